Context: an optimization exercise on an open-source flow, tuned for small area and a short achievable clock period. The choices shown serve that exercise and are no tape-out recipe.
RTL that was checked went through simulation tests only; none was proved equivalent to the original.
The runs stand in the order in which they began. Some may have run side by side, so a run need not build on the results above it, and the first need not be the original design.
The series may have gaps, and a smaller design here may also do less where the tests do not look.
For runs 2 to 4, 12, 16, 18 and 30, only the layout was checked, not whether the RTL still works.
The flow treats the clock pin as an ideal source, which a real chip does not have.
Power and IR drop assume default switching activity.

===== flow/run.sh =====
#!/bin/bash
# synth_recipe.tcl (not shown) runs the flow's synth.tcl, then flattens the netlist and writes it again
# the make line also repeats each setting of config.mk as NAME=value (left out here)
make -C /OpenROAD-flow-scripts/flow DESIGN_CONFIG=/design/flow/config.mk WORK_HOME=/design/flow/orfs CLKGATE_MAP_FILE= SYNTH_SCRIPT=/design/flow/synth_recipe.tcl finish

===== flow/constraint.sdc =====
create_clock -name core_clock -period 6.0 [get_ports {clk}]
set_input_delay 1.2000 -clock core_clock [delete_from_list [all_inputs] [get_ports {clk}]]
set_output_delay 1.2000 -clock core_clock [all_outputs]
set_load 0.01 [all_outputs]

===== flow/config.mk =====
export PLATFORM = sky130hd
export DESIGN_NAME = alu_top
export DESIGN_NICKNAME = alu_top
export VERILOG_FILES = /design/flow/design.v
export SDC_FILE = /design/flow/constraint.sdc
export NUM_CORES = 4
export LEC_CHECK = 0
export CAP_MARGIN = 20
export CORE_MARGIN = 2
export CORE_UTILIZATION = 40
export SLEW_MARGIN = 20

===== flow/design.v =====
`timescale 1ns / 1ps
module alu_top(
    input             clk,
    input      [31:0] a,
    input      [31:0] b,
    input      [3:0]  aluc,
    output reg [31:0] r,
    output reg        zero,
    output reg        carry,
    output reg        negative,
    output reg        overflow
    );
    reg  [31:0] a_q;
    reg  [31:0] b_q;
    reg  [3:0]  aluc_q;
    wire [31:0] r_w;
    wire        zero_w;
    wire        carry_w;
    wire        negative_w;
    wire        overflow_w;
    alu u_alu(
        .a(a_q), .b(b_q), .aluc(aluc_q),
        .r(r_w), .zero(zero_w), .carry(carry_w),
        .negative(negative_w), .overflow(overflow_w)
    );
    always @(posedge clk) begin
        a_q      <= a;
        b_q      <= b;
        aluc_q   <= aluc;
        r        <= r_w;
        zero     <= zero_w;
        carry    <= carry_w;
        negative <= negative_w;
        overflow <= overflow_w;
    end
endmodule

`timescale 1ns / 1ps
module alu(
    input [31:0] a,		
    input  [31:0] b,
    input [3:0] aluc,		     
    output reg [31:0] r,		 
    output reg zero,			 
    output reg carry,			 
    output reg negative,		 
    output reg overflow		     
    );
    reg mid;
    always @(*)
    begin
    overflow=0;             
    carry=0;
    zero=0;                 
    negative=0;             
    case (aluc)
    4'b0000: {carry,r}=$unsigned(a)+$unsigned(b);         
    4'b0010:                                                 
    begin
    r=$signed(a)+$signed(b);                               
    overflow=a[31]&b[31]^a[30]&b[30];                      
    negative=r[31];
    end    
    4'b0001:{carry,r}=$unsigned(a)-$unsigned(b);      
    4'b0011:                                                  
    begin
    r=$signed(a)-$signed(b);
   overflow=((a[31]==0&&b[31]==1&&r[31]==1)|| (a[31]==1&&b[31]==0&&r[31]==0))?1:0;
    negative=r[31];
    end
    4'b0100:r=a&b;        	 
    4'b0101:r=a|b;        	 
    4'b0110:r=a^b;            
    4'b0111:r=~(a|b);         
    4'b1001:r={b[15:0],16'b0};
    4'b1000:r={b[15:0],16'b0};
    4'b1011:
    begin
    r=( $signed(a)<$signed(b) )? 1:0;             
zero=(a-b==0)?1:0;
    negative=r;
    end
    4'b1010:
    begin
    r=(a<b)? 1:0;         
zero=(a-b==0)?1:0;	
    carry=r[0];
    end
   4'b1100:
        begin
        r=$signed(b)>>>a;                   
        carry=(a<32)? b[a[4:0]] : 1'b0;    
        end
        4'b1110:
        begin
        r=b<<a;              
        if(a>0)              
        carry=(a<=32)? b[6'd32-a[5:0]] : 1'b0;    
        end
        4'b1111:
        begin
        r=b<<a;              
        if(a>0)              
        carry=(a<=32)? b[6'd32-a[5:0]] : 1'b0;    
        end
        4'b1101:
        begin
        r=b>>a;        
        carry=(a<32)? b[a[4:0]] : 1'b0;    
        end
    endcase
    if(aluc!=4'b1011&&aluc!=4'b1010)
    zero=(r==0)?1:0;             
    if(aluc!=4'b1011&&aluc!=4'b0010&&aluc!=4'b0011)
    negative=r[31];
    end
endmodule

==> run summary, run 1 <==
The flow ran to the end and the layout has no timing, DRC or antenna violations. The number of fill cells in the layout came out at 3603. The yosys synthesis warning count is 2. The combinational fraction of design power is 48.9%. The count of unresolved DRC violations after routing came out at 0. Internal power comes to 1630 uW.

After clock tree synthesis, the flow added hold-fix buffers numbering 0. The average cell area after synthesis is 7.83 sq um. From bottom edge to top edge, the die measures 194 microns.

The number of antenna violations at the first check in global routing is 3. The initial core utilization came out at 40.7%. In this run the remaining antenna-violating nets after routing total 0. The worst vdd rail ir drop is 0.143 mV. The area growth from synthesis to layout is 13.0%.

Dividing the final minimum period by the clock period gives 90.6%. By startpoint and endpoint, the worst setup path is classified as flip-flop to flip-flop. The max-slew violation count came out at 0. After synthesis the netlist holds a flip-flop and latch count of 104. The max-slew headroom at the worst pin came out at 28.3%.

The share of total power dissipated in the clock network is 22.1%. The highest attainable clock frequency came out at 184 MHz. The signal arrival time at the worst endpoint came out at 5.78 ns. The dominant cell type by area after synthesis is sky130_fd_sc_hd__dfxtp_1. The post-route clock skew came out at 0.0145 ns. The count of unique library cells instantiated by Yosys is 92. The share of layout cells above drive strength 1 is 12.9%.

The wire length per cell is 33.7 microns. The share of total power dissipated in sequential elements is 29.0%. The number of enable flip-flop cells after synthesis is 0. The number of max-cap violations is 0. For this run, the leading register cell type out of synthesis is sky130_fd_sc_hd__dfxtp_1. The min-delay analysis places its worst path in the category flip-flop to flip-flop. The share of Yosys cell area claimed by the top area cell type is 14.3%. The category of the worst setup path launch point is a flip-flop. The number of H-tree levels is 3.

The number of cells on the worst reg-to-reg path is 14. The number of global-route vias before repair came to 15600. The length of the first detailed-routing pass in iterations came out at 6. The async set-or-reset flop fraction in the synthesized netlist came out at 0%. The proportion of synthesized chip area in sequential cells is 14.3%. The DRC marker count from the first detailed-route iteration is 2613.

The number of gates resized after CTS is 0. Summed over all nets, the switching power comes to 1270 uW. The clock insertion delay at the later pin of the skew report came out at 0.40 ns. The time the final worst path needs with I/O delays and setup came out at 5.44 ns.

The cell count after synthesis is 1854. The number of ports placed on the die boundary is 105. The total number of clock tree sinks is 104. The post-synthesis instance area came out at 0.0145 sq mm.

The core region is 0.0357 sq mm. The fraction of power spent switching nets came out at 43.9%. The die extent in x came out at 194 microns. In this run the clock root is driven by a sky130_fd_sc_hd__clkbuf_16. Global routing used 41.1% of the available tracks across all layers.

The count of endpoints failing setup in the final report is 0. Summed over all cells, the static leakage comes to 0.00634 uW. The hold violation total from the final report is 0. STA classifies the critical path endpoint as a flip-flop. The final net count came out at 2059.

The clock passes through at most 2 buffers. For this design the ratio of total power to cell area is 177 mW/mm^2. The first global-routing pass estimated 113 mm of wire.

The number of cells on the worst hold path is 3. Setup repair after global routing left no endpoint under its margin. Routability-driven placement finished with a final weighted congestion of 1.12.

The largest net degree at the start of global routing came out at 80. In the post-synthesis netlist, the biggest area contributors are sky130_fd_sc_hd__dfxtp_1 14%, sky130_fd_sc_hd__mux4_2 11%, sky130_fd_sc_hd__ha_1 8.4%. The remaining global-route overflow is 0.

Using the TritonRoute via totals, the vias-per-cell ratio works out to 7.04. The number of nets handed over by synthesis was 2023. The number of placement rows came out at 69. The count of buffers added by post-CTS timing repair for setup is 0. The number of non-filler instances in the completed layout is 2357.

The total number of vias came out at 16600. The slew at the pin closest to its max-slew limit came out at 1.07 ns. The quantity of I/O buffers inserted on ports is 104. The CTS tree is yes.

The maximum fanout count along the critical path is 19. Clock-pin slew was measured on the worst setup and hold paths at 0.08 ns. The setup total negative slack is 0 ns. The floorplan step defined a die boundary enclosing 0.0378 sq mm. STA puts the critical path data required time at 6.34 ns. Counting the buffers created by CTS gives 9.

After legalization and detailed placement, the total HPWL measured 61.3 mm. The wire length after detailed routing is 79.3 mm. The placed instance count is 2340.
## placed cells by master (no fill, tap or decap), drive strengths merged, types with 13 or more instances in the layout
cell type and count:
nor2 161, a21oi 130, nand2 129, inv 108, clkdlybuf4s50 104, dfxtp 104
ha 98, o21ai 93, buf 87, mux2i 77, xnor2 75, mux4 70
nor3 62, nand3 47, o211ai 33, a22oi 31, a211oi 28, o22ai 27
mux2 25, nor4 25, a221oi 22, a31oi 22, nand2b 21, o31ai 18
nor2b 15, a21o 14, nand4 13, or3 13, and3 13
## metrics by stage
stage / hold slack (ns) / total power, uW / util, % / setup slack (ns) / cell area [sq um]
floorplan: 0.722 / 1660 / - / 1.21 / 14500
global placement: 0.908 / 2210 / 45.1 / 0.803 / 16100
detailed placement: 0.909 / 2210 / 45.1 / 0.781 / 16100
CTS: 0.925 / 2860 / 46.0 / 0.759 / 16400
global route: 0.970 / 2990 / 46.0 / 0.286 / 16400
finish: 0.926 / 2900 / 46.0 / 0.564 / 16400
## kinds of logic after synthesis
group                    synth area share [%]
AO/OA/AOI/OAI                            26.7
XOR/XNOR                                 5.25
adder cells (fa/ha/maj)                  8.73
buffers and inverters                    7.96
flip-flops                               14.3
multiplexers                             18.1
AND/OR/NAND/NOR                          18.9
## state kept, by name, summed over array words and instances, names as in the netlist
name      count
aluc_q        4
r            32
carry         1
zero          1
overflow      1
negative      1
b_q          32
a_q          32
## path summary, 6_finish.rpt
check	slack, ns	endpoint	from
max	0.56	zero$_DFF_P_	a_q[4]$_DFF_P_
min	0.93	overflow$_DFF_P_	a_q[31]$_DFF_P_
max reg2reg	0.56	zero$_DFF_P_	a_q[4]$_DFF_P_
min reg2reg	0.93	overflow$_DFF_P_	a_q[31]$_DFF_P_
## power groups by stage
stage	logic (uW)	clock network, uW	registers [uW]
after detailed placement	1360	0	853
after global placement	1360	0	854
after global routing	1470	675	845
after CTS	1370	656	838
after floorplan	848	0	815
final	1420	639	842
## per-layer routing
layer	share of wire [%]	vias to the layer above	wire length (microns)	global-route usage, %
met3	12	307	9210	10.2
met5	0.016	-	13	0
met1	39	7922	30800	53.4
met2	42	1341	33200	60.5
met4	7.8	2	6160	26.6
li1	-	7025	-	-
## layout make-up
class / count / area [sq um] / area share [%]
timing repair buffer: 191 / 1730 / 10.6
clock buffer: 9 / 225 / 1.37
multi-input combinational: 1475 / 11300 / 68.8
tap: 461 / 577 / 3.52
sequential: 104 / 2100 / 12.8
inverter: 109 / 409 / 2.50
antenna: 1 / 2.50 / 0.0153
clock inverter: 7 / 77.6 / 0.473
## synthesized netlist by cell type (all sizes together), types with 10 or more instances
cell,n
nor2,161
a21oi,130
nand2,129
inv,105
dfxtp,104
ha,98
clkbuf,93
o21ai,93
mux2i,77
xnor2,75
buf,73
mux4,70
nor3,62
nand3,47
o211ai,33
a22oi,31
a211oi,28
o22ai,27
mux2,25
nor4,25
a221oi,22
a31oi,22
nand2b,21
o31ai,18
nor2b,15
a21o,14
and3,13
nand4,13
or3,13
o221ai,12
xor2,12
a311oi,11
and2,11
or2,11
or4,10
## critical path, cell delays in order, from the launching register on
cell	delay (ns)
sky130_fd_sc_hd__dfxtp_1	0.78
sky130_fd_sc_hd__clkinv_1	0.43
sky130_fd_sc_hd__ha_1	0.51
sky130_fd_sc_hd__a21oi_1	0.21
sky130_fd_sc_hd__o211ai_1	0.22
sky130_fd_sc_hd__a21boi_0	0.38
sky130_fd_sc_hd__mux2_2	0.38
sky130_fd_sc_hd__a211oi_1	0.36
sky130_fd_sc_hd__o211ai_1	0.18
sky130_fd_sc_hd__nor4_1	0.49
sky130_fd_sc_hd__o21ai_0	0.29
sky130_fd_sc_hd__nor4_2	0.38
sky130_fd_sc_hd__nand4b_1	0.21
sky130_fd_sc_hd__or4_1	0.50
sky130_fd_sc_hd__nand2_1	0.07
==> run 2: changes to the inputs <==
==> flow/design.v (replaced) <==
`timescale 1ns / 1ps
module alu_top(
    input             clk,
    input      [31:0] a,
    input      [31:0] b,
    input      [3:0]  aluc,
    output reg [31:0] r,
    output reg        zero,
    output reg        carry,
    output reg        negative,
    output reg        overflow
    );
    reg  [31:0] a_q;
    reg  [31:0] b_q;
    reg  [3:0]  aluc_q;
    wire [31:0] r_w;
    wire        zero_w;
    wire        carry_w;
    wire        negative_w;
    wire        overflow_w;
    alu u_alu(
        .a(a_q), .b(b_q), .aluc(aluc_q),
        .r(r_w), .zero(zero_w), .carry(carry_w),
        .negative(negative_w), .overflow(overflow_w)
    );
    always @(posedge clk) begin
        a_q      <= a;
        b_q      <= b;
        aluc_q   <= aluc;
        r        <= r_w;
        zero     <= zero_w;
        carry    <= carry_w;
        negative <= negative_w;
        overflow <= overflow_w;
    end
endmodule

`timescale 1ns / 1ps
module alu(
    input  [31:0] a,
    input  [31:0] b,
    input  [3:0]  aluc,
    output [31:0] r,
    output        zero,
    output        carry,
    output        negative,
    output        overflow
    );
    wire op_arith = (aluc[3:2] == 2'b00);             
    wire op_logic = (aluc[3:2] == 2'b01);             
    wire op_lui   = (aluc[3:1] == 3'b100);            
    wire op_slt   = (aluc[3:1] == 3'b101);            
    wire op_shift = (aluc[3:2] == 2'b11);             
    wire op_left  = (aluc[3:1] == 3'b111);            
    wire op_sra   = (aluc == 4'b1100);
    wire        inv = aluc[0] | aluc[3];
    wire [31:0] bx  = b ^ {32{inv}};
    wire [32:0] s   = {1'b0, a} + {1'b0, bx} + {32'b0, inv};
    wire [31:0] sum = s[31:0];
    wire        cout = s[32];
    wire [31:0] p  = a ^ bx;
    wire [31:0] kz = {p[31:1] ~^ (a[30:0] | bx[30:0]), p[0] ~^ inv};
    wire sum_zero  = &kz;
    wire eq   = ~|(a ^ b);
    wire lt_u = ~cout;
    wire lt_s = (a[31] ^ b[31]) ? a[31] : sum[31];
    wire lt   = aluc[0] ? lt_s : lt_u;
    reg [31:0] lg;
    always @(*) begin
        case (aluc[1:0])
            2'b00: lg = a & b;
            2'b01: lg = a | b;
            2'b10: lg = a ^ b;
            default: lg = ~(a | b);
        endcase
    end
    wire [31:0] brev;
    genvar i;
    generate for (i = 0; i < 32; i = i + 1) begin : g_rev
        assign brev[i] = b[31 - i];
    end endgenerate
    wire        fill = op_sra & b[31];
    wire [32:0] x    = {op_left ? brev : b, 1'b0};
    wire [32:0] y    = $signed({fill, x}) >>> a[4:0];
    wire [31:0] yr   = y[32:1];
    wire [31:0] yl;
    generate for (i = 0; i < 32; i = i + 1) begin : g_rrev
        assign yl[i] = yr[31 - i];
    end endgenerate
    wire big   = |a[31:5];
    wire a_is32 = (a == 32'd32);
    wire [31:0] sh = big ? (op_left ? 32'b0 : {32{fill}}) : (op_left ? yl : yr);
    wire sh_carry = op_left ? (big ? (a_is32 & b[0]) : y[0]) : (~big & y[1]);
    wire [31:0] other = ({32{op_logic}} & lg)
                      | ({32{op_lui}}   & {b[15:0], 16'b0})
                      | ({32{op_shift}} & sh);
    assign r = op_arith ? sum : (other | {31'b0, op_slt & lt});
    assign zero = op_arith ? sum_zero : op_slt ? eq : ~|other;
    assign negative = r[31] | (aluc == 4'b1011 & lt_s);
    assign carry = (aluc == 4'b0000 & cout)
                 | (aluc == 4'b0001 & ~cout)
                 | (aluc == 4'b1010 & lt_u)
                 | (op_shift & sh_carry);
    assign overflow = (aluc == 4'b0010 & ((a[31] & b[31]) ^ (a[30] & b[30])))
                    | (aluc == 4'b0011 & (a[31] ^ b[31]) & (sum[31] ^ a[31]));
endmodule
==> run summary, run 2 <==
The critical path capture point type was a flip-flop (unchanged). The startpoint of the lowest-slack hold path was a_q[31]$_DFF_P_ (unchanged). The count of buffers added by post-CTS timing repair for setup came out at 0 (unchanged). The total internal power is 1510 uW (was 1630 uW). The post-route antenna net violation count is 0 (unchanged).

The placed instance count is 1718 (was 2340). The cell depth of the worst flop-to-flop path is 16 (was 14). The switching power came out at 1090 uW (was 1270 uW). The initial core utilization was 40.8% (was 40.7%).

The TritonCTS buffer count is 9 (unchanged). The length of the first detailed-routing pass in iterations is 7 (was 6). Result of the run: complete, no violations (unchanged). The cts-stage hold buffer count came out at 0 (unchanged).

The count of unresolved DRC violations after routing is 0 (unchanged). The area growth from synthesis to layout is 13.7% (was 13.0%). The number of enable flip-flop cells after synthesis came to 0 (unchanged). The number of nets produced by synthesis is 1546 (was 2023). Top cells by count, synth: 125 x sky130_fd_sc_hd__ha_1, 111 x sky130_fd_sc_hd__nand2_1, 104 x sky130_fd_sc_hd__dfxtp_1 (was 157 x sky130_fd_sc_hd__nor2_1, 128 x sky130_fd_sc_hd__a21oi_1, 128 x sky130_fd_sc_hd__nand2_1). The async set-or-reset flop fraction in the synthesized netlist is 0% (unchanged). The end point of the most critical hold path was overflow$_DFF_P_ (unchanged). The share of Yosys cell area claimed by the top area cell type came out at 18.9% (was 14.3%).

The max-slew headroom at the worst pin is 34.0% (was 28.3%). The final net count is 1583 (was 2059). The share of the clock period used by the worst path after layout is 79.8% (was 90.6%). The total number of clock tree sinks came to 104 (unchanged). The signal arrival time at the worst endpoint came out at 5.09 ns (was 5.78 ns). The clock insertion delay at the later pin of the skew report came out at 0.38 ns (was 0.40 ns). The average cell area after synthesis came to 8.17 sq um (was 7.83 sq um). The area of the die is 0.0289 sq mm (was 0.0378 sq mm). The prevailing post-synth register cell is sky130_fd_sc_hd__dfxtp_1 (unchanged). The wire length per cell came out at 26.3 microns (was 33.7 microns).

The power density of the placed cells came out at 207 mW/mm^2 (was 177 mW/mm^2). The final HPWL from detailed placement came out at 35.2 mm (was 61.3 mm). The highest attainable clock frequency came to 209 MHz (was 184 MHz).

The DRC marker count from the first detailed-route iteration came out at 1499 (was 2613). The hold violation total from the final report came out at 0 (unchanged). The leading cell type in the layout, fill and taps excluded is sky130_fd_sc_hd__ha_1 (was sky130_fd_sc_hd__nor2_1). The wire length after detailed routing was 45.5 mm (was 79.3 mm). The max-slew violation count is 0 (unchanged).

The weighted congestion at the end of routability-driven global placement is 1.03 (was 1.12). The reported leakage power is 0.00547 uW (was 0.00634 uW). Top post-synthesis cells by area: sky130_fd_sc_hd__dfxtp_1 19%, sky130_fd_sc_hd__ha_1 14%, sky130_fd_sc_hd__mux2i_1 8.5% (was sky130_fd_sc_hd__dfxtp_1 14%, sky130_fd_sc_hd__mux4_2 11%, sky130_fd_sc_hd__ha_1 8.4%). The sequential group share of total power is 32.4% (was 29.0%). The most repeated cell in the gate-level netlist after synthesis is sky130_fd_sc_hd__ha_1 (was sky130_fd_sc_hd__nor2_1). The share of layout cells above drive strength 1 came out at 6.96% (was 12.9%).

The register bit total from synthesis is 104 (unchanged). The number of H-tree levels is 3 (unchanged). The fraction of power spent switching nets is 42.0% (was 43.9%). The clock root buffer is sky130_fd_sc_hd__clkbuf_16 (unchanged).

The worst reg-to-reg setup slack is 1.21 ns (was 0.56 ns). The worst vdd rail ir drop is 0.131 mV (was 0.143 mV). The number of cells on the worst hold path came out at 4 (was 3). The die extent in x came to 170 microns (was 194 microns). The number of placement rows is 60 (was 69). Commonest non-fill, non-tap cells in the layout: 125 x sky130_fd_sc_hd__ha_1, 111 x sky130_fd_sc_hd__nand2_1, 104 x sky130_fd_sc_hd__clkdlybuf4s50_1 (was 157 x sky130_fd_sc_hd__nor2_1, 128 x sky130_fd_sc_hd__nand2_1, 128 x sky130_fd_sc_hd__a21oi_1). The setup total negative slack was 0 ns (unchanged). The class of the tightest hold or removal check is flip-flop to flip-flop (unchanged).

The area of the core came out at 0.0270 sq mm (was 0.0357 sq mm). The slew at the pin closest to its max-slew limit was 0.988 ns (was 1.07 ns). The CTS tree was yes (unchanged). The die outline height is 170 microns (was 194 microns). The buffer levels on the longest clock path came out at 2 (unchanged).

The class of the most critical setup path is flip-flop to flip-flop (unchanged). Top flop regs: a_q (32), b_q (32), r (32) (unchanged). The total number of vias is 10900 (was 16600). The number of ports placed on the die boundary came out at 105 (unchanged).

The number of gates resized after CTS came out at 0 (unchanged). The first-pass GRT wire length is 66.3 mm (was 113 mm). The reg-to-reg critical path endpoint is r[0]$_DFF_P_ (was zero$_DFF_P_). The number of vias per cell is 6.30 (was 7.04). The time the final worst path needs with I/O delays and setup is 4.79 ns (was 5.44 ns).

The number of non-filler instances in the completed layout came to 1734 (was 2357). The post-route clock skew is 0.0203 ns (was 0.0145 ns). The aggregate global-route resource usage came out at 31.1% (was 41.1%). The post-synthesis instance area is 0.0110 sq mm (was 0.0145 sq mm).

The source of the worst register-to-register timing path is aluc_q[3]$_DFF_P_ (was a_q[4]$_DFF_P_). The dominant cell type by area after synthesis was sky130_fd_sc_hd__dfxtp_1 (unchanged). The quantity of I/O buffers inserted on ports came out at 104 (unchanged).

The number of max-cap violations was 0 (unchanged). The maximum fanout count along the critical path came out at 18 (was 19). The count of endpoints failing setup in the final report was 0 (unchanged). The remaining global-route overflow is 0 (unchanged). The category of the worst setup path launch point was a flip-flop (unchanged). The number of antenna violations at the first check in global routing is 0 (was 3).

The combinational fraction of design power came out at 43.1% (was 48.9%). The number of global-route vias before repair is 9898 (was 15600). The yosys synthesis warning count is 2 (unchanged). RSZ-0062 raised after global routing: no (unchanged).

The clock share of power is 24.5% (was 22.1%). The required arrival time at the worst endpoint came out at 6.31 ns (was 6.34 ns). The cell count after synthesis came to 1351 (was 1854).

The count of unique library cells instantiated by Yosys is 78 (was 92). The clock-pin slew on the worst setup and hold paths came out at 0.09 ns (was 0.08 ns). The proportion of synthesized chip area in sequential cells is 18.9% (was 14.3%). The largest net degree at the start of global routing came out at 74 (was 80).

The final antenna diode count came to 0 (was 1).
[run 2: worst max path at each step]
stage / slack (ns) / endpoint / cells after the start / start
3_5_place_dp: 1.33 / r[0]$_DFF_P_ / 16 / aluc_q[3]$_DFF_P_
6_report: 1.21 / r[0]$_DFF_P_ / 16 / aluc_q[3]$_DFF_P_
2_1_floorplan: 1.48 / r[0]$_DFF_P_ / 20 / aluc_q[0]$_DFF_P_
3_3_place_gp: 1.48 / r[0]$_DFF_P_ / 16 / aluc_q[3]$_DFF_P_
4_1_cts: 1.32 / r[0]$_DFF_P_ / 16 / aluc_q[3]$_DFF_P_
5_1_grt: 0.78 / r[0]$_DFF_P_ / 16 / aluc_q[3]$_DFF_P_
[run 2: final cells by class]
| class | count | area [sq um] |
|---|---|---|
| clock inverters | 7 | 70.1 |
| multi-input cells | 1050 | 8170 |
| fillers | 2734 | 14500 |
| repair buffers | 124 | 1190 |
| inverters | 99 | 372 |
| well taps | 341 | 427 |
| flip-flops and latches | 104 | 2090 |
| clock buffers | 9 | 225 |
[run 2: routing by layer]
layer | part of all wire [%] | global-route usage [%] | vias up
li1 | - | - | 4923
met1 | 43 | 45.1 | 5245
met2 | 43 | 46.1 | 687
met3 | 11 | 6.12 | 76
met4 | 3.0 | 10.0 | 0
met5 | 0 | 0 | -
[run 2: power by group through the flow]
| stage | clock (uW) | sequential, uW | combinational [uW] |
|---|---|---|---|
| finish | 636 | 841 | 1120 |
| global route | 668 | 846 | 1180 |
| CTS | 640 | 839 | 1080 |
| detailed placement | 0 | 855 | 1080 |
| global placement | 0 | 854 | 1080 |
| floorplan | 0 | 822 | 681 |
[run 2: metrics by stage]
stage	total power (uW)	setup slack [ns]	hold WS, ns	utilization, %	area [sq um]
detailed placement	1930	1.33	0.857	45.3	12300
global placement	1930	1.48	0.860	45.3	12300
CTS	2560	1.32	0.885	46.4	12500
floorplan	1500	1.48	0.627	-	11000
global route	2700	0.780	0.967	46.4	12500
finish	2600	1.21	0.888	46.4	12500
[run 2: kinds of logic (layout without fill, tap and decap cells)]
group / count (synthesis) / count (layout) / synth area share (%)
buffers and inverters: 197 / 239 / 7.22
xor gates and xnor gates: 125 / 125 / 9.92
and+or+nand+nor: 323 / 323 / 13.9
muxes: 135 / 135 / 15.6
DFF: 104 / 104 / 18.9
adders and majority gates: 126 / 126 / 14.3
AOI/OAI and AO/OA: 341 / 341 / 20.2
[run 2: worst max-delay path, cell delays in order, from the launching register on]
cell and delay (ns):
sky130_fd_sc_hd__dfxtp_1 0.50, sky130_fd_sc_hd__nor2_4 0.54, sky130_fd_sc_hd__buf_4 0.43, sky130_fd_sc_hd__xnor2_1 0.20
sky130_fd_sc_hd__inv_1 0.07, sky130_fd_sc_hd__ha_1 0.41, sky130_fd_sc_hd__nand4_1 0.11, sky130_fd_sc_hd__nor4b_1 0.30
sky130_fd_sc_hd__o32a_1 0.26, sky130_fd_sc_hd__a31o_2 0.23, sky130_fd_sc_hd__a21oi_1 0.12, sky130_fd_sc_hd__o31ai_1 0.52
sky130_fd_sc_hd__a31oi_1 0.19, sky130_fd_sc_hd__xnor2_1 0.31, sky130_fd_sc_hd__mux2_1 0.19, sky130_fd_sc_hd__nand3_1 0.10
sky130_fd_sc_hd__a31oi_1 0.21
==> run 3: changes to the inputs <==
--- a/flow/config.mk
+++ b/flow/config.mk
@@ -8,4 +8,5 @@
 export CAP_MARGIN = 20
 export CORE_MARGIN = 2
 export CORE_UTILIZATION = 40
+export SETUP_SLACK_MARGIN = 3.5
 export SLEW_MARGIN = 20
==> run summary, run 3 <==
The number of max-cap violations is 0 (unchanged). The number of non-filler instances in the completed layout is 1838 (was 1734). The area of the core is 0.0270 sq mm (unchanged).

The final HPWL from detailed placement came out at 37.1 mm (was 35.2 mm). The initial core utilization came out at 40.8% (unchanged). The worst hold slack across all endpoints came out at 0.849 ns (was 0.888 ns). The most repeated cell in the gate-level netlist after synthesis was sky130_fd_sc_hd__ha_1 (unchanged). The leading cell type in the layout, fill and taps excluded is sky130_fd_sc_hd__nand2_1 (was sky130_fd_sc_hd__ha_1). The total internal power is 1750 uW (was 1510 uW). The max-slew headroom at the worst pin came to 31.7% (was 34.0%).

The setup total negative slack is 0 ns (unchanged). The time the final worst path needs with I/O delays and setup came out at 3.50 ns (was 4.79 ns). Result of the run: complete, no violations (unchanged). The number of ports placed on the die boundary is 105 (unchanged). The async set-or-reset flop fraction in the synthesized netlist is 0% (unchanged). The worst vdd rail ir drop came out at 0.116 mV (was 0.131 mV). The TritonCTS buffer count came out at 9 (unchanged). The weighted congestion at the end of routability-driven global placement came out at 0.993 (was 1.03).

The average cell area after synthesis came out at 8.17 sq um (unchanged). The fraction of the mapped netlist area in adder cells is 14.3% (unchanged). The synthesized-area fraction occupied by ao, oa, aoi and oai cells is 20.2% (unchanged). The number of enable flip-flop cells after synthesis came out at 0 (unchanged). The fraction of power spent switching nets is 41.7% (was 42.0%). The slew at the pin closest to its max-slew limit came to 1.02 ns (was 0.988 ns). The maximum fanout count along the critical path is 8 (was 18). The number of global-route vias before repair came out at 11100 (was 9898). The number of placement rows is 60 (unchanged). Top post-synthesis cells by area: sky130_fd_sc_hd__dfxtp_1 19%, sky130_fd_sc_hd__ha_1 14%, sky130_fd_sc_hd__mux2i_1 8.5% (unchanged).

The highest-utilization routing layer at the global route stage is met2 (unchanged). The combinational fraction of design power is 50.7% (was 43.1%). The xor-xnor portion of the synthesized cell area is 9.92% (unchanged). The max-slew violation count came out at 0 (unchanged). The cell with the biggest individual delay on the critical path is sky130_fd_sc_hd__dfxtp_1 (was sky130_fd_sc_hd__nor2_4). The DRC marker count from the first detailed-route iteration came out at 1442 (was 1499). The share of the clock period used by the worst path after layout was 58.4% (was 79.8%). The quantity of I/O buffers inserted on ports came out at 104 (unchanged). Top flop regs: a_q (32), b_q (32), r (32) (unchanged). The fraction of the mapped netlist area in simple logic gates came out at 13.9% (unchanged). The main combinational cell family by area after synthesis was compound AO/OA/AOI/OAI gates (unchanged). The final net count is 1686 (was 1583). The hold violation total from the final report was 0 (unchanged). The cell count after synthesis came out at 1351 (unchanged). The clock insertion delay at the later pin of the skew report came out at 0.38 ns (about the same). The total number of vias came to 11800 (was 10900). The largest net degree at the start of global routing is 63 (was 74).

The class of the most critical setup path was flip-flop to flip-flop (unchanged). The number of H-tree levels came to 3 (unchanged). The share of Yosys cell area claimed by the top area cell type is 18.9% (unchanged).

The global routing usage on met2 came to 51.4% (was 46.1%). The clock share of power came out at 21.3% (was 24.5%). The count of unique library cells instantiated by Yosys is 78 (unchanged). The CTS tree is yes (unchanged). The first-pass GRT wire length came to 72.7 mm (was 66.3 mm). The remaining global-route overflow was 0 (unchanged). The count of unresolved DRC violations after routing came out at 0 (unchanged).

The yosys synthesis warning count came out at 2 (unchanged). The number of nets produced by synthesis is 1546 (unchanged). The number of cells on the worst hold path was 2 (was 4).

The highest attainable clock frequency came out at 286 MHz (was 209 MHz). The total number of clock tree sinks is 104 (unchanged). The length of the first detailed-routing pass in iterations is 5 (was 7). The clock root buffer is sky130_fd_sc_hd__clkbuf_16 (unchanged). The register bit total from synthesis was 104 (unchanged).

The die extent in x came out at 170 microns (unchanged). The proportion of synthesized chip area in sequential cells is 18.9% (unchanged). The post-synthesis mux area share came to 15.6% (unchanged). The met1 track utilization from global routing is 47.0% (was 45.1%). The clock-pin slew on the worst setup and hold paths came out at 0.08 ns (was 0.09 ns). The biggest cell delay along the critical path came to 0.83 ns (was 0.54 ns). The signal arrival time at the worst endpoint is 3.74 ns (was 5.09 ns). Chain of cells forming the critical path: xnor2_2 > inv_1 > ha_1 > nand4_1 > o221ai_2 > a221oi_2 > nand2_1 > a21oi_4 > buf_4 > buf_6 > buf_6 > buf_6 > nor2_4 > a31oi_4 > xor2_2 > o21ai_1 (was nor2_4 > buf_4 > xnor2_1 > inv_1 > ha_1 > nand4_1 > nor4b_1 > o32a_1 > a31o_2 > a21oi_1 > o31ai_1 > a31oi_1 > xnor2_1 > mux2_1 > nand3_1 > a31oi_1). The die outline height is 170 microns (unchanged). Commonest non-fill, non-tap cells in the layout: 107 x sky130_fd_sc_hd__nand2_1, 105 x sky130_fd_sc_hd__ha_1, 104 x sky130_fd_sc_hd__clkdlybuf4s50_1 (was 125 x sky130_fd_sc_hd__ha_1, 111 x sky130_fd_sc_hd__nand2_1, 104 x sky130_fd_sc_hd__clkdlybuf4s50_1). The met3 global-route usage came to 7.05% (was 6.12%). The post-route clock skew came out at 0.0188 ns (was 0.0203 ns). The count of endpoints failing setup in the final report is 0 (unchanged).

The share of layout cells above drive strength 1 was 25.3% (was 6.96%). Top cells by count, synth: 125 x sky130_fd_sc_hd__ha_1, 111 x sky130_fd_sc_hd__nand2_1, 104 x sky130_fd_sc_hd__dfxtp_1 (unchanged). The class of the tightest hold or removal check is flip-flop to flip-flop (unchanged). The power density of the placed cells is 200 mW/mm^2 (was 207 mW/mm^2).

The number of antenna violations at the first check in global routing was 1 (was 0). The buffer levels on the longest clock path is 2 (unchanged). The required arrival time at the worst endpoint is 6.23 ns (was 6.31 ns). The area of the die came out at 0.0289 sq mm (unchanged).

The post-route core utilization was 55.5% (was 46.4%). The total power came to 3000 uW (was 2600 uW). The critical path capture point type is a flip-flop (unchanged). RSZ-0062 raised after global routing: yes (was no). The placed instance count was 1723 (was 1718). The post-route antenna net violation count came to 0 (unchanged). The cell depth of the worst flop-to-flop path is 16 (unchanged). The wire length after detailed routing is 51.1 mm (was 45.5 mm). The wire length per cell is 27.8 microns (was 26.3 microns). The category of the worst setup path launch point is a flip-flop (unchanged). The aggregate global-route resource usage came out at 34.4% (was 31.1%). The prevailing post-synth register cell is sky130_fd_sc_hd__dfxtp_1 (unchanged). The sequential group share of total power is 28.0% (was 32.4%).

The switching power is 1250 uW (was 1090 uW). The area growth from synthesis to layout came out at 35.8% (was 13.7%). The number of vias per cell was 6.44 (was 6.30).

The post-synthesis instance area came out at 0.0110 sq mm (unchanged). The dominant cell type by area after synthesis was sky130_fd_sc_hd__dfxtp_1 (unchanged). The cts-stage hold buffer count is 0 (unchanged).

The cell type with the highest occurrence count on the critical path is sky130_fd_sc_hd__buf_6. The reported leakage power came out at 0.00642 uW (was 0.00547 uW).
-- run 3: changes by cell type in the layout (fill, tap and decap cells not counted), sizes merged --
cell | previous run | this run
diode | 0 | 1
buf | 20 | 116
clkinv | 3 | 2
bufbuf | 0 | 6
inv | 103 | 102
and3 | 5 | 6
clkinvlp | 0 | 1
clkbuf | 9 | 10
-- run 3: worst max-delay path: cells and delay by family, from the launching register on --
family / cells / cell delay, ns
compound gates: 5 / 0.96
xor+xnor: 2 / 0.38
fa+ha+maj: 1 / 0.35
buf+inv: 5 / 0.49
flops: 1 / 0.83
simple gates: 3 / 0.35
-- run 3: layout make-up --
| type | count | area, sq um |
|---|---|---|
| Fill cell | 2423 | 12000 |
| Multi-Input combinational cell | 1051 | 9430 |
| Inverter | 99 | 380 |
| Timing Repair Buffer | 226 | 2320 |
| Antenna cell | 1 | 2.50 |
| Clock inverter | 6 | 70.1 |
| Clock buffer | 10 | 239 |
| Tap cell | 341 | 427 |
| Sequential cell | 104 | 2120 |
-- run 3: timing repair --
action,in CTS,in global routing
gates resized for setup,185,125
endpoints found under the setup margin,36,36
cloned,7,0
pin swaps,54,53
buffers inserted,64,27
-- run 3: stage by stage --
stage	setup WS (ns)	cell area, sq um
6_report	2.50	15000
5_1_grt	2.39	15000
4_1_cts	2.61	14200
3_5_place_dp	1.75	12300
3_3_place_gp	1.62	12300
2_1_floorplan	2.19	11200
-- run 3: routing by layer --
| layer | vias to the layer above | share of wire (%) |
|---|---|---|
| met2 | 856 | 42 |
| met5 | - | 0 |
| met3 | 188 | 12 |
| met4 | 0 | 6.1 |
| met1 | 5657 | 40 |
| li1 | 5143 | - |
-- run 3: worst paths after layout --
check | slack [ns] | end | startpoint
worst min register to register | 0.85 | r[22]$_DFF_P_ | b_q[6]$_DFF_P_
worst min-delay path | 0.85 | r[22]$_DFF_P_ | b_q[6]$_DFF_P_
worst max-delay path | 2.50 | r[25]$_DFF_P_ | b_q[15]$_DFF_P_
worst max register to register | 2.50 | r[25]$_DFF_P_ | b_q[15]$_DFF_P_
-- run 3: power groups by stage --
stage | Clock (uW) | Sequential, uW | Combinational (uW)
floorplan | 0 | 822 | 699
global route | 669 | 840 | 1590
finish | 640 | 839 | 1520
global placement | 0 | 853 | 1100
CTS | 642 | 832 | 1310
detailed placement | 0 | 854 | 1100
-- run 3: logic make-up after synthesis --
| kind of cell | after synthesis |
|---|---|
| AO/OA/AOI/OAI | 341 |
| XOR/XNOR | 125 |
| adder cells (fa/ha/maj) | 126 |
| buffers and inverters | 197 |
| flip-flops | 104 |
| multiplexers | 135 |
| AND/OR/NAND/NOR | 323 |
==> run 4: changes to the inputs <==
--- a/flow/design.v
+++ b/flow/design.v
@@ -55,10 +55,18 @@
     wire op_sra   = (aluc == 4'b1100);
     wire        inv = aluc[0] | aluc[3];
     wire [31:0] bx  = b ^ {32{inv}};
-    wire [32:0] s   = {1'b0, a} + {1'b0, bx} + {32'b0, inv};
-    wire [31:0] sum = s[31:0];
-    wire        cout = s[32];
-    wire [31:0] p  = a ^ bx;
+    wire [31:0] p   = a ^ bx;
+    wire [31:0] g   = a & bx;
+    wire [31:0] g0 = {g[31:1], g[0] | (p[0] & inv)};
+    wire [31:0] g1, p1, g2, p2, g3, p3, g4, p4, g5, p5;
+    sk_level #(0) u_l0 (.gi(g0), .pi(p),  .go(g1), .po(p1));
+    sk_level #(1) u_l1 (.gi(g1), .pi(p1), .go(g2), .po(p2));
+    sk_level #(2) u_l2 (.gi(g2), .pi(p2), .go(g3), .po(p3));
+    sk_level #(3) u_l3 (.gi(g3), .pi(p3), .go(g4), .po(p4));
+    sk_level #(4) u_l4 (.gi(g4), .pi(p4), .go(g5), .po(p5));
+    wire [31:0] c    = {g5[30:0], inv};         
+    wire [31:0] sum  = p ^ c;
+    wire        cout = g5[31];
     wire [31:0] kz = {p[31:1] ~^ (a[30:0] | bx[30:0]), p[0] ~^ inv};
     wire sum_zero  = &kz;
     wire eq   = ~|(a ^ b);
@@ -104,3 +112,21 @@
     assign overflow = (aluc == 4'b0010 & ((a[31] & b[31]) ^ (a[30] & b[30])))
                     | (aluc == 4'b0011 & (a[31] ^ b[31]) & (sum[31] ^ a[31]));
 endmodule
+module sk_level #(parameter L = 0) (
+    input  [31:0] gi,
+    input  [31:0] pi,
+    output [31:0] go,
+    output [31:0] po
+    );
+    genvar k;
+    generate for (k = 0; k < 32; k = k + 1) begin : g_bit
+        if (k & (1 << L)) begin : g_op
+            localparam integer J = ((k >> L) << L) - 1;
+            assign go[k] = gi[k] | (pi[k] & gi[J]);
+            assign po[k] = pi[k] & pi[J];
+        end else begin : g_pass
+            assign go[k] = gi[k];
+            assign po[k] = pi[k];
+        end
+    end endgenerate
+endmodule
--- a/flow/config.mk
+++ b/flow/config.mk
@@ -5,8 +5,8 @@
 export SDC_FILE = /design/flow/constraint.sdc
 export NUM_CORES = 4
 export LEC_CHECK = 0
+export ABC_AREA = 1
 export CAP_MARGIN = 20
 export CORE_MARGIN = 2
-export CORE_UTILIZATION = 40
-export SETUP_SLACK_MARGIN = 3.5
+export CORE_UTILIZATION = 60
 export SLEW_MARGIN = 20
==> run summary, run 4 <==
The final HPWL from detailed placement came out at 29.5 mm (was 37.1 mm). The remaining global-route overflow is 0 (unchanged). The share of Yosys cell area claimed by the top area cell type came out at 20.5% (was 18.9%). The number of enable flip-flop cells after synthesis came out at 0 (unchanged). The final setup slack of the worst path is 1.48 ns (was 2.50 ns). The post-route antenna net violation count is 0 (unchanged). The class of the tightest hold or removal check is flip-flop to flip-flop (unchanged). The required arrival time at the worst endpoint is 6.21 ns (was 6.23 ns). The number of placement rows came out at 47 (was 60). The highest attainable clock frequency is 221 MHz (was 286 MHz). The length of the first detailed-routing pass in iterations is 10 (was 5).

The quantity of I/O buffers inserted on ports came out at 104 (unchanged). Top cells by count, synth: 342 x sky130_fd_sc_hd__nand3_1, 338 x sky130_fd_sc_hd__nand2_1, 147 x sky130_fd_sc_hd__inv_1 (was 125 x sky130_fd_sc_hd__ha_1, 111 x sky130_fd_sc_hd__nand2_1, 104 x sky130_fd_sc_hd__dfxtp_1). The total number of vias is 11500 (was 11800). The maximum fanout count along the critical path came out at 21 (was 8). The area of the die came out at 0.0180 sq mm (was 0.0289 sq mm). RSZ-0062 raised after global routing: no (was yes). The first-pass GRT wire length came out at 58.8 mm (was 72.7 mm). The proportion of synthesized chip area in sequential cells is 20.5% (was 18.9%).

The setup total negative slack came out at 0 ns (unchanged). The most repeated cell in the gate-level netlist after synthesis was sky130_fd_sc_hd__nand3_1 (was sky130_fd_sc_hd__ha_1). The hold violation total from the final report came out at 0 (unchanged). The async set-or-reset flop fraction in the synthesized netlist came out at 0% (unchanged). The final antenna diode count came to 0 (was 1).

The clock root buffer is sky130_fd_sc_hd__clkbuf_16 (unchanged). The number of max-cap violations came out at 0 (unchanged). The yosys synthesis warning count is 2 (unchanged). The CTS tree is yes (unchanged). The number of antenna violations at the first check in global routing came out at 1 (unchanged). The clock insertion delay at the later pin of the skew report is 0.37 ns (was 0.38 ns). The max-slew headroom at the worst pin is 20.5% (was 31.7%). The wire length per cell was 21.2 microns (was 27.8 microns). The count of endpoints failing setup in the final report came out at 0 (unchanged). Top post-synthesis cells by area: sky130_fd_sc_hd__dfxtp_1 20%, sky130_fd_sc_hd__nand3_1 17%, sky130_fd_sc_hd__ha_1 15% (was sky130_fd_sc_hd__dfxtp_1 19%, sky130_fd_sc_hd__ha_1 14%, sky130_fd_sc_hd__mux2i_1 8.5%). The slew at the pin closest to its max-slew limit came out at 1.19 ns (was 1.02 ns).

The critical path capture point type is a flip-flop (unchanged). The number of gates resized after CTS is 0 (was 185). The leading cell type in the layout, fill and taps excluded is sky130_fd_sc_hd__nand3_1 (was sky130_fd_sc_hd__nand2_1). The largest net degree at the start of global routing is 74 (was 63). The clock-pin slew on the worst setup and hold paths is 0.08 ns (about the same).

The wire length after detailed routing is 38.4 mm (was 51.1 mm). The placed instance count is 1789 (was 1723). The count of unresolved DRC violations after routing is 0 (unchanged). The die outline height was 134 microns (was 170 microns). The cell count after synthesis is 1531 (was 1351). The final net count is 1779 (was 1686). The time the final worst path needs with I/O delays and setup came to 4.52 ns (was 3.50 ns).

Commonest non-fill, non-tap cells in the layout: 342 x sky130_fd_sc_hd__nand3_1, 338 x sky130_fd_sc_hd__nand2_1, 146 x sky130_fd_sc_hd__inv_1 (was 107 x sky130_fd_sc_hd__nand2_1, 105 x sky130_fd_sc_hd__ha_1, 104 x sky130_fd_sc_hd__clkdlybuf4s50_1). The TritonCTS buffer count came to 9 (unchanged). The DRC marker count from the first detailed-route iteration is 1835 (was 1442). Result of the run: complete, no violations (unchanged). The class of the most critical setup path is flip-flop to flip-flop (unchanged). The count of buffers added by post-CTS timing repair for setup came out at 0 (was 64). The category of the worst setup path launch point is a flip-flop (unchanged). The average cell area after synthesis came out at 6.65 sq um (was 8.17 sq um).

The initial core utilization came to 61.4% (was 40.8%). The number of vias per cell came out at 6.34 (was 6.44). The buffer levels on the longest clock path came out at 2 (unchanged). The share of layout cells above drive strength 1 came out at 3.40% (was 25.3%). Top flop regs: a_q (32), b_q (32), r (32) (unchanged). The placement-stage worst setup slack came out at 1.68 ns (was 1.75 ns).

The post-route clock skew is 0.00838 ns (was 0.0188 ns). The max-slew violation count is 0 (unchanged). The reported leakage power came out at 0.00565 uW (was 0.00642 uW). The count of unique library cells instantiated by Yosys came out at 47 (was 78). The number of global-route vias before repair is 10400 (was 11100). The register bit total from synthesis came out at 104 (unchanged). The power density of the placed cells was 202 mW/mm^2 (was 200 mW/mm^2). The cts-stage hold buffer count is 0 (unchanged).

The number of ports placed on the die boundary came to 105 (unchanged). The worst vdd rail ir drop came out at 0.186 mV (was 0.116 mV). The number of H-tree levels was 3 (unchanged).

The die extent in x was 134 microns (was 170 microns). The number of nets produced by synthesis was 1729 (was 1546). The dominant cell type by area after synthesis is sky130_fd_sc_hd__dfxtp_1 (unchanged). The area of the core is 0.0166 sq mm (was 0.0270 sq mm). The area growth from synthesis to layout is 13.3% (was 35.8%). The weighted congestion at the end of routability-driven global placement is 1.13 (was 0.993).

The signal arrival time at the worst endpoint is 4.73 ns (was 3.74 ns). The post-synthesis instance area is 0.0102 sq mm (was 0.0110 sq mm). The aggregate global-route resource usage came out at 42.3% (was 34.4%). The prevailing post-synth register cell is sky130_fd_sc_hd__dfxtp_1 (unchanged). The share of the clock period used by the worst path after layout came out at 75.4% (was 58.4%). The total number of clock tree sinks came to 104 (unchanged). The number of non-filler instances in the completed layout is 1806 (was 1838).
[run 4: cell count changes in the layout (fill, tap and decap cells not counted), moves of 19 or more]
cell,delta
sky130_fd_sc_hd__xor2_1,+38
sky130_fd_sc_hd__mux2i_1,-91
sky130_fd_sc_hd__ha_1,+19
sky130_fd_sc_hd__buf_4,-69
sky130_fd_sc_hd__mux4_2,-28
sky130_fd_sc_hd__nand2_1,+231
sky130_fd_sc_hd__xnor2_1,-51
sky130_fd_sc_hd__inv_1,+55
sky130_fd_sc_hd__dfxtp_1,+20
sky130_fd_sc_hd__buf_6,-22
sky130_fd_sc_hd__o21ai_0,-30
sky130_fd_sc_hd__nand3_1,+321
[run 4: where the power goes]
part	total [uW]	internal (uW)	leakage, uW	switching [uW]
logic	930	361	0.00464	569
registers	809	749	0.000874	59.8
clock network	588	299	0.000141	289
total	2330	1410	0.00565	918
[run 4: kinds of logic (layout without fill, tap and decap cells)]
group | after synthesis | count (layout) | synth area share, %
AO/OA/AOI/OAI | 162 | 162 | 10.3
XOR/XNOR | 82 | 82 | 7.06
buffers and inverters | 234 | 289 | 9.49
adder cells (fa/ha/maj) | 129 | 129 | 16.2
AND/OR/NAND/NOR | 820 | 820 | 36.4
flip-flops | 104 | 104 | 20.5
[run 4: routing by layer]
layer / global-route usage [%] / routed length, microns / up-vias
met1: 54.1 / 14400 / 5129
li1: - / - / 5267
met3: 11.7 / 5220 / 191
met2: 64.0 / 15900 / 866
met5: 0 / 35 / -
met4: 23.9 / 2780 / 4
[run 4: cell type report]
type                       instances  area (sq um)
sequential                       104          2080
multi-input combinational       1193          7140
timing repair buffer             120          1170
clock inverter                     6          50.0
inverter                         153           574
clock buffer                      10           239
fill                            1461          5050
tap                              220           275
[run 4: worst paths after layout]
check	startpoint	to	slack (ns)	depth (start not counted)
max reg2reg	aluc_q[3]$_DFF_P_	r[0]$_DFF_P_	1.48	20
min	a_q[31]$_DFF_P_	overflow$_DFF_P_	0.66	3
min reg2reg	a_q[31]$_DFF_P_	overflow$_DFF_P_	0.66	3
max	aluc_q[3]$_DFF_P_	r[0]$_DFF_P_	1.48	20
[run 4: critical path, stage by stage, from the launching register on]
cell and delay (ns):
sky130_fd_sc_hd__dfxtp_1 0.82, sky130_fd_sc_hd__nor2_4 0.21, sky130_fd_sc_hd__nand2_1 0.13, sky130_fd_sc_hd__o21ai_0 0.13, sky130_fd_sc_hd__fa_1 0.44, sky130_fd_sc_hd__inv_1 0.11, sky130_fd_sc_hd__nand3_1 0.09, sky130_fd_sc_hd__nand2_1 0.11
sky130_fd_sc_hd__nand3_1 0.08, sky130_fd_sc_hd__nand2_1 0.12, sky130_fd_sc_hd__nand2_1 0.10, sky130_fd_sc_hd__a31oi_1 0.28, sky130_fd_sc_hd__a21oi_1 0.24, sky130_fd_sc_hd__o21ai_4 0.36, sky130_fd_sc_hd__nand3_1 0.17, sky130_fd_sc_hd__nand2_1 0.11
sky130_fd_sc_hd__nand2_1 0.08, sky130_fd_sc_hd__nand2_1 0.13, sky130_fd_sc_hd__o21ai_0 0.12, sky130_fd_sc_hd__o21ai_0 0.32, sky130_fd_sc_hd__nand3_1 0.20
[run 4: through the flow]
step / cell area (sq um) / hold WS [ns] / util (%) / power [uW]
6_report: 11500 / 0.662 / 69.5 / 2330
2_1_floorplan: 10200 / 0.545 / - / 1400
3_3_place_gp: 11200 / 0.625 / 67.7 / 1700
4_1_cts: 11500 / 0.644 / 69.4 / 2300
5_1_grt: 11500 / 0.698 / 69.5 / 2440
3_5_place_dp: 11200 / 0.630 / 67.7 / 1710
==> run 5: changes to the inputs <==
--- a/flow/design.v
+++ b/flow/design.v
@@ -50,10 +50,10 @@
     wire op_logic = (aluc[3:2] == 2'b01);             
     wire op_lui   = (aluc[3:1] == 3'b100);            
     wire op_slt   = (aluc[3:1] == 3'b101);            
-    wire op_shift = (aluc[3:2] == 2'b11);             
     wire op_left  = (aluc[3:1] == 3'b111);            
+    wire op_right = (aluc[3:1] == 3'b110);            
     wire op_sra   = (aluc == 4'b1100);
-    wire        inv = aluc[0] | aluc[3];
+    wire        inv = ~aluc[2] & (aluc[0] | aluc[3]);
     wire [31:0] bx  = b ^ {32{inv}};
     wire [31:0] p   = a ^ bx;
     wire [31:0] g   = a & bx;
@@ -67,48 +67,42 @@
     wire [31:0] c    = {g5[30:0], inv};         
     wire [31:0] sum  = p ^ c;
     wire        cout = g5[31];
-    wire [31:0] kz = {p[31:1] ~^ (a[30:0] | bx[30:0]), p[0] ~^ inv};
+    wire [31:0] kz = {p[31:1] ~^ (g[30:0] | p[30:0]), p[0] ~^ inv};
     wire sum_zero  = &kz;
-    wire eq   = ~|(a ^ b);
     wire lt_u = ~cout;
     wire lt_s = (a[31] ^ b[31]) ? a[31] : sum[31];
     wire lt   = aluc[0] ? lt_s : lt_u;
-    reg [31:0] lg;
-    always @(*) begin
-        case (aluc[1:0])
-            2'b00: lg = a & b;
-            2'b01: lg = a | b;
-            2'b10: lg = a ^ b;
-            default: lg = ~(a | b);
-        endcase
-    end
+    wire t_and = op_logic & ~aluc[1];                 
+    wire t_xor = op_logic & (aluc[1] ^ aluc[0]);      
+    wire t_nor = op_logic & aluc[1] & aluc[0];        
+    wire [31:0] lg = ({32{t_and}} & g) | ({32{t_xor}} & p) | ({32{t_nor}} & ~(g | p));
     wire [31:0] brev;
     genvar i;
     generate for (i = 0; i < 32; i = i + 1) begin : g_rev
         assign brev[i] = b[31 - i];
     end endgenerate
+    wire        big  = |a[31:5];
     wire        fill = op_sra & b[31];
-    wire [32:0] x    = {op_left ? brev : b, 1'b0};
-    wire [32:0] y    = $signed({fill, x}) >>> a[4:0];
+    wire [31:0] xs   = big ? {32{fill}} : (op_left ? brev : b);
+    wire [32:0] y    = $signed({fill, xs, 1'b0}) >>> a[4:0];
     wire [31:0] yr   = y[32:1];
     wire [31:0] yl;
     generate for (i = 0; i < 32; i = i + 1) begin : g_rrev
         assign yl[i] = yr[31 - i];
     end endgenerate
-    wire big   = |a[31:5];
-    wire a_is32 = (a == 32'd32);
-    wire [31:0] sh = big ? (op_left ? 32'b0 : {32{fill}}) : (op_left ? yl : yr);
+    wire a_is32   = ~|a[31:6] & a[5] & ~|a[4:0];
     wire sh_carry = op_left ? (big ? (a_is32 & b[0]) : y[0]) : (~big & y[1]);
-    wire [31:0] other = ({32{op_logic}} & lg)
+    wire [31:0] other = lg
                       | ({32{op_lui}}   & {b[15:0], 16'b0})
-                      | ({32{op_shift}} & sh);
+                      | ({32{op_right}} & yr)
+                      | ({32{op_left}}  & yl);
     assign r = op_arith ? sum : (other | {31'b0, op_slt & lt});
-    assign zero = op_arith ? sum_zero : op_slt ? eq : ~|other;
+    assign zero = (op_arith | op_slt) ? sum_zero : ~|other;
     assign negative = r[31] | (aluc == 4'b1011 & lt_s);
     assign carry = (aluc == 4'b0000 & cout)
                  | (aluc == 4'b0001 & ~cout)
                  | (aluc == 4'b1010 & lt_u)
-                 | (op_shift & sh_carry);
+                 | ((op_left | op_right) & sh_carry);
     assign overflow = (aluc == 4'b0010 & ((a[31] & b[31]) ^ (a[30] & b[30])))
                     | (aluc == 4'b0011 & (a[31] ^ b[31]) & (sum[31] ^ a[31]));
 endmodule
@@ -120,7 +114,7 @@
     );
     genvar k;
     generate for (k = 0; k < 32; k = k + 1) begin : g_bit
-        if (k & (1 << L)) begin : g_op
+        if ((k >> L) % 2 == 1) begin : g_op
             localparam integer J = ((k >> L) << L) - 1;
             assign go[k] = gi[k] | (pi[k] & gi[J]);
             assign po[k] = pi[k] & pi[J];
==> flow/flow/run.sh (new file) <==
#!/bin/bash
# Layout flow: the standard synthesis, then the combinational logic is
# mapped again onto the standard cells with a delay-oriented ABC script (the
# registers, their names and cell types are kept as the standard synthesis
# made them), then the standard layout from floorplan to finish with
# buf_1 port buffers.
# Each tool's output goes to a log file of its own in this folder.
set -euo pipefail
here=$(pwd)
res=$here/orfs/results/${FLOW_PLATFORM}/alu_top/base
lib=$FLOW_HOME/platforms/${FLOW_PLATFORM}/lib/sky130_fd_sc_hd__tt_025C_1v80.lib
yosys_bin=$FLOW_HOME/../tools/install/yosys/bin/yosys
[[ -x $yosys_bin ]] || yosys_bin=yosys

# 1. standard synthesis
bash standard.sh synth > "$here/flow_synth.log" 2>&1

# 2. map the combinational logic again
cp "$res/1_2_yosys.v" "$here/standard_synth.v"
dont_use=""
for c in $(sed -n '/^export DONT_USE_CELLS/,/^#/p' "$FLOW_HOME/platforms/${FLOW_PLATFORM}/config.mk" | grep -o 'sky130_fd_sc_hd__[A-Za-z0-9_]*'); do
  dont_use="$dont_use -dont_use $c"
done
cat > "$here/remap.ys" <<EOS
read_liberty -ignore_miss_func $lib
read_verilog $here/standard_synth.v
hierarchy -top $FLOW_TOP
setattr -mod -set keep_hierarchy 1 sky130_fd_sc_hd__dfxtp_1
flatten
opt_clean -purge
abc -script $here/flow/remap.abc -liberty $lib $dont_use
opt_clean -purge
hilomap -singleton -hicell sky130_fd_sc_hd__conb_1 HI -locell sky130_fd_sc_hd__conb_1 LO
splitnets
opt_clean -purge
select $FLOW_TOP
tee -o $here/remap_stat.txt stat -liberty $lib
write_verilog -noattr -nohex -nodec -selected $here/remap.v
EOS
"$yosys_bin" -s "$here/remap.ys" > "$here/remap.log" 2>&1
cp "$here/remap.v" "$res/1_2_yosys.v"
rm -f "$res/1_synth.odb" "$res/1_synth.sdc"

# 3. standard layout on the new netlist
bash standard.sh "BUFFER_PORTS_ARGS=-buffer_cell sky130_fd_sc_hd__buf_1" finish > "$here/flow_finish.log" 2>&1
==> flow/flow/remap.abc (new file) <==
strash
 dch -f
 map
 topo
 stime -c
 buffer -c
 upsize -c
 dnsize -c
 dnsize -c
==> flow/standard.sh (new file) <==
#!/bin/bash
# synth_recipe.tcl (not shown) runs the flow's synth.tcl, then flattens the netlist and writes it again
# the make line also repeats each setting of config.mk as NAME=value (left out here)
make -C /OpenROAD-flow-scripts/flow DESIGN_CONFIG=/design/flow/config.mk WORK_HOME=/design/flow/orfs CLKGATE_MAP_FILE= SYNTH_SCRIPT=/design/flow/synth_recipe.tcl "${@:-finish}"
--- a/flow/config.mk
+++ b/flow/config.mk
@@ -5,8 +5,7 @@
 export SDC_FILE = /design/flow/constraint.sdc
 export NUM_CORES = 4
 export LEC_CHECK = 0
-export ABC_AREA = 1
 export CAP_MARGIN = 20
 export CORE_MARGIN = 2
-export CORE_UTILIZATION = 60
+export CORE_UTILIZATION = 45
 export SLEW_MARGIN = 20
removed: flow/run.sh
==> run summary, run 5 <==
The startpoint of the lowest-slack hold path was a_q[30]$_DFF_P_ (was a_q[31]$_DFF_P_). The cell area after layout is 0.0107 sq mm (was 0.0115 sq mm). The register cell area after layout came out at 0.00208 sq mm (unchanged). The number of non-filler instances in the completed layout came out at 1911 (was 1806).

The placement-stage worst setup slack came out at 1.56 ns (was 1.68 ns). The buffer levels on the longest clock path was 2 (unchanged). The remaining global-route overflow is 0 (unchanged). The area growth from synthesis to layout is 9.82% (was 13.3%). The share of layout cells above drive strength 1 was 7.42% (was 3.40%). The buffers plus inverters on the worst setup path is 2 (was 1). The CTS tree is yes (unchanged). The worst vdd rail ir drop came to 0.169 mV (was 0.186 mV).

The weighted congestion at the end of routability-driven global placement is 1.14 (was 1.13). The average cell area after synthesis came out at 6.35 sq um (was 6.65 sq um). The number of cells on the worst hold path came out at 4 (was 3). The placed instance count is 1890 (was 1789).

The wire length per cell is 27.6 microns (was 21.2 microns). The number of global-route vias before repair is 11200 (was 10400). The largest net degree at the start of global routing came to 52 (was 74). The yosys synthesis warning count was 1 (was 2). The clock-pin slew on the worst setup and hold paths was 0.10 ns (was 0.08 ns).

The slew at the pin closest to its max-slew limit came out at 1.06 ns (was 1.19 ns). The length of the first detailed-routing pass in iterations came out at 9 (was 10). The post-synthesis instance area came out at 0.00976 sq mm (was 0.0102 sq mm). The post-route core utilization is 50.7% (was 69.5%). The switching power was 1030 uW (was 918 uW). The area of the core is 0.0212 sq mm (was 0.0166 sq mm).

The total number of clock tree sinks is 104 (unchanged). The total area of multi-input combinational cells came out at 0.00690 sq mm (was 0.00714 sq mm). The cell with the biggest individual delay on the critical path is sky130_fd_sc_hd__a2111oi_1 (was sky130_fd_sc_hd__dfxtp_1). The number of ports placed on the die boundary was 105 (unchanged). The area of the die is 0.0229 sq mm (was 0.0180 sq mm). The cell type with the highest occurrence count on the critical path is sky130_fd_sc_hd__o21ai_0 (was sky130_fd_sc_hd__nand2_1).

The power density of the placed cells came to 215 mW/mm^2 (was 202 mW/mm^2). The final setup slack of the worst path came to 1.29 ns (was 1.48 ns). The count of buffers added by post-CTS timing repair for setup is 0 (unchanged).

The final HPWL from detailed placement was 41.6 mm (was 29.5 mm). The biggest cell delay along the critical path is 0.90 ns (was 0.82 ns). The die extent in x came out at 151 microns (was 134 microns). The leading cell type in the layout, fill and taps excluded is sky130_fd_sc_hd__nand2_1 (was sky130_fd_sc_hd__nand3_1). The class of the tightest hold or removal check is flip-flop to flip-flop (unchanged). The number of max-cap violations came out at 0 (unchanged). The count of endpoints failing setup in the final report came to 0 (unchanged). The cell family with the largest share of critical-path delay is compound AO/OA/AOI/OAI gates (was simple AND/OR/NAND/NOR gates). The total cell area at the placement stage came out at 0.0104 sq mm (was 0.0112 sq mm). Commonest non-fill, non-tap cells in the layout: 389 x sky130_fd_sc_hd__nand2_1, 153 x sky130_fd_sc_hd__nand3_1, 115 x sky130_fd_sc_hd__inv_1 (was 342 x sky130_fd_sc_hd__nand3_1, 338 x sky130_fd_sc_hd__nand2_1, 146 x sky130_fd_sc_hd__inv_1).

The TritonCTS buffer count came out at 9 (unchanged). The first-pass GRT wire length came out at 75.3 mm (was 58.8 mm). The maximum fanout count along the critical path is 33 (was 21). Top flop regs: a_q (32), b_q (32), r (32) (unchanged). The number of vias per cell came to 6.86 (was 6.34). The sequential group share of total power came to 34.5% (was 34.8%). The class of the most critical setup path is flip-flop to flip-flop (unchanged). The combinational fraction of design power came out at 37.3% (was 40.0%). The aggregate global-route resource usage is 45.9% (was 42.3%). The reported leakage power is 0.00460 uW (was 0.00565 uW).

The total internal power was 1280 uW (was 1410 uW). RSZ-0062 raised after global routing: no (unchanged). The cell depth of the worst flop-to-flop path is 11 (was 20). The max-slew violation count came to 0 (unchanged). Chain of cells forming the critical path: inv_1 > nor2_4 > buf_4 > o21ai_0 > a2111oi_1 > o221ai_1 > nand4_1 > nor2_1 > a21oi_1 > a21boi_0 > o21ai_0 (was nor2_4 > nand2_1 > o21ai_0 > fa_1 > inv_1 > nand3_1 > nand2_1 > nand3_1 > nand2_1 > nand2_1 > a31oi_1 > a21oi_1 > o21ai_4 > nand3_1 > nand2_1 > nand2_1 > nand2_1 > o21ai_0 > o21ai_0 > nand3_1). The fraction of power spent switching nets came out at 44.6% (was 39.4%). The source of the worst register-to-register timing path is aluc_q[1]$_DFF_P_ (was aluc_q[3]$_DFF_P_). The highest attainable clock frequency is 212 MHz (was 221 MHz). The number of placement rows came out at 53 (was 47). The required arrival time at the worst endpoint is 6.25 ns (was 6.21 ns). The category of the worst setup path launch point is a flip-flop (unchanged).

The number of nets produced by synthesis came out at 1605 (was 1729). The clock root buffer was sky130_fd_sc_hd__clkbuf_16 (unchanged). The final net count is 1695 (was 1779). The count of unresolved DRC violations after routing is 0 (unchanged). The DRC marker count from the first detailed-route iteration is 2579 (was 1835).

The number of fill cells in the layout is 2238 (was 1461). The number of gates on the worst path with buffers counted came out at 11 (was 20). The clock insertion delay at the later pin of the skew report came to 0.39 ns (was 0.37 ns). The quantity of I/O buffers inserted on ports is 104 (unchanged). The total number of vias came out at 13100 (was 11500). The signal arrival time at the worst endpoint came out at 4.96 ns (was 4.73 ns).

The wire length after detailed routing is 52.7 mm (was 38.4 mm). The number of gates resized after CTS came out at 0 (unchanged). The critical path capture point type is a flip-flop (unchanged). The post-route clock skew is 0.0196 ns (was 0.00838 ns).

The first element of the critical path is aluc_q[1]$_DFF_P_ (was aluc_q[3]$_DFF_P_). The die outline height is 151 microns (was 134 microns). The hold violation total from the final report came to 0 (unchanged). The number of antenna violations at the first check in global routing came out at 3 (was 1).

The initial core utilization came to 46.1% (was 61.4%). The time the final worst path needs with I/O delays and setup is 4.71 ns (was 4.52 ns). The post-route antenna net violation count was 0 (unchanged). The max-slew headroom at the worst pin came out at 29.1% (was 20.5%). The number of H-tree levels came out at 3 (unchanged). The clock share of power came out at 28.2% (was 25.3%). The share of the clock period used by the worst path after layout is 78.5% (was 75.4%).

The cell count after synthesis came out at 1536 (was 1531). The cts-stage hold buffer count was 0 (unchanged). The setup total negative slack came out at 0 ns (unchanged). Result of the run: complete, no violations (unchanged).
run 5: worst paths after layout:
path | to | slack, ns
hold reg to reg | overflow$_DFF_P_ | 0.69
setup / recovery | r[26]$_DFF_P_ | 1.29
setup reg to reg | r[26]$_DFF_P_ | 1.29
hold / removal | overflow$_DFF_P_ | 0.69
run 5: per-stage QoR:
step,hold WS [ns],power (uW)
final,0.690,2310
after global routing,0.730,2380
after global placement,0.636,1620
after CTS,0.668,2250
after detailed placement,0.653,1610
after floorplan,0.562,1310
run 5: worst register-to-register path, cell delays in order, from the launching register on:
cell,delay (ns)
sky130_fd_sc_hd__dfxtp_1,0.62
sky130_fd_sc_hd__inv_1,0.17
sky130_fd_sc_hd__nor2_4,0.66
sky130_fd_sc_hd__buf_4,0.42
sky130_fd_sc_hd__o21ai_0,0.27
sky130_fd_sc_hd__a2111oi_1,0.90
sky130_fd_sc_hd__o221ai_1,0.31
sky130_fd_sc_hd__nand4_1,0.38
sky130_fd_sc_hd__nor2_1,0.08
sky130_fd_sc_hd__a21oi_1,0.26
sky130_fd_sc_hd__a21boi_0,0.17
sky130_fd_sc_hd__o21ai_0,0.35
run 5: cell type report:
cell class / instances / area share [%]
antenna: 5 / 0.117
clock buffer: 9 / 2.10
clock inverter: 7 / 0.806
inverter: 128 / 4.48
multi-input combinational: 1253 / 64.4
sequential: 104 / 19.4
tap: 275 / 3.21
timing repair buffer: 130 / 5.46
run 5: metal layers:
metal  vias to the layer above  part of all wire [%]  routed length (microns)  track usage (%)
li1                       5732                     -                        -                -
met1                      5929                    38                    20000             60.9
met2                      1238                    39                    20700             63.7
met3                       210                    17                     8890             19.1
met4                         2                   5.9                     3100             21.6
met5                         -                  0.12                       64             2.27
run 5: power by group through the flow:
stage | logic (uW) | registers [uW] | clock network (uW)
floorplan | 483 | 825 | 0
global placement | 808 | 808 | 0
detailed placement | 799 | 811 | 0
CTS | 802 | 795 | 653
global route | 900 | 801 | 679
finish | 859 | 797 | 650
==> run 6: changes to the inputs <==
==> flow/run.sh (new file) <==
#!/bin/bash
# synth_recipe.tcl (not shown) runs the flow's synth.tcl, then flattens the netlist and writes it again
# the make line also repeats each setting of config.mk as NAME=value (left out here)
make -C /OpenROAD-flow-scripts/flow DESIGN_CONFIG=/design/flow/config.mk WORK_HOME=/design/flow/orfs CLKGATE_MAP_FILE= SYNTH_SCRIPT=/design/flow/synth_recipe.tcl finish
--- a/flow/config.mk
+++ b/flow/config.mk
@@ -5,6 +5,7 @@
 export SDC_FILE = /design/flow/constraint.sdc
 export NUM_CORES = 4
 export LEC_CHECK = 0
+export ABC_AREA = 1
 export CAP_MARGIN = 20
 export CORE_MARGIN = 2
 export CORE_UTILIZATION = 45
removed: flow/flow/run.sh
removed: flow/flow/remap.abc
removed: flow/standard.sh
==> run summary, run 6 <==
The most common cell in the synthesized netlist is sky130_fd_sc_hd__nand3_1. The total number of vias is 9772 (was 13100). The maximum fanout count along the critical path came to 12 (was 33). The share of layout cells above drive strength 1 came to 4.53% (was 7.42%). The number of vias per cell came out at 5.67 (was 6.86). The first element of the critical path is aluc_q[3]$_DFF_P_ (was aluc_q[1]$_DFF_P_). The number of ports placed on the die boundary is 105 (unchanged).

After synthesis the netlist holds a flip-flop and latch count of 104. The count of unique library cells instantiated by Yosys is 47. The proportion of synthesized chip area in sequential cells is 23.2%. The initial core utilization is 45.9% (was 46.1%). The aggregate global-route resource usage is 33.4% (was 45.9%). Commonest non-fill, non-tap cells in the layout: 308 x sky130_fd_sc_hd__nand3_1, 296 x sky130_fd_sc_hd__nand2_1, 142 x sky130_fd_sc_hd__inv_1 (was 389 x sky130_fd_sc_hd__nand2_1, 153 x sky130_fd_sc_hd__nand3_1, 115 x sky130_fd_sc_hd__inv_1).

After synthesis, the most frequently instantiated cells are 308 x sky130_fd_sc_hd__nand3_1, 296 x sky130_fd_sc_hd__nand2_1, 142 x sky130_fd_sc_hd__inv_1. The cell area after layout is 0.0104 sq mm (was 0.0107 sq mm). The clock-pin slew on the worst setup and hold paths is 0.08 ns (was 0.10 ns). The total power came to 2310 uW (about the same).

The max-slew headroom at the worst pin came out at 29.2% (was 29.1%). The worst reg-to-reg setup slack came to 1.79 ns (was 1.29 ns). The die extent in x came to 145 microns (was 151 microns).

The combinational fraction of design power is 37.8% (was 37.3%). The clock share of power came out at 27.2% (was 28.2%). The required arrival time at the worst endpoint was 6.25 ns (about the same). The wire length per cell came out at 20.5 microns (was 27.6 microns). The largest net degree at the start of global routing is 64 (was 52). The post-route clock skew is 0.0163 ns (was 0.0196 ns).

The share of the clock period used by the worst path after layout came out at 70.2% (was 78.5%). The cell count after synthesis is 1395 (was 1536). Top flop regs: a_q (32), b_q (32), r (32) (unchanged).

Among all flip-flop cells after synthesis, the most frequent one is sky130_fd_sc_hd__dfxtp_1. The average cell area after synthesis is 6.43 sq um (was 6.35 sq um). The die outline height is 145 microns (was 151 microns). The source of the worst register-to-register timing path is aluc_q[3]$_DFF_P_ (was aluc_q[1]$_DFF_P_). The slew at the pin closest to its max-slew limit came to 1.06 ns (about the same). In the post-synthesis netlist, the biggest area contributors are sky130_fd_sc_hd__dfxtp_1 23%, sky130_fd_sc_hd__nand3_1 17%, sky130_fd_sc_hd__nand2_1 12%. The post-route antenna net violation count came out at 0 (unchanged). The class of the most critical setup path is flip-flop to flip-flop (unchanged). The reported leakage power is 0.00504 uW (was 0.00460 uW). The sequential group share of total power is 35.0% (was 34.5%). The share of Yosys cell area claimed by the top area cell type came out at 23.2%. The CTS tree is yes (unchanged).

The total number of clock tree sinks came out at 104 (unchanged). The number of gates resized after CTS is 0 (unchanged). RSZ-0062 raised after global routing: no (unchanged). The remaining global-route overflow is 0 (unchanged). The area of the die came out at 0.0211 sq mm (was 0.0229 sq mm). The count of endpoints failing setup in the final report is 0 (unchanged). The synthesized design spends more area on one cell type than any other, namely sky130_fd_sc_hd__dfxtp_1. The number of max-cap violations is 0 (unchanged).

The weighted congestion at the end of routability-driven global placement is 1.04 (was 1.14). The fraction of power spent switching nets is 39.0% (was 44.6%). The total cell area at the placement stage came out at 0.0101 sq mm (was 0.0104 sq mm). The class of the tightest hold or removal check is flip-flop to flip-flop (unchanged). The yosys synthesis warning count came out at 1 (unchanged). The time the final worst path needs with I/O delays and setup came out at 4.21 ns (was 4.71 ns). The final antenna diode count is 0 (was 5).

The first-pass GRT wire length came out at 53.7 mm (was 75.3 mm). The total internal power is 1410 uW (was 1280 uW). The leading cell type in the layout, fill and taps excluded is sky130_fd_sc_hd__nand3_1 (was sky130_fd_sc_hd__nand2_1). The number of antenna violations at the first check in global routing came to 0 (was 3). The number of global-route vias before repair is 8979 (was 11200). The switching power came out at 900 uW (was 1030 uW).

The TritonCTS buffer count is 9 (unchanged). The wire length after detailed routing is 35.3 mm (was 52.7 mm). The post-synthesis instance area is 0.00897 sq mm (was 0.00976 sq mm). The cts-stage hold buffer count came out at 0 (unchanged). The clock root buffer is sky130_fd_sc_hd__clkbuf_16 (unchanged).

Counting flops with an async set or reset pin after synthesis yields a share of 0%. The DRC marker count from the first detailed-route iteration is 1502 (was 2579). The setup total negative slack is 0 ns (unchanged). The area of the core is 0.0195 sq mm (was 0.0212 sq mm).

The buffer levels on the longest clock path came out at 2 (unchanged). The worst vdd rail ir drop came out at 0.143 mV (was 0.169 mV). The category of the worst setup path launch point was a flip-flop (unchanged).

The max-slew violation count came out at 0 (unchanged). The number of H-tree levels is 3 (unchanged). The hold violation total from the final report is 0 (unchanged). The area growth from synthesis to layout is 16.4% (was 9.82%). The final net count came out at 1595 (was 1695).

The final HPWL from detailed placement came out at 28.2 mm (was 41.6 mm). The length of the first detailed-routing pass in iterations came out at 6 (was 9). The highest attainable clock frequency was 237 MHz (was 212 MHz).

The startpoint of the lowest-slack hold path is a_q[31]$_DFF_P_ (was a_q[30]$_DFF_P_). Result of the run: complete, no violations (unchanged). The count of unresolved DRC violations after routing is 0 (unchanged). The critical path capture point type is a flip-flop (unchanged).

The signal arrival time at the worst endpoint came out at 4.46 ns (was 4.96 ns). The power density of the placed cells was 221 mW/mm^2 (was 215 mW/mm^2). The count of buffers added by post-CTS timing repair for setup is 0 (unchanged).

Yosys mapped a number of flops with a built-in enable equal to 0. The clock insertion delay at the later pin of the skew report was 0.38 ns (was 0.39 ns). The number of nets produced by synthesis came out at 1538 (was 1605). The quantity of I/O buffers inserted on ports is 104 (unchanged). The number of placement rows came out at 51 (was 53).
==> run 6: power groups by stage <==
stage,registers (uW),clock network (uW),logic [uW]
floorplan,822,0,524
global placement,824,0,853
detailed placement,823,0,852
CTS,807,644,857
global route,815,662,958
finish,808,628,872
==> run 6: area by class of cell <==
class	count	area (sq um)
clock buffers	9	225
clock inverters	7	85.1
fillers	2075	9080
inverters	161	604
multi-input cells	1057	5960
flip-flops and latches	104	2080
well taps	265	332
repair buffers	119	1150
==> run 6: logic make-up (layout without fill, tap and decap cells) <==
family                   after synthesis  in the layout  synth area share (%)
adder cells (fa/ha/maj)               74             74                  10.7
AND/OR/NAND/NOR                      744            744                  36.8
AO/OA/AOI/OAI                        160            160                  11.0
buffers and inverters                234            296                  10.6
XOR/XNOR                              79             79                  7.71
flip-flops                           104            104                  23.2
==> run 6: critical path, cell delays in order, from the launching register on <==
cell,delay (ns)
sky130_fd_sc_hd__dfxtp_1,0.42
sky130_fd_sc_hd__o21ai_4,0.43
sky130_fd_sc_hd__buf_4,0.32
sky130_fd_sc_hd__xor2_1,0.30
sky130_fd_sc_hd__inv_1,0.08
sky130_fd_sc_hd__ha_1,0.33
sky130_fd_sc_hd__a21oi_1,0.08
sky130_fd_sc_hd__o21ai_0,0.24
sky130_fd_sc_hd__nand2_1,0.08
sky130_fd_sc_hd__nand2_1,0.08
sky130_fd_sc_hd__nand2_1,0.09
sky130_fd_sc_hd__a31oi_1,0.23
sky130_fd_sc_hd__nand2_1,0.08
sky130_fd_sc_hd__nand2_1,0.11
sky130_fd_sc_hd__nand2_1,0.06
sky130_fd_sc_hd__nand2_1,0.17
sky130_fd_sc_hd__nand2_1,0.08
sky130_fd_sc_hd__nand2_1,0.25
sky130_fd_sc_hd__a21oi_1,0.13
sky130_fd_sc_hd__nor2_1,0.15
sky130_fd_sc_hd__inv_1,0.07
sky130_fd_sc_hd__nand3_1,0.08
sky130_fd_sc_hd__nand3_1,0.07
sky130_fd_sc_hd__nand2_1,0.09
sky130_fd_sc_hd__nand3_1,0.06
==> run 6: path summary, 6_finish.rpt <==
check,to,cells past startpoint
setup reg to reg,r[0]$_DFF_P_,24
hold reg to reg,overflow$_DFF_P_,3
setup / recovery,r[0]$_DFF_P_,24
hold / removal,overflow$_DFF_P_,3
==> run 6: metrics by stage <==
stage,hold WS [ns],cells,setup WS [ns],util [%]
2_1_floorplan,0.524,1395,2.42,-
5_1_grt,0.662,1722,1.45,53.5
6_report,0.611,1722,1.79,53.5
3_5_place_dp,0.599,1706,1.62,51.9
3_3_place_gp,0.611,1706,1.75,51.9
4_1_cts,0.612,1722,1.58,53.5
==> run 6: per-layer routing <==
| layer | wire, microns | track usage (%) |
|---|---|---|
| met3 | 3750 | 7.96 |
| met1 | 15200 | 46.6 |
| met4 | 1600 | 14.3 |
| met5 | 0 | 0 |
| met2 | 14700 | 49.0 |
==> run 7: changes to the inputs <==
==> flow/flow/run.sh (new file) <==
#!/bin/bash
# Layout flow: the standard synthesis, then the combinational logic is
# mapped again onto the standard cells with a delay-oriented ABC script (the
# registers, their names and cell types are kept as the standard synthesis
# made them), then the standard layout from floorplan to finish with
# buf_1 port buffers.
# Each tool's output goes to a log file of its own in this folder.
set -euo pipefail
here=$(pwd)
res=$here/orfs/results/${FLOW_PLATFORM}/alu_top/base
lib=$FLOW_HOME/platforms/${FLOW_PLATFORM}/lib/sky130_fd_sc_hd__tt_025C_1v80.lib
yosys_bin=$FLOW_HOME/../tools/install/yosys/bin/yosys
[[ -x $yosys_bin ]] || yosys_bin=yosys

# 1. standard synthesis
bash standard.sh synth > "$here/flow_synth.log" 2>&1

# 2. map the combinational logic again
cp "$res/1_2_yosys.v" "$here/standard_synth.v"
dont_use=""
for c in $(sed -n '/^export DONT_USE_CELLS/,/^#/p' "$FLOW_HOME/platforms/${FLOW_PLATFORM}/config.mk" | grep -o 'sky130_fd_sc_hd__[A-Za-z0-9_]*'); do
  dont_use="$dont_use -dont_use $c"
done
cat > "$here/remap.ys" <<EOS
read_liberty -ignore_miss_func $lib
read_verilog $here/standard_synth.v
hierarchy -top $FLOW_TOP
setattr -mod -set keep_hierarchy 1 sky130_fd_sc_hd__dfxtp_1
flatten
opt_clean -purge
abc -script $here/flow/remap.abc -liberty $lib $dont_use
opt_clean -purge
hilomap -singleton -hicell sky130_fd_sc_hd__conb_1 HI -locell sky130_fd_sc_hd__conb_1 LO
splitnets
opt_clean -purge
select $FLOW_TOP
tee -o $here/remap_stat.txt stat -liberty $lib
write_verilog -noattr -nohex -nodec -selected $here/remap.v
EOS
"$yosys_bin" -s "$here/remap.ys" > "$here/remap.log" 2>&1
cp "$here/remap.v" "$res/1_2_yosys.v"
rm -f "$res/1_synth.odb" "$res/1_synth.sdc"

# 3. standard layout on the new netlist
bash standard.sh "BUFFER_PORTS_ARGS=-buffer_cell sky130_fd_sc_hd__buf_1" finish > "$here/flow_finish.log" 2>&1
==> flow/flow/remap.abc (new file) <==
strash
 dch -f
 map
 topo
 stime -c
 buffer -c
 upsize -c
 dnsize -c
==> flow/standard.sh (new file) <==
#!/bin/bash
# synth_recipe.tcl (not shown) runs the flow's synth.tcl, then flattens the netlist and writes it again
# the make line also repeats each setting of config.mk as NAME=value (left out here)
make -C /OpenROAD-flow-scripts/flow DESIGN_CONFIG=/design/flow/config.mk WORK_HOME=/design/flow/orfs CLKGATE_MAP_FILE= SYNTH_SCRIPT=/design/flow/synth_recipe.tcl "${@:-finish}"
--- a/flow/config.mk
+++ b/flow/config.mk
@@ -8,5 +8,5 @@
 export ABC_AREA = 1
 export CAP_MARGIN = 20
 export CORE_MARGIN = 2
-export CORE_UTILIZATION = 45
+export CORE_UTILIZATION = 40
 export SLEW_MARGIN = 20
removed: flow/run.sh
==> run summary, run 7 <==
The clock root buffer is sky130_fd_sc_hd__clkbuf_16 (unchanged). The number of global-route vias before repair is 9484 (was 8979). The reported leakage power is 0.00415 uW (was 0.00504 uW). The category of the worst setup path launch point is a flip-flop (unchanged). The share of layout cells above drive strength 1 came out at 6.84% (was 4.53%). The number of max-cap violations came to 0 (unchanged). The highest attainable clock frequency was 233 MHz (was 237 MHz). The remaining global-route overflow is 0 (unchanged).

The count of unresolved DRC violations after routing came out at 0 (unchanged). The worst hold slack across all endpoints came out at 0.554 ns (was 0.611 ns). The combinational fraction of design power is 34.8% (was 37.8%). The number of antenna violations at the first check in global routing came out at 0 (unchanged).

The total number of clock tree sinks is 104 (unchanged). The total number of vias came out at 10700 (was 9772). The power density of the placed cells came out at 233 mW/mm^2 (was 221 mW/mm^2). The slew at the pin closest to its max-slew limit was 0.980 ns (was 1.06 ns). The critical path capture point type is a flip-flop (unchanged). The area of the die came out at 0.0227 sq mm (was 0.0211 sq mm).

The DRC marker count from the first detailed-route iteration came to 1446 (was 1502). The clock share of power came out at 29.5% (was 27.2%). The post-route core utilization came out at 45.3% (was 53.5%). The buffers plus inverters on the worst setup path came out at 1 (was 3). The signal arrival time at the worst endpoint is 4.53 ns (was 4.46 ns). The leading cell type in the layout, fill and taps excluded is sky130_fd_sc_hd__nand2_1 (was sky130_fd_sc_hd__nand3_1). The cell family with the largest share of critical-path delay is compound AO/OA/AOI/OAI gates (was simple AND/OR/NAND/NOR gates). The sequential group share of total power is 35.7% (was 35.0%). The area growth from synthesis to layout is 11.0% (was 16.4%). The time the final worst path needs with I/O delays and setup is 4.29 ns (was 4.21 ns).

Result of the run: complete, no violations (unchanged). The number of vias per cell came to 6.16 (was 5.67). The post-synthesis instance area is 0.00861 sq mm (was 0.00897 sq mm). The area of the core is 0.0211 sq mm (was 0.0195 sq mm). The yosys synthesis warning count is 1 (unchanged). The cts-stage hold buffer count came out at 0 (unchanged). The CTS tree is yes (unchanged). The die extent in x came out at 151 microns (was 145 microns).

The final setup slack of the worst path was 1.71 ns (was 1.79 ns). The final net count is 1526 (was 1595). The clock insertion delay at the later pin of the skew report came to 0.38 ns (about the same).

The source of the worst register-to-register timing path is a_q[7]$_DFF_P_ (was aluc_q[3]$_DFF_P_). The wire length after detailed routing came to 43.0 mm (was 35.3 mm). The number of nets produced by synthesis is 1444 (was 1538). The placement-stage worst setup slack came out at 1.64 ns (was 1.62 ns). The die outline height came out at 151 microns (was 145 microns). The clock-pin slew on the worst setup and hold paths came out at 0.09 ns (was 0.08 ns). The post-route antenna net violation count is 0 (unchanged). The first-pass GRT wire length is 62.4 mm (was 53.7 mm).

The number of H-tree levels is 3 (unchanged). Top flop regs: a_q (32), b_q (32), r (32) (unchanged). The required arrival time at the worst endpoint came out at 6.24 ns (was 6.25 ns). The average cell area after synthesis is 6.26 sq um (was 6.43 sq um). The share of the clock period used by the worst path after layout came out at 71.5% (was 70.2%). The TritonCTS buffer count is 9 (unchanged). The initial core utilization came to 40.8% (was 45.9%). The total internal power is 1280 uW (was 1410 uW). The post-route clock skew was 0.0241 ns (was 0.0163 ns). The quantity of I/O buffers inserted on ports was 104 (unchanged).

The first element of the critical path is a_q[7]$_DFF_P_ (was aluc_q[3]$_DFF_P_). The setup total negative slack came out at 0 ns (unchanged). The final antenna diode count came out at 0 (unchanged).

RSZ-0062 raised after global routing: no (unchanged). Chain of cells forming the critical path: nor4_1 > nand3b_1 > o21ai_4 > buf_4 > nand3_1 > nand3_1 > o211ai_1 > nand4_1 > a32oi_1 > o221ai_1 > nor3_1 > nand4_1 > o22ai_1 (was o21ai_4 > buf_4 > xor2_1 > inv_1 > ha_1 > a21oi_1 > o21ai_0 > nand2_1 > nand2_1 > nand2_1 > a31oi_1 > nand2_1 > nand2_1 > nand2_1 > nand2_1 > nand2_1 > nand2_1 > a21oi_1 > nor2_1 > inv_1 > nand3_1 > nand3_1 > nand2_1 > nand3_1). The number of gates resized after CTS came out at 0 (unchanged). The maximum fanout count along the critical path came to 45 (was 12).

The buffer levels on the longest clock path came out at 2 (unchanged). The class of the most critical setup path is flip-flop to flip-flop (unchanged). The number of ports placed on the die boundary is 105 (unchanged).

The count of endpoints failing setup in the final report was 0 (unchanged). The max-slew headroom at the worst pin is 34.4% (was 29.2%). The fraction of power spent switching nets is 42.5% (was 39.0%). The hold violation total from the final report is 0 (unchanged).

The worst vdd rail ir drop came to 0.127 mV (was 0.143 mV). The final HPWL from detailed placement is 34.9 mm (was 28.2 mm). The number of placement rows is 53 (was 51).

The startpoint of the lowest-slack hold path is b_q[30]$_DFF_P_ (was a_q[31]$_DFF_P_). The weighted congestion at the end of routability-driven global placement is 1.04 (about the same). The max-slew violation count is 0 (unchanged).

The total power was 2220 uW (was 2310 uW). The wire length per cell is 24.8 microns (was 20.5 microns). The switching power is 945 uW (was 900 uW).

The largest net degree at the start of global routing is 68 (was 64). The class of the tightest hold or removal check was flip-flop to flip-flop (unchanged). The count of buffers added by post-CTS timing repair for setup is 0 (unchanged). The aggregate global-route resource usage is 38.2% (was 33.4%).

Commonest non-fill, non-tap cells in the layout: 290 x sky130_fd_sc_hd__nand2_1, 223 x sky130_fd_sc_hd__nand3_1, 135 x sky130_fd_sc_hd__inv_1 (was 308 x sky130_fd_sc_hd__nand3_1, 296 x sky130_fd_sc_hd__nand2_1, 142 x sky130_fd_sc_hd__inv_1). The length of the first detailed-routing pass in iterations came out at 6 (unchanged). The cell count after synthesis was 1375 (was 1395). The biggest cell delay along the critical path is 0.86 ns (was 0.43 ns).

The number of fill cells in the layout came out at 2320 (was 2075). The cell with the biggest individual delay on the critical path was sky130_fd_sc_hd__o21ai_4 (unchanged).
[run 7: worst reg2reg max path, stage by stage (launching register included)]
cell and delay, ns:
sky130_fd_sc_hd__dfxtp_1 0.35, sky130_fd_sc_hd__nor4_1 0.55, sky130_fd_sc_hd__nand3b_1 0.34, sky130_fd_sc_hd__o21ai_4 0.87, sky130_fd_sc_hd__buf_4 0.36, sky130_fd_sc_hd__nand3_1 0.12
sky130_fd_sc_hd__nand3_1 0.15, sky130_fd_sc_hd__o211ai_1 0.15, sky130_fd_sc_hd__nand4_1 0.20, sky130_fd_sc_hd__a32oi_1 0.10, sky130_fd_sc_hd__o221ai_1 0.65, sky130_fd_sc_hd__nor3_1 0.12
sky130_fd_sc_hd__nand4_1 0.13, sky130_fd_sc_hd__o22ai_1 0.07
[run 7: cell type report]
| class | count | area, sq um | area share, % |
|---|---|---|---|
| clock buffers | 9 | 225 | 2.36 |
| clock inverters | 7 | 96.3 | 1.01 |
| inverters | 148 | 556 | 5.81 |
| multi-input cells | 1069 | 5710 | 59.7 |
| flip-flops and latches | 104 | 2080 | 21.8 |
| well taps | 275 | 344 | 3.60 |
| repair buffers | 125 | 548 | 5.73 |
[run 7: metal layers]
layer	routed length [microns]	share of wire (%)	vias to the layer above	track usage [%]
met5	0	0	-	0
met4	2240	5.2	0	17.1
met3	5020	12	99	9.03
met2	17900	42	719	55.9
met1	17900	41	4885	53.1
li1	-	-	4993	-
[run 7: per-stage QoR]
stage	instances	area, sq um
final	1737	9560
after floorplan	1375	8610
after CTS	1737	9550
after global routing	1737	9560
after global placement	1721	9230
after detailed placement	1721	9230
[run 7: power by group through the flow]
stage,sequential (uW),combinational [uW],clock [uW]
final,794,772,656
after global placement,809,753,0
after global routing,802,827,691
after CTS,793,746,666
after detailed placement,809,743,0
after floorplan,825,453,0
[run 7: path summary, 6_finish.rpt]
| kind | to | slack [ns] | cells past startpoint |
|---|---|---|---|
| worst max register to register | zero$_DFF_P_ | 1.71 | 13 |
| worst min-delay path | overflow$_DFF_P_ | 0.55 | 2 |
| worst min register to register | overflow$_DFF_P_ | 0.55 | 2 |
| worst max-delay path | zero$_DFF_P_ | 1.71 | 13 |
==> run 8: changes to the inputs <==
--- a/flow/config.mk
+++ b/flow/config.mk
@@ -9,4 +9,5 @@
 export CAP_MARGIN = 20
 export CORE_MARGIN = 2
 export CORE_UTILIZATION = 40
+export GPL_TIMING_DRIVEN = 0
 export SLEW_MARGIN = 20
==> run summary, run 8 <==
Result of the run: complete, no violations (unchanged). The number of max-cap violations came out at 0 (unchanged). The number of ports placed on the die boundary came out at 105 (unchanged).

The class of the most critical setup path is flip-flop to flip-flop (unchanged). The biggest cell delay along the critical path is 0.87 ns (was 0.86 ns). The yosys synthesis warning count is 1 (unchanged).

The DRC marker count from the first detailed-route iteration came to 1377 (was 1446). The critical path capture point type is a flip-flop (unchanged). The number of antenna violations at the first check in global routing is 1 (was 0).

The clock-pin slew on the worst setup and hold paths is 0.08 ns (was 0.09 ns). The cts-stage hold buffer count was 0 (unchanged). The cell with the biggest individual delay on the critical path is sky130_fd_sc_hd__nor4_2 (was sky130_fd_sc_hd__o21ai_4). The remaining global-route overflow came out at 0 (unchanged). The total number of clock tree sinks came out at 104 (unchanged). The number of vias per cell came out at 6.17 (was 6.16). The wire length after detailed routing came to 44.1 mm (was 43.0 mm). The count of unresolved DRC violations after routing came out at 0 (unchanged).

The average cell area after synthesis was 6.26 sq um (unchanged). The reported leakage power came out at 0.00420 uW (was 0.00415 uW). The largest net degree at the start of global routing came out at 40 (was 68). The initial core utilization is 40.8% (unchanged). The final net count came out at 1559 (was 1526).

The category of the worst setup path launch point was a flip-flop (unchanged). The number of gates resized after CTS came out at 0 (unchanged). The number of H-tree levels came out at 3 (unchanged). The class of the tightest hold or removal check is flip-flop to flip-flop (unchanged).

The post-route antenna net violation count is 0 (unchanged). The power density of the placed cells came to 228 mW/mm^2 (was 233 mW/mm^2). Top flop regs: a_q (32), b_q (32), r (32) (unchanged). The clock root buffer is sky130_fd_sc_hd__clkbuf_16 (unchanged). The wire length per cell came out at 24.9 microns (was 24.8 microns).

The number of global-route vias before repair is 9803 (was 9484). The length of the first detailed-routing pass in iterations came out at 6 (unchanged). The quantity of I/O buffers inserted on ports came out at 104 (unchanged). The share of layout cells above drive strength 1 came out at 6.76% (was 6.84%).

The signal arrival time at the worst endpoint came to 4.83 ns (was 4.53 ns). The buffer levels on the longest clock path is 2 (unchanged). The share of the clock period used by the worst path after layout is 76.4% (was 71.5%). The first-pass GRT wire length was 63.5 mm (was 62.4 mm). The cell count after synthesis came to 1375 (unchanged). The worst vdd rail ir drop came out at 0.136 mV (was 0.127 mV). The post-route clock skew came out at 0.00934 ns (was 0.0241 ns). The total number of vias is 10900 (was 10700).

The time the final worst path needs with I/O delays and setup came out at 4.59 ns (was 4.29 ns). The required arrival time at the worst endpoint was 6.24 ns (about the same). The number of non-filler instances in the completed layout was 1771 (was 1737). The maximum fanout count along the critical path came out at 11 (was 45).

The count of buffers added by post-CTS timing repair for setup was 0 (unchanged). RSZ-0062 raised after global routing: no (unchanged). The weighted congestion at the end of routability-driven global placement came out at 1.05 (was 1.04). Chain of cells forming the critical path: nand2_1 > nor4_2 > inv_1 > o21ai_2 > buf_2 > nand3_1 > nand3_1 > nand2_1 > o211ai_1 > a32oi_1 > o221ai_1 > nor3_1 > nand4_1 > o22ai_1 (was nor4_1 > nand3b_1 > o21ai_4 > buf_4 > nand3_1 > nand3_1 > o211ai_1 > nand4_1 > a32oi_1 > o221ai_1 > nor3_1 > nand4_1 > o22ai_1).

The die outline height came to 151 microns (unchanged). The post-synthesis instance area came to 0.00861 sq mm (unchanged). The highest attainable clock frequency is 218 MHz (was 233 MHz). The area of the core is 0.0211 sq mm (unchanged). The number of placement rows is 53 (unchanged). The die extent in x was 151 microns (unchanged). The CTS tree is yes (unchanged).

The setup total negative slack came out at 0 ns (unchanged). The final HPWL from detailed placement is 36.1 mm (was 34.9 mm). The area growth from synthesis to layout came out at 12.1% (was 11.0%). The placed instance count came out at 1754 (was 1721). The slew at the pin closest to its max-slew limit came out at 1.04 ns (was 0.980 ns). The max-slew violation count came out at 0 (unchanged).

The hold violation total from the final report came to 0 (unchanged). The aggregate global-route resource usage is 38.8% (was 38.2%). The number of nets produced by synthesis is 1444 (unchanged).

The leading cell type in the layout, fill and taps excluded is sky130_fd_sc_hd__nand2_1 (unchanged). Commonest non-fill, non-tap cells in the layout: 290 x sky130_fd_sc_hd__nand2_1, 224 x sky130_fd_sc_hd__nand3_1, 135 x sky130_fd_sc_hd__inv_1 (was 290 x sky130_fd_sc_hd__nand2_1, 223 x sky130_fd_sc_hd__nand3_1, 135 x sky130_fd_sc_hd__inv_1). The area of the die is 0.0227 sq mm (unchanged). The max-slew headroom at the worst pin came to 30.2% (was 34.4%).

The count of endpoints failing setup in the final report came to 0 (unchanged). The clock insertion delay at the later pin of the skew report is 0.37 ns (was 0.38 ns). The TritonCTS buffer count is 9 (unchanged). The number of fill cells in the layout came out at 2353 (was 2320).
run 8: layer usage:
metal,global-route usage (%),vias up,wire length [microns]
li1,-,5053,-
met1,52.8,5004,18400
met2,57.6,741,18200
met3,10.5,130,5210
met4,16.8,0,2270
met5,0,-,0
run 8: layout make-up:
cell class,instances,area [sq um],share of cell area [%]
multi-input combinational,1069,5690,58.9
sequential,104,2080,21.6
inverter,148,556,5.75
timing repair buffer,104,390,4.04
tap,275,344,3.56
buffer,54,287,2.97
clock buffer,10,229,2.37
clock inverter,6,76.3,0.791
antenna,1,2.50,0.0259
run 8: final timing paths:
check	from	endpoint	slack, ns	depth (start not counted)
setup / recovery	aluc_q[3]$_DFF_P_	zero$_DFF_P_	1.41	14
setup reg to reg	aluc_q[3]$_DFF_P_	zero$_DFF_P_	1.41	14
hold / removal	b_q[30]$_DFF_P_	overflow$_DFF_P_	0.58	2
hold reg to reg	b_q[30]$_DFF_P_	overflow$_DFF_P_	0.58	2
run 8: worst max-delay path, delay by kind of cell (launching register included):
family / cells / cell delay, ns
buf+inv: 2 / 0.64
compound gates: 5 / 1.49
flops: 1 / 0.60
simple gates: 7 / 1.73
run 8: per-stage QoR:
stage	hold WS (ns)	utilization [%]	total power, uW	area, sq um	setup slack, ns
after global placement	0.553	44.3	1560	9340	1.62
after CTS	0.585	45.8	2180	9650	1.74
after detailed placement	0.567	44.3	1560	9350	1.74
after global routing	0.610	45.8	2290	9650	1.29
final	0.583	45.8	2210	9650	1.41
after floorplan	0.521	-	1280	8610	3.18
run 8: power by group:
group          total [uW]  internal, uW  switching [uW]
Sequential            806           754            52.4
Clock                 625           331             294
Combinational         774           220             554
==> run 9: changes to the inputs <==
--- a/flow/config.mk
+++ b/flow/config.mk
@@ -9,5 +9,5 @@
 export CAP_MARGIN = 20
 export CORE_MARGIN = 2
 export CORE_UTILIZATION = 40
-export GPL_TIMING_DRIVEN = 0
+export SETUP_SLACK_MARGIN = 3.2
 export SLEW_MARGIN = 20
==> run summary, run 9 <==
The share of layout cells above drive strength 1 came to 23.5% (was 6.76%). The setup total negative slack came to 0 ns (unchanged). The share of the clock period used by the worst path after layout was 55.2% (was 76.4%). The number of antenna violations at the first check in global routing came to 0 (was 1). The total internal power is 1410 uW (was 1300 uW). The final setup slack of the worst path is 2.69 ns (was 1.41 ns). The weighted congestion at the end of routability-driven global placement came out at 1.07 (was 1.05).

The class of the most critical setup path was flip-flop to flip-flop (unchanged). The required arrival time at the worst endpoint is 6.29 ns (was 6.24 ns). The die extent in x came out at 151 microns (unchanged). The final HPWL from detailed placement came out at 35.0 mm (was 36.1 mm).

The clock insertion delay at the later pin of the skew report was 0.37 ns (about the same). The number of cells on the worst hold path is 2 (unchanged). Chain of cells forming the critical path: nor4_4 > nand2_1 > nor2_4 > buf_12 > nand4_1 > nand3_2 > nand2_2 > o211ai_1 > nand4_1 > a32oi_2 > o221ai_4 > nor3_2 > nand4_1 > o22ai_1 (was nand2_1 > nor4_2 > inv_1 > o21ai_2 > buf_2 > nand3_1 > nand3_1 > nand2_1 > o211ai_1 > a32oi_1 > o221ai_1 > nor3_1 > nand4_1 > o22ai_1). The number of gates on the worst path with buffers counted came out at 14 (unchanged). The post-synthesis instance area is 0.00861 sq mm (unchanged). The length of the first detailed-routing pass in iterations came out at 7 (was 6). The quantity of I/O buffers inserted on ports is 104 (unchanged). The fraction of power spent switching nets was 42.2% (was 40.8%). The cell count after synthesis came out at 1375 (unchanged).

The post-route antenna net violation count came to 0 (unchanged). The number of non-filler instances in the completed layout was 1798 (was 1771). The slew at the pin closest to its max-slew limit was 0.835 ns (was 1.04 ns). The number of max-cap violations came out at 0 (unchanged). The clock share of power is 27.4% (was 28.3%).

The reported leakage power was 0.00479 uW (was 0.00420 uW). The sequential group share of total power came out at 33.0% (was 36.5%). The total power came to 2430 uW (was 2210 uW). The signal arrival time at the worst endpoint came out at 3.61 ns (was 4.83 ns). The combinational fraction of design power came out at 39.6% (was 35.1%). The number of nets produced by synthesis is 1444 (unchanged).

The switching power came out at 1030 uW (was 901 uW). The initial core utilization came out at 40.8% (unchanged). The count of endpoints failing setup in the final report is 0 (unchanged). The number of placement rows came out at 53 (unchanged). The hold violation total from the final report came out at 0 (unchanged).

The total number of clock tree sinks is 104 (unchanged). The area growth from synthesis to layout came out at 32.5% (was 12.1%). The cell area after layout was 0.0114 sq mm (was 0.00965 sq mm). The cell that appears most often on the critical path is sky130_fd_sc_hd__nand4_1. The max-slew violation count came out at 0 (unchanged). The clock root buffer is sky130_fd_sc_hd__clkbuf_16 (unchanged). The final antenna diode count is 0 (was 1). The highest attainable clock frequency is 302 MHz (was 218 MHz). The biggest cell delay along the critical path is 0.41 ns (was 0.87 ns).

The placement-stage worst setup slack is 1.88 ns (was 1.74 ns). The max-slew headroom at the worst pin is 43.7% (was 30.2%). The class of the tightest hold or removal check is flip-flop to flip-flop (unchanged). The die outline height came out at 151 microns (unchanged). The reg-to-reg critical path endpoint is zero$_DFF_P_ (unchanged). The time the final worst path needs with I/O delays and setup came out at 3.31 ns (was 4.59 ns). The wire length after detailed routing came to 46.5 mm (was 44.1 mm).

The cell with the biggest individual delay on the critical path is sky130_fd_sc_hd__nor4_4 (was sky130_fd_sc_hd__nor4_2). The leading cell type in the layout, fill and taps excluded was sky130_fd_sc_hd__nand2_1 (unchanged). RSZ-0062 raised after global routing: yes (was no). Top flop regs: a_q (32), b_q (32), r (32) (unchanged). The clock-pin slew on the worst setup and hold paths came out at 0.08 ns (about the same). The buffer levels on the longest clock path came out at 2 (unchanged). The first element of the critical path is a_q[7]$_DFF_P_ (was aluc_q[3]$_DFF_P_).

The count of unresolved DRC violations after routing is 0 (unchanged). The category of the worst setup path launch point is a flip-flop (unchanged). The largest net degree at the start of global routing is 40 (unchanged). The area of the die is 0.0227 sq mm (unchanged). The area of the core came to 0.0211 sq mm (unchanged). The total cell area at the placement stage is 0.00920 sq mm (was 0.00935 sq mm).

The cell depth of the worst flop-to-flop path came to 14 (unchanged). Commonest non-fill, non-tap cells in the layout: 260 x sky130_fd_sc_hd__nand2_1, 172 x sky130_fd_sc_hd__nand3_1, 128 x sky130_fd_sc_hd__inv_1 (was 290 x sky130_fd_sc_hd__nand2_1, 224 x sky130_fd_sc_hd__nand3_1, 135 x sky130_fd_sc_hd__inv_1). The first-pass GRT wire length came out at 65.8 mm (was 63.5 mm). The TritonCTS buffer count is 9 (unchanged). The final net count is 1587 (was 1559). The yosys synthesis warning count is 1 (unchanged).

The worst vdd rail ir drop is 0.147 mV (was 0.136 mV). The cell family with the largest share of critical-path delay is simple AND/OR/NAND/NOR gates (unchanged). The destination of the critical timing path is zero$_DFF_P_ (unchanged). The number of vias per cell came to 6.38 (was 6.17). The cts-stage hold buffer count came out at 0 (unchanged). The buffers plus inverters on the worst setup path came out at 1 (was 2).

The maximum fanout count along the critical path is 16 (was 11). The average cell area after synthesis came to 6.26 sq um (unchanged). The power density of the placed cells came out at 213 mW/mm^2 (was 228 mW/mm^2).

The critical path capture point type is a flip-flop (unchanged). The total number of vias is 11500 (was 10900). The number of global-route vias before repair is 10200 (was 9803). The number of H-tree levels is 3 (unchanged).

Result of the run: complete, no violations (unchanged). The placed instance count came out at 1717 (was 1754). The aggregate global-route resource usage came out at 40.0% (was 38.8%). The remaining global-route overflow came to 0 (unchanged). The source of the worst register-to-register timing path was a_q[7]$_DFF_P_ (was aluc_q[3]$_DFF_P_). The DRC marker count from the first detailed-route iteration is 1558 (was 1377). The worst reg-to-reg setup slack is 2.69 ns (was 1.41 ns). The wire length per cell is 25.9 microns (was 24.9 microns). The number of ports placed on the die boundary is 105 (unchanged). The post-route clock skew was 0.0166 ns (was 0.00934 ns). The CTS tree is yes (unchanged).
[run 9: cell types whose count changed in the layout (fill, tap and decap cells not counted), moves of 17 or more]
cell / before / now
sky130_fd_sc_hd__buf_4: 4 / 56
sky130_fd_sc_hd__nand3_1: 224 / 172
sky130_fd_sc_hd__nand3_2: 6 / 54
sky130_fd_sc_hd__clkbuf_1: 30 / 0
sky130_fd_sc_hd__nand2_1: 290 / 260
sky130_fd_sc_hd__a21oi_1: 72 / 49
sky130_fd_sc_hd__a21oi_2: 2 / 23
sky130_fd_sc_hd__nand2_2: 6 / 27
sky130_fd_sc_hd__nor2_1: 104 / 84
sky130_fd_sc_hd__o21ai_0: 77 / 60
[run 9: worst register-to-register path, stage by stage, from the launching register on]
cell	delay [ns]
sky130_fd_sc_hd__dfxtp_2	0.37
sky130_fd_sc_hd__nor4_4	0.41
sky130_fd_sc_hd__nand2_1	0.16
sky130_fd_sc_hd__nor2_4	0.18
sky130_fd_sc_hd__buf_12	0.17
sky130_fd_sc_hd__nand4_1	0.22
sky130_fd_sc_hd__nand3_2	0.15
sky130_fd_sc_hd__nand2_2	0.08
sky130_fd_sc_hd__o211ai_1	0.29
sky130_fd_sc_hd__nand4_1	0.24
sky130_fd_sc_hd__a32oi_2	0.30
sky130_fd_sc_hd__o221ai_4	0.20
sky130_fd_sc_hd__nor3_2	0.22
sky130_fd_sc_hd__nand4_1	0.12
sky130_fd_sc_hd__o22ai_1	0.13
[run 9: worst min-delay path by stage]
| stage | startpoint | to | slack (ns) |
|---|---|---|---|
| after floorplan | b_q[30]$_DFF_P_ | overflow$_DFF_P_ | 0.52 |
| after global placement | b_q[30]$_DFF_P_ | overflow$_DFF_P_ | 0.56 |
| after detailed placement | b_q[30]$_DFF_P_ | overflow$_DFF_P_ | 0.55 |
| after CTS | b_q[30]$_DFF_P_ | overflow$_DFF_P_ | 0.57 |
| after global routing | b_q[30]$_DFF_P_ | overflow$_DFF_P_ | 0.59 |
| final | b_q[30]$_DFF_P_ | overflow$_DFF_P_ | 0.58 |
[run 9: what timing repair did]
item	CTS	global route
cloned	7	4
setup buffers	40	14
endpoints found under the setup margin	36	36
pin swaps	57	37
resized for setup	195	109
[run 9: layout make-up]
| type | instances | area (sq um) |
|---|---|---|
| multi-input cells | 1070 | 6780 |
| inverters | 148 | 572 |
| flip-flops and latches | 104 | 2110 |
| clock buffers | 9 | 225 |
| repair buffers | 184 | 1260 |
| well taps | 275 | 344 |
| clock inverters | 7 | 100 |
| fillers | 2109 | 9680 |
| repair inverters | 1 | 5.00 |
[run 9: power groups by stage]
| stage | logic [uW] | clock network (uW) | registers, uW |
|---|---|---|---|
| floorplan | 453 | 0 | 825 |
| CTS | 874 | 667 | 801 |
| global placement | 758 | 0 | 813 |
| finish | 964 | 666 | 803 |
| detailed placement | 744 | 0 | 813 |
| global route | 1010 | 695 | 808 |
[run 9: per-layer routing]
| layer | vias up | GRT usage (%) | part of all wire [%] |
|---|---|---|---|
| li1 | 5130 | - | - |
| met1 | 5298 | 54.2 | 39 |
| met2 | 886 | 58.8 | 42 |
| met3 | 161 | 9.55 | 13 |
| met4 | 0 | 20.4 | 6.3 |
| met5 | - | 0 | 0 |
[run 9: metrics by stage]
stage / utilization (%) / hold slack [ns]
after floorplan: - / 0.521
after global routing: 54.1 / 0.586
after CTS: 51.0 / 0.568
after global placement: 43.6 / 0.560
final: 54.1 / 0.585
after detailed placement: 43.6 / 0.548
==> run 10: changes to the inputs <==
--- a/flow/config.mk
+++ b/flow/config.mk
@@ -9,5 +9,5 @@
 export CAP_MARGIN = 20
 export CORE_MARGIN = 2
 export CORE_UTILIZATION = 40
-export SETUP_SLACK_MARGIN = 3.2
+export SETUP_SLACK_MARGIN = 2.5
 export SLEW_MARGIN = 20
==> run summary, run 10 <==
Result of the run: complete, no violations (unchanged). The die extent in x is 151 microns (unchanged). The maximum fanout count along the critical path came out at 31 (was 16). The post-route clock skew came out at 0.0285 ns (was 0.0166 ns). The number of antenna violations at the first check in global routing is 0 (unchanged). The number of H-tree levels came out at 3 (unchanged). The setup total negative slack is 0 ns (unchanged). The number of cells on the worst hold path is 2 (unchanged). The class of the tightest hold or removal check is flip-flop to flip-flop (unchanged). The area of the core came out at 0.0211 sq mm (unchanged).

The number of ports placed on the die boundary came out at 105 (unchanged). The weighted congestion at the end of routability-driven global placement came out at 1.04 (was 1.07). The hold violation total from the final report came to 0 (unchanged). The highest attainable clock frequency came out at 289 MHz (was 302 MHz). The signal arrival time at the worst endpoint is 3.75 ns (was 3.61 ns). The worst hold slack across all endpoints was 0.550 ns (was 0.585 ns). The cell type with the highest occurrence count on the critical path is sky130_fd_sc_hd__nand3_1 (was sky130_fd_sc_hd__nand4_1). The reported leakage power is 0.00425 uW (was 0.00479 uW). The placed instance count is 1721 (was 1717). The category of the worst setup path launch point is a flip-flop (unchanged). The highest-utilization routing layer at the global route stage is met2 (unchanged). The length of the first detailed-routing pass in iterations is 6 (was 7). The total number of clock tree sinks is 104 (unchanged). The share of layout cells above drive strength 1 is 9.48% (was 23.5%).

The wire length after detailed routing is 43.9 mm (was 46.5 mm). The first-pass GRT wire length came out at 63.5 mm (was 65.8 mm). The max-slew violation count is 0 (unchanged). The die outline height is 151 microns (unchanged).

The buffer levels on the longest clock path came out at 2 (unchanged). The worst vdd rail ir drop was 0.129 mV (was 0.147 mV). Commonest non-fill, non-tap cells in the layout: 289 x sky130_fd_sc_hd__nand2_1, 222 x sky130_fd_sc_hd__nand3_1, 134 x sky130_fd_sc_hd__inv_1 (was 260 x sky130_fd_sc_hd__nand2_1, 172 x sky130_fd_sc_hd__nand3_1, 128 x sky130_fd_sc_hd__inv_1). The cell count after synthesis came out at 1375 (unchanged). The CTS tree is yes (unchanged). The buffers plus inverters on the worst setup path came out at 1 (unchanged). The share of the clock period used by the worst path after layout is 57.7% (was 55.2%). The initial core utilization is 40.8% (unchanged).

The met3 global-route usage came to 9.58% (was 9.55%). The power density of the placed cells is 227 mW/mm^2 (was 213 mW/mm^2). The final antenna diode count is 0 (unchanged). The area of the die came to 0.0227 sq mm (unchanged).

The slew at the pin closest to its max-slew limit came out at 0.902 ns (was 0.835 ns). The count of endpoints failing setup in the final report is 0 (unchanged). The aggregate global-route resource usage was 38.8% (was 40.0%). The total number of vias came out at 11000 (was 11500). The final HPWL from detailed placement came to 34.9 mm (was 35.0 mm). RSZ-0062 raised after global routing: yes (unchanged).

The leading cell type in the layout, fill and taps excluded is sky130_fd_sc_hd__nand2_1 (unchanged). The required arrival time at the worst endpoint is 6.29 ns (about the same). The biggest cell delay along the critical path is 0.39 ns (was 0.41 ns). The final net count came out at 1541 (was 1587). The remaining global-route overflow came out at 0 (unchanged). The area growth from synthesis to layout was 15.1% (was 32.5%). The count of unresolved DRC violations after routing is 0 (unchanged).

The number of fill cells in the layout came out at 2285 (was 2109). The largest net degree at the start of global routing is 40 (unchanged). The number of non-filler instances in the completed layout is 1752 (was 1798).

The quantity of I/O buffers inserted on ports is 104 (unchanged). The global routing usage on met2 is 56.1% (was 58.8%). The class of the most critical setup path is flip-flop to flip-flop (unchanged). The critical path capture point type is a flip-flop (unchanged).

The TritonCTS buffer count is 9 (unchanged). The number of global-route vias before repair is 9688 (was 10200). The clock root buffer was sky130_fd_sc_hd__clkbuf_16 (unchanged). The cell with the biggest individual delay on the critical path is sky130_fd_sc_hd__nor4_4 (unchanged). The DRC marker count from the first detailed-route iteration came out at 1590 (was 1558).

The number of placement rows is 53 (unchanged). The post-route core utilization came out at 47.0% (was 54.1%). The yosys synthesis warning count is 1 (unchanged). The time the final worst path needs with I/O delays and setup was 3.46 ns (was 3.31 ns). The clock-pin slew on the worst setup and hold paths was 0.09 ns (was 0.08 ns). The number of vias per cell was 6.27 (was 6.38). The number of gates on the worst path with buffers counted was 15 (was 14). The wire length per cell is 25.1 microns (was 25.9 microns).

The met1 track utilization from global routing came out at 53.4% (was 54.2%). Top flop regs: a_q (32), b_q (32), r (32) (unchanged). The max-slew headroom at the worst pin came out at 39.6% (was 43.7%).

The post-route antenna net violation count came out at 0 (unchanged). The average cell area after synthesis came out at 6.26 sq um (unchanged). The number of max-cap violations came out at 0 (unchanged). Chain of cells forming the critical path: nor4_4 > nand2_1 > nor2_2 > buf_8 > nand4_1 > nand3_1 > nand3_1 > nand3_1 > o21ai_0 > o21a_1 > nand3_1 > o2111ai_2 > nor3b_2 > nand4_1 > o22ai_1 (was nor4_4 > nand2_1 > nor2_4 > buf_12 > nand4_1 > nand3_2 > nand2_2 > o211ai_1 > nand4_1 > a32oi_2 > o221ai_4 > nor3_2 > nand4_1 > o22ai_1). The cell family with the largest share of critical-path delay is simple AND/OR/NAND/NOR gates (unchanged). The number of nets produced by synthesis came out at 1444 (unchanged).

The clock insertion delay at the later pin of the skew report was 0.39 ns (was 0.37 ns). The post-synthesis instance area is 0.00861 sq mm (unchanged). The cell depth of the worst flop-to-flop path came out at 15 (was 14).
run 10: routing by layer:
layer	up-vias	wire, microns
met4	0	2670
met3	124	5200
li1	5040	-
met2	796	18200
met5	-	0
met1	5018	17900
run 10: cell type report:
class / count / area, sq um / share of cell area (%)
Clock buffer: 9 / 225 / 2.27
Clock inverter: 7 / 96.3 / 0.972
Inverter: 148 / 564 / 5.69
Multi-Input combinational cell: 1073 / 5920 / 59.7
Sequential cell: 104 / 2090 / 21.1
Tap cell: 275 / 344 / 3.47
Timing Repair Buffer: 136 / 677 / 6.83
run 10: per-stage QoR:
| stage | power (uW) | setup WS, ns | cell area (sq um) |
|---|---|---|---|
| after global routing | 2350 | 2.45 | 9910 |
| after CTS | 2210 | 2.51 | 9700 |
| after floorplan | 1280 | 3.18 | 8610 |
| after detailed placement | 1550 | 1.64 | 9230 |
| final | 2250 | 2.54 | 9910 |
| after global placement | 1560 | 1.67 | 9230 |
run 10: power by group:
group / leakage, uW / switching [uW] / internal [uW]
clock: 0.000156 / 353 / 307
sequential: 0.000876 / 44.9 / 754
combinational: 0.00322 / 565 / 228
total: 0.00425 / 963 / 1290
run 10: timing repair:
| action | CTS | global route |
|---|---|---|
| setup endpoints to repair | 36 | 23 |
| hold endpoints to repair | 0 | 0 |
| pin swaps | 6 | 6 |
| hold buffers | 0 | 0 |
| setup buffers | 6 | 5 |
| cloned | 4 | 0 |
| gates resized for setup | 13 | 38 |
run 10: final timing paths:
path	from	end	slack (ns)
worst max register to register	a_q[7]$_DFF_P_	zero$_DFF_P_	2.54
worst min register to register	b_q[30]$_DFF_P_	overflow$_DFF_P_	0.55
worst min-delay path	b_q[30]$_DFF_P_	overflow$_DFF_P_	0.55
worst max-delay path	a_q[7]$_DFF_P_	zero$_DFF_P_	2.54
run 10: worst register-to-register path, cell delays in order, from the launching register on:
cell and delay, ns:
sky130_fd_sc_hd__dfxtp_1 0.37, sky130_fd_sc_hd__nor4_4 0.39, sky130_fd_sc_hd__nand2_1 0.11, sky130_fd_sc_hd__nor2_2 0.14
sky130_fd_sc_hd__buf_8 0.23, sky130_fd_sc_hd__nand4_1 0.33, sky130_fd_sc_hd__nand3_1 0.22, sky130_fd_sc_hd__nand3_1 0.11
sky130_fd_sc_hd__nand3_1 0.10, sky130_fd_sc_hd__o21ai_0 0.12, sky130_fd_sc_hd__o21a_1 0.24, sky130_fd_sc_hd__nand3_1 0.16
sky130_fd_sc_hd__o2111ai_2 0.23, sky130_fd_sc_hd__nor3b_2 0.37, sky130_fd_sc_hd__nand4_1 0.14, sky130_fd_sc_hd__o22ai_1 0.13
==> run 11: changes to the inputs <==
==> flow/flow/remap.abc (replaced) <==
strash
 dch -f
 amap
 topo
 stime -c
 buffer -c
 upsize -c
 dnsize -c
==> run summary, run 11 <==
The number of max-cap violations is 0 (unchanged). The placed instance count is 1345 (was 1721). The total number of vias is 9244 (was 11000).

The buffer levels on the longest clock path is 2 (unchanged). The cell with the biggest individual delay on the critical path is sky130_fd_sc_hd__a2111o_1 (was sky130_fd_sc_hd__nor4_4). The number of nets produced by synthesis was 1112 (was 1444). The number of non-filler instances in the completed layout is 1451 (was 1752). The first element of the critical path is aluc_q[0]$_DFF_P_ (was a_q[7]$_DFF_P_). The share of layout cells above drive strength 1 came out at 23.3% (was 9.48%). The critical path capture point type is a flip-flop (unchanged).

The final net count came out at 1286 (was 1541). The yosys synthesis warning count is 1 (unchanged). The final setup slack of the worst path is 1.54 ns (was 2.54 ns).

The cell depth of the worst flop-to-flop path came to 28 (was 15). The share of the clock period used by the worst path after layout is 74.3% (was 57.7%). The final antenna diode count came out at 0 (unchanged). The aggregate global-route resource usage was 34.0% (was 38.8%). The number of ports placed on the die boundary is 105 (unchanged). The post-route clock skew is 0.0115 ns (was 0.0285 ns). The die outline height is 138 microns (was 151 microns). The max-slew headroom at the worst pin came out at 26.1% (was 39.6%). The final HPWL from detailed placement is 24.6 mm (was 34.9 mm). The buffers plus inverters on the worst setup path came out at 7 (was 1).

The length of the first detailed-routing pass in iterations is 6 (unchanged). The weighted congestion at the end of routability-driven global placement came out at 1.06 (was 1.04). The max-slew violation count came out at 0 (unchanged).

The average cell area after synthesis came to 6.90 sq um (was 6.26 sq um). The source of the worst register-to-register timing path was aluc_q[0]$_DFF_P_ (was a_q[7]$_DFF_P_). The cell count after synthesis came out at 1043 (was 1375). Commonest non-fill, non-tap cells in the layout: 161 x sky130_fd_sc_hd__nor2_1, 122 x sky130_fd_sc_hd__o22ai_1, 105 x sky130_fd_sc_hd__buf_1 (was 289 x sky130_fd_sc_hd__nand2_1, 222 x sky130_fd_sc_hd__nand3_1, 134 x sky130_fd_sc_hd__inv_1). The area of the die is 0.0191 sq mm (was 0.0227 sq mm). The clock insertion delay at the later pin of the skew report came out at 0.37 ns (was 0.39 ns). The quantity of I/O buffers inserted on ports came out at 104 (unchanged). The wire length after detailed routing is 33.9 mm (was 43.9 mm). Result of the run: complete, no violations (unchanged).

The remaining global-route overflow came out at 0 (unchanged). The required arrival time at the worst endpoint was 6.24 ns (was 6.29 ns). The count of unresolved DRC violations after routing was 0 (unchanged). The class of the most critical setup path was flip-flop to flip-flop (unchanged).

The total power is 2270 uW (was 2250 uW). The number of vias per cell came out at 6.37 (was 6.27). The post-synthesis instance area came out at 0.00720 sq mm (was 0.00861 sq mm). The DRC marker count from the first detailed-route iteration is 1615 (was 1590). The power density of the placed cells is 238 mW/mm^2 (was 227 mW/mm^2). The initial core utilization is 40.5% (was 40.8%). The number of fill cells in the layout came out at 1788 (was 2285). The largest net degree at the start of global routing is 38 (was 40). The biggest cell delay along the critical path is 0.37 ns (was 0.39 ns). The hold violation total from the final report is 0 (unchanged). The TritonCTS buffer count is 9 (unchanged). The number of global-route vias before repair was 8273 (was 9688). The leading cell type in the layout, fill and taps excluded was sky130_fd_sc_hd__nor2_1 (was sky130_fd_sc_hd__nand2_1). The count of endpoints failing setup in the final report was 0 (unchanged). The number of antenna violations at the first check in global routing came out at 1 (was 0).

The slew at the pin closest to its max-slew limit came to 1.10 ns (was 0.902 ns). The highest attainable clock frequency came to 224 MHz (was 289 MHz). Top flop regs: a_q (32), b_q (32), r (32) (unchanged). RSZ-0062 raised after global routing: yes (unchanged).

The cell type with the highest occurrence count on the critical path is sky130_fd_sc_hd__inv_2 (was sky130_fd_sc_hd__nand3_1). The number of H-tree levels is 3 (unchanged). The signal arrival time at the worst endpoint is 4.70 ns (was 3.75 ns).

The worst vdd rail ir drop came out at 0.145 mV (was 0.129 mV). The maximum fanout count along the critical path is 6 (was 31). The total number of clock tree sinks is 104 (unchanged).

The startpoint of the lowest-slack hold path is a_q[31]$_DFF_P_ (was b_q[30]$_DFF_P_). The cell family with the largest share of critical-path delay is compound AO/OA/AOI/OAI gates (was simple AND/OR/NAND/NOR gates). The area of the core came out at 0.0178 sq mm (was 0.0211 sq mm). The time the final worst path needs with I/O delays and setup is 4.46 ns (was 3.46 ns). The placement-stage worst setup slack is 1.12 ns (was 1.64 ns). The setup total negative slack was 0 ns (unchanged). The number of gates on the worst path with buffers counted is 28 (was 15). The post-route antenna net violation count was 0 (unchanged). The first-pass GRT wire length came to 49.9 mm (was 63.5 mm). The area growth from synthesis to layout came out at 32.7% (was 15.1%). The die extent in x is 138 microns (was 151 microns).

The class of the tightest hold or removal check is flip-flop to flip-flop (unchanged). The category of the worst setup path launch point is a flip-flop (unchanged). The number of placement rows is 49 (was 53).

The reported leakage power was 0.00387 uW (was 0.00425 uW). The CTS tree was yes (unchanged). The clock root buffer was sky130_fd_sc_hd__clkbuf_16 (unchanged). The clock-pin slew on the worst setup and hold paths is 0.08 ns (was 0.09 ns).

The number of cells on the worst hold path is 2 (unchanged). The wire length per cell came out at 23.4 microns (was 25.1 microns).
## run 11: power by group
group          leakage (uW)  internal, uW  switching, uW  total, uW
sequential         0.000877           751           53.0        804
clock              0.000150           300            307        607
combinational       0.00285           336            527        863
total               0.00387          1390            888       2270
## run 11: final timing paths
path,endpoint,slack [ns]
hold reg to reg,overflow$_DFF_P_,0.70
setup reg to reg,r[0]$_DFF_P_,1.54
hold / removal,overflow$_DFF_P_,0.70
setup / recovery,r[0]$_DFF_P_,1.54
## run 11: layout make-up
type / count / area [sq um] / share of cell area (%)
Tap cell: 229 / 287 / 3.00
Clock buffer: 9 / 225 / 2.36
Multi-Input combinational cell: 773 / 5090 / 53.3
Sequential cell: 104 / 2110 / 22.1
Timing Repair inverter: 5 / 31.3 / 0.328
Timing Repair Buffer: 204 / 1230 / 12.9
Clock inverter: 7 / 81.3 / 0.852
Inverter: 120 / 494 / 5.17
## run 11: repair_timing
action / 4_1_cts / 5_1_grt
buffers inserted: 67 / 17
endpoints found under the setup margin: 36 / 36
gates cloned: 6 / 0
pin swaps: 35 / 9
hold buffers: 0 / 0
gates resized for setup: 105 / 73
## run 11: layer usage
metal	vias to the layer above	GRT usage (%)	wire length (microns)
met5	-	0	0
met4	0	13.5	1560
met3	109	7.48	3960
met2	729	50.7	14300
met1	4147	47.8	14100
li1	4259	-	-
## run 11: worst min-delay path: stages, from the launching register on
cell and delay (ns):
sky130_fd_sc_hd__dfxtp_2 0.38, sky130_fd_sc_hd__o22ai_4 0.18, sky130_fd_sc_hd__o41ai_2 0.09
## run 11: per-stage QoR
stage               utilization (%)  instance area (sq um)  hold WS, ns
CTS                            51.2                   9100        0.680
detailed placement             44.2                   7860        0.652
global placement               44.2                   7850        0.665
global route                   53.7                   9550        0.715
floorplan                         -                   7240        0.560
finish                         53.7                   9550        0.702
==> run 12: changes to the inputs <==
--- a/flow/design.v
+++ b/flow/design.v
@@ -55,8 +55,9 @@
     wire op_sra   = (aluc == 4'b1100);
     wire        inv = ~aluc[2] & (aluc[0] | aluc[3]);
     wire [31:0] bx  = b ^ {32{inv}};
-    wire [31:0] p   = a ^ bx;
-    wire [31:0] g   = a & bx;
+    wire [31:0] xab = a ^ b;
+    wire [31:0] p   = xab ^ {32{inv}};
+    wire [31:0] g   = inv ? (a & ~b) : (a & b);
     wire [31:0] g0 = {g[31:1], g[0] | (p[0] & inv)};
     wire [31:0] g1, p1, g2, p2, g3, p3, g4, p4, g5, p5;
     sk_level #(0) u_l0 (.gi(g0), .pi(p),  .go(g1), .po(p1));
@@ -83,7 +84,7 @@
     end endgenerate
     wire        big  = |a[31:5];
     wire        fill = op_sra & b[31];
-    wire [31:0] xs   = big ? {32{fill}} : (op_left ? brev : b);
+    wire [31:0] xs   = op_left ? brev : b;
     wire [32:0] y    = $signed({fill, xs, 1'b0}) >>> a[4:0];
     wire [31:0] yr   = y[32:1];
     wire [31:0] yl;
@@ -92,10 +93,14 @@
     end endgenerate
     wire a_is32   = ~|a[31:6] & a[5] & ~|a[4:0];
     wire sh_carry = op_left ? (big ? (a_is32 & b[0]) : y[0]) : (~big & y[1]);
+    wire en_right = op_right & ~big;
+    wire en_left  = op_left & ~big;
+    wire fill_big = fill & big;
     wire [31:0] other = lg
                       | ({32{op_lui}}   & {b[15:0], 16'b0})
-                      | ({32{op_right}} & yr)
-                      | ({32{op_left}}  & yl);
+                      | ({32{en_right}} & yr)
+                      | ({32{en_left}}  & yl)
+                      | {32{fill_big}};
     assign r = op_arith ? sum : (other | {31'b0, op_slt & lt});
     assign zero = (op_arith | op_slt) ? sum_zero : ~|other;
     assign negative = r[31] | (aluc == 4'b1011 & lt_s);
==> flow/flow/remap.abc (replaced) <==
strash
 dch -f
 map
 topo
 stime -c
 buffer -c
 upsize -c
 dnsize -c
==> run summary, run 12 <==
Result of the run: complete, no violations (unchanged). The number of H-tree levels is 3 (unchanged). The class of the most critical setup path is flip-flop to flip-flop (unchanged). The post-synthesis instance area came to 0.00941 sq mm (was 0.00720 sq mm).

The final antenna diode count is 0 (unchanged). The cts-stage hold buffer count was 0 (unchanged). The cell family with the largest share of critical-path delay was simple AND/OR/NAND/NOR gates (was compound AO/OA/AOI/OAI gates). The clock insertion delay at the later pin of the skew report was 0.37 ns (about the same). The final net count is 1647 (was 1286). The hold violation total from the final report is 0 (unchanged).

The area of the core is 0.0233 sq mm (was 0.0178 sq mm). The highest attainable clock frequency came out at 275 MHz (was 224 MHz). The DRC marker count from the first detailed-route iteration came out at 2131 (was 1615). The largest net degree at the start of global routing is 48 (was 38). The count of endpoints failing setup in the final report came out at 0 (unchanged).

The max-slew violation count came out at 0 (unchanged). The worst hold slack across all endpoints came out at 0.701 ns (was 0.702 ns). Top flop regs: a_q (32), b_q (32), r (32) (unchanged). The first-pass GRT wire length was 74.3 mm (was 49.9 mm). The total number of vias came out at 12500 (was 9244).

The yosys synthesis warning count came out at 1 (unchanged). The cell with the biggest individual delay on the critical path is sky130_fd_sc_hd__nand4_1 (was sky130_fd_sc_hd__a2111o_1). The weighted congestion at the end of routability-driven global placement came out at 1.09 (was 1.06). The area growth from synthesis to layout is 12.5% (was 32.7%). The buffers plus inverters on the worst setup path is 1 (was 7). The share of layout cells above drive strength 1 is 5.94% (was 23.3%).

The number of nets produced by synthesis came out at 1556 (was 1112). The aggregate global-route resource usage came out at 41.8% (was 34.0%). The TritonCTS buffer count came out at 9 (unchanged). The number of placement rows is 56 (was 49).

The required arrival time at the worst endpoint came out at 6.29 ns (was 6.24 ns). The signal arrival time at the worst endpoint is 3.92 ns (was 4.70 ns). The max-slew headroom at the worst pin is 41.3% (was 26.1%). The length of the first detailed-routing pass in iterations came out at 7 (was 6). The die outline height came out at 157 microns (was 138 microns). The number of ports placed on the die boundary came to 105 (unchanged). The critical path capture point type is a flip-flop (unchanged). The wire length per cell is 27.4 microns (was 23.4 microns). The leading cell type in the layout, fill and taps excluded is sky130_fd_sc_hd__nand2_1 (was sky130_fd_sc_hd__nor2_1). The reported leakage power came out at 0.00461 uW (was 0.00387 uW). The initial core utilization came out at 40.4% (was 40.5%). The time the final worst path needs with I/O delays and setup came out at 3.63 ns (was 4.46 ns).

Traced cell by cell, the critical path runs through nor2_1 > nand4_1 > o21ai_4 > buf_12 > nor3b_1 > nand4_1 > nor4_2 > nand4_1 > o22ai_1. The cell count after synthesis is 1487 (was 1043). The buffer levels on the longest clock path is 2 (unchanged). The setup total negative slack came out at 0 ns (unchanged). The die extent in x came out at 157 microns (was 138 microns). The total number of clock tree sinks came out at 104 (unchanged). The quantity of I/O buffers inserted on ports came out at 104 (unchanged). The share of the clock period used by the worst path after layout came out at 60.5% (was 74.3%).

The number of antenna violations at the first check in global routing is 0 (was 1). The clock-pin slew on the worst setup and hold paths is 0.08 ns (about the same). The count of unresolved DRC violations after routing came out at 0 (unchanged). The area of the die was 0.0248 sq mm (was 0.0191 sq mm). The category of the worst setup path launch point is a flip-flop (unchanged). The class of the tightest hold or removal check is flip-flop to flip-flop (unchanged).

The slew at the pin closest to its max-slew limit was 0.871 ns (was 1.10 ns). The final HPWL from detailed placement came out at 41.9 mm (was 24.6 mm). Commonest non-fill, non-tap cells in the layout: 343 x sky130_fd_sc_hd__nand2_1, 271 x sky130_fd_sc_hd__nand3_1, 126 x sky130_fd_sc_hd__inv_1 (was 161 x sky130_fd_sc_hd__nor2_1, 122 x sky130_fd_sc_hd__o22ai_1, 105 x sky130_fd_sc_hd__buf_1).

The power density of the placed cells came out at 221 mW/mm^2 (was 238 mW/mm^2). The maximum fanout count along the critical path is 17 (was 6). The post-route clock skew came out at 0.0117 ns (was 0.0115 ns). The worst vdd rail ir drop is 0.164 mV (was 0.145 mV). RSZ-0062 raised after global routing: yes (unchanged). The wire length after detailed routing came out at 52.1 mm (was 33.9 mm). The remaining global-route overflow came to 0 (unchanged).

The CTS tree was yes (unchanged). The average cell area after synthesis came out at 6.33 sq um (was 6.90 sq um). The biggest cell delay along the critical path came out at 0.65 ns (was 0.37 ns).

The cell type with the highest occurrence count on the critical path is sky130_fd_sc_hd__nand4_1 (was sky130_fd_sc_hd__inv_2). The post-route antenna net violation count came out at 0 (unchanged). The clock root buffer is sky130_fd_sc_hd__clkbuf_16 (unchanged). The number of max-cap violations is 0 (unchanged). The number of global-route vias before repair came out at 10900 (was 8273).

The number of vias per cell came out at 6.58 (was 6.37).
[run 12: layout make-up]
class	count	area (sq um)
clock buffers	9	225
flip-flops and latches	104	2080
multi-input cells	1193	6590
fillers	2619	12700
inverters	133	513
clock inverters	7	70.1
repair buffers	137	697
well taps	319	399
[run 12: tightest hold or removal path, stage by stage (launching register included)]
cell and delay (ns):
sky130_fd_sc_hd__dfxtp_1 0.37, sky130_fd_sc_hd__nand3_1 0.12, sky130_fd_sc_hd__nand3_1 0.07, sky130_fd_sc_hd__o21ai_0 0.10
[run 12: final timing paths]
check | slack [ns] | depth (start not counted) | endpoint | start
min | 0.70 | 3 | overflow$_DFF_P_ | a_q[31]$_DFF_P_
max reg2reg | 2.37 | 9 | zero$_DFF_P_ | a_q[31]$_DFF_P_
max | 2.37 | 9 | zero$_DFF_P_ | a_q[31]$_DFF_P_
min reg2reg | 0.70 | 3 | overflow$_DFF_P_ | a_q[31]$_DFF_P_
[run 12: timing repair]
item	in CTS	in global routing
endpoints found under the setup margin	26	21
pin swaps	3	3
gates resized for setup	8	12
gates cloned	1	0
buffers inserted	2	3
[run 12: per-stage QoR]
step                total power, uW  cell area, sq um  cells  worst slack [ns]  utilization [%]
detailed placement             1670             10100   1880              2.03             43.6
global placement               1680             10100   1880              1.94             43.6
finish                         2340             10600   1902              2.37             45.5
CTS                            2290             10500   1899              2.51             45.1
global route                   2430             10600   1902              2.43             45.5
floorplan                      1350              9410   1487              3.04                -
[run 12: power breakdown]
part           switching (uW)  internal, uW  total, uW
Combinational             657           261        918
Sequential               58.8           748        807
Clock                     317           296        613
Total                    1030          1310       2340
[run 12: metal layers]
layer  global-route usage (%)  up-vias  wire, microns
met4                     22.3        0           3560
li1                         -     5606              -
met5                        0        -              0
met2                     58.6     1046          20500
met1                     58.3     5691          21100
met3                     10.2      173           6880
==> run 13: changes to the inputs <==
--- a/flow/design.v
+++ b/flow/design.v
@@ -55,9 +55,8 @@
     wire op_sra   = (aluc == 4'b1100);
     wire        inv = ~aluc[2] & (aluc[0] | aluc[3]);
     wire [31:0] bx  = b ^ {32{inv}};
-    wire [31:0] xab = a ^ b;
-    wire [31:0] p   = xab ^ {32{inv}};
-    wire [31:0] g   = inv ? (a & ~b) : (a & b);
+    wire [31:0] p   = a ^ bx;
+    wire [31:0] g   = a & bx;
     wire [31:0] g0 = {g[31:1], g[0] | (p[0] & inv)};
     wire [31:0] g1, p1, g2, p2, g3, p3, g4, p4, g5, p5;
     sk_level #(0) u_l0 (.gi(g0), .pi(p),  .go(g1), .po(p1));
@@ -84,7 +83,7 @@
     end endgenerate
     wire        big  = |a[31:5];
     wire        fill = op_sra & b[31];
-    wire [31:0] xs   = op_left ? brev : b;
+    wire [31:0] xs   = big ? {32{fill}} : (op_left ? brev : b);
     wire [32:0] y    = $signed({fill, xs, 1'b0}) >>> a[4:0];
     wire [31:0] yr   = y[32:1];
     wire [31:0] yl;
@@ -93,14 +92,10 @@
     end endgenerate
     wire a_is32   = ~|a[31:6] & a[5] & ~|a[4:0];
     wire sh_carry = op_left ? (big ? (a_is32 & b[0]) : y[0]) : (~big & y[1]);
-    wire en_right = op_right & ~big;
-    wire en_left  = op_left & ~big;
-    wire fill_big = fill & big;
     wire [31:0] other = lg
                       | ({32{op_lui}}   & {b[15:0], 16'b0})
-                      | ({32{en_right}} & yr)
-                      | ({32{en_left}}  & yl)
-                      | {32{fill_big}};
+                      | ({32{op_right}} & yr)
+                      | ({32{op_left}}  & yl);
     assign r = op_arith ? sum : (other | {31'b0, op_slt & lt});
     assign zero = (op_arith | op_slt) ? sum_zero : ~|other;
     assign negative = r[31] | (aluc == 4'b1011 & lt_s);
==> flow/flow/remap.abc (replaced) <==
strash
 dch -f
 map -D 2500
 topo
 stime -c
 buffer -c
 upsize -c
 dnsize -c
==> run summary, run 13 <==
Result of the run: complete, no violations (unchanged). The share of the clock period used by the worst path after layout came out at 61.7% (was 60.5%). The reported leakage power came out at 0.00426 uW (was 0.00461 uW). The total number of clock tree sinks came to 104 (unchanged).

The highest attainable clock frequency came out at 270 MHz (was 275 MHz). The clock root buffer is sky130_fd_sc_hd__clkbuf_16 (unchanged). The biggest cell delay along the critical path is 0.37 ns (was 0.65 ns). The top layer reached by signal wires was met4 (unchanged). The number of H-tree levels is 3 (unchanged). The routed metal-1 wire length came out at 15.0 mm (was 21.1 mm).

The quantity of I/O buffers inserted on ports came to 104 (unchanged). Top flop regs: a_q (32), b_q (32), r (32) (unchanged). The time the final worst path needs with I/O delays and setup is 3.70 ns (was 3.63 ns).

The die extent in x is 145 microns (was 157 microns). The required arrival time at the worst endpoint is 6.29 ns (about the same). The worst vdd rail ir drop came to 0.148 mV (was 0.164 mV). Chain of cells forming the critical path: nor4_2 > nand2_1 > nor3_4 > nand3_4 > buf_12 > inv_12 > a21oi_1 > o21ai_1 > nand2_1 > o21ai_1 > o21ai_1 > nor2_1 > a31oi_2 > o21ai_2 > a21oi_2 > a21oi_2 > o21ai_2 > nor4_4 > nand4_1 > o22ai_1 (was nor2_1 > nand4_1 > o21ai_4 > buf_12 > nor3b_1 > nand4_1 > nor4_2 > nand4_1 > o22ai_1).

The worst hold slack across all endpoints came out at 0.559 ns (was 0.701 ns). The cell count after synthesis came out at 1243 (was 1487). The post-route antenna net violation count is 0 (unchanged). The post-route clock skew was 0.0107 ns (was 0.0117 ns). The cell type with the highest occurrence count on the critical path is sky130_fd_sc_hd__o21ai_1 (was sky130_fd_sc_hd__nand4_1).

The final HPWL from detailed placement came out at 27.1 mm (was 41.9 mm). The first-pass GRT wire length came out at 52.7 mm (was 74.3 mm). The buffer levels on the longest clock path is 2 (unchanged). The area of the core is 0.0195 sq mm (was 0.0233 sq mm). The remaining global-route overflow was 0 (unchanged).

The post-route core utilization came out at 50.3% (was 45.5%). The cell area after layout came to 0.00982 sq mm (was 0.0106 sq mm). The power density of the placed cells was 231 mW/mm^2 (was 221 mW/mm^2). The DRC marker count from the first detailed-route iteration came out at 1833 (was 2131). The number of placement rows is 51 (was 56). The number of fill cells in the layout came to 2091 (was 2619). The clock-pin slew on the worst setup and hold paths came out at 0.07 ns (was 0.08 ns). The signal arrival time at the worst endpoint came out at 3.99 ns (was 3.92 ns). The final net count is 1451 (was 1647).

The hold violation total from the final report came out at 0 (unchanged). The placed instance count is 1587 (was 1880). The post-synthesis instance area was 0.00797 sq mm (was 0.00941 sq mm). The class of the tightest hold or removal check is flip-flop to flip-flop (unchanged).

The number of ports placed on the die boundary is 105 (unchanged). The cell with the biggest individual delay on the critical path is sky130_fd_sc_hd__nor4_4 (was sky130_fd_sc_hd__nand4_1). The cell depth of the worst flop-to-flop path came out at 20 (was 9). The total number of vias is 9814 (was 12500). The worst reg-to-reg setup slack was 2.30 ns (was 2.37 ns). The average cell area after synthesis came out at 6.41 sq um (was 6.33 sq um).

The number of antenna violations at the first check in global routing came out at 1 (was 0). The weighted congestion at the end of routability-driven global placement is 1.05 (was 1.09). The slew at the pin closest to its max-slew limit is 0.788 ns (was 0.871 ns). The maximum fanout count along the critical path was 7 (was 17). The TritonCTS buffer count is 9 (unchanged).

The clock insertion delay at the later pin of the skew report came out at 0.37 ns (about the same). The CTS tree is yes (unchanged). The max-slew violation count came out at 0 (unchanged). The aggregate global-route resource usage is 32.8% (was 41.8%).

The count of unresolved DRC violations after routing came out at 0 (unchanged). The class of the most critical setup path is flip-flop to flip-flop (unchanged). The setup total negative slack came out at 0 ns (unchanged). The final antenna diode count is 0 (unchanged). The number of vias per cell came out at 5.94 (was 6.58). The number of max-cap violations is 0 (unchanged). The critical path capture point type is a flip-flop (unchanged). The startpoint of the lowest-slack hold path is b_q[30]$_DFF_P_ (was a_q[31]$_DFF_P_). RSZ-0062 raised after global routing: yes (unchanged). The largest net degree at the start of global routing is 66 (was 48). The number of nets produced by synthesis came out at 1312 (was 1556).

The area growth from synthesis to layout came out at 23.3% (was 12.5%). The end point of the most critical hold path is overflow$_DFF_P_ (unchanged). The category of the worst setup path launch point is a flip-flop (unchanged). Commonest non-fill, non-tap cells in the layout: 259 x sky130_fd_sc_hd__nand2_1, 165 x sky130_fd_sc_hd__nor2_1, 132 x sky130_fd_sc_hd__inv_1 (was 343 x sky130_fd_sc_hd__nand2_1, 271 x sky130_fd_sc_hd__nand3_1, 126 x sky130_fd_sc_hd__inv_1). The number of non-filler instances in the completed layout came out at 1651 (was 1902). The length of the first detailed-routing pass in iterations is 7 (unchanged). The number of cells on the worst hold path was 2 (was 3). The share of layout cells above drive strength 1 came out at 16.0% (was 5.94%).

The source of the worst register-to-register timing path is a_q[27]$_DFF_P_ (was a_q[31]$_DFF_P_). The wire length per cell came out at 21.9 microns (was 27.4 microns). The reg-to-reg critical path endpoint is zero$_DFF_P_ (unchanged). The wire length on met3 is 4.50 mm (was 6.88 mm). The leading cell type in the layout, fill and taps excluded is sky130_fd_sc_hd__nand2_1 (unchanged). The die outline height is 145 microns (was 157 microns).

The number of global-route vias before repair is 8624 (was 10900). The max-slew headroom at the worst pin is 47.2% (was 41.3%). The area of the die is 0.0211 sq mm (was 0.0248 sq mm).

The yosys synthesis warning count is 1 (unchanged). The count of endpoints failing setup in the final report was 0 (unchanged). The initial core utilization is 40.8% (was 40.4%). The sum of met2 wire segment lengths after detailed routing is 14.6 mm (was 20.5 mm). The wire length after detailed routing is 36.2 mm (was 52.1 mm). The total cell area at the placement stage is 0.00858 sq mm (was 0.0101 sq mm).
[run 13: timing repair]
item / CTS / global route
endpoints found under the setup margin: 36 / 25
pin swaps: 15 / 19
gates resized for setup: 57 / 80
gates cloned: 5 / 2
buffers inserted: 17 / 25
hold buffers: 0 / 0
endpoints found under the hold margin: 0 / 0
[run 13: worst max-delay path by stage]
stage                                  from       endpoint  slack, ns  depth (start not counted)
after floorplan              a_q[0]$_DFF_P_  carry$_DFF_P_       2.80                         21
after global placement       a_q[1]$_DFF_P_  carry$_DFF_P_       1.43                         21
after detailed placement    a_q[30]$_DFF_P_   zero$_DFF_P_       1.44                         20
after CTS                 aluc_q[0]$_DFF_P_  carry$_DFF_P_       2.35                         25
after global routing        a_q[25]$_DFF_P_   zero$_DFF_P_       2.19                         19
final                       a_q[27]$_DFF_P_   zero$_DFF_P_       2.30                         20
[run 13: routing by layer]
metal / global-route usage [%] / vias up
met5: 0 / -
met4: 18.4 / 0
met3: 6.57 / 123
met2: 45.6 / 730
met1: 46.9 / 4446
li1: - / 4515
[run 13: worst max-delay path, delay by kind of cell (launching register included)]
kind | cells | cell delay (ns)
AOI/OAI and AO/OA | 10 | 1.46
buffers and inverters | 2 | 0.27
DFF | 1 | 0.33
and+or+nand+nor | 8 | 1.54
[run 13: layout make-up]
type / count / area, sq um / area share (%)
Clock buffer: 10 / 229 / 2.33
Clock inverter: 5 / 81.3 / 0.828
Inverter: 146 / 587 / 5.98
Multi-Input combinational cell: 954 / 5570 / 56.8
Sequential cell: 104 / 2100 / 21.4
Tap cell: 265 / 332 / 3.38
Timing Repair Buffer: 161 / 867 / 8.83
Timing Repair inverter: 6 / 48.8 / 0.497
[run 13: per-stage QoR]
stage | power [uW] | setup slack [ns]
final | 2270 | 2.30
after global routing | 2360 | 2.19
after CTS | 2180 | 2.35
after detailed placement | 1500 | 1.44
after global placement | 1510 | 1.43
after floorplan | 1260 | 2.80
[run 13: power by group]
| part | switching, uW | internal (uW) |
|---|---|---|
| clock | 290 | 365 |
| combinational | 555 | 265 |
| sequential | 38.2 | 755 |
==> run 14: changes to the inputs <==
==> flow/flow/remap.abc (replaced) <==
strash
 dch -f
 map
 topo
 stime -c
 buffer -c
 upsize -c
 dnsize -c
--- a/flow/config.mk
+++ b/flow/config.mk
@@ -9,5 +9,5 @@
 export CAP_MARGIN = 20
 export CORE_MARGIN = 2
 export CORE_UTILIZATION = 40
-export SETUP_SLACK_MARGIN = 2.5
+export SETUP_SLACK_MARGIN = 2.8
 export SLEW_MARGIN = 20
==> run summary, run 14 <==
Result of the run: complete, no violations (unchanged). The startpoint of the lowest-slack hold path is b_q[30]$_DFF_P_ (unchanged). The reg-to-reg critical path endpoint is zero$_DFF_P_ (unchanged). Commonest non-fill, non-tap cells in the layout: 272 x sky130_fd_sc_hd__nand2_1, 204 x sky130_fd_sc_hd__nand3_1, 133 x sky130_fd_sc_hd__inv_1 (was 259 x sky130_fd_sc_hd__nand2_1, 165 x sky130_fd_sc_hd__nor2_1, 132 x sky130_fd_sc_hd__inv_1). The worst hold slack across all endpoints came out at 0.549 ns (was 0.559 ns). The routed metal-1 wire length came out at 18.2 mm (was 15.0 mm). The category of the worst setup path launch point is a flip-flop (unchanged). The final net count is 1577 (was 1451). The number of H-tree levels came out at 3 (unchanged). The time the final worst path needs with I/O delays and setup is 3.34 ns (was 3.70 ns). The total number of vias was 11300 (was 9814). The total power came to 2340 uW (was 2270 uW). The setup total negative slack came out at 0 ns (unchanged). The clock root buffer is sky130_fd_sc_hd__clkbuf_16 (unchanged). The reported leakage power came out at 0.00456 uW (was 0.00426 uW). The power density of the placed cells is 218 mW/mm^2 (was 231 mW/mm^2).

The number of max-cap violations came to 0 (unchanged). The DRC marker count from the first detailed-route iteration is 1503 (was 1833). The highest attainable clock frequency is 299 MHz (was 270 MHz).

The end point of the most critical hold path was overflow$_DFF_P_ (unchanged). The share of the clock period used by the worst path after layout came to 55.7% (was 61.7%). The CTS tree was yes (unchanged). The total number of clock tree sinks came out at 104 (unchanged).

The clock-pin slew on the worst setup and hold paths was 0.09 ns (was 0.07 ns). The area of the die is 0.0227 sq mm (was 0.0211 sq mm). The source of the worst register-to-register timing path is a_q[11]$_DFF_P_ (was a_q[27]$_DFF_P_). The critical path capture point type is a flip-flop (unchanged). The share of layout cells above drive strength 1 came out at 16.0% (about the same).

The TritonCTS buffer count is 9 (unchanged). The buffer levels on the longest clock path came out at 2 (unchanged). The class of the tightest hold or removal check is flip-flop to flip-flop (unchanged). The clock insertion delay at the later pin of the skew report was 0.39 ns (was 0.37 ns). The wire length on met3 is 5.41 mm (was 4.50 mm). The final antenna diode count is 0 (unchanged). The worst vdd rail ir drop is 0.132 mV (was 0.148 mV). The wire length per cell came to 25.2 microns (was 21.9 microns). The max-slew headroom at the worst pin came out at 33.1% (was 47.2%). The average cell area after synthesis is 6.26 sq um (was 6.41 sq um). Top flop regs: a_q (32), b_q (32), r (32) (unchanged).

The class of the most critical setup path is flip-flop to flip-flop (unchanged). The number of ports placed on the die boundary is 105 (unchanged). The first-pass GRT wire length is 63.9 mm (was 52.7 mm). The maximum fanout count along the critical path was 16 (was 7).

The count of endpoints failing setup in the final report is 0 (unchanged). The top layer reached by signal wires is met4 (unchanged). The number of vias per cell is 6.34 (was 5.94). The number of antenna violations at the first check in global routing is 0 (was 1). The remaining global-route overflow is 0 (unchanged). The hold violation total from the final report is 0 (unchanged).

The aggregate global-route resource usage came out at 39.0% (was 32.8%). The area of the core is 0.0211 sq mm (was 0.0195 sq mm). The leading cell type in the layout, fill and taps excluded is sky130_fd_sc_hd__nand2_1 (unchanged). The initial core utilization was 40.8% (about the same). The post-route clock skew came out at 0.0292 ns (was 0.0107 ns). The cell count after synthesis came out at 1375 (was 1243). The post-synthesis instance area came out at 0.00861 sq mm (was 0.00797 sq mm).

The required arrival time at the worst endpoint came out at 6.29 ns (about the same). RSZ-0062 raised after global routing: yes (unchanged). The count of unresolved DRC violations after routing is 0 (unchanged). The length of the first detailed-routing pass in iterations came out at 8 (was 7). The quantity of I/O buffers inserted on ports came out at 104 (unchanged). The die outline height came out at 151 microns (was 145 microns). The area growth from synthesis to layout is 24.8% (was 23.3%). The max-slew violation count is 0 (unchanged). The number of nets produced by synthesis is 1444 (was 1312).

The number of cells on the worst hold path is 2 (unchanged). The slew at the pin closest to its max-slew limit came out at 0.999 ns (was 0.788 ns). The sum of met2 wire segment lengths after detailed routing came out at 18.5 mm (was 14.6 mm). The yosys synthesis warning count came out at 1 (unchanged). The number of placement rows is 53 (was 51). The final HPWL from detailed placement came out at 34.9 mm (was 27.1 mm).

The cell depth of the worst flop-to-flop path is 14 (was 20). The post-route antenna net violation count was 0 (unchanged). The wire length after detailed routing is 45.1 mm (was 36.2 mm). The number of global-route vias before repair is 9774 (was 8624). The die extent in x came to 151 microns (was 145 microns). The weighted congestion at the end of routability-driven global placement was 1.04 (was 1.05). The signal arrival time at the worst endpoint came out at 3.64 ns (was 3.99 ns). The largest net degree at the start of global routing came out at 40 (was 66). The worst reg-to-reg setup slack came to 2.66 ns (was 2.30 ns).
==> run 14: worst max path at each step <==
| stage | from | endpoint | slack [ns] | depth (start not counted) |
|---|---|---|---|---|
| CTS | a_q[7]$_DFF_P_ | zero$_DFF_P_ | 2.72 | 15 |
| detailed placement | aluc_q[3]$_DFF_P_ | zero$_DFF_P_ | 1.64 | 13 |
| global placement | aluc_q[3]$_DFF_P_ | zero$_DFF_P_ | 1.67 | 13 |
| global route | a_q[26]$_DFF_P_ | zero$_DFF_P_ | 2.59 | 15 |
| floorplan | a_q[0]$_DFF_P_ | negative$_DFF_P_ | 3.18 | 15 |
| finish | a_q[11]$_DFF_P_ | zero$_DFF_P_ | 2.66 | 14 |
==> run 14: timing repair <==
item,4_1_cts,5_1_grt
setup endpoints to repair,36,26
gates cloned,4,4
hold buffers,0,0
buffers inserted,13,30
pin swaps,11,41
gates resized for setup,46,109
==> run 14: where the power goes <==
part	internal (uW)	switching [uW]	total, uW
clock	307	358	665
combinational	273	600	873
sequential	754	45.1	799
==> run 14: through the flow <==
| stage | cell area [sq um] | instances | utilization, % | worst slack, ns |
|---|---|---|---|---|
| finish | 10700 | 1788 | 50.9 | 2.66 |
| global route | 10700 | 1788 | 50.9 | 2.59 |
| CTS | 9920 | 1754 | 47.0 | 2.72 |
| detailed placement | 9230 | 1721 | 43.8 | 1.64 |
| global placement | 9230 | 1721 | 43.8 | 1.67 |
| floorplan | 8610 | 1375 | - | 3.18 |
==> run 14: layout make-up <==
class                   count  area [sq um]
fillers                  2223         10300
multi-input cells        1074          6300
flip-flops and latches    104          2100
repair buffers            171          1100
inverters                 148           571
well taps                 275           344
clock buffers               9           225
clock inverters             7          96.3
==> run 14: worst max-delay path, stage by stage (launching register included) <==
cell and delay, ns:
sky130_fd_sc_hd__dfxtp_2 0.36, sky130_fd_sc_hd__nor4_4 0.36, sky130_fd_sc_hd__nand2_1 0.15, sky130_fd_sc_hd__nor2_4 0.23, sky130_fd_sc_hd__buf_12 0.18, sky130_fd_sc_hd__nand4_1 0.25
sky130_fd_sc_hd__nand3_1 0.22, sky130_fd_sc_hd__nand3_1 0.10, sky130_fd_sc_hd__o211ai_1 0.16, sky130_fd_sc_hd__nand4_1 0.24, sky130_fd_sc_hd__a32oi_2 0.30, sky130_fd_sc_hd__o221ai_4 0.23
sky130_fd_sc_hd__nor3_1 0.23, sky130_fd_sc_hd__nand4_1 0.11, sky130_fd_sc_hd__o22ai_1 0.13
==> run 14: routing by layer <==
| metal | track usage (%) | vias up |
|---|---|---|
| met5 | 0 | - |
| met2 | 56.1 | 815 |
| met4 | 20.3 | 0 |
| met3 | 10.0 | 158 |
| met1 | 53.4 | 5247 |
| li1 | - | 5116 |
==> run 15: changes to the inputs <==
==> flow/flow/remap.abc (replaced) <==
strash
 dch -f
 map
 strash
 dch -f
 map
 topo
 stime -c
 buffer -c
 upsize -c
 dnsize -c
--- a/flow/config.mk
+++ b/flow/config.mk
@@ -9,5 +9,5 @@
 export CAP_MARGIN = 20
 export CORE_MARGIN = 2
 export CORE_UTILIZATION = 40
-export SETUP_SLACK_MARGIN = 2.8
+export SETUP_SLACK_MARGIN = 2.5
 export SLEW_MARGIN = 20
==> run summary, run 15 <==
Result of the run: complete, no violations (unchanged). The die outline height was 149 microns (was 151 microns). The TritonCTS buffer count came out at 9 (unchanged). The max-slew headroom at the worst pin is 42.4% (was 33.1%).

The post-route antenna net violation count is 0 (unchanged). The share of the clock period used by the worst path after layout was 56.8% (was 55.7%). The category of the worst setup path launch point was a flip-flop (unchanged). The highest attainable clock frequency is 293 MHz (was 299 MHz).

Commonest non-fill, non-tap cells in the layout: 255 x sky130_fd_sc_hd__nand2_1, 239 x sky130_fd_sc_hd__nand3_1, 126 x sky130_fd_sc_hd__inv_1 (was 272 x sky130_fd_sc_hd__nand2_1, 204 x sky130_fd_sc_hd__nand3_1, 133 x sky130_fd_sc_hd__inv_1). The required arrival time at the worst endpoint came out at 6.23 ns (was 6.29 ns). The final HPWL from detailed placement came out at 33.1 mm (was 34.9 mm).

The number of fill cells in the layout came out at 2222 (was 2223). The weighted congestion at the end of routability-driven global placement came out at 1.05 (was 1.04). The buffers plus inverters on the worst setup path came to 0 (was 1). The number of max-cap violations was 0 (unchanged). The area growth from synthesis to layout was 18.3% (was 24.8%). The cts-stage hold buffer count was 0 (unchanged). The cell area after layout is 0.00999 sq mm (was 0.0107 sq mm). The die extent in x is 149 microns (was 151 microns). The slew at the pin closest to its max-slew limit is 0.864 ns (was 0.999 ns). The cell count after synthesis came to 1342 (was 1375). The number of placement rows is 53 (unchanged). The total number of vias is 10900 (was 11300).

The initial core utilization came out at 40.4% (was 40.8%). The count of endpoints failing setup in the final report was 0 (unchanged). The cell with the biggest individual delay on the critical path is sky130_fd_sc_hd__xor2_1 (was sky130_fd_sc_hd__dfxtp_2). The number of H-tree levels is 3 (unchanged). The biggest cell delay along the critical path came out at 0.49 ns (was 0.36 ns).

The largest net degree at the start of global routing came out at 62 (was 40). The number of nets produced by synthesis is 1411 (was 1444). The number of vias per cell is 6.29 (was 6.34). The buffer levels on the longest clock path is 2 (unchanged). The signal arrival time at the worst endpoint is 3.64 ns (about the same).

The reported leakage power came out at 0.00417 uW (was 0.00456 uW). The max-slew violation count came out at 0 (unchanged). The length of the first detailed-routing pass in iterations came out at 6 (was 8). The final net count was 1517 (was 1577). The class of the tightest hold or removal check is flip-flop to flip-flop (unchanged). The remaining global-route overflow came out at 0 (unchanged). The area of the core was 0.0209 sq mm (was 0.0211 sq mm). The clock insertion delay at the later pin of the skew report is 0.38 ns (was 0.39 ns). The wire length per cell is 24.6 microns (was 25.2 microns). The clock-pin slew on the worst setup and hold paths was 0.10 ns (was 0.09 ns). The share of layout cells above drive strength 1 came out at 11.5% (was 16.0%). The cell type with the highest occurrence count on the critical path is sky130_fd_sc_hd__a21oi_1 (was sky130_fd_sc_hd__nand4_1). The maximum fanout count along the critical path came out at 8 (was 16). The average cell area after synthesis is 6.29 sq um (was 6.26 sq um).

The setup total negative slack is 0 ns (unchanged). The worst vdd rail ir drop is 0.136 mV (was 0.132 mV). RSZ-0062 raised after global routing: yes (unchanged).

The clock root buffer is sky130_fd_sc_hd__clkbuf_16 (unchanged). The hold violation total from the final report came out at 0 (unchanged). The total number of clock tree sinks came out at 104 (unchanged). The yosys synthesis warning count came out at 1 (unchanged). The number of ports placed on the die boundary was 105 (unchanged). The final antenna diode count came out at 0 (unchanged). The area of the die is 0.0223 sq mm (was 0.0227 sq mm). The number of antenna violations at the first check in global routing came to 0 (unchanged).

The first-pass GRT wire length is 61.6 mm (was 63.9 mm). The number of global-route vias before repair came out at 9661 (was 9774). The time the final worst path needs with I/O delays and setup came out at 3.41 ns (was 3.34 ns). Chain of cells forming the critical path: o21bai_4 > xor2_1 > nor2_1 > nor2_2 > nand4_1 > a21oi_1 > o21bai_1 > a21boi_1 > o21ai_0 > nand2_1 > a21oi_1 > o21ai_2 > nand3_1 (was nor4_4 > nand2_1 > nor2_4 > buf_12 > nand4_1 > nand3_1 > nand3_1 > o211ai_1 > nand4_1 > a32oi_2 > o221ai_4 > nor3_1 > nand4_1 > o22ai_1).

The leading cell type in the layout, fill and taps excluded is sky130_fd_sc_hd__nand2_1 (unchanged). The post-synthesis instance area is 0.00844 sq mm (was 0.00861 sq mm). The DRC marker count from the first detailed-route iteration is 1702 (was 1503). The critical path capture point type is a flip-flop (unchanged). The cell family with the largest share of critical-path delay is compound AO/OA/AOI/OAI gates (was simple AND/OR/NAND/NOR gates). The class of the most critical setup path was flip-flop to flip-flop (unchanged).

The aggregate global-route resource usage was 37.8% (was 39.0%). The CTS tree is yes (unchanged). The wire length after detailed routing came out at 42.5 mm (was 45.1 mm). The total cell area at the placement stage is 0.00907 sq mm (was 0.00923 sq mm). Top flop regs: a_q (32), b_q (32), r (32) (unchanged). The quantity of I/O buffers inserted on ports came out at 104 (unchanged). The post-route clock skew came out at 0.0240 ns (was 0.0292 ns).

The power density of the placed cells came out at 227 mW/mm^2 (was 218 mW/mm^2). The count of unresolved DRC violations after routing is 0 (unchanged).
run 15: cell count changes in the layout (fill, tap and decap cells not counted), moves of 7 or more:
cell	change
sky130_fd_sc_hd__nand3_1	+35
sky130_fd_sc_hd__o21ai_1	-8
sky130_fd_sc_hd__nand4_1	-26
sky130_fd_sc_hd__o22ai_1	+11
sky130_fd_sc_hd__buf_4	-20
sky130_fd_sc_hd__nand2_1	-17
sky130_fd_sc_hd__nor2_1	-7
sky130_fd_sc_hd__nand3_2	-8
sky130_fd_sc_hd__nand2_2	-15
sky130_fd_sc_hd__inv_1	-7
run 15: cell type report:
cell class              count  area (sq um)  area share, %
well taps                 275           344           3.44
inverters                 141           551           5.51
clock inverters             7           103           1.03
repair inverters            1          5.00         0.0501
flip-flops and latches    104          2090           20.9
repair buffers            140           764           7.65
multi-input cells        1051          5900           59.1
clock buffers               9           225           2.25
run 15: path summary, 6_finish.rpt:
kind | cells after the start | start | slack (ns) | end
max reg2reg | 13 | aluc_q[2]$_DFF_P_ | 2.59 | r[23]$_DFF_P_
max | 13 | aluc_q[2]$_DFF_P_ | 2.59 | r[23]$_DFF_P_
min | 3 | aluc_q[2]$_DFF_P_ | 0.67 | carry$_DFF_P_
min reg2reg | 3 | aluc_q[2]$_DFF_P_ | 0.67 | carry$_DFF_P_
run 15: power breakdown:
group	total (uW)	internal, uW	leakage (uW)	switching (uW)
clock network	668	310	0.000160	358
logic	801	239	0.00314	562
registers	802	754	0.000876	47.4
run 15: stage by stage:
stage	hold slack, ns	util [%]	worst slack, ns	total power (uW)	cells
after floorplan	0.597	-	3.09	1270	1342
after global placement	0.687	43.4	1.62	1540	1689
after global routing	0.729	47.8	2.47	2360	1728
final	0.670	47.8	2.59	2270	1728
after CTS	0.670	46.2	2.50	2210	1719
after detailed placement	0.680	43.4	1.66	1540	1689
run 15: worst register-to-register path, cell delays in order (launching register included):
cell	delay [ns]
sky130_fd_sc_hd__dfxtp_2	0.42
sky130_fd_sc_hd__o21bai_4	0.18
sky130_fd_sc_hd__xor2_1	0.49
sky130_fd_sc_hd__nor2_1	0.24
sky130_fd_sc_hd__nor2_2	0.40
sky130_fd_sc_hd__nand4_1	0.27
sky130_fd_sc_hd__a21oi_1	0.19
sky130_fd_sc_hd__o21bai_1	0.16
sky130_fd_sc_hd__a21boi_1	0.32
sky130_fd_sc_hd__o21ai_0	0.12
sky130_fd_sc_hd__nand2_1	0.11
sky130_fd_sc_hd__a21oi_1	0.09
sky130_fd_sc_hd__o21ai_2	0.15
sky130_fd_sc_hd__nand3_1	0.12
run 15: metal layers:
layer	up-vias	GRT usage (%)	wire (microns)
met1	5014	51.9	17500
met4	2	22.3	2830
met2	757	53.7	17200
met3	125	8.41	4820
li1	4968	-	-
met5	-	0	81
run 15: timing repair:
action	in CTS	in global routing
resized for setup	25	57
setup buffers	9	9
setup endpoints to repair	32	21
gates cloned	5	0
pin swaps	5	5
==> run 16: changes to the inputs <==
--- a/flow/design.v
+++ b/flow/design.v
@@ -83,7 +83,7 @@
     end endgenerate
     wire        big  = |a[31:5];
     wire        fill = op_sra & b[31];
-    wire [31:0] xs   = big ? {32{fill}} : (op_left ? brev : b);
+    wire [31:0] xs   = op_left ? brev : b;
     wire [32:0] y    = $signed({fill, xs, 1'b0}) >>> a[4:0];
     wire [31:0] yr   = y[32:1];
     wire [31:0] yl;
@@ -96,8 +96,10 @@
                       | ({32{op_lui}}   & {b[15:0], 16'b0})
                       | ({32{op_right}} & yr)
                       | ({32{op_left}}  & yl);
-    assign r = op_arith ? sum : (other | {31'b0, op_slt & lt});
-    assign zero = (op_arith | op_slt) ? sum_zero : ~|other;
+    wire kill = big & (op_left | op_right);
+    wire [31:0] other_k = (other & {32{~kill}}) | {32{kill & fill}};
+    assign r = op_arith ? sum : (other_k | {31'b0, op_slt & lt});
+    assign zero = (op_arith | op_slt) ? sum_zero : kill ? ~fill : ~|other;
     assign negative = r[31] | (aluc == 4'b1011 & lt_s);
     assign carry = (aluc == 4'b0000 & cout)
                  | (aluc == 4'b0001 & ~cout)
==> flow/flow/remap.abc (replaced) <==
strash
 dch -f
 map
 topo
 stime -c
 buffer -c
 upsize -c
 dnsize -c
==> run summary, run 16 <==
The number of fill cells in the layout is 2323 (was 2222). The final setup slack of the worst path is 2.55 ns (was 2.59 ns). The remaining global-route overflow came out at 0 (unchanged). The cell depth of the worst flop-to-flop path is 10 (was 13).

The area of the die is 0.0233 sq mm (was 0.0223 sq mm). The quantity of I/O buffers inserted on ports is 104 (unchanged). The total number of vias came out at 11500 (was 10900).

The cell type with the highest occurrence count on the critical path is sky130_fd_sc_hd__nor2_1 (was sky130_fd_sc_hd__a21oi_1). The critical path capture point type was a flip-flop (unchanged). The clock root buffer is sky130_fd_sc_hd__clkbuf_16 (unchanged).

The number of global-route vias before repair is 10500 (was 9661). The category of the worst setup path launch point was a flip-flop (unchanged). The die extent in x is 153 microns (was 149 microns). The share of the clock period used by the worst path after layout came out at 57.5% (was 56.8%). The clock-pin slew on the worst setup and hold paths is 0.09 ns (was 0.10 ns). The destination of the critical timing path is r[0]$_DFF_P_ (was r[23]$_DFF_P_).

The post-synthesis instance area came out at 0.00882 sq mm (was 0.00844 sq mm). The hold violation total from the final report came to 0 (unchanged). The worst reg-to-reg setup slack came out at 2.55 ns (was 2.59 ns). The max-slew headroom at the worst pin came out at 48.7% (was 42.4%).

The reported leakage power is 0.00421 uW (was 0.00417 uW). The number of antenna violations at the first check in global routing came to 2 (was 0). The signal arrival time at the worst endpoint is 3.75 ns (was 3.64 ns). The DRC marker count from the first detailed-route iteration came out at 1868 (was 1702).

The count of unresolved DRC violations after routing came out at 0 (unchanged). The post-route antenna net violation count came to 0 (unchanged). The total power came out at 2330 uW (was 2270 uW).

The first-pass GRT wire length came to 65.8 mm (was 61.6 mm). The clock insertion delay at the later pin of the skew report is 0.38 ns (about the same). The cell area after layout was 0.00993 sq mm (was 0.00999 sq mm). The maximum fanout count along the critical path is 27 (was 8). The biggest cell delay along the critical path is 0.59 ns (was 0.49 ns). The first element of the critical path is a_q[8]$_DFF_P_ (was aluc_q[2]$_DFF_P_). The highest attainable clock frequency is 290 MHz (was 293 MHz). The wire length after detailed routing came out at 43.9 mm (was 42.5 mm). The cell with the biggest individual delay on the critical path is sky130_fd_sc_hd__nor4_1 (was sky130_fd_sc_hd__xor2_1). The post-route clock skew is 0.0212 ns (was 0.0240 ns). The total cell area at the placement stage came out at 0.00944 sq mm (was 0.00907 sq mm). Result of the run: complete, no violations (unchanged). The placement-stage worst setup slack is 1.85 ns (was 1.66 ns).

The share of layout cells above drive strength 1 is 7.22% (was 11.5%). The average cell area after synthesis was 6.29 sq um (about the same). The aggregate global-route resource usage came out at 37.1% (was 37.8%). The number of nets produced by synthesis is 1472 (was 1411). The reg-to-reg critical path endpoint is r[0]$_DFF_P_ (was r[23]$_DFF_P_).

The area of the core came out at 0.0218 sq mm (was 0.0209 sq mm). Commonest non-fill, non-tap cells in the layout: 299 x sky130_fd_sc_hd__nand2_1, 238 x sky130_fd_sc_hd__nand3_1, 104 x sky130_fd_sc_hd__inv_1, 104 x sky130_fd_sc_hd__buf_1, 100 x sky130_fd_sc_hd__dfxtp_1 (was 255 x sky130_fd_sc_hd__nand2_1, 239 x sky130_fd_sc_hd__nand3_1, 126 x sky130_fd_sc_hd__inv_1). The wire length per cell is 24.7 microns (was 24.6 microns). The length of the first detailed-routing pass in iterations came out at 8 (was 6).

The power density of the placed cells is 235 mW/mm^2 (was 227 mW/mm^2). The weighted congestion at the end of routability-driven global placement is 1.12 (was 1.05). The final antenna diode count is 0 (unchanged).

The class of the most critical setup path is flip-flop to flip-flop (unchanged). Top flop regs: a_q (32), b_q (32), r (32) (unchanged). The worst vdd rail ir drop is 0.159 mV (was 0.136 mV). The largest net degree at the start of global routing came out at 54 (was 62).

The time the final worst path needs with I/O delays and setup came out at 3.45 ns (was 3.41 ns). The die outline height came out at 153 microns (was 149 microns). The source of the worst register-to-register timing path is a_q[8]$_DFF_P_ (was aluc_q[2]$_DFF_P_). The area growth from synthesis to layout was 12.5% (was 18.3%).

The count of endpoints failing setup in the final report came out at 0 (unchanged). The slew at the pin closest to its max-slew limit is 0.769 ns (was 0.864 ns). The number of placement rows came out at 54 (was 53). The initial core utilization came out at 40.6% (was 40.4%). The TritonCTS buffer count is 9 (unchanged). The class of the tightest hold or removal check is flip-flop to flip-flop (unchanged). The number of max-cap violations came out at 0 (unchanged). The leading cell type in the layout, fill and taps excluded was sky130_fd_sc_hd__nand2_1 (unchanged). The yosys synthesis warning count is 1 (unchanged). The total number of clock tree sinks came out at 104 (unchanged). The final net count came out at 1559 (was 1517).

The number of ports placed on the die boundary came out at 105 (unchanged). RSZ-0062 raised after global routing: yes (unchanged). The number of H-tree levels came to 3 (unchanged). The CTS tree is yes (unchanged). The cts-stage hold buffer count is 0 (unchanged). The final HPWL from detailed placement came to 34.0 mm (was 33.1 mm). Chain of cells forming the critical path: nor4_1 > nand4_1 > or2_2 > nor2_1 > nor2_1 > clkinvlp_4 > a21oi_1 > o21ai_0 > a41oi_1 > o21ai_1 (was o21bai_4 > xor2_1 > nor2_1 > nor2_2 > nand4_1 > a21oi_1 > o21bai_1 > a21boi_1 > o21ai_0 > nand2_1 > a21oi_1 > o21ai_2 > nand3_1). The cell count after synthesis came to 1403 (was 1342). The required arrival time at the worst endpoint came to 6.30 ns (was 6.23 ns). The post-route core utilization is 45.6% (was 47.8%). The number of vias per cell came to 6.49 (was 6.29). The buffer levels on the longest clock path came out at 2 (unchanged). The setup total negative slack came out at 0 ns (unchanged). The max-slew violation count is 0 (unchanged).
==> run 16: cell count changes in the layout (fill, tap and decap cells not counted), moves of 8 or more <==
cell                       before  now
sky130_fd_sc_hd__nand3_2       13    4
sky130_fd_sc_hd__o21ai_0       73   93
sky130_fd_sc_hd__inv_1        126  104
sky130_fd_sc_hd__nor2_1        88   66
sky130_fd_sc_hd__buf_4         28   14
sky130_fd_sc_hd__o211ai_1      37   78
sky130_fd_sc_hd__o221ai_1      11   19
sky130_fd_sc_hd__o22ai_1       36   16
sky130_fd_sc_hd__nand2_1      255  299
sky130_fd_sc_hd__nand4_1       34   52
sky130_fd_sc_hd__a21oi_1       68   94
==> run 16: routing by layer <==
layer | vias up | GRT usage (%) | wire length (microns)
li1 | 5231 | - | -
met1 | 5280 | 49.7 | 17500
met2 | 842 | 54.3 | 17900
met3 | 167 | 10.8 | 5860
met4 | 2 | 18.7 | 2690
met5 | - | 0 | 12
==> run 16: critical path: cells and delay by family, from the launching register on <==
family                 cells  cell delay [ns]
AOI/OAI and AO/OA          4             0.58
buffers and inverters      1             0.43
DFF                        1             0.36
and+or+nand+nor            5             2.00
==> run 16: repair_timing <==
action / 4_1_cts / 5_1_grt
pin swaps: 1 / 2
setup endpoints to repair: 36 / 33
buffers inserted: 3 / 2
cloned: 2 / 1
resized for setup: 9 / 23
==> run 16: area by class of cell <==
| type | count | area [sq um] | area share (%) |
|---|---|---|---|
| Clock buffer | 9 | 225 | 2.27 |
| Clock inverter | 7 | 88.8 | 0.895 |
| Inverter | 114 | 440 | 4.44 |
| Timing Repair inverter | 1 | 5.00 | 0.0504 |
| Multi-Input combinational cell | 1135 | 6140 | 61.9 |
| Sequential cell | 104 | 2090 | 21.1 |
| Tap cell | 280 | 350 | 3.53 |
| Timing Repair Buffer | 125 | 583 | 5.87 |
==> run 16: worst min path at each step <==
stage | start | cells after the start | slack [ns] | endpoint
final | b_q[30]$_DFF_P_ | 3 | 0.62 | overflow$_DFF_P_
after global routing | b_q[30]$_DFF_P_ | 3 | 0.66 | overflow$_DFF_P_
after CTS | b_q[30]$_DFF_P_ | 3 | 0.62 | overflow$_DFF_P_
after detailed placement | b_q[30]$_DFF_P_ | 3 | 0.59 | overflow$_DFF_P_
after global placement | b_q[30]$_DFF_P_ | 3 | 0.60 | overflow$_DFF_P_
after floorplan | b_q[30]$_DFF_P_ | 3 | 0.52 | overflow$_DFF_P_
==> run 16: power breakdown <==
group | switching (uW) | internal, uW
logic | 622 | 260
clock network | 330 | 304
registers | 60.6 | 754
==> run 16: stage by stage <==
stage          cells  hold WS, ns
2_1_floorplan   1403        0.518
6_report        1775        0.623
3_5_place_dp    1751        0.589
4_1_cts         1772        0.617
5_1_grt         1775        0.662
3_3_place_gp    1751        0.601
==> run 17: changes to the inputs <==
--- a/flow/design.v
+++ b/flow/design.v
@@ -83,7 +83,7 @@
     end endgenerate
     wire        big  = |a[31:5];
     wire        fill = op_sra & b[31];
-    wire [31:0] xs   = op_left ? brev : b;
+    wire [31:0] xs   = big ? {32{fill}} : (op_left ? brev : b);
     wire [32:0] y    = $signed({fill, xs, 1'b0}) >>> a[4:0];
     wire [31:0] yr   = y[32:1];
     wire [31:0] yl;
@@ -96,10 +96,8 @@
                       | ({32{op_lui}}   & {b[15:0], 16'b0})
                       | ({32{op_right}} & yr)
                       | ({32{op_left}}  & yl);
-    wire kill = big & (op_left | op_right);
-    wire [31:0] other_k = (other & {32{~kill}}) | {32{kill & fill}};
-    assign r = op_arith ? sum : (other_k | {31'b0, op_slt & lt});
-    assign zero = (op_arith | op_slt) ? sum_zero : kill ? ~fill : ~|other;
+    assign r = op_arith ? sum : (other | {31'b0, op_slt & lt});
+    assign zero = (op_arith | op_slt) ? sum_zero : ~|other;
     assign negative = r[31] | (aluc == 4'b1011 & lt_s);
     assign carry = (aluc == 4'b0000 & cout)
                  | (aluc == 4'b0001 & ~cout)
--- a/flow/config.mk
+++ b/flow/config.mk
@@ -8,6 +8,6 @@
 export ABC_AREA = 1
 export CAP_MARGIN = 20
 export CORE_MARGIN = 2
-export CORE_UTILIZATION = 40
+export CORE_UTILIZATION = 55
 export SETUP_SLACK_MARGIN = 2.5
 export SLEW_MARGIN = 20
==> run summary, run 17 <==
The number of nets produced by synthesis came to 1444 (was 1472). The count of endpoints failing setup in the final report came out at 0 (unchanged). The largest net degree at the start of global routing came out at 40 (was 54). The signal arrival time at the worst endpoint came out at 3.80 ns (was 3.75 ns). The worst vdd rail ir drop came out at 0.200 mV (was 0.159 mV). The wire length per cell is 24.7 microns (about the same). The clock root buffer was sky130_fd_sc_hd__clkbuf_16 (unchanged). The slew at the pin closest to its max-slew limit is 0.910 ns (was 0.769 ns). The final HPWL from detailed placement is 32.0 mm (was 34.0 mm). The DRC marker count from the first detailed-route iteration came out at 2414 (was 1868).

The number of fill cells in the layout is 1420 (was 2323). The clock share of power is 28.5% (was 27.2%). The die outline height came out at 129 microns (was 153 microns). The hold violation total from the final report came to 0 (unchanged). The share of layout cells above drive strength 1 came to 10.1% (was 7.22%). The total number of vias came to 11600 (was 11500).

The number of cells on the worst hold path is 2 (was 3). The clock-pin slew on the worst setup and hold paths is 0.09 ns (about the same). The final antenna diode count came out at 0 (unchanged). The area growth from synthesis to layout is 14.1% (was 12.5%). The cts-stage hold buffer count is 0 (unchanged).

The category of the worst setup path launch point is a flip-flop (unchanged). The average cell area after synthesis is 6.26 sq um (was 6.29 sq um). The total area of multi-input combinational cells came out at 0.00590 sq mm (was 0.00614 sq mm). The source of the worst register-to-register timing path is a_q[25]$_DFF_P_ (was a_q[8]$_DFF_P_). The yosys synthesis warning count is 1 (unchanged). The register cell area after layout came out at 0.00209 sq mm (about the same). The number of placement rows came out at 45 (was 54). The number of global-route vias before repair came to 10300 (was 10500). The final net count came to 1544 (was 1559).

The number of ports placed on the die boundary is 105 (unchanged). The power density of the placed cells came to 230 mW/mm^2 (was 235 mW/mm^2). The length of the first detailed-routing pass in iterations came out at 11 (was 8). RSZ-0062 raised after global routing: yes (unchanged). The post-route clock skew came out at 0.0149 ns (was 0.0212 ns). The number of antenna violations at the first check in global routing is 0 (was 2). The critical path capture point type is a flip-flop (unchanged).

The setup total negative slack is 0 ns (unchanged). The quantity of I/O buffers inserted on ports came out at 104 (unchanged). The count of unresolved DRC violations after routing came out at 0 (unchanged). The die extent in x came to 129 microns (was 153 microns). The area of the die was 0.0167 sq mm (was 0.0233 sq mm). The remaining global-route overflow came out at 0 (unchanged). The leading cell type in the layout, fill and taps excluded is sky130_fd_sc_hd__nand2_1 (unchanged). The total power came out at 2260 uW (was 2330 uW). The aggregate global-route resource usage was 49.9% (was 37.1%). The total number of clock tree sinks came out at 104 (unchanged). The post-route antenna net violation count came out at 0 (unchanged). The cell count after synthesis was 1375 (was 1403). The highest attainable clock frequency came out at 282 MHz (was 290 MHz). The class of the most critical setup path is flip-flop to flip-flop (unchanged). The switching power came to 964 uW (was 1010 uW).

The reported leakage power is 0.00425 uW (was 0.00421 uW). The post-synthesis instance area was 0.00861 sq mm (was 0.00882 sq mm). Top flop regs: a_q (32), b_q (32), r (32) (unchanged). The area of the core was 0.0153 sq mm (was 0.0218 sq mm). The first-pass GRT wire length came out at 61.6 mm (was 65.8 mm). Result of the run: complete, no violations (unchanged).

The combinational fraction of design power came to 36.0% (was 37.9%). The number of H-tree levels came to 3 (unchanged). The required arrival time at the worst endpoint came to 6.25 ns (was 6.30 ns).

The cell depth of the worst flop-to-flop path is 17 (was 10). The wire length after detailed routing came out at 41.8 mm (was 43.9 mm). The worst reg-to-reg setup slack is 2.45 ns (was 2.55 ns). The max-slew violation count came out at 0 (unchanged). The CTS tree is yes (unchanged). The fraction of power spent switching nets came out at 42.8% (was 43.4%). The max-slew headroom at the worst pin is 39.1% (was 48.7%). The class of the tightest hold or removal check is flip-flop to flip-flop (unchanged). The weighted congestion at the end of routability-driven global placement is 1.16 (was 1.12). The share of the clock period used by the worst path after layout is 59.2% (was 57.5%).

The buffer levels on the longest clock path came out at 2 (unchanged). The clock insertion delay at the later pin of the skew report came out at 0.38 ns (about the same). The reg-to-reg critical path endpoint is zero$_DFF_P_ (was r[0]$_DFF_P_). The number of vias per cell came out at 6.85 (was 6.49).

The total internal power came out at 1290 uW (was 1320 uW). The initial core utilization came out at 56.4% (was 40.6%). The end point of the most critical hold path is overflow$_DFF_P_ (unchanged). The maximum fanout count along the critical path was 36 (was 27). Commonest non-fill, non-tap cells in the layout: 286 x sky130_fd_sc_hd__nand2_1, 223 x sky130_fd_sc_hd__nand3_1, 133 x sky130_fd_sc_hd__inv_1 (was 299 x sky130_fd_sc_hd__nand2_1, 238 x sky130_fd_sc_hd__nand3_1, 104 x sky130_fd_sc_hd__inv_1, 104 x sky130_fd_sc_hd__buf_1, 100 x sky130_fd_sc_hd__dfxtp_1). The number of max-cap violations came out at 0 (unchanged).

The startpoint of the lowest-slack hold path was b_q[30]$_DFF_P_ (unchanged). The sequential group share of total power was 35.4% (was 34.9%). The time the final worst path needs with I/O delays and setup came out at 3.55 ns (was 3.45 ns). The TritonCTS buffer count came out at 9 (unchanged).
[run 17: cell count changes in the layout (fill, tap and decap cells not counted), sizes merged, moves of 17 or more]
cell	previous run	this run
o211ai	78	31
nor2	83	120
inv	113	143
a21oi	98	76
nand2	313	296
[run 17: worst max-delay path, stage by stage, from the launching register on]
cell and delay, ns:
sky130_fd_sc_hd__dfxtp_1 0.38, sky130_fd_sc_hd__nor2_1 0.16, sky130_fd_sc_hd__nand4_1 0.30, sky130_fd_sc_hd__nand3b_1 0.26, sky130_fd_sc_hd__buf_4 0.18, sky130_fd_sc_hd__o21ai_4 0.23, sky130_fd_sc_hd__buf_6 0.28, sky130_fd_sc_hd__nand3_1 0.15
sky130_fd_sc_hd__nand3_1 0.24, sky130_fd_sc_hd__nand3_1 0.13, sky130_fd_sc_hd__nand3_1 0.09, sky130_fd_sc_hd__nand3_1 0.08, sky130_fd_sc_hd__a31oi_1 0.31, sky130_fd_sc_hd__nand2_1 0.09, sky130_fd_sc_hd__o211ai_1 0.24, sky130_fd_sc_hd__nor3b_2 0.13
sky130_fd_sc_hd__nand4_1 0.11, sky130_fd_sc_hd__o22ai_1 0.07
[run 17: power by group through the flow]
stage / Combinational (uW) / Clock, uW / Sequential [uW]
finish: 813 / 644 / 799
global route: 855 / 661 / 804
CTS: 740 / 642 / 796
detailed placement: 730 / 0 / 810
global placement: 731 / 0 / 808
floorplan: 453 / 0 / 825
[run 17: cell type report]
type                            count  area share [%]
Multi-Input combinational cell   1072            60.0
Sequential cell                   104            21.3
Timing Repair Buffer              139            6.93
Inverter                          148            5.77
Tap cell                          211            2.69
Clock buffer                        9            2.29
Clock inverter                      7           0.955
Timing Repair inverter              1          0.0509
[run 17: timing repair]
item / in CTS / in global routing
cloned: 4 / 0
setup endpoints to repair: 36 / 27
gates resized for setup: 22 / 30
setup buffers: 7 / 10
pin swaps: 5 / 7
[run 17: layer usage]
| layer | part of all wire [%] | track usage, % |
|---|---|---|
| met5 | 0 | 0 |
| met4 | 9.2 | 31.8 |
| met3 | 16 | 19.3 |
| met2 | 39 | 71.2 |
| met1 | 36 | 62.9 |
[run 17: worst max path at each step]
stage                            from          endpoint  slack (ns)  depth (start not counted)
finish                a_q[25]$_DFF_P_      zero$_DFF_P_        2.45                         17
global route          a_q[11]$_DFF_P_      zero$_DFF_P_        2.41                         15
CTS                 aluc_q[3]$_DFF_P_     r[29]$_DFF_P_        2.51                         17
detailed placement  aluc_q[3]$_DFF_P_  negative$_DFF_P_        1.60                         11
global placement    aluc_q[3]$_DFF_P_  negative$_DFF_P_        1.58                         11
floorplan              a_q[0]$_DFF_P_  negative$_DFF_P_        3.18                         15
[run 17: stage by stage]
| step | cell area [sq um] | util (%) | setup WS, ns | hold WS, ns | cells |
|---|---|---|---|---|---|
| after global placement | 9130 | 59.8 | 1.58 | 0.604 | 1654 |
| after global routing | 9830 | 64.4 | 2.41 | 0.635 | 1691 |
| after floorplan | 8610 | - | 3.18 | 0.521 | 1375 |
| after detailed placement | 9130 | 59.8 | 1.60 | 0.629 | 1654 |
| after CTS | 9610 | 63.0 | 2.51 | 0.639 | 1681 |
| final | 9830 | 64.4 | 2.45 | 0.641 | 1691 |
==> run 18: changes to the inputs <==
--- a/flow/design.v
+++ b/flow/design.v
@@ -83,7 +83,7 @@
     end endgenerate
     wire        big  = |a[31:5];
     wire        fill = op_sra & b[31];
-    wire [31:0] xs   = big ? {32{fill}} : (op_left ? brev : b);
+    wire [31:0] xs   = op_left ? brev : b;
     wire [32:0] y    = $signed({fill, xs, 1'b0}) >>> a[4:0];
     wire [31:0] yr   = y[32:1];
     wire [31:0] yl;
@@ -96,8 +96,10 @@
                       | ({32{op_lui}}   & {b[15:0], 16'b0})
                       | ({32{op_right}} & yr)
                       | ({32{op_left}}  & yl);
-    assign r = op_arith ? sum : (other | {31'b0, op_slt & lt});
-    assign zero = (op_arith | op_slt) ? sum_zero : ~|other;
+    wire kill = big & (op_left | op_right);
+    wire [31:0] other_k = (other & {32{~kill}}) | {32{kill & fill}};
+    assign r = op_arith ? sum : (other_k | {31'b0, op_slt & lt});
+    assign zero = (op_arith | op_slt) ? sum_zero : kill ? ~fill : ~|other;
     assign negative = r[31] | (aluc == 4'b1011 & lt_s);
     assign carry = (aluc == 4'b0000 & cout)
                  | (aluc == 4'b0001 & ~cout)
--- a/flow/config.mk
+++ b/flow/config.mk
@@ -8,6 +8,6 @@
 export ABC_AREA = 1
 export CAP_MARGIN = 20
 export CORE_MARGIN = 2
-export CORE_UTILIZATION = 55
-export SETUP_SLACK_MARGIN = 2.5
+export CORE_UTILIZATION = 40
+export SETUP_SLACK_MARGIN = 3.0
 export SLEW_MARGIN = 20
==> run summary, run 18 <==
The setup total negative slack came out at 0 ns (unchanged). The average cell area after synthesis came out at 6.29 sq um (was 6.26 sq um). The aggregate global-route resource usage came out at 38.9% (was 49.9%). The post-route antenna net violation count is 0 (unchanged). The class of the tightest hold or removal check is flip-flop to flip-flop (unchanged). The max-slew violation count came to 0 (unchanged). The highest attainable clock frequency is 332 MHz (was 282 MHz).

The signal arrival time at the worst endpoint is 3.32 ns (was 3.80 ns). The number of H-tree levels is 3 (unchanged). The area of the die is 0.0233 sq mm (was 0.0167 sq mm). The total number of vias is 11900 (was 11600). The cell count after synthesis was 1403 (was 1375). The CTS tree is yes (unchanged). The cell with the biggest individual delay on the critical path is sky130_fd_sc_hd__dfxtp_4 (was sky130_fd_sc_hd__dfxtp_1). The worst vdd rail ir drop came out at 0.149 mV (was 0.200 mV). The number of nets produced by synthesis came out at 1472 (was 1444).

The cts-stage hold buffer count was 0 (unchanged). The number of non-filler instances in the completed layout came to 1843 (was 1691). The buffer levels on the longest clock path was 2 (unchanged). The class of the most critical setup path was flip-flop to flip-flop (unchanged).

The number of max-cap violations is 0 (unchanged). The quantity of I/O buffers inserted on ports came to 104 (unchanged). The time the final worst path needs with I/O delays and setup came out at 3.01 ns (was 3.55 ns).

The die extent in x is 153 microns (was 129 microns). The total number of clock tree sinks came out at 104 (unchanged). The wire length per cell came out at 25.7 microns (was 24.7 microns).

The area growth from synthesis to layout is 28.2% (was 14.1%). The post-route clock skew came out at 0.0296 ns (was 0.0149 ns). The sequential group share of total power was 32.5% (was 35.4%). The initial core utilization is 40.6% (was 56.4%). The buffers plus inverters on the worst setup path was 4 (was 2). The area of the core came out at 0.0218 sq mm (was 0.0153 sq mm). The clock insertion delay at the later pin of the skew report was 0.40 ns (was 0.38 ns). The final HPWL from detailed placement was 35.7 mm (was 32.0 mm). The yosys synthesis warning count is 1 (unchanged). The reported leakage power came out at 0.00473 uW (was 0.00425 uW). The leading cell type in the layout, fill and taps excluded is sky130_fd_sc_hd__nand2_1 (unchanged). The number of antenna violations at the first check in global routing is 0 (unchanged). Chain of cells forming the critical path: clkinvlp_4 > nor2_1 > nor2_1 > nand2_1 > buf_8 > clkinvlp_4 > buf_4 > nand3_1 > o211ai_1 > a41oi_2 > nand4_1 > nor2_2 > nand4_1 > o22ai_2 > o2bb2ai_1 (was nor2_1 > nand4_1 > nand3b_1 > buf_4 > o21ai_4 > buf_6 > nand3_1 > nand3_1 > nand3_1 > nand3_1 > nand3_1 > a31oi_1 > nand2_1 > o211ai_1 > nor3b_2 > nand4_1 > o22ai_1). The placed instance count came out at 1757 (was 1654).

The category of the worst setup path launch point was a flip-flop (unchanged). The slew at the pin closest to its max-slew limit was 0.813 ns (was 0.910 ns). The first-pass GRT wire length came out at 68.3 mm (was 61.6 mm). The count of endpoints failing setup in the final report came to 0 (unchanged). The length of the first detailed-routing pass in iterations came out at 7 (was 11). The power density of the placed cells came to 222 mW/mm^2 (was 230 mW/mm^2). The wire length after detailed routing is 47.3 mm (was 41.8 mm).

The TritonCTS buffer count came out at 9 (unchanged). The register cell area after layout is 0.00210 sq mm (was 0.00209 sq mm). The post-synthesis instance area is 0.00882 sq mm (was 0.00861 sq mm).

The number of vias per cell came out at 6.44 (was 6.85). The max-slew headroom at the worst pin came to 45.6% (was 39.1%). The clock root buffer is sky130_fd_sc_hd__clkbuf_16 (unchanged). The cell family with the largest share of critical-path delay was compound AO/OA/AOI/OAI gates (was simple AND/OR/NAND/NOR gates).

The number of global-route vias before repair was 10500 (was 10300). The largest net degree at the start of global routing came out at 53 (was 40). The combinational fraction of design power came out at 41.0% (was 36.0%). The required arrival time at the worst endpoint is 6.31 ns (was 6.25 ns). The share of the clock period used by the worst path after layout is 50.2% (was 59.2%). The clock share of power came out at 26.5% (was 28.5%).

The share of layout cells above drive strength 1 is 17.6% (was 10.1%). The total internal power is 1400 uW (was 1290 uW). The number of fill cells in the layout was 2242 (was 1420). The critical path capture point type was a flip-flop (unchanged). The hold violation total from the final report came out at 0 (unchanged). The final net count came out at 1626 (was 1544). The total area of multi-input combinational cells was 0.00683 sq mm (was 0.00590 sq mm). The switching power is 1110 uW (was 964 uW). The fraction of power spent switching nets came out at 44.3% (was 42.8%). The biggest cell delay along the critical path is 0.46 ns (was 0.38 ns). The DRC marker count from the first detailed-route iteration was 1792 (was 2414). Top flop regs: a_q (32), b_q (32), r (32) (unchanged).

The clock-pin slew on the worst setup and hold paths came out at 0.09 ns (about the same). The post-route core utilization came out at 52.0% (was 64.4%). Commonest non-fill, non-tap cells in the layout: 287 x sky130_fd_sc_hd__nand2_1, 214 x sky130_fd_sc_hd__nand3_1, 104 x sky130_fd_sc_hd__buf_1 (was 286 x sky130_fd_sc_hd__nand2_1, 223 x sky130_fd_sc_hd__nand3_1, 133 x sky130_fd_sc_hd__inv_1). The weighted congestion at the end of routability-driven global placement came out at 1.04 (was 1.16). The count of unresolved DRC violations after routing came out at 0 (unchanged). The number of ports placed on the die boundary is 105 (unchanged). RSZ-0062 raised after global routing: yes (unchanged). The number of placement rows is 54 (was 45).

The maximum fanout count along the critical path is 20 (was 36). Result of the run: complete, no violations (unchanged). The remaining global-route overflow came out at 0 (unchanged). The die outline height is 153 microns (was 129 microns).
==> run 18: metrics by stage <==
stage | setup slack, ns | hold WS (ns) | cell area [sq um] | total power, uW
floorplan | 3.17 | 0.518 | 8830 | 1360
global placement | 1.91 | 0.579 | 9490 | 1670
detailed placement | 1.77 | 0.579 | 9490 | 1670
CTS | 2.99 | 0.615 | 10400 | 2370
global route | 2.95 | 0.680 | 11300 | 2610
finish | 2.99 | 0.641 | 11300 | 2510
==> run 18: cell type report <==
type	count	share of cell area (%)
multi-input combinational	1138	60.3
timing repair buffer	189	11.0
clock buffer	9	1.99
antenna	1	0.0221
inverter	114	4.08
sequential	104	18.6
clock inverter	7	0.874
tap	280	3.10
timing repair inverter	1	0.0442
==> run 18: what timing repair did <==
item                                    in CTS  in global routing
endpoints found under the hold margin        0                  0
gates cloned                                 5                  4
gates resized for setup                     91                137
buffers inserted                            26                 34
pin swaps                                   11                 41
endpoints found under the setup margin      36                 26
==> run 18: worst reg2reg max path: stages, from the launching register on <==
cell and delay (ns):
sky130_fd_sc_hd__dfxtp_4 0.46, sky130_fd_sc_hd__clkinvlp_4 0.18, sky130_fd_sc_hd__nor2_1 0.17, sky130_fd_sc_hd__nor2_1 0.06, sky130_fd_sc_hd__nand2_1 0.10, sky130_fd_sc_hd__buf_8 0.21
sky130_fd_sc_hd__clkinvlp_4 0.24, sky130_fd_sc_hd__buf_4 0.19, sky130_fd_sc_hd__nand3_1 0.07, sky130_fd_sc_hd__o211ai_1 0.26, sky130_fd_sc_hd__a41oi_2 0.32, sky130_fd_sc_hd__nand4_1 0.16
sky130_fd_sc_hd__nor2_2 0.12, sky130_fd_sc_hd__nand4_1 0.11, sky130_fd_sc_hd__o22ai_2 0.14, sky130_fd_sc_hd__o2bb2ai_1 0.14
==> run 18: power by group through the flow <==
stage | sequential (uW) | combinational, uW | clock, uW
after floorplan | 835 | 527 | 0
after global placement | 827 | 847 | 0
after detailed placement | 826 | 840 | 0
after CTS | 810 | 895 | 665
after global routing | 818 | 1090 | 693
final | 815 | 1030 | 665
==> run 18: final timing paths <==
kind	slack (ns)	cells after the start	endpoint	from
worst max-delay path	2.99	15	zero$_DFF_P_	aluc_q[1]$_DFF_P_
worst min-delay path	0.64	3	overflow$_DFF_P_	b_q[30]$_DFF_P_
worst max register to register	2.99	15	zero$_DFF_P_	aluc_q[1]$_DFF_P_
worst min register to register	0.64	3	overflow$_DFF_P_	b_q[30]$_DFF_P_
==> run 18: per-layer routing <==
metal	vias to the layer above	track usage [%]	part of all wire [%]
met5	-	0	0
met4	0	18.4	6.3
met3	186	9.22	12
met2	839	57.1	41
met1	5477	53.9	41
li1	5374	-	-
==> run 19: changes to the inputs <==
--- a/flow/design.v
+++ b/flow/design.v
@@ -83,7 +83,7 @@
     end endgenerate
     wire        big  = |a[31:5];
     wire        fill = op_sra & b[31];
-    wire [31:0] xs   = op_left ? brev : b;
+    wire [31:0] xs   = big ? {32{fill}} : (op_left ? brev : b);
     wire [32:0] y    = $signed({fill, xs, 1'b0}) >>> a[4:0];
     wire [31:0] yr   = y[32:1];
     wire [31:0] yl;
@@ -96,10 +96,8 @@
                       | ({32{op_lui}}   & {b[15:0], 16'b0})
                       | ({32{op_right}} & yr)
                       | ({32{op_left}}  & yl);
-    wire kill = big & (op_left | op_right);
-    wire [31:0] other_k = (other & {32{~kill}}) | {32{kill & fill}};
-    assign r = op_arith ? sum : (other_k | {31'b0, op_slt & lt});
-    assign zero = (op_arith | op_slt) ? sum_zero : kill ? ~fill : ~|other;
+    assign r = op_arith ? sum : (other | {31'b0, op_slt & lt});
+    assign zero = (op_arith | op_slt) ? sum_zero : ~|other;
     assign negative = r[31] | (aluc == 4'b1011 & lt_s);
     assign carry = (aluc == 4'b0000 & cout)
                  | (aluc == 4'b0001 & ~cout)
==> flow/flow/remap.abc (replaced) <==
strash
 dch -f
 map
 strash
 dch -f
 map
 topo
 stime -c
 buffer -c
 upsize -c
 dnsize -c
--- a/flow/config.mk
+++ b/flow/config.mk
@@ -9,5 +9,5 @@
 export CAP_MARGIN = 20
 export CORE_MARGIN = 2
 export CORE_UTILIZATION = 40
-export SETUP_SLACK_MARGIN = 3.0
+export SETUP_SLACK_MARGIN = 2.65
 export SLEW_MARGIN = 20
==> run summary, run 19 <==
The placement-stage worst setup slack came out at 1.66 ns (was 1.77 ns). The category of the worst setup path launch point is a flip-flop (unchanged). The TritonCTS buffer count came out at 9 (unchanged). Result of the run: complete, no violations (unchanged).

The yosys synthesis warning count is 1 (unchanged). The share of the clock period used by the worst path after layout is 55.1% (was 50.2%). The number of nets produced by synthesis is 1411 (was 1472). Top flop regs: a_q (32), b_q (32), r (32) (unchanged). The quantity of I/O buffers inserted on ports came out at 104 (unchanged). The required arrival time at the worst endpoint came to 6.31 ns (about the same).

The largest net degree at the start of global routing is 62 (was 53). The number of ports placed on the die boundary is 105 (unchanged). The post-route antenna net violation count came out at 0 (unchanged).

Commonest non-fill, non-tap cells in the layout: 248 x sky130_fd_sc_hd__nand2_1, 232 x sky130_fd_sc_hd__nand3_1, 125 x sky130_fd_sc_hd__inv_1 (was 287 x sky130_fd_sc_hd__nand2_1, 214 x sky130_fd_sc_hd__nand3_1, 104 x sky130_fd_sc_hd__buf_1). The final setup slack of the worst path is 2.69 ns (was 2.99 ns). The hold violation total from the final report came out at 0 (unchanged). The worst hold slack across all endpoints is 0.673 ns (was 0.641 ns). RSZ-0062 raised after global routing: no (was yes). The share of layout cells above drive strength 1 came out at 14.1% (was 17.6%). The leading cell type in the layout, fill and taps excluded is sky130_fd_sc_hd__nand2_1 (unchanged). The max-slew headroom at the worst pin is 35.9% (was 45.6%). The number of fill cells in the layout came out at 2199 (was 2242). The CTS tree is yes (unchanged). The reported leakage power is 0.00428 uW (was 0.00473 uW). The highest attainable clock frequency was 303 MHz (was 332 MHz). The number of max-cap violations is 0 (unchanged). The count of unresolved DRC violations after routing is 0 (unchanged). The clock root buffer is sky130_fd_sc_hd__clkbuf_16 (unchanged). The first-pass GRT wire length is 61.7 mm (was 68.3 mm). The length of the first detailed-routing pass in iterations came out at 6 (was 7). The final antenna diode count is 0 (was 1).

The DRC marker count from the first detailed-route iteration came to 1838 (was 1792). The worst vdd rail ir drop came to 0.136 mV (was 0.149 mV). The max-slew violation count is 0 (unchanged). The critical path capture point type is a flip-flop (unchanged). The aggregate global-route resource usage came out at 37.8% (was 38.9%).

The post-route core utilization came out at 49.4% (was 52.0%). The die extent in x is 149 microns (was 153 microns). The post-synthesis instance area came to 0.00844 sq mm (was 0.00882 sq mm).

The final net count came out at 1531 (was 1626). The register cell area after layout came to 0.00209 sq mm (was 0.00210 sq mm). The number of H-tree levels is 3 (unchanged). The slew at the pin closest to its max-slew limit is 0.961 ns (was 0.813 ns). The signal arrival time at the worst endpoint is 3.61 ns (was 3.32 ns). The total number of vias was 11000 (was 11900). The setup total negative slack is 0 ns (unchanged). The area of the core was 0.0209 sq mm (was 0.0218 sq mm). The area of the die is 0.0223 sq mm (was 0.0233 sq mm).

The cell count after synthesis came out at 1342 (was 1403). The total number of clock tree sinks came out at 104 (unchanged). The power density of the placed cells is 223 mW/mm^2 (was 222 mW/mm^2). The average cell area after synthesis came out at 6.29 sq um (about the same). The class of the most critical setup path is flip-flop to flip-flop (unchanged). The remaining global-route overflow came out at 0 (unchanged). The area growth from synthesis to layout is 22.1% (was 28.2%). The number of placement rows is 53 (was 54).

The count of endpoints failing setup in the final report came to 0 (unchanged). The wire length per cell came to 24.8 microns (was 25.7 microns). The class of the tightest hold or removal check was flip-flop to flip-flop (unchanged). The time the final worst path needs with I/O delays and setup came out at 3.31 ns (was 3.01 ns). The post-route clock skew came out at 0.0243 ns (was 0.0296 ns). The clock insertion delay at the later pin of the skew report was 0.38 ns (was 0.40 ns). The die outline height is 149 microns (was 153 microns).

The final HPWL from detailed placement was 33.1 mm (was 35.7 mm). The buffer levels on the longest clock path is 2 (unchanged). The number of antenna violations at the first check in global routing is 0 (unchanged). The wire length after detailed routing is 43.1 mm (was 47.3 mm). The total area of multi-input combinational cells is 0.00611 sq mm (was 0.00683 sq mm). The weighted congestion at the end of routability-driven global placement is 1.05 (was 1.04). The clock-pin slew on the worst setup and hold paths came to 0.10 ns (was 0.09 ns).

The initial core utilization is 40.4% (was 40.6%). The number of vias per cell was 6.34 (was 6.44). The number of global-route vias before repair is 9704 (was 10500).

The maximum fanout count along the critical path came out at 18 (was 20).
==> run 19: path summary, 6_finish.rpt <==
path | startpoint | end | slack [ns] | depth (start not counted)
hold reg to reg | aluc_q[2]$_DFF_P_ | carry$_DFF_P_ | 0.67 | 3
setup / recovery | aluc_q[3]$_DFF_P_ | zero$_DFF_P_ | 2.69 | 11
setup reg to reg | aluc_q[3]$_DFF_P_ | zero$_DFF_P_ | 2.69 | 11
hold / removal | aluc_q[2]$_DFF_P_ | carry$_DFF_P_ | 0.67 | 3
==> run 19: timing repair <==
action,in CTS,in global routing
cloned,5,2
hold buffers,0,0
pin swaps,5,15
buffers inserted,11,19
resized for setup,45,86
endpoints found under the setup margin,36,23
==> run 19: area by class of cell <==
| class | instances | area share, % |
|---|---|---|
| Timing Repair Buffer | 152 | 8.45 |
| Timing Repair inverter | 2 | 0.0971 |
| Clock inverter | 7 | 0.995 |
| Tap cell | 275 | 3.34 |
| Multi-Input combinational cell | 1052 | 59.3 |
| Sequential cell | 104 | 20.3 |
| Clock buffer | 9 | 2.18 |
| Inverter | 141 | 5.34 |
==> run 19: metrics by stage <==
stage,power (uW),cell area (sq um),instances
final,2300,10300,1742
after CTS,2220,9760,1721
after detailed placement,1540,9070,1689
after global placement,1540,9070,1689
after global routing,2390,10300,1742
after floorplan,1270,8440,1342
==> run 19: layer usage <==
| metal | track usage (%) | up-vias | part of all wire, % |
|---|---|---|---|
| met1 | 51.6 | 5105 | 41 |
| met3 | 8.62 | 159 | 11 |
| li1 | - | 4991 | - |
| met2 | 54.0 | 786 | 40 |
| met5 | 3.64 | - | 0.24 |
| met4 | 22.0 | 2 | 7.4 |
==> run 19: critical path: stages (launching register included) <==
cell and delay [ns]:
sky130_fd_sc_hd__dfxtp_4 0.41, sky130_fd_sc_hd__o21bai_4 0.20, sky130_fd_sc_hd__bufbuf_16 0.37, sky130_fd_sc_hd__xor2_2 0.29, sky130_fd_sc_hd__nand2_1 0.18, sky130_fd_sc_hd__inv_1 0.12, sky130_fd_sc_hd__nor2_2 0.08, sky130_fd_sc_hd__a221oi_1 0.81
sky130_fd_sc_hd__nand3_2 0.29, sky130_fd_sc_hd__nor3_1 0.24, sky130_fd_sc_hd__nand4_1 0.11, sky130_fd_sc_hd__o22ai_1 0.12
==> run 19: power by group <==
| group | internal (uW) | leakage (uW) | switching [uW] |
|---|---|---|---|
| Sequential | 754 | 0.000876 | 50.2 |
| Combinational | 253 | 0.00324 | 577 |
| Clock | 310 | 0.000160 | 357 |
| Total | 1320 | 0.00428 | 984 |
==> run 20: changes to the inputs <==
--- a/flow/config.mk
+++ b/flow/config.mk
@@ -9,5 +9,5 @@
 export CAP_MARGIN = 20
 export CORE_MARGIN = 2
 export CORE_UTILIZATION = 40
-export SETUP_SLACK_MARGIN = 2.65
+export SETUP_SLACK_MARGIN = 2.3
 export SLEW_MARGIN = 20
==> run summary, run 20 <==
Result of the run: complete, no violations (unchanged). The buffer levels on the longest clock path came out at 2 (unchanged). The aggregate global-route resource usage was 37.4% (was 37.8%). The wire length after detailed routing came out at 42.3 mm (was 43.1 mm).

The remaining global-route overflow is 0 (unchanged). The CTS tree was yes (unchanged). The worst vdd rail ir drop is 0.136 mV (about the same). The number of fill cells in the layout was 2241 (was 2199). The max-slew headroom at the worst pin came out at 46.5% (was 35.9%).

The power density of the placed cells is 230 mW/mm^2 (was 223 mW/mm^2). The total number of clock tree sinks is 104 (unchanged). The final setup slack of the worst path is 2.41 ns (was 2.69 ns). The largest net degree at the start of global routing came out at 62 (unchanged). The biggest cell delay along the critical path came out at 0.49 ns (was 0.81 ns). The total number of vias is 10700 (was 11000). The number of placement rows is 53 (unchanged).

The weighted congestion at the end of routability-driven global placement was 1.05 (unchanged). The number of vias per cell came out at 6.23 (was 6.34). The share of layout cells above drive strength 1 came out at 9.68% (was 14.1%). The cell family with the largest share of critical-path delay was compound AO/OA/AOI/OAI gates (unchanged). The post-route clock skew is 0.0252 ns (was 0.0243 ns). The maximum fanout count along the critical path came out at 18 (unchanged).

The number of max-cap violations is 0 (unchanged). The placement-stage worst setup slack came out at 1.66 ns (unchanged). The post-synthesis instance area came out at 0.00844 sq mm (unchanged). The time the final worst path needs with I/O delays and setup is 3.59 ns (was 3.31 ns). The clock insertion delay at the later pin of the skew report is 0.39 ns (was 0.38 ns).

The number of antenna violations at the first check in global routing came to 0 (unchanged). The total cell area at the placement stage is 0.00907 sq mm (unchanged). The class of the most critical setup path is flip-flop to flip-flop (unchanged).

The die extent in x is 149 microns (unchanged). The final net count is 1511 (was 1531). The length of the first detailed-routing pass in iterations came out at 6 (unchanged). The category of the worst setup path launch point is a flip-flop (unchanged). The average cell area after synthesis was 6.29 sq um (unchanged). The area of the die is 0.0223 sq mm (unchanged). The wire length per cell is 24.6 microns (was 24.8 microns). The share of the clock period used by the worst path after layout came out at 59.8% (was 55.1%). Commonest non-fill, non-tap cells in the layout: 256 x sky130_fd_sc_hd__nand2_1, 247 x sky130_fd_sc_hd__nand3_1, 126 x sky130_fd_sc_hd__inv_1 (was 248 x sky130_fd_sc_hd__nand2_1, 232 x sky130_fd_sc_hd__nand3_1, 125 x sky130_fd_sc_hd__inv_1).

The class of the tightest hold or removal check is flip-flop to flip-flop (unchanged). Top flop regs: a_q (32), b_q (32), r (32) (unchanged). The cts-stage hold buffer count came to 0 (unchanged). The setup total negative slack came out at 0 ns (unchanged).

The count of unresolved DRC violations after routing is 0 (unchanged). Chain of cells forming the critical path: o21bai_4 > buf_12 > clkinvlp_4 > buf_4 > nand2_1 > a21oi_2 > inv_1 > nand2_1 > inv_1 > a31oi_2 > o21bai_2 > a21boi_4 > o21ai_2 > nand3_1 > nand2_1 > nor2_1 > o21bai_2 (was o21bai_4 > bufbuf_16 > xor2_2 > nand2_1 > inv_1 > nor2_2 > a221oi_1 > nand3_2 > nor3_1 > nand4_1 > o22ai_1). The buffers plus inverters on the worst setup path is 5 (was 2). The final HPWL from detailed placement is 33.1 mm (unchanged). The max-slew violation count is 0 (unchanged). The area of the core is 0.0209 sq mm (unchanged).

The TritonCTS buffer count is 9 (unchanged). The cell area after layout came out at 0.00977 sq mm (was 0.0103 sq mm). The count of endpoints failing setup in the final report came out at 0 (unchanged).

The post-route core utilization came to 46.8% (was 49.4%). The number of global-route vias before repair came to 9538 (was 9704). The cell count after synthesis is 1342 (unchanged). The reported leakage power came out at 0.00409 uW (was 0.00428 uW).

The final antenna diode count is 0 (unchanged). The number of ports placed on the die boundary came to 105 (unchanged). The clock-pin slew on the worst setup and hold paths is 0.10 ns (about the same). The quantity of I/O buffers inserted on ports came to 104 (unchanged). The highest attainable clock frequency came out at 279 MHz (was 303 MHz). The required arrival time at the worst endpoint came to 6.25 ns (was 6.31 ns). The leading cell type in the layout, fill and taps excluded is sky130_fd_sc_hd__nand2_1 (unchanged). The signal arrival time at the worst endpoint is 3.84 ns (was 3.61 ns). The initial core utilization is 40.4% (unchanged).

The cell with the biggest individual delay on the critical path was sky130_fd_sc_hd__dfxtp_2 (was sky130_fd_sc_hd__a221oi_1). The DRC marker count from the first detailed-route iteration was 1691 (was 1838). The clock root buffer was sky130_fd_sc_hd__clkbuf_16 (unchanged). The first-pass GRT wire length is 61.1 mm (was 61.7 mm).

The yosys synthesis warning count came out at 1 (unchanged). The number of nets produced by synthesis is 1411 (unchanged). The post-route antenna net violation count was 0 (unchanged). The hold violation total from the final report was 0 (unchanged).

The die outline height is 149 microns (unchanged). RSZ-0062 raised after global routing: yes (was no). The slew at the pin closest to its max-slew limit came to 0.803 ns (was 0.961 ns). The cell type with the highest occurrence count on the critical path is sky130_fd_sc_hd__nand2_1. The critical path capture point type was a flip-flop (unchanged).

The number of H-tree levels is 3 (unchanged). The area growth from synthesis to layout came out at 15.6% (was 22.1%).
run 20: worst min-delay path: stages (launching register included):
cell	delay (ns)
sky130_fd_sc_hd__dfxtp_2	0.38
sky130_fd_sc_hd__nor2_1	0.11
sky130_fd_sc_hd__nand4_1	0.09
sky130_fd_sc_hd__nand4_1	0.09
run 20: final cells by class:
type                            instances  area, sq um  share of cell area [%]
Timing Repair Buffer                  134          696                    7.12
Timing Repair inverter                  1         5.00                  0.0512
Multi-Input combinational cell       1051         5750                    58.9
Sequential cell                       104         2090                    21.4
Clock inverter                          7          103                    1.05
Tap cell                              275          344                    3.52
Clock buffer                            9          225                    2.31
Inverter                              141          553                    5.66
run 20: layer usage:
metal | part of all wire (%) | GRT usage, % | wire length [microns]
met1 | 42 | 52.6 | 17900
met2 | 40 | 53.3 | 17000
met3 | 11 | 7.58 | 4460
met4 | 6.9 | 20.6 | 2900
met5 | 0 | 0 | 0
run 20: path summary, 6_finish.rpt:
kind / startpoint / end / slack (ns) / cells past startpoint
hold reg to reg: aluc_q[2]$_DFF_P_ / carry$_DFF_P_ / 0.67 / 3
setup reg to reg: aluc_q[3]$_DFF_P_ / r[30]$_DFF_P_ / 2.41 / 17
setup / recovery: aluc_q[3]$_DFF_P_ / r[30]$_DFF_P_ / 2.41 / 17
hold / removal: aluc_q[2]$_DFF_P_ / carry$_DFF_P_ / 0.67 / 3
run 20: timing repair:
item / 4_1_cts / 5_1_grt
setup endpoints to repair: 25 / 20
gates cloned: 2 / 3
setup buffers: 5 / 7
resized for setup: 17 / 33
pin swaps: 3 / 2
run 20: through the flow:
| stage | hold slack [ns] | std cells | total power [uW] |
|---|---|---|---|
| detailed placement | 0.680 | 1689 | 1540 |
| global placement | 0.687 | 1689 | 1540 |
| global route | 0.729 | 1722 | 2340 |
| floorplan | 0.597 | 1342 | 1270 |
| finish | 0.671 | 1722 | 2250 |
| CTS | 0.699 | 1712 | 2200 |
run 20: report_power, final:
part           total, uW  internal [uW]  switching (uW)
logic                779            228             551
clock network        669            310             359
registers            801            755            46.6
total               2250           1290             956
==> run 21: changes to the inputs <==
--- a/flow/flow/run.sh
+++ b/flow/flow/run.sh
@@ -3,7 +3,8 @@
 # mapped again onto the standard cells with a delay-oriented ABC script (the
 # registers, their names and cell types are kept as the standard synthesis
 # made them), then the standard layout from floorplan to finish with
-# buf_1 port buffers.
+# buf_1 port buffers. After clock tree synthesis flow/skew.tcl delays the
+# clock of the result registers (useful skew for the paths into them).
 # Each tool's output goes to a log file of its own in this folder.
 set -euo pipefail
 here=$(pwd)
@@ -42,4 +43,4 @@
 rm -f "$res/1_synth.odb" "$res/1_synth.sdc"
 
 # 3. standard layout on the new netlist
-bash standard.sh "BUFFER_PORTS_ARGS=-buffer_cell sky130_fd_sc_hd__buf_1" finish > "$here/flow_finish.log" 2>&1
+bash standard.sh "BUFFER_PORTS_ARGS=-buffer_cell sky130_fd_sc_hd__buf_1" "POST_CTS_TCL=$here/flow/skew.tcl" finish > "$here/flow_finish.log" 2>&1
==> flow/flow/skew.tcl (new file) <==
# Delay the clock of the result registers (the alu's outputs) behind a delay
# cell and a clock buffer per clock-tree leaf net, giving the paths from the
# operand registers to them more time. Runs as ORFS's POST_CTS_TCL hook.
set skew_cells [expr {[info exists ::env(SKEW_CELLS)] ? $::env(SKEW_CELLS) : "sky130_fd_sc_hd__clkdlybuf4s50_1 sky130_fd_sc_hd__clkbuf_8"}]
set block [ord::get_db_block]
set groups [dict create]
foreach inst [$block getInsts] {
  set name [$inst getName]
  if {[regexp {^(r\\?\[[0-9]+\\?\]|zero|carry|negative|overflow)\$_DFF_P_$} $name]} {
    set net [[$inst findITerm CLK] getNet]
    dict lappend groups [$net getName] $inst
  }
}
set k 0
dict for {netname insts} $groups {
  set net [$block findNet $netname]
  set sx 0; set sy 0; set n 0
  foreach inst $insts {
    set loc [$inst getLocation]
    set sx [expr {$sx + [lindex $loc 0]}]
    set sy [expr {$sy + [lindex $loc 1]}]
    incr n
  }
  set in_net $net
  set j 0
  foreach cell $skew_cells {
    set master [[ord::get_db] findMaster $cell]
    set buf [odb::dbInst_create $block $master skewbuf_${k}_$j]
    set nnet [odb::dbNet_create $block skewnet_${k}_$j]
    $nnet setSigType CLOCK
    [$buf findITerm A] connect $in_net
    [$buf findITerm X] connect $nnet
    $buf setLocation [expr {$sx / $n}] [expr {$sy / $n}]
    $buf setPlacementStatus PLACED
    set in_net $nnet
    incr j
  }
  foreach inst $insts {
    set it [$inst findITerm CLK]
    $it disconnect
    $it connect $in_net
  }
  puts "skew: $n registers on $netname behind $j cells"
  incr k
}
global_connect
detailed_placement
check_placement
--- a/flow/config.mk
+++ b/flow/config.mk
@@ -9,5 +9,5 @@
 export CAP_MARGIN = 20
 export CORE_MARGIN = 2
 export CORE_UTILIZATION = 40
-export SETUP_SLACK_MARGIN = 2.3
+export SETUP_SLACK_MARGIN = 2.5
 export SLEW_MARGIN = 20
==> run summary, run 21 <==
Result of the run: complete, no violations (unchanged). The die outline height came out at 149 microns (unchanged). The number of max-cap violations came to 0 (unchanged). The highest attainable clock frequency was 314 MHz (was 279 MHz).

The clock-pin slew on the worst setup and hold paths is 0.08 ns (was 0.10 ns). The first-pass GRT wire length is 62.2 mm (was 61.1 mm). The number of vias per cell is 6.27 (was 6.23). The max-slew violation count came to 0 (unchanged). The final setup slack of the worst path came out at 2.81 ns (was 2.41 ns). The wire length after detailed routing came to 42.4 mm (was 42.3 mm). The max-slew headroom at the worst pin is 45.7% (was 46.5%). The cell count after synthesis is 1342 (unchanged). The number of antenna violations at the first check in global routing came out at 0 (unchanged). The number of fill cells in the layout is 2248 (was 2241). The reported leakage power is 0.00414 uW (was 0.00409 uW). The count of unresolved DRC violations after routing is 0 (unchanged). The worst vdd rail ir drop came out at 0.205 mV (was 0.136 mV).

The combinational fraction of design power came out at 31.6% (was 34.6%). The wire length per cell is 24.5 microns (was 24.6 microns). The class of the most critical setup path is flip-flop to flip-flop (unchanged). The fraction of power spent switching nets is 40.9% (was 42.5%). The share of layout cells above drive strength 1 came out at 8.65% (was 9.68%).

The post-route core utilization came to 46.9% (was 46.8%). The length of the first detailed-routing pass in iterations is 8 (was 6). The post-synthesis instance area was 0.00844 sq mm (unchanged). The time the final worst path needs with I/O delays and setup is 3.19 ns (was 3.59 ns). The share of the clock period used by the worst path after layout is 53.1% (was 59.8%).

The number of ports placed on the die boundary is 105 (unchanged). The power density of the placed cells is 250 mW/mm^2 (was 230 mW/mm^2). The number of nets produced by synthesis came to 1411 (unchanged).

The DRC marker count from the first detailed-route iteration came out at 1540 (was 1691). The area of the core came out at 0.0209 sq mm (unchanged). The clock share of power came out at 35.6% (was 29.7%). The class of the tightest hold or removal check is flip-flop to flip-flop (unchanged). The critical path capture point type was a flip-flop (unchanged). The initial core utilization came to 40.4% (unchanged).

The remaining global-route overflow is 0 (unchanged). The hold violation total from the final report is 0 (unchanged). The average cell area after synthesis was 6.29 sq um (unchanged). The weighted congestion at the end of routability-driven global placement came out at 1.05 (unchanged).

The post-route clock skew came out at 0.702 ns (was 0.0252 ns). The setup total negative slack is 0 ns (unchanged). The final net count came to 1520 (was 1511). The count of endpoints failing setup in the final report is 0 (unchanged). The total number of vias came out at 10900 (was 10700).

The number of placement rows was 53 (unchanged). The sequential group share of total power came to 32.8% (was 35.6%). The category of the worst setup path launch point is a flip-flop (unchanged). RSZ-0062 raised after global routing: no (was yes). The aggregate global-route resource usage was 38.1% (was 37.4%). The final antenna diode count was 0 (unchanged).

The required arrival time at the worst endpoint came out at 6.91 ns (was 6.25 ns). The die extent in x came out at 149 microns (unchanged). The area growth from synthesis to layout came to 16.0% (was 15.6%). The CTS tree is yes (unchanged). The area of the die came out at 0.0223 sq mm (unchanged). The leading cell type in the layout, fill and taps excluded is sky130_fd_sc_hd__nand2_1 (unchanged). The total number of clock tree sinks came out at 104 (unchanged). The final HPWL from detailed placement came out at 33.1 mm (unchanged).

The slew at the pin closest to its max-slew limit was 0.810 ns (was 0.803 ns). The maximum fanout count along the critical path was 18 (unchanged). The post-route antenna net violation count is 0 (unchanged).

The yosys synthesis warning count was 1 (unchanged). The signal arrival time at the worst endpoint is 4.10 ns (was 3.84 ns). The switching power came out at 1000 uW (was 956 uW). Commonest non-fill, non-tap cells in the layout: 258 x sky130_fd_sc_hd__nand2_1, 248 x sky130_fd_sc_hd__nand3_1, 127 x sky130_fd_sc_hd__inv_1 (was 256 x sky130_fd_sc_hd__nand2_1, 247 x sky130_fd_sc_hd__nand3_1, 126 x sky130_fd_sc_hd__inv_1).

The number of global-route vias before repair is 9748 (was 9538). The largest net degree at the start of global routing came out at 62 (unchanged). The total internal power is 1440 uW (was 1290 uW). Top flop regs: a_q (32), b_q (32), r (32) (unchanged).

The placement-stage worst setup slack is 1.66 ns (unchanged). The clock insertion delay at the later pin of the skew report was 1.04 ns (was 0.39 ns). The quantity of I/O buffers inserted on ports is 104 (unchanged).
[run 21: area by class of cell, without the clock buffers]
type	count	area (sq um)	area share [%]
multi-input cells	1051	5670	57.9
flip-flops and latches	104	2090	21.3
repair buffers	131	668	6.82
inverters	141	543	5.55
well taps	275	344	3.51
plain buffers	12	143	1.46
clock inverters	7	103	1.05
repair inverters	1	5.00	0.0511
[run 21: per-stage QoR]
step | power [uW] | cell area, sq um | instances | hold WS (ns)
2_1_floorplan | 1270 | 8440 | 1342 | 0.597
3_3_place_gp | 1540 | 9070 | 1689 | 0.687
3_5_place_dp | 1540 | 9070 | 1689 | 0.680
5_1_grt | 2540 | 9790 | 1731 | 0.0672
6_report | 2440 | 9790 | 1731 | 0.0108
[run 21: power groups by stage]
stage          Clock (uW)  Sequential [uW]  Combinational, uW
2_1_floorplan           0              825                448
3_3_place_gp            0              812                732
3_5_place_dp            0              814                723
5_1_grt               906              806                827
6_report              871              801                773
[run 21: metal layers]
metal / global-route usage [%] / share of wire (%) / up-vias
li1: - / - / 4970
met1: 52.5 / 42 / 4980
met2: 54.7 / 40 / 768
met3: 7.74 / 11 / 142
met4: 22.2 / 7.1 / 0
met5: 0 / 0 / -
[run 21: worst paths after layout]
check / startpoint / to / slack (ns) / cells past startpoint
max: aluc_q[3]$_DFF_P_ / r[30]$_DFF_P_ / 2.81 / 17
min: aluc_q[2]$_DFF_P_ / carry$_DFF_P_ / 0.01 / 3
max reg2reg: aluc_q[3]$_DFF_P_ / r[30]$_DFF_P_ / 2.81 / 17
min reg2reg: aluc_q[2]$_DFF_P_ / carry$_DFF_P_ / 0.01 / 3
[run 21: worst max-delay path: stages (launching register included)]
cell	delay, ns
sky130_fd_sc_hd__dfxtp_2	0.49
sky130_fd_sc_hd__o21bai_4	0.12
sky130_fd_sc_hd__buf_12	0.17
sky130_fd_sc_hd__clkinvlp_4	0.08
sky130_fd_sc_hd__buf_4	0.20
sky130_fd_sc_hd__nand2_1	0.25
sky130_fd_sc_hd__a21oi_2	0.36
sky130_fd_sc_hd__a21oi_1	0.07
sky130_fd_sc_hd__a21boi_0	0.32
sky130_fd_sc_hd__nor2_1	0.07
sky130_fd_sc_hd__nor2_1	0.32
sky130_fd_sc_hd__a21boi_4	0.37
sky130_fd_sc_hd__o21ai_2	0.16
sky130_fd_sc_hd__nand3_1	0.09
sky130_fd_sc_hd__nand2_1	0.07
sky130_fd_sc_hd__nand2_1	0.14
sky130_fd_sc_hd__nand2_1	0.07
sky130_fd_sc_hd__o21bai_1	0.35
==> run 22: changes to the inputs <==
--- a/flow/config.mk
+++ b/flow/config.mk
@@ -9,5 +9,5 @@
 export CAP_MARGIN = 20
 export CORE_MARGIN = 2
 export CORE_UTILIZATION = 40
-export SETUP_SLACK_MARGIN = 2.5
+export SETUP_SLACK_MARGIN = 3.4
 export SLEW_MARGIN = 20
==> run summary, run 22 <==
The cell family with the largest share of critical-path delay is flip-flops (was compound AO/OA/AOI/OAI gates). The post-route core utilization is 59.0% (was 46.9%). The switching power came out at 1130 uW (was 1000 uW). The count of endpoints failing setup in the final report came out at 0 (unchanged). The biggest cell delay along the critical path came out at 0.37 ns (was 0.49 ns).

The DRC marker count from the first detailed-route iteration came out at 1769 (was 1540). The share of the clock period used by the worst path after layout is 45.8% (was 53.1%). The number of fill cells in the layout is 2034 (was 2248). The number of nets produced by synthesis is 1411 (unchanged).

The cell with the biggest individual delay on the critical path is sky130_fd_sc_hd__dfxtp_2 (unchanged). The weighted congestion at the end of routability-driven global placement came out at 1.05 (about the same). The cell area after layout is 0.0123 sq mm (was 0.00979 sq mm). The leading cell type in the layout, fill and taps excluded is sky130_fd_sc_hd__nand2_1 (unchanged). The reported leakage power is 0.00517 uW (was 0.00414 uW). The buffers plus inverters on the worst setup path came out at 1 (was 3). The time the final worst path needs with I/O delays and setup came out at 2.75 ns (was 3.19 ns). The first-pass GRT wire length is 67.3 mm (was 62.2 mm). The clock share of power came to 31.9% (was 35.6%). Result of the run: complete, no violations (unchanged).

The area of the die was 0.0223 sq mm (unchanged). The wire length after detailed routing came to 46.6 mm (was 42.4 mm). The category of the worst setup path launch point is a flip-flop (unchanged). The max-slew violation count was 0 (unchanged). The number of placement rows came out at 53 (unchanged). The final net count came out at 1624 (was 1520). The area of the core came to 0.0209 sq mm (unchanged).

The slew at the pin closest to its max-slew limit came out at 0.907 ns (was 0.810 ns). The quantity of I/O buffers inserted on ports came out at 104 (unchanged). The total internal power came to 1600 uW (was 1440 uW). The critical path capture point type is a primary output (was flip-flop). The remaining global-route overflow is 0 (unchanged). The share of layout cells above drive strength 1 came out at 32.7% (was 8.65%). The required arrival time at the worst endpoint is 4.80 ns (was 6.91 ns). The signal arrival time at the worst endpoint came out at 1.55 ns (was 4.10 ns). Commonest non-fill, non-tap cells in the layout: 223 x sky130_fd_sc_hd__nand2_1, 163 x sky130_fd_sc_hd__nand3_1, 119 x sky130_fd_sc_hd__inv_1 (was 258 x sky130_fd_sc_hd__nand2_1, 248 x sky130_fd_sc_hd__nand3_1, 127 x sky130_fd_sc_hd__inv_1). The wire length per cell is 25.4 microns (was 24.5 microns). The post-route antenna net violation count is 0 (unchanged).

The worst vdd rail ir drop came to 0.188 mV (was 0.205 mV). The number of global-route vias before repair is 10800 (was 9748). The class of the tightest hold or removal check was flip-flop to flip-flop (unchanged).

The aggregate global-route resource usage is 41.0% (was 38.1%). The final setup slack of the worst path is 3.25 ns (was 2.81 ns). The number of vias per cell came out at 6.45 (was 6.27). The final antenna diode count is 0 (unchanged).

Chain of cells forming the critical path: buf_6 (was o21bai_4 > buf_12 > clkinvlp_4 > buf_4 > nand2_1 > a21oi_2 > a21oi_1 > a21boi_0 > nor2_1 > nor2_1 > a21boi_4 > o21ai_2 > nand3_1 > nand2_1 > nand2_1 > nand2_1 > o21bai_1). The clock insertion delay at the later pin of the skew report was 1.07 ns (was 1.04 ns). The final HPWL from detailed placement is 33.1 mm (about the same). The die extent in x was 149 microns (unchanged). The average cell area after synthesis came out at 6.29 sq um (unchanged). The highest attainable clock frequency was 364 MHz (was 314 MHz). The length of the first detailed-routing pass in iterations is 7 (was 8). The placement-stage worst setup slack came out at 1.60 ns (was 1.66 ns). The number of max-cap violations is 0 (unchanged). The CTS tree is yes (unchanged).

The number of antenna violations at the first check in global routing was 1 (was 0). The post-synthesis instance area came out at 0.00844 sq mm (unchanged). Top flop regs: a_q (32), b_q (32), r (32) (unchanged).

RSZ-0062 raised after global routing: yes (was no). The sequential group share of total power came out at 29.9% (was 32.8%). The setup total negative slack came out at 0 ns (unchanged).

The class of the most critical setup path is flip-flop to primary output (was flip-flop to flip-flop). The power density of the placed cells was 222 mW/mm^2 (was 250 mW/mm^2). The total number of clock tree sinks came out at 104 (unchanged).

The total number of vias is 11800 (was 10900). The largest net degree at the start of global routing came to 38 (was 62). The post-route clock skew was 0.709 ns (was 0.702 ns). The fraction of power spent switching nets is 41.4% (was 40.9%). The die outline height is 149 microns (unchanged).

The area growth from synthesis to layout is 45.8% (was 16.0%). The worst hold slack across all endpoints came out at 0.0256 ns (was 0.0108 ns). The initial core utilization came out at 40.4% (unchanged). The clock-pin slew on the worst setup and hold paths is 0.09 ns (was 0.08 ns). The cell count after synthesis was 1342 (unchanged). The maximum fanout count along the critical path is 1 (was 18).

The count of unresolved DRC violations after routing came to 0 (unchanged). The yosys synthesis warning count came to 1 (unchanged). The hold violation total from the final report came to 0 (unchanged). The combinational fraction of design power came out at 38.3% (was 31.6%). The total cell area at the placement stage came out at 0.00906 sq mm (was 0.00907 sq mm). The max-slew headroom at the worst pin came out at 39.5% (was 45.7%). The number of ports placed on the die boundary came out at 105 (unchanged).
run 22: layer usage:
metal | track usage, % | share of wire [%] | up-vias
li1 | - | - | 5189
met1 | 53.5 | 39 | 5504
met2 | 59.6 | 40 | 928
met3 | 12.0 | 13 | 210
met4 | 24.7 | 8.0 | 0
met5 | 0 | 0 | -
run 22: path summary, 6_finish.rpt:
check / startpoint / endpoint / slack, ns / cells past startpoint
worst max-delay path: r[21]$_DFF_P_ / r[21] / 3.25 / 1
worst max register to register: aluc_q[2]$_DFF_P_ / r[25]$_DFF_P_ / 3.40 / 19
worst min register to register: b_q[31]$_DFF_P_ / negative$_DFF_P_ / 0.03 / 3
worst min-delay path: b_q[31]$_DFF_P_ / negative$_DFF_P_ / 0.03 / 3
run 22: cell type report, without the clock buffers:
| type | count | area, sq um | area share [%] |
|---|---|---|---|
| Tap cell | 275 | 344 | 2.79 |
| Multi-Input combinational cell | 1051 | 6990 | 56.8 |
| Timing Repair Buffer | 233 | 1810 | 14.7 |
| Timing Repair inverter | 3 | 17.5 | 0.142 |
| Sequential cell | 104 | 2130 | 17.3 |
| Inverter | 141 | 547 | 4.44 |
| Clock inverter | 7 | 98.8 | 0.803 |
| Buffer | 12 | 143 | 1.16 |
run 22: tightest hold or removal path, stage by stage (launching register included):
cell	delay [ns]
sky130_fd_sc_hd__dfxtp_1	0.38
sky130_fd_sc_hd__nor2_1	0.09
sky130_fd_sc_hd__a21oi_2	0.12
sky130_fd_sc_hd__o21ai_1	0.06
run 22: stage by stage:
step           std cells  power [uW]
6_report            1835        2740
5_1_grt             1835        2820
3_5_place_dp        1686        1540
3_3_place_gp        1686        1550
2_1_floorplan       1342        1270
run 22: power groups by stage:
| stage | registers [uW] | logic [uW] | clock network [uW] |
|---|---|---|---|
| detailed placement | 822 | 713 | 0 |
| floorplan | 826 | 448 | 0 |
| global placement | 822 | 723 | 0 |
| finish | 818 | 1050 | 872 |
| global route | 823 | 1090 | 902 |
==> run 23: changes to the inputs <==
--- a/flow/flow/skew.tcl
+++ b/flow/flow/skew.tcl
@@ -1,7 +1,7 @@
 # Delay the clock of the result registers (the alu's outputs) behind a delay
 # cell and a clock buffer per clock-tree leaf net, giving the paths from the
 # operand registers to them more time. Runs as ORFS's POST_CTS_TCL hook.
-set skew_cells [expr {[info exists ::env(SKEW_CELLS)] ? $::env(SKEW_CELLS) : "sky130_fd_sc_hd__clkdlybuf4s50_1 sky130_fd_sc_hd__clkbuf_8"}]
+set skew_cells [expr {[info exists ::env(SKEW_CELLS)] ? $::env(SKEW_CELLS) : "sky130_fd_sc_hd__clkdlybuf4s25_1 sky130_fd_sc_hd__clkbuf_8"}]
 set block [ord::get_db_block]
 set groups [dict create]
 foreach inst [$block getInsts] {
--- a/flow/config.mk
+++ b/flow/config.mk
@@ -9,5 +9,5 @@
 export CAP_MARGIN = 20
 export CORE_MARGIN = 2
 export CORE_UTILIZATION = 40
-export SETUP_SLACK_MARGIN = 3.4
+export SETUP_SLACK_MARGIN = 3.2
 export SLEW_MARGIN = 20
==> run summary, run 23 <==
Result of the run: complete, no violations (unchanged). The wire length per cell came out at 24.7 microns (was 25.4 microns). The cell family with the largest share of critical-path delay is simple AND/OR/NAND/NOR gates (was flip-flops). The number of non-filler instances in the completed layout is 1793 (was 1835). The fraction of power spent switching nets came out at 40.1% (was 41.4%). The required arrival time at the worst endpoint is 6.69 ns (was 4.80 ns). The final antenna diode count is 0 (unchanged). The area of the core is 0.0209 sq mm (unchanged).

The die extent in x came out at 149 microns (unchanged). The aggregate global-route resource usage came out at 39.6% (was 41.0%). The reported leakage power is 0.00462 uW (was 0.00517 uW).

The share of the clock period used by the worst path after layout is 47.8% (was 45.8%). The length of the first detailed-routing pass in iterations came out at 9 (was 7). The first-pass GRT wire length was 64.9 mm (was 67.3 mm). The number of global-route vias before repair came out at 10400 (was 10800). The post-route core utilization came out at 53.9% (was 59.0%). The time the final worst path needs with I/O delays and setup is 2.87 ns (was 2.75 ns). The switching power was 1010 uW (was 1130 uW).

The CTS tree is yes (unchanged). The count of endpoints failing setup in the final report is 0 (unchanged). The area growth from synthesis to layout was 33.4% (was 45.8%). The clock insertion delay at the later pin of the skew report came to 0.81 ns (was 1.07 ns). The count of unresolved DRC violations after routing came out at 0 (unchanged). The initial core utilization is 40.4% (unchanged). The remaining global-route overflow is 0 (unchanged). The critical path capture point type was a flip-flop (was primary output).

The number of max-cap violations is 0 (unchanged). Chain of cells forming the critical path: nor4_4 > nand2_1 > buf_6 > nor2_4 > buf_6 > buf_16 > nand3_2 > nand3_1 > nand3_1 > nand3_1 > nand3_1 > nand3_1 > o2111ai_2 > nand2_1 > nand4_1 > nor3_2 > nand4_1 > o22ai_1 (was buf_6). The total number of vias is 11400 (was 11800).

The worst vdd rail ir drop was 0.181 mV (was 0.188 mV). Top flop regs: a_q (32), b_q (32), r (32) (unchanged). The category of the worst setup path launch point is a flip-flop (unchanged). The leading cell type in the layout, fill and taps excluded was sky130_fd_sc_hd__nand2_1 (unchanged). The max-slew headroom at the worst pin is 36.8% (was 39.5%). The number of ports placed on the die boundary came out at 105 (unchanged). The class of the most critical setup path is flip-flop to flip-flop (was flip-flop to primary output). The yosys synthesis warning count came to 1 (unchanged). The share of layout cells above drive strength 1 is 22.3% (was 32.7%). The total number of clock tree sinks came out at 104 (unchanged). The signal arrival time at the worst endpoint came out at 3.55 ns (was 1.55 ns).

The final net count is 1582 (was 1624). The post-route clock skew came to 0.462 ns (was 0.709 ns). The final HPWL from detailed placement is 33.0 mm (was 33.1 mm). The cell type with the highest occurrence count on the critical path is sky130_fd_sc_hd__nand3_1. The number of placement rows is 53 (unchanged). The post-synthesis instance area came out at 0.00844 sq mm (unchanged).

The slew at the pin closest to its max-slew limit is 0.937 ns (was 0.907 ns). The cell count after synthesis is 1342 (unchanged). The biggest cell delay along the critical path came to 0.36 ns (was 0.37 ns). The placed instance count is 1691 (was 1686).

The combinational fraction of design power is 35.4% (was 38.3%). The area of the die came out at 0.0223 sq mm (unchanged). The sequential group share of total power was 32.1% (was 29.9%). The weighted congestion at the end of routability-driven global placement is 1.08 (was 1.05). The number of antenna violations at the first check in global routing is 1 (unchanged).

Commonest non-fill, non-tap cells in the layout: 238 x sky130_fd_sc_hd__nand2_1, 192 x sky130_fd_sc_hd__nand3_1, 127 x sky130_fd_sc_hd__inv_1 (was 223 x sky130_fd_sc_hd__nand2_1, 163 x sky130_fd_sc_hd__nand3_1, 119 x sky130_fd_sc_hd__inv_1). The post-route antenna net violation count came out at 0 (unchanged). The setup total negative slack came out at 0 ns (unchanged). The power density of the placed cells is 224 mW/mm^2 (was 222 mW/mm^2). The total internal power came out at 1510 uW (was 1600 uW). The hold violation total from the final report came out at 0 (unchanged).

The average cell area after synthesis came out at 6.29 sq um (unchanged). The buffers plus inverters on the worst setup path was 3 (was 1). The highest attainable clock frequency is 349 MHz (was 364 MHz). The clock-pin slew on the worst setup and hold paths came out at 0.07 ns (was 0.09 ns). The quantity of I/O buffers inserted on ports is 104 (unchanged). The die outline height came out at 149 microns (unchanged). The number of vias per cell came out at 6.34 (was 6.45). The maximum fanout count along the critical path came out at 6 (was 1). The DRC marker count from the first detailed-route iteration came to 1657 (was 1769).

The wire length after detailed routing is 44.3 mm (was 46.6 mm). The placement-stage worst setup slack came to 1.85 ns (was 1.60 ns). RSZ-0062 raised after global routing: yes (unchanged). The clock share of power came to 32.5% (was 31.9%). The largest net degree at the start of global routing came out at 62 (was 38). The total power is 2520 uW (was 2740 uW). The class of the tightest hold or removal check is flip-flop to flip-flop (unchanged). The final setup slack of the worst path came to 3.13 ns (was 3.25 ns).

The max-slew violation count came out at 0 (unchanged). The cell with the biggest individual delay on the critical path is sky130_fd_sc_hd__dfxtp_2 (unchanged). The number of nets produced by synthesis came out at 1411 (unchanged).
-- run 23: tightest hold or removal path: cells and delay by family (launching register included) --
kind,cells,cell delay [ns]
and+or+nand+nor,2,0.18
DFF,1,0.38
AOI/OAI and AO/OA,1,0.07
-- run 23: metal layers --
layer | GRT usage (%) | vias up | wire length (microns)
li1 | - | 5091 | -
met1 | 54.5 | 5273 | 18000
met2 | 56.6 | 853 | 17900
met3 | 9.45 | 159 | 5350
met4 | 22.2 | 0 | 3080
met5 | 0 | - | 0
-- run 23: stage by stage --
step / hold slack (ns) / instance area (sq um)
after detailed placement: 0.671 / 9070
final: 0.295 / 11300
after global placement: 0.682 / 9070
after global routing: 0.300 / 11300
after floorplan: 0.597 / 8450
-- run 23: power by group through the flow --
stage               combinational, uW  sequential (uW)  clock [uW]
floorplan                         448              826           0
global placement                  724              816           0
detailed placement                718              816           0
global route                      942              815         860
finish                            892              809         818
-- run 23: layout make-up, without the clock buffers --
| type | count | area [sq um] |
|---|---|---|
| Buffer | 12 | 143 |
| Clock inverter | 7 | 77.6 |
| Fill cell | 2147 | 9630 |
| Inverter | 141 | 544 |
| Multi-Input combinational cell | 1053 | 6630 |
| Sequential cell | 104 | 2110 |
| Tap cell | 275 | 344 |
| Timing Repair Buffer | 190 | 1180 |
| Timing Repair inverter | 2 | 12.5 |
-- run 23: worst paths after layout --
check | start | end | slack [ns] | cells after the start
worst max register to register | a_q[15]$_DFF_P_ | zero$_DFF_P_ | 3.13 | 18
worst max-delay path | a_q[15]$_DFF_P_ | zero$_DFF_P_ | 3.13 | 18
worst min register to register | b_q[31]$_DFF_P_ | overflow$_DFF_P_ | 0.29 | 3
worst min-delay path | b_q[31]$_DFF_P_ | overflow$_DFF_P_ | 0.29 | 3
==> run 24: changes to the inputs <==
--- a/flow/flow/skew.tcl
+++ b/flow/flow/skew.tcl
@@ -1,7 +1,7 @@
 # Delay the clock of the result registers (the alu's outputs) behind a delay
 # cell and a clock buffer per clock-tree leaf net, giving the paths from the
 # operand registers to them more time. Runs as ORFS's POST_CTS_TCL hook.
-set skew_cells [expr {[info exists ::env(SKEW_CELLS)] ? $::env(SKEW_CELLS) : "sky130_fd_sc_hd__clkdlybuf4s25_1 sky130_fd_sc_hd__clkbuf_8"}]
+set skew_cells [expr {[info exists ::env(SKEW_CELLS)] ? $::env(SKEW_CELLS) : "sky130_fd_sc_hd__clkdlybuf4s50_1 sky130_fd_sc_hd__clkbuf_8"}]
 set block [ord::get_db_block]
 set groups [dict create]
 foreach inst [$block getInsts] {
--- a/flow/config.mk
+++ b/flow/config.mk
@@ -9,5 +9,5 @@
 export CAP_MARGIN = 20
 export CORE_MARGIN = 2
 export CORE_UTILIZATION = 40
-export SETUP_SLACK_MARGIN = 3.2
+export SETUP_SLACK_MARGIN = 3.0
 export SLEW_MARGIN = 20
==> run summary, run 24 <==
Result of the run: complete, no violations (unchanged). The number of ports placed on the die boundary came out at 105 (unchanged). The length of the first detailed-routing pass in iterations came out at 6 (was 9). The average cell area after synthesis came out at 6.29 sq um (unchanged).

The total cell area at the placement stage came out at 0.00907 sq mm (about the same). The power density of the placed cells came out at 236 mW/mm^2 (was 224 mW/mm^2). The number of antenna violations at the first check in global routing is 0 (was 1). The weighted congestion at the end of routability-driven global placement is 1.05 (was 1.08). The first-pass GRT wire length is 64.4 mm (was 64.9 mm). The total internal power is 1490 uW (was 1510 uW). The required arrival time at the worst endpoint is 4.80 ns (was 6.69 ns). The final net count came to 1558 (was 1582). The cell with the biggest individual delay on the critical path was sky130_fd_sc_hd__dfxtp_1 (was sky130_fd_sc_hd__dfxtp_2). The clock insertion delay at the later pin of the skew report came out at 1.02 ns (was 0.81 ns). The cell depth of the worst flop-to-flop path came out at 17 (was 18). The highest attainable clock frequency came to 349 MHz (about the same). The switching power is 1050 uW (was 1010 uW). The cell area after layout came to 0.0108 sq mm (was 0.0113 sq mm). The clock-pin slew on the worst setup and hold paths is 0.08 ns (was 0.07 ns). The total number of clock tree sinks is 104 (unchanged). The end point of the most critical hold path is carry$_DFF_P_ (was overflow$_DFF_P_).

Chain of cells forming the critical path: buf_1 (was nor4_4 > nand2_1 > buf_6 > nor2_4 > buf_6 > buf_16 > nand3_2 > nand3_1 > nand3_1 > nand3_1 > nand3_1 > nand3_1 > o2111ai_2 > nand2_1 > nand4_1 > nor3_2 > nand4_1 > o22ai_1). The worst hold slack across all endpoints is 0.0353 ns (was 0.295 ns). The maximum fanout count along the critical path is 1 (was 6). The total number of vias came out at 11200 (was 11400). The final HPWL from detailed placement came to 33.1 mm (was 33.0 mm). The reg-to-reg critical path endpoint is r[0]$_DFF_P_ (was zero$_DFF_P_). The critical path capture point type is a primary output (was flip-flop). The post-synthesis instance area came out at 0.00844 sq mm (unchanged). The class of the tightest hold or removal check is flip-flop to flip-flop (unchanged). The max-slew headroom at the worst pin is 43.9% (was 36.8%). The initial core utilization is 40.4% (unchanged). The source of the worst register-to-register timing path is aluc_q[2]$_DFF_P_ (was a_q[15]$_DFF_P_). The count of unresolved DRC violations after routing came to 0 (unchanged). The cell count after synthesis came out at 1342 (unchanged). The number of cells on the worst hold path is 3 (unchanged). The signal arrival time at the worst endpoint came out at 1.67 ns (was 3.55 ns). The final antenna diode count is 0 (unchanged). The biggest cell delay along the critical path came out at 0.45 ns (was 0.36 ns). The wire length per cell is 24.8 microns (was 24.7 microns). The startpoint of the lowest-slack hold path is aluc_q[2]$_DFF_P_ (was b_q[31]$_DFF_P_). The area of the core is 0.0209 sq mm (unchanged). The max-slew violation count is 0 (unchanged). Commonest non-fill, non-tap cells in the layout: 247 x sky130_fd_sc_hd__nand2_1, 232 x sky130_fd_sc_hd__nand3_1, 124 x sky130_fd_sc_hd__inv_1 (was 238 x sky130_fd_sc_hd__nand2_1, 192 x sky130_fd_sc_hd__nand3_1, 127 x sky130_fd_sc_hd__inv_1).

The share of the clock period used by the worst path after layout came out at 47.8% (about the same). The post-route core utilization is 51.6% (was 53.9%). The number of placement rows came out at 53 (unchanged). The post-route clock skew came out at 0.686 ns (was 0.462 ns).

The CTS tree is yes (unchanged). The category of the worst setup path launch point is a flip-flop (unchanged). The leading cell type in the layout, fill and taps excluded is sky130_fd_sc_hd__nand2_1 (unchanged). The hold violation total from the final report came out at 0 (unchanged). The share of layout cells above drive strength 1 came out at 16.5% (was 22.3%). The slew at the pin closest to its max-slew limit is 0.840 ns (was 0.937 ns). The area of the die came out at 0.0223 sq mm (unchanged). The worst vdd rail ir drop is 0.200 mV (was 0.181 mV). The setup total negative slack is 0 ns (unchanged). The combinational fraction of design power is 34.1% (was 35.4%). The number of max-cap violations is 0 (unchanged). The remaining global-route overflow came out at 0 (unchanged). The buffers plus inverters on the worst setup path is 1 (was 3).

The cell family with the largest share of critical-path delay was flip-flops (was simple AND/OR/NAND/NOR gates). The number of global-route vias before repair came out at 10200 (was 10400). The time the final worst path needs with I/O delays and setup was 2.87 ns (about the same). Top flop regs: a_q (32), b_q (32), r (32) (unchanged). The die outline height is 149 microns (unchanged). The area growth from synthesis to layout is 27.6% (was 33.4%). The count of endpoints failing setup in the final report came to 0 (unchanged). The DRC marker count from the first detailed-route iteration came out at 1828 (was 1657).

RSZ-0062 raised after global routing: no (was yes). The clock share of power is 34.2% (was 32.5%). The wire length after detailed routing is 43.8 mm (was 44.3 mm). The placed instance count came to 1689 (was 1691).

The number of non-filler instances in the completed layout is 1769 (was 1793). The class of the most critical setup path was flip-flop to primary output (was flip-flop to flip-flop). The largest net degree at the start of global routing is 62 (unchanged). The worst reg-to-reg setup slack is 3.45 ns (was 3.13 ns). The quantity of I/O buffers inserted on ports came to 104 (unchanged).

The number of nets produced by synthesis came out at 1411 (unchanged). The sequential group share of total power is 31.7% (was 32.1%). The post-route antenna net violation count is 0 (unchanged). The aggregate global-route resource usage was 39.3% (was 39.6%).

The die extent in x came to 149 microns (unchanged). The yosys synthesis warning count came out at 1 (unchanged). The reported leakage power came out at 0.00447 uW (was 0.00462 uW).

The fraction of power spent switching nets was 41.3% (was 40.1%). The number of vias per cell is 6.33 (was 6.34).
-- run 24: cell count changes in the layout (fill, tap and decap cells not counted), moves of 6 or more --
| cell | change |
|---|---|
| sky130_fd_sc_hd__a21oi_1 | +10 |
| sky130_fd_sc_hd__a21oi_2 | -10 |
| sky130_fd_sc_hd__buf_4 | -22 |
| sky130_fd_sc_hd__clkdlybuf4s25_1 | -6 |
| sky130_fd_sc_hd__clkdlybuf4s50_1 | +6 |
| sky130_fd_sc_hd__nand2_1 | +9 |
| sky130_fd_sc_hd__nand2_2 | -10 |
| sky130_fd_sc_hd__nand3_1 | +40 |
| sky130_fd_sc_hd__nand3_2 | -34 |
| sky130_fd_sc_hd__nand3_4 | -6 |
| sky130_fd_sc_hd__o21ai_0 | +6 |
-- run 24: worst max path at each step --
stage,from,end,slack [ns],cells past startpoint
final,r[29]$_DFF_P_,r[29],3.13,1
after floorplan,a_q[2]$_DFF_P_,r[27]$_DFF_P_,3.09,11
after global routing,r[29]$_DFF_P_,r[29],3.10,1
after detailed placement,aluc_q[2]$_DFF_P_,r[30]$_DFF_P_,1.66,14
after global placement,aluc_q[2]$_DFF_P_,r[30]$_DFF_P_,1.62,14
-- run 24: metal layers --
layer | part of all wire (%) | vias to the layer above | GRT usage (%)
met3 | 12 | 145 | 9.51
li1 | - | 5043 | -
met5 | 0 | - | 0
met1 | 40 | 5215 | 52.9
met2 | 40 | 803 | 56.9
met4 | 7.3 | 0 | 23.5
-- run 24: layout make-up, without the clock buffers --
class,instances,area (sq um)
multi-input combinational,1051,6260
tap,275,344
timing repair buffer,168,1050
sequential,104,2090
inverter,141,548
timing repair inverter,2,10.0
fill,2157,10100
clock inverter,7,103
buffer,12,143
-- run 24: per-stage QoR --
stage / setup WS, ns / power [uW]
3_5_place_dp: 1.66 / 1540
6_report: 3.13 / 2540
2_1_floorplan: 3.09 / 1270
3_3_place_gp: 1.62 / 1540
5_1_grt: 3.10 / 2640
-- run 24: power groups by stage --
stage	combinational, uW	sequential, uW	clock (uW)
floorplan	448	825	0
global placement	732	812	0
detailed placement	723	814	0
global route	920	811	905
finish	867	805	867
-- run 24: worst reg2reg max path, stage by stage (launching register included) --
cell	delay [ns]
sky130_fd_sc_hd__dfxtp_4	0.39
sky130_fd_sc_hd__o21bai_4	0.21
sky130_fd_sc_hd__buf_12	0.17
sky130_fd_sc_hd__buf_4	0.14
sky130_fd_sc_hd__a21oi_1	0.25
sky130_fd_sc_hd__nand2_1	0.15
sky130_fd_sc_hd__nand3_2	0.13
sky130_fd_sc_hd__a21oi_4	0.08
sky130_fd_sc_hd__o22ai_4	0.25
sky130_fd_sc_hd__nand3_2	0.12
sky130_fd_sc_hd__a21oi_2	0.19
sky130_fd_sc_hd__o21bai_4	0.10
sky130_fd_sc_hd__a21oi_2	0.22
sky130_fd_sc_hd__nor2_2	0.09
sky130_fd_sc_hd__nand2_1	0.13
sky130_fd_sc_hd__nand3_4	0.13
sky130_fd_sc_hd__a41oi_2	0.17
sky130_fd_sc_hd__o21ai_0	0.12
==> run 25: changes to the inputs <==
--- a/flow/flow/run.sh
+++ b/flow/flow/run.sh
@@ -43,4 +43,8 @@
 rm -f "$res/1_synth.odb" "$res/1_synth.sdc"
 
 # 3. standard layout on the new netlist
-bash standard.sh "BUFFER_PORTS_ARGS=-buffer_cell sky130_fd_sc_hd__buf_1" "POST_CTS_TCL=$here/flow/skew.tcl" finish > "$here/flow_finish.log" 2>&1
+# Up to clock tree synthesis the repair aims at a slack margin of 2.4 ns
+# (the skew added after it gives the result registers more); global routing's
+# repair then aims at 3.1 ns with the skew in place.
+bash standard.sh "BUFFER_PORTS_ARGS=-buffer_cell sky130_fd_sc_hd__buf_1" "POST_CTS_TCL=$here/flow/skew.tcl" "SETUP_SLACK_MARGIN=2.4" cts > "$here/flow_cts.log" 2>&1
+bash standard.sh "BUFFER_PORTS_ARGS=-buffer_cell sky130_fd_sc_hd__buf_1" "POST_CTS_TCL=$here/flow/skew.tcl" "SETUP_SLACK_MARGIN=3.1" finish > "$here/flow_finish.log" 2>&1
--- a/flow/config.mk
+++ b/flow/config.mk
@@ -9,5 +9,5 @@
 export CAP_MARGIN = 20
 export CORE_MARGIN = 2
 export CORE_UTILIZATION = 40
-export SETUP_SLACK_MARGIN = 3.0
+export SETUP_SLACK_MARGIN = 3.1
 export SLEW_MARGIN = 20
==> run summary, run 25 <==
The yosys synthesis warning count is 1 (unchanged). The DRC marker count from the first detailed-route iteration is 1683 (was 1828). The area of the die came out at 0.0223 sq mm (unchanged).

The die outline height came out at 149 microns (unchanged). The worst vdd rail ir drop came out at 0.205 mV (was 0.200 mV). The leading cell type in the layout, fill and taps excluded was sky130_fd_sc_hd__nand2_1 (unchanged). The final antenna diode count came out at 0 (unchanged). Result of the run: complete, no violations (unchanged). The area growth from synthesis to layout came out at 19.4% (was 27.6%). The power density of the placed cells came out at 245 mW/mm^2 (was 236 mW/mm^2).

The biggest cell delay along the critical path is 0.50 ns (was 0.45 ns). The first-pass GRT wire length was 61.6 mm (was 64.4 mm). The number of fill cells in the layout was 2207 (was 2157). The count of unresolved DRC violations after routing came out at 0 (unchanged). The worst hold slack across all endpoints came out at 0.00930 ns (was 0.0353 ns).

The CTS tree is yes (unchanged). The post-route clock skew is 0.704 ns (was 0.686 ns). The count of endpoints failing setup in the final report is 0 (unchanged).

The final HPWL from detailed placement came to 33.1 mm (unchanged). The average cell area after synthesis came out at 6.29 sq um (unchanged). Top flop regs: a_q (32), b_q (32), r (32) (unchanged).

The largest net degree at the start of global routing came to 62 (unchanged). The number of ports placed on the die boundary is 105 (unchanged). The source of the worst register-to-register timing path was aluc_q[0]$_DFF_P_ (was aluc_q[2]$_DFF_P_). The total area of multi-input combinational cells came out at 0.00585 sq mm (was 0.00626 sq mm).

The aggregate global-route resource usage is 37.7% (was 39.3%). The startpoint of the lowest-slack hold path is aluc_q[2]$_DFF_P_ (unchanged). The wire length after detailed routing came out at 42.7 mm (was 43.8 mm).

Commonest non-fill, non-tap cells in the layout: 252 x sky130_fd_sc_hd__nand2_1, 244 x sky130_fd_sc_hd__nand3_1, 126 x sky130_fd_sc_hd__inv_1 (was 247 x sky130_fd_sc_hd__nand2_1, 232 x sky130_fd_sc_hd__nand3_1, 124 x sky130_fd_sc_hd__inv_1). The total number of clock tree sinks was 104 (unchanged). The worst reg-to-reg setup slack is 3.17 ns (was 3.45 ns). The critical path capture point type is a flip-flop (was primary output). RSZ-0062 raised after global routing: no (unchanged). The class of the tightest hold or removal check is flip-flop to flip-flop (unchanged).

The maximum fanout count along the critical path is 9 (was 1). The die extent in x was 149 microns (unchanged). The category of the worst setup path launch point is a flip-flop (unchanged). The register cell area after layout is 0.00209 sq mm (about the same). The class of the most critical setup path was flip-flop to flip-flop (was flip-flop to primary output). The slew at the pin closest to its max-slew limit came out at 0.830 ns (was 0.840 ns).

The required arrival time at the worst endpoint came out at 6.85 ns (was 4.80 ns). Chain of cells forming the critical path: o21bai_4 > xor2_1 > inv_1 > nor2_1 > nor2_2 > nand4_1 > a21oi_1 > o21bai_1 > a21boi_1 > o21ai_0 > nand2_1 > o21ai_1 > nand3_1 (was buf_1). The cell with the biggest individual delay on the critical path is sky130_fd_sc_hd__xor2_1 (was sky130_fd_sc_hd__dfxtp_1).

The total number of vias came out at 10900 (was 11200). The share of layout cells above drive strength 1 came out at 11.6% (was 16.5%). The cell count after synthesis came out at 1342 (unchanged). The buffers plus inverters on the worst setup path is 1 (unchanged). The clock-pin slew on the worst setup and hold paths came out at 0.08 ns (about the same).

The reg-to-reg critical path endpoint was r[23]$_DFF_P_ (was r[0]$_DFF_P_). The hold violation total from the final report is 0 (unchanged). The max-slew headroom at the worst pin is 44.6% (was 43.9%). The initial core utilization came out at 40.4% (unchanged). The wire length per cell is 24.5 microns (was 24.8 microns).

The share of the clock period used by the worst path after layout came to 47.2% (was 47.8%). The end point of the most critical hold path is carry$_DFF_P_ (unchanged). The number of antenna violations at the first check in global routing came out at 0 (unchanged). The total power was 2470 uW (was 2540 uW).

The number of max-cap violations came out at 0 (unchanged). The number of nets produced by synthesis came out at 1411 (unchanged). The number of cells on the worst hold path is 3 (unchanged).

The post-route antenna net violation count came out at 0 (unchanged). The number of global-route vias before repair came out at 9696 (was 10200). The cell depth of the worst flop-to-flop path came out at 13 (was 17). The number of placement rows came out at 53 (unchanged). The final net count was 1533 (was 1558). The area of the core was 0.0209 sq mm (unchanged). The first element of the critical path is aluc_q[0]$_DFF_P_ (was r[29]$_DFF_P_). The highest attainable clock frequency was 353 MHz (was 349 MHz). The weighted congestion at the end of routability-driven global placement came to 1.05 (unchanged). The setup total negative slack came to 0 ns (unchanged).

The length of the first detailed-routing pass in iterations came out at 6 (unchanged). The time the final worst path needs with I/O delays and setup came out at 2.83 ns (was 2.87 ns). The reported leakage power came out at 0.00423 uW (was 0.00447 uW). The max-slew violation count is 0 (unchanged). The remaining global-route overflow is 0 (unchanged).

The signal arrival time at the worst endpoint is 3.68 ns (was 1.67 ns). The cell family with the largest share of critical-path delay is compound AO/OA/AOI/OAI gates (was flip-flops). The clock insertion delay at the later pin of the skew report came out at 1.05 ns (was 1.02 ns). The number of vias per cell is 6.26 (was 6.33). The quantity of I/O buffers inserted on ports is 104 (unchanged). The post-synthesis instance area came out at 0.00844 sq mm (unchanged).
run 25: through the flow:
stage	cells	area, sq um	setup slack (ns)	utilization, %
final	1744	10100	3.17	48.3
after floorplan	1342	8440	3.09	-
after global routing	1744	10100	3.07	48.3
after global placement	1689	9070	1.62	43.4
after detailed placement	1689	9070	1.66	43.4
run 25: routing by layer:
| metal | share of wire, % | GRT usage, % | vias up |
|---|---|---|---|
| met4 | 6.7 | 22.8 | 0 |
| met3 | 11 | 7.80 | 131 |
| met5 | 0 | 0 | - |
| met2 | 40 | 53.5 | 747 |
| met1 | 42 | 52.3 | 5058 |
| li1 | - | - | 4988 |
run 25: power by group:
group          total, uW  switching, uW  internal, uW
clock                876            412           464
sequential           803           47.6           755
combinational        792            557           235
run 25: worst min-delay path, cell delays in order (launching register included):
cell	delay, ns
sky130_fd_sc_hd__dfxtp_2	0.37
sky130_fd_sc_hd__nor2_1	0.11
sky130_fd_sc_hd__nand4_1	0.09
sky130_fd_sc_hd__nand4_1	0.09
run 25: how the worst max path moves through the flow:
stage | end | slack, ns | cells past startpoint
after detailed placement | r[30]$_DFF_P_ | 1.66 | 14
after global placement | r[30]$_DFF_P_ | 1.62 | 14
final | r[23]$_DFF_P_ | 3.17 | 13
after floorplan | r[27]$_DFF_P_ | 3.09 | 11
after global routing | zero$_DFF_P_ | 3.07 | 16
run 25: cell type report, without the clock buffers:
cell class	count	share of cell area, %
inverter	141	5.49
sequential	104	20.8
multi-input combinational	1051	58.1
timing repair buffer	144	7.56
tap	275	3.41
buffer	12	1.41
clock inverter	7	1.02
timing repair inverter	1	0.0496
==> run 26: changes to the inputs <==
--- a/flow/flow/run.sh
+++ b/flow/flow/run.sh
@@ -45,6 +45,6 @@
 # 3. standard layout on the new netlist
 # Up to clock tree synthesis the repair aims at a slack margin of 2.4 ns
 # (the skew added after it gives the result registers more); global routing's
-# repair then aims at 3.1 ns with the skew in place.
+# repair then aims at 3.4 ns with the skew in place.
 bash standard.sh "BUFFER_PORTS_ARGS=-buffer_cell sky130_fd_sc_hd__buf_1" "POST_CTS_TCL=$here/flow/skew.tcl" "SETUP_SLACK_MARGIN=2.4" cts > "$here/flow_cts.log" 2>&1
-bash standard.sh "BUFFER_PORTS_ARGS=-buffer_cell sky130_fd_sc_hd__buf_1" "POST_CTS_TCL=$here/flow/skew.tcl" "SETUP_SLACK_MARGIN=3.1" finish > "$here/flow_finish.log" 2>&1
+bash standard.sh "BUFFER_PORTS_ARGS=-buffer_cell sky130_fd_sc_hd__buf_1" "POST_CTS_TCL=$here/flow/skew.tcl" "SETUP_SLACK_MARGIN=3.4" finish > "$here/flow_finish.log" 2>&1
--- a/flow/flow/skew.tcl
+++ b/flow/flow/skew.tcl
@@ -1,7 +1,7 @@
 # Delay the clock of the result registers (the alu's outputs) behind a delay
 # cell and a clock buffer per clock-tree leaf net, giving the paths from the
 # operand registers to them more time. Runs as ORFS's POST_CTS_TCL hook.
-set skew_cells [expr {[info exists ::env(SKEW_CELLS)] ? $::env(SKEW_CELLS) : "sky130_fd_sc_hd__clkdlybuf4s50_1 sky130_fd_sc_hd__clkbuf_8"}]
+set skew_cells [expr {[info exists ::env(SKEW_CELLS)] ? $::env(SKEW_CELLS) : "sky130_fd_sc_hd__clkdlybuf4s25_1 sky130_fd_sc_hd__clkbuf_8"}]
 set block [ord::get_db_block]
 set groups [dict create]
 foreach inst [$block getInsts] {
--- a/flow/config.mk
+++ b/flow/config.mk
@@ -9,5 +9,5 @@
 export CAP_MARGIN = 20
 export CORE_MARGIN = 2
 export CORE_UTILIZATION = 40
-export SETUP_SLACK_MARGIN = 3.1
+export SETUP_SLACK_MARGIN = 3.4
 export SLEW_MARGIN = 20
==> run summary, run 26 <==
The placed instance count is 1689 (unchanged). The CTS tree is yes (unchanged). The share of layout cells above drive strength 1 came out at 25.7% (was 11.6%). The aggregate global-route resource usage came out at 37.7% (unchanged). The count of endpoints failing setup in the final report is 0 (unchanged). The maximum fanout count along the critical path came to 19 (was 9). The remaining global-route overflow is 0 (unchanged). The class of the tightest hold or removal check was flip-flop to flip-flop (unchanged). The register cell area after layout is 0.00210 sq mm (was 0.00209 sq mm). The required arrival time at the worst endpoint is 6.67 ns (was 6.85 ns). The area of the die is 0.0223 sq mm (unchanged). The total power is 2630 uW (was 2470 uW). The post-route clock skew came to 0.479 ns (was 0.704 ns). The number of nets produced by synthesis is 1411 (unchanged). The startpoint of the lowest-slack hold path is aluc_q[2]$_DFF_P_ (unchanged). The first element of the critical path is a_q[20]$_DFF_P_ (was aluc_q[0]$_DFF_P_).

The number of fill cells in the layout came out at 2043 (was 2207). The setup total negative slack is 0 ns (unchanged). The source of the worst register-to-register timing path was a_q[20]$_DFF_P_ (was aluc_q[0]$_DFF_P_). The time the final worst path needs with I/O delays and setup came to 2.82 ns (was 2.83 ns). The length of the first detailed-routing pass in iterations is 6 (unchanged). The clock insertion delay at the later pin of the skew report is 0.82 ns (was 1.05 ns). The signal arrival time at the worst endpoint came out at 3.49 ns (was 3.68 ns). The category of the worst setup path launch point is a flip-flop (unchanged). The final HPWL from detailed placement came to 33.1 mm (unchanged). Chain of cells forming the critical path: nor3_4 > nand3_4 > nand3b_1 > o21ai_4 > buf_12 > buf_12 > nand3_1 > nand3_1 > o21ai_0 > o211ai_1 > nand4_1 > nand4_1 > nor2_1 > nand4_1 > o22ai_1 (was o21bai_4 > xor2_1 > inv_1 > nor2_1 > nor2_2 > nand4_1 > a21oi_1 > o21bai_1 > a21boi_1 > o21ai_0 > nand2_1 > o21ai_1 > nand3_1). The total number of vias came out at 11400 (was 10900).

The area growth from synthesis to layout came out at 39.0% (was 19.4%). The reg-to-reg critical path endpoint is zero$_DFF_P_ (was r[23]$_DFF_P_). The die outline height is 149 microns (unchanged). The power density of the placed cells is 224 mW/mm^2 (was 245 mW/mm^2).

The worst vdd rail ir drop came out at 0.208 mV (was 0.205 mV). The clock-pin slew on the worst setup and hold paths came to 0.08 ns (about the same). The highest attainable clock frequency is 355 MHz (was 353 MHz). The max-slew violation count is 0 (unchanged). The weighted congestion at the end of routability-driven global placement is 1.05 (unchanged). The DRC marker count from the first detailed-route iteration is 1550 (was 1683).

The number of placement rows came out at 53 (unchanged). The post-route core utilization is 56.2% (was 48.3%). The number of antenna violations at the first check in global routing is 1 (was 0). The wire length per cell came out at 24.8 microns (was 24.5 microns). Top flop regs: a_q (32), b_q (32), r (32) (unchanged). The yosys synthesis warning count is 1 (unchanged). The largest net degree at the start of global routing came out at 62 (unchanged). The cell family with the largest share of critical-path delay is simple AND/OR/NAND/NOR gates (was compound AO/OA/AOI/OAI gates).

The cell with the biggest individual delay on the critical path is sky130_fd_sc_hd__o211ai_1 (was sky130_fd_sc_hd__xor2_1). The slew at the pin closest to its max-slew limit is 0.917 ns (was 0.830 ns). The reported leakage power was 0.00481 uW (was 0.00423 uW). RSZ-0062 raised after global routing: yes (was no).

Result of the run: complete, no violations (unchanged). The number of ports placed on the die boundary came to 105 (unchanged). The wire length after detailed routing came out at 44.9 mm (was 42.7 mm). The critical path capture point type is a flip-flop (unchanged).

The number of global-route vias before repair is 9696 (unchanged). The area of the core came to 0.0209 sq mm (unchanged). The share of the clock period used by the worst path after layout came out at 47.0% (was 47.2%). The die extent in x is 149 microns (unchanged).

The first-pass GRT wire length is 61.6 mm (unchanged). Among the stages of the critical path, the cell type that occurs most often is sky130_fd_sc_hd__nand4_1. The buffers plus inverters on the worst setup path is 2 (was 1). The post-synthesis instance area came out at 0.00844 sq mm (unchanged). The class of the most critical setup path is flip-flop to flip-flop (unchanged). The average cell area after synthesis is 6.29 sq um (unchanged). The number of max-cap violations came out at 0 (unchanged). The leading cell type in the layout, fill and taps excluded is sky130_fd_sc_hd__nand2_1 (unchanged). The total area of multi-input combinational cells is 0.00684 sq mm (was 0.00585 sq mm). The post-route antenna net violation count is 0 (unchanged). The biggest cell delay along the critical path is 0.37 ns (was 0.50 ns). The cell depth of the worst flop-to-flop path was 15 (was 13).

The hold violation total from the final report is 0 (unchanged). The cell count after synthesis is 1342 (unchanged). The final antenna diode count is 0 (unchanged). The number of vias per cell is 6.26 (about the same). The worst reg-to-reg setup slack came out at 3.18 ns (was 3.17 ns). The count of unresolved DRC violations after routing is 0 (unchanged). The max-slew headroom at the worst pin is 38.8% (was 44.6%). The total number of clock tree sinks is 104 (unchanged).

Commonest non-fill, non-tap cells in the layout: 228 x sky130_fd_sc_hd__nand2_1, 195 x sky130_fd_sc_hd__nand3_1, 123 x sky130_fd_sc_hd__inv_1 (was 252 x sky130_fd_sc_hd__nand2_1, 244 x sky130_fd_sc_hd__nand3_1, 126 x sky130_fd_sc_hd__inv_1). The final net count came to 1604 (was 1533). The initial core utilization is 40.4% (unchanged). The number of cells on the worst hold path came out at 3 (unchanged). The end point of the most critical hold path is carry$_DFF_P_ (unchanged). The number of non-filler instances in the completed layout came out at 1815 (was 1744). The quantity of I/O buffers inserted on ports was 104 (unchanged).
-- run 26: cell types whose count changed in the layout (fill, tap and decap cells not counted), sizes merged --
cell / change
clkinvlp: +1
clkdlybuf4s25: +6
nor2: +1
clkdlybuf4s50: -6
clkbuf: +4
buf: +65
-- run 26: where the power goes --
part           switching [uW]  total (uW)  internal (uW)
registers                51.5         807            755
logic                     639         959            321
clock network             411         861            450
-- run 26: worst max-delay path by stage --
stage / end / slack [ns] / cells after the start
3_5_place_dp: r[30]$_DFF_P_ / 1.66 / 14
2_1_floorplan: r[27]$_DFF_P_ / 3.09 / 11
6_report: zero$_DFF_P_ / 3.18 / 15
5_1_grt: zero$_DFF_P_ / 3.08 / 17
3_3_place_gp: r[30]$_DFF_P_ / 1.62 / 14
-- run 26: metal layers --
layer / global-route usage, % / vias up / share of wire [%]
li1: - / 5133 / -
met2: 53.5 / 807 / 41
met3: 7.80 / 145 / 11
met5: 0 / - / 0
met4: 22.8 / 0 / 7.0
met1: 52.3 / 5276 / 41
-- run 26: worst reg2reg max path, delay by kind of cell, from the launching register on --
kind / cells / cell delay [ns]
compound gates: 4 / 0.81
buf+inv: 2 / 0.30
flops: 1 / 0.36
simple gates: 9 / 1.65
-- run 26: final cells by class, without the clock buffers --
| cell class | count | share of cell area [%] |
|---|---|---|
| Multi-Input combinational cell | 1052 | 58.3 |
| Sequential cell | 104 | 17.9 |
| Timing Repair Buffer | 213 | 12.1 |
| Inverter | 141 | 4.71 |
| Tap cell | 275 | 2.93 |
| Buffer | 12 | 1.22 |
| Clock inverter | 7 | 0.874 |
| Timing Repair inverter | 2 | 0.0853 |
-- run 26: stage by stage --
stage | hold WS (ns) | worst slack, ns | cell area [sq um]
after floorplan | 0.597 | 3.09 | 8440
after global placement | 0.687 | 1.62 | 9070
after detailed placement | 0.680 | 1.66 | 9070
after global routing | 0.225 | 3.08 | 11700
final | 0.202 | 3.18 | 11700
==> run 27: changes to the inputs <==
--- a/flow/flow/run.sh
+++ b/flow/flow/run.sh
@@ -43,8 +43,8 @@
 rm -f "$res/1_synth.odb" "$res/1_synth.sdc"
 
 # 3. standard layout on the new netlist
-# Up to clock tree synthesis the repair aims at a slack margin of 2.4 ns
+# Up to clock tree synthesis the repair aims at a slack margin of 2.0 ns
 # (the skew added after it gives the result registers more); global routing's
 # repair then aims at 3.4 ns with the skew in place.
-bash standard.sh "BUFFER_PORTS_ARGS=-buffer_cell sky130_fd_sc_hd__buf_1" "POST_CTS_TCL=$here/flow/skew.tcl" "SETUP_SLACK_MARGIN=2.4" cts > "$here/flow_cts.log" 2>&1
+bash standard.sh "BUFFER_PORTS_ARGS=-buffer_cell sky130_fd_sc_hd__buf_1" "POST_CTS_TCL=$here/flow/skew.tcl" "SETUP_SLACK_MARGIN=2.0" cts > "$here/flow_cts.log" 2>&1
 bash standard.sh "BUFFER_PORTS_ARGS=-buffer_cell sky130_fd_sc_hd__buf_1" "POST_CTS_TCL=$here/flow/skew.tcl" "SETUP_SLACK_MARGIN=3.4" finish > "$here/flow_finish.log" 2>&1
--- a/flow/flow/skew.tcl
+++ b/flow/flow/skew.tcl
@@ -1,7 +1,7 @@
 # Delay the clock of the result registers (the alu's outputs) behind a delay
 # cell and a clock buffer per clock-tree leaf net, giving the paths from the
 # operand registers to them more time. Runs as ORFS's POST_CTS_TCL hook.
-set skew_cells [expr {[info exists ::env(SKEW_CELLS)] ? $::env(SKEW_CELLS) : "sky130_fd_sc_hd__clkdlybuf4s25_1 sky130_fd_sc_hd__clkbuf_8"}]
+set skew_cells [expr {[info exists ::env(SKEW_CELLS)] ? $::env(SKEW_CELLS) : "sky130_fd_sc_hd__clkdlybuf4s50_1 sky130_fd_sc_hd__clkbuf_8"}]
 set block [ord::get_db_block]
 set groups [dict create]
 foreach inst [$block getInsts] {
==> run summary, run 27 <==
The wire length on met3 was 5.20 mm (was 5.14 mm). The class of the most critical setup path is flip-flop to primary output (was flip-flop to flip-flop). The cell area after layout came out at 0.0111 sq mm (was 0.0117 sq mm). The largest net degree at the start of global routing was 62 (unchanged).

The count of endpoints failing setup in the final report came to 0 (unchanged). The category of the worst setup path launch point is a flip-flop (unchanged). The aggregate global-route resource usage came out at 37.4% (was 37.7%). The biggest cell delay along the critical path came out at 0.40 ns (was 0.37 ns). The maximum fanout count along the critical path is 1 (was 19). The number of max-cap violations is 0 (unchanged). The DRC marker count from the first detailed-route iteration came to 1778 (was 1550).

The weighted congestion at the end of routability-driven global placement is 1.05 (unchanged). The post-route clock skew is 0.709 ns (was 0.479 ns). The final setup slack of the worst path is 3.24 ns (was 3.18 ns). The placement-stage worst setup slack is 1.66 ns (unchanged). The area growth from synthesis to layout came out at 31.4% (was 39.0%). The signal arrival time at the worst endpoint is 1.56 ns (was 3.49 ns). The max-slew headroom at the worst pin came to 41.2% (was 38.8%). The number of nets produced by synthesis is 1411 (unchanged).

The cell with the biggest individual delay on the critical path is sky130_fd_sc_hd__dfxtp_4 (was sky130_fd_sc_hd__o211ai_1). The area of the die was 0.0223 sq mm (unchanged). The number of ports placed on the die boundary came to 105 (unchanged).

The startpoint of the lowest-slack hold path is aluc_q[0]$_DFF_P_ (was aluc_q[2]$_DFF_P_). The quantity of I/O buffers inserted on ports came out at 104 (unchanged). The total cell area at the placement stage is 0.00907 sq mm (unchanged).

The post-route antenna net violation count came out at 0 (unchanged). The source of the worst register-to-register timing path is aluc_q[3]$_DFF_P_ (was a_q[20]$_DFF_P_). The count of unresolved DRC violations after routing is 0 (unchanged). The final antenna diode count is 0 (unchanged).

The class of the tightest hold or removal check is flip-flop to flip-flop (unchanged). The setup total negative slack came out at 0 ns (unchanged). The area of the core came out at 0.0209 sq mm (unchanged). RSZ-0062 raised after global routing: yes (unchanged).

The average cell area after synthesis is 6.29 sq um (unchanged). The top layer reached by signal wires is met5 (was met4). The worst reg-to-reg setup slack came to 3.32 ns (was 3.18 ns). The max-slew violation count is 0 (unchanged).

The share of layout cells above drive strength 1 is 21.3% (was 25.7%). The critical path capture point type is a primary output (was flip-flop). The number of global-route vias before repair is 9662 (was 9696). The first-pass GRT wire length is 61.1 mm (was 61.6 mm). The hold violation total from the final report is 0 (unchanged). The die extent in x is 149 microns (unchanged). The number of antenna violations at the first check in global routing is 1 (unchanged). The number of placement rows is 53 (unchanged). The yosys synthesis warning count came out at 1 (unchanged). The highest attainable clock frequency came out at 362 MHz (was 355 MHz). The final net count came out at 1571 (was 1604).

Top flop regs: a_q (32), b_q (32), r (32) (unchanged). Commonest non-fill, non-tap cells in the layout: 239 x sky130_fd_sc_hd__nand2_1, 229 x sky130_fd_sc_hd__nand3_1, 123 x sky130_fd_sc_hd__inv_1 (was 228 x sky130_fd_sc_hd__nand2_1, 195 x sky130_fd_sc_hd__nand3_1, 123 x sky130_fd_sc_hd__inv_1). The CTS tree is yes (unchanged). The share of the clock period used by the worst path after layout came to 46.0% (was 47.0%). The clock insertion delay at the later pin of the skew report was 1.05 ns (was 0.82 ns). The first element of the critical path is r[29]$_DFF_P_ (was a_q[20]$_DFF_P_). The power density of the placed cells came out at 234 mW/mm^2 (was 224 mW/mm^2). The worst hold slack across all endpoints is 0.0262 ns (was 0.202 ns).

Result of the run: complete, no violations (unchanged). The leading cell type in the layout, fill and taps excluded was sky130_fd_sc_hd__nand2_1 (unchanged). The slew at the pin closest to its max-slew limit is 0.880 ns (was 0.917 ns). The routed metal-1 wire length is 17.8 mm (was 18.2 mm).

Chain of cells forming the critical path: buf_6 (was nor3_4 > nand3_4 > nand3b_1 > o21ai_4 > buf_12 > buf_12 > nand3_1 > nand3_1 > o21ai_0 > o211ai_1 > nand4_1 > nand4_1 > nor2_1 > nand4_1 > o22ai_1). The total power is 2600 uW (was 2630 uW). The length of the first detailed-routing pass in iterations came out at 6 (unchanged). The number of vias per cell is 6.32 (was 6.26).

The initial core utilization is 40.4% (unchanged). The time the final worst path needs with I/O delays and setup was 2.76 ns (was 2.82 ns). The final HPWL from detailed placement is 33.1 mm (unchanged). The clock-pin slew on the worst setup and hold paths came out at 0.08 ns (about the same). The die outline height is 149 microns (unchanged). The total number of vias is 11300 (was 11400).

The remaining global-route overflow is 0 (unchanged). The reported leakage power is 0.00469 uW (was 0.00481 uW). The worst vdd rail ir drop came out at 0.194 mV (was 0.208 mV).

The buffers plus inverters on the worst setup path was 1 (was 2). The required arrival time at the worst endpoint is 4.80 ns (was 6.67 ns). The cell family with the largest share of critical-path delay is flip-flops (was simple AND/OR/NAND/NOR gates). The total number of clock tree sinks came out at 104 (unchanged). The cell count after synthesis came out at 1342 (unchanged).

The sum of met2 wire segment lengths after detailed routing is 18.0 mm (was 18.4 mm). The post-synthesis instance area is 0.00844 sq mm (unchanged). The wire length after detailed routing is 44.2 mm (was 44.9 mm).

The wire length per cell is 24.8 microns (about the same).
-- run 27: cell count changes in the layout (fill, tap and decap cells not counted), sizes merged --
cell           delta
clkinv            -1
clkinvlp          +1
buf              -30
clkdlybuf4s25     -6
clkbuf            -3
clkdlybuf4s50     +6
-- run 27: path summary, 6_finish.rpt --
| check | to | depth (start not counted) |
|---|---|---|
| setup reg to reg | zero$_DFF_P_ | 12 |
| hold reg to reg | carry$_DFF_P_ | 3 |
| hold / removal | carry$_DFF_P_ | 3 |
| setup / recovery | r[29] | 1 |
-- run 27: metrics by stage --
stage	instances	utilization [%]
global route	1782	53.1
global placement	1689	43.4
detailed placement	1689	43.4
floorplan	1342	-
finish	1782	53.1
-- run 27: per-layer routing --
layer	up-vias	GRT usage (%)
met5	-	0
met4	4	22.4
met2	827	52.5
met1	5194	51.2
li1	5075	-
met3	154	9.69
-- run 27: area by class of cell, without the clock buffers --
cell class                      count  area, sq um
Fill cell                        2128         9790
Clock inverter                      7          103
Sequential cell                   104         2120
Tap cell                          275          344
Buffer                             12          143
Timing Repair inverter              2         10.0
Inverter                          141          556
Timing Repair Buffer              180         1290
Multi-Input combinational cell   1052         6310
-- run 27: power breakdown --
part	switching, uW	leakage (uW)	internal, uW	total (uW)
combinational	602	0.00359	313	915
clock	408	0.000226	464	872
sequential	53.6	0.000880	758	812
total	1060	0.00469	1540	2600
==> run 28: changes to the inputs <==
--- a/flow/flow/run.sh
+++ b/flow/flow/run.sh
@@ -43,8 +43,8 @@
 rm -f "$res/1_synth.odb" "$res/1_synth.sdc"
 
 # 3. standard layout on the new netlist
-# Up to clock tree synthesis the repair aims at a slack margin of 2.0 ns
+# Up to clock tree synthesis the repair aims at a slack margin of 2.2 ns
 # (the skew added after it gives the result registers more); global routing's
-# repair then aims at 3.4 ns with the skew in place.
-bash standard.sh "BUFFER_PORTS_ARGS=-buffer_cell sky130_fd_sc_hd__buf_1" "POST_CTS_TCL=$here/flow/skew.tcl" "SETUP_SLACK_MARGIN=2.0" cts > "$here/flow_cts.log" 2>&1
-bash standard.sh "BUFFER_PORTS_ARGS=-buffer_cell sky130_fd_sc_hd__buf_1" "POST_CTS_TCL=$here/flow/skew.tcl" "SETUP_SLACK_MARGIN=3.4" finish > "$here/flow_finish.log" 2>&1
+# repair then aims at 3.2 ns with the skew in place.
+bash standard.sh "BUFFER_PORTS_ARGS=-buffer_cell sky130_fd_sc_hd__buf_1" "POST_CTS_TCL=$here/flow/skew.tcl" "SETUP_SLACK_MARGIN=2.2" cts > "$here/flow_cts.log" 2>&1
+bash standard.sh "BUFFER_PORTS_ARGS=-buffer_cell sky130_fd_sc_hd__buf_1" "POST_CTS_TCL=$here/flow/skew.tcl" "SETUP_SLACK_MARGIN=3.2" finish > "$here/flow_finish.log" 2>&1
--- a/flow/config.mk
+++ b/flow/config.mk
@@ -9,5 +9,5 @@
 export CAP_MARGIN = 20
 export CORE_MARGIN = 2
 export CORE_UTILIZATION = 40
-export SETUP_SLACK_MARGIN = 3.4
+export SETUP_SLACK_MARGIN = 3.2
 export SLEW_MARGIN = 20
==> run summary, run 28 <==
Result of the run: complete, no violations (unchanged). The hold violation total from the final report came out at 0 (unchanged). The maximum fanout count along the critical path came to 1 (unchanged). The total power came out at 2480 uW (was 2600 uW). The number of vias per cell came out at 6.27 (was 6.32).

The required arrival time at the worst endpoint was 4.80 ns (about the same). Top flop regs: a_q (32), b_q (32), r (32) (unchanged). The final net count is 1538 (was 1571). RSZ-0062 raised after global routing: yes (unchanged). The wire length per cell came out at 24.5 microns (was 24.8 microns).

The sequential group share of total power was 32.4% (was 31.2%). The share of layout cells above drive strength 1 came to 13.2% (was 21.3%). The buffers plus inverters on the worst setup path came out at 1 (unchanged). The quantity of I/O buffers inserted on ports came out at 104 (unchanged). The number of max-cap violations is 0 (unchanged). The total number of vias came out at 11000 (was 11300).

The max-slew headroom at the worst pin is 44.9% (was 41.2%). The post-route antenna net violation count is 0 (unchanged). The area of the die came out at 0.0223 sq mm (unchanged). The worst vdd rail ir drop came to 0.205 mV (was 0.194 mV). The number of ports placed on the die boundary is 105 (unchanged).

The switching power came out at 1020 uW (was 1060 uW). The die outline height is 149 microns (unchanged). The max-slew violation count is 0 (unchanged). The category of the worst setup path launch point is a flip-flop (unchanged). The CTS tree is yes (unchanged). The clock-pin slew on the worst setup and hold paths is 0.08 ns (about the same). The combinational fraction of design power is 32.6% (was 35.2%). The power density of the placed cells was 243 mW/mm^2 (was 234 mW/mm^2).

The cell depth of the worst flop-to-flop path came out at 13 (was 12). The destination of the critical timing path is r[29] (unchanged). The area of the core is 0.0209 sq mm (unchanged).

The signal arrival time at the worst endpoint came out at 1.57 ns (was 1.56 ns). The biggest cell delay along the critical path was 0.38 ns (was 0.40 ns). The die extent in x is 149 microns (unchanged). The number of non-filler instances in the completed layout came out at 1749 (was 1782).

The critical path capture point type was a primary output (unchanged). The initial core utilization came to 40.4% (unchanged). The number of nets produced by synthesis is 1411 (unchanged). The average cell area after synthesis came out at 6.29 sq um (unchanged). The setup total negative slack came out at 0 ns (unchanged).

The clock insertion delay at the later pin of the skew report came out at 1.05 ns (about the same). The aggregate global-route resource usage came to 37.7% (was 37.4%). The final HPWL from detailed placement is 33.1 mm (unchanged). Chain of cells forming the critical path: clkbuf_2 (was buf_6). The post-route core utilization came to 48.9% (was 53.1%).

The class of the most critical setup path was flip-flop to primary output (unchanged). The post-route clock skew is 0.710 ns (was 0.709 ns). The weighted congestion at the end of routability-driven global placement came to 1.05 (unchanged). The source of the worst register-to-register timing path is aluc_q[0]$_DFF_P_ (was aluc_q[3]$_DFF_P_). The cell count after synthesis came out at 1342 (unchanged). The fraction of power spent switching nets is 41.1% (was 40.9%).

The total number of clock tree sinks came out at 104 (unchanged). The DRC marker count from the first detailed-route iteration is 1747 (was 1778). The area growth from synthesis to layout came out at 21.1% (was 31.4%). The count of endpoints failing setup in the final report came out at 0 (unchanged). The placed instance count came out at 1689 (unchanged). The number of global-route vias before repair is 9673 (was 9662).

The number of gates on the worst path with buffers counted came out at 1 (unchanged). The leading cell type in the layout, fill and taps excluded was sky130_fd_sc_hd__nand2_1 (unchanged). The length of the first detailed-routing pass in iterations is 6 (unchanged).

The worst reg-to-reg setup slack came out at 3.27 ns (was 3.32 ns). The time the final worst path needs with I/O delays and setup is 2.77 ns (was 2.76 ns). The reg-to-reg critical path endpoint is r[21]$_DFF_P_ (was zero$_DFF_P_). Commonest non-fill, non-tap cells in the layout: 249 x sky130_fd_sc_hd__nand2_1, 239 x sky130_fd_sc_hd__nand3_1, 126 x sky130_fd_sc_hd__inv_1 (was 239 x sky130_fd_sc_hd__nand2_1, 229 x sky130_fd_sc_hd__nand3_1, 123 x sky130_fd_sc_hd__inv_1). The cell family with the largest share of critical-path delay is flip-flops (unchanged). The count of unresolved DRC violations after routing is 0 (unchanged).

The yosys synthesis warning count came out at 1 (unchanged). The cell with the biggest individual delay on the critical path is sky130_fd_sc_hd__dfxtp_4 (unchanged). The slew at the pin closest to its max-slew limit came out at 0.826 ns (was 0.880 ns). The reported leakage power came out at 0.00429 uW (was 0.00469 uW). The remaining global-route overflow came to 0 (unchanged). The first-pass GRT wire length came to 61.6 mm (was 61.1 mm). The number of placement rows is 53 (unchanged). The number of antenna violations at the first check in global routing is 0 (was 1). The largest net degree at the start of global routing came out at 62 (unchanged).

The clock share of power came out at 35.1% (was 33.6%). The first element of the critical path was r[29]$_DFF_P_ (unchanged). The total internal power came to 1460 uW (was 1540 uW).

The post-synthesis instance area is 0.00844 sq mm (unchanged). The wire length after detailed routing is 42.8 mm (was 44.2 mm). The class of the tightest hold or removal check was flip-flop to flip-flop (unchanged).

The highest attainable clock frequency came out at 361 MHz (was 362 MHz). The startpoint of the lowest-slack hold path was aluc_q[2]$_DFF_P_ (was aluc_q[0]$_DFF_P_). The share of the clock period used by the worst path after layout is 46.2% (was 46.0%).

The final antenna diode count came out at 0 (unchanged).
==> run 28: layer usage <==
layer  part of all wire (%)  track usage [%]  vias up
met5                      0                0        -
met4                    6.9             23.0        0
met3                     12             7.83      135
met2                     40             53.0      775
met1                     41             52.4     5051
li1                       -                -     4999
==> run 28: layout make-up, without the clock buffers <==
cell class	instances	area (sq um)
plain buffers	12	143
inverters	141	553
fillers	2210	10700
flip-flops and latches	104	2100
well taps	275	344
repair buffers	149	815
repair inverters	1	5.00
multi-input cells	1051	5940
clock inverters	7	103
==> run 28: worst min path at each step <==
stage                                   to  slack [ns]  cells after the start
after detailed placement  overflow$_DFF_P_        0.68                      3
final                        carry$_DFF_P_        0.04                      3
after global placement    overflow$_DFF_P_        0.69                      3
after global routing         carry$_DFF_P_        0.07                      3
after floorplan           overflow$_DFF_P_        0.60                      4
==> run 28: power by group through the flow <==
stage	Clock, uW	Sequential (uW)	Combinational (uW)
after floorplan	0	825	448
after global placement	0	812	732
after detailed placement	0	814	723
after global routing	906	809	864
final	870	803	808
==> run 28: through the flow <==
| step | worst slack (ns) | area [sq um] | hold WS, ns |
|---|---|---|---|
| 5_1_grt | 3.12 | 10200 | 0.0700 |
| 3_3_place_gp | 1.62 | 9070 | 0.687 |
| 6_report | 3.23 | 10200 | 0.0428 |
| 3_5_place_dp | 1.66 | 9070 | 0.680 |
| 2_1_floorplan | 3.09 | 8440 | 0.597 |
==> run 29: changes to the inputs <==
--- a/flow/flow/run.sh
+++ b/flow/flow/run.sh
@@ -43,8 +43,8 @@
 rm -f "$res/1_synth.odb" "$res/1_synth.sdc"
 
 # 3. standard layout on the new netlist
-# Up to clock tree synthesis the repair aims at a slack margin of 2.2 ns
+# Up to clock tree synthesis the repair aims at a slack margin of 2.0 ns
 # (the skew added after it gives the result registers more); global routing's
-# repair then aims at 3.2 ns with the skew in place.
-bash standard.sh "BUFFER_PORTS_ARGS=-buffer_cell sky130_fd_sc_hd__buf_1" "POST_CTS_TCL=$here/flow/skew.tcl" "SETUP_SLACK_MARGIN=2.2" cts > "$here/flow_cts.log" 2>&1
-bash standard.sh "BUFFER_PORTS_ARGS=-buffer_cell sky130_fd_sc_hd__buf_1" "POST_CTS_TCL=$here/flow/skew.tcl" "SETUP_SLACK_MARGIN=3.2" finish > "$here/flow_finish.log" 2>&1
+# repair then aims at 3.25 ns with the skew in place.
+bash standard.sh "BUFFER_PORTS_ARGS=-buffer_cell sky130_fd_sc_hd__buf_1" "POST_CTS_TCL=$here/flow/skew.tcl" "SETUP_SLACK_MARGIN=2.0" cts > "$here/flow_cts.log" 2>&1
+bash standard.sh "BUFFER_PORTS_ARGS=-buffer_cell sky130_fd_sc_hd__buf_1" "POST_CTS_TCL=$here/flow/skew.tcl" "SETUP_SLACK_MARGIN=3.25" finish > "$here/flow_finish.log" 2>&1
--- a/flow/config.mk
+++ b/flow/config.mk
@@ -9,5 +9,5 @@
 export CAP_MARGIN = 20
 export CORE_MARGIN = 2
 export CORE_UTILIZATION = 40
-export SETUP_SLACK_MARGIN = 3.2
+export SETUP_SLACK_MARGIN = 3.25
 export SLEW_MARGIN = 20
==> run summary, run 29 <==
Result of the run: complete, no violations (unchanged). The total power is 2500 uW (was 2480 uW). The CTS tree was yes (unchanged). The first-pass GRT wire length is 61.1 mm (was 61.6 mm). The final net count is 1546 (was 1538).

The final antenna diode count is 0 (unchanged). The final setup slack of the worst path is 3.24 ns (was 3.23 ns). The post-route antenna net violation count came out at 0 (unchanged). The hold violation total from the final report is 0 (unchanged).

The area growth from synthesis to layout is 22.8% (was 21.1%). The time the final worst path needs with I/O delays and setup came out at 2.76 ns (was 2.77 ns). The signal arrival time at the worst endpoint is 1.56 ns (was 1.57 ns). The cell family with the largest share of critical-path delay is flip-flops (unchanged).

The largest net degree at the start of global routing is 62 (unchanged). The routed metal-1 wire length came out at 17.9 mm (was 17.6 mm). The total number of clock tree sinks came out at 104 (unchanged).

The critical path capture point type is a primary output (unchanged). The share of the clock period used by the worst path after layout came out at 46.0% (was 46.2%). The aggregate global-route resource usage is 37.4% (was 37.7%). The number of max-cap violations is 0 (unchanged). Chain of cells forming the critical path: buf_6 (was clkbuf_2). The highest attainable clock frequency is 362 MHz (was 361 MHz). The class of the tightest hold or removal check was flip-flop to flip-flop (unchanged). The number of placement rows is 53 (unchanged). The share of layout cells above drive strength 1 was 14.2% (was 13.2%). The DRC marker count from the first detailed-route iteration is 1577 (was 1747). The total number of vias is 11000 (about the same).

Commonest non-fill, non-tap cells in the layout: 250 x sky130_fd_sc_hd__nand2_1, 239 x sky130_fd_sc_hd__nand3_1, 126 x sky130_fd_sc_hd__inv_1 (was 249 x sky130_fd_sc_hd__nand2_1, 239 x sky130_fd_sc_hd__nand3_1, 126 x sky130_fd_sc_hd__inv_1). The count of endpoints failing setup in the final report is 0 (unchanged). The length of the first detailed-routing pass in iterations came out at 6 (unchanged). The power density of the placed cells came to 241 mW/mm^2 (was 243 mW/mm^2). The number of vias per cell is 6.24 (was 6.27). The yosys synthesis warning count came out at 1 (unchanged).

The post-route clock skew was 0.708 ns (was 0.710 ns). The wire length after detailed routing came out at 43.1 mm (was 42.8 mm). The biggest cell delay along the critical path is 0.40 ns (was 0.38 ns).

The area of the core is 0.0209 sq mm (unchanged). The initial core utilization was 40.4% (unchanged). The buffers plus inverters on the worst setup path came out at 1 (unchanged).

The number of nets produced by synthesis came to 1411 (unchanged). The average cell area after synthesis was 6.29 sq um (unchanged). The number of antenna violations at the first check in global routing is 1 (was 0). The area of the die came out at 0.0223 sq mm (unchanged). The cell area after layout was 0.0104 sq mm (was 0.0102 sq mm).

The sum of met2 wire segment lengths after detailed routing is 17.4 mm (was 17.3 mm). The setup total negative slack is 0 ns (unchanged). The max-slew violation count is 0 (unchanged). The cell with the biggest individual delay on the critical path is sky130_fd_sc_hd__dfxtp_4 (unchanged).

The remaining global-route overflow is 0 (unchanged). The class of the most critical setup path is flip-flop to primary output (unchanged). The wire length per cell came out at 24.5 microns (about the same). The die outline height came out at 149 microns (unchanged). RSZ-0062 raised after global routing: yes (unchanged). The slew at the pin closest to its max-slew limit came out at 0.863 ns (was 0.826 ns).

The wire length on met3 is 4.75 mm (was 4.96 mm). The number of fill cells in the layout came out at 2195 (was 2210). The worst vdd rail ir drop is 0.206 mV (was 0.205 mV). The post-synthesis instance area came out at 0.00844 sq mm (unchanged). The top layer reached by signal wires is met5 (was met4). Top flop regs: a_q (32), b_q (32), r (32) (unchanged). The maximum fanout count along the critical path is 1 (unchanged). The placement-stage worst setup slack came to 1.66 ns (unchanged).

The total cell area at the placement stage is 0.00907 sq mm (unchanged). The quantity of I/O buffers inserted on ports is 104 (unchanged). The required arrival time at the worst endpoint is 4.80 ns (about the same). The number of global-route vias before repair is 9662 (was 9673). The weighted congestion at the end of routability-driven global placement was 1.05 (unchanged). The reported leakage power came out at 0.00434 uW (was 0.00429 uW).

The category of the worst setup path launch point is a flip-flop (unchanged). The clock insertion delay at the later pin of the skew report is 1.05 ns (about the same). The number of ports placed on the die boundary came to 105 (unchanged).

The clock-pin slew on the worst setup and hold paths is 0.08 ns (about the same). The die extent in x came to 149 microns (unchanged). The count of unresolved DRC violations after routing came to 0 (unchanged). The max-slew headroom at the worst pin is 42.3% (was 44.9%). The leading cell type in the layout, fill and taps excluded is sky130_fd_sc_hd__nand2_1 (unchanged). The cell count after synthesis is 1342 (unchanged).

The final HPWL from detailed placement is 33.1 mm (unchanged).
run 29: final cells by class, without the clock buffers:
class / count / area, sq um / share of cell area, %
flip-flops and latches: 104 / 2100 / 20.2
repair inverters: 2 / 10.0 / 0.0965
well taps: 275 / 344 / 3.32
clock inverters: 7 / 103 / 0.990
multi-input cells: 1051 / 5990 / 57.8
inverters: 141 / 556 / 5.36
repair buffers: 156 / 901 / 8.69
plain buffers: 12 / 143 / 1.38
run 29: power by group:
group          internal (uW)  switching (uW)  leakage, uW
Sequential               756            49.6     0.000877
Combinational            250             571      0.00323
Clock                    464             407     0.000226
run 29: per-layer routing:
metal | global-route usage, % | up-vias
met4 | 22.4 | 4
met2 | 52.5 | 749
met5 | 0 | -
met1 | 51.2 | 5061
li1 | - | 5011
met3 | 9.69 | 134
run 29: final timing paths:
| path | startpoint | cells past startpoint | slack (ns) | end |
|---|---|---|---|---|
| worst min register to register | aluc_q[2]$_DFF_P_ | 3 | 0.04 | carry$_DFF_P_ |
| worst max-delay path | r[29]$_DFF_P_ | 1 | 3.24 | r[29] |
| worst max register to register | a_q[20]$_DFF_P_ | 14 | 3.25 | zero$_DFF_P_ |
| worst min-delay path | aluc_q[2]$_DFF_P_ | 3 | 0.04 | carry$_DFF_P_ |
run 29: metrics by stage:
step | instances | utilization [%] | hold slack, ns
after floorplan | 1342 | - | 0.597
after global placement | 1689 | 43.4 | 0.687
after detailed placement | 1689 | 43.4 | 0.680
after global routing | 1757 | 49.6 | 0.0687
final | 1757 | 49.6 | 0.0370
==> run 30: changes to the inputs <==
--- a/flow/design.v
+++ b/flow/design.v
@@ -83,7 +83,7 @@
     end endgenerate
     wire        big  = |a[31:5];
     wire        fill = op_sra & b[31];
-    wire [31:0] xs   = big ? {32{fill}} : (op_left ? brev : b);
+    wire [31:0] xs   = op_left ? brev : b;
     wire [32:0] y    = $signed({fill, xs, 1'b0}) >>> a[4:0];
     wire [31:0] yr   = y[32:1];
     wire [31:0] yl;
@@ -96,8 +96,10 @@
                       | ({32{op_lui}}   & {b[15:0], 16'b0})
                       | ({32{op_right}} & yr)
                       | ({32{op_left}}  & yl);
-    assign r = op_arith ? sum : (other | {31'b0, op_slt & lt});
-    assign zero = (op_arith | op_slt) ? sum_zero : ~|other;
+    wire kill = big & (op_left | op_right);
+    wire [31:0] other_k = (other & {32{~kill}}) | {32{kill & fill}};
+    assign r = op_arith ? sum : (other_k | {31'b0, op_slt & lt});
+    assign zero = (op_arith | op_slt) ? sum_zero : kill ? ~fill : ~|other;
     assign negative = r[31] | (aluc == 4'b1011 & lt_s);
     assign carry = (aluc == 4'b0000 & cout)
                  | (aluc == 4'b0001 & ~cout)
--- a/flow/flow/run.sh
+++ b/flow/flow/run.sh
@@ -43,8 +43,8 @@
 rm -f "$res/1_synth.odb" "$res/1_synth.sdc"
 
 # 3. standard layout on the new netlist
-# Up to clock tree synthesis the repair aims at a slack margin of 2.0 ns
+# Up to clock tree synthesis the repair aims at a slack margin of 2.2 ns
 # (the skew added after it gives the result registers more); global routing's
-# repair then aims at 3.25 ns with the skew in place.
-bash standard.sh "BUFFER_PORTS_ARGS=-buffer_cell sky130_fd_sc_hd__buf_1" "POST_CTS_TCL=$here/flow/skew.tcl" "SETUP_SLACK_MARGIN=2.0" cts > "$here/flow_cts.log" 2>&1
-bash standard.sh "BUFFER_PORTS_ARGS=-buffer_cell sky130_fd_sc_hd__buf_1" "POST_CTS_TCL=$here/flow/skew.tcl" "SETUP_SLACK_MARGIN=3.25" finish > "$here/flow_finish.log" 2>&1
+# repair then aims at 3.2 ns with the skew in place.
+bash standard.sh "BUFFER_PORTS_ARGS=-buffer_cell sky130_fd_sc_hd__buf_1" "POST_CTS_TCL=$here/flow/skew.tcl" "SETUP_SLACK_MARGIN=2.2" cts > "$here/flow_cts.log" 2>&1
+bash standard.sh "BUFFER_PORTS_ARGS=-buffer_cell sky130_fd_sc_hd__buf_1" "POST_CTS_TCL=$here/flow/skew.tcl" "SETUP_SLACK_MARGIN=3.2" finish > "$here/flow_finish.log" 2>&1
--- a/flow/config.mk
+++ b/flow/config.mk
@@ -9,5 +9,5 @@
 export CAP_MARGIN = 20
 export CORE_MARGIN = 2
 export CORE_UTILIZATION = 40
-export SETUP_SLACK_MARGIN = 3.25
+export SETUP_SLACK_MARGIN = 3.2
 export SLEW_MARGIN = 20
==> run summary, run 30 <==
The setup total negative slack came to 0 ns (unchanged). The total number of vias is 12700 (was 11000). The number of antenna violations at the first check in global routing came out at 2 (was 1). The total number of clock tree sinks is 104 (unchanged). The maximum fanout count along the critical path is 1 (unchanged). The die outline height is 157 microns (was 149 microns). The number of global-route vias before repair is 11400 (was 9662). The hold violation total from the final report is 0 (unchanged). The biggest cell delay along the critical path is 0.41 ns (was 0.40 ns). The number of max-cap violations came out at 0 (unchanged).

The area growth from synthesis to layout was 14.2% (was 22.8%). The cell family with the largest share of critical-path delay is flip-flops (unchanged). The weighted congestion at the end of routability-driven global placement came out at 1.16 (was 1.05). The area of the core is 0.0228 sq mm (was 0.0209 sq mm). The class of the tightest hold or removal check is flip-flop to flip-flop (unchanged).

The category of the worst setup path launch point is a flip-flop (unchanged). Chain of cells forming the critical path: buf_1 (was buf_6). The share of layout cells above drive strength 1 is 9.09% (was 14.2%). The count of endpoints failing setup in the final report is 0 (unchanged). The initial core utilization is 41.1% (was 40.4%). The wire length after detailed routing is 53.1 mm (was 43.1 mm).

The number of fill cells in the layout came out at 2496 (was 2195). The source of the worst register-to-register timing path is aluc_q[2]$_DFF_P_ (was a_q[20]$_DFF_P_). The clock insertion delay at the later pin of the skew report is 1.02 ns (was 1.05 ns). The number of nets produced by synthesis came to 1569 (was 1411). The remaining global-route overflow is 0 (unchanged). The cell with the biggest individual delay on the critical path was sky130_fd_sc_hd__dfxtp_1 (was sky130_fd_sc_hd__dfxtp_4).

The quantity of I/O buffers inserted on ports is 104 (unchanged). The largest net degree at the start of global routing is 47 (was 62). The total power came out at 2570 uW (was 2500 uW). The number of placement rows came out at 55 (was 53).

The length of the first detailed-routing pass in iterations came out at 6 (unchanged). The post-route antenna net violation count came out at 0 (unchanged). The slew at the pin closest to its max-slew limit is 1.20 ns (was 0.863 ns). The first element of the critical path is r[0]$_DFF_P_ (was r[29]$_DFF_P_).

The post-route core utilization came out at 46.9% (was 49.6%). The post-synthesis instance area is 0.00935 sq mm (was 0.00844 sq mm). The leading cell type in the layout, fill and taps excluded was sky130_fd_sc_hd__nand2_1 (unchanged). The first-pass GRT wire length is 75.5 mm (was 61.1 mm).

The total cell area at the placement stage is 0.0100 sq mm (was 0.00907 sq mm). The required arrival time at the worst endpoint came out at 4.80 ns (about the same). The share of the clock period used by the worst path after layout is 46.6% (was 46.0%).

The cell count after synthesis is 1500 (was 1342). RSZ-0062 raised after global routing: no (was yes). Top flop regs: a_q (32), b_q (32), r (32) (unchanged). The class of the most critical setup path was flip-flop to primary output (unchanged). The cell area after layout came out at 0.0107 sq mm (was 0.0104 sq mm). The CTS tree was yes (unchanged). The max-slew violation count came out at 0 (unchanged). Result of the run: complete, no violations (unchanged). The DRC marker count from the first detailed-route iteration came out at 1845 (was 1577). The power density of the placed cells came to 241 mW/mm^2 (about the same). The count of unresolved DRC violations after routing is 0 (unchanged). The signal arrival time at the worst endpoint is 1.60 ns (was 1.56 ns).

The number of ports placed on the die boundary is 105 (unchanged). Commonest non-fill, non-tap cells in the layout: 344 x sky130_fd_sc_hd__nand2_1, 276 x sky130_fd_sc_hd__nand3_1, 105 x sky130_fd_sc_hd__inv_1 (was 250 x sky130_fd_sc_hd__nand2_1, 239 x sky130_fd_sc_hd__nand3_1, 126 x sky130_fd_sc_hd__inv_1). The max-slew headroom at the worst pin came out at 18.7% (was 42.3%).

The yosys synthesis warning count was 1 (unchanged). The time the final worst path needs with I/O delays and setup was 2.80 ns (was 2.76 ns). The aggregate global-route resource usage came to 42.5% (was 37.4%).

The final net count is 1671 (was 1546). The startpoint of the lowest-slack hold path is b_q[30]$_DFF_P_ (was aluc_q[2]$_DFF_P_). The area of the die is 0.0246 sq mm (was 0.0223 sq mm). The final HPWL from detailed placement is 41.8 mm (was 33.1 mm). The worst vdd rail ir drop came out at 0.153 mV (was 0.206 mV). The highest attainable clock frequency came to 358 MHz (was 362 MHz).

The post-route clock skew was 0.655 ns (was 0.708 ns). The critical path capture point type is a primary output (unchanged). The average cell area after synthesis is 6.24 sq um (was 6.29 sq um). The wire length per cell is 27.6 microns (was 24.5 microns).

The clock-pin slew on the worst setup and hold paths came out at 0.08 ns (about the same). The number of vias per cell is 6.61 (was 6.24). The reported leakage power was 0.00467 uW (was 0.00434 uW). The die extent in x came to 157 microns (was 149 microns). The buffers plus inverters on the worst setup path came out at 1 (unchanged).
==> run 30: cell type report, without the clock buffers <==
| class | instances | area [sq um] | area share, % |
|---|---|---|---|
| repair buffers | 137 | 677 | 6.34 |
| inverters | 112 | 433 | 4.05 |
| well taps | 313 | 392 | 3.67 |
| multi-input cells | 1227 | 6640 | 62.2 |
| diodes | 1 | 2.50 | 0.0234 |
| plain buffers | 10 | 119 | 1.11 |
| clock inverters | 7 | 88.8 | 0.832 |
| flip-flops and latches | 104 | 2090 | 19.6 |
| repair inverters | 1 | 5.00 | 0.0469 |
==> run 30: through the flow <==
stage	hold slack, ns	setup slack [ns]	cells
floorplan	0.529	2.87	1500
global placement	0.636	2.38	1883
detailed placement	0.619	2.41	1883
global route	0.0661	3.20	1920
finish	0.0573	3.20	1921
==> run 30: worst paths after layout <==
| path | cells after the start | slack, ns | endpoint |
|---|---|---|---|
| worst max-delay path | 1 | 3.20 | r[0] |
| worst min register to register | 3 | 0.06 | overflow$_DFF_P_ |
| worst min-delay path | 3 | 0.06 | overflow$_DFF_P_ |
| worst max register to register | 14 | 3.27 | overflow$_DFF_P_ |
==> run 30: per-layer routing <==
layer	share of wire, %	track usage (%)	vias up
met5	0.051	0	-
met4	6.6	22.5	4
met3	13	11.4	209
met2	41	62.9	996
met1	39	56.1	5838
li1	-	-	5646
==> run 30: power by group <==
part           switching (uW)  total [uW]  leakage, uW  internal, uW
Sequential               60.6         814     0.000876           753
Combinational             684         952      0.00358           268
Clock                     373         803     0.000208           430
==> run 31: changes to the inputs <==
--- a/flow/design.v
+++ b/flow/design.v
@@ -83,7 +83,7 @@
     end endgenerate
     wire        big  = |a[31:5];
     wire        fill = op_sra & b[31];
-    wire [31:0] xs   = op_left ? brev : b;
+    wire [31:0] xs   = big ? {32{fill}} : (op_left ? brev : b);
     wire [32:0] y    = $signed({fill, xs, 1'b0}) >>> a[4:0];
     wire [31:0] yr   = y[32:1];
     wire [31:0] yl;
@@ -96,10 +96,8 @@
                       | ({32{op_lui}}   & {b[15:0], 16'b0})
                       | ({32{op_right}} & yr)
                       | ({32{op_left}}  & yl);
-    wire kill = big & (op_left | op_right);
-    wire [31:0] other_k = (other & {32{~kill}}) | {32{kill & fill}};
-    assign r = op_arith ? sum : (other_k | {31'b0, op_slt & lt});
-    assign zero = (op_arith | op_slt) ? sum_zero : kill ? ~fill : ~|other;
+    assign r = op_arith ? sum : (other | {31'b0, op_slt & lt});
+    assign zero = (op_arith | op_slt) ? sum_zero : ~|other;
     assign negative = r[31] | (aluc == 4'b1011 & lt_s);
     assign carry = (aluc == 4'b0000 & cout)
                  | (aluc == 4'b0001 & ~cout)
--- a/flow/flow/run.sh
+++ b/flow/flow/run.sh
@@ -43,8 +43,8 @@
 rm -f "$res/1_synth.odb" "$res/1_synth.sdc"
 
 # 3. standard layout on the new netlist
-# Up to clock tree synthesis the repair aims at a slack margin of 2.2 ns
+# Up to clock tree synthesis the repair aims at a slack margin of 2.4 ns
 # (the skew added after it gives the result registers more); global routing's
 # repair then aims at 3.2 ns with the skew in place.
-bash standard.sh "BUFFER_PORTS_ARGS=-buffer_cell sky130_fd_sc_hd__buf_1" "POST_CTS_TCL=$here/flow/skew.tcl" "SETUP_SLACK_MARGIN=2.2" cts > "$here/flow_cts.log" 2>&1
+bash standard.sh "BUFFER_PORTS_ARGS=-buffer_cell sky130_fd_sc_hd__buf_1" "POST_CTS_TCL=$here/flow/skew.tcl" "SETUP_SLACK_MARGIN=2.4" cts > "$here/flow_cts.log" 2>&1
 bash standard.sh "BUFFER_PORTS_ARGS=-buffer_cell sky130_fd_sc_hd__buf_1" "POST_CTS_TCL=$here/flow/skew.tcl" "SETUP_SLACK_MARGIN=3.2" finish > "$here/flow_finish.log" 2>&1
==> run summary, run 31 <==
The final HPWL from detailed placement came to 33.1 mm (was 41.8 mm). The number of vias per cell is 6.24 (was 6.61). The aggregate global-route resource usage came to 37.7% (was 42.5%). The clock-pin slew on the worst setup and hold paths is 0.08 ns (about the same). The time the final worst path needs with I/O delays and setup is 2.79 ns (was 2.80 ns). The number of nets produced by synthesis was 1411 (was 1569). The area growth from synthesis to layout was 21.1% (was 14.2%). The max-slew violation count is 0 (unchanged). The cell family with the largest share of critical-path delay was compound AO/OA/AOI/OAI gates (was flip-flops).

The post-route clock skew came out at 0.705 ns (was 0.655 ns). The share of the clock period used by the worst path after layout came out at 46.5% (was 46.6%). The total number of vias is 10900 (was 12700).

The class of the most critical setup path is flip-flop to flip-flop (was flip-flop to primary output). The quantity of I/O buffers inserted on ports is 104 (unchanged). The post-synthesis instance area is 0.00844 sq mm (was 0.00935 sq mm). The category of the worst setup path launch point is a flip-flop (unchanged). The reported leakage power is 0.00429 uW (was 0.00467 uW). The placed instance count is 1689 (was 1883). The yosys synthesis warning count came out at 1 (unchanged). The wire length after detailed routing was 42.8 mm (was 53.1 mm). The number of placement rows is 53 (was 55). The final antenna diode count is 0 (was 1). The number of fill cells in the layout is 2202 (was 2496). The slew at the pin closest to its max-slew limit is 0.819 ns (was 1.20 ns). Commonest non-fill, non-tap cells in the layout: 251 x sky130_fd_sc_hd__nand2_1, 240 x sky130_fd_sc_hd__nand3_1, 126 x sky130_fd_sc_hd__inv_1 (was 344 x sky130_fd_sc_hd__nand2_1, 276 x sky130_fd_sc_hd__nand3_1, 105 x sky130_fd_sc_hd__inv_1). The DRC marker count from the first detailed-route iteration came out at 1574 (was 1845). The CTS tree is yes (unchanged).

The worst reg-to-reg setup slack was 3.21 ns (was 3.27 ns). The die outline height came out at 149 microns (was 157 microns). The number of ports placed on the die boundary is 105 (unchanged). The required arrival time at the worst endpoint came to 6.84 ns (was 4.80 ns). The biggest cell delay along the critical path came out at 0.49 ns (was 0.41 ns).

The weighted congestion at the end of routability-driven global placement is 1.05 (was 1.16). The cell count after synthesis is 1342 (was 1500). The maximum fanout count along the critical path came out at 12 (was 1).

The area of the core is 0.0209 sq mm (was 0.0228 sq mm). The total number of clock tree sinks is 104 (unchanged). The number of antenna violations at the first check in global routing is 0 (was 2). Top flop regs: a_q (32), b_q (32), r (32) (unchanged). The area of the die is 0.0223 sq mm (was 0.0246 sq mm). The worst vdd rail ir drop is 0.205 mV (was 0.153 mV).

The total power is 2490 uW (was 2570 uW). The clock insertion delay at the later pin of the skew report is 1.05 ns (was 1.02 ns). The setup total negative slack is 0 ns (unchanged). The remaining global-route overflow is 0 (unchanged). The number of non-filler instances in the completed layout was 1750 (was 1921). The share of layout cells above drive strength 1 is 12.8% (was 9.09%). The max-slew headroom at the worst pin came out at 44.8% (was 18.7%). By instance count, the cell type seen most on the critical path is sky130_fd_sc_hd__a21oi_1. The cell with the biggest individual delay on the critical path is sky130_fd_sc_hd__xor2_1 (was sky130_fd_sc_hd__dfxtp_1). The buffers plus inverters on the worst setup path came out at 0 (was 1). The count of endpoints failing setup in the final report was 0 (unchanged).

The die extent in x came out at 149 microns (was 157 microns). The first-pass GRT wire length is 61.6 mm (was 75.5 mm). The leading cell type in the layout, fill and taps excluded was sky130_fd_sc_hd__nand2_1 (unchanged). The largest net degree at the start of global routing came out at 62 (was 47). The number of max-cap violations is 0 (unchanged). The critical path capture point type is a flip-flop (was primary output). The average cell area after synthesis came to 6.29 sq um (was 6.24 sq um). The signal arrival time at the worst endpoint is 3.63 ns (was 1.60 ns). The length of the first detailed-routing pass in iterations was 7 (was 6). RSZ-0062 raised after global routing: yes (was no). The wire length per cell came out at 24.5 microns (was 27.6 microns). The number of global-route vias before repair is 9696 (was 11400). The count of unresolved DRC violations after routing is 0 (unchanged). Chain of cells forming the critical path: o21bai_4 > xor2_1 > nor2_1 > nor2_2 > nand4_1 > a21oi_1 > o21bai_2 > a21boi_1 > o21ai_1 > a21oi_1 > o211ai_1 (was buf_1). The power density of the placed cells came out at 243 mW/mm^2 (was 241 mW/mm^2). Result of the run: complete, no violations (unchanged).

The hold violation total from the final report is 0 (unchanged). The final net count came out at 1539 (was 1671). The highest attainable clock frequency came to 359 MHz (was 358 MHz). The class of the tightest hold or removal check is flip-flop to flip-flop (unchanged). The post-route antenna net violation count came to 0 (unchanged). The initial core utilization is 40.4% (was 41.1%).
run 31: cell types whose count changed in the layout (fill, tap and decap cells not counted), sizes merged, moves of 10 or more:
| cell | change |
|---|---|
| nand2 | -108 |
| nand3 | -43 |
| o211ai | -42 |
| nor2 | +37 |
| a21oi | -33 |
| inv | +22 |
| o22ai | +21 |
| xor2 | +19 |
| nand4 | -17 |
| buf | +12 |
| o221ai | -12 |
| a221oi | +10 |
run 31: path summary, 6_finish.rpt:
check                           depth (start not counted)         startpoint             to
worst min-delay path                                    3  aluc_q[2]$_DFF_P_  carry$_DFF_P_
worst max register to register                         11  aluc_q[3]$_DFF_P_  r[21]$_DFF_P_
worst max-delay path                                   11  aluc_q[3]$_DFF_P_  r[21]$_DFF_P_
worst min register to register                          3  aluc_q[2]$_DFF_P_  carry$_DFF_P_
run 31: per-stage QoR:
stage	utilization (%)	setup slack, ns	hold WS [ns]	instance area (sq um)
final	49.0	3.21	0.0113	10200
after detailed placement	43.4	1.66	0.680	9070
after floorplan	-	3.09	0.597	8440
after global routing	49.0	3.09	0.0322	10200
after global placement	43.4	1.62	0.687	9070
run 31: worst reg2reg max path: cells and delay by family (launching register included):
kind,cells,cell delay [ns]
AO/OA/AOI/OAI,7,1.52
AND/OR/NAND/NOR,3,0.85
XOR/XNOR,1,0.49
flip-flops,1,0.41
run 31: layout make-up, without the clock buffers:
type,instances,area [sq um],share of cell area (%)
clock inverter,7,103,1.00
multi-input combinational,1051,5930,58.0
buffer,12,143,1.39
sequential,104,2100,20.5
tap,275,344,3.36
timing repair buffer,150,822,8.04
timing repair inverter,1,5.00,0.0489
inverter,141,553,5.41
run 31: power by group:
group	total [uW]	internal (uW)	switching, uW	leakage, uW
registers	804	755	49.1	0.000876
logic	807	242	565	0.00319
clock network	874	464	411	0.000226
total	2490	1460	1020	0.00429
run 31: metal layers:
layer	vias up	wire length [microns]	track usage, %	part of all wire, %
met5	-	0	0	0
met4	0	3010	22.8	7.0
met1	5045	18000	52.3	42
met2	740	17200	53.5	40
met3	140	4570	7.80	11
li1	5003	-	-	-
==> run 32: changes to the inputs <==
--- a/flow/flow/run.sh
+++ b/flow/flow/run.sh
@@ -43,8 +43,8 @@
 rm -f "$res/1_synth.odb" "$res/1_synth.sdc"
 
 # 3. standard layout on the new netlist
-# Up to clock tree synthesis the repair aims at a slack margin of 2.4 ns
+# Up to clock tree synthesis the repair aims at a slack margin of 2.2 ns
 # (the skew added after it gives the result registers more); global routing's
 # repair then aims at 3.2 ns with the skew in place.
-bash standard.sh "BUFFER_PORTS_ARGS=-buffer_cell sky130_fd_sc_hd__buf_1" "POST_CTS_TCL=$here/flow/skew.tcl" "SETUP_SLACK_MARGIN=2.4" cts > "$here/flow_cts.log" 2>&1
+bash standard.sh "BUFFER_PORTS_ARGS=-buffer_cell sky130_fd_sc_hd__buf_1" "POST_CTS_TCL=$here/flow/skew.tcl" "SETUP_SLACK_MARGIN=2.2" cts > "$here/flow_cts.log" 2>&1
 bash standard.sh "BUFFER_PORTS_ARGS=-buffer_cell sky130_fd_sc_hd__buf_1" "POST_CTS_TCL=$here/flow/skew.tcl" "SETUP_SLACK_MARGIN=3.2" finish > "$here/flow_finish.log" 2>&1
==> flow/flow/remap.abc (replaced) <==
strash
 dch -f
 map
 topo
 stime -c
 buffer -c
 upsize -c
 dnsize -c
==> run summary, run 32 <==
The required arrival time at the worst endpoint came out at 6.92 ns (was 6.84 ns). The share of the clock period used by the worst path after layout is 47.4% (was 46.5%). The final HPWL from detailed placement came out at 34.9 mm (was 33.1 mm). The sum of met2 wire segment lengths after detailed routing came out at 18.5 mm (was 17.2 mm). The number of antenna violations at the first check in global routing came out at 0 (unchanged). The routed metal-1 wire length is 18.4 mm (was 18.0 mm). Result of the run: complete, no violations (unchanged).

The number of global-route vias before repair came out at 9736 (was 9696). The CTS tree is yes (unchanged). The aggregate global-route resource usage is 39.1% (was 37.7%).

The biggest cell delay along the critical path is 0.45 ns (was 0.49 ns). The initial core utilization came out at 40.8% (was 40.4%). The top layer reached by signal wires is met4 (unchanged). The buffers plus inverters on the worst setup path came out at 1 (was 0). The signal arrival time at the worst endpoint came out at 3.76 ns (was 3.63 ns).

The area of the die came out at 0.0227 sq mm (was 0.0223 sq mm). The post-route clock skew is 0.690 ns (was 0.705 ns). The cell family with the largest share of critical-path delay is simple AND/OR/NAND/NOR gates (was compound AO/OA/AOI/OAI gates). The highest attainable clock frequency is 352 MHz (was 359 MHz). The number of ports placed on the die boundary came out at 105 (unchanged). The area growth from synthesis to layout came to 17.6% (was 21.1%). The class of the most critical setup path is flip-flop to flip-flop (unchanged). The final antenna diode count came out at 0 (unchanged).

The largest net degree at the start of global routing came out at 40 (was 62). The number of nets produced by synthesis came out at 1444 (was 1411). The worst vdd rail ir drop came out at 0.166 mV (was 0.205 mV).

The die extent in x came to 151 microns (was 149 microns). The average cell area after synthesis came out at 6.26 sq um (was 6.29 sq um). The total area of multi-input combinational cells came out at 0.00591 sq mm (was 0.00593 sq mm). The share of layout cells above drive strength 1 came to 9.97% (was 12.8%).

The area of the core came out at 0.0211 sq mm (was 0.0209 sq mm). The post-route antenna net violation count is 0 (unchanged). Commonest non-fill, non-tap cells in the layout: 288 x sky130_fd_sc_hd__nand2_1, 222 x sky130_fd_sc_hd__nand3_1, 133 x sky130_fd_sc_hd__inv_1 (was 251 x sky130_fd_sc_hd__nand2_1, 240 x sky130_fd_sc_hd__nand3_1, 126 x sky130_fd_sc_hd__inv_1). RSZ-0062 raised after global routing: yes (unchanged). The slew at the pin closest to its max-slew limit is 0.897 ns (was 0.819 ns). The setup total negative slack came to 0 ns (unchanged). The max-slew violation count is 0 (unchanged).

The total number of vias is 11000 (was 10900). The worst reg-to-reg setup slack is 3.16 ns (was 3.21 ns). The category of the worst setup path launch point is a flip-flop (unchanged). The total number of clock tree sinks came out at 104 (unchanged). The clock insertion delay at the later pin of the skew report came out at 1.04 ns (was 1.05 ns). The total cell area at the placement stage came to 0.00923 sq mm (was 0.00907 sq mm).

The clock-pin slew on the worst setup and hold paths came out at 0.09 ns (was 0.08 ns). The count of unresolved DRC violations after routing was 0 (unchanged). The quantity of I/O buffers inserted on ports was 104 (unchanged). The placed instance count is 1721 (was 1689). The number of vias per cell came out at 6.23 (was 6.24).

The number of placement rows came out at 53 (unchanged). The max-slew headroom at the worst pin is 40.0% (was 44.8%). The wire length after detailed routing came out at 44.4 mm (was 42.8 mm). The weighted congestion at the end of routability-driven global placement came out at 1.04 (was 1.05). The cell area after layout came to 0.0101 sq mm (was 0.0102 sq mm). Chain of cells forming the critical path: nor3_2 > and2_0 > buf_6 > nand4_1 > nand3_1 > nand3_1 > nand3_1 > o21ai_0 > o21a_1 > nand3_1 > o2111ai_2 > nor3b_2 > nand4_1 > o22ai_1 (was o21bai_4 > xor2_1 > nor2_1 > nor2_2 > nand4_1 > a21oi_1 > o21bai_2 > a21boi_1 > o21ai_1 > a21oi_1 > o211ai_1).

The count of endpoints failing setup in the final report is 0 (unchanged). The cell with the biggest individual delay on the critical path is sky130_fd_sc_hd__nor3_2 (was sky130_fd_sc_hd__xor2_1). The final net count is 1558 (was 1539). The class of the tightest hold or removal check was flip-flop to flip-flop (unchanged). The yosys synthesis warning count was 1 (unchanged). The leading cell type in the layout, fill and taps excluded is sky130_fd_sc_hd__nand2_1 (unchanged). Top flop regs: a_q (32), b_q (32), r (32) (unchanged). The wire length per cell is 25.1 microns (was 24.5 microns). The number of non-filler instances in the completed layout came out at 1769 (was 1750). The first-pass GRT wire length is 64.0 mm (was 61.6 mm). The reported leakage power is 0.00436 uW (was 0.00429 uW). The critical path capture point type is a flip-flop (unchanged). The number of max-cap violations is 0 (unchanged). The wire length on met3 came out at 4.96 mm (was 4.57 mm).

The number of fill cells in the layout is 2282 (was 2202). The die outline height is 151 microns (was 149 microns). The post-synthesis instance area is 0.00861 sq mm (was 0.00844 sq mm). The maximum fanout count along the critical path came out at 31 (was 12).

The hold violation total from the final report came to 0 (unchanged). The DRC marker count from the first detailed-route iteration came out at 1493 (was 1574). The power density of the placed cells came out at 243 mW/mm^2 (about the same).

The register cell area after layout is 0.00209 sq mm (was 0.00210 sq mm). The remaining global-route overflow came out at 0 (unchanged). The time the final worst path needs with I/O delays and setup came out at 2.84 ns (was 2.79 ns). The cell type with the highest occurrence count on the critical path is sky130_fd_sc_hd__nand3_1 (was sky130_fd_sc_hd__a21oi_1).

The length of the first detailed-routing pass in iterations is 6 (was 7). The cell count after synthesis is 1375 (was 1342).
run 32: tightest hold or removal path, delay by kind of cell (launching register included):
family | cells | cell delay (ns)
DFF | 1 | 0.35
AOI/OAI and AO/OA | 2 | 0.23
run 32: layer usage:
| layer | track usage [%] | up-vias |
|---|---|---|
| met4 | 19.2 | 0 |
| met3 | 9.85 | 111 |
| met1 | 53.9 | 5091 |
| met2 | 56.6 | 740 |
| met5 | 0 | - |
| li1 | - | 5076 |
run 32: stage by stage:
stage	setup slack [ns]	util (%)	power, uW	hold slack, ns
finish	3.16	48.0	2460	0.0125
global route	3.08	48.0	2560	0.0898
detailed placement	1.64	43.8	1550	0.540
global placement	1.67	43.8	1560	0.553
floorplan	3.18	-	1280	0.521
run 32: power by group:
group,switching (uW),internal [uW]
clock,403,460
sequential,44.6,754
combinational,566,230
run 32: worst paths after layout:
path / from / endpoint / cells after the start
worst max-delay path: a_q[16]$_DFF_P_ / zero$_DFF_P_ / 14
worst min-delay path: a_q[30]$_DFF_P_ / overflow$_DFF_P_ / 2
worst max register to register: a_q[16]$_DFF_P_ / zero$_DFF_P_ / 14
worst min register to register: a_q[30]$_DFF_P_ / overflow$_DFF_P_ / 2
run 32: layout make-up, without the clock buffers:
| class | instances | area share (%) |
|---|---|---|
| multi-input combinational | 1073 | 58.4 |
| sequential | 104 | 20.7 |
| timing repair buffer | 141 | 7.34 |
| inverter | 148 | 5.61 |
| tap | 275 | 3.40 |
| buffer | 12 | 1.41 |
| clock inverter | 7 | 0.952 |
==> run 33: changes to the inputs <==
==> flow/flow/remap.abc (replaced) <==
strash
 dch -f
 map
 strash
 dch -f
 map
 topo
 stime -c
 buffer -c
 upsize -c
 dnsize -c
--- a/flow/config.mk
+++ b/flow/config.mk
@@ -8,6 +8,6 @@
 export ABC_AREA = 1
 export CAP_MARGIN = 20
 export CORE_MARGIN = 2
-export CORE_UTILIZATION = 40
+export CORE_UTILIZATION = 47
 export SETUP_SLACK_MARGIN = 3.2
 export SLEW_MARGIN = 20
==> run summary, run 33 <==
Result of the run: complete, no violations (unchanged). The initial core utilization came out at 47.5% (was 40.8%). The power density of the placed cells came out at 231 mW/mm^2 (was 243 mW/mm^2). The cell count after synthesis is 1342 (was 1375). The startpoint of the lowest-slack hold path is aluc_q[0]$_DFF_P_ (was a_q[30]$_DFF_P_). The clock insertion delay at the later pin of the skew report was 1.00 ns (was 1.04 ns).

The number of antenna violations at the first check in global routing was 0 (unchanged). The share of layout cells above drive strength 1 was 14.3% (was 9.97%). The first-pass GRT wire length is 59.2 mm (was 64.0 mm).

The buffers plus inverters on the worst setup path is 3 (was 1). The number of fill cells in the layout is 1856 (was 2282). The area growth from synthesis to layout came out at 22.2% (was 17.6%).

The worst reg-to-reg setup slack came to 3.12 ns (was 3.16 ns). The number of vias per cell came to 6.46 (was 6.23). The final antenna diode count came to 0 (unchanged). The number of max-cap violations is 0 (unchanged). The number of global-route vias before repair is 9749 (was 9736). The number of placement rows came out at 49 (was 53).

The die outline height is 138 microns (was 151 microns). RSZ-0062 raised after global routing: yes (unchanged). Commonest non-fill, non-tap cells in the layout: 252 x sky130_fd_sc_hd__nand2_1, 241 x sky130_fd_sc_hd__nand3_1, 125 x sky130_fd_sc_hd__inv_1 (was 288 x sky130_fd_sc_hd__nand2_1, 222 x sky130_fd_sc_hd__nand3_1, 133 x sky130_fd_sc_hd__inv_1). The DRC marker count from the first detailed-route iteration is 1725 (was 1493).

The time the final worst path needs with I/O delays and setup is 2.88 ns (was 2.84 ns). The class of the tightest hold or removal check is flip-flop to flip-flop (unchanged). The reg-to-reg critical path endpoint is r[27]$_DFF_P_ (was zero$_DFF_P_). The critical path capture point type was a flip-flop (unchanged).

The post-synthesis instance area is 0.00844 sq mm (was 0.00861 sq mm). The final net count was 1558 (unchanged). The remaining global-route overflow came out at 0 (unchanged).

The cell depth of the worst flop-to-flop path is 15 (was 14). The cell family with the largest share of critical-path delay is compound AO/OA/AOI/OAI gates (was simple AND/OR/NAND/NOR gates). The total number of vias came to 11100 (was 11000). The share of the clock period used by the worst path after layout came to 48.0% (was 47.4%).

The weighted congestion at the end of routability-driven global placement is 1.12 (was 1.04). The source of the worst register-to-register timing path is aluc_q[2]$_DFF_P_ (was a_q[16]$_DFF_P_). The die extent in x is 138 microns (was 151 microns).

The cell with the biggest individual delay on the critical path was sky130_fd_sc_hd__dfxtp_2 (was sky130_fd_sc_hd__nor3_2). Top flop regs: a_q (32), b_q (32), r (32) (unchanged). The total power is 2380 uW (was 2460 uW). The wire length after detailed routing is 41.7 mm (was 44.4 mm). The number of nets produced by synthesis is 1411 (was 1444). The final HPWL from detailed placement came to 31.7 mm (was 34.9 mm). The reported leakage power came out at 0.00435 uW (was 0.00436 uW). The highest attainable clock frequency came out at 347 MHz (was 352 MHz). The leading cell type in the layout, fill and taps excluded is sky130_fd_sc_hd__nand2_1 (unchanged). The number of ports placed on the die boundary is 105 (unchanged). The length of the first detailed-routing pass in iterations is 6 (unchanged). The signal arrival time at the worst endpoint is 3.67 ns (was 3.76 ns).

The maximum fanout count along the critical path is 8 (was 31). The max-slew headroom at the worst pin is 41.1% (was 40.0%). The cell type with the highest occurrence count on the critical path is sky130_fd_sc_hd__nand3_1 (unchanged).

The area of the die is 0.0191 sq mm (was 0.0227 sq mm). The post-route clock skew was 0.652 ns (was 0.690 ns). The count of endpoints failing setup in the final report is 0 (unchanged). The required arrival time at the worst endpoint is 6.79 ns (was 6.92 ns). The setup total negative slack is 0 ns (unchanged). The yosys synthesis warning count came out at 1 (unchanged). Chain of cells forming the critical path: o21bai_4 > buf_12 > clkinvlp_4 > nand2_1 > nand3_1 > nand2_1 > inv_1 > a31oi_4 > o21bai_4 > a21boi_4 > o21ai_4 > nand3_1 > nand3_1 > o21ai_2 > o211ai_1 (was nor3_2 > and2_0 > buf_6 > nand4_1 > nand3_1 > nand3_1 > nand3_1 > o21ai_0 > o21a_1 > nand3_1 > o2111ai_2 > nor3b_2 > nand4_1 > o22ai_1). The slew at the pin closest to its max-slew limit is 0.880 ns (was 0.897 ns). The class of the most critical setup path is flip-flop to flip-flop (unchanged). The post-route antenna net violation count is 0 (unchanged). The total number of clock tree sinks is 104 (unchanged). The worst vdd rail ir drop is 0.200 mV (was 0.166 mV). The CTS tree is yes (unchanged). The clock-pin slew on the worst setup and hold paths is 0.07 ns (was 0.09 ns). The count of unresolved DRC violations after routing is 0 (unchanged). The biggest cell delay along the critical path came to 0.42 ns (was 0.45 ns). The category of the worst setup path launch point is a flip-flop (unchanged). The quantity of I/O buffers inserted on ports came out at 104 (unchanged). The area of the core is 0.0178 sq mm (was 0.0211 sq mm). The hold violation total from the final report came out at 0 (unchanged).

The end point of the most critical hold path is overflow$_DFF_P_ (unchanged). The largest net degree at the start of global routing is 63 (was 40). The max-slew violation count came out at 0 (unchanged). The number of cells on the worst hold path was 3 (was 2). The wire length per cell came to 24.2 microns (was 25.1 microns). The average cell area after synthesis is 6.29 sq um (was 6.26 sq um).

The aggregate global-route resource usage came out at 40.6% (was 39.1%).
run 33: per-stage QoR:
stage / hold WS (ns) / utilization, % / instance area, sq um / setup slack (ns) / instances
2_1_floorplan: 0.597 / - / 8440 / 3.09 / 1342
3_3_place_gp: 0.706 / 50.7 / 9010 / 1.30 / 1644
3_5_place_dp: 0.694 / 50.7 / 9010 / 1.44 / 1644
5_1_grt: 0.0996 / 58.0 / 10300 / 3.14 / 1723
6_report: 0.0943 / 58.0 / 10300 / 3.12 / 1723
run 33: metal layers:
metal	vias to the layer above	part of all wire [%]	global-route usage, %
li1	5045	-	-
met1	5029	39	54.8
met2	888	40	58.3
met3	170	14	11.7
met4	0	6.7	22.5
met5	-	0	0
run 33: worst max path at each step:
stage | from | endpoint | slack [ns] | cells past startpoint
floorplan | a_q[2]$_DFF_P_ | r[27]$_DFF_P_ | 3.09 | 11
global route | aluc_q[2]$_DFF_P_ | r[27]$_DFF_P_ | 3.14 | 16
finish | aluc_q[2]$_DFF_P_ | r[27]$_DFF_P_ | 3.12 | 15
detailed placement | aluc_q[3]$_DFF_P_ | r[27]$_DFF_P_ | 1.44 | 15
global placement | a_q[3]$_DFF_P_ | r[27]$_DFF_P_ | 1.30 | 13
run 33: power breakdown:
part | switching [uW] | internal, uW
sequential | 50.0 | 755
clock | 331 | 418
combinational | 566 | 259
run 33: area by class of cell, without the clock buffers:
cell class | instances | area, sq um | area share [%]
Buffer | 10 | 119 | 1.15
Clock inverter | 7 | 63.8 | 0.619
Inverter | 141 | 553 | 5.36
Multi-Input combinational cell | 1052 | 5960 | 57.7
Sequential cell | 104 | 2090 | 20.3
Tap cell | 229 | 287 | 2.78
Timing Repair Buffer | 167 | 992 | 9.62
Timing Repair inverter | 4 | 25.0 | 0.243
run 33: worst min-delay path, cell delays in order, from the launching register on:
cell and delay, ns:
sky130_fd_sc_hd__dfxtp_4 0.42, sky130_fd_sc_hd__nor2_1 0.09, sky130_fd_sc_hd__nand3_1 0.08, sky130_fd_sc_hd__o22ai_1 0.07
==> run 34: changes to the inputs <==
--- a/flow/flow/skew.tcl
+++ b/flow/flow/skew.tcl
@@ -39,6 +39,8 @@
     set it [$inst findITerm CLK]
     $it disconnect
     $it connect $in_net
+    # a stronger flip-flop of the same type for the output path
+    $inst swapMaster [[ord::get_db] findMaster sky130_fd_sc_hd__dfxtp_2]
   }
   puts "skew: $n registers on $netname behind $j cells"
   incr k
--- a/flow/config.mk
+++ b/flow/config.mk
@@ -8,6 +8,6 @@
 export ABC_AREA = 1
 export CAP_MARGIN = 20
 export CORE_MARGIN = 2
-export CORE_UTILIZATION = 47
+export CORE_UTILIZATION = 40
 export SETUP_SLACK_MARGIN = 3.2
 export SLEW_MARGIN = 20
==> run summary, run 34 <==
The area growth from synthesis to layout is 21.4% (was 22.2%). The final antenna diode count came to 0 (unchanged). The weighted congestion at the end of routability-driven global placement came out at 1.05 (was 1.12). The worst vdd rail ir drop came out at 0.206 mV (was 0.200 mV). The cell count after synthesis is 1342 (unchanged). Chain of cells forming the critical path: clkbuf_2 (was o21bai_4 > buf_12 > clkinvlp_4 > nand2_1 > nand3_1 > nand2_1 > inv_1 > a31oi_4 > o21bai_4 > a21boi_4 > o21ai_4 > nand3_1 > nand3_1 > o21ai_2 > o211ai_1). The total area of multi-input combinational cells is 0.00594 sq mm (was 0.00596 sq mm). The wire length per cell came out at 24.6 microns (was 24.2 microns). The quantity of I/O buffers inserted on ports was 104 (unchanged). The setup total negative slack came out at 0 ns (unchanged).

Result of the run: complete, no violations (unchanged). The class of the tightest hold or removal check is flip-flop to flip-flop (unchanged). The die extent in x is 149 microns (was 138 microns). The yosys synthesis warning count came out at 1 (unchanged).

Top flop regs: a_q (32), b_q (32), r (32) (unchanged). The count of unresolved DRC violations after routing came to 0 (unchanged). The power density of the placed cells is 243 mW/mm^2 (was 231 mW/mm^2).

The wire length after detailed routing is 43.0 mm (was 41.7 mm). The hold violation total from the final report is 0 (unchanged). Commonest non-fill, non-tap cells in the layout: 249 x sky130_fd_sc_hd__nand2_1, 239 x sky130_fd_sc_hd__nand3_1, 126 x sky130_fd_sc_hd__inv_1 (was 252 x sky130_fd_sc_hd__nand2_1, 241 x sky130_fd_sc_hd__nand3_1, 125 x sky130_fd_sc_hd__inv_1). The maximum fanout count along the critical path came to 1 (was 8). The total number of vias is 11000 (was 11100). The leading cell type in the layout, fill and taps excluded is sky130_fd_sc_hd__nand2_1 (unchanged). The category of the worst setup path launch point is a flip-flop (unchanged). The placed instance count came to 1689 (was 1644).

The total power was 2490 uW (was 2380 uW). The average cell area after synthesis came out at 6.29 sq um (unchanged). The total number of clock tree sinks came out at 104 (unchanged).

The number of max-cap violations came to 0 (unchanged). The critical path capture point type is a primary output (was flip-flop). The cell depth of the worst flop-to-flop path is 13 (was 15).

The final net count is 1536 (was 1558). The slew at the pin closest to its max-slew limit is 0.853 ns (was 0.880 ns). The area of the core is 0.0209 sq mm (was 0.0178 sq mm). The length of the first detailed-routing pass in iterations came out at 7 (was 6).

The placement-stage worst setup slack is 1.66 ns (was 1.44 ns). The cell with the biggest individual delay on the critical path was sky130_fd_sc_hd__dfxtp_4 (was sky130_fd_sc_hd__dfxtp_2). The number of nets produced by synthesis came out at 1411 (unchanged). The initial core utilization is 40.4% (was 47.5%). The signal arrival time at the worst endpoint came to 1.56 ns (was 3.67 ns). The time the final worst path needs with I/O delays and setup came to 2.76 ns (was 2.88 ns). The post-route clock skew is 0.701 ns (was 0.652 ns). The required arrival time at the worst endpoint was 4.80 ns (was 6.79 ns). The register cell area after layout came to 0.00214 sq mm (was 0.00209 sq mm). The highest attainable clock frequency is 362 MHz (was 347 MHz). The largest net degree at the start of global routing came to 62 (was 63).

The post-synthesis instance area came out at 0.00844 sq mm (unchanged). The die outline height came out at 149 microns (was 138 microns). The number of vias per cell is 6.30 (was 6.46). The aggregate global-route resource usage is 37.7% (was 40.6%).

The number of global-route vias before repair came out at 9705 (was 9749). The number of fill cells in the layout came out at 2221 (was 1856). The area of the die came out at 0.0223 sq mm (was 0.0191 sq mm).

The biggest cell delay along the critical path came out at 0.38 ns (was 0.42 ns). The number of placement rows came out at 53 (was 49). The reported leakage power was 0.00428 uW (was 0.00435 uW). The number of cells on the worst hold path came out at 3 (unchanged). The share of layout cells above drive strength 1 is 15.4% (was 14.3%). The final setup slack of the worst path came out at 3.24 ns (was 3.12 ns). The number of antenna violations at the first check in global routing came out at 0 (unchanged). The final HPWL from detailed placement is 33.1 mm (was 31.7 mm). The first-pass GRT wire length was 61.6 mm (was 59.2 mm). The share of the clock period used by the worst path after layout was 46.0% (was 48.0%). The class of the most critical setup path is flip-flop to primary output (was flip-flop to flip-flop). RSZ-0062 raised after global routing: yes (unchanged). The clock insertion delay at the later pin of the skew report came out at 1.04 ns (was 1.00 ns).

The post-route antenna net violation count is 0 (unchanged). The number of gates on the worst path with buffers counted is 1 (was 15). The max-slew violation count came out at 0 (unchanged). The cell family with the largest share of critical-path delay is flip-flops (was compound AO/OA/AOI/OAI gates). The remaining global-route overflow is 0 (unchanged). The clock-pin slew on the worst setup and hold paths came out at 0.08 ns (was 0.07 ns). The buffers plus inverters on the worst setup path is 1 (was 3). The number of ports placed on the die boundary came out at 105 (unchanged). The DRC marker count from the first detailed-route iteration is 1588 (was 1725).

The CTS tree is yes (unchanged). The number of non-filler instances in the completed layout came out at 1747 (was 1723). The max-slew headroom at the worst pin is 43.1% (was 41.1%).

The count of endpoints failing setup in the final report came out at 0 (unchanged).
==> run 34: through the flow <==
step / util (%) / hold WS, ns / cell area [sq um]
6_report: 49.1 / 0.0303 / 10300
5_1_grt: 49.1 / 0.0664 / 10300
3_5_place_dp: 43.4 / 0.680 / 9070
3_3_place_gp: 43.4 / 0.687 / 9070
2_1_floorplan: - / 0.597 / 8440
==> run 34: final timing paths <==
check | startpoint | endpoint | slack [ns]
worst max-delay path | r[29]$_DFF_P_ | r[29] | 3.24
worst min-delay path | aluc_q[2]$_DFF_P_ | carry$_DFF_P_ | 0.03
worst max register to register | aluc_q[0]$_DFF_P_ | r[23]$_DFF_P_ | 3.25
worst min register to register | aluc_q[2]$_DFF_P_ | carry$_DFF_P_ | 0.03
==> run 34: area by class of cell, without the clock buffers <==
cell class	count	area share [%]
Multi-Input combinational cell	1051	58.0
Sequential cell	104	20.9
Timing Repair Buffer	147	7.78
Inverter	141	5.39
Tap cell	275	3.36
Buffer	12	1.39
Clock inverter	7	1.00
Timing Repair inverter	1	0.0488
==> run 34: power by group <==
| part | switching [uW] | internal [uW] |
|---|---|---|
| combinational | 565 | 241 |
| sequential | 48.0 | 763 |
| clock | 407 | 464 |
| total | 1020 | 1470 |
==> run 34: metal layers <==
metal / track usage (%) / vias up / wire, microns / share of wire, %
li1: - / 4990 / - / -
met1: 52.4 / 5105 / 17600 / 41
met2: 53.0 / 769 / 17300 / 40
met3: 8.10 / 136 / 4980 / 12
met4: 23.0 / 0 / 3030 / 7.1
met5: 0 / - / 0 / 0

## port drivers added, routing unchanged
No port has a modelled driver above. Below, the same layouts with a new extraction and two added sets of constraints.
Step 1, drivers: a clkbuf_16 drives clk and a buf_2 each remaining input, both assumed.
Step 2, shift: input delay + t, output delay - t, t = (earliest + latest rising clock arrival at the registers) / 2. This alone moves slack from input paths to output paths.
a / b / c = ideal / step 1 / step 2; a / b = the first two.
run | t (ns) | slack for setup (ns) | latest minus earliest clock arrival (ns) | worst slew at a driven data input, ns | pins driven straight from the clock port
run 1 | 0.448 | 0.564 / 0.564 / 0.564 | 0.015 / 0.016 | 0.04 | 1
run 2 | 0.423 | 1.212 / 1.212 / 1.212 | 0.021 / 0.022 | 0.06 | 1
run 3 | 0.424 | 2.497 / 2.497 / 2.497 | 0.019 / 0.019 | 0.06 | 1
run 4 | 0.415 | 1.477 / 1.477 / 1.477 | 0.008 / 0.008 | 0.04 | 1
run 5 | 0.433 | 1.293 / 1.293 / 1.293 | 0.020 / 0.020 | 0.07 | 1
run 6 | 0.419 | 1.787 / 1.787 / 1.787 | 0.016 / 0.016 | 0.06 | 1
run 7 | 0.422 | 1.710 / 1.710 / 1.710 | 0.024 / 0.024 | 0.05 | 1
run 8 | 0.416 | 1.414 / 1.414 / 1.414 | 0.009 / 0.009 | 0.05 | 1
run 9 | 0.414 | 2.685 / 2.685 / 2.685 | 0.017 / 0.016 | 0.06 | 1
run 10 | 0.423 | 2.540 / 2.540 / 2.540 | 0.029 / 0.029 | 0.05 | 1
run 11 | 0.403 | 1.542 / 1.542 / 1.542 | 0.011 / 0.012 | 0.04 | 1
run 12 | 0.418 | 2.368 / 2.368 / 2.368 | 0.014 / 0.013 | 0.05 | 1
run 13 | 0.411 | 2.301 / 2.301 / 2.301 | 0.011 / 0.011 | 0.04 | 1
run 14 | 0.424 | 2.656 / 2.656 / 2.656 | 0.029 / 0.029 | 0.05 | 1
run 15 | 0.421 | 2.592 / 2.592 / 2.592 | 0.025 / 0.025 | 0.05 | 1
run 16 | 0.422 | 2.551 / 2.551 / 2.551 | 0.021 / 0.021 | 0.05 | 1
run 17 | 0.412 | 2.451 / 2.451 / 2.451 | 0.015 / 0.015 | 0.05 | 1
run 18 | 0.435 | 2.990 / 2.990 / 2.990 | 0.030 / 0.030 | 0.05 | 1
run 19 | 0.421 | 2.695 / 2.695 / 2.695 | 0.025 / 0.025 | 0.05 | 1
run 20 | 0.420 | 2.411 / 2.411 / 2.411 | 0.025 / 0.025 | 0.05 | 1
run 21 | 0.739 | 2.811 / 2.811 / 2.811 | 0.702 / 0.702 | 0.05 | 1
run 22 | 0.758 | 3.252 / 3.208 / 3.404 | 0.708 / 0.709 | 0.05 | 1
run 23 | 0.627 | 3.133 / 3.133 / 3.133 | 0.462 / 0.462 | 0.05 | 1
run 24 | 0.733 | 3.134 / 3.084 / 3.448 | 0.686 / 0.686 | 0.05 | 1
run 25 | 0.742 | 3.170 / 3.145 / 3.170 | 0.704 / 0.704 | 0.05 | 1
run 26 | 0.632 | 3.182 / 3.182 / 3.182 | 0.479 / 0.478 | 0.05 | 1
run 27 | 0.748 | 3.238 / 3.188 / 3.317 | 0.709 / 0.709 | 0.05 | 1
run 28 | 0.748 | 3.230 / 3.180 / 3.274 | 0.710 / 0.709 | 0.05 | 1
run 29 | 0.749 | 3.237 / 3.188 / 3.251 | 0.708 / 0.708 | 0.05 | 1
run 30 | 0.749 | 3.203 / 3.150 / 3.268 | 0.655 / 0.655 | 0.05 | 1
run 31 | 0.746 | 3.211 / 3.184 / 3.211 | 0.705 / 0.705 | 0.05 | 1
run 32 | 0.744 | 3.156 / 3.156 / 3.156 | 0.690 / 0.690 | 0.05 | 1
run 33 | 0.716 | 3.120 / 3.120 / 3.120 | 0.652 / 0.652 | 0.04 | 1
run 34 | 0.741 | 3.239 / 3.189 / 3.245 | 0.700 / 0.700 | 0.05 | 1
In 14 of these runs the clock reaches the registers at very different times; t lies between them, and the last value is a rough guide only.
